What follows belongs to an exercise in optimizing a design on an open flow for small area and a short achievable clock period; a production flow would make more cautious choices. Function was checked by simulation only, so behaviour that the tests miss may differ from the original. The runs stand in the order in which they began. Some may have run side by side, so a run need not build on the results above it, and the first need not be the original design. Not every run is shown, and edits may drop behaviour that the tests do not exercise. Power is estimated from default activity; no workload was simulated.

**flow/design.v**
```verilog
module bigkey_top (
  input  wire         clk,
  input  wire [255:0] key,
  input  wire [3:0]   count,
  input  wire         start,
  input  wire         encrypt,
  output wire [191:0] ksi,
  output wire [3:0]   new_count,
  output wire         data_ready
);
bigkey u_bigkey(
  .pcount_3_(count[3]),
  .pkey_5_(key[5]),
  .pkey_131_(key[131]),
  .pkey_144_(key[144]),
  .pkey_157_(key[157]),
  .pkey_230_(key[230]),
  .pkey_243_(key[243]),
  .pcount_2_(count[2]),
  .pkey_4_(key[4]),
  .pkey_132_(key[132]),
  .pkey_143_(key[143]),
  .pkey_158_(key[158]),
  .pkey_169_(key[169]),
  .pkey_231_(key[231]),
  .pkey_242_(key[242]),
  .pcount_1_(count[1]),
  .pkey_7_(key[7]),
  .pkey_146_(key[146]),
  .pkey_159_(key[159]),
  .pkey_168_(key[168]),
  .pkey_245_(key[245]),
  .pcount_0_(count[0]),
  .pkey_6_(key[6]),
  .pkey_130_(key[130]),
  .pkey_145_(key[145]),
  .pkey_167_(key[167]),
  .pkey_244_(key[244]),
  .pkey_9_(key[9]),
  .pkey_16_(key[16]),
  .pkey_27_(key[27]),
  .pkey_38_(key[38]),
  .pkey_49_(key[49]),
  .pkey_122_(key[122]),
  .pkey_148_(key[148]),
  .pkey_153_(key[153]),
  .pkey_166_(key[166]),
  .pkey_221_(key[221]),
  .pkey_247_(key[247]),
  .pkey_252_(key[252]),
  .pkey_8_(key[8]),
  .pkey_17_(key[17]),
  .pkey_26_(key[26]),
  .pkey_39_(key[39]),
  .pkey_48_(key[48]),
  .pkey_110_(key[110]),
  .pkey_121_(key[121]),
  .pkey_147_(key[147]),
  .pkey_154_(key[154]),
  .pkey_165_(key[165]),
  .pkey_220_(key[220]),
  .pkey_246_(key[246]),
  .pkey_253_(key[253]),
  .pkey_18_(key[18]),
  .pkey_29_(key[29]),
  .pkey_36_(key[36]),
  .pkey_47_(key[47]),
  .pkey_111_(key[111]),
  .pkey_120_(key[120]),
  .pkey_155_(key[155]),
  .pkey_164_(key[164]),
  .pkey_210_(key[210]),
  .pkey_249_(key[249]),
  .pkey_254_(key[254]),
  .pkey_19_(key[19]),
  .pkey_28_(key[28]),
  .pkey_37_(key[37]),
  .pkey_46_(key[46]),
  .pkey_112_(key[112]),
  .pkey_149_(key[149]),
  .pkey_156_(key[156]),
  .pkey_163_(key[163]),
  .pkey_211_(key[211]),
  .pkey_248_(key[248]),
  .pkey_255_(key[255]),
  .pkey_56_(key[56]),
  .pkey_67_(key[67]),
  .pkey_78_(key[78]),
  .pkey_89_(key[89]),
  .pkey_113_(key[113]),
  .pkey_126_(key[126]),
  .pkey_139_(key[139]),
  .pkey_162_(key[162]),
  .pkey_212_(key[212]),
  .pkey_225_(key[225]),
  .pkey_238_(key[238]),
  .pkey_57_(key[57]),
  .pkey_66_(key[66]),
  .pkey_79_(key[79]),
  .pkey_88_(key[88]),
  .pkey_114_(key[114]),
  .pkey_125_(key[125]),
  .pkey_150_(key[150]),
  .pkey_161_(key[161]),
  .pkey_213_(key[213]),
  .pkey_224_(key[224]),
  .pkey_239_(key[239]),
  .pkey_58_(key[58]),
  .pkey_69_(key[69]),
  .pkey_76_(key[76]),
  .pkey_87_(key[87]),
  .pkey_115_(key[115]),
  .pkey_124_(key[124]),
  .pkey_137_(key[137]),
  .pkey_151_(key[151]),
  .pkey_160_(key[160]),
  .pkey_214_(key[214]),
  .pkey_223_(key[223]),
  .pkey_236_(key[236]),
  .pkey_250_(key[250]),
  .pkey_59_(key[59]),
  .pkey_68_(key[68]),
  .pkey_77_(key[77]),
  .pkey_86_(key[86]),
  .pkey_116_(key[116]),
  .pkey_123_(key[123]),
  .pkey_138_(key[138]),
  .pkey_152_(key[152]),
  .pkey_215_(key[215]),
  .pkey_222_(key[222]),
  .pkey_237_(key[237]),
  .pkey_251_(key[251]),
  .pkey_1_(key[1]),
  .pkey_96_(key[96]),
  .pkey_117_(key[117]),
  .pkey_135_(key[135]),
  .pkey_140_(key[140]),
  .pkey_216_(key[216]),
  .pkey_229_(key[229]),
  .pkey_234_(key[234]),
  .pkey_0_(key[0]),
  .pkey_97_(key[97]),
  .pkey_118_(key[118]),
  .pkey_129_(key[129]),
  .pkey_136_(key[136]),
  .pkey_217_(key[217]),
  .pkey_228_(key[228]),
  .pkey_235_(key[235]),
  .pkey_3_(key[3]),
  .pkey_98_(key[98]),
  .pkey_119_(key[119]),
  .pkey_128_(key[128]),
  .pkey_133_(key[133]),
  .pkey_142_(key[142]),
  .pkey_218_(key[218]),
  .pkey_227_(key[227]),
  .pkey_232_(key[232]),
  .pkey_241_(key[241]),
  .pkey_2_(key[2]),
  .pkey_99_(key[99]),
  .pkey_127_(key[127]),
  .pkey_134_(key[134]),
  .pkey_141_(key[141]),
  .pkey_219_(key[219]),
  .pkey_226_(key[226]),
  .pkey_233_(key[233]),
  .pkey_240_(key[240]),
  .pkey_70_(key[70]),
  .pkey_81_(key[81]),
  .pkey_92_(key[92]),
  .pkey_108_(key[108]),
  .pkey_180_(key[180]),
  .pkey_193_(key[193]),
  .pkey_207_(key[207]),
  .pkey_71_(key[71]),
  .pkey_80_(key[80]),
  .pkey_93_(key[93]),
  .pkey_107_(key[107]),
  .pkey_194_(key[194]),
  .pkey_206_(key[206]),
  .clk(clk),
  .pkey_50_(key[50]),
  .pkey_61_(key[61]),
  .pkey_94_(key[94]),
  .pkey_182_(key[182]),
  .pkey_195_(key[195]),
  .pkey_209_(key[209]),
  .pstart_0_(start),
  .pkey_51_(key[51]),
  .pkey_60_(key[60]),
  .pkey_95_(key[95]),
  .pkey_109_(key[109]),
  .pkey_181_(key[181]),
  .pkey_196_(key[196]),
  .pkey_208_(key[208]),
  .pkey_52_(key[52]),
  .pkey_63_(key[63]),
  .pkey_74_(key[74]),
  .pkey_85_(key[85]),
  .pkey_104_(key[104]),
  .pkey_171_(key[171]),
  .pkey_197_(key[197]),
  .pkey_203_(key[203]),
  .pencrypt_0_(encrypt),
  .pkey_53_(key[53]),
  .pkey_62_(key[62]),
  .pkey_75_(key[75]),
  .pkey_84_(key[84]),
  .pkey_103_(key[103]),
  .pkey_172_(key[172]),
  .pkey_198_(key[198]),
  .pkey_202_(key[202]),
  .pkey_54_(key[54]),
  .pkey_65_(key[65]),
  .pkey_72_(key[72]),
  .pkey_83_(key[83]),
  .pkey_90_(key[90]),
  .pkey_106_(key[106]),
  .pkey_199_(key[199]),
  .pkey_205_(key[205]),
  .pkey_55_(key[55]),
  .pkey_64_(key[64]),
  .pkey_73_(key[73]),
  .pkey_82_(key[82]),
  .pkey_91_(key[91]),
  .pkey_105_(key[105]),
  .pkey_170_(key[170]),
  .pkey_204_(key[204]),
  .pkey_12_(key[12]),
  .pkey_23_(key[23]),
  .pkey_34_(key[34]),
  .pkey_45_(key[45]),
  .pkey_100_(key[100]),
  .pkey_175_(key[175]),
  .pkey_188_(key[188]),
  .pkey_13_(key[13]),
  .pkey_22_(key[22]),
  .pkey_35_(key[35]),
  .pkey_44_(key[44]),
  .pkey_176_(key[176]),
  .pkey_187_(key[187]),
  .pkey_14_(key[14]),
  .pkey_25_(key[25]),
  .pkey_32_(key[32]),
  .pkey_43_(key[43]),
  .pkey_102_(key[102]),
  .pkey_173_(key[173]),
  .pkey_201_(key[201]),
  .pkey_15_(key[15]),
  .pkey_24_(key[24]),
  .pkey_33_(key[33]),
  .pkey_42_(key[42]),
  .pkey_101_(key[101]),
  .pkey_174_(key[174]),
  .pkey_189_(key[189]),
  .pkey_200_(key[200]),
  .pkey_30_(key[30]),
  .pkey_41_(key[41]),
  .pkey_179_(key[179]),
  .pkey_184_(key[184]),
  .pkey_31_(key[31]),
  .pkey_40_(key[40]),
  .pkey_183_(key[183]),
  .pkey_190_(key[190]),
  .pkey_10_(key[10]),
  .pkey_21_(key[21]),
  .pkey_177_(key[177]),
  .pkey_186_(key[186]),
  .pkey_191_(key[191]),
  .pkey_11_(key[11]),
  .pkey_20_(key[20]),
  .pkey_178_(key[178]),
  .pkey_185_(key[185]),
  .pkey_192_(key[192]),
  .pksi_50_(ksi[50]),
  .pksi_61_(ksi[61]),
  .pksi_72_(ksi[72]),
  .pksi_83_(ksi[83]),
  .pksi_94_(ksi[94]),
  .pksi_102_(ksi[102]),
  .pksi_115_(ksi[115]),
  .pksi_128_(ksi[128]),
  .pdata_ready_0_(data_ready),
  .pksi_51_(ksi[51]),
  .pksi_60_(ksi[60]),
  .pksi_73_(ksi[73]),
  .pksi_82_(ksi[82]),
  .pksi_95_(ksi[95]),
  .pksi_101_(ksi[101]),
  .pksi_116_(ksi[116]),
  .pksi_127_(ksi[127]),
  .pksi_52_(ksi[52]),
  .pksi_63_(ksi[63]),
  .pksi_70_(ksi[70]),
  .pksi_81_(ksi[81]),
  .pksi_96_(ksi[96]),
  .pksi_100_(ksi[100]),
  .pksi_113_(ksi[113]),
  .pksi_53_(ksi[53]),
  .pksi_62_(ksi[62]),
  .pksi_71_(ksi[71]),
  .pksi_80_(ksi[80]),
  .pksi_97_(ksi[97]),
  .pksi_114_(ksi[114]),
  .pksi_129_(ksi[129]),
  .pksi_54_(ksi[54]),
  .pksi_65_(ksi[65]),
  .pksi_76_(ksi[76]),
  .pksi_87_(ksi[87]),
  .pksi_90_(ksi[90]),
  .pksi_119_(ksi[119]),
  .pksi_124_(ksi[124]),
  .pksi_191_(ksi[191]),
  .pksi_55_(ksi[55]),
  .pksi_64_(ksi[64]),
  .pksi_77_(ksi[77]),
  .pksi_86_(ksi[86]),
  .pksi_91_(ksi[91]),
  .pksi_123_(ksi[123]),
  .pksi_56_(ksi[56]),
  .pksi_67_(ksi[67]),
  .pksi_74_(ksi[74]),
  .pksi_85_(ksi[85]),
  .pksi_92_(ksi[92]),
  .pksi_117_(ksi[117]),
  .pksi_126_(ksi[126]),
  .pksi_57_(ksi[57]),
  .pksi_66_(ksi[66]),
  .pksi_75_(ksi[75]),
  .pksi_84_(ksi[84]),
  .pksi_93_(ksi[93]),
  .pksi_118_(ksi[118]),
  .pksi_125_(ksi[125]),
  .pksi_190_(ksi[190]),
  .pksi_14_(ksi[14]),
  .pksi_25_(ksi[25]),
  .pksi_36_(ksi[36]),
  .pksi_47_(ksi[47]),
  .pksi_120_(ksi[120]),
  .pksi_15_(ksi[15]),
  .pksi_24_(ksi[24]),
  .pksi_37_(ksi[37]),
  .pksi_46_(ksi[46]),
  .pksi_109_(ksi[109]),
  .pnew_count_3_(new_count[3]),
  .pksi_16_(ksi[16]),
  .pksi_27_(ksi[27]),
  .pksi_34_(ksi[34]),
  .pksi_45_(ksi[45]),
  .pksi_108_(ksi[108]),
  .pksi_122_(ksi[122]),
  .pksi_17_(ksi[17]),
  .pksi_26_(ksi[26]),
  .pksi_35_(ksi[35]),
  .pksi_44_(ksi[44]),
  .pksi_107_(ksi[107]),
  .pksi_121_(ksi[121]),
  .pksi_10_(ksi[10]),
  .pksi_21_(ksi[21]),
  .pksi_32_(ksi[32]),
  .pksi_43_(ksi[43]),
  .pksi_106_(ksi[106]),
  .pksi_111_(ksi[111]),
  .pnew_count_0_(new_count[0]),
  .pksi_11_(ksi[11]),
  .pksi_20_(ksi[20]),
  .pksi_33_(ksi[33]),
  .pksi_42_(ksi[42]),
  .pksi_105_(ksi[105]),
  .pksi_112_(ksi[112]),
  .pksi_12_(ksi[12]),
  .pksi_23_(ksi[23]),
  .pksi_30_(ksi[30]),
  .pksi_41_(ksi[41]),
  .pksi_104_(ksi[104]),
  .pnew_count_2_(new_count[2]),
  .pksi_13_(ksi[13]),
  .pksi_22_(ksi[22]),
  .pksi_31_(ksi[31]),
  .pksi_40_(ksi[40]),
  .pksi_103_(ksi[103]),
  .pksi_110_(ksi[110]),
  .pnew_count_1_(new_count[1]),
  .pksi_3_(ksi[3]),
  .pksi_151_(ksi[151]),
  .pksi_164_(ksi[164]),
  .pksi_177_(ksi[177]),
  .pksi_2_(ksi[2]),
  .pksi_152_(ksi[152]),
  .pksi_163_(ksi[163]),
  .pksi_178_(ksi[178]),
  .pksi_189_(ksi[189]),
  .pksi_1_(ksi[1]),
  .pksi_166_(ksi[166]),
  .pksi_179_(ksi[179]),
  .pksi_188_(ksi[188]),
  .pksi_0_(ksi[0]),
  .pksi_150_(ksi[150]),
  .pksi_165_(ksi[165]),
  .pksi_187_(ksi[187]),
  .pksi_18_(ksi[18]),
  .pksi_29_(ksi[29]),
  .pksi_142_(ksi[142]),
  .pksi_168_(ksi[168]),
  .pksi_173_(ksi[173]),
  .pksi_186_(ksi[186]),
  .pksi_19_(ksi[19]),
  .pksi_28_(ksi[28]),
  .pksi_130_(ksi[130]),
  .pksi_141_(ksi[141]),
  .pksi_167_(ksi[167]),
  .pksi_174_(ksi[174]),
  .pksi_185_(ksi[185]),
  .pksi_38_(ksi[38]),
  .pksi_49_(ksi[49]),
  .pksi_131_(ksi[131]),
  .pksi_140_(ksi[140]),
  .pksi_175_(ksi[175]),
  .pksi_184_(ksi[184]),
  .pksi_39_(ksi[39]),
  .pksi_48_(ksi[48]),
  .pksi_132_(ksi[132]),
  .pksi_169_(ksi[169]),
  .pksi_176_(ksi[176]),
  .pksi_183_(ksi[183]),
  .pksi_58_(ksi[58]),
  .pksi_69_(ksi[69]),
  .pksi_133_(ksi[133]),
  .pksi_146_(ksi[146]),
  .pksi_159_(ksi[159]),
  .pksi_182_(ksi[182]),
  .pksi_59_(ksi[59]),
  .pksi_68_(ksi[68]),
  .pksi_134_(ksi[134]),
  .pksi_145_(ksi[145]),
  .pksi_170_(ksi[170]),
  .pksi_181_(ksi[181]),
  .pksi_9_(ksi[9]),
  .pksi_78_(ksi[78]),
  .pksi_89_(ksi[89]),
  .pksi_135_(ksi[135]),
  .pksi_144_(ksi[144]),
  .pksi_157_(ksi[157]),
  .pksi_171_(ksi[171]),
  .pksi_180_(ksi[180]),
  .pksi_8_(ksi[8]),
  .pksi_79_(ksi[79]),
  .pksi_88_(ksi[88]),
  .pksi_136_(ksi[136]),
  .pksi_143_(ksi[143]),
  .pksi_158_(ksi[158]),
  .pksi_172_(ksi[172]),
  .pksi_7_(ksi[7]),
  .pksi_98_(ksi[98]),
  .pksi_137_(ksi[137]),
  .pksi_155_(ksi[155]),
  .pksi_160_(ksi[160]),
  .pksi_6_(ksi[6]),
  .pksi_99_(ksi[99]),
  .pksi_138_(ksi[138]),
  .pksi_149_(ksi[149]),
  .pksi_156_(ksi[156]),
  .pksi_5_(ksi[5]),
  .pksi_139_(ksi[139]),
  .pksi_148_(ksi[148]),
  .pksi_153_(ksi[153]),
  .pksi_162_(ksi[162]),
  .pksi_4_(ksi[4]),
  .pksi_147_(ksi[147]),
  .pksi_154_(ksi[154]),
  .pksi_161_(ksi[161]));
endmodule

module bigkey (
	pcount_3_, pkey_5_, pkey_131_, pkey_144_, pkey_157_, pkey_230_, pkey_243_, pcount_2_, 
	pkey_4_, pkey_132_, pkey_143_, pkey_158_, pkey_169_, pkey_231_, pkey_242_, pcount_1_, pkey_7_, pkey_146_, 
	pkey_159_, pkey_168_, pkey_245_, pcount_0_, pkey_6_, pkey_130_, pkey_145_, pkey_167_, pkey_244_, pkey_9_, 
	pkey_16_, pkey_27_, pkey_38_, pkey_49_, pkey_122_, pkey_148_, pkey_153_, pkey_166_, pkey_221_, pkey_247_, 
	pkey_252_, pkey_8_, pkey_17_, pkey_26_, pkey_39_, pkey_48_, pkey_110_, pkey_121_, pkey_147_, pkey_154_, 
	pkey_165_, pkey_220_, pkey_246_, pkey_253_, pkey_18_, pkey_29_, pkey_36_, pkey_47_, pkey_111_, pkey_120_, 
	pkey_155_, pkey_164_, pkey_210_, pkey_249_, pkey_254_, pkey_19_, pkey_28_, pkey_37_, pkey_46_, pkey_112_, 
	pkey_149_, pkey_156_, pkey_163_, pkey_211_, pkey_248_, pkey_255_, pkey_56_, pkey_67_, pkey_78_, pkey_89_, 
	pkey_113_, pkey_126_, pkey_139_, pkey_162_, pkey_212_, pkey_225_, pkey_238_, pkey_57_, pkey_66_, pkey_79_, 
	pkey_88_, pkey_114_, pkey_125_, pkey_150_, pkey_161_, pkey_213_, pkey_224_, pkey_239_, pkey_58_, pkey_69_, 
	pkey_76_, pkey_87_, pkey_115_, pkey_124_, pkey_137_, pkey_151_, pkey_160_, pkey_214_, pkey_223_, pkey_236_, 
	pkey_250_, pkey_59_, pkey_68_, pkey_77_, pkey_86_, pkey_116_, pkey_123_, pkey_138_, pkey_152_, pkey_215_, 
	pkey_222_, pkey_237_, pkey_251_, pkey_1_, pkey_96_, pkey_117_, pkey_135_, pkey_140_, pkey_216_, pkey_229_, 
	pkey_234_, pkey_0_, pkey_97_, pkey_118_, pkey_129_, pkey_136_, pkey_217_, pkey_228_, pkey_235_, pkey_3_, 
	pkey_98_, pkey_119_, pkey_128_, pkey_133_, pkey_142_, pkey_218_, pkey_227_, pkey_232_, pkey_241_, pkey_2_, 
	pkey_99_, pkey_127_, pkey_134_, pkey_141_, pkey_219_, pkey_226_, pkey_233_, pkey_240_, pkey_70_, pkey_81_, 
	pkey_92_, pkey_108_, pkey_180_, pkey_193_, pkey_207_, pkey_71_, pkey_80_, pkey_93_, pkey_107_, pkey_194_, 
	pkey_206_, clk, pkey_50_, pkey_61_, pkey_94_, pkey_182_, pkey_195_, pkey_209_, pstart_0_, pkey_51_, 
	pkey_60_, pkey_95_, pkey_109_, pkey_181_, pkey_196_, pkey_208_, pkey_52_, pkey_63_, pkey_74_, pkey_85_, 
	pkey_104_, pkey_171_, pkey_197_, pkey_203_, pencrypt_0_, pkey_53_, pkey_62_, pkey_75_, pkey_84_, pkey_103_, 
	pkey_172_, pkey_198_, pkey_202_, pkey_54_, pkey_65_, pkey_72_, pkey_83_, pkey_90_, pkey_106_, pkey_199_, 
	pkey_205_, pkey_55_, pkey_64_, pkey_73_, pkey_82_, pkey_91_, pkey_105_, pkey_170_, pkey_204_, pkey_12_, 
	pkey_23_, pkey_34_, pkey_45_, pkey_100_, pkey_175_, pkey_188_, pkey_13_, pkey_22_, pkey_35_, pkey_44_, 
	pkey_176_, pkey_187_, pkey_14_, pkey_25_, pkey_32_, pkey_43_, pkey_102_, pkey_173_, pkey_201_, pkey_15_, 
	pkey_24_, pkey_33_, pkey_42_, pkey_101_, pkey_174_, pkey_189_, pkey_200_, pkey_30_, pkey_41_, pkey_179_, 
	pkey_184_, pkey_31_, pkey_40_, pkey_183_, pkey_190_, pkey_10_, pkey_21_, pkey_177_, pkey_186_, pkey_191_, 
	pkey_11_, pkey_20_, pkey_178_, pkey_185_, pkey_192_, pksi_50_, pksi_61_, pksi_72_, pksi_83_, pksi_94_, 
	pksi_102_, pksi_115_, pksi_128_, pdata_ready_0_, pksi_51_, pksi_60_, pksi_73_, pksi_82_, pksi_95_, pksi_101_, 
	pksi_116_, pksi_127_, pksi_52_, pksi_63_, pksi_70_, pksi_81_, pksi_96_, pksi_100_, pksi_113_, pksi_53_, 
	pksi_62_, pksi_71_, pksi_80_, pksi_97_, pksi_114_, pksi_129_, pksi_54_, pksi_65_, pksi_76_, pksi_87_, 
	pksi_90_, pksi_119_, pksi_124_, pksi_191_, pksi_55_, pksi_64_, pksi_77_, pksi_86_, pksi_91_, pksi_123_, 
	pksi_56_, pksi_67_, pksi_74_, pksi_85_, pksi_92_, pksi_117_, pksi_126_, pksi_57_, pksi_66_, pksi_75_, 
	pksi_84_, pksi_93_, pksi_118_, pksi_125_, pksi_190_, pksi_14_, pksi_25_, pksi_36_, pksi_47_, pksi_120_, 
	pksi_15_, pksi_24_, pksi_37_, pksi_46_, pksi_109_, pnew_count_3_, pksi_16_, pksi_27_, pksi_34_, pksi_45_, 
	pksi_108_, pksi_122_, pksi_17_, pksi_26_, pksi_35_, pksi_44_, pksi_107_, pksi_121_, pksi_10_, pksi_21_, 
	pksi_32_, pksi_43_, pksi_106_, pksi_111_, pnew_count_0_, pksi_11_, pksi_20_, pksi_33_, pksi_42_, pksi_105_, 
	pksi_112_, pksi_12_, pksi_23_, pksi_30_, pksi_41_, pksi_104_, pnew_count_2_, pksi_13_, pksi_22_, pksi_31_, 
	pksi_40_, pksi_103_, pksi_110_, pnew_count_1_, pksi_3_, pksi_151_, pksi_164_, pksi_177_, pksi_2_, pksi_152_, 
	pksi_163_, pksi_178_, pksi_189_, pksi_1_, pksi_166_, pksi_179_, pksi_188_, pksi_0_, pksi_150_, pksi_165_, 
	pksi_187_, pksi_18_, pksi_29_, pksi_142_, pksi_168_, pksi_173_, pksi_186_, pksi_19_, pksi_28_, pksi_130_, 
	pksi_141_, pksi_167_, pksi_174_, pksi_185_, pksi_38_, pksi_49_, pksi_131_, pksi_140_, pksi_175_, pksi_184_, 
	pksi_39_, pksi_48_, pksi_132_, pksi_169_, pksi_176_, pksi_183_, pksi_58_, pksi_69_, pksi_133_, pksi_146_, 
	pksi_159_, pksi_182_, pksi_59_, pksi_68_, pksi_134_, pksi_145_, pksi_170_, pksi_181_, pksi_9_, pksi_78_, 
	pksi_89_, pksi_135_, pksi_144_, pksi_157_, pksi_171_, pksi_180_, pksi_8_, pksi_79_, pksi_88_, pksi_136_, 
	pksi_143_, pksi_158_, pksi_172_, pksi_7_, pksi_98_, pksi_137_, pksi_155_, pksi_160_, pksi_6_, pksi_99_, 
	pksi_138_, pksi_149_, pksi_156_, pksi_5_, pksi_139_, pksi_148_, pksi_153_, pksi_162_, pksi_4_, pksi_147_, 
	pksi_154_, pksi_161_);
input pcount_3_;
input pkey_5_;
input pkey_131_;
input pkey_144_;
input pkey_157_;
input pkey_230_;
input pkey_243_;
input pcount_2_;
input pkey_4_;
input pkey_132_;
input pkey_143_;
input pkey_158_;
input pkey_169_;
input pkey_231_;
input pkey_242_;
input pcount_1_;
input pkey_7_;
input pkey_146_;
input pkey_159_;
input pkey_168_;
input pkey_245_;
input pcount_0_;
input pkey_6_;
input pkey_130_;
input pkey_145_;
input pkey_167_;
input pkey_244_;
input pkey_9_;
input pkey_16_;
input pkey_27_;
input pkey_38_;
input pkey_49_;
input pkey_122_;
input pkey_148_;
input pkey_153_;
input pkey_166_;
input pkey_221_;
input pkey_247_;
input pkey_252_;
input pkey_8_;
input pkey_17_;
input pkey_26_;
input pkey_39_;
input pkey_48_;
input pkey_110_;
input pkey_121_;
input pkey_147_;
input pkey_154_;
input pkey_165_;
input pkey_220_;
input pkey_246_;
input pkey_253_;
input pkey_18_;
input pkey_29_;
input pkey_36_;
input pkey_47_;
input pkey_111_;
input pkey_120_;
input pkey_155_;
input pkey_164_;
input pkey_210_;
input pkey_249_;
input pkey_254_;
input pkey_19_;
input pkey_28_;
input pkey_37_;
input pkey_46_;
input pkey_112_;
input pkey_149_;
input pkey_156_;
input pkey_163_;
input pkey_211_;
input pkey_248_;
input pkey_255_;
input pkey_56_;
input pkey_67_;
input pkey_78_;
input pkey_89_;
input pkey_113_;
input pkey_126_;
input pkey_139_;
input pkey_162_;
input pkey_212_;
input pkey_225_;
input pkey_238_;
input pkey_57_;
input pkey_66_;
input pkey_79_;
input pkey_88_;
input pkey_114_;
input pkey_125_;
input pkey_150_;
input pkey_161_;
input pkey_213_;
input pkey_224_;
input pkey_239_;
input pkey_58_;
input pkey_69_;
input pkey_76_;
input pkey_87_;
input pkey_115_;
input pkey_124_;
input pkey_137_;
input pkey_151_;
input pkey_160_;
input pkey_214_;
input pkey_223_;
input pkey_236_;
input pkey_250_;
input pkey_59_;
input pkey_68_;
input pkey_77_;
input pkey_86_;
input pkey_116_;
input pkey_123_;
input pkey_138_;
input pkey_152_;
input pkey_215_;
input pkey_222_;
input pkey_237_;
input pkey_251_;
input pkey_1_;
input pkey_96_;
input pkey_117_;
input pkey_135_;
input pkey_140_;
input pkey_216_;
input pkey_229_;
input pkey_234_;
input pkey_0_;
input pkey_97_;
input pkey_118_;
input pkey_129_;
input pkey_136_;
input pkey_217_;
input pkey_228_;
input pkey_235_;
input pkey_3_;
input pkey_98_;
input pkey_119_;
input pkey_128_;
input pkey_133_;
input pkey_142_;
input pkey_218_;
input pkey_227_;
input pkey_232_;
input pkey_241_;
input pkey_2_;
input pkey_99_;
input pkey_127_;
input pkey_134_;
input pkey_141_;
input pkey_219_;
input pkey_226_;
input pkey_233_;
input pkey_240_;
input pkey_70_;
input pkey_81_;
input pkey_92_;
input pkey_108_;
input pkey_180_;
input pkey_193_;
input pkey_207_;
input pkey_71_;
input pkey_80_;
input pkey_93_;
input pkey_107_;
input pkey_194_;
input pkey_206_;
input clk;
input pkey_50_;
input pkey_61_;
input pkey_94_;
input pkey_182_;
input pkey_195_;
input pkey_209_;
input pstart_0_;
input pkey_51_;
input pkey_60_;
input pkey_95_;
input pkey_109_;
input pkey_181_;
input pkey_196_;
input pkey_208_;
input pkey_52_;
input pkey_63_;
input pkey_74_;
input pkey_85_;
input pkey_104_;
input pkey_171_;
input pkey_197_;
input pkey_203_;
input pencrypt_0_;
input pkey_53_;
input pkey_62_;
input pkey_75_;
input pkey_84_;
input pkey_103_;
input pkey_172_;
input pkey_198_;
input pkey_202_;
input pkey_54_;
input pkey_65_;
input pkey_72_;
input pkey_83_;
input pkey_90_;
input pkey_106_;
input pkey_199_;
input pkey_205_;
input pkey_55_;
input pkey_64_;
input pkey_73_;
input pkey_82_;
input pkey_91_;
input pkey_105_;
input pkey_170_;
input pkey_204_;
input pkey_12_;
input pkey_23_;
input pkey_34_;
input pkey_45_;
input pkey_100_;
input pkey_175_;
input pkey_188_;
input pkey_13_;
input pkey_22_;
input pkey_35_;
input pkey_44_;
input pkey_176_;
input pkey_187_;
input pkey_14_;
input pkey_25_;
input pkey_32_;
input pkey_43_;
input pkey_102_;
input pkey_173_;
input pkey_201_;
input pkey_15_;
input pkey_24_;
input pkey_33_;
input pkey_42_;
input pkey_101_;
input pkey_174_;
input pkey_189_;
input pkey_200_;
input pkey_30_;
input pkey_41_;
input pkey_179_;
input pkey_184_;
input pkey_31_;
input pkey_40_;
input pkey_183_;
input pkey_190_;
input pkey_10_;
input pkey_21_;
input pkey_177_;
input pkey_186_;
input pkey_191_;
input pkey_11_;
input pkey_20_;
input pkey_178_;
input pkey_185_;
input pkey_192_;
output pksi_50_;
output pksi_61_;
output pksi_72_;
output pksi_83_;
output pksi_94_;
output pksi_102_;
output pksi_115_;
output pksi_128_;
output pdata_ready_0_;
output pksi_51_;
output pksi_60_;
output pksi_73_;
output pksi_82_;
output pksi_95_;
output pksi_101_;
output pksi_116_;
output pksi_127_;
output pksi_52_;
output pksi_63_;
output pksi_70_;
output pksi_81_;
output pksi_96_;
output pksi_100_;
output pksi_113_;
output pksi_53_;
output pksi_62_;
output pksi_71_;
output pksi_80_;
output pksi_97_;
output pksi_114_;
output pksi_129_;
output pksi_54_;
output pksi_65_;
output pksi_76_;
output pksi_87_;
output pksi_90_;
output pksi_119_;
output pksi_124_;
output pksi_191_;
output pksi_55_;
output pksi_64_;
output pksi_77_;
output pksi_86_;
output pksi_91_;
output pksi_123_;
output pksi_56_;
output pksi_67_;
output pksi_74_;
output pksi_85_;
output pksi_92_;
output pksi_117_;
output pksi_126_;
output pksi_57_;
output pksi_66_;
output pksi_75_;
output pksi_84_;
output pksi_93_;
output pksi_118_;
output pksi_125_;
output pksi_190_;
output pksi_14_;
output pksi_25_;
output pksi_36_;
output pksi_47_;
output pksi_120_;
output pksi_15_;
output pksi_24_;
output pksi_37_;
output pksi_46_;
output pksi_109_;
output pnew_count_3_;
output pksi_16_;
output pksi_27_;
output pksi_34_;
output pksi_45_;
output pksi_108_;
output pksi_122_;
output pksi_17_;
output pksi_26_;
output pksi_35_;
output pksi_44_;
output pksi_107_;
output pksi_121_;
output pksi_10_;
output pksi_21_;
output pksi_32_;
output pksi_43_;
output pksi_106_;
output pksi_111_;
output pnew_count_0_;
output pksi_11_;
output pksi_20_;
output pksi_33_;
output pksi_42_;
output pksi_105_;
output pksi_112_;
output pksi_12_;
output pksi_23_;
output pksi_30_;
output pksi_41_;
output pksi_104_;
output pnew_count_2_;
output pksi_13_;
output pksi_22_;
output pksi_31_;
output pksi_40_;
output pksi_103_;
output pksi_110_;
output pnew_count_1_;
output pksi_3_;
output pksi_151_;
output pksi_164_;
output pksi_177_;
output pksi_2_;
output pksi_152_;
output pksi_163_;
output pksi_178_;
output pksi_189_;
output pksi_1_;
output pksi_166_;
output pksi_179_;
output pksi_188_;
output pksi_0_;
output pksi_150_;
output pksi_165_;
output pksi_187_;
output pksi_18_;
output pksi_29_;
output pksi_142_;
output pksi_168_;
output pksi_173_;
output pksi_186_;
output pksi_19_;
output pksi_28_;
output pksi_130_;
output pksi_141_;
output pksi_167_;
output pksi_174_;
output pksi_185_;
output pksi_38_;
output pksi_49_;
output pksi_131_;
output pksi_140_;
output pksi_175_;
output pksi_184_;
output pksi_39_;
output pksi_48_;
output pksi_132_;
output pksi_169_;
output pksi_176_;
output pksi_183_;
output pksi_58_;
output pksi_69_;
output pksi_133_;
output pksi_146_;
output pksi_159_;
output pksi_182_;
output pksi_59_;
output pksi_68_;
output pksi_134_;
output pksi_145_;
output pksi_170_;
output pksi_181_;
output pksi_9_;
output pksi_78_;
output pksi_89_;
output pksi_135_;
output pksi_144_;
output pksi_157_;
output pksi_171_;
output pksi_180_;
output pksi_8_;
output pksi_79_;
output pksi_88_;
output pksi_136_;
output pksi_143_;
output pksi_158_;
output pksi_172_;
output pksi_7_;
output pksi_98_;
output pksi_137_;
output pksi_155_;
output pksi_160_;
output pksi_6_;
output pksi_99_;
output pksi_138_;
output pksi_149_;
output pksi_156_;
output pksi_5_;
output pksi_139_;
output pksi_148_;
output pksi_153_;
output pksi_162_;
output pksi_4_;
output pksi_147_;
output pksi_154_;
output pksi_161_;
wire n_n2854;
wire n_n2866;
wire n_n2878;
wire n_n2893;
wire n_n2905;
wire n_n2918;
wire n_n2969;
wire n_n2981;
wire n_n2855;
wire n_n2864;
wire n_n2880;
wire n_n2892;
wire n_n2906;
wire n_n2916;
wire n_n2970;
wire n_n2980;
wire n_n2856;
wire n_n2868;
wire n_n2875;
wire n_n2891;
wire n_n2928;
wire n_n2940;
wire n_n2971;
wire n_n2984;
wire n_n2992;
wire n_n2857;
wire n_n2867;
wire n_n2876;
wire n_n2890;
wire n_n2929;
wire n_n2939;
wire n_n2972;
wire n_n2983;
wire n_n2744;
wire n_n2849;
wire n_n2861;
wire n_n2873;
wire n_n2888;
wire n_n2952;
wire n_n2965;
wire n_n2977;
wire n_n2990;
wire n_n2850;
wire n_n2860;
wire n_n2874;
wire n_n2887;
wire n_n2953;
wire n_n2963;
wire n_n2966;
wire n_n2991;
wire n_n2851;
wire n_n2863;
wire n_n2871;
wire n_n2886;
wire n_n2967;
wire n_n2979;
wire n_n2852;
wire n_n2862;
wire n_n2872;
wire n_n2884;
wire n_n2968;
wire n_n2978;
wire n_n2989;
wire n_n2739;
wire n_n2896;
wire n_n2908;
wire n_n2922;
wire n_n2934;
wire n_n2947;
wire n_n2960;
wire n_n2740;
wire n_n2897;
wire n_n2907;
wire n_n2923;
wire n_n2933;
wire n_n2948;
wire n_n2959;
wire n_n2742;
wire n_n2898;
wire n_n2911;
wire n_n2919;
wire n_n2932;
wire n_n2949;
wire n_n2962;
wire n_n2743;
wire n_n2900;
wire n_n2910;
wire n_n2920;
wire n_n2930;
wire n_n2951;
wire n_n2961;
wire n_n2734;
wire n_n2858;
wire n_n2870;
wire n_n2901;
wire n_n2913;
wire n_n2926;
wire n_n2938;
wire n_n2941;
wire n_n2956;
wire n_n2973;
wire n_n2987;
wire n_n2735;
wire n_n2859;
wire n_n2869;
wire n_n2902;
wire n_n2912;
wire n_n2927;
wire n_n2937;
wire n_n2942;
wire n_n2955;
wire n_n2974;
wire n_n2985;
wire n_n2736;
wire n_n2882;
wire n_n2895;
wire n_n2903;
wire n_n2915;
wire n_n2924;
wire n_n2936;
wire n_n2944;
wire n_n2958;
wire n_n2975;
wire n_n2738;
wire n_n2883;
wire n_n2894;
wire n_n2904;
wire n_n2914;
wire n_n2925;
wire n_n2935;
wire n_n2946;
wire n_n2957;
wire n_n2988;
wire n_n2792;
wire n_n2804;
wire n_n2817;
wire n_n2829;
wire n_n2842;
wire n_n2793;
wire n_n2803;
wire n_n2818;
wire n_n2828;
wire n_n2844;
wire n_n2794;
wire n_n2807;
wire n_n2815;
wire n_n2827;
wire n_n2845;
wire n_n2733;
wire n_n2795;
wire n_n2805;
wire n_n2816;
wire n_n2826;
wire n_n2846;
wire n_n2745;
wire n_n2759;
wire n_n2771;
wire n_n2784;
wire n_n2847;
wire n_n2747;
wire n_n2758;
wire n_n2772;
wire n_n2783;
wire n_n2848;
wire n_n2748;
wire n_n2761;
wire n_n2768;
wire n_n2782;
wire n_n2750;
wire n_n2760;
wire n_n2769;
wire n_n2781;
wire n_n2751;
wire n_n2763;
wire n_n2776;
wire n_n2788;
wire n_n2800;
wire n_n2814;
wire n_n2752;
wire n_n2762;
wire n_n2777;
wire n_n2787;
wire n_n2801;
wire n_n2813;
wire n_n2753;
wire n_n2765;
wire n_n2773;
wire n_n2786;
wire n_n2824;
wire n_n2836;
wire n_n2754;
wire n_n2764;
wire n_n2775;
wire n_n2785;
wire n_n2825;
wire n_n2835;
wire n_n2755;
wire n_n2767;
wire n_n2796;
wire n_n2809;
wire n_n2822;
wire n_n2833;
wire n_n2837;
wire n_n2756;
wire n_n2766;
wire n_n2797;
wire n_n2808;
wire n_n2823;
wire n_n2832;
wire n_n2839;
wire n_n2778;
wire n_n2791;
wire n_n2798;
wire n_n2812;
wire n_n2819;
wire n_n2831;
wire n_n2840;
wire n_n2780;
wire n_n2790;
wire n_n2799;
wire n_n2810;
wire n_n2820;
wire n_n2830;
wire n_n2841;
wire wire891;
wire wire894;
wire wire775;
wire wire776;
wire wire777;
wire wire778;
wire wire779;
wire wire780;
wire wire781;
wire wire782;
wire wire783;
wire wire887;
wire wire890;
wire n_n2997;
wire wire774;
wire n_n2993;
wire wire784;
wire wire785;
wire wire786;
wire wire787;
wire wire788;
wire wire789;
wire wire790;
wire wire791;
wire wire792;
wire wire793;
wire wire794;
wire wire795;
wire wire796;
wire wire797;
wire wire798;
wire wire799;
wire wire800;
wire wire801;
wire wire802;
wire wire803;
wire wire804;
wire wire805;
wire wire806;
wire wire807;
wire wire808;
wire wire809;
wire wire810;
wire wire811;
wire wire812;
wire wire813;
wire wire814;
wire wire815;
wire wire816;
wire wire817;
wire wire818;
wire wire819;
wire wire820;
wire wire821;
wire wire822;
wire wire823;
wire wire824;
wire wire825;
wire wire826;
wire wire827;
wire wire828;
wire wire829;
wire wire830;
wire wire831;
wire wire832;
wire wire833;
wire wire834;
wire wire835;
wire wire836;
wire wire837;
wire wire838;
wire wire839;
wire wire840;
wire wire841;
wire wire842;
wire wire843;
wire wire844;
wire wire845;
wire wire846;
wire wire847;
wire wire848;
wire wire849;
wire wire850;
wire wire851;
wire wire852;
wire wire853;
wire wire854;
wire wire855;
wire wire856;
wire wire857;
wire wire858;
wire wire859;
wire wire860;
wire wire861;
wire wire862;
wire wire863;
wire wire864;
wire wire865;
wire wire866;
wire wire867;
wire wire868;
wire wire869;
wire wire870;
wire wire871;
wire wire872;
wire wire873;
wire wire874;
wire wire875;
wire wire876;
wire wire877;
wire wire878;
wire wire879;
wire wire880;
wire wire881;
wire wire882;
wire wire883;
wire wire884;
wire wire885;
wire wire886;
wire wire893;
wire wire907;
wire wire917;
wire wire919;
wire wire920;
wire wire923;
wire wire925;
wire wire926;
wire wire929;
wire wire931;
wire wire932;
wire wire935;
wire wire937;
wire wire938;
wire wire941;
wire wire943;
wire wire944;
wire wire947;
wire wire949;
wire wire950;
wire wire953;
wire wire955;
wire wire956;
wire wire959;
wire wire961;
wire wire962;
wire wire965;
wire wire967;
wire wire968;
wire wire971;
wire wire973;
wire wire974;
wire wire977;
wire wire979;
wire wire980;
wire wire983;
wire wire985;
wire wire986;
wire wire989;
wire wire991;
wire wire992;
wire wire995;
wire wire997;
wire wire998;
wire wire1001;
wire wire1003;
wire wire1004;
wire wire1007;
wire wire1009;
wire wire1010;
wire wire1013;
wire wire1015;
wire wire1016;
wire wire1019;
wire wire1021;
wire wire1022;
wire wire1025;
wire wire1027;
wire wire1028;
wire wire1031;
wire wire1033;
wire wire1034;
wire wire1037;
wire wire1039;
wire wire1040;
wire wire1043;
wire wire1045;
wire wire1046;
wire wire1049;
wire wire1051;
wire wire1052;
wire wire1055;
wire wire1057;
wire wire1058;
wire wire1061;
wire wire1063;
wire wire1064;
wire wire1067;
wire wire1069;
wire wire1070;
wire wire1073;
wire wire1075;
wire wire1076;
wire wire1079;
wire wire1081;
wire wire1082;
wire wire1085;
wire wire1087;
wire wire1088;
wire wire1091;
wire wire1093;
wire wire1094;
wire wire1097;
wire wire1099;
wire wire1100;
wire wire1103;
wire wire1105;
wire wire1106;
wire wire1109;
wire wire1111;
wire wire1112;
wire wire1115;
wire wire1117;
wire wire1118;
wire wire1121;
wire wire1123;
wire wire1124;
wire wire1127;
wire wire1129;
wire wire1130;
wire wire1133;
wire wire1135;
wire wire1136;
wire wire1139;
wire wire1141;
wire wire1142;
wire wire1145;
wire wire1147;
wire wire1148;
wire wire1151;
wire wire1153;
wire wire1154;
wire wire1157;
wire wire1159;
wire wire1160;
wire wire1163;
wire wire1165;
wire wire1166;
wire wire1169;
wire wire1171;
wire wire1172;
wire wire1175;
wire wire1177;
wire wire1178;
wire wire1181;
wire wire1183;
wire wire1184;
wire wire1187;
wire wire1189;
wire wire1190;
wire wire1193;
wire wire1195;
wire wire1196;
wire wire1199;
wire wire1201;
wire wire1202;
wire wire1205;
wire wire1207;
wire wire1208;
wire wire1211;
wire wire1213;
wire wire1214;
wire wire1217;
wire wire1219;
wire wire1220;
wire wire1223;
wire wire1225;
wire wire1226;
wire wire1229;
wire wire1231;
wire wire1232;
wire wire1235;
wire wire1237;
wire wire1238;
wire wire1241;
wire wire1243;
wire wire1244;
wire wire1247;
wire wire1249;
wire wire1250;
wire wire1253;
wire wire1255;
wire wire1256;
wire wire1259;
wire wire1261;
wire wire1262;
wire wire1265;
wire wire1267;
wire wire1268;
wire wire1271;
wire wire1273;
wire wire1274;
wire wire1277;
wire wire1279;
wire wire1280;
wire wire1283;
wire wire1285;
wire wire1286;
wire wire1289;
wire wire1291;
wire wire1292;
wire wire1295;
wire wire1297;
wire wire1298;
wire wire1301;
wire wire1303;
wire wire1304;
wire wire1307;
wire wire1309;
wire wire1310;
wire wire1313;
wire wire1315;
wire wire1316;
wire wire1319;
wire wire1321;
wire wire1322;
wire wire1325;
wire wire1327;
wire wire1328;
wire wire1331;
wire wire1333;
wire wire1334;
wire wire1337;
wire wire1339;
wire wire1340;
wire wire1343;
wire wire1345;
wire wire1346;
wire wire1349;
wire wire1351;
wire wire1352;
wire wire1355;
wire wire1357;
wire wire1358;
wire wire1361;
wire wire1363;
wire wire1364;
wire wire1367;
wire wire1369;
wire wire1370;
wire wire1373;
wire wire1375;
wire wire1376;
wire wire1379;
wire wire1381;
wire wire1382;
wire wire1385;
wire wire1387;
wire wire1388;
wire wire1391;
wire wire1393;
wire wire1394;
wire wire1397;
wire wire1399;
wire wire1400;
wire wire1403;
wire wire1405;
wire wire1406;
wire wire1409;
wire wire1411;
wire wire1412;
wire wire1415;
wire wire1417;
wire wire1418;
wire wire1421;
wire wire1423;
wire wire1424;
wire wire1427;
wire wire1429;
wire wire1430;
wire wire1433;
wire wire1435;
wire wire1436;
wire wire1439;
wire wire1441;
wire wire1442;
wire wire1445;
wire wire1447;
wire wire1448;
wire wire1451;
wire wire1453;
wire wire1454;
wire wire1457;
wire wire1459;
wire wire1460;
wire wire1463;
wire wire1465;
wire wire1466;
wire wire1469;
wire wire1471;
wire wire1472;
wire wire1477;
wire wire1479;
wire wire1480;
wire wire1485;
wire wire1487;
wire wire1488;
wire wire1493;
wire wire1495;
wire wire1496;
wire wire1501;
wire wire1503;
wire wire1504;
wire wire1509;
wire wire1511;
wire wire1512;
wire wire1517;
wire wire1519;
wire wire1520;
wire wire1525;
wire wire1527;
wire wire1528;
wire wire1533;
wire wire1535;
wire wire1536;
wire wire1539;
wire wire1541;
wire wire1542;
wire wire1547;
wire wire1549;
wire wire1550;
wire wire1555;
wire wire1557;
wire wire1558;
wire wire1563;
wire wire1565;
wire wire1566;
wire wire1571;
wire wire1573;
wire wire1574;
wire wire1579;
wire wire1581;
wire wire1582;
wire wire1587;
wire wire1589;
wire wire1590;
wire wire1595;
wire wire1597;
wire wire1598;
wire wire1603;
wire wire1605;
wire wire1606;
wire wire1611;
wire wire1613;
wire wire1614;
wire wire1617;
wire wire1619;
wire wire1620;
wire wire1623;
wire wire1625;
wire wire1626;
wire wire1631;
wire wire1633;
wire wire1634;
wire wire1639;
wire wire1641;
wire wire1642;
wire wire1647;
wire wire1649;
wire wire1650;
wire wire1655;
wire wire1657;
wire wire1658;
wire wire1663;
wire wire1665;
wire wire1666;
wire wire1671;
wire wire1673;
wire wire1674;
wire wire1679;
wire wire1681;
wire wire1682;
wire wire1685;
wire wire1687;
wire wire1688;
wire wire1691;
wire wire1693;
wire wire1694;
wire wire1697;
wire wire1699;
wire wire1700;
wire wire1703;
wire wire1705;
wire wire1706;
wire wire1711;
wire wire1713;
wire wire1714;
wire wire1719;
wire wire1721;
wire wire1722;
wire wire1727;
wire wire1729;
wire wire1730;
wire wire1735;
wire wire1737;
wire wire1738;
wire wire1743;
wire wire1745;
wire wire1746;
wire wire1751;
wire wire1753;
wire wire1754;
wire wire1759;
wire wire1761;
wire wire1762;
wire wire1765;
wire wire1767;
wire wire1768;
wire wire1771;
wire wire1773;
wire wire1774;
wire wire1777;
wire wire1779;
wire wire1780;
wire wire1785;
wire wire1787;
wire wire1788;
wire wire1793;
wire wire1795;
wire wire1796;
wire wire1801;
wire wire1803;
wire wire1804;
wire wire1809;
wire wire1811;
wire wire1812;
wire wire1817;
wire wire1819;
wire wire1820;
wire wire1825;
wire wire1827;
wire wire1828;
wire wire1831;
wire wire1833;
wire wire1834;
wire wire1839;
wire wire1841;
wire wire1842;
wire wire1847;
wire wire1849;
wire wire1850;
wire wire1855;
wire wire1857;
wire wire1858;
wire wire1863;
wire wire1865;
wire wire1866;
wire wire1871;
wire wire1873;
wire wire1874;
wire wire1879;
wire wire1881;
wire wire1882;
wire wire1887;
wire wire1889;
wire wire1890;
wire wire1895;
wire wire1897;
wire wire1898;
wire wire1903;
wire wire1905;
wire wire1906;
wire wire1911;
wire wire1913;
wire wire1914;
wire wire1919;
wire wire1921;
wire wire1922;
wire wire1927;
wire wire1929;
wire wire1930;
wire wire1935;
wire wire1937;
wire wire1938;
wire wire1943;
wire wire1945;
wire wire1946;
wire wire1951;
wire wire1953;
wire wire1954;
wire wire1959;
wire wire1961;
wire wire1962;
wire wire1967;
wire wire1969;
wire wire1970;
wire wire1975;
wire wire1977;
wire wire1978;
wire wire1983;
wire wire1985;
wire wire1986;
wire wire1991;
wire wire1993;
wire wire1994;
wire wire1997;
wire wire1999;
wire wire2000;
wire wire2005;
wire wire2007;
wire wire2008;
wire wire2013;
wire wire2015;
wire wire2016;
wire wire2021;
wire wire2023;
wire wire2024;
wire wire2029;
wire wire2031;
wire wire2032;
wire wire2035;
wire wire2037;
wire wire2038;
wire wire2043;
wire wire2045;
wire wire2046;
wire wire2049;
wire wire2051;
wire wire2052;
wire wire2055;
wire wire2057;
wire wire2058;
wire wire2063;
wire wire2065;
wire wire2066;
wire wire2071;
wire wire2073;
wire wire2074;
wire wire2079;
wire wire2081;
wire wire2082;
wire wire2087;
wire wire2089;
wire wire2090;
wire wire2093;
wire wire2095;
wire wire2096;
wire wire2099;
wire wire2101;
wire wire2102;
wire wire2107;
wire wire2109;
wire wire2110;
wire wire2115;
wire wire2117;
wire wire2118;
wire wire2123;
wire wire2125;
wire wire2126;
wire wire2131;
wire wire2133;
wire wire2134;
wire wire2139;
wire wire2141;
wire wire2142;
wire wire2147;
wire wire2149;
wire wire2150;
wire wire2153;
wire wire2155;
wire wire2156;
wire wire2161;
wire wire2163;
wire wire2164;
wire wire2169;
wire wire2171;
wire wire2172;
wire wire2177;
wire wire2179;
wire wire2180;
wire wire2185;
wire wire2187;
wire wire2188;
wire wire2193;
wire wire2195;
wire wire2196;
wire wire2201;
wire wire2203;
wire wire2204;
wire wire2207;
wire wire2209;
wire wire2210;
wire wire2215;
wire wire2217;
wire wire2218;
wire wire2223;
wire wire2225;
wire wire2226;
wire wire2231;
wire wire2233;
wire wire2234;
wire wire2239;
wire wire2241;
wire wire2242;
wire wire2247;
wire wire2249;
wire wire2250;
wire wire2255;
wire wire2257;
wire wire2258;
wire wire2263;
wire wire2265;
wire wire2266;
wire wire2271;
wire wire2273;
wire wire2274;
wire wire2279;
wire wire2281;
wire wire2282;
wire wire2287;
wire wire2289;
wire wire2290;
wire wire2295;
wire wire2297;
wire wire2298;
wire wire2301;
wire wire2303;
wire wire2304;
wire wire2309;
wire wire2311;
wire wire2312;
wire wire2317;
wire wire2319;
wire wire2320;
wire wire2325;
wire wire2327;
wire wire2328;
wire wire2333;
wire wire2335;
wire wire2336;
wire wire2341;
wire wire2343;
wire wire2344;
wire wire2349;
wire wire2351;
wire wire2352;
wire wire2357;
wire wire2359;
wire wire2360;
wire wire2365;
wire wire2367;
wire wire2368;
wire wire2373;
wire wire2375;
wire wire2376;
wire wire2381;
wire wire2383;
wire wire2384;
wire wire2389;
wire wire2391;
wire wire2392;
wire wire2397;
wire wire2399;
wire wire2400;
wire wire2405;
wire wire2407;
wire wire2408;
wire wire2413;
wire wire2415;
wire wire2416;
wire wire2421;
wire wire2423;
wire wire2424;
wire wire2429;
wire wire2431;
wire wire2432;
wire wire2437;
wire wire2439;
wire wire2440;
wire wire2445;
wire wire2447;
wire wire2448;
wire wire2453;
wire wire2455;
wire wire2456;
wire wire2461;
wire wire2463;
wire wire2464;
wire wire2469;
wire wire2471;
wire wire2472;
wire wire2477;
wire wire2479;
wire wire2480;
wire wire7760;
wire wire7763;
wire wire7764;
wire wire7765;
wire wire7766;
wire wire7767;
wire wire7770;
wire wire7771;
wire wire7772;
wire wire7773;
wire wire7776;
wire wire7777;
wire wire7778;
wire wire7781;
wire wire7782;
wire wire7783;
wire wire7786;
wire wire7787;
wire wire7788;
wire wire7791;
wire wire7792;
wire wire7793;
wire wire7796;
wire wire7797;
wire wire7798;
wire wire7801;
wire wire7802;
wire wire7803;
wire wire7806;
wire wire7807;
wire wire7808;
wire wire7811;
wire wire7812;
wire wire7813;
wire wire7816;
wire wire7817;
wire wire7818;
wire wire7821;
wire wire7822;
wire wire7823;
wire wire7826;
wire wire7827;
wire wire7828;
wire wire7831;
wire wire7832;
wire wire7833;
wire wire7836;
wire wire7837;
wire wire7838;
wire wire7841;
wire wire7842;
wire wire7843;
wire wire7846;
wire wire7847;
wire wire7848;
wire wire7851;
wire wire7852;
wire wire7853;
wire wire7856;
wire wire7857;
wire wire7858;
wire wire7861;
wire wire7862;
wire wire7863;
wire wire7866;
wire wire7867;
wire wire7868;
wire wire7871;
wire wire7872;
wire wire7873;
wire wire7876;
wire wire7877;
wire wire7878;
wire wire7881;
wire wire7882;
wire wire7883;
wire wire7886;
wire wire7887;
wire wire7888;
wire wire7891;
wire wire7892;
wire wire7893;
wire wire7896;
wire wire7897;
wire wire7898;
wire wire7901;
wire wire7902;
wire wire7903;
wire wire7906;
wire wire7907;
wire wire7908;
wire wire7911;
wire wire7912;
wire wire7913;
wire wire7916;
wire wire7917;
wire wire7918;
wire wire7921;
wire wire7922;
wire wire7923;
wire wire7926;
wire wire7927;
wire wire7928;
wire wire7931;
wire wire7932;
wire wire7933;
wire wire7936;
wire wire7937;
wire wire7938;
wire wire7941;
wire wire7942;
wire wire7943;
wire wire7946;
wire wire7947;
wire wire7948;
wire wire7951;
wire wire7952;
wire wire7953;
wire wire7956;
wire wire7957;
wire wire7958;
wire wire7961;
wire wire7962;
wire wire7963;
wire wire7966;
wire wire7967;
wire wire7968;
wire wire7971;
wire wire7972;
wire wire7973;
wire wire7976;
wire wire7977;
wire wire7978;
wire wire7981;
wire wire7982;
wire wire7983;
wire wire7986;
wire wire7987;
wire wire7988;
wire wire7991;
wire wire7992;
wire wire7993;
wire wire7996;
wire wire7997;
wire wire7998;
wire wire8001;
wire wire8002;
wire wire8003;
wire wire8006;
wire wire8007;
wire wire8008;
wire wire8011;
wire wire8012;
wire wire8013;
wire wire8016;
wire wire8017;
wire wire8018;
wire wire8021;
wire wire8022;
wire wire8023;
wire wire8026;
wire wire8027;
wire wire8028;
wire wire8031;
wire wire8032;
wire wire8033;
wire wire8036;
wire wire8037;
wire wire8038;
wire wire8041;
wire wire8042;
wire wire8043;
wire wire8046;
wire wire8047;
wire wire8048;
wire wire8051;
wire wire8052;
wire wire8053;
wire wire8056;
wire wire8057;
wire wire8058;
wire wire8061;
wire wire8062;
wire wire8063;
wire wire8066;
wire wire8067;
wire wire8068;
wire wire8071;
wire wire8072;
wire wire8073;
wire wire8076;
wire wire8077;
wire wire8078;
wire wire8081;
wire wire8082;
wire wire8083;
wire wire8086;
wire wire8087;
wire wire8088;
wire wire8091;
wire wire8092;
wire wire8093;
wire wire8096;
wire wire8097;
wire wire8098;
wire wire8101;
wire wire8102;
wire wire8103;
wire wire8106;
wire wire8107;
wire wire8108;
wire wire8111;
wire wire8112;
wire wire8113;
wire wire8116;
wire wire8117;
wire wire8118;
wire wire8121;
wire wire8122;
wire wire8123;
wire wire8126;
wire wire8127;
wire wire8128;
wire wire8131;
wire wire8132;
wire wire8133;
wire wire8136;
wire wire8137;
wire wire8138;
wire wire8141;
wire wire8142;
wire wire8143;
wire wire8146;
wire wire8147;
wire wire8148;
wire wire8151;
wire wire8152;
wire wire8153;
wire wire8156;
wire wire8157;
wire wire8158;
wire wire8161;
wire wire8162;
wire wire8163;
wire wire8166;
wire wire8167;
wire wire8168;
wire wire8171;
wire wire8172;
wire wire8173;
wire wire8176;
wire wire8177;
wire wire8178;
wire wire8181;
wire wire8182;
wire wire8183;
wire wire8186;
wire wire8187;
wire wire8188;
wire wire8191;
wire wire8192;
wire wire8193;
wire wire8196;
wire wire8197;
wire wire8198;
wire wire8201;
wire wire8202;
wire wire8203;
wire wire8206;
wire wire8207;
wire wire8208;
wire wire8211;
wire wire8212;
wire wire8213;
wire wire8216;
wire wire8217;
wire wire8218;
wire wire8221;
wire wire8222;
wire wire8223;
wire wire8226;
wire wire8227;
wire wire8228;
wire wire8231;
wire wire8232;
wire wire8233;
wire wire8236;
wire wire8237;
wire wire8238;
wire wire8241;
wire wire8242;
wire wire8243;
wire wire8246;
wire wire8247;
wire wire8248;
wire wire8251;
wire wire8252;
wire wire8253;
wire wire8256;
wire wire8257;
wire wire8258;
wire wire8261;
wire wire8262;
wire wire8263;
wire wire8266;
wire wire8267;
wire wire8268;
wire wire8271;
wire wire8272;
wire wire8273;
wire wire8276;
wire wire8277;
wire wire8278;
wire wire8281;
wire wire8282;
wire wire8283;
wire wire8286;
wire wire8287;
wire wire8288;
wire wire8291;
wire wire8292;
wire wire8293;
wire wire8296;
wire wire8297;
wire wire8298;
wire wire8301;
wire wire8302;
wire wire8303;
wire wire8306;
wire wire8307;
wire wire8308;
wire wire8311;
wire wire8312;
wire wire8313;
wire wire8316;
wire wire8317;
wire wire8318;
wire wire8321;
wire wire8322;
wire wire8323;
wire wire8326;
wire wire8327;
wire wire8328;
wire wire8331;
wire wire8332;
wire wire8333;
wire wire8336;
wire wire8337;
wire wire8338;
wire wire8341;
wire wire8342;
wire wire8343;
wire wire8346;
wire wire8347;
wire wire8348;
wire wire8351;
wire wire8352;
wire wire8353;
wire wire8356;
wire wire8357;
wire wire8358;
wire wire8361;
wire wire8362;
wire wire8363;
wire wire8366;
wire wire8367;
wire wire8368;
wire wire8371;
wire wire8372;
wire wire8373;
wire wire8376;
wire wire8377;
wire wire8378;
wire wire8381;
wire wire8382;
wire wire8383;
wire wire8386;
wire wire8387;
wire wire8388;
wire wire8391;
wire wire8392;
wire wire8393;
wire wire8396;
wire wire8397;
wire wire8398;
wire wire8401;
wire wire8402;
wire wire8403;
wire wire8406;
wire wire8407;
wire wire8408;
wire wire8411;
wire wire8412;
wire wire8413;
wire wire8416;
wire wire8417;
wire wire8418;
wire wire8421;
wire wire8422;
wire wire8423;
wire wire8426;
wire wire8427;
wire wire8428;
wire wire8431;
wire wire8432;
wire wire8433;
wire wire8436;
wire wire8437;
wire wire8438;
wire wire8441;
wire wire8442;
wire wire8443;
wire wire8446;
wire wire8447;
wire wire8448;
wire wire8451;
wire wire8452;
wire wire8453;
wire wire8456;
wire wire8457;
wire wire8458;
wire wire8461;
wire wire8462;
wire wire8463;
wire wire8466;
wire wire8467;
wire wire8468;
wire wire8471;
wire wire8472;
wire wire8473;
wire wire8476;
wire wire8477;
wire wire8478;
wire wire8481;
wire wire8482;
wire wire8483;
wire wire8486;
wire wire8487;
wire wire8488;
wire wire8491;
wire wire8492;
wire wire8493;
wire wire8496;
wire wire8497;
wire wire8498;
wire wire8501;
wire wire8502;
wire wire8503;
wire wire8506;
wire wire8507;
wire wire8508;
wire wire8511;
wire wire8512;
wire wire8513;
wire wire8516;
wire wire8517;
wire wire8518;
wire wire8521;
wire wire8522;
wire wire8523;
wire wire8526;
wire wire8527;
wire wire8528;
wire wire8531;
wire wire8532;
wire wire8533;
wire wire8536;
wire wire8537;
wire wire8538;
wire wire8541;
wire wire8542;
wire wire8543;
wire wire8546;
wire wire8547;
wire wire8548;
wire wire8551;
wire wire8552;
wire wire8553;
wire wire8556;
wire wire8557;
wire wire8558;
wire wire8561;
wire wire8562;
wire wire8563;
wire wire8566;
wire wire8567;
wire wire8568;
wire wire8571;
wire wire8572;
wire wire8573;
wire wire8576;
wire wire8577;
wire wire8578;
wire wire8581;
wire wire8582;
wire wire8583;
wire wire8586;
wire wire8587;
wire wire8588;
wire wire8591;
wire wire8592;
wire wire8593;
wire wire8596;
wire wire8597;
wire wire8598;
wire wire8601;
wire wire8602;
wire wire8603;
wire wire8606;
wire wire8607;
wire wire8608;
wire wire8611;
wire wire8612;
wire wire8613;
wire wire8616;
wire wire8617;
wire wire8618;
wire wire8621;
wire wire8622;
wire wire8623;
wire wire8626;
wire wire8627;
wire wire8628;
wire wire8631;
wire wire8632;
wire wire8633;
wire wire8636;
wire wire8637;
wire wire8638;
wire wire8641;
wire wire8642;
wire wire8643;
wire wire8646;
wire wire8647;
wire wire8648;
wire wire8651;
wire wire8652;
wire wire8653;
wire wire8656;
wire wire8657;
wire wire8658;
wire wire8661;
wire wire8662;
wire wire8663;
wire wire8666;
wire wire8667;
wire wire8668;
wire wire8671;
wire wire8672;
wire wire8673;
wire wire8676;
wire wire8677;
wire wire8678;
wire wire8681;
wire wire8682;
wire wire8683;
wire wire8686;
wire wire8687;
wire wire8688;
wire wire8691;
wire wire8692;
wire wire8693;
wire wire8696;
wire wire8697;
wire wire8698;
wire wire8701;
wire wire8702;
wire wire8703;
wire wire8706;
wire wire8707;
wire wire8708;
wire wire8711;
wire wire8712;
wire wire8713;
wire wire8716;
wire wire8717;
wire wire8718;
wire wire8721;
wire wire8722;
wire wire8723;
wire wire8726;
wire wire8727;
wire wire8728;
wire wire8731;
wire wire8732;
wire wire8733;
wire wire8736;
wire wire8737;
wire wire8738;
wire wire8741;
wire wire8742;
wire wire8743;
wire wire8746;
wire wire8747;
wire wire8748;
wire wire8751;
wire wire8752;
wire wire8753;
wire wire8756;
wire wire8757;
wire wire8758;
wire wire8761;
wire wire8762;
wire wire8763;
wire wire8766;
wire wire8767;
wire wire8768;
wire wire8771;
wire wire8772;
wire wire8773;
wire wire8776;
wire wire8777;
wire wire8778;
wire wire8781;
wire wire8782;
wire wire8783;
wire wire8786;
wire wire8787;
wire wire8788;
wire wire8791;
wire wire8792;
wire wire8793;
wire wire8796;
wire wire8797;
wire wire8798;
wire wire8801;
wire wire8802;
wire wire8803;
wire wire8806;
wire wire8807;
wire wire8808;
wire wire8811;
wire wire8812;
wire wire8813;
wire wire8816;
wire wire8817;
wire wire8818;
wire wire8821;
wire wire8822;
wire wire8823;
wire wire8826;
wire wire8827;
wire wire8828;
wire wire8831;
wire wire8832;
wire wire8833;
wire wire8836;
wire wire8837;
wire wire8838;
wire wire8841;
wire wire8842;
wire wire8843;
wire wire8846;
wire wire8847;
wire wire8848;
wire wire8851;
wire wire8852;
wire wire8853;
wire wire8856;
wire wire8857;
wire wire8858;
wire wire8861;
wire wire8862;
wire wire8863;
wire wire8866;
wire wire8867;
wire wire8868;
wire wire8871;
wire wire8872;
wire wire8873;
wire wire8876;
wire wire8877;
wire wire8878;
wire wire8881;
wire wire8882;
wire wire8883;
wire wire8889;
reg pksi_17_;
reg pksi_185_;
reg n_n2879;
reg pksi_170_;
reg pksi_155_;
reg pksi_147_;
reg pksi_109_;
reg n_n2982;
reg pksi_19_;
reg n_n2865;
reg n_n2881;
reg n_n2391;
reg pksi_148_;
reg n_n2917;
reg pksi_107_;
reg pksi_110_;
reg pksi_9_;
reg pksi_176_;
reg pksi_180_;
reg pksi_178_;
reg pksi_135_;
reg pksi_129_;
reg pksi_100_;
reg pksi_117_;
reg pksi_118_;
reg pksi_5_;
reg pksi_169_;
reg n_n2877;
reg pksi_184_;
reg pksi_125_;
reg pksi_138_;
reg pksi_114_;
reg pksi_99_;
reg pksi_85_;
reg pksi_14_;
reg pksi_4_;
reg pksi_186_;
reg n_n2889;
reg pksi_141_;
reg pksi_113_;
reg pksi_115_;
reg pksi_98_;
reg pksi_2_;
reg pksi_23_;
reg pksi_177_;
reg pksi_189_;
reg n_n2954;
reg n_n2964;
reg pksi_97_;
reg pksi_102_;
reg pksi_11_;
reg pksi_173_;
reg pksi_179_;
reg pksi_171_;
reg pksi_104_;
reg pksi_103_;
reg n_n2853;
reg pksi_183_;
reg pksi_172_;
reg n_n2885;
reg pksi_116_;
reg pksi_96_;
reg pksi_119_;
reg pksi_84_;
reg pksi_159_;
reg n_n2909;
reg pksi_160_;
reg pksi_128_;
reg pksi_127_;
reg pksi_142_;
reg n_n2741;
reg pksi_149_;
reg pksi_162_;
reg pksi_154_;
reg pksi_121_;
reg pksi_134_;
reg pksi_126_;
reg pksi_82_;
reg n_n2899;
reg pksi_153_;
reg pksi_165_;
reg pksi_137_;
reg n_n2950;
reg pksi_101_;
reg pksi_93_;
reg pksi_161_;
reg pksi_156_;
reg n_n2921;
reg n_n2931;
reg pksi_123_;
reg pksi_111_;
reg pksi_92_;
reg pksi_15_;
reg n_n2379;
reg pksi_145_;
reg pksi_144_;
reg pksi_150_;
reg pksi_124_;
reg pksi_132_;
reg pksi_130_;
reg pksi_105_;
reg pksi_112_;
reg n_n2280;
reg pksi_6_;
reg pksi_188_;
reg pksi_152_;
reg pksi_163_;
reg pksi_166_;
reg pksi_131_;
reg n_n2943;
reg pksi_136_;
reg pksi_108_;
reg n_n2986;
reg n_n2737;
reg pksi_175_;
reg pksi_190_;
reg pksi_164_;
reg pksi_158_;
reg pksi_167_;
reg pksi_133_;
reg n_n2945;
reg pksi_122_;
reg n_n2976;
reg pksi_75_;
reg pksi_182_;
reg pksi_174_;
reg pksi_157_;
reg pksi_151_;
reg pksi_146_;
reg pksi_140_;
reg pksi_120_;
reg n_n2438;
reg pksi_106_;
reg pksi_57_;
reg pksi_36_;
reg pksi_38_;
reg pksi_28_;
reg n_n2843;
reg pksi_53_;
reg pksi_27_;
reg pksi_26_;
reg pksi_47_;
reg pksi_1_;
reg pksi_63_;
reg pksi_34_;
reg pksi_24_;
reg pksi_30_;
reg pksi_18_;
reg pksi_79_;
reg pksi_54_;
reg n_n2806;
reg pksi_46_;
reg pksi_39_;
reg pksi_8_;
reg n_n2746;
reg pksi_91_;
reg pksi_51_;
reg pksi_70_;
reg pksi_0_;
reg pksi_73_;
reg pksi_89_;
reg pksi_60_;
reg pksi_48_;
reg pksi_22_;
reg n_n2749;
reg pksi_77_;
reg pksi_64_;
reg pksi_56_;
reg pksi_80_;
reg pksi_81_;
reg n_n2770;
reg pksi_66_;
reg pksi_72_;
reg pksi_78_;
reg pksi_69_;
reg n_n2789;
reg pksi_40_;
reg pksi_32_;
reg pksi_94_;
reg pksi_87_;
reg pksi_61_;
reg pksi_59_;
reg n_n2802;
reg pksi_42_;
reg pksi_86_;
reg pksi_76_;
reg n_n2774;
reg pksi_50_;
reg pksi_33_;
reg pksi_12_;
reg pksi_74_;
reg pksi_95_;
reg pksi_58_;
reg pksi_62_;
reg pksi_29_;
reg pksi_3_;
reg pksi_83_;
reg pksi_68_;
reg pksi_71_;
reg pksi_37_;
reg pksi_41_;
reg n_n2834;
reg n_n2838;
reg n_n2757;
reg pksi_55_;
reg pksi_52_;
reg pksi_45_;
reg pksi_43_;
reg pksi_16_;
reg pksi_10_;
reg n_n2779;
reg pksi_67_;
reg pksi_31_;
reg pksi_25_;
reg pksi_35_;
reg pksi_20_;
reg pksi_21_;
reg pksi_49_;
reg pksi_65_;
reg pksi_44_;
reg n_n2811;
reg n_n2821;
reg pksi_7_;
reg pksi_13_;
always  @(posedge clk)
	pksi_17_<=n_n2854;
 always  @(posedge clk)
	pksi_185_<=n_n2866;
 always  @(posedge clk)
	n_n2879<=n_n2878;
 always  @(posedge clk)
	pksi_170_<=n_n2893;
 always  @(posedge clk)
	pksi_155_<=n_n2905;
 always  @(posedge clk)
	pksi_147_<=n_n2918;
 always  @(posedge clk)
	pksi_109_<=n_n2969;
 always  @(posedge clk)
	n_n2982<=n_n2981;
 always  @(posedge clk)
	pksi_19_<=n_n2855;
 always  @(posedge clk)
	n_n2865<=n_n2864;
 always  @(posedge clk)
	n_n2881<=n_n2880;
 always  @(posedge clk)
	n_n2391<=n_n2892;
 always  @(posedge clk)
	pksi_148_<=n_n2906;
 always  @(posedge clk)
	n_n2917<=n_n2916;
 always  @(posedge clk)
	pksi_107_<=n_n2970;
 always  @(posedge clk)
	pksi_110_<=n_n2980;
 always  @(posedge clk)
	pksi_9_<=n_n2856;
 always  @(posedge clk)
	pksi_176_<=n_n2868;
 always  @(posedge clk)
	pksi_180_<=n_n2875;
 always  @(posedge clk)
	pksi_178_<=n_n2891;
 always  @(posedge clk)
	pksi_135_<=n_n2928;
 always  @(posedge clk)
	pksi_129_<=n_n2940;
 always  @(posedge clk)
	pksi_100_<=n_n2971;
 always  @(posedge clk)
	pksi_117_<=n_n2984;
 always  @(posedge clk)
	pksi_118_<=n_n2992;
 always  @(posedge clk)
	pksi_5_<=n_n2857;
 always  @(posedge clk)
	pksi_169_<=n_n2867;
 always  @(posedge clk)
	n_n2877<=n_n2876;
 always  @(posedge clk)
	pksi_184_<=n_n2890;
 always  @(posedge clk)
	pksi_125_<=n_n2929;
 always  @(posedge clk)
	pksi_138_<=n_n2939;
 always  @(posedge clk)
	pksi_114_<=n_n2972;
 always  @(posedge clk)
	pksi_99_<=n_n2983;
 always  @(posedge clk)
	pksi_85_<=n_n2744;
 always  @(posedge clk)
	pksi_14_<=n_n2849;
 always  @(posedge clk)
	pksi_4_<=n_n2861;
 always  @(posedge clk)
	pksi_186_<=n_n2873;
 always  @(posedge clk)
	n_n2889<=n_n2888;
 always  @(posedge clk)
	pksi_141_<=n_n2952;
 always  @(posedge clk)
	pksi_113_<=n_n2965;
 always  @(posedge clk)
	pksi_115_<=n_n2977;
 always  @(posedge clk)
	pksi_98_<=n_n2990;
 always  @(posedge clk)
	pksi_2_<=n_n2850;
 always  @(posedge clk)
	pksi_23_<=n_n2860;
 always  @(posedge clk)
	pksi_177_<=n_n2874;
 always  @(posedge clk)
	pksi_189_<=n_n2887;
 always  @(posedge clk)
	n_n2954<=n_n2953;
 always  @(posedge clk)
	n_n2964<=n_n2963;
 always  @(posedge clk)
	pksi_97_<=n_n2966;
 always  @(posedge clk)
	pksi_102_<=n_n2991;
 always  @(posedge clk)
	pksi_11_<=n_n2851;
 always  @(posedge clk)
	pksi_173_<=n_n2863;
 always  @(posedge clk)
	pksi_179_<=n_n2871;
 always  @(posedge clk)
	pksi_171_<=n_n2886;
 always  @(posedge clk)
	pksi_104_<=n_n2967;
 always  @(posedge clk)
	pksi_103_<=n_n2979;
 always  @(posedge clk)
	n_n2853<=n_n2852;
 always  @(posedge clk)
	pksi_183_<=n_n2862;
 always  @(posedge clk)
	pksi_172_<=n_n2872;
 always  @(posedge clk)
	n_n2885<=n_n2884;
 always  @(posedge clk)
	pksi_116_<=n_n2968;
 always  @(posedge clk)
	pksi_96_<=n_n2978;
 always  @(posedge clk)
	pksi_119_<=n_n2989;
 always  @(posedge clk)
	pksi_84_<=n_n2739;
 always  @(posedge clk)
	pksi_159_<=n_n2896;
 always  @(posedge clk)
	n_n2909<=n_n2908;
 always  @(posedge clk)
	pksi_160_<=n_n2922;
 always  @(posedge clk)
	pksi_128_<=n_n2934;
 always  @(posedge clk)
	pksi_127_<=n_n2947;
 always  @(posedge clk)
	pksi_142_<=n_n2960;
 always  @(posedge clk)
	n_n2741<=n_n2740;
 always  @(posedge clk)
	pksi_149_<=n_n2897;
 always  @(posedge clk)
	pksi_162_<=n_n2907;
 always  @(posedge clk)
	pksi_154_<=n_n2923;
 always  @(posedge clk)
	pksi_121_<=n_n2933;
 always  @(posedge clk)
	pksi_134_<=n_n2948;
 always  @(posedge clk)
	pksi_126_<=n_n2959;
 always  @(posedge clk)
	pksi_82_<=n_n2742;
 always  @(posedge clk)
	n_n2899<=n_n2898;
 always  @(posedge clk)
	pksi_153_<=n_n2911;
 always  @(posedge clk)
	pksi_165_<=n_n2919;
 always  @(posedge clk)
	pksi_137_<=n_n2932;
 always  @(posedge clk)
	n_n2950<=n_n2949;
 always  @(posedge clk)
	pksi_101_<=n_n2962;
 always  @(posedge clk)
	pksi_93_<=n_n2743;
 always  @(posedge clk)
	pksi_161_<=n_n2900;
 always  @(posedge clk)
	pksi_156_<=n_n2910;
 always  @(posedge clk)
	n_n2921<=n_n2920;
 always  @(posedge clk)
	n_n2931<=n_n2930;
 always  @(posedge clk)
	pksi_123_<=n_n2951;
 always  @(posedge clk)
	pksi_111_<=n_n2961;
 always  @(posedge clk)
	pksi_92_<=n_n2734;
 always  @(posedge clk)
	pksi_15_<=n_n2858;
 always  @(posedge clk)
	n_n2379<=n_n2870;
 always  @(posedge clk)
	pksi_145_<=n_n2901;
 always  @(posedge clk)
	pksi_144_<=n_n2913;
 always  @(posedge clk)
	pksi_150_<=n_n2926;
 always  @(posedge clk)
	pksi_124_<=n_n2938;
 always  @(posedge clk)
	pksi_132_<=n_n2941;
 always  @(posedge clk)
	pksi_130_<=n_n2956;
 always  @(posedge clk)
	pksi_105_<=n_n2973;
 always  @(posedge clk)
	pksi_112_<=n_n2987;
 always  @(posedge clk)
	n_n2280<=n_n2735;
 always  @(posedge clk)
	pksi_6_<=n_n2859;
 always  @(posedge clk)
	pksi_188_<=n_n2869;
 always  @(posedge clk)
	pksi_152_<=n_n2902;
 always  @(posedge clk)
	pksi_163_<=n_n2912;
 always  @(posedge clk)
	pksi_166_<=n_n2927;
 always  @(posedge clk)
	pksi_131_<=n_n2937;
 always  @(posedge clk)
	n_n2943<=n_n2942;
 always  @(posedge clk)
	pksi_136_<=n_n2955;
 always  @(posedge clk)
	pksi_108_<=n_n2974;
 always  @(posedge clk)
	n_n2986<=n_n2985;
 always  @(posedge clk)
	n_n2737<=n_n2736;
 always  @(posedge clk)
	pksi_175_<=n_n2882;
 always  @(posedge clk)
	pksi_190_<=n_n2895;
 always  @(posedge clk)
	pksi_164_<=n_n2903;
 always  @(posedge clk)
	pksi_158_<=n_n2915;
 always  @(posedge clk)
	pksi_167_<=n_n2924;
 always  @(posedge clk)
	pksi_133_<=n_n2936;
 always  @(posedge clk)
	n_n2945<=n_n2944;
 always  @(posedge clk)
	pksi_122_<=n_n2958;
 always  @(posedge clk)
	n_n2976<=n_n2975;
 always  @(posedge clk)
	pksi_75_<=n_n2738;
 always  @(posedge clk)
	pksi_182_<=n_n2883;
 always  @(posedge clk)
	pksi_174_<=n_n2894;
 always  @(posedge clk)
	pksi_157_<=n_n2904;
 always  @(posedge clk)
	pksi_151_<=n_n2914;
 always  @(posedge clk)
	pksi_146_<=n_n2925;
 always  @(posedge clk)
	pksi_140_<=n_n2935;
 always  @(posedge clk)
	pksi_120_<=n_n2946;
 always  @(posedge clk)
	n_n2438<=n_n2957;
 always  @(posedge clk)
	pksi_106_<=n_n2988;
 always  @(posedge clk)
	pksi_57_<=n_n2792;
 always  @(posedge clk)
	pksi_36_<=n_n2804;
 always  @(posedge clk)
	pksi_38_<=n_n2817;
 always  @(posedge clk)
	pksi_28_<=n_n2829;
 always  @(posedge clk)
	n_n2843<=n_n2842;
 always  @(posedge clk)
	pksi_53_<=n_n2793;
 always  @(posedge clk)
	pksi_27_<=n_n2803;
 always  @(posedge clk)
	pksi_26_<=n_n2818;
 always  @(posedge clk)
	pksi_47_<=n_n2828;
 always  @(posedge clk)
	pksi_1_<=n_n2844;
 always  @(posedge clk)
	pksi_63_<=n_n2794;
 always  @(posedge clk)
	pksi_34_<=n_n2807;
 always  @(posedge clk)
	pksi_24_<=n_n2815;
 always  @(posedge clk)
	pksi_30_<=n_n2827;
 always  @(posedge clk)
	pksi_18_<=n_n2845;
 always  @(posedge clk)
	pksi_79_<=n_n2733;
 always  @(posedge clk)
	pksi_54_<=n_n2795;
 always  @(posedge clk)
	n_n2806<=n_n2805;
 always  @(posedge clk)
	pksi_46_<=n_n2816;
 always  @(posedge clk)
	pksi_39_<=n_n2826;
 always  @(posedge clk)
	pksi_8_<=n_n2846;
 always  @(posedge clk)
	n_n2746<=n_n2745;
 always  @(posedge clk)
	pksi_91_<=n_n2759;
 always  @(posedge clk)
	pksi_51_<=n_n2771;
 always  @(posedge clk)
	pksi_70_<=n_n2784;
 always  @(posedge clk)
	pksi_0_<=n_n2847;
 always  @(posedge clk)
	pksi_73_<=n_n2747;
 always  @(posedge clk)
	pksi_89_<=n_n2758;
 always  @(posedge clk)
	pksi_60_<=n_n2772;
 always  @(posedge clk)
	pksi_48_<=n_n2783;
 always  @(posedge clk)
	pksi_22_<=n_n2848;
 always  @(posedge clk)
	n_n2749<=n_n2748;
 always  @(posedge clk)
	pksi_77_<=n_n2761;
 always  @(posedge clk)
	pksi_64_<=n_n2768;
 always  @(posedge clk)
	pksi_56_<=n_n2782;
 always  @(posedge clk)
	pksi_80_<=n_n2750;
 always  @(posedge clk)
	pksi_81_<=n_n2760;
 always  @(posedge clk)
	n_n2770<=n_n2769;
 always  @(posedge clk)
	pksi_66_<=n_n2781;
 always  @(posedge clk)
	pksi_72_<=n_n2751;
 always  @(posedge clk)
	pksi_78_<=n_n2763;
 always  @(posedge clk)
	pksi_69_<=n_n2776;
 always  @(posedge clk)
	n_n2789<=n_n2788;
 always  @(posedge clk)
	pksi_40_<=n_n2800;
 always  @(posedge clk)
	pksi_32_<=n_n2814;
 always  @(posedge clk)
	pksi_94_<=n_n2752;
 always  @(posedge clk)
	pksi_87_<=n_n2762;
 always  @(posedge clk)
	pksi_61_<=n_n2777;
 always  @(posedge clk)
	pksi_59_<=n_n2787;
 always  @(posedge clk)
	n_n2802<=n_n2801;
 always  @(posedge clk)
	pksi_42_<=n_n2813;
 always  @(posedge clk)
	pksi_86_<=n_n2753;
 always  @(posedge clk)
	pksi_76_<=n_n2765;
 always  @(posedge clk)
	n_n2774<=n_n2773;
 always  @(posedge clk)
	pksi_50_<=n_n2786;
 always  @(posedge clk)
	pksi_33_<=n_n2824;
 always  @(posedge clk)
	pksi_12_<=n_n2836;
 always  @(posedge clk)
	pksi_74_<=n_n2754;
 always  @(posedge clk)
	pksi_95_<=n_n2764;
 always  @(posedge clk)
	pksi_58_<=n_n2775;
 always  @(posedge clk)
	pksi_62_<=n_n2785;
 always  @(posedge clk)
	pksi_29_<=n_n2825;
 always  @(posedge clk)
	pksi_3_<=n_n2835;
 always  @(posedge clk)
	pksi_83_<=n_n2755;
 always  @(posedge clk)
	pksi_68_<=n_n2767;
 always  @(posedge clk)
	pksi_71_<=n_n2796;
 always  @(posedge clk)
	pksi_37_<=n_n2809;
 always  @(posedge clk)
	pksi_41_<=n_n2822;
 always  @(posedge clk)
	n_n2834<=n_n2833;
 always  @(posedge clk)
	n_n2838<=n_n2837;
 always  @(posedge clk)
	n_n2757<=n_n2756;
 always  @(posedge clk)
	pksi_55_<=n_n2766;
 always  @(posedge clk)
	pksi_52_<=n_n2797;
 always  @(posedge clk)
	pksi_45_<=n_n2808;
 always  @(posedge clk)
	pksi_43_<=n_n2823;
 always  @(posedge clk)
	pksi_16_<=n_n2832;
 always  @(posedge clk)
	pksi_10_<=n_n2839;
 always  @(posedge clk)
	n_n2779<=n_n2778;
 always  @(posedge clk)
	pksi_67_<=n_n2791;
 always  @(posedge clk)
	pksi_31_<=n_n2798;
 always  @(posedge clk)
	pksi_25_<=n_n2812;
 always  @(posedge clk)
	pksi_35_<=n_n2819;
 always  @(posedge clk)
	pksi_20_<=n_n2831;
 always  @(posedge clk)
	pksi_21_<=n_n2840;
 always  @(posedge clk)
	pksi_49_<=n_n2780;
 always  @(posedge clk)
	pksi_65_<=n_n2790;
 always  @(posedge clk)
	pksi_44_<=n_n2799;
 always  @(posedge clk)
	n_n2811<=n_n2810;
 always  @(posedge clk)
	n_n2821<=n_n2820;
 always  @(posedge clk)
	pksi_7_<=n_n2830;
 always  @(posedge clk)
	pksi_13_<=n_n2841;
 assign pdata_ready_0_ = ( (~ pstart_0_)  &  wire891 ) ;
 assign pnew_count_3_ = ( pstart_0_  &  (~ pencrypt_0_) ) | ( (~ pstart_0_)  &  wire907 ) | ( (~ pstart_0_)  &  wire8889 ) ;
 assign pnew_count_0_ = ( (~ pcount_0_)  &  (~ pstart_0_) ) | ( pstart_0_  &  (~ pencrypt_0_) ) ;
 assign pnew_count_2_ = ( pstart_0_  &  (~ pencrypt_0_) ) | ( (~ pstart_0_)  &  wire894 ) ;
 assign pnew_count_1_ = ( pstart_0_  &  (~ pencrypt_0_) ) | ( pcount_1_  &  pcount_0_  &  (~ pencrypt_0_) ) | ( (~ pcount_1_)  &  (~ pcount_0_)  &  (~ pencrypt_0_) ) | ( (~ pcount_1_)  &  pcount_0_  &  (~ pstart_0_)  &  pencrypt_0_ ) | ( pcount_1_  &  (~ pcount_0_)  &  (~ pstart_0_)  &  pencrypt_0_ ) ;
 assign n_n2854 = ( wire2477 ) | ( wire2479 ) | ( wire2480 ) | ( wire7767 ) ;
 assign n_n2866 = ( wire2469 ) | ( wire2471 ) | ( wire2472 ) | ( wire7773 ) ;
 assign n_n2878 = ( wire2461 ) | ( wire2463 ) | ( wire2464 ) | ( wire7778 ) ;
 assign n_n2893 = ( wire2453 ) | ( wire2455 ) | ( wire2456 ) | ( wire7783 ) ;
 assign n_n2905 = ( wire2445 ) | ( wire2447 ) | ( wire2448 ) | ( wire7788 ) ;
 assign n_n2918 = ( wire2437 ) | ( wire2439 ) | ( wire2440 ) | ( wire7793 ) ;
 assign n_n2969 = ( wire2429 ) | ( wire2431 ) | ( wire2432 ) | ( wire7798 ) ;
 assign n_n2981 = ( wire2421 ) | ( wire2423 ) | ( wire2424 ) | ( wire7803 ) ;
 assign n_n2855 = ( wire2413 ) | ( wire2415 ) | ( wire2416 ) | ( wire7808 ) ;
 assign n_n2864 = ( wire2405 ) | ( wire2407 ) | ( wire2408 ) | ( wire7813 ) ;
 assign n_n2880 = ( wire2397 ) | ( wire2399 ) | ( wire2400 ) | ( wire7818 ) ;
 assign n_n2892 = ( wire2389 ) | ( wire2391 ) | ( wire2392 ) | ( wire7823 ) ;
 assign n_n2906 = ( wire2381 ) | ( wire2383 ) | ( wire2384 ) | ( wire7828 ) ;
 assign n_n2916 = ( wire2373 ) | ( wire2375 ) | ( wire2376 ) | ( wire7833 ) ;
 assign n_n2970 = ( wire2365 ) | ( wire2367 ) | ( wire2368 ) | ( wire7838 ) ;
 assign n_n2980 = ( wire2357 ) | ( wire2359 ) | ( wire2360 ) | ( wire7843 ) ;
 assign n_n2856 = ( wire2349 ) | ( wire2351 ) | ( wire2352 ) | ( wire7848 ) ;
 assign n_n2868 = ( wire2341 ) | ( wire2343 ) | ( wire2344 ) | ( wire7853 ) ;
 assign n_n2875 = ( wire2333 ) | ( wire2335 ) | ( wire2336 ) | ( wire7858 ) ;
 assign n_n2891 = ( wire2325 ) | ( wire2327 ) | ( wire2328 ) | ( wire7863 ) ;
 assign n_n2928 = ( wire2317 ) | ( wire2319 ) | ( wire2320 ) | ( wire7868 ) ;
 assign n_n2940 = ( wire2309 ) | ( wire2311 ) | ( wire2312 ) | ( wire7873 ) ;
 assign n_n2971 = ( wire2301 ) | ( wire2303 ) | ( wire2304 ) | ( wire7878 ) ;
 assign n_n2984 = ( wire2295 ) | ( wire2297 ) | ( wire2298 ) | ( wire7883 ) ;
 assign n_n2992 = ( wire2287 ) | ( wire2289 ) | ( wire2290 ) | ( wire7888 ) ;
 assign n_n2857 = ( wire2279 ) | ( wire2281 ) | ( wire2282 ) | ( wire7893 ) ;
 assign n_n2867 = ( wire2271 ) | ( wire2273 ) | ( wire2274 ) | ( wire7898 ) ;
 assign n_n2876 = ( wire2263 ) | ( wire2265 ) | ( wire2266 ) | ( wire7903 ) ;
 assign n_n2890 = ( wire2255 ) | ( wire2257 ) | ( wire2258 ) | ( wire7908 ) ;
 assign n_n2929 = ( wire2247 ) | ( wire2249 ) | ( wire2250 ) | ( wire7913 ) ;
 assign n_n2939 = ( wire2239 ) | ( wire2241 ) | ( wire2242 ) | ( wire7918 ) ;
 assign n_n2972 = ( wire2231 ) | ( wire2233 ) | ( wire2234 ) | ( wire7923 ) ;
 assign n_n2983 = ( wire2223 ) | ( wire2225 ) | ( wire2226 ) | ( wire7928 ) ;
 assign n_n2744 = ( wire2215 ) | ( wire2217 ) | ( wire2218 ) | ( wire7933 ) ;
 assign n_n2849 = ( wire2207 ) | ( wire2209 ) | ( wire2210 ) | ( wire7938 ) ;
 assign n_n2861 = ( wire2201 ) | ( wire2203 ) | ( wire2204 ) | ( wire7943 ) ;
 assign n_n2873 = ( wire2193 ) | ( wire2195 ) | ( wire2196 ) | ( wire7948 ) ;
 assign n_n2888 = ( wire2185 ) | ( wire2187 ) | ( wire2188 ) | ( wire7953 ) ;
 assign n_n2952 = ( wire2177 ) | ( wire2179 ) | ( wire2180 ) | ( wire7958 ) ;
 assign n_n2965 = ( wire2169 ) | ( wire2171 ) | ( wire2172 ) | ( wire7963 ) ;
 assign n_n2977 = ( wire2161 ) | ( wire2163 ) | ( wire2164 ) | ( wire7968 ) ;
 assign n_n2990 = ( wire2153 ) | ( wire2155 ) | ( wire2156 ) | ( wire7973 ) ;
 assign n_n2850 = ( wire2147 ) | ( wire2149 ) | ( wire2150 ) | ( wire7978 ) ;
 assign n_n2860 = ( wire2139 ) | ( wire2141 ) | ( wire2142 ) | ( wire7983 ) ;
 assign n_n2874 = ( wire2131 ) | ( wire2133 ) | ( wire2134 ) | ( wire7988 ) ;
 assign n_n2887 = ( wire2123 ) | ( wire2125 ) | ( wire2126 ) | ( wire7993 ) ;
 assign n_n2953 = ( wire2115 ) | ( wire2117 ) | ( wire2118 ) | ( wire7998 ) ;
 assign n_n2963 = ( wire2107 ) | ( wire2109 ) | ( wire2110 ) | ( wire8003 ) ;
 assign n_n2966 = ( wire2099 ) | ( wire2101 ) | ( wire2102 ) | ( wire8008 ) ;
 assign n_n2991 = ( wire2093 ) | ( wire2095 ) | ( wire2096 ) | ( wire8013 ) ;
 assign n_n2851 = ( wire2087 ) | ( wire2089 ) | ( wire2090 ) | ( wire8018 ) ;
 assign n_n2863 = ( wire2079 ) | ( wire2081 ) | ( wire2082 ) | ( wire8023 ) ;
 assign n_n2871 = ( wire2071 ) | ( wire2073 ) | ( wire2074 ) | ( wire8028 ) ;
 assign n_n2886 = ( wire2063 ) | ( wire2065 ) | ( wire2066 ) | ( wire8033 ) ;
 assign n_n2967 = ( wire2055 ) | ( wire2057 ) | ( wire2058 ) | ( wire8038 ) ;
 assign n_n2979 = ( wire2049 ) | ( wire2051 ) | ( wire2052 ) | ( wire8043 ) ;
 assign n_n2852 = ( wire2043 ) | ( wire2045 ) | ( wire2046 ) | ( wire8048 ) ;
 assign n_n2862 = ( wire2035 ) | ( wire2037 ) | ( wire2038 ) | ( wire8053 ) ;
 assign n_n2872 = ( wire2029 ) | ( wire2031 ) | ( wire2032 ) | ( wire8058 ) ;
 assign n_n2884 = ( wire2021 ) | ( wire2023 ) | ( wire2024 ) | ( wire8063 ) ;
 assign n_n2968 = ( wire2013 ) | ( wire2015 ) | ( wire2016 ) | ( wire8068 ) ;
 assign n_n2978 = ( wire2005 ) | ( wire2007 ) | ( wire2008 ) | ( wire8073 ) ;
 assign n_n2989 = ( wire1997 ) | ( wire1999 ) | ( wire2000 ) | ( wire8078 ) ;
 assign n_n2739 = ( wire1991 ) | ( wire1993 ) | ( wire1994 ) | ( wire8083 ) ;
 assign n_n2896 = ( wire1983 ) | ( wire1985 ) | ( wire1986 ) | ( wire8088 ) ;
 assign n_n2908 = ( wire1975 ) | ( wire1977 ) | ( wire1978 ) | ( wire8093 ) ;
 assign n_n2922 = ( wire1967 ) | ( wire1969 ) | ( wire1970 ) | ( wire8098 ) ;
 assign n_n2934 = ( wire1959 ) | ( wire1961 ) | ( wire1962 ) | ( wire8103 ) ;
 assign n_n2947 = ( wire1951 ) | ( wire1953 ) | ( wire1954 ) | ( wire8108 ) ;
 assign n_n2960 = ( wire1943 ) | ( wire1945 ) | ( wire1946 ) | ( wire8113 ) ;
 assign n_n2740 = ( wire1935 ) | ( wire1937 ) | ( wire1938 ) | ( wire8118 ) ;
 assign n_n2897 = ( wire1927 ) | ( wire1929 ) | ( wire1930 ) | ( wire8123 ) ;
 assign n_n2907 = ( wire1919 ) | ( wire1921 ) | ( wire1922 ) | ( wire8128 ) ;
 assign n_n2923 = ( wire1911 ) | ( wire1913 ) | ( wire1914 ) | ( wire8133 ) ;
 assign n_n2933 = ( wire1903 ) | ( wire1905 ) | ( wire1906 ) | ( wire8138 ) ;
 assign n_n2948 = ( wire1895 ) | ( wire1897 ) | ( wire1898 ) | ( wire8143 ) ;
 assign n_n2959 = ( wire1887 ) | ( wire1889 ) | ( wire1890 ) | ( wire8148 ) ;
 assign n_n2742 = ( wire1879 ) | ( wire1881 ) | ( wire1882 ) | ( wire8153 ) ;
 assign n_n2898 = ( wire1871 ) | ( wire1873 ) | ( wire1874 ) | ( wire8158 ) ;
 assign n_n2911 = ( wire1863 ) | ( wire1865 ) | ( wire1866 ) | ( wire8163 ) ;
 assign n_n2919 = ( wire1855 ) | ( wire1857 ) | ( wire1858 ) | ( wire8168 ) ;
 assign n_n2932 = ( wire1847 ) | ( wire1849 ) | ( wire1850 ) | ( wire8173 ) ;
 assign n_n2949 = ( wire1839 ) | ( wire1841 ) | ( wire1842 ) | ( wire8178 ) ;
 assign n_n2962 = ( wire1831 ) | ( wire1833 ) | ( wire1834 ) | ( wire8183 ) ;
 assign n_n2743 = ( wire1825 ) | ( wire1827 ) | ( wire1828 ) | ( wire8188 ) ;
 assign n_n2900 = ( wire1817 ) | ( wire1819 ) | ( wire1820 ) | ( wire8193 ) ;
 assign n_n2910 = ( wire1809 ) | ( wire1811 ) | ( wire1812 ) | ( wire8198 ) ;
 assign n_n2920 = ( wire1801 ) | ( wire1803 ) | ( wire1804 ) | ( wire8203 ) ;
 assign n_n2930 = ( wire1793 ) | ( wire1795 ) | ( wire1796 ) | ( wire8208 ) ;
 assign n_n2951 = ( wire1785 ) | ( wire1787 ) | ( wire1788 ) | ( wire8213 ) ;
 assign n_n2961 = ( wire1777 ) | ( wire1779 ) | ( wire1780 ) | ( wire8218 ) ;
 assign n_n2734 = ( wire1771 ) | ( wire1773 ) | ( wire1774 ) | ( wire8223 ) ;
 assign n_n2858 = ( wire1765 ) | ( wire1767 ) | ( wire1768 ) | ( wire8228 ) ;
 assign n_n2870 = ( wire1759 ) | ( wire1761 ) | ( wire1762 ) | ( wire8233 ) ;
 assign n_n2901 = ( wire1751 ) | ( wire1753 ) | ( wire1754 ) | ( wire8238 ) ;
 assign n_n2913 = ( wire1743 ) | ( wire1745 ) | ( wire1746 ) | ( wire8243 ) ;
 assign n_n2926 = ( wire1735 ) | ( wire1737 ) | ( wire1738 ) | ( wire8248 ) ;
 assign n_n2938 = ( wire1727 ) | ( wire1729 ) | ( wire1730 ) | ( wire8253 ) ;
 assign n_n2941 = ( wire1719 ) | ( wire1721 ) | ( wire1722 ) | ( wire8258 ) ;
 assign n_n2956 = ( wire1711 ) | ( wire1713 ) | ( wire1714 ) | ( wire8263 ) ;
 assign n_n2973 = ( wire1703 ) | ( wire1705 ) | ( wire1706 ) | ( wire8268 ) ;
 assign n_n2987 = ( wire1697 ) | ( wire1699 ) | ( wire1700 ) | ( wire8273 ) ;
 assign n_n2735 = ( wire1691 ) | ( wire1693 ) | ( wire1694 ) | ( wire8278 ) ;
 assign n_n2859 = ( wire1685 ) | ( wire1687 ) | ( wire1688 ) | ( wire8283 ) ;
 assign n_n2869 = ( wire1679 ) | ( wire1681 ) | ( wire1682 ) | ( wire8288 ) ;
 assign n_n2902 = ( wire1671 ) | ( wire1673 ) | ( wire1674 ) | ( wire8293 ) ;
 assign n_n2912 = ( wire1663 ) | ( wire1665 ) | ( wire1666 ) | ( wire8298 ) ;
 assign n_n2927 = ( wire1655 ) | ( wire1657 ) | ( wire1658 ) | ( wire8303 ) ;
 assign n_n2937 = ( wire1647 ) | ( wire1649 ) | ( wire1650 ) | ( wire8308 ) ;
 assign n_n2942 = ( wire1639 ) | ( wire1641 ) | ( wire1642 ) | ( wire8313 ) ;
 assign n_n2955 = ( wire1631 ) | ( wire1633 ) | ( wire1634 ) | ( wire8318 ) ;
 assign n_n2974 = ( wire1623 ) | ( wire1625 ) | ( wire1626 ) | ( wire8323 ) ;
 assign n_n2985 = ( wire1617 ) | ( wire1619 ) | ( wire1620 ) | ( wire8328 ) ;
 assign n_n2736 = ( wire1611 ) | ( wire1613 ) | ( wire1614 ) | ( wire8333 ) ;
 assign n_n2882 = ( wire1603 ) | ( wire1605 ) | ( wire1606 ) | ( wire8338 ) ;
 assign n_n2895 = ( wire1595 ) | ( wire1597 ) | ( wire1598 ) | ( wire8343 ) ;
 assign n_n2903 = ( wire1587 ) | ( wire1589 ) | ( wire1590 ) | ( wire8348 ) ;
 assign n_n2915 = ( wire1579 ) | ( wire1581 ) | ( wire1582 ) | ( wire8353 ) ;
 assign n_n2924 = ( wire1571 ) | ( wire1573 ) | ( wire1574 ) | ( wire8358 ) ;
 assign n_n2936 = ( wire1563 ) | ( wire1565 ) | ( wire1566 ) | ( wire8363 ) ;
 assign n_n2944 = ( wire1555 ) | ( wire1557 ) | ( wire1558 ) | ( wire8368 ) ;
 assign n_n2958 = ( wire1547 ) | ( wire1549 ) | ( wire1550 ) | ( wire8373 ) ;
 assign n_n2975 = ( wire1539 ) | ( wire1541 ) | ( wire1542 ) | ( wire8378 ) ;
 assign n_n2738 = ( wire1533 ) | ( wire1535 ) | ( wire1536 ) | ( wire8383 ) ;
 assign n_n2883 = ( wire1525 ) | ( wire1527 ) | ( wire1528 ) | ( wire8388 ) ;
 assign n_n2894 = ( wire1517 ) | ( wire1519 ) | ( wire1520 ) | ( wire8393 ) ;
 assign n_n2904 = ( wire1509 ) | ( wire1511 ) | ( wire1512 ) | ( wire8398 ) ;
 assign n_n2914 = ( wire1501 ) | ( wire1503 ) | ( wire1504 ) | ( wire8403 ) ;
 assign n_n2925 = ( wire1493 ) | ( wire1495 ) | ( wire1496 ) | ( wire8408 ) ;
 assign n_n2935 = ( wire1485 ) | ( wire1487 ) | ( wire1488 ) | ( wire8413 ) ;
 assign n_n2946 = ( wire1477 ) | ( wire1479 ) | ( wire1480 ) | ( wire8418 ) ;
 assign n_n2957 = ( wire1469 ) | ( wire1471 ) | ( wire1472 ) | ( wire8423 ) ;
 assign n_n2988 = ( wire1463 ) | ( wire1465 ) | ( wire1466 ) | ( wire8428 ) ;
 assign n_n2792 = ( wire1457 ) | ( wire1459 ) | ( wire1460 ) | ( wire8433 ) ;
 assign n_n2804 = ( wire1451 ) | ( wire1453 ) | ( wire1454 ) | ( wire8438 ) ;
 assign n_n2817 = ( wire1445 ) | ( wire1447 ) | ( wire1448 ) | ( wire8443 ) ;
 assign n_n2829 = ( wire1439 ) | ( wire1441 ) | ( wire1442 ) | ( wire8448 ) ;
 assign n_n2842 = ( wire1433 ) | ( wire1435 ) | ( wire1436 ) | ( wire8453 ) ;
 assign n_n2793 = ( wire1427 ) | ( wire1429 ) | ( wire1430 ) | ( wire8458 ) ;
 assign n_n2803 = ( wire1421 ) | ( wire1423 ) | ( wire1424 ) | ( wire8463 ) ;
 assign n_n2818 = ( wire1415 ) | ( wire1417 ) | ( wire1418 ) | ( wire8468 ) ;
 assign n_n2828 = ( wire1409 ) | ( wire1411 ) | ( wire1412 ) | ( wire8473 ) ;
 assign n_n2844 = ( wire1403 ) | ( wire1405 ) | ( wire1406 ) | ( wire8478 ) ;
 assign n_n2794 = ( wire1397 ) | ( wire1399 ) | ( wire1400 ) | ( wire8483 ) ;
 assign n_n2807 = ( wire1391 ) | ( wire1393 ) | ( wire1394 ) | ( wire8488 ) ;
 assign n_n2815 = ( wire1385 ) | ( wire1387 ) | ( wire1388 ) | ( wire8493 ) ;
 assign n_n2827 = ( wire1379 ) | ( wire1381 ) | ( wire1382 ) | ( wire8498 ) ;
 assign n_n2845 = ( wire1373 ) | ( wire1375 ) | ( wire1376 ) | ( wire8503 ) ;
 assign n_n2733 = ( wire1367 ) | ( wire1369 ) | ( wire1370 ) | ( wire8508 ) ;
 assign n_n2795 = ( wire1361 ) | ( wire1363 ) | ( wire1364 ) | ( wire8513 ) ;
 assign n_n2805 = ( wire1355 ) | ( wire1357 ) | ( wire1358 ) | ( wire8518 ) ;
 assign n_n2816 = ( wire1349 ) | ( wire1351 ) | ( wire1352 ) | ( wire8523 ) ;
 assign n_n2826 = ( wire1343 ) | ( wire1345 ) | ( wire1346 ) | ( wire8528 ) ;
 assign n_n2846 = ( wire1337 ) | ( wire1339 ) | ( wire1340 ) | ( wire8533 ) ;
 assign n_n2745 = ( wire1331 ) | ( wire1333 ) | ( wire1334 ) | ( wire8538 ) ;
 assign n_n2759 = ( wire1325 ) | ( wire1327 ) | ( wire1328 ) | ( wire8543 ) ;
 assign n_n2771 = ( wire1319 ) | ( wire1321 ) | ( wire1322 ) | ( wire8548 ) ;
 assign n_n2784 = ( wire1313 ) | ( wire1315 ) | ( wire1316 ) | ( wire8553 ) ;
 assign n_n2847 = ( wire1307 ) | ( wire1309 ) | ( wire1310 ) | ( wire8558 ) ;
 assign n_n2747 = ( wire1301 ) | ( wire1303 ) | ( wire1304 ) | ( wire8563 ) ;
 assign n_n2758 = ( wire1295 ) | ( wire1297 ) | ( wire1298 ) | ( wire8568 ) ;
 assign n_n2772 = ( wire1289 ) | ( wire1291 ) | ( wire1292 ) | ( wire8573 ) ;
 assign n_n2783 = ( wire1283 ) | ( wire1285 ) | ( wire1286 ) | ( wire8578 ) ;
 assign n_n2848 = ( wire1277 ) | ( wire1279 ) | ( wire1280 ) | ( wire8583 ) ;
 assign n_n2748 = ( wire1271 ) | ( wire1273 ) | ( wire1274 ) | ( wire8588 ) ;
 assign n_n2761 = ( wire1265 ) | ( wire1267 ) | ( wire1268 ) | ( wire8593 ) ;
 assign n_n2768 = ( wire1259 ) | ( wire1261 ) | ( wire1262 ) | ( wire8598 ) ;
 assign n_n2782 = ( wire1253 ) | ( wire1255 ) | ( wire1256 ) | ( wire8603 ) ;
 assign n_n2750 = ( wire1247 ) | ( wire1249 ) | ( wire1250 ) | ( wire8608 ) ;
 assign n_n2760 = ( wire1241 ) | ( wire1243 ) | ( wire1244 ) | ( wire8613 ) ;
 assign n_n2769 = ( wire1235 ) | ( wire1237 ) | ( wire1238 ) | ( wire8618 ) ;
 assign n_n2781 = ( wire1229 ) | ( wire1231 ) | ( wire1232 ) | ( wire8623 ) ;
 assign n_n2751 = ( wire1223 ) | ( wire1225 ) | ( wire1226 ) | ( wire8628 ) ;
 assign n_n2763 = ( wire1217 ) | ( wire1219 ) | ( wire1220 ) | ( wire8633 ) ;
 assign n_n2776 = ( wire1211 ) | ( wire1213 ) | ( wire1214 ) | ( wire8638 ) ;
 assign n_n2788 = ( wire1205 ) | ( wire1207 ) | ( wire1208 ) | ( wire8643 ) ;
 assign n_n2800 = ( wire1199 ) | ( wire1201 ) | ( wire1202 ) | ( wire8648 ) ;
 assign n_n2814 = ( wire1193 ) | ( wire1195 ) | ( wire1196 ) | ( wire8653 ) ;
 assign n_n2752 = ( wire1187 ) | ( wire1189 ) | ( wire1190 ) | ( wire8658 ) ;
 assign n_n2762 = ( wire1181 ) | ( wire1183 ) | ( wire1184 ) | ( wire8663 ) ;
 assign n_n2777 = ( wire1175 ) | ( wire1177 ) | ( wire1178 ) | ( wire8668 ) ;
 assign n_n2787 = ( wire1169 ) | ( wire1171 ) | ( wire1172 ) | ( wire8673 ) ;
 assign n_n2801 = ( wire1163 ) | ( wire1165 ) | ( wire1166 ) | ( wire8678 ) ;
 assign n_n2813 = ( wire1157 ) | ( wire1159 ) | ( wire1160 ) | ( wire8683 ) ;
 assign n_n2753 = ( wire1151 ) | ( wire1153 ) | ( wire1154 ) | ( wire8688 ) ;
 assign n_n2765 = ( wire1145 ) | ( wire1147 ) | ( wire1148 ) | ( wire8693 ) ;
 assign n_n2773 = ( wire1139 ) | ( wire1141 ) | ( wire1142 ) | ( wire8698 ) ;
 assign n_n2786 = ( wire1133 ) | ( wire1135 ) | ( wire1136 ) | ( wire8703 ) ;
 assign n_n2824 = ( wire1127 ) | ( wire1129 ) | ( wire1130 ) | ( wire8708 ) ;
 assign n_n2836 = ( wire1121 ) | ( wire1123 ) | ( wire1124 ) | ( wire8713 ) ;
 assign n_n2754 = ( wire1115 ) | ( wire1117 ) | ( wire1118 ) | ( wire8718 ) ;
 assign n_n2764 = ( wire1109 ) | ( wire1111 ) | ( wire1112 ) | ( wire8723 ) ;
 assign n_n2775 = ( wire1103 ) | ( wire1105 ) | ( wire1106 ) | ( wire8728 ) ;
 assign n_n2785 = ( wire1097 ) | ( wire1099 ) | ( wire1100 ) | ( wire8733 ) ;
 assign n_n2825 = ( wire1091 ) | ( wire1093 ) | ( wire1094 ) | ( wire8738 ) ;
 assign n_n2835 = ( wire1085 ) | ( wire1087 ) | ( wire1088 ) | ( wire8743 ) ;
 assign n_n2755 = ( wire1079 ) | ( wire1081 ) | ( wire1082 ) | ( wire8748 ) ;
 assign n_n2767 = ( wire1073 ) | ( wire1075 ) | ( wire1076 ) | ( wire8753 ) ;
 assign n_n2796 = ( wire1067 ) | ( wire1069 ) | ( wire1070 ) | ( wire8758 ) ;
 assign n_n2809 = ( wire1061 ) | ( wire1063 ) | ( wire1064 ) | ( wire8763 ) ;
 assign n_n2822 = ( wire1055 ) | ( wire1057 ) | ( wire1058 ) | ( wire8768 ) ;
 assign n_n2833 = ( wire1049 ) | ( wire1051 ) | ( wire1052 ) | ( wire8773 ) ;
 assign n_n2837 = ( wire1043 ) | ( wire1045 ) | ( wire1046 ) | ( wire8778 ) ;
 assign n_n2756 = ( wire1037 ) | ( wire1039 ) | ( wire1040 ) | ( wire8783 ) ;
 assign n_n2766 = ( wire1031 ) | ( wire1033 ) | ( wire1034 ) | ( wire8788 ) ;
 assign n_n2797 = ( wire1025 ) | ( wire1027 ) | ( wire1028 ) | ( wire8793 ) ;
 assign n_n2808 = ( wire1019 ) | ( wire1021 ) | ( wire1022 ) | ( wire8798 ) ;
 assign n_n2823 = ( wire1013 ) | ( wire1015 ) | ( wire1016 ) | ( wire8803 ) ;
 assign n_n2832 = ( wire1007 ) | ( wire1009 ) | ( wire1010 ) | ( wire8808 ) ;
 assign n_n2839 = ( wire1001 ) | ( wire1003 ) | ( wire1004 ) | ( wire8813 ) ;
 assign n_n2778 = ( wire995 ) | ( wire997 ) | ( wire998 ) | ( wire8818 ) ;
 assign n_n2791 = ( wire989 ) | ( wire991 ) | ( wire992 ) | ( wire8823 ) ;
 assign n_n2798 = ( wire983 ) | ( wire985 ) | ( wire986 ) | ( wire8828 ) ;
 assign n_n2812 = ( wire977 ) | ( wire979 ) | ( wire980 ) | ( wire8833 ) ;
 assign n_n2819 = ( wire971 ) | ( wire973 ) | ( wire974 ) | ( wire8838 ) ;
 assign n_n2831 = ( wire965 ) | ( wire967 ) | ( wire968 ) | ( wire8843 ) ;
 assign n_n2840 = ( wire959 ) | ( wire961 ) | ( wire962 ) | ( wire8848 ) ;
 assign n_n2780 = ( wire953 ) | ( wire955 ) | ( wire956 ) | ( wire8853 ) ;
 assign n_n2790 = ( wire947 ) | ( wire949 ) | ( wire950 ) | ( wire8858 ) ;
 assign n_n2799 = ( wire941 ) | ( wire943 ) | ( wire944 ) | ( wire8863 ) ;
 assign n_n2810 = ( wire935 ) | ( wire937 ) | ( wire938 ) | ( wire8868 ) ;
 assign n_n2820 = ( wire929 ) | ( wire931 ) | ( wire932 ) | ( wire8873 ) ;
 assign n_n2830 = ( wire923 ) | ( wire925 ) | ( wire926 ) | ( wire8878 ) ;
 assign n_n2841 = ( wire917 ) | ( wire919 ) | ( wire920 ) | ( wire8883 ) ;
 assign wire891 = ( (~ pcount_0_)  &  (~ pencrypt_0_)  &  wire887 ) | ( pcount_0_  &  pencrypt_0_  &  wire890 ) ;
 assign wire894 = ( pcount_2_  &  (~ pcount_1_)  &  pencrypt_0_ ) | ( pcount_2_  &  (~ pcount_0_)  &  pencrypt_0_ ) | ( pcount_2_  &  pcount_1_  &  (~ pencrypt_0_) ) | ( pcount_2_  &  pcount_0_  &  (~ pencrypt_0_) ) | ( (~ pcount_2_)  &  pcount_1_  &  pcount_0_  &  pencrypt_0_ ) | ( (~ pcount_2_)  &  (~ pcount_1_)  &  (~ pcount_0_)  &  (~ pencrypt_0_) ) ;
 assign wire775 = ( pksi_117_ ) | ( pksi_17_ ) ;
 assign wire776 = ( pksi_185_ ) | ( n_n2737 ) ;
 assign wire777 = ( pksi_72_ ) | ( n_n2879 ) ;
 assign wire778 = ( pksi_170_ ) | ( pksi_78_ ) ;
 assign wire779 = ( pksi_69_ ) | ( pksi_155_ ) ;
 assign wire780 = ( pksi_147_ ) | ( n_n2789 ) ;
 assign wire781 = ( pksi_109_ ) | ( pksi_10_ ) ;
 assign wire782 = ( pksi_11_ ) | ( n_n2982 ) ;
 assign wire783 = ( pksi_188_ ) | ( n_n2741 ) ;
 assign wire887 = ( (~ pcount_3_)  &  (~ pcount_2_)  &  (~ pcount_1_) ) ;
 assign wire890 = ( pcount_3_  &  pcount_2_  &  pcount_1_ ) ;
 assign n_n2997 = ( (~ pcount_3_)  &  (~ pcount_2_)  &  (~ pcount_1_) ) | ( (~ pcount_2_)  &  (~ pcount_1_)  &  (~ pcount_0_) ) | ( pcount_3_  &  pcount_2_  &  pcount_1_  &  pcount_0_ ) ;
 assign wire774 = ( (~ pcount_3_)  &  pcount_2_  &  pcount_1_  &  pcount_0_ ) ;
 assign n_n2993 = ( (~ pcount_3_)  &  pcount_2_  &  pcount_1_  &  pcount_0_ ) | ( pcount_3_  &  pcount_2_  &  pcount_1_  &  (~ pcount_0_) ) | ( (~ pcount_3_)  &  (~ pcount_2_)  &  (~ pcount_1_)  &  (~ pcount_0_) ) ;
 assign wire784 = ( pksi_94_ ) | ( n_n2881 ) ;
 assign wire785 = ( pksi_95_ ) | ( pksi_174_ ) ;
 assign wire786 = ( pksi_61_ ) | ( pksi_148_ ) ;
 assign wire787 = ( pksi_65_ ) | ( pksi_165_ ) ;
 assign wire788 = ( pksi_137_ ) | ( n_n2802 ) ;
 assign wire789 = ( pksi_122_ ) | ( pksi_30_ ) ;
 assign wire790 = ( pksi_114_ ) | ( n_n2843 ) ;
 assign wire791 = ( pksi_71_ ) | ( pksi_150_ ) ;
 assign wire792 = ( pksi_42_ ) | ( pksi_132_ ) ;
 assign wire793 = ( pksi_19_ ) | ( n_n2986 ) ;
 assign wire794 = ( n_n2865 ) | ( n_n2280 ) ;
 assign wire795 = ( pksi_87_ ) | ( n_n2391 ) ;
 assign wire796 = ( pksi_59_ ) | ( n_n2917 ) ;
 assign wire797 = ( pksi_107_ ) | ( pksi_21_ ) ;
 assign wire798 = ( pksi_110_ ) | ( pksi_2_ ) ;
 assign wire799 = ( pksi_84_ ) | ( pksi_176_ ) ;
 assign wire800 = ( pksi_86_ ) | ( pksi_175_ ) ;
 assign wire801 = ( pksi_162_ ) | ( n_n2779 ) ;
 assign wire802 = ( pksi_27_ ) | ( pksi_121_ ) ;
 assign wire803 = ( pksi_39_ ) | ( n_n2438 ) ;
 assign wire804 = ( pksi_105_ ) | ( pksi_1_ ) ;
 assign wire805 = ( pksi_52_ ) | ( pksi_166_ ) ;
 assign wire806 = ( pksi_129_ ) | ( pksi_25_ ) ;
 assign wire807 = ( pksi_126_ ) | ( pksi_47_ ) ;
 assign wire808 = ( pksi_100_ ) | ( pksi_13_ ) ;
 assign wire809 = ( pksi_112_ ) | ( pksi_9_ ) ;
 assign wire810 = ( pksi_180_ ) | ( n_n2749 ) ;
 assign wire811 = ( pksi_77_ ) | ( pksi_178_ ) ;
 assign wire812 = ( pksi_31_ ) | ( pksi_135_ ) ;
 assign wire813 = ( pksi_118_ ) | ( pksi_4_ ) ;
 assign wire814 = ( pksi_93_ ) | ( pksi_179_ ) ;
 assign wire815 = ( pksi_74_ ) | ( pksi_182_ ) ;
 assign wire816 = ( pksi_55_ ) | ( pksi_159_ ) ;
 assign wire817 = ( pksi_58_ ) | ( pksi_157_ ) ;
 assign wire818 = ( pksi_128_ ) | ( pksi_36_ ) ;
 assign wire819 = ( pksi_142_ ) | ( pksi_28_ ) ;
 assign wire820 = ( pksi_24_ ) | ( n_n2945 ) ;
 assign wire821 = ( pksi_106_ ) | ( pksi_5_ ) ;
 assign wire822 = ( pksi_75_ ) | ( pksi_169_ ) ;
 assign wire823 = ( pksi_80_ ) | ( n_n2877 ) ;
 assign wire824 = ( pksi_81_ ) | ( pksi_184_ ) ;
 assign wire825 = ( pksi_125_ ) | ( pksi_44_ ) ;
 assign wire826 = ( pksi_138_ ) | ( n_n2811 ) ;
 assign wire827 = ( pksi_99_ ) | ( n_n2853 ) ;
 assign wire828 = ( pksi_82_ ) | ( n_n2379 ) ;
 assign wire829 = ( pksi_83_ ) | ( n_n2885 ) ;
 assign wire830 = ( pksi_76_ ) | ( pksi_190_ ) ;
 assign wire831 = ( pksi_50_ ) | ( pksi_158_ ) ;
 assign wire832 = ( pksi_140_ ) | ( n_n2806 ) ;
 assign wire833 = ( pksi_32_ ) | ( n_n2943 ) ;
 assign wire834 = ( pksi_85_ ) | ( pksi_172_ ) ;
 assign wire835 = ( pksi_14_ ) | ( pksi_103_ ) ;
 assign wire836 = ( pksi_186_ ) | ( n_n2746 ) ;
 assign wire837 = ( pksi_91_ ) | ( n_n2889 ) ;
 assign wire838 = ( pksi_41_ ) | ( pksi_141_ ) ;
 assign wire839 = ( pksi_113_ ) | ( n_n2834 ) ;
 assign wire840 = ( pksi_115_ ) | ( pksi_0_ ) ;
 assign wire841 = ( pksi_98_ ) | ( pksi_6_ ) ;
 assign wire842 = ( pksi_34_ ) | ( pksi_133_ ) ;
 assign wire843 = ( pksi_43_ ) | ( n_n2954 ) ;
 assign wire844 = ( pksi_40_ ) | ( n_n2931 ) ;
 assign wire845 = ( pksi_45_ ) | ( pksi_131_ ) ;
 assign wire846 = ( pksi_102_ ) | ( pksi_23_ ) ;
 assign wire847 = ( pksi_73_ ) | ( pksi_177_ ) ;
 assign wire848 = ( pksi_189_ ) | ( pksi_89_ ) ;
 assign wire849 = ( pksi_16_ ) | ( n_n2964 ) ;
 assign wire850 = ( pksi_97_ ) | ( pksi_3_ ) ;
 assign wire851 = ( pksi_92_ ) | ( pksi_173_ ) ;
 assign wire852 = ( pksi_171_ ) | ( n_n2757 ) ;
 assign wire853 = ( pksi_12_ ) | ( pksi_104_ ) ;
 assign wire854 = ( pksi_29_ ) | ( pksi_130_ ) ;
 assign wire855 = ( pksi_183_ ) | ( pksi_79_ ) ;
 assign wire856 = ( pksi_116_ ) | ( n_n2838 ) ;
 assign wire857 = ( pksi_96_ ) | ( pksi_22_ ) ;
 assign wire858 = ( pksi_119_ ) | ( pksi_15_ ) ;
 assign wire859 = ( pksi_33_ ) | ( pksi_136_ ) ;
 assign wire860 = ( pksi_124_ ) | ( pksi_37_ ) ;
 assign wire861 = ( pksi_49_ ) | ( n_n2909 ) ;
 assign wire862 = ( pksi_57_ ) | ( pksi_160_ ) ;
 assign wire863 = ( pksi_127_ ) | ( pksi_38_ ) ;
 assign wire864 = ( pksi_164_ ) | ( n_n2774 ) ;
 assign wire865 = ( pksi_68_ ) | ( pksi_149_ ) ;
 assign wire866 = ( pksi_53_ ) | ( pksi_154_ ) ;
 assign wire867 = ( pksi_26_ ) | ( pksi_134_ ) ;
 assign wire868 = ( pksi_60_ ) | ( pksi_152_ ) ;
 assign wire869 = ( pksi_35_ ) | ( n_n2950 ) ;
 assign wire870 = ( pksi_101_ ) | ( pksi_20_ ) ;
 assign wire871 = ( pksi_64_ ) | ( n_n2899 ) ;
 assign wire872 = ( pksi_56_ ) | ( pksi_153_ ) ;
 assign wire873 = ( pksi_70_ ) | ( pksi_144_ ) ;
 assign wire874 = ( pksi_8_ ) | ( n_n2976 ) ;
 assign wire875 = ( pksi_123_ ) | ( n_n2821 ) ;
 assign wire876 = ( pksi_111_ ) | ( pksi_7_ ) ;
 assign wire877 = ( pksi_161_ ) | ( n_n2770 ) ;
 assign wire878 = ( pksi_66_ ) | ( pksi_156_ ) ;
 assign wire879 = ( pksi_67_ ) | ( n_n2921 ) ;
 assign wire880 = ( pksi_62_ ) | ( pksi_151_ ) ;
 assign wire881 = ( pksi_54_ ) | ( pksi_146_ ) ;
 assign wire882 = ( pksi_108_ ) | ( pksi_18_ ) ;
 assign wire883 = ( pksi_51_ ) | ( pksi_145_ ) ;
 assign wire884 = ( pksi_63_ ) | ( pksi_167_ ) ;
 assign wire885 = ( pksi_163_ ) | ( pksi_48_ ) ;
 assign wire886 = ( pksi_120_ ) | ( pksi_46_ ) ;
 assign wire893 = ( (~ pcount_2_)  &  pencrypt_0_ ) | ( (~ pcount_1_)  &  pencrypt_0_ ) | ( (~ pcount_0_)  &  pencrypt_0_ ) | ( pcount_2_  &  (~ pencrypt_0_) ) | ( pcount_1_  &  (~ pencrypt_0_) ) | ( pcount_0_  &  (~ pencrypt_0_) ) ;
 assign pksi_90_ = ( n_n2280 ) ;
 assign pksi_191_ = ( n_n2391 ) ;
 assign pksi_187_ = ( n_n2391 ) ;
 assign pksi_168_ = ( n_n2379 ) ;
 assign pksi_181_ = ( n_n2379 ) ;
 assign pksi_88_ = ( n_n2280 ) ;
 assign pksi_143_ = ( n_n2438 ) ;
 assign pksi_139_ = ( n_n2438 ) ;
 assign wire907 = ( pcount_3_  &  wire893 ) ;
 assign wire917 = ( (~ pstart_0_)  &  (~ pencrypt_0_)  &  wire8881 ) | ( (~ pstart_0_)  &  n_n2993  &  wire8881 ) ;
 assign wire919 = ( pksi_100_  &  (~ n_n2997)  &  wire7764 ) | ( pksi_13_  &  (~ n_n2997)  &  wire7764 ) ;
 assign wire920 = ( (~ pksi_100_)  &  pksi_13_  &  (~ n_n2993)  &  wire7765 ) | ( pksi_100_  &  (~ pksi_13_)  &  (~ n_n2993)  &  wire7765 ) ;
 assign wire923 = ( (~ pstart_0_)  &  (~ pencrypt_0_)  &  wire8876 ) | ( (~ pstart_0_)  &  n_n2993  &  wire8876 ) ;
 assign wire925 = ( pksi_111_  &  (~ n_n2997)  &  wire7764 ) | ( pksi_7_  &  (~ n_n2997)  &  wire7764 ) ;
 assign wire926 = ( (~ pksi_111_)  &  pksi_7_  &  (~ n_n2993)  &  wire7765 ) | ( pksi_111_  &  (~ pksi_7_)  &  (~ n_n2993)  &  wire7765 ) ;
 assign wire929 = ( (~ pstart_0_)  &  (~ pencrypt_0_)  &  wire8871 ) | ( (~ pstart_0_)  &  n_n2993  &  wire8871 ) ;
 assign wire931 = ( pksi_123_  &  (~ n_n2997)  &  wire7764 ) | ( n_n2821  &  (~ n_n2997)  &  wire7764 ) ;
 assign wire932 = ( (~ pksi_123_)  &  n_n2821  &  (~ n_n2993)  &  wire7765 ) | ( pksi_123_  &  (~ n_n2821)  &  (~ n_n2993)  &  wire7765 ) ;
 assign wire935 = ( (~ pstart_0_)  &  (~ pencrypt_0_)  &  wire8866 ) | ( (~ pstart_0_)  &  n_n2993  &  wire8866 ) ;
 assign wire937 = ( pksi_138_  &  (~ n_n2997)  &  wire7764 ) | ( n_n2811  &  (~ n_n2997)  &  wire7764 ) ;
 assign wire938 = ( (~ pksi_138_)  &  n_n2811  &  (~ n_n2993)  &  wire7765 ) | ( pksi_138_  &  (~ n_n2811)  &  (~ n_n2993)  &  wire7765 ) ;
 assign wire941 = ( (~ pstart_0_)  &  (~ pencrypt_0_)  &  wire8861 ) | ( (~ pstart_0_)  &  n_n2993  &  wire8861 ) ;
 assign wire943 = ( pksi_125_  &  (~ n_n2997)  &  wire7764 ) | ( pksi_44_  &  (~ n_n2997)  &  wire7764 ) ;
 assign wire944 = ( (~ pksi_125_)  &  pksi_44_  &  (~ n_n2993)  &  wire7765 ) | ( pksi_125_  &  (~ pksi_44_)  &  (~ n_n2993)  &  wire7765 ) ;
 assign wire947 = ( (~ pstart_0_)  &  (~ pencrypt_0_)  &  wire8856 ) | ( (~ pstart_0_)  &  n_n2993  &  wire8856 ) ;
 assign wire949 = ( pksi_65_  &  (~ n_n2997)  &  wire7764 ) | ( pksi_165_  &  (~ n_n2997)  &  wire7764 ) ;
 assign wire950 = ( (~ pksi_65_)  &  pksi_165_  &  (~ n_n2993)  &  wire7765 ) | ( pksi_65_  &  (~ pksi_165_)  &  (~ n_n2993)  &  wire7765 ) ;
 assign wire953 = ( (~ pstart_0_)  &  (~ pencrypt_0_)  &  wire8851 ) | ( (~ pstart_0_)  &  n_n2993  &  wire8851 ) ;
 assign wire955 = ( pksi_49_  &  (~ n_n2997)  &  wire7764 ) | ( n_n2909  &  (~ n_n2997)  &  wire7764 ) ;
 assign wire956 = ( (~ pksi_49_)  &  n_n2909  &  (~ n_n2993)  &  wire7765 ) | ( pksi_49_  &  (~ n_n2909)  &  (~ n_n2993)  &  wire7765 ) ;
 assign wire959 = ( (~ pstart_0_)  &  (~ pencrypt_0_)  &  wire8846 ) | ( (~ pstart_0_)  &  n_n2993  &  wire8846 ) ;
 assign wire961 = ( pksi_107_  &  (~ n_n2997)  &  wire7764 ) | ( pksi_21_  &  (~ n_n2997)  &  wire7764 ) ;
 assign wire962 = ( (~ pksi_107_)  &  pksi_21_  &  (~ n_n2993)  &  wire7765 ) | ( pksi_107_  &  (~ pksi_21_)  &  (~ n_n2993)  &  wire7765 ) ;
 assign wire965 = ( (~ pstart_0_)  &  (~ pencrypt_0_)  &  wire8841 ) | ( (~ pstart_0_)  &  n_n2993  &  wire8841 ) ;
 assign wire967 = ( pksi_101_  &  (~ n_n2997)  &  wire7764 ) | ( pksi_20_  &  (~ n_n2997)  &  wire7764 ) ;
 assign wire968 = ( (~ pksi_101_)  &  pksi_20_  &  (~ n_n2993)  &  wire7765 ) | ( pksi_101_  &  (~ pksi_20_)  &  (~ n_n2993)  &  wire7765 ) ;
 assign wire971 = ( (~ pstart_0_)  &  (~ pencrypt_0_)  &  wire8836 ) | ( (~ pstart_0_)  &  n_n2993  &  wire8836 ) ;
 assign wire973 = ( pksi_35_  &  (~ n_n2997)  &  wire7764 ) | ( n_n2950  &  (~ n_n2997)  &  wire7764 ) ;
 assign wire974 = ( (~ pksi_35_)  &  n_n2950  &  (~ n_n2993)  &  wire7765 ) | ( pksi_35_  &  (~ n_n2950)  &  (~ n_n2993)  &  wire7765 ) ;
 assign wire977 = ( (~ pstart_0_)  &  (~ pencrypt_0_)  &  wire8831 ) | ( (~ pstart_0_)  &  n_n2993  &  wire8831 ) ;
 assign wire979 = ( pksi_129_  &  (~ n_n2997)  &  wire7764 ) | ( pksi_25_  &  (~ n_n2997)  &  wire7764 ) ;
 assign wire980 = ( (~ pksi_129_)  &  pksi_25_  &  (~ n_n2993)  &  wire7765 ) | ( pksi_129_  &  (~ pksi_25_)  &  (~ n_n2993)  &  wire7765 ) ;
 assign wire983 = ( (~ pstart_0_)  &  (~ pencrypt_0_)  &  wire8826 ) | ( (~ pstart_0_)  &  n_n2993  &  wire8826 ) ;
 assign wire985 = ( pksi_31_  &  (~ n_n2997)  &  wire7764 ) | ( pksi_135_  &  (~ n_n2997)  &  wire7764 ) ;
 assign wire986 = ( (~ pksi_31_)  &  pksi_135_  &  (~ n_n2993)  &  wire7765 ) | ( pksi_31_  &  (~ pksi_135_)  &  (~ n_n2993)  &  wire7765 ) ;
 assign wire989 = ( (~ pstart_0_)  &  (~ pencrypt_0_)  &  wire8821 ) | ( (~ pstart_0_)  &  n_n2993  &  wire8821 ) ;
 assign wire991 = ( pksi_67_  &  (~ n_n2997)  &  wire7764 ) | ( n_n2921  &  (~ n_n2997)  &  wire7764 ) ;
 assign wire992 = ( (~ pksi_67_)  &  n_n2921  &  (~ n_n2993)  &  wire7765 ) | ( pksi_67_  &  (~ n_n2921)  &  (~ n_n2993)  &  wire7765 ) ;
 assign wire995 = ( (~ pstart_0_)  &  (~ pencrypt_0_)  &  wire8816 ) | ( (~ pstart_0_)  &  n_n2993  &  wire8816 ) ;
 assign wire997 = ( pksi_162_  &  (~ n_n2997)  &  wire7764 ) | ( n_n2779  &  (~ n_n2997)  &  wire7764 ) ;
 assign wire998 = ( (~ pksi_162_)  &  n_n2779  &  (~ n_n2993)  &  wire7765 ) | ( pksi_162_  &  (~ n_n2779)  &  (~ n_n2993)  &  wire7765 ) ;
 assign wire1001 = ( (~ pstart_0_)  &  (~ pencrypt_0_)  &  wire8811 ) | ( (~ pstart_0_)  &  n_n2993  &  wire8811 ) ;
 assign wire1003 = ( pksi_109_  &  (~ n_n2997)  &  wire7764 ) | ( pksi_10_  &  (~ n_n2997)  &  wire7764 ) ;
 assign wire1004 = ( (~ pksi_109_)  &  pksi_10_  &  (~ n_n2993)  &  wire7765 ) | ( pksi_109_  &  (~ pksi_10_)  &  (~ n_n2993)  &  wire7765 ) ;
 assign wire1007 = ( (~ pstart_0_)  &  (~ pencrypt_0_)  &  wire8806 ) | ( (~ pstart_0_)  &  n_n2993  &  wire8806 ) ;
 assign wire1009 = ( pksi_16_  &  (~ n_n2997)  &  wire7764 ) | ( n_n2964  &  (~ n_n2997)  &  wire7764 ) ;
 assign wire1010 = ( (~ pksi_16_)  &  n_n2964  &  (~ n_n2993)  &  wire7765 ) | ( pksi_16_  &  (~ n_n2964)  &  (~ n_n2993)  &  wire7765 ) ;
 assign wire1013 = ( (~ pstart_0_)  &  (~ pencrypt_0_)  &  wire8801 ) | ( (~ pstart_0_)  &  n_n2993  &  wire8801 ) ;
 assign wire1015 = ( pksi_43_  &  (~ n_n2997)  &  wire7764 ) | ( n_n2954  &  (~ n_n2997)  &  wire7764 ) ;
 assign wire1016 = ( (~ pksi_43_)  &  n_n2954  &  (~ n_n2993)  &  wire7765 ) | ( pksi_43_  &  (~ n_n2954)  &  (~ n_n2993)  &  wire7765 ) ;
 assign wire1019 = ( (~ pstart_0_)  &  (~ pencrypt_0_)  &  wire8796 ) | ( (~ pstart_0_)  &  n_n2993  &  wire8796 ) ;
 assign wire1021 = ( pksi_45_  &  (~ n_n2997)  &  wire7764 ) | ( pksi_131_  &  (~ n_n2997)  &  wire7764 ) ;
 assign wire1022 = ( (~ pksi_45_)  &  pksi_131_  &  (~ n_n2993)  &  wire7765 ) | ( pksi_45_  &  (~ pksi_131_)  &  (~ n_n2993)  &  wire7765 ) ;
 assign wire1025 = ( (~ pstart_0_)  &  (~ pencrypt_0_)  &  wire8791 ) | ( (~ pstart_0_)  &  n_n2993  &  wire8791 ) ;
 assign wire1027 = ( pksi_52_  &  (~ n_n2997)  &  wire7764 ) | ( pksi_166_  &  (~ n_n2997)  &  wire7764 ) ;
 assign wire1028 = ( (~ pksi_52_)  &  pksi_166_  &  (~ n_n2993)  &  wire7765 ) | ( pksi_52_  &  (~ pksi_166_)  &  (~ n_n2993)  &  wire7765 ) ;
 assign wire1031 = ( (~ pstart_0_)  &  (~ pencrypt_0_)  &  wire8786 ) | ( (~ pstart_0_)  &  n_n2993  &  wire8786 ) ;
 assign wire1033 = ( pksi_55_  &  (~ n_n2997)  &  wire7764 ) | ( pksi_159_  &  (~ n_n2997)  &  wire7764 ) ;
 assign wire1034 = ( (~ pksi_55_)  &  pksi_159_  &  (~ n_n2993)  &  wire7765 ) | ( pksi_55_  &  (~ pksi_159_)  &  (~ n_n2993)  &  wire7765 ) ;
 assign wire1037 = ( (~ pstart_0_)  &  (~ pencrypt_0_)  &  wire8781 ) | ( (~ pstart_0_)  &  n_n2993  &  wire8781 ) ;
 assign wire1039 = ( pksi_171_  &  (~ n_n2997)  &  wire7764 ) | ( n_n2757  &  (~ n_n2997)  &  wire7764 ) ;
 assign wire1040 = ( (~ pksi_171_)  &  n_n2757  &  (~ n_n2993)  &  wire7765 ) | ( pksi_171_  &  (~ n_n2757)  &  (~ n_n2993)  &  wire7765 ) ;
 assign wire1043 = ( (~ pstart_0_)  &  (~ pencrypt_0_)  &  wire8776 ) | ( (~ pstart_0_)  &  n_n2993  &  wire8776 ) ;
 assign wire1045 = ( pksi_116_  &  (~ n_n2997)  &  wire7764 ) | ( n_n2838  &  (~ n_n2997)  &  wire7764 ) ;
 assign wire1046 = ( (~ pksi_116_)  &  n_n2838  &  (~ n_n2993)  &  wire7765 ) | ( pksi_116_  &  (~ n_n2838)  &  (~ n_n2993)  &  wire7765 ) ;
 assign wire1049 = ( (~ pstart_0_)  &  (~ pencrypt_0_)  &  wire8771 ) | ( (~ pstart_0_)  &  n_n2993  &  wire8771 ) ;
 assign wire1051 = ( pksi_113_  &  (~ n_n2997)  &  wire7764 ) | ( n_n2834  &  (~ n_n2997)  &  wire7764 ) ;
 assign wire1052 = ( (~ pksi_113_)  &  n_n2834  &  (~ n_n2993)  &  wire7765 ) | ( pksi_113_  &  (~ n_n2834)  &  (~ n_n2993)  &  wire7765 ) ;
 assign wire1055 = ( (~ pstart_0_)  &  (~ pencrypt_0_)  &  wire8766 ) | ( (~ pstart_0_)  &  n_n2993  &  wire8766 ) ;
 assign wire1057 = ( pksi_41_  &  (~ n_n2997)  &  wire7764 ) | ( pksi_141_  &  (~ n_n2997)  &  wire7764 ) ;
 assign wire1058 = ( (~ pksi_41_)  &  pksi_141_  &  (~ n_n2993)  &  wire7765 ) | ( pksi_41_  &  (~ pksi_141_)  &  (~ n_n2993)  &  wire7765 ) ;
 assign wire1061 = ( (~ pstart_0_)  &  (~ pencrypt_0_)  &  wire8761 ) | ( (~ pstart_0_)  &  n_n2993  &  wire8761 ) ;
 assign wire1063 = ( pksi_124_  &  (~ n_n2997)  &  wire7764 ) | ( pksi_37_  &  (~ n_n2997)  &  wire7764 ) ;
 assign wire1064 = ( (~ pksi_124_)  &  pksi_37_  &  (~ n_n2993)  &  wire7765 ) | ( pksi_124_  &  (~ pksi_37_)  &  (~ n_n2993)  &  wire7765 ) ;
 assign wire1067 = ( (~ pstart_0_)  &  (~ pencrypt_0_)  &  wire8756 ) | ( (~ pstart_0_)  &  n_n2993  &  wire8756 ) ;
 assign wire1069 = ( pksi_71_  &  (~ n_n2997)  &  wire7764 ) | ( pksi_150_  &  (~ n_n2997)  &  wire7764 ) ;
 assign wire1070 = ( (~ pksi_71_)  &  pksi_150_  &  (~ n_n2993)  &  wire7765 ) | ( pksi_71_  &  (~ pksi_150_)  &  (~ n_n2993)  &  wire7765 ) ;
 assign wire1073 = ( (~ pstart_0_)  &  (~ pencrypt_0_)  &  wire8751 ) | ( (~ pstart_0_)  &  n_n2993  &  wire8751 ) ;
 assign wire1075 = ( pksi_68_  &  (~ n_n2997)  &  wire7764 ) | ( pksi_149_  &  (~ n_n2997)  &  wire7764 ) ;
 assign wire1076 = ( (~ pksi_68_)  &  pksi_149_  &  (~ n_n2993)  &  wire7765 ) | ( pksi_68_  &  (~ pksi_149_)  &  (~ n_n2993)  &  wire7765 ) ;
 assign wire1079 = ( (~ pstart_0_)  &  (~ pencrypt_0_)  &  wire8746 ) | ( (~ pstart_0_)  &  n_n2993  &  wire8746 ) ;
 assign wire1081 = ( pksi_83_  &  (~ n_n2997)  &  wire7764 ) | ( n_n2885  &  (~ n_n2997)  &  wire7764 ) ;
 assign wire1082 = ( (~ pksi_83_)  &  n_n2885  &  (~ n_n2993)  &  wire7765 ) | ( pksi_83_  &  (~ n_n2885)  &  (~ n_n2993)  &  wire7765 ) ;
 assign wire1085 = ( (~ pstart_0_)  &  (~ pencrypt_0_)  &  wire8741 ) | ( (~ pstart_0_)  &  n_n2993  &  wire8741 ) ;
 assign wire1087 = ( pksi_97_  &  (~ n_n2997)  &  wire7764 ) | ( pksi_3_  &  (~ n_n2997)  &  wire7764 ) ;
 assign wire1088 = ( (~ pksi_97_)  &  pksi_3_  &  (~ n_n2993)  &  wire7765 ) | ( pksi_97_  &  (~ pksi_3_)  &  (~ n_n2993)  &  wire7765 ) ;
 assign wire1091 = ( (~ pstart_0_)  &  (~ pencrypt_0_)  &  wire8736 ) | ( (~ pstart_0_)  &  n_n2993  &  wire8736 ) ;
 assign wire1093 = ( pksi_29_  &  (~ n_n2997)  &  wire7764 ) | ( pksi_130_  &  (~ n_n2997)  &  wire7764 ) ;
 assign wire1094 = ( (~ pksi_29_)  &  pksi_130_  &  (~ n_n2993)  &  wire7765 ) | ( pksi_29_  &  (~ pksi_130_)  &  (~ n_n2993)  &  wire7765 ) ;
 assign wire1097 = ( (~ pstart_0_)  &  (~ pencrypt_0_)  &  wire8731 ) | ( (~ pstart_0_)  &  n_n2993  &  wire8731 ) ;
 assign wire1099 = ( pksi_62_  &  (~ n_n2997)  &  wire7764 ) | ( pksi_151_  &  (~ n_n2997)  &  wire7764 ) ;
 assign wire1100 = ( (~ pksi_62_)  &  pksi_151_  &  (~ n_n2993)  &  wire7765 ) | ( pksi_62_  &  (~ pksi_151_)  &  (~ n_n2993)  &  wire7765 ) ;
 assign wire1103 = ( (~ pstart_0_)  &  (~ pencrypt_0_)  &  wire8726 ) | ( (~ pstart_0_)  &  n_n2993  &  wire8726 ) ;
 assign wire1105 = ( pksi_58_  &  (~ n_n2997)  &  wire7764 ) | ( pksi_157_  &  (~ n_n2997)  &  wire7764 ) ;
 assign wire1106 = ( (~ pksi_58_)  &  pksi_157_  &  (~ n_n2993)  &  wire7765 ) | ( pksi_58_  &  (~ pksi_157_)  &  (~ n_n2993)  &  wire7765 ) ;
 assign wire1109 = ( (~ pstart_0_)  &  (~ pencrypt_0_)  &  wire8721 ) | ( (~ pstart_0_)  &  n_n2993  &  wire8721 ) ;
 assign wire1111 = ( pksi_95_  &  (~ n_n2997)  &  wire7764 ) | ( pksi_174_  &  (~ n_n2997)  &  wire7764 ) ;
 assign wire1112 = ( (~ pksi_95_)  &  pksi_174_  &  (~ n_n2993)  &  wire7765 ) | ( pksi_95_  &  (~ pksi_174_)  &  (~ n_n2993)  &  wire7765 ) ;
 assign wire1115 = ( (~ pstart_0_)  &  (~ pencrypt_0_)  &  wire8716 ) | ( (~ pstart_0_)  &  n_n2993  &  wire8716 ) ;
 assign wire1117 = ( pksi_74_  &  (~ n_n2997)  &  wire7764 ) | ( pksi_182_  &  (~ n_n2997)  &  wire7764 ) ;
 assign wire1118 = ( (~ pksi_74_)  &  pksi_182_  &  (~ n_n2993)  &  wire7765 ) | ( pksi_74_  &  (~ pksi_182_)  &  (~ n_n2993)  &  wire7765 ) ;
 assign wire1121 = ( (~ pstart_0_)  &  (~ pencrypt_0_)  &  wire8711 ) | ( (~ pstart_0_)  &  n_n2993  &  wire8711 ) ;
 assign wire1123 = ( pksi_12_  &  (~ n_n2997)  &  wire7764 ) | ( pksi_104_  &  (~ n_n2997)  &  wire7764 ) ;
 assign wire1124 = ( (~ pksi_12_)  &  pksi_104_  &  (~ n_n2993)  &  wire7765 ) | ( pksi_12_  &  (~ pksi_104_)  &  (~ n_n2993)  &  wire7765 ) ;
 assign wire1127 = ( (~ pstart_0_)  &  (~ pencrypt_0_)  &  wire8706 ) | ( (~ pstart_0_)  &  n_n2993  &  wire8706 ) ;
 assign wire1129 = ( pksi_33_  &  (~ n_n2997)  &  wire7764 ) | ( pksi_136_  &  (~ n_n2997)  &  wire7764 ) ;
 assign wire1130 = ( (~ pksi_33_)  &  pksi_136_  &  (~ n_n2993)  &  wire7765 ) | ( pksi_33_  &  (~ pksi_136_)  &  (~ n_n2993)  &  wire7765 ) ;
 assign wire1133 = ( (~ pstart_0_)  &  (~ pencrypt_0_)  &  wire8701 ) | ( (~ pstart_0_)  &  n_n2993  &  wire8701 ) ;
 assign wire1135 = ( pksi_50_  &  (~ n_n2997)  &  wire7764 ) | ( pksi_158_  &  (~ n_n2997)  &  wire7764 ) ;
 assign wire1136 = ( (~ pksi_50_)  &  pksi_158_  &  (~ n_n2993)  &  wire7765 ) | ( pksi_50_  &  (~ pksi_158_)  &  (~ n_n2993)  &  wire7765 ) ;
 assign wire1139 = ( (~ pstart_0_)  &  (~ pencrypt_0_)  &  wire8696 ) | ( (~ pstart_0_)  &  n_n2993  &  wire8696 ) ;
 assign wire1141 = ( pksi_164_  &  (~ n_n2997)  &  wire7764 ) | ( n_n2774  &  (~ n_n2997)  &  wire7764 ) ;
 assign wire1142 = ( (~ pksi_164_)  &  n_n2774  &  (~ n_n2993)  &  wire7765 ) | ( pksi_164_  &  (~ n_n2774)  &  (~ n_n2993)  &  wire7765 ) ;
 assign wire1145 = ( (~ pstart_0_)  &  (~ pencrypt_0_)  &  wire8691 ) | ( (~ pstart_0_)  &  n_n2993  &  wire8691 ) ;
 assign wire1147 = ( pksi_76_  &  (~ n_n2997)  &  wire7764 ) | ( pksi_190_  &  (~ n_n2997)  &  wire7764 ) ;
 assign wire1148 = ( (~ pksi_76_)  &  pksi_190_  &  (~ n_n2993)  &  wire7765 ) | ( pksi_76_  &  (~ pksi_190_)  &  (~ n_n2993)  &  wire7765 ) ;
 assign wire1151 = ( (~ pstart_0_)  &  (~ pencrypt_0_)  &  wire8686 ) | ( (~ pstart_0_)  &  n_n2993  &  wire8686 ) ;
 assign wire1153 = ( pksi_86_  &  (~ n_n2997)  &  wire7764 ) | ( pksi_175_  &  (~ n_n2997)  &  wire7764 ) ;
 assign wire1154 = ( (~ pksi_86_)  &  pksi_175_  &  (~ n_n2993)  &  wire7765 ) | ( pksi_86_  &  (~ pksi_175_)  &  (~ n_n2993)  &  wire7765 ) ;
 assign wire1157 = ( (~ pstart_0_)  &  (~ pencrypt_0_)  &  wire8681 ) | ( (~ pstart_0_)  &  n_n2993  &  wire8681 ) ;
 assign wire1159 = ( pksi_42_  &  (~ n_n2997)  &  wire7764 ) | ( pksi_132_  &  (~ n_n2997)  &  wire7764 ) ;
 assign wire1160 = ( (~ pksi_42_)  &  pksi_132_  &  (~ n_n2993)  &  wire7765 ) | ( pksi_42_  &  (~ pksi_132_)  &  (~ n_n2993)  &  wire7765 ) ;
 assign wire1163 = ( (~ pstart_0_)  &  (~ pencrypt_0_)  &  wire8676 ) | ( (~ pstart_0_)  &  n_n2993  &  wire8676 ) ;
 assign wire1165 = ( pksi_137_  &  (~ n_n2997)  &  wire7764 ) | ( n_n2802  &  (~ n_n2997)  &  wire7764 ) ;
 assign wire1166 = ( (~ pksi_137_)  &  n_n2802  &  (~ n_n2993)  &  wire7765 ) | ( pksi_137_  &  (~ n_n2802)  &  (~ n_n2993)  &  wire7765 ) ;
 assign wire1169 = ( (~ pstart_0_)  &  (~ pencrypt_0_)  &  wire8671 ) | ( (~ pstart_0_)  &  n_n2993  &  wire8671 ) ;
 assign wire1171 = ( pksi_59_  &  (~ n_n2997)  &  wire7764 ) | ( n_n2917  &  (~ n_n2997)  &  wire7764 ) ;
 assign wire1172 = ( (~ pksi_59_)  &  n_n2917  &  (~ n_n2993)  &  wire7765 ) | ( pksi_59_  &  (~ n_n2917)  &  (~ n_n2993)  &  wire7765 ) ;
 assign wire1175 = ( (~ pstart_0_)  &  (~ pencrypt_0_)  &  wire8666 ) | ( (~ pstart_0_)  &  n_n2993  &  wire8666 ) ;
 assign wire1177 = ( pksi_61_  &  (~ n_n2997)  &  wire7764 ) | ( pksi_148_  &  (~ n_n2997)  &  wire7764 ) ;
 assign wire1178 = ( (~ pksi_61_)  &  pksi_148_  &  (~ n_n2993)  &  wire7765 ) | ( pksi_61_  &  (~ pksi_148_)  &  (~ n_n2993)  &  wire7765 ) ;
 assign wire1181 = ( (~ pstart_0_)  &  (~ pencrypt_0_)  &  wire8661 ) | ( (~ pstart_0_)  &  n_n2993  &  wire8661 ) ;
 assign wire1183 = ( pksi_87_  &  (~ n_n2997)  &  wire7764 ) | ( n_n2391  &  (~ n_n2997)  &  wire7764 ) ;
 assign wire1184 = ( (~ pksi_87_)  &  n_n2391  &  (~ n_n2993)  &  wire7765 ) | ( pksi_87_  &  (~ n_n2391)  &  (~ n_n2993)  &  wire7765 ) ;
 assign wire1187 = ( (~ pstart_0_)  &  (~ pencrypt_0_)  &  wire8656 ) | ( (~ pstart_0_)  &  n_n2993  &  wire8656 ) ;
 assign wire1189 = ( pksi_94_  &  (~ n_n2997)  &  wire7764 ) | ( n_n2881  &  (~ n_n2997)  &  wire7764 ) ;
 assign wire1190 = ( (~ pksi_94_)  &  n_n2881  &  (~ n_n2993)  &  wire7765 ) | ( pksi_94_  &  (~ n_n2881)  &  (~ n_n2993)  &  wire7765 ) ;
 assign wire1193 = ( (~ pstart_0_)  &  (~ pencrypt_0_)  &  wire8651 ) | ( (~ pstart_0_)  &  n_n2993  &  wire8651 ) ;
 assign wire1195 = ( pksi_32_  &  (~ n_n2997)  &  wire7764 ) | ( n_n2943  &  (~ n_n2997)  &  wire7764 ) ;
 assign wire1196 = ( (~ pksi_32_)  &  n_n2943  &  (~ n_n2993)  &  wire7765 ) | ( pksi_32_  &  (~ n_n2943)  &  (~ n_n2993)  &  wire7765 ) ;
 assign wire1199 = ( (~ pstart_0_)  &  (~ pencrypt_0_)  &  wire8646 ) | ( (~ pstart_0_)  &  n_n2993  &  wire8646 ) ;
 assign wire1201 = ( pksi_40_  &  (~ n_n2997)  &  wire7764 ) | ( n_n2931  &  (~ n_n2997)  &  wire7764 ) ;
 assign wire1202 = ( (~ pksi_40_)  &  n_n2931  &  (~ n_n2993)  &  wire7765 ) | ( pksi_40_  &  (~ n_n2931)  &  (~ n_n2993)  &  wire7765 ) ;
 assign wire1205 = ( (~ pstart_0_)  &  (~ pencrypt_0_)  &  wire8641 ) | ( (~ pstart_0_)  &  n_n2993  &  wire8641 ) ;
 assign wire1207 = ( pksi_147_  &  (~ n_n2997)  &  wire7764 ) | ( n_n2789  &  (~ n_n2997)  &  wire7764 ) ;
 assign wire1208 = ( (~ pksi_147_)  &  n_n2789  &  (~ n_n2993)  &  wire7765 ) | ( pksi_147_  &  (~ n_n2789)  &  (~ n_n2993)  &  wire7765 ) ;
 assign wire1211 = ( (~ pstart_0_)  &  (~ pencrypt_0_)  &  wire8636 ) | ( (~ pstart_0_)  &  n_n2993  &  wire8636 ) ;
 assign wire1213 = ( pksi_69_  &  (~ n_n2997)  &  wire7764 ) | ( pksi_155_  &  (~ n_n2997)  &  wire7764 ) ;
 assign wire1214 = ( (~ pksi_69_)  &  pksi_155_  &  (~ n_n2993)  &  wire7765 ) | ( pksi_69_  &  (~ pksi_155_)  &  (~ n_n2993)  &  wire7765 ) ;
 assign wire1217 = ( (~ pstart_0_)  &  (~ pencrypt_0_)  &  wire8631 ) | ( (~ pstart_0_)  &  n_n2993  &  wire8631 ) ;
 assign wire1219 = ( pksi_170_  &  (~ n_n2997)  &  wire7764 ) | ( pksi_78_  &  (~ n_n2997)  &  wire7764 ) ;
 assign wire1220 = ( (~ pksi_170_)  &  pksi_78_  &  (~ n_n2993)  &  wire7765 ) | ( pksi_170_  &  (~ pksi_78_)  &  (~ n_n2993)  &  wire7765 ) ;
 assign wire1223 = ( (~ pstart_0_)  &  (~ pencrypt_0_)  &  wire8626 ) | ( (~ pstart_0_)  &  n_n2993  &  wire8626 ) ;
 assign wire1225 = ( pksi_72_  &  (~ n_n2997)  &  wire7764 ) | ( n_n2879  &  (~ n_n2997)  &  wire7764 ) ;
 assign wire1226 = ( (~ pksi_72_)  &  n_n2879  &  (~ n_n2993)  &  wire7765 ) | ( pksi_72_  &  (~ n_n2879)  &  (~ n_n2993)  &  wire7765 ) ;
 assign wire1229 = ( (~ pstart_0_)  &  (~ pencrypt_0_)  &  wire8621 ) | ( (~ pstart_0_)  &  n_n2993  &  wire8621 ) ;
 assign wire1231 = ( pksi_66_  &  (~ n_n2997)  &  wire7764 ) | ( pksi_156_  &  (~ n_n2997)  &  wire7764 ) ;
 assign wire1232 = ( (~ pksi_66_)  &  pksi_156_  &  (~ n_n2993)  &  wire7765 ) | ( pksi_66_  &  (~ pksi_156_)  &  (~ n_n2993)  &  wire7765 ) ;
 assign wire1235 = ( (~ pstart_0_)  &  (~ pencrypt_0_)  &  wire8616 ) | ( (~ pstart_0_)  &  n_n2993  &  wire8616 ) ;
 assign wire1237 = ( pksi_161_  &  (~ n_n2997)  &  wire7764 ) | ( n_n2770  &  (~ n_n2997)  &  wire7764 ) ;
 assign wire1238 = ( (~ pksi_161_)  &  n_n2770  &  (~ n_n2993)  &  wire7765 ) | ( pksi_161_  &  (~ n_n2770)  &  (~ n_n2993)  &  wire7765 ) ;
 assign wire1241 = ( (~ pstart_0_)  &  (~ pencrypt_0_)  &  wire8611 ) | ( (~ pstart_0_)  &  n_n2993  &  wire8611 ) ;
 assign wire1243 = ( pksi_81_  &  (~ n_n2997)  &  wire7764 ) | ( pksi_184_  &  (~ n_n2997)  &  wire7764 ) ;
 assign wire1244 = ( (~ pksi_81_)  &  pksi_184_  &  (~ n_n2993)  &  wire7765 ) | ( pksi_81_  &  (~ pksi_184_)  &  (~ n_n2993)  &  wire7765 ) ;
 assign wire1247 = ( (~ pstart_0_)  &  (~ pencrypt_0_)  &  wire8606 ) | ( (~ pstart_0_)  &  n_n2993  &  wire8606 ) ;
 assign wire1249 = ( pksi_80_  &  (~ n_n2997)  &  wire7764 ) | ( n_n2877  &  (~ n_n2997)  &  wire7764 ) ;
 assign wire1250 = ( (~ pksi_80_)  &  n_n2877  &  (~ n_n2993)  &  wire7765 ) | ( pksi_80_  &  (~ n_n2877)  &  (~ n_n2993)  &  wire7765 ) ;
 assign wire1253 = ( (~ pstart_0_)  &  (~ pencrypt_0_)  &  wire8601 ) | ( (~ pstart_0_)  &  n_n2993  &  wire8601 ) ;
 assign wire1255 = ( pksi_56_  &  (~ n_n2997)  &  wire7764 ) | ( pksi_153_  &  (~ n_n2997)  &  wire7764 ) ;
 assign wire1256 = ( (~ pksi_56_)  &  pksi_153_  &  (~ n_n2993)  &  wire7765 ) | ( pksi_56_  &  (~ pksi_153_)  &  (~ n_n2993)  &  wire7765 ) ;
 assign wire1259 = ( (~ pstart_0_)  &  (~ pencrypt_0_)  &  wire8596 ) | ( (~ pstart_0_)  &  n_n2993  &  wire8596 ) ;
 assign wire1261 = ( pksi_64_  &  (~ n_n2997)  &  wire7764 ) | ( n_n2899  &  (~ n_n2997)  &  wire7764 ) ;
 assign wire1262 = ( (~ pksi_64_)  &  n_n2899  &  (~ n_n2993)  &  wire7765 ) | ( pksi_64_  &  (~ n_n2899)  &  (~ n_n2993)  &  wire7765 ) ;
 assign wire1265 = ( (~ pstart_0_)  &  (~ pencrypt_0_)  &  wire8591 ) | ( (~ pstart_0_)  &  n_n2993  &  wire8591 ) ;
 assign wire1267 = ( pksi_77_  &  (~ n_n2997)  &  wire7764 ) | ( pksi_178_  &  (~ n_n2997)  &  wire7764 ) ;
 assign wire1268 = ( (~ pksi_77_)  &  pksi_178_  &  (~ n_n2993)  &  wire7765 ) | ( pksi_77_  &  (~ pksi_178_)  &  (~ n_n2993)  &  wire7765 ) ;
 assign wire1271 = ( (~ pstart_0_)  &  (~ pencrypt_0_)  &  wire8586 ) | ( (~ pstart_0_)  &  n_n2993  &  wire8586 ) ;
 assign wire1273 = ( pksi_180_  &  (~ n_n2997)  &  wire7764 ) | ( n_n2749  &  (~ n_n2997)  &  wire7764 ) ;
 assign wire1274 = ( (~ pksi_180_)  &  n_n2749  &  (~ n_n2993)  &  wire7765 ) | ( pksi_180_  &  (~ n_n2749)  &  (~ n_n2993)  &  wire7765 ) ;
 assign wire1277 = ( (~ pstart_0_)  &  (~ pencrypt_0_)  &  wire8581 ) | ( (~ pstart_0_)  &  n_n2993  &  wire8581 ) ;
 assign wire1279 = ( pksi_96_  &  (~ n_n2997)  &  wire7764 ) | ( pksi_22_  &  (~ n_n2997)  &  wire7764 ) ;
 assign wire1280 = ( (~ pksi_96_)  &  pksi_22_  &  (~ n_n2993)  &  wire7765 ) | ( pksi_96_  &  (~ pksi_22_)  &  (~ n_n2993)  &  wire7765 ) ;
 assign wire1283 = ( (~ pstart_0_)  &  (~ pencrypt_0_)  &  wire8576 ) | ( (~ pstart_0_)  &  n_n2993  &  wire8576 ) ;
 assign wire1285 = ( pksi_163_  &  (~ n_n2997)  &  wire7764 ) | ( pksi_48_  &  (~ n_n2997)  &  wire7764 ) ;
 assign wire1286 = ( (~ pksi_163_)  &  pksi_48_  &  (~ n_n2993)  &  wire7765 ) | ( pksi_163_  &  (~ pksi_48_)  &  (~ n_n2993)  &  wire7765 ) ;
 assign wire1289 = ( (~ pstart_0_)  &  (~ pencrypt_0_)  &  wire8571 ) | ( (~ pstart_0_)  &  n_n2993  &  wire8571 ) ;
 assign wire1291 = ( pksi_60_  &  (~ n_n2997)  &  wire7764 ) | ( pksi_152_  &  (~ n_n2997)  &  wire7764 ) ;
 assign wire1292 = ( (~ pksi_60_)  &  pksi_152_  &  (~ n_n2993)  &  wire7765 ) | ( pksi_60_  &  (~ pksi_152_)  &  (~ n_n2993)  &  wire7765 ) ;
 assign wire1295 = ( (~ pstart_0_)  &  (~ pencrypt_0_)  &  wire8566 ) | ( (~ pstart_0_)  &  n_n2993  &  wire8566 ) ;
 assign wire1297 = ( pksi_189_  &  (~ n_n2997)  &  wire7764 ) | ( pksi_89_  &  (~ n_n2997)  &  wire7764 ) ;
 assign wire1298 = ( (~ pksi_189_)  &  pksi_89_  &  (~ n_n2993)  &  wire7765 ) | ( pksi_189_  &  (~ pksi_89_)  &  (~ n_n2993)  &  wire7765 ) ;
 assign wire1301 = ( (~ pstart_0_)  &  (~ pencrypt_0_)  &  wire8561 ) | ( (~ pstart_0_)  &  n_n2993  &  wire8561 ) ;
 assign wire1303 = ( pksi_73_  &  (~ n_n2997)  &  wire7764 ) | ( pksi_177_  &  (~ n_n2997)  &  wire7764 ) ;
 assign wire1304 = ( (~ pksi_73_)  &  pksi_177_  &  (~ n_n2993)  &  wire7765 ) | ( pksi_73_  &  (~ pksi_177_)  &  (~ n_n2993)  &  wire7765 ) ;
 assign wire1307 = ( (~ pstart_0_)  &  (~ pencrypt_0_)  &  wire8556 ) | ( (~ pstart_0_)  &  n_n2993  &  wire8556 ) ;
 assign wire1309 = ( pksi_115_  &  (~ n_n2997)  &  wire7764 ) | ( pksi_0_  &  (~ n_n2997)  &  wire7764 ) ;
 assign wire1310 = ( (~ pksi_115_)  &  pksi_0_  &  (~ n_n2993)  &  wire7765 ) | ( pksi_115_  &  (~ pksi_0_)  &  (~ n_n2993)  &  wire7765 ) ;
 assign wire1313 = ( (~ pstart_0_)  &  (~ pencrypt_0_)  &  wire8551 ) | ( (~ pstart_0_)  &  n_n2993  &  wire8551 ) ;
 assign wire1315 = ( pksi_70_  &  (~ n_n2997)  &  wire7764 ) | ( pksi_144_  &  (~ n_n2997)  &  wire7764 ) ;
 assign wire1316 = ( (~ pksi_70_)  &  pksi_144_  &  (~ n_n2993)  &  wire7765 ) | ( pksi_70_  &  (~ pksi_144_)  &  (~ n_n2993)  &  wire7765 ) ;
 assign wire1319 = ( (~ pstart_0_)  &  (~ pencrypt_0_)  &  wire8546 ) | ( (~ pstart_0_)  &  n_n2993  &  wire8546 ) ;
 assign wire1321 = ( pksi_51_  &  (~ n_n2997)  &  wire7764 ) | ( pksi_145_  &  (~ n_n2997)  &  wire7764 ) ;
 assign wire1322 = ( (~ pksi_51_)  &  pksi_145_  &  (~ n_n2993)  &  wire7765 ) | ( pksi_51_  &  (~ pksi_145_)  &  (~ n_n2993)  &  wire7765 ) ;
 assign wire1325 = ( (~ pstart_0_)  &  (~ pencrypt_0_)  &  wire8541 ) | ( (~ pstart_0_)  &  n_n2993  &  wire8541 ) ;
 assign wire1327 = ( pksi_91_  &  (~ n_n2997)  &  wire7764 ) | ( n_n2889  &  (~ n_n2997)  &  wire7764 ) ;
 assign wire1328 = ( (~ pksi_91_)  &  n_n2889  &  (~ n_n2993)  &  wire7765 ) | ( pksi_91_  &  (~ n_n2889)  &  (~ n_n2993)  &  wire7765 ) ;
 assign wire1331 = ( (~ pstart_0_)  &  (~ pencrypt_0_)  &  wire8536 ) | ( (~ pstart_0_)  &  n_n2993  &  wire8536 ) ;
 assign wire1333 = ( pksi_186_  &  (~ n_n2997)  &  wire7764 ) | ( n_n2746  &  (~ n_n2997)  &  wire7764 ) ;
 assign wire1334 = ( (~ pksi_186_)  &  n_n2746  &  (~ n_n2993)  &  wire7765 ) | ( pksi_186_  &  (~ n_n2746)  &  (~ n_n2993)  &  wire7765 ) ;
 assign wire1337 = ( (~ pstart_0_)  &  (~ pencrypt_0_)  &  wire8531 ) | ( (~ pstart_0_)  &  n_n2993  &  wire8531 ) ;
 assign wire1339 = ( pksi_8_  &  (~ n_n2997)  &  wire7764 ) | ( n_n2976  &  (~ n_n2997)  &  wire7764 ) ;
 assign wire1340 = ( (~ pksi_8_)  &  n_n2976  &  (~ n_n2993)  &  wire7765 ) | ( pksi_8_  &  (~ n_n2976)  &  (~ n_n2993)  &  wire7765 ) ;
 assign wire1343 = ( (~ pstart_0_)  &  (~ pencrypt_0_)  &  wire8526 ) | ( (~ pstart_0_)  &  n_n2993  &  wire8526 ) ;
 assign wire1345 = ( pksi_39_  &  (~ n_n2997)  &  wire7764 ) | ( n_n2438  &  (~ n_n2997)  &  wire7764 ) ;
 assign wire1346 = ( (~ pksi_39_)  &  n_n2438  &  (~ n_n2993)  &  wire7765 ) | ( pksi_39_  &  (~ n_n2438)  &  (~ n_n2993)  &  wire7765 ) ;
 assign wire1349 = ( (~ pstart_0_)  &  (~ pencrypt_0_)  &  wire8521 ) | ( (~ pstart_0_)  &  n_n2993  &  wire8521 ) ;
 assign wire1351 = ( pksi_120_  &  (~ n_n2997)  &  wire7764 ) | ( pksi_46_  &  (~ n_n2997)  &  wire7764 ) ;
 assign wire1352 = ( (~ pksi_120_)  &  pksi_46_  &  (~ n_n2993)  &  wire7765 ) | ( pksi_120_  &  (~ pksi_46_)  &  (~ n_n2993)  &  wire7765 ) ;
 assign wire1355 = ( (~ pstart_0_)  &  (~ pencrypt_0_)  &  wire8516 ) | ( (~ pstart_0_)  &  n_n2993  &  wire8516 ) ;
 assign wire1357 = ( pksi_140_  &  (~ n_n2997)  &  wire7764 ) | ( n_n2806  &  (~ n_n2997)  &  wire7764 ) ;
 assign wire1358 = ( (~ pksi_140_)  &  n_n2806  &  (~ n_n2993)  &  wire7765 ) | ( pksi_140_  &  (~ n_n2806)  &  (~ n_n2993)  &  wire7765 ) ;
 assign wire1361 = ( (~ pstart_0_)  &  (~ pencrypt_0_)  &  wire8511 ) | ( (~ pstart_0_)  &  n_n2993  &  wire8511 ) ;
 assign wire1363 = ( pksi_54_  &  (~ n_n2997)  &  wire7764 ) | ( pksi_146_  &  (~ n_n2997)  &  wire7764 ) ;
 assign wire1364 = ( (~ pksi_54_)  &  pksi_146_  &  (~ n_n2993)  &  wire7765 ) | ( pksi_54_  &  (~ pksi_146_)  &  (~ n_n2993)  &  wire7765 ) ;
 assign wire1367 = ( (~ pstart_0_)  &  (~ pencrypt_0_)  &  wire8506 ) | ( (~ pstart_0_)  &  n_n2993  &  wire8506 ) ;
 assign wire1369 = ( pksi_183_  &  (~ n_n2997)  &  wire7764 ) | ( pksi_79_  &  (~ n_n2997)  &  wire7764 ) ;
 assign wire1370 = ( (~ pksi_183_)  &  pksi_79_  &  (~ n_n2993)  &  wire7765 ) | ( pksi_183_  &  (~ pksi_79_)  &  (~ n_n2993)  &  wire7765 ) ;
 assign wire1373 = ( (~ pstart_0_)  &  (~ pencrypt_0_)  &  wire8501 ) | ( (~ pstart_0_)  &  n_n2993  &  wire8501 ) ;
 assign wire1375 = ( pksi_108_  &  (~ n_n2997)  &  wire7764 ) | ( pksi_18_  &  (~ n_n2997)  &  wire7764 ) ;
 assign wire1376 = ( (~ pksi_108_)  &  pksi_18_  &  (~ n_n2993)  &  wire7765 ) | ( pksi_108_  &  (~ pksi_18_)  &  (~ n_n2993)  &  wire7765 ) ;
 assign wire1379 = ( (~ pstart_0_)  &  (~ pencrypt_0_)  &  wire8496 ) | ( (~ pstart_0_)  &  n_n2993  &  wire8496 ) ;
 assign wire1381 = ( pksi_122_  &  (~ n_n2997)  &  wire7764 ) | ( pksi_30_  &  (~ n_n2997)  &  wire7764 ) ;
 assign wire1382 = ( (~ pksi_122_)  &  pksi_30_  &  (~ n_n2993)  &  wire7765 ) | ( pksi_122_  &  (~ pksi_30_)  &  (~ n_n2993)  &  wire7765 ) ;
 assign wire1385 = ( (~ pstart_0_)  &  (~ pencrypt_0_)  &  wire8491 ) | ( (~ pstart_0_)  &  n_n2993  &  wire8491 ) ;
 assign wire1387 = ( pksi_24_  &  (~ n_n2997)  &  wire7764 ) | ( n_n2945  &  (~ n_n2997)  &  wire7764 ) ;
 assign wire1388 = ( (~ pksi_24_)  &  n_n2945  &  (~ n_n2993)  &  wire7765 ) | ( pksi_24_  &  (~ n_n2945)  &  (~ n_n2993)  &  wire7765 ) ;
 assign wire1391 = ( (~ pstart_0_)  &  (~ pencrypt_0_)  &  wire8486 ) | ( (~ pstart_0_)  &  n_n2993  &  wire8486 ) ;
 assign wire1393 = ( pksi_34_  &  (~ n_n2997)  &  wire7764 ) | ( pksi_133_  &  (~ n_n2997)  &  wire7764 ) ;
 assign wire1394 = ( (~ pksi_34_)  &  pksi_133_  &  (~ n_n2993)  &  wire7765 ) | ( pksi_34_  &  (~ pksi_133_)  &  (~ n_n2993)  &  wire7765 ) ;
 assign wire1397 = ( (~ pstart_0_)  &  (~ pencrypt_0_)  &  wire8481 ) | ( (~ pstart_0_)  &  n_n2993  &  wire8481 ) ;
 assign wire1399 = ( pksi_63_  &  (~ n_n2997)  &  wire7764 ) | ( pksi_167_  &  (~ n_n2997)  &  wire7764 ) ;
 assign wire1400 = ( (~ pksi_63_)  &  pksi_167_  &  (~ n_n2993)  &  wire7765 ) | ( pksi_63_  &  (~ pksi_167_)  &  (~ n_n2993)  &  wire7765 ) ;
 assign wire1403 = ( (~ pstart_0_)  &  (~ pencrypt_0_)  &  wire8476 ) | ( (~ pstart_0_)  &  n_n2993  &  wire8476 ) ;
 assign wire1405 = ( pksi_105_  &  (~ n_n2997)  &  wire7764 ) | ( pksi_1_  &  (~ n_n2997)  &  wire7764 ) ;
 assign wire1406 = ( (~ pksi_105_)  &  pksi_1_  &  (~ n_n2993)  &  wire7765 ) | ( pksi_105_  &  (~ pksi_1_)  &  (~ n_n2993)  &  wire7765 ) ;
 assign wire1409 = ( (~ pstart_0_)  &  (~ pencrypt_0_)  &  wire8471 ) | ( (~ pstart_0_)  &  n_n2993  &  wire8471 ) ;
 assign wire1411 = ( pksi_126_  &  (~ n_n2997)  &  wire7764 ) | ( pksi_47_  &  (~ n_n2997)  &  wire7764 ) ;
 assign wire1412 = ( (~ pksi_126_)  &  pksi_47_  &  (~ n_n2993)  &  wire7765 ) | ( pksi_126_  &  (~ pksi_47_)  &  (~ n_n2993)  &  wire7765 ) ;
 assign wire1415 = ( (~ pstart_0_)  &  (~ pencrypt_0_)  &  wire8466 ) | ( (~ pstart_0_)  &  n_n2993  &  wire8466 ) ;
 assign wire1417 = ( pksi_26_  &  (~ n_n2997)  &  wire7764 ) | ( pksi_134_  &  (~ n_n2997)  &  wire7764 ) ;
 assign wire1418 = ( (~ pksi_26_)  &  pksi_134_  &  (~ n_n2993)  &  wire7765 ) | ( pksi_26_  &  (~ pksi_134_)  &  (~ n_n2993)  &  wire7765 ) ;
 assign wire1421 = ( (~ pstart_0_)  &  (~ pencrypt_0_)  &  wire8461 ) | ( (~ pstart_0_)  &  n_n2993  &  wire8461 ) ;
 assign wire1423 = ( pksi_27_  &  (~ n_n2997)  &  wire7764 ) | ( pksi_121_  &  (~ n_n2997)  &  wire7764 ) ;
 assign wire1424 = ( (~ pksi_27_)  &  pksi_121_  &  (~ n_n2993)  &  wire7765 ) | ( pksi_27_  &  (~ pksi_121_)  &  (~ n_n2993)  &  wire7765 ) ;
 assign wire1427 = ( (~ pstart_0_)  &  (~ pencrypt_0_)  &  wire8456 ) | ( (~ pstart_0_)  &  n_n2993  &  wire8456 ) ;
 assign wire1429 = ( pksi_53_  &  (~ n_n2997)  &  wire7764 ) | ( pksi_154_  &  (~ n_n2997)  &  wire7764 ) ;
 assign wire1430 = ( (~ pksi_53_)  &  pksi_154_  &  (~ n_n2993)  &  wire7765 ) | ( pksi_53_  &  (~ pksi_154_)  &  (~ n_n2993)  &  wire7765 ) ;
 assign wire1433 = ( (~ pstart_0_)  &  (~ pencrypt_0_)  &  wire8451 ) | ( (~ pstart_0_)  &  n_n2993  &  wire8451 ) ;
 assign wire1435 = ( pksi_114_  &  (~ n_n2997)  &  wire7764 ) | ( n_n2843  &  (~ n_n2997)  &  wire7764 ) ;
 assign wire1436 = ( (~ pksi_114_)  &  n_n2843  &  (~ n_n2993)  &  wire7765 ) | ( pksi_114_  &  (~ n_n2843)  &  (~ n_n2993)  &  wire7765 ) ;
 assign wire1439 = ( (~ pstart_0_)  &  (~ pencrypt_0_)  &  wire8446 ) | ( (~ pstart_0_)  &  n_n2993  &  wire8446 ) ;
 assign wire1441 = ( pksi_142_  &  (~ n_n2997)  &  wire7764 ) | ( pksi_28_  &  (~ n_n2997)  &  wire7764 ) ;
 assign wire1442 = ( (~ pksi_142_)  &  pksi_28_  &  (~ n_n2993)  &  wire7765 ) | ( pksi_142_  &  (~ pksi_28_)  &  (~ n_n2993)  &  wire7765 ) ;
 assign wire1445 = ( (~ pstart_0_)  &  (~ pencrypt_0_)  &  wire8441 ) | ( (~ pstart_0_)  &  n_n2993  &  wire8441 ) ;
 assign wire1447 = ( pksi_127_  &  (~ n_n2997)  &  wire7764 ) | ( pksi_38_  &  (~ n_n2997)  &  wire7764 ) ;
 assign wire1448 = ( (~ pksi_127_)  &  pksi_38_  &  (~ n_n2993)  &  wire7765 ) | ( pksi_127_  &  (~ pksi_38_)  &  (~ n_n2993)  &  wire7765 ) ;
 assign wire1451 = ( (~ pstart_0_)  &  (~ pencrypt_0_)  &  wire8436 ) | ( (~ pstart_0_)  &  n_n2993  &  wire8436 ) ;
 assign wire1453 = ( pksi_128_  &  (~ n_n2997)  &  wire7764 ) | ( pksi_36_  &  (~ n_n2997)  &  wire7764 ) ;
 assign wire1454 = ( (~ pksi_128_)  &  pksi_36_  &  (~ n_n2993)  &  wire7765 ) | ( pksi_128_  &  (~ pksi_36_)  &  (~ n_n2993)  &  wire7765 ) ;
 assign wire1457 = ( (~ pstart_0_)  &  (~ pencrypt_0_)  &  wire8431 ) | ( (~ pstart_0_)  &  n_n2993  &  wire8431 ) ;
 assign wire1459 = ( pksi_57_  &  (~ n_n2997)  &  wire7764 ) | ( pksi_160_  &  (~ n_n2997)  &  wire7764 ) ;
 assign wire1460 = ( (~ pksi_57_)  &  pksi_160_  &  (~ n_n2993)  &  wire7765 ) | ( pksi_57_  &  (~ pksi_160_)  &  (~ n_n2993)  &  wire7765 ) ;
 assign wire1463 = ( (~ pstart_0_)  &  (~ pencrypt_0_)  &  wire8426 ) | ( (~ pstart_0_)  &  (~ n_n2993)  &  wire8426 ) ;
 assign wire1465 = ( pksi_106_  &  n_n2997  &  wire7763 ) | ( pksi_5_  &  n_n2997  &  wire7763 ) ;
 assign wire1466 = ( (~ pksi_106_)  &  pksi_5_  &  n_n2993  &  wire7771 ) | ( pksi_106_  &  (~ pksi_5_)  &  n_n2993  &  wire7771 ) ;
 assign wire1469 = ( (~ pstart_0_)  &  (~ pencrypt_0_)  &  wire8421 ) | ( (~ pstart_0_)  &  (~ n_n2993)  &  wire8421 ) ;
 assign wire1471 = ( pksi_39_  &  n_n2997  &  wire7763 ) | ( n_n2438  &  n_n2997  &  wire7763 ) ;
 assign wire1472 = ( (~ pksi_39_)  &  n_n2438  &  n_n2993  &  wire7771 ) | ( pksi_39_  &  (~ n_n2438)  &  n_n2993  &  wire7771 ) ;
 assign wire1477 = ( (~ pstart_0_)  &  (~ pencrypt_0_)  &  wire8416 ) | ( (~ pstart_0_)  &  (~ n_n2993)  &  wire8416 ) ;
 assign wire1479 = ( pksi_120_  &  n_n2997  &  wire7763 ) | ( pksi_46_  &  n_n2997  &  wire7763 ) ;
 assign wire1480 = ( (~ pksi_120_)  &  pksi_46_  &  n_n2993  &  wire7771 ) | ( pksi_120_  &  (~ pksi_46_)  &  n_n2993  &  wire7771 ) ;
 assign wire1485 = ( (~ pstart_0_)  &  (~ pencrypt_0_)  &  wire8411 ) | ( (~ pstart_0_)  &  (~ n_n2993)  &  wire8411 ) ;
 assign wire1487 = ( pksi_140_  &  n_n2997  &  wire7763 ) | ( n_n2806  &  n_n2997  &  wire7763 ) ;
 assign wire1488 = ( (~ pksi_140_)  &  n_n2806  &  n_n2993  &  wire7771 ) | ( pksi_140_  &  (~ n_n2806)  &  n_n2993  &  wire7771 ) ;
 assign wire1493 = ( (~ pstart_0_)  &  (~ pencrypt_0_)  &  wire8406 ) | ( (~ pstart_0_)  &  (~ n_n2993)  &  wire8406 ) ;
 assign wire1495 = ( pksi_54_  &  n_n2997  &  wire7763 ) | ( pksi_146_  &  n_n2997  &  wire7763 ) ;
 assign wire1496 = ( (~ pksi_54_)  &  pksi_146_  &  n_n2993  &  wire7771 ) | ( pksi_54_  &  (~ pksi_146_)  &  n_n2993  &  wire7771 ) ;
 assign wire1501 = ( (~ pstart_0_)  &  (~ pencrypt_0_)  &  wire8401 ) | ( (~ pstart_0_)  &  (~ n_n2993)  &  wire8401 ) ;
 assign wire1503 = ( pksi_62_  &  n_n2997  &  wire7763 ) | ( pksi_151_  &  n_n2997  &  wire7763 ) ;
 assign wire1504 = ( (~ pksi_62_)  &  pksi_151_  &  n_n2993  &  wire7771 ) | ( pksi_62_  &  (~ pksi_151_)  &  n_n2993  &  wire7771 ) ;
 assign wire1509 = ( (~ pstart_0_)  &  (~ pencrypt_0_)  &  wire8396 ) | ( (~ pstart_0_)  &  (~ n_n2993)  &  wire8396 ) ;
 assign wire1511 = ( pksi_58_  &  n_n2997  &  wire7763 ) | ( pksi_157_  &  n_n2997  &  wire7763 ) ;
 assign wire1512 = ( (~ pksi_58_)  &  pksi_157_  &  n_n2993  &  wire7771 ) | ( pksi_58_  &  (~ pksi_157_)  &  n_n2993  &  wire7771 ) ;
 assign wire1517 = ( (~ pstart_0_)  &  (~ pencrypt_0_)  &  wire8391 ) | ( (~ pstart_0_)  &  (~ n_n2993)  &  wire8391 ) ;
 assign wire1519 = ( pksi_95_  &  n_n2997  &  wire7763 ) | ( pksi_174_  &  n_n2997  &  wire7763 ) ;
 assign wire1520 = ( (~ pksi_95_)  &  pksi_174_  &  n_n2993  &  wire7771 ) | ( pksi_95_  &  (~ pksi_174_)  &  n_n2993  &  wire7771 ) ;
 assign wire1525 = ( (~ pstart_0_)  &  (~ pencrypt_0_)  &  wire8386 ) | ( (~ pstart_0_)  &  (~ n_n2993)  &  wire8386 ) ;
 assign wire1527 = ( pksi_74_  &  n_n2997  &  wire7763 ) | ( pksi_182_  &  n_n2997  &  wire7763 ) ;
 assign wire1528 = ( (~ pksi_74_)  &  pksi_182_  &  n_n2993  &  wire7771 ) | ( pksi_74_  &  (~ pksi_182_)  &  n_n2993  &  wire7771 ) ;
 assign wire1533 = ( (~ pstart_0_)  &  (~ pencrypt_0_)  &  wire8381 ) | ( (~ pstart_0_)  &  n_n2993  &  wire8381 ) ;
 assign wire1535 = ( pksi_75_  &  (~ n_n2997)  &  wire7764 ) | ( pksi_169_  &  (~ n_n2997)  &  wire7764 ) ;
 assign wire1536 = ( (~ pksi_75_)  &  pksi_169_  &  (~ n_n2993)  &  wire7765 ) | ( pksi_75_  &  (~ pksi_169_)  &  (~ n_n2993)  &  wire7765 ) ;
 assign wire1539 = ( (~ pstart_0_)  &  (~ pencrypt_0_)  &  wire8376 ) | ( (~ pstart_0_)  &  (~ n_n2993)  &  wire8376 ) ;
 assign wire1541 = ( pksi_8_  &  n_n2997  &  wire7763 ) | ( n_n2976  &  n_n2997  &  wire7763 ) ;
 assign wire1542 = ( (~ pksi_8_)  &  n_n2976  &  n_n2993  &  wire7771 ) | ( pksi_8_  &  (~ n_n2976)  &  n_n2993  &  wire7771 ) ;
 assign wire1547 = ( (~ pstart_0_)  &  (~ pencrypt_0_)  &  wire8371 ) | ( (~ pstart_0_)  &  (~ n_n2993)  &  wire8371 ) ;
 assign wire1549 = ( pksi_122_  &  n_n2997  &  wire7763 ) | ( pksi_30_  &  n_n2997  &  wire7763 ) ;
 assign wire1550 = ( (~ pksi_122_)  &  pksi_30_  &  n_n2993  &  wire7771 ) | ( pksi_122_  &  (~ pksi_30_)  &  n_n2993  &  wire7771 ) ;
 assign wire1555 = ( (~ pstart_0_)  &  (~ pencrypt_0_)  &  wire8366 ) | ( (~ pstart_0_)  &  (~ n_n2993)  &  wire8366 ) ;
 assign wire1557 = ( pksi_24_  &  n_n2997  &  wire7763 ) | ( n_n2945  &  n_n2997  &  wire7763 ) ;
 assign wire1558 = ( (~ pksi_24_)  &  n_n2945  &  n_n2993  &  wire7771 ) | ( pksi_24_  &  (~ n_n2945)  &  n_n2993  &  wire7771 ) ;
 assign wire1563 = ( (~ pstart_0_)  &  (~ pencrypt_0_)  &  wire8361 ) | ( (~ pstart_0_)  &  (~ n_n2993)  &  wire8361 ) ;
 assign wire1565 = ( pksi_34_  &  n_n2997  &  wire7763 ) | ( pksi_133_  &  n_n2997  &  wire7763 ) ;
 assign wire1566 = ( (~ pksi_34_)  &  pksi_133_  &  n_n2993  &  wire7771 ) | ( pksi_34_  &  (~ pksi_133_)  &  n_n2993  &  wire7771 ) ;
 assign wire1571 = ( (~ pstart_0_)  &  (~ pencrypt_0_)  &  wire8356 ) | ( (~ pstart_0_)  &  (~ n_n2993)  &  wire8356 ) ;
 assign wire1573 = ( pksi_63_  &  n_n2997  &  wire7763 ) | ( pksi_167_  &  n_n2997  &  wire7763 ) ;
 assign wire1574 = ( (~ pksi_63_)  &  pksi_167_  &  n_n2993  &  wire7771 ) | ( pksi_63_  &  (~ pksi_167_)  &  n_n2993  &  wire7771 ) ;
 assign wire1579 = ( (~ pstart_0_)  &  (~ pencrypt_0_)  &  wire8351 ) | ( (~ pstart_0_)  &  (~ n_n2993)  &  wire8351 ) ;
 assign wire1581 = ( pksi_50_  &  n_n2997  &  wire7763 ) | ( pksi_158_  &  n_n2997  &  wire7763 ) ;
 assign wire1582 = ( (~ pksi_50_)  &  pksi_158_  &  n_n2993  &  wire7771 ) | ( pksi_50_  &  (~ pksi_158_)  &  n_n2993  &  wire7771 ) ;
 assign wire1587 = ( (~ pstart_0_)  &  (~ pencrypt_0_)  &  wire8346 ) | ( (~ pstart_0_)  &  (~ n_n2993)  &  wire8346 ) ;
 assign wire1589 = ( pksi_164_  &  n_n2997  &  wire7763 ) | ( n_n2774  &  n_n2997  &  wire7763 ) ;
 assign wire1590 = ( (~ pksi_164_)  &  n_n2774  &  n_n2993  &  wire7771 ) | ( pksi_164_  &  (~ n_n2774)  &  n_n2993  &  wire7771 ) ;
 assign wire1595 = ( (~ pstart_0_)  &  (~ pencrypt_0_)  &  wire8341 ) | ( (~ pstart_0_)  &  (~ n_n2993)  &  wire8341 ) ;
 assign wire1597 = ( pksi_76_  &  n_n2997  &  wire7763 ) | ( pksi_190_  &  n_n2997  &  wire7763 ) ;
 assign wire1598 = ( (~ pksi_76_)  &  pksi_190_  &  n_n2993  &  wire7771 ) | ( pksi_76_  &  (~ pksi_190_)  &  n_n2993  &  wire7771 ) ;
 assign wire1603 = ( (~ pstart_0_)  &  (~ pencrypt_0_)  &  wire8336 ) | ( (~ pstart_0_)  &  (~ n_n2993)  &  wire8336 ) ;
 assign wire1605 = ( pksi_86_  &  n_n2997  &  wire7763 ) | ( pksi_175_  &  n_n2997  &  wire7763 ) ;
 assign wire1606 = ( (~ pksi_86_)  &  pksi_175_  &  n_n2993  &  wire7771 ) | ( pksi_86_  &  (~ pksi_175_)  &  n_n2993  &  wire7771 ) ;
 assign wire1611 = ( (~ pstart_0_)  &  (~ pencrypt_0_)  &  wire8331 ) | ( (~ pstart_0_)  &  n_n2993  &  wire8331 ) ;
 assign wire1613 = ( pksi_185_  &  (~ n_n2997)  &  wire7764 ) | ( n_n2737  &  (~ n_n2997)  &  wire7764 ) ;
 assign wire1614 = ( (~ pksi_185_)  &  n_n2737  &  (~ n_n2993)  &  wire7765 ) | ( pksi_185_  &  (~ n_n2737)  &  (~ n_n2993)  &  wire7765 ) ;
 assign wire1617 = ( (~ pstart_0_)  &  (~ pencrypt_0_)  &  wire8326 ) | ( (~ pstart_0_)  &  (~ n_n2993)  &  wire8326 ) ;
 assign wire1619 = ( pksi_19_  &  n_n2997  &  wire7763 ) | ( n_n2986  &  n_n2997  &  wire7763 ) ;
 assign wire1620 = ( (~ pksi_19_)  &  n_n2986  &  n_n2993  &  wire7771 ) | ( pksi_19_  &  (~ n_n2986)  &  n_n2993  &  wire7771 ) ;
 assign wire1623 = ( (~ pstart_0_)  &  (~ pencrypt_0_)  &  wire8321 ) | ( (~ pstart_0_)  &  (~ n_n2993)  &  wire8321 ) ;
 assign wire1625 = ( pksi_108_  &  n_n2997  &  wire7763 ) | ( pksi_18_  &  n_n2997  &  wire7763 ) ;
 assign wire1626 = ( (~ pksi_108_)  &  pksi_18_  &  n_n2993  &  wire7771 ) | ( pksi_108_  &  (~ pksi_18_)  &  n_n2993  &  wire7771 ) ;
 assign wire1631 = ( (~ pstart_0_)  &  (~ pencrypt_0_)  &  wire8316 ) | ( (~ pstart_0_)  &  (~ n_n2993)  &  wire8316 ) ;
 assign wire1633 = ( pksi_33_  &  n_n2997  &  wire7763 ) | ( pksi_136_  &  n_n2997  &  wire7763 ) ;
 assign wire1634 = ( (~ pksi_33_)  &  pksi_136_  &  n_n2993  &  wire7771 ) | ( pksi_33_  &  (~ pksi_136_)  &  n_n2993  &  wire7771 ) ;
 assign wire1639 = ( (~ pstart_0_)  &  (~ pencrypt_0_)  &  wire8311 ) | ( (~ pstart_0_)  &  (~ n_n2993)  &  wire8311 ) ;
 assign wire1641 = ( pksi_32_  &  n_n2997  &  wire7763 ) | ( n_n2943  &  n_n2997  &  wire7763 ) ;
 assign wire1642 = ( (~ pksi_32_)  &  n_n2943  &  n_n2993  &  wire7771 ) | ( pksi_32_  &  (~ n_n2943)  &  n_n2993  &  wire7771 ) ;
 assign wire1647 = ( (~ pstart_0_)  &  (~ pencrypt_0_)  &  wire8306 ) | ( (~ pstart_0_)  &  (~ n_n2993)  &  wire8306 ) ;
 assign wire1649 = ( pksi_45_  &  n_n2997  &  wire7763 ) | ( pksi_131_  &  n_n2997  &  wire7763 ) ;
 assign wire1650 = ( (~ pksi_45_)  &  pksi_131_  &  n_n2993  &  wire7771 ) | ( pksi_45_  &  (~ pksi_131_)  &  n_n2993  &  wire7771 ) ;
 assign wire1655 = ( (~ pstart_0_)  &  (~ pencrypt_0_)  &  wire8301 ) | ( (~ pstart_0_)  &  (~ n_n2993)  &  wire8301 ) ;
 assign wire1657 = ( pksi_52_  &  n_n2997  &  wire7763 ) | ( pksi_166_  &  n_n2997  &  wire7763 ) ;
 assign wire1658 = ( (~ pksi_52_)  &  pksi_166_  &  n_n2993  &  wire7771 ) | ( pksi_52_  &  (~ pksi_166_)  &  n_n2993  &  wire7771 ) ;
 assign wire1663 = ( (~ pstart_0_)  &  (~ pencrypt_0_)  &  wire8296 ) | ( (~ pstart_0_)  &  (~ n_n2993)  &  wire8296 ) ;
 assign wire1665 = ( pksi_163_  &  n_n2997  &  wire7763 ) | ( pksi_48_  &  n_n2997  &  wire7763 ) ;
 assign wire1666 = ( (~ pksi_163_)  &  pksi_48_  &  n_n2993  &  wire7771 ) | ( pksi_163_  &  (~ pksi_48_)  &  n_n2993  &  wire7771 ) ;
 assign wire1671 = ( (~ pstart_0_)  &  (~ pencrypt_0_)  &  wire8291 ) | ( (~ pstart_0_)  &  (~ n_n2993)  &  wire8291 ) ;
 assign wire1673 = ( pksi_60_  &  n_n2997  &  wire7763 ) | ( pksi_152_  &  n_n2997  &  wire7763 ) ;
 assign wire1674 = ( (~ pksi_60_)  &  pksi_152_  &  n_n2993  &  wire7771 ) | ( pksi_60_  &  (~ pksi_152_)  &  n_n2993  &  wire7771 ) ;
 assign wire1679 = ( (~ pstart_0_)  &  (~ pencrypt_0_)  &  wire8286 ) | ( (~ pstart_0_)  &  (~ n_n2993)  &  wire8286 ) ;
 assign wire1681 = ( pksi_188_  &  n_n2997  &  wire7763 ) | ( n_n2741  &  n_n2997  &  wire7763 ) ;
 assign wire1682 = ( (~ pksi_188_)  &  n_n2741  &  n_n2993  &  wire7771 ) | ( pksi_188_  &  (~ n_n2741)  &  n_n2993  &  wire7771 ) ;
 assign wire1685 = ( (~ pstart_0_)  &  (~ pencrypt_0_)  &  wire8281 ) | ( (~ pstart_0_)  &  n_n2993  &  wire8281 ) ;
 assign wire1687 = ( pksi_98_  &  (~ n_n2997)  &  wire7764 ) | ( pksi_6_  &  (~ n_n2997)  &  wire7764 ) ;
 assign wire1688 = ( (~ pksi_98_)  &  pksi_6_  &  (~ n_n2993)  &  wire7765 ) | ( pksi_98_  &  (~ pksi_6_)  &  (~ n_n2993)  &  wire7765 ) ;
 assign wire1691 = ( (~ pstart_0_)  &  (~ pencrypt_0_)  &  wire8276 ) | ( (~ pstart_0_)  &  n_n2993  &  wire8276 ) ;
 assign wire1693 = ( n_n2865  &  (~ n_n2997)  &  wire7764 ) | ( n_n2280  &  (~ n_n2997)  &  wire7764 ) ;
 assign wire1694 = ( (~ n_n2865)  &  n_n2280  &  (~ n_n2993)  &  wire7765 ) | ( n_n2865  &  (~ n_n2280)  &  (~ n_n2993)  &  wire7765 ) ;
 assign wire1697 = ( (~ pstart_0_)  &  (~ pencrypt_0_)  &  wire8271 ) | ( (~ pstart_0_)  &  (~ n_n2993)  &  wire8271 ) ;
 assign wire1699 = ( pksi_112_  &  n_n2997  &  wire7763 ) | ( pksi_9_  &  n_n2997  &  wire7763 ) ;
 assign wire1700 = ( (~ pksi_112_)  &  pksi_9_  &  n_n2993  &  wire7771 ) | ( pksi_112_  &  (~ pksi_9_)  &  n_n2993  &  wire7771 ) ;
 assign wire1703 = ( (~ pstart_0_)  &  (~ pencrypt_0_)  &  wire8266 ) | ( (~ pstart_0_)  &  (~ n_n2993)  &  wire8266 ) ;
 assign wire1705 = ( pksi_105_  &  n_n2997  &  wire7763 ) | ( pksi_1_  &  n_n2997  &  wire7763 ) ;
 assign wire1706 = ( (~ pksi_105_)  &  pksi_1_  &  n_n2993  &  wire7771 ) | ( pksi_105_  &  (~ pksi_1_)  &  n_n2993  &  wire7771 ) ;
 assign wire1711 = ( (~ pstart_0_)  &  (~ pencrypt_0_)  &  wire8261 ) | ( (~ pstart_0_)  &  (~ n_n2993)  &  wire8261 ) ;
 assign wire1713 = ( pksi_29_  &  n_n2997  &  wire7763 ) | ( pksi_130_  &  n_n2997  &  wire7763 ) ;
 assign wire1714 = ( (~ pksi_29_)  &  pksi_130_  &  n_n2993  &  wire7771 ) | ( pksi_29_  &  (~ pksi_130_)  &  n_n2993  &  wire7771 ) ;
 assign wire1719 = ( (~ pstart_0_)  &  (~ pencrypt_0_)  &  wire8256 ) | ( (~ pstart_0_)  &  (~ n_n2993)  &  wire8256 ) ;
 assign wire1721 = ( pksi_42_  &  n_n2997  &  wire7763 ) | ( pksi_132_  &  n_n2997  &  wire7763 ) ;
 assign wire1722 = ( (~ pksi_42_)  &  pksi_132_  &  n_n2993  &  wire7771 ) | ( pksi_42_  &  (~ pksi_132_)  &  n_n2993  &  wire7771 ) ;
 assign wire1727 = ( (~ pstart_0_)  &  (~ pencrypt_0_)  &  wire8251 ) | ( (~ pstart_0_)  &  (~ n_n2993)  &  wire8251 ) ;
 assign wire1729 = ( pksi_124_  &  n_n2997  &  wire7763 ) | ( pksi_37_  &  n_n2997  &  wire7763 ) ;
 assign wire1730 = ( (~ pksi_124_)  &  pksi_37_  &  n_n2993  &  wire7771 ) | ( pksi_124_  &  (~ pksi_37_)  &  n_n2993  &  wire7771 ) ;
 assign wire1735 = ( (~ pstart_0_)  &  (~ pencrypt_0_)  &  wire8246 ) | ( (~ pstart_0_)  &  (~ n_n2993)  &  wire8246 ) ;
 assign wire1737 = ( pksi_71_  &  n_n2997  &  wire7763 ) | ( pksi_150_  &  n_n2997  &  wire7763 ) ;
 assign wire1738 = ( (~ pksi_71_)  &  pksi_150_  &  n_n2993  &  wire7771 ) | ( pksi_71_  &  (~ pksi_150_)  &  n_n2993  &  wire7771 ) ;
 assign wire1743 = ( (~ pstart_0_)  &  (~ pencrypt_0_)  &  wire8241 ) | ( (~ pstart_0_)  &  (~ n_n2993)  &  wire8241 ) ;
 assign wire1745 = ( pksi_70_  &  n_n2997  &  wire7763 ) | ( pksi_144_  &  n_n2997  &  wire7763 ) ;
 assign wire1746 = ( (~ pksi_70_)  &  pksi_144_  &  n_n2993  &  wire7771 ) | ( pksi_70_  &  (~ pksi_144_)  &  n_n2993  &  wire7771 ) ;
 assign wire1751 = ( (~ pstart_0_)  &  (~ pencrypt_0_)  &  wire8236 ) | ( (~ pstart_0_)  &  (~ n_n2993)  &  wire8236 ) ;
 assign wire1753 = ( pksi_51_  &  n_n2997  &  wire7763 ) | ( pksi_145_  &  n_n2997  &  wire7763 ) ;
 assign wire1754 = ( (~ pksi_51_)  &  pksi_145_  &  n_n2993  &  wire7771 ) | ( pksi_51_  &  (~ pksi_145_)  &  n_n2993  &  wire7771 ) ;
 assign wire1759 = ( (~ pstart_0_)  &  (~ pencrypt_0_)  &  wire8231 ) | ( (~ pstart_0_)  &  (~ n_n2993)  &  wire8231 ) ;
 assign wire1761 = ( pksi_82_  &  n_n2997  &  wire7763 ) | ( n_n2379  &  n_n2997  &  wire7763 ) ;
 assign wire1762 = ( (~ pksi_82_)  &  n_n2379  &  n_n2993  &  wire7771 ) | ( pksi_82_  &  (~ n_n2379)  &  n_n2993  &  wire7771 ) ;
 assign wire1765 = ( (~ pstart_0_)  &  (~ pencrypt_0_)  &  wire8226 ) | ( (~ pstart_0_)  &  n_n2993  &  wire8226 ) ;
 assign wire1767 = ( pksi_119_  &  (~ n_n2997)  &  wire7764 ) | ( pksi_15_  &  (~ n_n2997)  &  wire7764 ) ;
 assign wire1768 = ( (~ pksi_119_)  &  pksi_15_  &  (~ n_n2993)  &  wire7765 ) | ( pksi_119_  &  (~ pksi_15_)  &  (~ n_n2993)  &  wire7765 ) ;
 assign wire1771 = ( (~ pstart_0_)  &  (~ pencrypt_0_)  &  wire8221 ) | ( (~ pstart_0_)  &  n_n2993  &  wire8221 ) ;
 assign wire1773 = ( pksi_92_  &  (~ n_n2997)  &  wire7764 ) | ( pksi_173_  &  (~ n_n2997)  &  wire7764 ) ;
 assign wire1774 = ( (~ pksi_92_)  &  pksi_173_  &  (~ n_n2993)  &  wire7765 ) | ( pksi_92_  &  (~ pksi_173_)  &  (~ n_n2993)  &  wire7765 ) ;
 assign wire1777 = ( (~ pstart_0_)  &  (~ pencrypt_0_)  &  wire8216 ) | ( (~ pstart_0_)  &  (~ n_n2993)  &  wire8216 ) ;
 assign wire1779 = ( pksi_111_  &  n_n2997  &  wire7763 ) | ( pksi_7_  &  n_n2997  &  wire7763 ) ;
 assign wire1780 = ( (~ pksi_111_)  &  pksi_7_  &  n_n2993  &  wire7771 ) | ( pksi_111_  &  (~ pksi_7_)  &  n_n2993  &  wire7771 ) ;
 assign wire1785 = ( (~ pstart_0_)  &  (~ pencrypt_0_)  &  wire8211 ) | ( (~ pstart_0_)  &  (~ n_n2993)  &  wire8211 ) ;
 assign wire1787 = ( pksi_123_  &  n_n2997  &  wire7763 ) | ( n_n2821  &  n_n2997  &  wire7763 ) ;
 assign wire1788 = ( (~ pksi_123_)  &  n_n2821  &  n_n2993  &  wire7771 ) | ( pksi_123_  &  (~ n_n2821)  &  n_n2993  &  wire7771 ) ;
 assign wire1793 = ( (~ pstart_0_)  &  (~ pencrypt_0_)  &  wire8206 ) | ( (~ pstart_0_)  &  (~ n_n2993)  &  wire8206 ) ;
 assign wire1795 = ( pksi_40_  &  n_n2997  &  wire7763 ) | ( n_n2931  &  n_n2997  &  wire7763 ) ;
 assign wire1796 = ( (~ pksi_40_)  &  n_n2931  &  n_n2993  &  wire7771 ) | ( pksi_40_  &  (~ n_n2931)  &  n_n2993  &  wire7771 ) ;
 assign wire1801 = ( (~ pstart_0_)  &  (~ pencrypt_0_)  &  wire8201 ) | ( (~ pstart_0_)  &  (~ n_n2993)  &  wire8201 ) ;
 assign wire1803 = ( pksi_67_  &  n_n2997  &  wire7763 ) | ( n_n2921  &  n_n2997  &  wire7763 ) ;
 assign wire1804 = ( (~ pksi_67_)  &  n_n2921  &  n_n2993  &  wire7771 ) | ( pksi_67_  &  (~ n_n2921)  &  n_n2993  &  wire7771 ) ;
 assign wire1809 = ( (~ pstart_0_)  &  (~ pencrypt_0_)  &  wire8196 ) | ( (~ pstart_0_)  &  (~ n_n2993)  &  wire8196 ) ;
 assign wire1811 = ( pksi_66_  &  n_n2997  &  wire7763 ) | ( pksi_156_  &  n_n2997  &  wire7763 ) ;
 assign wire1812 = ( (~ pksi_66_)  &  pksi_156_  &  n_n2993  &  wire7771 ) | ( pksi_66_  &  (~ pksi_156_)  &  n_n2993  &  wire7771 ) ;
 assign wire1817 = ( (~ pstart_0_)  &  (~ pencrypt_0_)  &  wire8191 ) | ( (~ pstart_0_)  &  (~ n_n2993)  &  wire8191 ) ;
 assign wire1819 = ( pksi_161_  &  n_n2997  &  wire7763 ) | ( n_n2770  &  n_n2997  &  wire7763 ) ;
 assign wire1820 = ( (~ pksi_161_)  &  n_n2770  &  n_n2993  &  wire7771 ) | ( pksi_161_  &  (~ n_n2770)  &  n_n2993  &  wire7771 ) ;
 assign wire1825 = ( (~ pstart_0_)  &  (~ pencrypt_0_)  &  wire8186 ) | ( (~ pstart_0_)  &  n_n2993  &  wire8186 ) ;
 assign wire1827 = ( pksi_93_  &  (~ n_n2997)  &  wire7764 ) | ( pksi_179_  &  (~ n_n2997)  &  wire7764 ) ;
 assign wire1828 = ( (~ pksi_93_)  &  pksi_179_  &  (~ n_n2993)  &  wire7765 ) | ( pksi_93_  &  (~ pksi_179_)  &  (~ n_n2993)  &  wire7765 ) ;
 assign wire1831 = ( (~ pstart_0_)  &  (~ pencrypt_0_)  &  wire8181 ) | ( (~ pstart_0_)  &  (~ n_n2993)  &  wire8181 ) ;
 assign wire1833 = ( pksi_101_  &  n_n2997  &  wire7763 ) | ( pksi_20_  &  n_n2997  &  wire7763 ) ;
 assign wire1834 = ( (~ pksi_101_)  &  pksi_20_  &  n_n2993  &  wire7771 ) | ( pksi_101_  &  (~ pksi_20_)  &  n_n2993  &  wire7771 ) ;
 assign wire1839 = ( (~ pstart_0_)  &  (~ pencrypt_0_)  &  wire8176 ) | ( (~ pstart_0_)  &  (~ n_n2993)  &  wire8176 ) ;
 assign wire1841 = ( pksi_35_  &  n_n2997  &  wire7763 ) | ( n_n2950  &  n_n2997  &  wire7763 ) ;
 assign wire1842 = ( (~ pksi_35_)  &  n_n2950  &  n_n2993  &  wire7771 ) | ( pksi_35_  &  (~ n_n2950)  &  n_n2993  &  wire7771 ) ;
 assign wire1847 = ( (~ pstart_0_)  &  (~ pencrypt_0_)  &  wire8171 ) | ( (~ pstart_0_)  &  (~ n_n2993)  &  wire8171 ) ;
 assign wire1849 = ( pksi_137_  &  n_n2997  &  wire7763 ) | ( n_n2802  &  n_n2997  &  wire7763 ) ;
 assign wire1850 = ( (~ pksi_137_)  &  n_n2802  &  n_n2993  &  wire7771 ) | ( pksi_137_  &  (~ n_n2802)  &  n_n2993  &  wire7771 ) ;
 assign wire1855 = ( (~ pstart_0_)  &  (~ pencrypt_0_)  &  wire8166 ) | ( (~ pstart_0_)  &  (~ n_n2993)  &  wire8166 ) ;
 assign wire1857 = ( pksi_65_  &  n_n2997  &  wire7763 ) | ( pksi_165_  &  n_n2997  &  wire7763 ) ;
 assign wire1858 = ( (~ pksi_65_)  &  pksi_165_  &  n_n2993  &  wire7771 ) | ( pksi_65_  &  (~ pksi_165_)  &  n_n2993  &  wire7771 ) ;
 assign wire1863 = ( (~ pstart_0_)  &  (~ pencrypt_0_)  &  wire8161 ) | ( (~ pstart_0_)  &  (~ n_n2993)  &  wire8161 ) ;
 assign wire1865 = ( pksi_56_  &  n_n2997  &  wire7763 ) | ( pksi_153_  &  n_n2997  &  wire7763 ) ;
 assign wire1866 = ( (~ pksi_56_)  &  pksi_153_  &  n_n2993  &  wire7771 ) | ( pksi_56_  &  (~ pksi_153_)  &  n_n2993  &  wire7771 ) ;
 assign wire1871 = ( (~ pstart_0_)  &  (~ pencrypt_0_)  &  wire8156 ) | ( (~ pstart_0_)  &  (~ n_n2993)  &  wire8156 ) ;
 assign wire1873 = ( pksi_64_  &  n_n2997  &  wire7763 ) | ( n_n2899  &  n_n2997  &  wire7763 ) ;
 assign wire1874 = ( (~ pksi_64_)  &  n_n2899  &  n_n2993  &  wire7771 ) | ( pksi_64_  &  (~ n_n2899)  &  n_n2993  &  wire7771 ) ;
 assign wire1879 = ( (~ pstart_0_)  &  (~ pencrypt_0_)  &  wire8151 ) | ( (~ pstart_0_)  &  n_n2993  &  wire8151 ) ;
 assign wire1881 = ( pksi_82_  &  (~ n_n2997)  &  wire7764 ) | ( n_n2379  &  (~ n_n2997)  &  wire7764 ) ;
 assign wire1882 = ( (~ pksi_82_)  &  n_n2379  &  (~ n_n2993)  &  wire7765 ) | ( pksi_82_  &  (~ n_n2379)  &  (~ n_n2993)  &  wire7765 ) ;
 assign wire1887 = ( (~ pstart_0_)  &  (~ pencrypt_0_)  &  wire8146 ) | ( (~ pstart_0_)  &  (~ n_n2993)  &  wire8146 ) ;
 assign wire1889 = ( pksi_126_  &  n_n2997  &  wire7763 ) | ( pksi_47_  &  n_n2997  &  wire7763 ) ;
 assign wire1890 = ( (~ pksi_126_)  &  pksi_47_  &  n_n2993  &  wire7771 ) | ( pksi_126_  &  (~ pksi_47_)  &  n_n2993  &  wire7771 ) ;
 assign wire1895 = ( (~ pstart_0_)  &  (~ pencrypt_0_)  &  wire8141 ) | ( (~ pstart_0_)  &  (~ n_n2993)  &  wire8141 ) ;
 assign wire1897 = ( pksi_26_  &  n_n2997  &  wire7763 ) | ( pksi_134_  &  n_n2997  &  wire7763 ) ;
 assign wire1898 = ( (~ pksi_26_)  &  pksi_134_  &  n_n2993  &  wire7771 ) | ( pksi_26_  &  (~ pksi_134_)  &  n_n2993  &  wire7771 ) ;
 assign wire1903 = ( (~ pstart_0_)  &  (~ pencrypt_0_)  &  wire8136 ) | ( (~ pstart_0_)  &  (~ n_n2993)  &  wire8136 ) ;
 assign wire1905 = ( pksi_27_  &  n_n2997  &  wire7763 ) | ( pksi_121_  &  n_n2997  &  wire7763 ) ;
 assign wire1906 = ( (~ pksi_27_)  &  pksi_121_  &  n_n2993  &  wire7771 ) | ( pksi_27_  &  (~ pksi_121_)  &  n_n2993  &  wire7771 ) ;
 assign wire1911 = ( (~ pstart_0_)  &  (~ pencrypt_0_)  &  wire8131 ) | ( (~ pstart_0_)  &  (~ n_n2993)  &  wire8131 ) ;
 assign wire1913 = ( pksi_53_  &  n_n2997  &  wire7763 ) | ( pksi_154_  &  n_n2997  &  wire7763 ) ;
 assign wire1914 = ( (~ pksi_53_)  &  pksi_154_  &  n_n2993  &  wire7771 ) | ( pksi_53_  &  (~ pksi_154_)  &  n_n2993  &  wire7771 ) ;
 assign wire1919 = ( (~ pstart_0_)  &  (~ pencrypt_0_)  &  wire8126 ) | ( (~ pstart_0_)  &  (~ n_n2993)  &  wire8126 ) ;
 assign wire1921 = ( pksi_162_  &  n_n2997  &  wire7763 ) | ( n_n2779  &  n_n2997  &  wire7763 ) ;
 assign wire1922 = ( (~ pksi_162_)  &  n_n2779  &  n_n2993  &  wire7771 ) | ( pksi_162_  &  (~ n_n2779)  &  n_n2993  &  wire7771 ) ;
 assign wire1927 = ( (~ pstart_0_)  &  (~ pencrypt_0_)  &  wire8121 ) | ( (~ pstart_0_)  &  (~ n_n2993)  &  wire8121 ) ;
 assign wire1929 = ( pksi_68_  &  n_n2997  &  wire7763 ) | ( pksi_149_  &  n_n2997  &  wire7763 ) ;
 assign wire1930 = ( (~ pksi_68_)  &  pksi_149_  &  n_n2993  &  wire7771 ) | ( pksi_68_  &  (~ pksi_149_)  &  n_n2993  &  wire7771 ) ;
 assign wire1935 = ( (~ pstart_0_)  &  (~ pencrypt_0_)  &  wire8116 ) | ( (~ pstart_0_)  &  n_n2993  &  wire8116 ) ;
 assign wire1937 = ( pksi_188_  &  (~ n_n2997)  &  wire7764 ) | ( n_n2741  &  (~ n_n2997)  &  wire7764 ) ;
 assign wire1938 = ( (~ pksi_188_)  &  n_n2741  &  (~ n_n2993)  &  wire7765 ) | ( pksi_188_  &  (~ n_n2741)  &  (~ n_n2993)  &  wire7765 ) ;
 assign wire1943 = ( (~ pstart_0_)  &  (~ pencrypt_0_)  &  wire8111 ) | ( (~ pstart_0_)  &  (~ n_n2993)  &  wire8111 ) ;
 assign wire1945 = ( pksi_142_  &  n_n2997  &  wire7763 ) | ( pksi_28_  &  n_n2997  &  wire7763 ) ;
 assign wire1946 = ( (~ pksi_142_)  &  pksi_28_  &  n_n2993  &  wire7771 ) | ( pksi_142_  &  (~ pksi_28_)  &  n_n2993  &  wire7771 ) ;
 assign wire1951 = ( (~ pstart_0_)  &  (~ pencrypt_0_)  &  wire8106 ) | ( (~ pstart_0_)  &  (~ n_n2993)  &  wire8106 ) ;
 assign wire1953 = ( pksi_127_  &  n_n2997  &  wire7763 ) | ( pksi_38_  &  n_n2997  &  wire7763 ) ;
 assign wire1954 = ( (~ pksi_127_)  &  pksi_38_  &  n_n2993  &  wire7771 ) | ( pksi_127_  &  (~ pksi_38_)  &  n_n2993  &  wire7771 ) ;
 assign wire1959 = ( (~ pstart_0_)  &  (~ pencrypt_0_)  &  wire8101 ) | ( (~ pstart_0_)  &  (~ n_n2993)  &  wire8101 ) ;
 assign wire1961 = ( pksi_128_  &  n_n2997  &  wire7763 ) | ( pksi_36_  &  n_n2997  &  wire7763 ) ;
 assign wire1962 = ( (~ pksi_128_)  &  pksi_36_  &  n_n2993  &  wire7771 ) | ( pksi_128_  &  (~ pksi_36_)  &  n_n2993  &  wire7771 ) ;
 assign wire1967 = ( (~ pstart_0_)  &  (~ pencrypt_0_)  &  wire8096 ) | ( (~ pstart_0_)  &  (~ n_n2993)  &  wire8096 ) ;
 assign wire1969 = ( pksi_57_  &  n_n2997  &  wire7763 ) | ( pksi_160_  &  n_n2997  &  wire7763 ) ;
 assign wire1970 = ( (~ pksi_57_)  &  pksi_160_  &  n_n2993  &  wire7771 ) | ( pksi_57_  &  (~ pksi_160_)  &  n_n2993  &  wire7771 ) ;
 assign wire1975 = ( (~ pstart_0_)  &  (~ pencrypt_0_)  &  wire8091 ) | ( (~ pstart_0_)  &  (~ n_n2993)  &  wire8091 ) ;
 assign wire1977 = ( pksi_49_  &  n_n2997  &  wire7763 ) | ( n_n2909  &  n_n2997  &  wire7763 ) ;
 assign wire1978 = ( (~ pksi_49_)  &  n_n2909  &  n_n2993  &  wire7771 ) | ( pksi_49_  &  (~ n_n2909)  &  n_n2993  &  wire7771 ) ;
 assign wire1983 = ( (~ pstart_0_)  &  (~ pencrypt_0_)  &  wire8086 ) | ( (~ pstart_0_)  &  (~ n_n2993)  &  wire8086 ) ;
 assign wire1985 = ( pksi_55_  &  n_n2997  &  wire7763 ) | ( pksi_159_  &  n_n2997  &  wire7763 ) ;
 assign wire1986 = ( (~ pksi_55_)  &  pksi_159_  &  n_n2993  &  wire7771 ) | ( pksi_55_  &  (~ pksi_159_)  &  n_n2993  &  wire7771 ) ;
 assign wire1991 = ( (~ pstart_0_)  &  (~ pencrypt_0_)  &  wire8081 ) | ( (~ pstart_0_)  &  n_n2993  &  wire8081 ) ;
 assign wire1993 = ( pksi_84_  &  (~ n_n2997)  &  wire7764 ) | ( pksi_176_  &  (~ n_n2997)  &  wire7764 ) ;
 assign wire1994 = ( (~ pksi_84_)  &  pksi_176_  &  (~ n_n2993)  &  wire7765 ) | ( pksi_84_  &  (~ pksi_176_)  &  (~ n_n2993)  &  wire7765 ) ;
 assign wire1997 = ( (~ pstart_0_)  &  (~ pencrypt_0_)  &  wire8076 ) | ( (~ pstart_0_)  &  (~ n_n2993)  &  wire8076 ) ;
 assign wire1999 = ( pksi_119_  &  n_n2997  &  wire7763 ) | ( pksi_15_  &  n_n2997  &  wire7763 ) ;
 assign wire2000 = ( (~ pksi_119_)  &  pksi_15_  &  n_n2993  &  wire7771 ) | ( pksi_119_  &  (~ pksi_15_)  &  n_n2993  &  wire7771 ) ;
 assign wire2005 = ( (~ pstart_0_)  &  (~ pencrypt_0_)  &  wire8071 ) | ( (~ pstart_0_)  &  (~ n_n2993)  &  wire8071 ) ;
 assign wire2007 = ( pksi_96_  &  n_n2997  &  wire7763 ) | ( pksi_22_  &  n_n2997  &  wire7763 ) ;
 assign wire2008 = ( (~ pksi_96_)  &  pksi_22_  &  n_n2993  &  wire7771 ) | ( pksi_96_  &  (~ pksi_22_)  &  n_n2993  &  wire7771 ) ;
 assign wire2013 = ( (~ pstart_0_)  &  (~ pencrypt_0_)  &  wire8066 ) | ( (~ pstart_0_)  &  (~ n_n2993)  &  wire8066 ) ;
 assign wire2015 = ( pksi_116_  &  n_n2997  &  wire7763 ) | ( n_n2838  &  n_n2997  &  wire7763 ) ;
 assign wire2016 = ( (~ pksi_116_)  &  n_n2838  &  n_n2993  &  wire7771 ) | ( pksi_116_  &  (~ n_n2838)  &  n_n2993  &  wire7771 ) ;
 assign wire2021 = ( (~ pstart_0_)  &  (~ pencrypt_0_)  &  wire8061 ) | ( (~ pstart_0_)  &  (~ n_n2993)  &  wire8061 ) ;
 assign wire2023 = ( pksi_83_  &  n_n2997  &  wire7763 ) | ( n_n2885  &  n_n2997  &  wire7763 ) ;
 assign wire2024 = ( (~ pksi_83_)  &  n_n2885  &  n_n2993  &  wire7771 ) | ( pksi_83_  &  (~ n_n2885)  &  n_n2993  &  wire7771 ) ;
 assign wire2029 = ( (~ pstart_0_)  &  (~ pencrypt_0_)  &  wire8056 ) | ( (~ pstart_0_)  &  (~ n_n2993)  &  wire8056 ) ;
 assign wire2031 = ( pksi_85_  &  n_n2997  &  wire7763 ) | ( pksi_172_  &  n_n2997  &  wire7763 ) ;
 assign wire2032 = ( (~ pksi_85_)  &  pksi_172_  &  n_n2993  &  wire7771 ) | ( pksi_85_  &  (~ pksi_172_)  &  n_n2993  &  wire7771 ) ;
 assign wire2035 = ( (~ pstart_0_)  &  (~ pencrypt_0_)  &  wire8051 ) | ( (~ pstart_0_)  &  (~ n_n2993)  &  wire8051 ) ;
 assign wire2037 = ( pksi_183_  &  n_n2997  &  wire7763 ) | ( pksi_79_  &  n_n2997  &  wire7763 ) ;
 assign wire2038 = ( (~ pksi_183_)  &  pksi_79_  &  n_n2993  &  wire7771 ) | ( pksi_183_  &  (~ pksi_79_)  &  n_n2993  &  wire7771 ) ;
 assign wire2043 = ( (~ pstart_0_)  &  (~ pencrypt_0_)  &  wire8046 ) | ( (~ pstart_0_)  &  n_n2993  &  wire8046 ) ;
 assign wire2045 = ( pksi_99_  &  (~ n_n2997)  &  wire7764 ) | ( n_n2853  &  (~ n_n2997)  &  wire7764 ) ;
 assign wire2046 = ( (~ pksi_99_)  &  n_n2853  &  (~ n_n2993)  &  wire7765 ) | ( pksi_99_  &  (~ n_n2853)  &  (~ n_n2993)  &  wire7765 ) ;
 assign wire2049 = ( (~ pstart_0_)  &  (~ pencrypt_0_)  &  wire8041 ) | ( (~ pstart_0_)  &  (~ n_n2993)  &  wire8041 ) ;
 assign wire2051 = ( pksi_14_  &  n_n2997  &  wire7763 ) | ( pksi_103_  &  n_n2997  &  wire7763 ) ;
 assign wire2052 = ( (~ pksi_14_)  &  pksi_103_  &  n_n2993  &  wire7771 ) | ( pksi_14_  &  (~ pksi_103_)  &  n_n2993  &  wire7771 ) ;
 assign wire2055 = ( (~ pstart_0_)  &  (~ pencrypt_0_)  &  wire8036 ) | ( (~ pstart_0_)  &  (~ n_n2993)  &  wire8036 ) ;
 assign wire2057 = ( pksi_12_  &  n_n2997  &  wire7763 ) | ( pksi_104_  &  n_n2997  &  wire7763 ) ;
 assign wire2058 = ( (~ pksi_12_)  &  pksi_104_  &  n_n2993  &  wire7771 ) | ( pksi_12_  &  (~ pksi_104_)  &  n_n2993  &  wire7771 ) ;
 assign wire2063 = ( (~ pstart_0_)  &  (~ pencrypt_0_)  &  wire8031 ) | ( (~ pstart_0_)  &  (~ n_n2993)  &  wire8031 ) ;
 assign wire2065 = ( pksi_171_  &  n_n2997  &  wire7763 ) | ( n_n2757  &  n_n2997  &  wire7763 ) ;
 assign wire2066 = ( (~ pksi_171_)  &  n_n2757  &  n_n2993  &  wire7771 ) | ( pksi_171_  &  (~ n_n2757)  &  n_n2993  &  wire7771 ) ;
 assign wire2071 = ( (~ pstart_0_)  &  (~ pencrypt_0_)  &  wire8026 ) | ( (~ pstart_0_)  &  (~ n_n2993)  &  wire8026 ) ;
 assign wire2073 = ( pksi_93_  &  n_n2997  &  wire7763 ) | ( pksi_179_  &  n_n2997  &  wire7763 ) ;
 assign wire2074 = ( (~ pksi_93_)  &  pksi_179_  &  n_n2993  &  wire7771 ) | ( pksi_93_  &  (~ pksi_179_)  &  n_n2993  &  wire7771 ) ;
 assign wire2079 = ( (~ pstart_0_)  &  (~ pencrypt_0_)  &  wire8021 ) | ( (~ pstart_0_)  &  (~ n_n2993)  &  wire8021 ) ;
 assign wire2081 = ( pksi_92_  &  n_n2997  &  wire7763 ) | ( pksi_173_  &  n_n2997  &  wire7763 ) ;
 assign wire2082 = ( (~ pksi_92_)  &  pksi_173_  &  n_n2993  &  wire7771 ) | ( pksi_92_  &  (~ pksi_173_)  &  n_n2993  &  wire7771 ) ;
 assign wire2087 = ( (~ pstart_0_)  &  (~ pencrypt_0_)  &  wire8016 ) | ( (~ pstart_0_)  &  n_n2993  &  wire8016 ) ;
 assign wire2089 = ( pksi_11_  &  (~ n_n2997)  &  wire7764 ) | ( n_n2982  &  (~ n_n2997)  &  wire7764 ) ;
 assign wire2090 = ( (~ pksi_11_)  &  n_n2982  &  (~ n_n2993)  &  wire7765 ) | ( pksi_11_  &  (~ n_n2982)  &  (~ n_n2993)  &  wire7765 ) ;
 assign wire2093 = ( (~ pstart_0_)  &  (~ pencrypt_0_)  &  wire8011 ) | ( (~ pstart_0_)  &  (~ n_n2993)  &  wire8011 ) ;
 assign wire2095 = ( pksi_102_  &  n_n2997  &  wire7763 ) | ( pksi_23_  &  n_n2997  &  wire7763 ) ;
 assign wire2096 = ( (~ pksi_102_)  &  pksi_23_  &  n_n2993  &  wire7771 ) | ( pksi_102_  &  (~ pksi_23_)  &  n_n2993  &  wire7771 ) ;
 assign wire2099 = ( (~ pstart_0_)  &  (~ pencrypt_0_)  &  wire8006 ) | ( (~ pstart_0_)  &  (~ n_n2993)  &  wire8006 ) ;
 assign wire2101 = ( pksi_97_  &  n_n2997  &  wire7763 ) | ( pksi_3_  &  n_n2997  &  wire7763 ) ;
 assign wire2102 = ( (~ pksi_97_)  &  pksi_3_  &  n_n2993  &  wire7771 ) | ( pksi_97_  &  (~ pksi_3_)  &  n_n2993  &  wire7771 ) ;
 assign wire2107 = ( (~ pstart_0_)  &  (~ pencrypt_0_)  &  wire8001 ) | ( (~ pstart_0_)  &  (~ n_n2993)  &  wire8001 ) ;
 assign wire2109 = ( pksi_16_  &  n_n2997  &  wire7763 ) | ( n_n2964  &  n_n2997  &  wire7763 ) ;
 assign wire2110 = ( (~ pksi_16_)  &  n_n2964  &  n_n2993  &  wire7771 ) | ( pksi_16_  &  (~ n_n2964)  &  n_n2993  &  wire7771 ) ;
 assign wire2115 = ( (~ pstart_0_)  &  (~ pencrypt_0_)  &  wire7996 ) | ( (~ pstart_0_)  &  (~ n_n2993)  &  wire7996 ) ;
 assign wire2117 = ( pksi_43_  &  n_n2997  &  wire7763 ) | ( n_n2954  &  n_n2997  &  wire7763 ) ;
 assign wire2118 = ( (~ pksi_43_)  &  n_n2954  &  n_n2993  &  wire7771 ) | ( pksi_43_  &  (~ n_n2954)  &  n_n2993  &  wire7771 ) ;
 assign wire2123 = ( (~ pstart_0_)  &  (~ pencrypt_0_)  &  wire7991 ) | ( (~ pstart_0_)  &  (~ n_n2993)  &  wire7991 ) ;
 assign wire2125 = ( pksi_189_  &  n_n2997  &  wire7763 ) | ( pksi_89_  &  n_n2997  &  wire7763 ) ;
 assign wire2126 = ( (~ pksi_189_)  &  pksi_89_  &  n_n2993  &  wire7771 ) | ( pksi_189_  &  (~ pksi_89_)  &  n_n2993  &  wire7771 ) ;
 assign wire2131 = ( (~ pstart_0_)  &  (~ pencrypt_0_)  &  wire7986 ) | ( (~ pstart_0_)  &  (~ n_n2993)  &  wire7986 ) ;
 assign wire2133 = ( pksi_73_  &  n_n2997  &  wire7763 ) | ( pksi_177_  &  n_n2997  &  wire7763 ) ;
 assign wire2134 = ( (~ pksi_73_)  &  pksi_177_  &  n_n2993  &  wire7771 ) | ( pksi_73_  &  (~ pksi_177_)  &  n_n2993  &  wire7771 ) ;
 assign wire2139 = ( (~ pstart_0_)  &  (~ pencrypt_0_)  &  wire7981 ) | ( (~ pstart_0_)  &  n_n2993  &  wire7981 ) ;
 assign wire2141 = ( pksi_102_  &  (~ n_n2997)  &  wire7764 ) | ( pksi_23_  &  (~ n_n2997)  &  wire7764 ) ;
 assign wire2142 = ( (~ pksi_102_)  &  pksi_23_  &  (~ n_n2993)  &  wire7765 ) | ( pksi_102_  &  (~ pksi_23_)  &  (~ n_n2993)  &  wire7765 ) ;
 assign wire2147 = ( (~ pstart_0_)  &  (~ pencrypt_0_)  &  wire7976 ) | ( (~ pstart_0_)  &  n_n2993  &  wire7976 ) ;
 assign wire2149 = ( pksi_110_  &  (~ n_n2997)  &  wire7764 ) | ( pksi_2_  &  (~ n_n2997)  &  wire7764 ) ;
 assign wire2150 = ( (~ pksi_110_)  &  pksi_2_  &  (~ n_n2993)  &  wire7765 ) | ( pksi_110_  &  (~ pksi_2_)  &  (~ n_n2993)  &  wire7765 ) ;
 assign wire2153 = ( (~ pstart_0_)  &  (~ pencrypt_0_)  &  wire7971 ) | ( (~ pstart_0_)  &  (~ n_n2993)  &  wire7971 ) ;
 assign wire2155 = ( pksi_98_  &  n_n2997  &  wire7763 ) | ( pksi_6_  &  n_n2997  &  wire7763 ) ;
 assign wire2156 = ( (~ pksi_98_)  &  pksi_6_  &  n_n2993  &  wire7771 ) | ( pksi_98_  &  (~ pksi_6_)  &  n_n2993  &  wire7771 ) ;
 assign wire2161 = ( (~ pstart_0_)  &  (~ pencrypt_0_)  &  wire7966 ) | ( (~ pstart_0_)  &  (~ n_n2993)  &  wire7966 ) ;
 assign wire2163 = ( pksi_115_  &  n_n2997  &  wire7763 ) | ( pksi_0_  &  n_n2997  &  wire7763 ) ;
 assign wire2164 = ( (~ pksi_115_)  &  pksi_0_  &  n_n2993  &  wire7771 ) | ( pksi_115_  &  (~ pksi_0_)  &  n_n2993  &  wire7771 ) ;
 assign wire2169 = ( (~ pstart_0_)  &  (~ pencrypt_0_)  &  wire7961 ) | ( (~ pstart_0_)  &  (~ n_n2993)  &  wire7961 ) ;
 assign wire2171 = ( pksi_113_  &  n_n2997  &  wire7763 ) | ( n_n2834  &  n_n2997  &  wire7763 ) ;
 assign wire2172 = ( (~ pksi_113_)  &  n_n2834  &  n_n2993  &  wire7771 ) | ( pksi_113_  &  (~ n_n2834)  &  n_n2993  &  wire7771 ) ;
 assign wire2177 = ( (~ pstart_0_)  &  (~ pencrypt_0_)  &  wire7956 ) | ( (~ pstart_0_)  &  (~ n_n2993)  &  wire7956 ) ;
 assign wire2179 = ( pksi_41_  &  n_n2997  &  wire7763 ) | ( pksi_141_  &  n_n2997  &  wire7763 ) ;
 assign wire2180 = ( (~ pksi_41_)  &  pksi_141_  &  n_n2993  &  wire7771 ) | ( pksi_41_  &  (~ pksi_141_)  &  n_n2993  &  wire7771 ) ;
 assign wire2185 = ( (~ pstart_0_)  &  (~ pencrypt_0_)  &  wire7951 ) | ( (~ pstart_0_)  &  (~ n_n2993)  &  wire7951 ) ;
 assign wire2187 = ( pksi_91_  &  n_n2997  &  wire7763 ) | ( n_n2889  &  n_n2997  &  wire7763 ) ;
 assign wire2188 = ( (~ pksi_91_)  &  n_n2889  &  n_n2993  &  wire7771 ) | ( pksi_91_  &  (~ n_n2889)  &  n_n2993  &  wire7771 ) ;
 assign wire2193 = ( (~ pstart_0_)  &  (~ pencrypt_0_)  &  wire7946 ) | ( (~ pstart_0_)  &  (~ n_n2993)  &  wire7946 ) ;
 assign wire2195 = ( pksi_186_  &  n_n2997  &  wire7763 ) | ( n_n2746  &  n_n2997  &  wire7763 ) ;
 assign wire2196 = ( (~ pksi_186_)  &  n_n2746  &  n_n2993  &  wire7771 ) | ( pksi_186_  &  (~ n_n2746)  &  n_n2993  &  wire7771 ) ;
 assign wire2201 = ( (~ pstart_0_)  &  (~ pencrypt_0_)  &  wire7941 ) | ( (~ pstart_0_)  &  n_n2993  &  wire7941 ) ;
 assign wire2203 = ( pksi_118_  &  (~ n_n2997)  &  wire7764 ) | ( pksi_4_  &  (~ n_n2997)  &  wire7764 ) ;
 assign wire2204 = ( (~ pksi_118_)  &  pksi_4_  &  (~ n_n2993)  &  wire7765 ) | ( pksi_118_  &  (~ pksi_4_)  &  (~ n_n2993)  &  wire7765 ) ;
 assign wire2207 = ( (~ pstart_0_)  &  (~ pencrypt_0_)  &  wire7936 ) | ( (~ pstart_0_)  &  n_n2993  &  wire7936 ) ;
 assign wire2209 = ( pksi_14_  &  (~ n_n2997)  &  wire7764 ) | ( pksi_103_  &  (~ n_n2997)  &  wire7764 ) ;
 assign wire2210 = ( (~ pksi_14_)  &  pksi_103_  &  (~ n_n2993)  &  wire7765 ) | ( pksi_14_  &  (~ pksi_103_)  &  (~ n_n2993)  &  wire7765 ) ;
 assign wire2215 = ( (~ pstart_0_)  &  (~ pencrypt_0_)  &  wire7931 ) | ( (~ pstart_0_)  &  n_n2993  &  wire7931 ) ;
 assign wire2217 = ( pksi_85_  &  (~ n_n2997)  &  wire7764 ) | ( pksi_172_  &  (~ n_n2997)  &  wire7764 ) ;
 assign wire2218 = ( (~ pksi_85_)  &  pksi_172_  &  (~ n_n2993)  &  wire7765 ) | ( pksi_85_  &  (~ pksi_172_)  &  (~ n_n2993)  &  wire7765 ) ;
 assign wire2223 = ( (~ pstart_0_)  &  (~ pencrypt_0_)  &  wire7926 ) | ( (~ pstart_0_)  &  (~ n_n2993)  &  wire7926 ) ;
 assign wire2225 = ( pksi_99_  &  n_n2997  &  wire7763 ) | ( n_n2853  &  n_n2997  &  wire7763 ) ;
 assign wire2226 = ( (~ pksi_99_)  &  n_n2853  &  n_n2993  &  wire7771 ) | ( pksi_99_  &  (~ n_n2853)  &  n_n2993  &  wire7771 ) ;
 assign wire2231 = ( (~ pstart_0_)  &  (~ pencrypt_0_)  &  wire7921 ) | ( (~ pstart_0_)  &  (~ n_n2993)  &  wire7921 ) ;
 assign wire2233 = ( pksi_114_  &  n_n2997  &  wire7763 ) | ( n_n2843  &  n_n2997  &  wire7763 ) ;
 assign wire2234 = ( (~ pksi_114_)  &  n_n2843  &  n_n2993  &  wire7771 ) | ( pksi_114_  &  (~ n_n2843)  &  n_n2993  &  wire7771 ) ;
 assign wire2239 = ( (~ pstart_0_)  &  (~ pencrypt_0_)  &  wire7916 ) | ( (~ pstart_0_)  &  (~ n_n2993)  &  wire7916 ) ;
 assign wire2241 = ( pksi_138_  &  n_n2997  &  wire7763 ) | ( n_n2811  &  n_n2997  &  wire7763 ) ;
 assign wire2242 = ( (~ pksi_138_)  &  n_n2811  &  n_n2993  &  wire7771 ) | ( pksi_138_  &  (~ n_n2811)  &  n_n2993  &  wire7771 ) ;
 assign wire2247 = ( (~ pstart_0_)  &  (~ pencrypt_0_)  &  wire7911 ) | ( (~ pstart_0_)  &  (~ n_n2993)  &  wire7911 ) ;
 assign wire2249 = ( pksi_125_  &  n_n2997  &  wire7763 ) | ( pksi_44_  &  n_n2997  &  wire7763 ) ;
 assign wire2250 = ( (~ pksi_125_)  &  pksi_44_  &  n_n2993  &  wire7771 ) | ( pksi_125_  &  (~ pksi_44_)  &  n_n2993  &  wire7771 ) ;
 assign wire2255 = ( (~ pstart_0_)  &  (~ pencrypt_0_)  &  wire7906 ) | ( (~ pstart_0_)  &  (~ n_n2993)  &  wire7906 ) ;
 assign wire2257 = ( pksi_81_  &  n_n2997  &  wire7763 ) | ( pksi_184_  &  n_n2997  &  wire7763 ) ;
 assign wire2258 = ( (~ pksi_81_)  &  pksi_184_  &  n_n2993  &  wire7771 ) | ( pksi_81_  &  (~ pksi_184_)  &  n_n2993  &  wire7771 ) ;
 assign wire2263 = ( (~ pstart_0_)  &  (~ pencrypt_0_)  &  wire7901 ) | ( (~ pstart_0_)  &  (~ n_n2993)  &  wire7901 ) ;
 assign wire2265 = ( pksi_80_  &  n_n2997  &  wire7763 ) | ( n_n2877  &  n_n2997  &  wire7763 ) ;
 assign wire2266 = ( (~ pksi_80_)  &  n_n2877  &  n_n2993  &  wire7771 ) | ( pksi_80_  &  (~ n_n2877)  &  n_n2993  &  wire7771 ) ;
 assign wire2271 = ( (~ pstart_0_)  &  (~ pencrypt_0_)  &  wire7896 ) | ( (~ pstart_0_)  &  (~ n_n2993)  &  wire7896 ) ;
 assign wire2273 = ( pksi_75_  &  n_n2997  &  wire7763 ) | ( pksi_169_  &  n_n2997  &  wire7763 ) ;
 assign wire2274 = ( (~ pksi_75_)  &  pksi_169_  &  n_n2993  &  wire7771 ) | ( pksi_75_  &  (~ pksi_169_)  &  n_n2993  &  wire7771 ) ;
 assign wire2279 = ( (~ pstart_0_)  &  (~ pencrypt_0_)  &  wire7891 ) | ( (~ pstart_0_)  &  n_n2993  &  wire7891 ) ;
 assign wire2281 = ( pksi_106_  &  (~ n_n2997)  &  wire7764 ) | ( pksi_5_  &  (~ n_n2997)  &  wire7764 ) ;
 assign wire2282 = ( (~ pksi_106_)  &  pksi_5_  &  (~ n_n2993)  &  wire7765 ) | ( pksi_106_  &  (~ pksi_5_)  &  (~ n_n2993)  &  wire7765 ) ;
 assign wire2287 = ( (~ pstart_0_)  &  (~ pencrypt_0_)  &  wire7886 ) | ( (~ pstart_0_)  &  (~ n_n2993)  &  wire7886 ) ;
 assign wire2289 = ( pksi_118_  &  n_n2997  &  wire7763 ) | ( pksi_4_  &  n_n2997  &  wire7763 ) ;
 assign wire2290 = ( (~ pksi_118_)  &  pksi_4_  &  n_n2993  &  wire7771 ) | ( pksi_118_  &  (~ pksi_4_)  &  n_n2993  &  wire7771 ) ;
 assign wire2295 = ( (~ pstart_0_)  &  (~ pencrypt_0_)  &  wire7881 ) | ( (~ pstart_0_)  &  (~ n_n2993)  &  wire7881 ) ;
 assign wire2297 = ( pksi_117_  &  n_n2997  &  wire7763 ) | ( pksi_17_  &  n_n2997  &  wire7763 ) ;
 assign wire2298 = ( (~ pksi_117_)  &  pksi_17_  &  n_n2993  &  wire7771 ) | ( pksi_117_  &  (~ pksi_17_)  &  n_n2993  &  wire7771 ) ;
 assign wire2301 = ( (~ pstart_0_)  &  (~ pencrypt_0_)  &  wire7876 ) | ( (~ pstart_0_)  &  (~ n_n2993)  &  wire7876 ) ;
 assign wire2303 = ( pksi_100_  &  n_n2997  &  wire7763 ) | ( pksi_13_  &  n_n2997  &  wire7763 ) ;
 assign wire2304 = ( (~ pksi_100_)  &  pksi_13_  &  n_n2993  &  wire7771 ) | ( pksi_100_  &  (~ pksi_13_)  &  n_n2993  &  wire7771 ) ;
 assign wire2309 = ( (~ pstart_0_)  &  (~ pencrypt_0_)  &  wire7871 ) | ( (~ pstart_0_)  &  (~ n_n2993)  &  wire7871 ) ;
 assign wire2311 = ( pksi_129_  &  n_n2997  &  wire7763 ) | ( pksi_25_  &  n_n2997  &  wire7763 ) ;
 assign wire2312 = ( (~ pksi_129_)  &  pksi_25_  &  n_n2993  &  wire7771 ) | ( pksi_129_  &  (~ pksi_25_)  &  n_n2993  &  wire7771 ) ;
 assign wire2317 = ( (~ pstart_0_)  &  (~ pencrypt_0_)  &  wire7866 ) | ( (~ pstart_0_)  &  (~ n_n2993)  &  wire7866 ) ;
 assign wire2319 = ( pksi_31_  &  n_n2997  &  wire7763 ) | ( pksi_135_  &  n_n2997  &  wire7763 ) ;
 assign wire2320 = ( (~ pksi_31_)  &  pksi_135_  &  n_n2993  &  wire7771 ) | ( pksi_31_  &  (~ pksi_135_)  &  n_n2993  &  wire7771 ) ;
 assign wire2325 = ( (~ pstart_0_)  &  (~ pencrypt_0_)  &  wire7861 ) | ( (~ pstart_0_)  &  (~ n_n2993)  &  wire7861 ) ;
 assign wire2327 = ( pksi_77_  &  n_n2997  &  wire7763 ) | ( pksi_178_  &  n_n2997  &  wire7763 ) ;
 assign wire2328 = ( (~ pksi_77_)  &  pksi_178_  &  n_n2993  &  wire7771 ) | ( pksi_77_  &  (~ pksi_178_)  &  n_n2993  &  wire7771 ) ;
 assign wire2333 = ( (~ pstart_0_)  &  (~ pencrypt_0_)  &  wire7856 ) | ( (~ pstart_0_)  &  (~ n_n2993)  &  wire7856 ) ;
 assign wire2335 = ( pksi_180_  &  n_n2997  &  wire7763 ) | ( n_n2749  &  n_n2997  &  wire7763 ) ;
 assign wire2336 = ( (~ pksi_180_)  &  n_n2749  &  n_n2993  &  wire7771 ) | ( pksi_180_  &  (~ n_n2749)  &  n_n2993  &  wire7771 ) ;
 assign wire2341 = ( (~ pstart_0_)  &  (~ pencrypt_0_)  &  wire7851 ) | ( (~ pstart_0_)  &  (~ n_n2993)  &  wire7851 ) ;
 assign wire2343 = ( pksi_84_  &  n_n2997  &  wire7763 ) | ( pksi_176_  &  n_n2997  &  wire7763 ) ;
 assign wire2344 = ( (~ pksi_84_)  &  pksi_176_  &  n_n2993  &  wire7771 ) | ( pksi_84_  &  (~ pksi_176_)  &  n_n2993  &  wire7771 ) ;
 assign wire2349 = ( (~ pstart_0_)  &  (~ pencrypt_0_)  &  wire7846 ) | ( (~ pstart_0_)  &  n_n2993  &  wire7846 ) ;
 assign wire2351 = ( pksi_112_  &  (~ n_n2997)  &  wire7764 ) | ( pksi_9_  &  (~ n_n2997)  &  wire7764 ) ;
 assign wire2352 = ( (~ pksi_112_)  &  pksi_9_  &  (~ n_n2993)  &  wire7765 ) | ( pksi_112_  &  (~ pksi_9_)  &  (~ n_n2993)  &  wire7765 ) ;
 assign wire2357 = ( (~ pstart_0_)  &  (~ pencrypt_0_)  &  wire7841 ) | ( (~ pstart_0_)  &  (~ n_n2993)  &  wire7841 ) ;
 assign wire2359 = ( pksi_110_  &  n_n2997  &  wire7763 ) | ( pksi_2_  &  n_n2997  &  wire7763 ) ;
 assign wire2360 = ( (~ pksi_110_)  &  pksi_2_  &  n_n2993  &  wire7771 ) | ( pksi_110_  &  (~ pksi_2_)  &  n_n2993  &  wire7771 ) ;
 assign wire2365 = ( (~ pstart_0_)  &  (~ pencrypt_0_)  &  wire7836 ) | ( (~ pstart_0_)  &  (~ n_n2993)  &  wire7836 ) ;
 assign wire2367 = ( pksi_107_  &  n_n2997  &  wire7763 ) | ( pksi_21_  &  n_n2997  &  wire7763 ) ;
 assign wire2368 = ( (~ pksi_107_)  &  pksi_21_  &  n_n2993  &  wire7771 ) | ( pksi_107_  &  (~ pksi_21_)  &  n_n2993  &  wire7771 ) ;
 assign wire2373 = ( (~ pstart_0_)  &  (~ pencrypt_0_)  &  wire7831 ) | ( (~ pstart_0_)  &  (~ n_n2993)  &  wire7831 ) ;
 assign wire2375 = ( pksi_59_  &  n_n2997  &  wire7763 ) | ( n_n2917  &  n_n2997  &  wire7763 ) ;
 assign wire2376 = ( (~ pksi_59_)  &  n_n2917  &  n_n2993  &  wire7771 ) | ( pksi_59_  &  (~ n_n2917)  &  n_n2993  &  wire7771 ) ;
 assign wire2381 = ( (~ pstart_0_)  &  (~ pencrypt_0_)  &  wire7826 ) | ( (~ pstart_0_)  &  (~ n_n2993)  &  wire7826 ) ;
 assign wire2383 = ( pksi_61_  &  n_n2997  &  wire7763 ) | ( pksi_148_  &  n_n2997  &  wire7763 ) ;
 assign wire2384 = ( (~ pksi_61_)  &  pksi_148_  &  n_n2993  &  wire7771 ) | ( pksi_61_  &  (~ pksi_148_)  &  n_n2993  &  wire7771 ) ;
 assign wire2389 = ( (~ pstart_0_)  &  (~ pencrypt_0_)  &  wire7821 ) | ( (~ pstart_0_)  &  (~ n_n2993)  &  wire7821 ) ;
 assign wire2391 = ( pksi_87_  &  n_n2997  &  wire7763 ) | ( n_n2391  &  n_n2997  &  wire7763 ) ;
 assign wire2392 = ( (~ pksi_87_)  &  n_n2391  &  n_n2993  &  wire7771 ) | ( pksi_87_  &  (~ n_n2391)  &  n_n2993  &  wire7771 ) ;
 assign wire2397 = ( (~ pstart_0_)  &  (~ pencrypt_0_)  &  wire7816 ) | ( (~ pstart_0_)  &  (~ n_n2993)  &  wire7816 ) ;
 assign wire2399 = ( pksi_94_  &  n_n2997  &  wire7763 ) | ( n_n2881  &  n_n2997  &  wire7763 ) ;
 assign wire2400 = ( (~ pksi_94_)  &  n_n2881  &  n_n2993  &  wire7771 ) | ( pksi_94_  &  (~ n_n2881)  &  n_n2993  &  wire7771 ) ;
 assign wire2405 = ( (~ pstart_0_)  &  (~ pencrypt_0_)  &  wire7811 ) | ( (~ pstart_0_)  &  (~ n_n2993)  &  wire7811 ) ;
 assign wire2407 = ( n_n2865  &  n_n2997  &  wire7763 ) | ( n_n2280  &  n_n2997  &  wire7763 ) ;
 assign wire2408 = ( (~ n_n2865)  &  n_n2280  &  n_n2993  &  wire7771 ) | ( n_n2865  &  (~ n_n2280)  &  n_n2993  &  wire7771 ) ;
 assign wire2413 = ( (~ pstart_0_)  &  (~ pencrypt_0_)  &  wire7806 ) | ( (~ pstart_0_)  &  n_n2993  &  wire7806 ) ;
 assign wire2415 = ( pksi_19_  &  (~ n_n2997)  &  wire7764 ) | ( n_n2986  &  (~ n_n2997)  &  wire7764 ) ;
 assign wire2416 = ( (~ pksi_19_)  &  n_n2986  &  (~ n_n2993)  &  wire7765 ) | ( pksi_19_  &  (~ n_n2986)  &  (~ n_n2993)  &  wire7765 ) ;
 assign wire2421 = ( (~ pstart_0_)  &  (~ pencrypt_0_)  &  wire7801 ) | ( (~ pstart_0_)  &  (~ n_n2993)  &  wire7801 ) ;
 assign wire2423 = ( pksi_11_  &  n_n2997  &  wire7763 ) | ( n_n2982  &  n_n2997  &  wire7763 ) ;
 assign wire2424 = ( (~ pksi_11_)  &  n_n2982  &  n_n2993  &  wire7771 ) | ( pksi_11_  &  (~ n_n2982)  &  n_n2993  &  wire7771 ) ;
 assign wire2429 = ( (~ pstart_0_)  &  (~ pencrypt_0_)  &  wire7796 ) | ( (~ pstart_0_)  &  (~ n_n2993)  &  wire7796 ) ;
 assign wire2431 = ( pksi_109_  &  n_n2997  &  wire7763 ) | ( pksi_10_  &  n_n2997  &  wire7763 ) ;
 assign wire2432 = ( (~ pksi_109_)  &  pksi_10_  &  n_n2993  &  wire7771 ) | ( pksi_109_  &  (~ pksi_10_)  &  n_n2993  &  wire7771 ) ;
 assign wire2437 = ( (~ pstart_0_)  &  (~ pencrypt_0_)  &  wire7791 ) | ( (~ pstart_0_)  &  (~ n_n2993)  &  wire7791 ) ;
 assign wire2439 = ( pksi_147_  &  n_n2997  &  wire7763 ) | ( n_n2789  &  n_n2997  &  wire7763 ) ;
 assign wire2440 = ( (~ pksi_147_)  &  n_n2789  &  n_n2993  &  wire7771 ) | ( pksi_147_  &  (~ n_n2789)  &  n_n2993  &  wire7771 ) ;
 assign wire2445 = ( (~ pstart_0_)  &  (~ pencrypt_0_)  &  wire7786 ) | ( (~ pstart_0_)  &  (~ n_n2993)  &  wire7786 ) ;
 assign wire2447 = ( pksi_69_  &  n_n2997  &  wire7763 ) | ( pksi_155_  &  n_n2997  &  wire7763 ) ;
 assign wire2448 = ( (~ pksi_69_)  &  pksi_155_  &  n_n2993  &  wire7771 ) | ( pksi_69_  &  (~ pksi_155_)  &  n_n2993  &  wire7771 ) ;
 assign wire2453 = ( (~ pstart_0_)  &  (~ pencrypt_0_)  &  wire7781 ) | ( (~ pstart_0_)  &  (~ n_n2993)  &  wire7781 ) ;
 assign wire2455 = ( pksi_170_  &  n_n2997  &  wire7763 ) | ( pksi_78_  &  n_n2997  &  wire7763 ) ;
 assign wire2456 = ( (~ pksi_170_)  &  pksi_78_  &  n_n2993  &  wire7771 ) | ( pksi_170_  &  (~ pksi_78_)  &  n_n2993  &  wire7771 ) ;
 assign wire2461 = ( (~ pstart_0_)  &  (~ pencrypt_0_)  &  wire7776 ) | ( (~ pstart_0_)  &  (~ n_n2993)  &  wire7776 ) ;
 assign wire2463 = ( pksi_72_  &  n_n2997  &  wire7763 ) | ( n_n2879  &  n_n2997  &  wire7763 ) ;
 assign wire2464 = ( (~ pksi_72_)  &  n_n2879  &  n_n2993  &  wire7771 ) | ( pksi_72_  &  (~ n_n2879)  &  n_n2993  &  wire7771 ) ;
 assign wire2469 = ( (~ pstart_0_)  &  (~ pencrypt_0_)  &  wire7770 ) | ( (~ pstart_0_)  &  (~ n_n2993)  &  wire7770 ) ;
 assign wire2471 = ( pksi_185_  &  n_n2997  &  wire7763 ) | ( n_n2737  &  n_n2997  &  wire7763 ) ;
 assign wire2472 = ( (~ pksi_185_)  &  n_n2737  &  n_n2993  &  wire7771 ) | ( pksi_185_  &  (~ n_n2737)  &  n_n2993  &  wire7771 ) ;
 assign wire2477 = ( (~ pstart_0_)  &  (~ pencrypt_0_)  &  wire7760 ) | ( (~ pstart_0_)  &  n_n2993  &  wire7760 ) ;
 assign wire2479 = ( pksi_117_  &  (~ n_n2997)  &  wire7764 ) | ( pksi_17_  &  (~ n_n2997)  &  wire7764 ) ;
 assign wire2480 = ( (~ pksi_117_)  &  pksi_17_  &  (~ n_n2993)  &  wire7765 ) | ( pksi_117_  &  (~ pksi_17_)  &  (~ n_n2993)  &  wire7765 ) ;
 assign wire7760 = ( pksi_17_  &  pksi_117_ ) ;
 assign wire7763 = ( (~ pencrypt_0_)  &  (~ pstart_0_) ) ;
 assign wire7764 = ( (~ pencrypt_0_)  &  (~ pstart_0_) ) ;
 assign wire7765 = ( pencrypt_0_  &  (~ pstart_0_) ) ;
 assign wire7766 = ( pkey_57_  &  pstart_0_  &  pencrypt_0_ ) | ( pkey_0_  &  pstart_0_  &  (~ pencrypt_0_) ) ;
 assign wire7767 = ( wire7766 ) | ( (~ wire775)  &  n_n2997  &  wire7763 ) ;
 assign wire7770 = ( n_n2737  &  pksi_185_ ) ;
 assign wire7771 = ( pencrypt_0_  &  (~ pstart_0_) ) ;
 assign wire7772 = ( pkey_211_  &  pstart_0_  &  pencrypt_0_ ) | ( pkey_219_  &  pstart_0_  &  (~ pencrypt_0_) ) ;
 assign wire7773 = ( wire7772 ) | ( (~ wire776)  &  (~ n_n2997)  &  wire7764 ) ;
 assign wire7776 = ( n_n2879  &  pksi_72_ ) ;
 assign wire7777 = ( pkey_213_  &  pstart_0_  &  (~ pencrypt_0_) ) | ( pstart_0_  &  pencrypt_0_  &  pkey_205_ ) ;
 assign wire7778 = ( wire7777 ) | ( (~ wire777)  &  (~ n_n2997)  &  wire7764 ) ;
 assign wire7781 = ( pksi_78_  &  pksi_170_ ) ;
 assign wire7782 = ( pkey_230_  &  pstart_0_  &  pencrypt_0_ ) | ( pkey_238_  &  pstart_0_  &  (~ pencrypt_0_) ) ;
 assign wire7783 = ( wire7782 ) | ( (~ wire778)  &  (~ n_n2997)  &  wire7764 ) ;
 assign wire7786 = ( pksi_155_  &  pksi_69_ ) ;
 assign wire7787 = ( pkey_156_  &  pstart_0_  &  pencrypt_0_ ) | ( pkey_164_  &  pstart_0_  &  (~ pencrypt_0_) ) ;
 assign wire7788 = ( wire7787 ) | ( (~ wire779)  &  (~ n_n2997)  &  wire7764 ) ;
 assign wire7791 = ( n_n2789  &  pksi_147_ ) ;
 assign wire7792 = ( pstart_0_  &  pkey_181_  &  pencrypt_0_ ) | ( pstart_0_  &  (~ pencrypt_0_)  &  pkey_189_ ) ;
 assign wire7793 = ( wire7792 ) | ( (~ wire780)  &  (~ n_n2997)  &  wire7764 ) ;
 assign wire7796 = ( pksi_10_  &  pksi_109_ ) ;
 assign wire7797 = ( pkey_28_  &  pstart_0_  &  (~ pencrypt_0_) ) | ( pstart_0_  &  pencrypt_0_  &  pkey_20_ ) ;
 assign wire7798 = ( wire7797 ) | ( (~ wire781)  &  (~ n_n2997)  &  wire7764 ) ;
 assign wire7801 = ( n_n2982  &  pksi_11_ ) ;
 assign wire7802 = ( pstart_0_  &  (~ pencrypt_0_)  &  pkey_53_ ) | ( pstart_0_  &  pencrypt_0_  &  pkey_45_ ) ;
 assign wire7803 = ( wire7802 ) | ( (~ wire782)  &  (~ n_n2997)  &  wire7764 ) ;
 assign wire7806 = ( n_n2986  &  pksi_19_ ) ;
 assign wire7807 = ( pkey_0_  &  pstart_0_  &  pencrypt_0_ ) | ( pkey_8_  &  pstart_0_  &  (~ pencrypt_0_) ) ;
 assign wire7808 = ( wire7807 ) | ( n_n2997  &  (~ wire793)  &  wire7763 ) ;
 assign wire7811 = ( n_n2280  &  n_n2865 ) ;
 assign wire7812 = ( pstart_0_  &  pkey_203_  &  pencrypt_0_ ) | ( pkey_211_  &  pstart_0_  &  (~ pencrypt_0_) ) ;
 assign wire7813 = ( wire7812 ) | ( (~ n_n2997)  &  (~ wire794)  &  wire7764 ) ;
 assign wire7816 = ( n_n2881  &  pksi_94_ ) ;
 assign wire7817 = ( pkey_213_  &  pstart_0_  &  pencrypt_0_ ) | ( pkey_221_  &  pstart_0_  &  (~ pencrypt_0_) ) ;
 assign wire7818 = ( wire7817 ) | ( (~ n_n2997)  &  (~ wire784)  &  wire7764 ) ;
 assign wire7821 = ( n_n2391  &  pksi_87_ ) ;
 assign wire7822 = ( pkey_222_  &  pstart_0_  &  pencrypt_0_ ) | ( pkey_230_  &  pstart_0_  &  (~ pencrypt_0_) ) ;
 assign wire7823 = ( wire7822 ) | ( (~ n_n2997)  &  (~ wire795)  &  wire7764 ) ;
 assign wire7826 = ( pksi_148_  &  pksi_61_ ) ;
 assign wire7827 = ( pkey_164_  &  pstart_0_  &  pencrypt_0_ ) | ( pstart_0_  &  (~ pencrypt_0_)  &  pkey_172_ ) ;
 assign wire7828 = ( wire7827 ) | ( (~ n_n2997)  &  (~ wire786)  &  wire7764 ) ;
 assign wire7831 = ( n_n2917  &  pksi_59_ ) ;
 assign wire7832 = ( pstart_0_  &  pkey_181_  &  (~ pencrypt_0_) ) | ( pstart_0_  &  pencrypt_0_  &  pkey_173_ ) ;
 assign wire7833 = ( wire7832 ) | ( (~ n_n2997)  &  (~ wire796)  &  wire7764 ) ;
 assign wire7836 = ( pksi_21_  &  pksi_107_ ) ;
 assign wire7837 = ( pkey_28_  &  pstart_0_  &  pencrypt_0_ ) | ( pkey_36_  &  pstart_0_  &  (~ pencrypt_0_) ) ;
 assign wire7838 = ( wire7837 ) | ( (~ n_n2997)  &  (~ wire797)  &  wire7764 ) ;
 assign wire7841 = ( pksi_2_  &  pksi_110_ ) ;
 assign wire7842 = ( pkey_37_  &  pstart_0_  &  pencrypt_0_ ) | ( pstart_0_  &  (~ pencrypt_0_)  &  pkey_45_ ) ;
 assign wire7843 = ( wire7842 ) | ( (~ n_n2997)  &  (~ wire798)  &  wire7764 ) ;
 assign wire7846 = ( pksi_9_  &  pksi_112_ ) ;
 assign wire7847 = ( pkey_8_  &  pstart_0_  &  pencrypt_0_ ) | ( pkey_16_  &  pstart_0_  &  (~ pencrypt_0_) ) ;
 assign wire7848 = ( wire7847 ) | ( n_n2997  &  (~ wire809)  &  wire7763 ) ;
 assign wire7851 = ( pksi_176_  &  pksi_84_ ) ;
 assign wire7852 = ( pstart_0_  &  pkey_196_  &  pencrypt_0_ ) | ( pstart_0_  &  (~ pencrypt_0_)  &  pkey_204_ ) ;
 assign wire7853 = ( wire7852 ) | ( (~ n_n2997)  &  (~ wire799)  &  wire7764 ) ;
 assign wire7856 = ( n_n2749  &  pksi_180_ ) ;
 assign wire7857 = ( pkey_252_  &  pstart_0_  &  pencrypt_0_ ) | ( pstart_0_  &  pkey_197_  &  (~ pencrypt_0_) ) ;
 assign wire7858 = ( wire7857 ) | ( (~ n_n2997)  &  (~ wire810)  &  wire7764 ) ;
 assign wire7861 = ( pksi_178_  &  pksi_77_ ) ;
 assign wire7862 = ( pkey_214_  &  pstart_0_  &  pencrypt_0_ ) | ( pkey_222_  &  pstart_0_  &  (~ pencrypt_0_) ) ;
 assign wire7863 = ( wire7862 ) | ( (~ n_n2997)  &  (~ wire811)  &  wire7764 ) ;
 assign wire7866 = ( pksi_135_  &  pksi_31_ ) ;
 assign wire7867 = ( pkey_67_  &  pstart_0_  &  (~ pencrypt_0_) ) | ( pstart_0_  &  pencrypt_0_  &  pkey_190_ ) ;
 assign wire7868 = ( wire7867 ) | ( (~ n_n2997)  &  (~ wire812)  &  wire7764 ) ;
 assign wire7871 = ( pksi_25_  &  pksi_129_ ) ;
 assign wire7872 = ( pkey_116_  &  pstart_0_  &  pencrypt_0_ ) | ( pkey_124_  &  pstart_0_  &  (~ pencrypt_0_) ) ;
 assign wire7873 = ( wire7872 ) | ( (~ n_n2997)  &  (~ wire806)  &  wire7764 ) ;
 assign wire7876 = ( pksi_13_  &  pksi_100_ ) ;
 assign wire7877 = ( pkey_36_  &  pstart_0_  &  pencrypt_0_ ) | ( pstart_0_  &  (~ pencrypt_0_)  &  pkey_44_ ) ;
 assign wire7878 = ( wire7877 ) | ( (~ n_n2997)  &  (~ wire808)  &  wire7764 ) ;
 assign wire7881 = ( pksi_17_  &  pksi_117_ ) ;
 assign wire7882 = ( pkey_61_  &  pstart_0_  &  pencrypt_0_ ) | ( pkey_6_  &  pstart_0_  &  (~ pencrypt_0_) ) ;
 assign wire7883 = ( wire7882 ) | ( (~ wire775)  &  (~ n_n2997)  &  wire7764 ) ;
 assign wire7886 = ( pksi_4_  &  pksi_118_ ) ;
 assign wire7887 = ( pstart_0_  &  (~ pencrypt_0_)  &  pkey_62_ ) | ( pstart_0_  &  pencrypt_0_  &  pkey_54_ ) ;
 assign wire7888 = ( wire7887 ) | ( (~ n_n2997)  &  (~ wire813)  &  wire7764 ) ;
 assign wire7891 = ( pksi_5_  &  pksi_106_ ) ;
 assign wire7892 = ( pkey_16_  &  pstart_0_  &  pencrypt_0_ ) | ( pstart_0_  &  (~ pencrypt_0_)  &  pkey_24_ ) ;
 assign wire7893 = ( wire7892 ) | ( n_n2997  &  (~ wire821)  &  wire7763 ) ;
 assign wire7896 = ( pksi_169_  &  pksi_75_ ) ;
 assign wire7897 = ( pkey_219_  &  pstart_0_  &  pencrypt_0_ ) | ( pstart_0_  &  pkey_196_  &  (~ pencrypt_0_) ) ;
 assign wire7898 = ( wire7897 ) | ( (~ n_n2997)  &  (~ wire822)  &  wire7764 ) ;
 assign wire7901 = ( n_n2877  &  pksi_80_ ) ;
 assign wire7902 = ( pstart_0_  &  pkey_197_  &  pencrypt_0_ ) | ( pstart_0_  &  (~ pencrypt_0_)  &  pkey_205_ ) ;
 assign wire7903 = ( wire7902 ) | ( (~ n_n2997)  &  (~ wire823)  &  wire7764 ) ;
 assign wire7906 = ( pksi_184_  &  pksi_81_ ) ;
 assign wire7907 = ( pkey_206_  &  pstart_0_  &  pencrypt_0_ ) | ( pkey_214_  &  pstart_0_  &  (~ pencrypt_0_) ) ;
 assign wire7908 = ( wire7907 ) | ( (~ n_n2997)  &  (~ wire824)  &  wire7764 ) ;
 assign wire7911 = ( pksi_44_  &  pksi_125_ ) ;
 assign wire7912 = ( pkey_67_  &  pstart_0_  &  pencrypt_0_ ) | ( pstart_0_  &  (~ pencrypt_0_)  &  pkey_75_ ) ;
 assign wire7913 = ( wire7912 ) | ( (~ n_n2997)  &  (~ wire825)  &  wire7764 ) ;
 assign wire7916 = ( n_n2811  &  pksi_138_ ) ;
 assign wire7917 = ( pkey_116_  &  pstart_0_  &  (~ pencrypt_0_) ) | ( pstart_0_  &  pencrypt_0_  &  pkey_44_ ) ;
 assign wire7918 = ( wire7917 ) | ( (~ n_n2997)  &  (~ wire826)  &  wire7764 ) ;
 assign wire7921 = ( n_n2843  &  pksi_114_ ) ;
 assign wire7922 = ( pstart_0_  &  pkey_52_  &  (~ pencrypt_0_) ) | ( pstart_0_  &  pencrypt_0_  &  pkey_44_ ) ;
 assign wire7923 = ( wire7922 ) | ( (~ n_n2997)  &  (~ wire790)  &  wire7764 ) ;
 assign wire7926 = ( n_n2853  &  pksi_99_ ) ;
 assign wire7927 = ( pkey_61_  &  pstart_0_  &  (~ pencrypt_0_) ) | ( pstart_0_  &  pencrypt_0_  &  pkey_53_ ) ;
 assign wire7928 = ( wire7927 ) | ( (~ n_n2997)  &  (~ wire827)  &  wire7764 ) ;
 assign wire7931 = ( pksi_172_  &  pksi_85_ ) ;
 assign wire7932 = ( pkey_226_  &  pstart_0_  &  pencrypt_0_ ) | ( pkey_234_  &  pstart_0_  &  (~ pencrypt_0_) ) ;
 assign wire7933 = ( wire7932 ) | ( n_n2997  &  (~ wire834)  &  wire7763 ) ;
 assign wire7936 = ( pksi_103_  &  pksi_14_ ) ;
 assign wire7937 = ( pstart_0_  &  pencrypt_0_  &  pkey_25_ ) | ( pstart_0_  &  (~ pencrypt_0_)  &  pkey_33_ ) ;
 assign wire7938 = ( wire7937 ) | ( n_n2997  &  (~ wire835)  &  wire7763 ) ;
 assign wire7941 = ( pksi_4_  &  pksi_118_ ) ;
 assign wire7942 = ( pkey_48_  &  pstart_0_  &  pencrypt_0_ ) | ( pkey_56_  &  pstart_0_  &  (~ pencrypt_0_) ) ;
 assign wire7943 = ( wire7942 ) | ( n_n2997  &  (~ wire813)  &  wire7763 ) ;
 assign wire7946 = ( n_n2746  &  pksi_186_ ) ;
 assign wire7947 = ( pkey_244_  &  pstart_0_  &  (~ pencrypt_0_) ) | ( pstart_0_  &  pencrypt_0_  &  pkey_172_ ) ;
 assign wire7948 = ( wire7947 ) | ( (~ n_n2997)  &  (~ wire836)  &  wire7764 ) ;
 assign wire7951 = ( n_n2889  &  pksi_91_ ) ;
 assign wire7952 = ( pkey_206_  &  pstart_0_  &  (~ pencrypt_0_) ) | ( pstart_0_  &  pencrypt_0_  &  pkey_198_ ) ;
 assign wire7953 = ( wire7952 ) | ( (~ n_n2997)  &  (~ wire837)  &  wire7764 ) ;
 assign wire7956 = ( pksi_141_  &  pksi_41_ ) ;
 assign wire7957 = ( pkey_125_  &  pstart_0_  &  pencrypt_0_ ) | ( pkey_70_  &  pstart_0_  &  (~ pencrypt_0_) ) ;
 assign wire7958 = ( wire7957 ) | ( (~ n_n2997)  &  (~ wire838)  &  wire7764 ) ;
 assign wire7961 = ( n_n2834  &  pksi_113_ ) ;
 assign wire7962 = ( pkey_19_  &  pstart_0_  &  pencrypt_0_ ) | ( pkey_27_  &  pstart_0_  &  (~ pencrypt_0_) ) ;
 assign wire7963 = ( wire7962 ) | ( (~ n_n2997)  &  (~ wire839)  &  wire7764 ) ;
 assign wire7966 = ( pksi_0_  &  pksi_115_ ) ;
 assign wire7967 = ( pstart_0_  &  pencrypt_0_  &  pkey_13_ ) | ( pstart_0_  &  (~ pencrypt_0_)  &  pkey_21_ ) ;
 assign wire7968 = ( wire7967 ) | ( (~ n_n2997)  &  (~ wire840)  &  wire7764 ) ;
 assign wire7971 = ( pksi_6_  &  pksi_98_ ) ;
 assign wire7972 = ( pkey_38_  &  pstart_0_  &  pencrypt_0_ ) | ( pkey_46_  &  pstart_0_  &  (~ pencrypt_0_) ) ;
 assign wire7973 = ( wire7972 ) | ( (~ n_n2997)  &  (~ wire841)  &  wire7764 ) ;
 assign wire7976 = ( pksi_2_  &  pksi_110_ ) ;
 assign wire7977 = ( pstart_0_  &  pencrypt_0_  &  pkey_33_ ) | ( pstart_0_  &  (~ pencrypt_0_)  &  pkey_41_ ) ;
 assign wire7978 = ( wire7977 ) | ( n_n2997  &  (~ wire798)  &  wire7763 ) ;
 assign wire7981 = ( pksi_23_  &  pksi_102_ ) ;
 assign wire7982 = ( pkey_48_  &  pstart_0_  &  (~ pencrypt_0_) ) | ( pstart_0_  &  pencrypt_0_  &  pkey_40_ ) ;
 assign wire7983 = ( wire7982 ) | ( n_n2997  &  (~ wire846)  &  wire7763 ) ;
 assign wire7986 = ( pksi_177_  &  pksi_73_ ) ;
 assign wire7987 = ( pkey_244_  &  pstart_0_  &  pencrypt_0_ ) | ( pkey_252_  &  pstart_0_  &  (~ pencrypt_0_) ) ;
 assign wire7988 = ( wire7987 ) | ( (~ n_n2997)  &  (~ wire847)  &  wire7764 ) ;
 assign wire7991 = ( pksi_89_  &  pksi_189_ ) ;
 assign wire7992 = ( pkey_253_  &  pstart_0_  &  pencrypt_0_ ) | ( pstart_0_  &  (~ pencrypt_0_)  &  pkey_198_ ) ;
 assign wire7993 = ( wire7992 ) | ( (~ n_n2997)  &  (~ wire848)  &  wire7764 ) ;
 assign wire7996 = ( n_n2954  &  pksi_43_ ) ;
 assign wire7997 = ( pkey_70_  &  pstart_0_  &  pencrypt_0_ ) | ( pkey_78_  &  pstart_0_  &  (~ pencrypt_0_) ) ;
 assign wire7998 = ( wire7997 ) | ( (~ n_n2997)  &  (~ wire843)  &  wire7764 ) ;
 assign wire8001 = ( n_n2964  &  pksi_16_ ) ;
 assign wire8002 = ( pkey_19_  &  pstart_0_  &  (~ pencrypt_0_) ) | ( pstart_0_  &  pencrypt_0_  &  pkey_11_ ) ;
 assign wire8003 = ( wire8002 ) | ( (~ n_n2997)  &  (~ wire849)  &  wire7764 ) ;
 assign wire8006 = ( pksi_3_  &  pksi_97_ ) ;
 assign wire8007 = ( pkey_27_  &  pstart_0_  &  pencrypt_0_ ) | ( pkey_4_  &  pstart_0_  &  (~ pencrypt_0_) ) ;
 assign wire8008 = ( wire8007 ) | ( (~ n_n2997)  &  (~ wire850)  &  wire7764 ) ;
 assign wire8011 = ( pksi_23_  &  pksi_102_ ) ;
 assign wire8012 = ( pkey_46_  &  pstart_0_  &  pencrypt_0_ ) | ( pstart_0_  &  (~ pencrypt_0_)  &  pkey_54_ ) ;
 assign wire8013 = ( wire8012 ) | ( (~ n_n2997)  &  (~ wire846)  &  wire7764 ) ;
 assign wire8016 = ( n_n2982  &  pksi_11_ ) ;
 assign wire8017 = ( pkey_49_  &  pstart_0_  &  (~ pencrypt_0_) ) | ( pstart_0_  &  pencrypt_0_  &  pkey_41_ ) ;
 assign wire8018 = ( wire8017 ) | ( (~ wire782)  &  n_n2997  &  wire7763 ) ;
 assign wire8021 = ( pksi_173_  &  pksi_92_ ) ;
 assign wire8022 = ( pkey_195_  &  pstart_0_  &  pencrypt_0_ ) | ( pstart_0_  &  pkey_203_  &  (~ pencrypt_0_) ) ;
 assign wire8023 = ( wire8022 ) | ( (~ n_n2997)  &  (~ wire851)  &  wire7764 ) ;
 assign wire8026 = ( pksi_179_  &  pksi_93_ ) ;
 assign wire8027 = ( pkey_220_  &  pstart_0_  &  pencrypt_0_ ) | ( pkey_228_  &  pstart_0_  &  (~ pencrypt_0_) ) ;
 assign wire8028 = ( wire8027 ) | ( (~ n_n2997)  &  (~ wire814)  &  wire7764 ) ;
 assign wire8031 = ( n_n2757  &  pksi_171_ ) ;
 assign wire8032 = ( pkey_245_  &  pstart_0_  &  pencrypt_0_ ) | ( pkey_253_  &  pstart_0_  &  (~ pencrypt_0_) ) ;
 assign wire8033 = ( wire8032 ) | ( (~ n_n2997)  &  (~ wire852)  &  wire7764 ) ;
 assign wire8036 = ( pksi_104_  &  pksi_12_ ) ;
 assign wire8037 = ( pkey_4_  &  pstart_0_  &  pencrypt_0_ ) | ( pstart_0_  &  (~ pencrypt_0_)  &  pkey_12_ ) ;
 assign wire8038 = ( wire8037 ) | ( (~ n_n2997)  &  (~ wire853)  &  wire7764 ) ;
 assign wire8041 = ( pksi_103_  &  pksi_14_ ) ;
 assign wire8042 = ( pkey_29_  &  pstart_0_  &  pencrypt_0_ ) | ( pkey_37_  &  pstart_0_  &  (~ pencrypt_0_) ) ;
 assign wire8043 = ( wire8042 ) | ( (~ n_n2997)  &  (~ wire835)  &  wire7764 ) ;
 assign wire8046 = ( n_n2853  &  pksi_99_ ) ;
 assign wire8047 = ( pkey_49_  &  pstart_0_  &  pencrypt_0_ ) | ( pkey_57_  &  pstart_0_  &  (~ pencrypt_0_) ) ;
 assign wire8048 = ( wire8047 ) | ( n_n2997  &  (~ wire827)  &  wire7763 ) ;
 assign wire8051 = ( pksi_79_  &  pksi_183_ ) ;
 assign wire8052 = ( pkey_195_  &  pstart_0_  &  (~ pencrypt_0_) ) | ( pstart_0_  &  pencrypt_0_  &  pkey_62_ ) ;
 assign wire8053 = ( wire8052 ) | ( (~ n_n2997)  &  (~ wire855)  &  wire7764 ) ;
 assign wire8056 = ( pksi_172_  &  pksi_85_ ) ;
 assign wire8057 = ( pkey_228_  &  pstart_0_  &  pencrypt_0_ ) | ( pstart_0_  &  (~ pencrypt_0_)  &  pkey_172_ ) ;
 assign wire8058 = ( wire8057 ) | ( (~ n_n2997)  &  (~ wire834)  &  wire7764 ) ;
 assign wire8061 = ( n_n2885  &  pksi_83_ ) ;
 assign wire8062 = ( pkey_237_  &  pstart_0_  &  pencrypt_0_ ) | ( pkey_245_  &  pstart_0_  &  (~ pencrypt_0_) ) ;
 assign wire8063 = ( wire8062 ) | ( (~ n_n2997)  &  (~ wire829)  &  wire7764 ) ;
 assign wire8066 = ( n_n2838  &  pksi_116_ ) ;
 assign wire8067 = ( pstart_0_  &  pencrypt_0_  &  pkey_12_ ) | ( pstart_0_  &  (~ pencrypt_0_)  &  pkey_20_ ) ;
 assign wire8068 = ( wire8067 ) | ( (~ n_n2997)  &  (~ wire856)  &  wire7764 ) ;
 assign wire8071 = ( pksi_22_  &  pksi_96_ ) ;
 assign wire8072 = ( pkey_29_  &  pstart_0_  &  (~ pencrypt_0_) ) | ( pstart_0_  &  pencrypt_0_  &  pkey_21_ ) ;
 assign wire8073 = ( wire8072 ) | ( (~ n_n2997)  &  (~ wire857)  &  wire7764 ) ;
 assign wire8076 = ( pksi_15_  &  pksi_119_ ) ;
 assign wire8077 = ( pkey_38_  &  pstart_0_  &  (~ pencrypt_0_) ) | ( pstart_0_  &  pencrypt_0_  &  pkey_30_ ) ;
 assign wire8078 = ( wire8077 ) | ( (~ n_n2997)  &  (~ wire858)  &  wire7764 ) ;
 assign wire8081 = ( pksi_176_  &  pksi_84_ ) ;
 assign wire8082 = ( pkey_194_  &  pstart_0_  &  pencrypt_0_ ) | ( pstart_0_  &  (~ pencrypt_0_)  &  pkey_202_ ) ;
 assign wire8083 = ( wire8082 ) | ( n_n2997  &  (~ wire799)  &  wire7763 ) ;
 assign wire8086 = ( pksi_159_  &  pksi_55_ ) ;
 assign wire8087 = ( pkey_254_  &  pstart_0_  &  pencrypt_0_ ) | ( pkey_131_  &  pstart_0_  &  (~ pencrypt_0_) ) ;
 assign wire8088 = ( wire8087 ) | ( (~ n_n2997)  &  (~ wire816)  &  wire7764 ) ;
 assign wire8091 = ( n_n2909  &  pksi_49_ ) ;
 assign wire8092 = ( pkey_180_  &  pstart_0_  &  pencrypt_0_ ) | ( pstart_0_  &  (~ pencrypt_0_)  &  pkey_188_ ) ;
 assign wire8093 = ( wire8092 ) | ( (~ n_n2997)  &  (~ wire861)  &  wire7764 ) ;
 assign wire8096 = ( pksi_160_  &  pksi_57_ ) ;
 assign wire8097 = ( pkey_142_  &  pstart_0_  &  pencrypt_0_ ) | ( pkey_150_  &  pstart_0_  &  (~ pencrypt_0_) ) ;
 assign wire8098 = ( wire8097 ) | ( (~ n_n2997)  &  (~ wire862)  &  wire7764 ) ;
 assign wire8101 = ( pksi_36_  &  pksi_128_ ) ;
 assign wire8102 = ( pkey_68_  &  pstart_0_  &  pencrypt_0_ ) | ( pkey_76_  &  pstart_0_  &  (~ pencrypt_0_) ) ;
 assign wire8103 = ( wire8102 ) | ( (~ n_n2997)  &  (~ wire818)  &  wire7764 ) ;
 assign wire8106 = ( pksi_38_  &  pksi_127_ ) ;
 assign wire8107 = ( pkey_93_  &  pstart_0_  &  pencrypt_0_ ) | ( pstart_0_  &  (~ pencrypt_0_)  &  pkey_101_ ) ;
 assign wire8108 = ( wire8107 ) | ( (~ n_n2997)  &  (~ wire863)  &  wire7764 ) ;
 assign wire8111 = ( pksi_28_  &  pksi_142_ ) ;
 assign wire8112 = ( pkey_118_  &  pstart_0_  &  pencrypt_0_ ) | ( pkey_126_  &  pstart_0_  &  (~ pencrypt_0_) ) ;
 assign wire8113 = ( wire8112 ) | ( (~ n_n2997)  &  (~ wire819)  &  wire7764 ) ;
 assign wire8116 = ( n_n2741  &  pksi_188_ ) ;
 assign wire8117 = ( pkey_210_  &  pstart_0_  &  (~ pencrypt_0_) ) | ( pstart_0_  &  pencrypt_0_  &  pkey_202_ ) ;
 assign wire8118 = ( wire8117 ) | ( (~ wire783)  &  n_n2997  &  wire7763 ) ;
 assign wire8121 = ( pksi_149_  &  pksi_68_ ) ;
 assign wire8122 = ( pkey_131_  &  pstart_0_  &  pencrypt_0_ ) | ( pkey_139_  &  pstart_0_  &  (~ pencrypt_0_) ) ;
 assign wire8123 = ( wire8122 ) | ( (~ n_n2997)  &  (~ wire865)  &  wire7764 ) ;
 assign wire8126 = ( n_n2779  &  pksi_162_ ) ;
 assign wire8127 = ( pkey_180_  &  pstart_0_  &  (~ pencrypt_0_) ) | ( pstart_0_  &  pencrypt_0_  &  pkey_172_ ) ;
 assign wire8128 = ( wire8127 ) | ( (~ n_n2997)  &  (~ wire801)  &  wire7764 ) ;
 assign wire8131 = ( pksi_154_  &  pksi_53_ ) ;
 assign wire8132 = ( pkey_150_  &  pstart_0_  &  pencrypt_0_ ) | ( pkey_158_  &  pstart_0_  &  (~ pencrypt_0_) ) ;
 assign wire8133 = ( wire8132 ) | ( (~ n_n2997)  &  (~ wire866)  &  wire7764 ) ;
 assign wire8136 = ( pksi_121_  &  pksi_27_ ) ;
 assign wire8137 = ( pkey_68_  &  pstart_0_  &  (~ pencrypt_0_) ) | ( pstart_0_  &  pencrypt_0_  &  pkey_91_ ) ;
 assign wire8138 = ( wire8137 ) | ( (~ n_n2997)  &  (~ wire802)  &  wire7764 ) ;
 assign wire8141 = ( pksi_134_  &  pksi_26_ ) ;
 assign wire8142 = ( pstart_0_  &  pkey_109_  &  (~ pencrypt_0_) ) | ( pstart_0_  &  pencrypt_0_  &  pkey_101_ ) ;
 assign wire8143 = ( wire8142 ) | ( (~ n_n2997)  &  (~ wire867)  &  wire7764 ) ;
 assign wire8146 = ( pksi_47_  &  pksi_126_ ) ;
 assign wire8147 = ( pkey_110_  &  pstart_0_  &  pencrypt_0_ ) | ( pkey_118_  &  pstart_0_  &  (~ pencrypt_0_) ) ;
 assign wire8148 = ( wire8147 ) | ( (~ n_n2997)  &  (~ wire807)  &  wire7764 ) ;
 assign wire8151 = ( n_n2379  &  pksi_82_ ) ;
 assign wire8152 = ( pkey_210_  &  pstart_0_  &  pencrypt_0_ ) | ( pkey_218_  &  pstart_0_  &  (~ pencrypt_0_) ) ;
 assign wire8153 = ( wire8152 ) | ( n_n2997  &  (~ wire828)  &  wire7763 ) ;
 assign wire8156 = ( n_n2899  &  pksi_64_ ) ;
 assign wire8157 = ( pkey_139_  &  pstart_0_  &  pencrypt_0_ ) | ( pkey_147_  &  pstart_0_  &  (~ pencrypt_0_) ) ;
 assign wire8158 = ( wire8157 ) | ( (~ n_n2997)  &  (~ wire871)  &  wire7764 ) ;
 assign wire8161 = ( pksi_153_  &  pksi_56_ ) ;
 assign wire8162 = ( pkey_133_  &  pstart_0_  &  pencrypt_0_ ) | ( pkey_141_  &  pstart_0_  &  (~ pencrypt_0_) ) ;
 assign wire8163 = ( wire8162 ) | ( (~ n_n2997)  &  (~ wire872)  &  wire7764 ) ;
 assign wire8166 = ( pksi_165_  &  pksi_65_ ) ;
 assign wire8167 = ( pkey_134_  &  pstart_0_  &  (~ pencrypt_0_) ) | ( pstart_0_  &  pencrypt_0_  &  pkey_189_ ) ;
 assign wire8168 = ( wire8167 ) | ( (~ n_n2997)  &  (~ wire787)  &  wire7764 ) ;
 assign wire8171 = ( n_n2802  &  pksi_137_ ) ;
 assign wire8172 = ( pstart_0_  &  pencrypt_0_  &  pkey_83_ ) | ( pstart_0_  &  (~ pencrypt_0_)  &  pkey_91_ ) ;
 assign wire8173 = ( wire8172 ) | ( (~ n_n2997)  &  (~ wire788)  &  wire7764 ) ;
 assign wire8176 = ( n_n2950  &  pksi_35_ ) ;
 assign wire8177 = ( pstart_0_  &  pkey_109_  &  pencrypt_0_ ) | ( pkey_117_  &  pstart_0_  &  (~ pencrypt_0_) ) ;
 assign wire8178 = ( wire8177 ) | ( (~ n_n2997)  &  (~ wire869)  &  wire7764 ) ;
 assign wire8181 = ( pksi_20_  &  pksi_101_ ) ;
 assign wire8182 = ( pkey_3_  &  pstart_0_  &  pencrypt_0_ ) | ( pstart_0_  &  (~ pencrypt_0_)  &  pkey_11_ ) ;
 assign wire8183 = ( wire8182 ) | ( (~ n_n2997)  &  (~ wire870)  &  wire7764 ) ;
 assign wire8186 = ( pksi_179_  &  pksi_93_ ) ;
 assign wire8187 = ( pkey_218_  &  pstart_0_  &  pencrypt_0_ ) | ( pkey_226_  &  pstart_0_  &  (~ pencrypt_0_) ) ;
 assign wire8188 = ( wire8187 ) | ( n_n2997  &  (~ wire814)  &  wire7763 ) ;
 assign wire8191 = ( n_n2770  &  pksi_161_ ) ;
 assign wire8192 = ( pkey_147_  &  pstart_0_  &  pencrypt_0_ ) | ( pkey_155_  &  pstart_0_  &  (~ pencrypt_0_) ) ;
 assign wire8193 = ( wire8192 ) | ( (~ n_n2997)  &  (~ wire877)  &  wire7764 ) ;
 assign wire8196 = ( pksi_156_  &  pksi_66_ ) ;
 assign wire8197 = ( pkey_133_  &  pstart_0_  &  (~ pencrypt_0_) ) | ( pstart_0_  &  pencrypt_0_  &  pkey_188_ ) ;
 assign wire8198 = ( wire8197 ) | ( (~ n_n2997)  &  (~ wire878)  &  wire7764 ) ;
 assign wire8201 = ( n_n2921  &  pksi_67_ ) ;
 assign wire8202 = ( pkey_134_  &  pstart_0_  &  pencrypt_0_ ) | ( pkey_142_  &  pstart_0_  &  (~ pencrypt_0_) ) ;
 assign wire8203 = ( wire8202 ) | ( (~ n_n2997)  &  (~ wire879)  &  wire7764 ) ;
 assign wire8206 = ( n_n2931  &  pksi_40_ ) ;
 assign wire8207 = ( pstart_0_  &  pencrypt_0_  &  pkey_75_ ) | ( pstart_0_  &  (~ pencrypt_0_)  &  pkey_83_ ) ;
 assign wire8208 = ( wire8207 ) | ( (~ n_n2997)  &  (~ wire844)  &  wire7764 ) ;
 assign wire8211 = ( n_n2821  &  pksi_123_ ) ;
 assign wire8212 = ( pkey_117_  &  pstart_0_  &  pencrypt_0_ ) | ( pkey_125_  &  pstart_0_  &  (~ pencrypt_0_) ) ;
 assign wire8213 = ( wire8212 ) | ( (~ n_n2997)  &  (~ wire875)  &  wire7764 ) ;
 assign wire8216 = ( pksi_7_  &  pksi_111_ ) ;
 assign wire8217 = ( pkey_126_  &  pstart_0_  &  pencrypt_0_ ) | ( pkey_3_  &  pstart_0_  &  (~ pencrypt_0_) ) ;
 assign wire8218 = ( wire8217 ) | ( (~ n_n2997)  &  (~ wire876)  &  wire7764 ) ;
 assign wire8221 = ( pksi_173_  &  pksi_92_ ) ;
 assign wire8222 = ( pkey_227_  &  pstart_0_  &  pencrypt_0_ ) | ( pkey_235_  &  pstart_0_  &  (~ pencrypt_0_) ) ;
 assign wire8223 = ( wire8222 ) | ( n_n2997  &  (~ wire851)  &  wire7763 ) ;
 assign wire8226 = ( pksi_15_  &  pksi_119_ ) ;
 assign wire8227 = ( pstart_0_  &  (~ pencrypt_0_)  &  pkey_32_ ) | ( pstart_0_  &  pencrypt_0_  &  pkey_24_ ) ;
 assign wire8228 = ( wire8227 ) | ( n_n2997  &  (~ wire858)  &  wire7763 ) ;
 assign wire8231 = ( n_n2379  &  pksi_82_ ) ;
 assign wire8232 = ( pkey_212_  &  pstart_0_  &  pencrypt_0_ ) | ( pkey_220_  &  pstart_0_  &  (~ pencrypt_0_) ) ;
 assign wire8233 = ( wire8232 ) | ( (~ n_n2997)  &  (~ wire828)  &  wire7764 ) ;
 assign wire8236 = ( pksi_145_  &  pksi_51_ ) ;
 assign wire8237 = ( pkey_155_  &  pstart_0_  &  pencrypt_0_ ) | ( pkey_132_  &  pstart_0_  &  (~ pencrypt_0_) ) ;
 assign wire8238 = ( wire8237 ) | ( (~ n_n2997)  &  (~ wire883)  &  wire7764 ) ;
 assign wire8241 = ( pksi_144_  &  pksi_70_ ) ;
 assign wire8242 = ( pkey_149_  &  pstart_0_  &  pencrypt_0_ ) | ( pkey_157_  &  pstart_0_  &  (~ pencrypt_0_) ) ;
 assign wire8243 = ( wire8242 ) | ( (~ n_n2997)  &  (~ wire873)  &  wire7764 ) ;
 assign wire8246 = ( pksi_150_  &  pksi_71_ ) ;
 assign wire8247 = ( pkey_182_  &  pstart_0_  &  (~ pencrypt_0_) ) | ( pstart_0_  &  pencrypt_0_  &  pkey_174_ ) ;
 assign wire8248 = ( wire8247 ) | ( (~ n_n2997)  &  (~ wire791)  &  wire7764 ) ;
 assign wire8251 = ( pksi_37_  &  pksi_124_ ) ;
 assign wire8252 = ( pstart_0_  &  pencrypt_0_  &  pkey_100_ ) | ( pstart_0_  &  (~ pencrypt_0_)  &  pkey_44_ ) ;
 assign wire8253 = ( wire8252 ) | ( (~ n_n2997)  &  (~ wire860)  &  wire7764 ) ;
 assign wire8256 = ( pksi_132_  &  pksi_42_ ) ;
 assign wire8257 = ( pkey_124_  &  pstart_0_  &  pencrypt_0_ ) | ( pkey_69_  &  pstart_0_  &  (~ pencrypt_0_) ) ;
 assign wire8258 = ( wire8257 ) | ( (~ n_n2997)  &  (~ wire792)  &  wire7764 ) ;
 assign wire8261 = ( pksi_130_  &  pksi_29_ ) ;
 assign wire8262 = ( pkey_86_  &  pstart_0_  &  pencrypt_0_ ) | ( pkey_94_  &  pstart_0_  &  (~ pencrypt_0_) ) ;
 assign wire8263 = ( wire8262 ) | ( (~ n_n2997)  &  (~ wire854)  &  wire7764 ) ;
 assign wire8266 = ( pksi_1_  &  pksi_105_ ) ;
 assign wire8267 = ( pstart_0_  &  pkey_52_  &  pencrypt_0_ ) | ( pstart_0_  &  pkey_60_  &  (~ pencrypt_0_) ) ;
 assign wire8268 = ( wire8267 ) | ( (~ n_n2997)  &  (~ wire804)  &  wire7764 ) ;
 assign wire8271 = ( pksi_9_  &  pksi_112_ ) ;
 assign wire8272 = ( pstart_0_  &  (~ pencrypt_0_)  &  pkey_22_ ) | ( pstart_0_  &  pencrypt_0_  &  pkey_14_ ) ;
 assign wire8273 = ( wire8272 ) | ( (~ n_n2997)  &  (~ wire809)  &  wire7764 ) ;
 assign wire8276 = ( n_n2280  &  n_n2865 ) ;
 assign wire8277 = ( pkey_235_  &  pstart_0_  &  pencrypt_0_ ) | ( pkey_243_  &  pstart_0_  &  (~ pencrypt_0_) ) ;
 assign wire8278 = ( wire8277 ) | ( n_n2997  &  (~ wire794)  &  wire7763 ) ;
 assign wire8281 = ( pksi_6_  &  pksi_98_ ) ;
 assign wire8282 = ( pstart_0_  &  pencrypt_0_  &  pkey_32_ ) | ( pstart_0_  &  (~ pencrypt_0_)  &  pkey_40_ ) ;
 assign wire8283 = ( wire8282 ) | ( n_n2997  &  (~ wire841)  &  wire7763 ) ;
 assign wire8286 = ( n_n2741  &  pksi_188_ ) ;
 assign wire8287 = ( pkey_212_  &  pstart_0_  &  (~ pencrypt_0_) ) | ( pstart_0_  &  pencrypt_0_  &  pkey_204_ ) ;
 assign wire8288 = ( wire8287 ) | ( (~ wire783)  &  (~ n_n2997)  &  wire7764 ) ;
 assign wire8291 = ( pksi_152_  &  pksi_60_ ) ;
 assign wire8292 = ( pkey_132_  &  pstart_0_  &  pencrypt_0_ ) | ( pkey_140_  &  pstart_0_  &  (~ pencrypt_0_) ) ;
 assign wire8293 = ( wire8292 ) | ( (~ n_n2997)  &  (~ wire868)  &  wire7764 ) ;
 assign wire8296 = ( pksi_48_  &  pksi_163_ ) ;
 assign wire8297 = ( pkey_141_  &  pstart_0_  &  pencrypt_0_ ) | ( pkey_149_  &  pstart_0_  &  (~ pencrypt_0_) ) ;
 assign wire8298 = ( wire8297 ) | ( (~ n_n2997)  &  (~ wire885)  &  wire7764 ) ;
 assign wire8301 = ( pksi_166_  &  pksi_52_ ) ;
 assign wire8302 = ( pkey_182_  &  pstart_0_  &  pencrypt_0_ ) | ( pstart_0_  &  (~ pencrypt_0_)  &  pkey_190_ ) ;
 assign wire8303 = ( wire8302 ) | ( (~ n_n2997)  &  (~ wire805)  &  wire7764 ) ;
 assign wire8306 = ( pksi_131_  &  pksi_45_ ) ;
 assign wire8307 = ( pkey_92_  &  pstart_0_  &  pencrypt_0_ ) | ( pstart_0_  &  (~ pencrypt_0_)  &  pkey_100_ ) ;
 assign wire8308 = ( wire8307 ) | ( (~ n_n2997)  &  (~ wire845)  &  wire7764 ) ;
 assign wire8311 = ( n_n2943  &  pksi_32_ ) ;
 assign wire8312 = ( pkey_69_  &  pstart_0_  &  pencrypt_0_ ) | ( pkey_77_  &  pstart_0_  &  (~ pencrypt_0_) ) ;
 assign wire8313 = ( wire8312 ) | ( (~ n_n2997)  &  (~ wire833)  &  wire7764 ) ;
 assign wire8316 = ( pksi_136_  &  pksi_33_ ) ;
 assign wire8317 = ( pkey_78_  &  pstart_0_  &  pencrypt_0_ ) | ( pkey_86_  &  pstart_0_  &  (~ pencrypt_0_) ) ;
 assign wire8318 = ( wire8317 ) | ( (~ n_n2997)  &  (~ wire859)  &  wire7764 ) ;
 assign wire8321 = ( pksi_18_  &  pksi_108_ ) ;
 assign wire8322 = ( pstart_0_  &  pkey_60_  &  pencrypt_0_ ) | ( pkey_5_  &  pstart_0_  &  (~ pencrypt_0_) ) ;
 assign wire8323 = ( wire8322 ) | ( (~ n_n2997)  &  (~ wire882)  &  wire7764 ) ;
 assign wire8326 = ( n_n2986  &  pksi_19_ ) ;
 assign wire8327 = ( pkey_6_  &  pstart_0_  &  pencrypt_0_ ) | ( pstart_0_  &  (~ pencrypt_0_)  &  pkey_14_ ) ;
 assign wire8328 = ( wire8327 ) | ( (~ n_n2997)  &  (~ wire793)  &  wire7764 ) ;
 assign wire8331 = ( n_n2737  &  pksi_185_ ) ;
 assign wire8332 = ( pkey_243_  &  pstart_0_  &  pencrypt_0_ ) | ( pkey_251_  &  pstart_0_  &  (~ pencrypt_0_) ) ;
 assign wire8333 = ( wire8332 ) | ( (~ wire776)  &  n_n2997  &  wire7763 ) ;
 assign wire8336 = ( pksi_175_  &  pksi_86_ ) ;
 assign wire8337 = ( pkey_221_  &  pstart_0_  &  pencrypt_0_ ) | ( pkey_229_  &  pstart_0_  &  (~ pencrypt_0_) ) ;
 assign wire8338 = ( wire8337 ) | ( (~ n_n2997)  &  (~ wire800)  &  wire7764 ) ;
 assign wire8341 = ( pksi_190_  &  pksi_76_ ) ;
 assign wire8342 = ( pkey_246_  &  pstart_0_  &  pencrypt_0_ ) | ( pkey_254_  &  pstart_0_  &  (~ pencrypt_0_) ) ;
 assign wire8343 = ( wire8342 ) | ( (~ n_n2997)  &  (~ wire830)  &  wire7764 ) ;
 assign wire8346 = ( n_n2774  &  pksi_164_ ) ;
 assign wire8347 = ( pkey_140_  &  pstart_0_  &  pencrypt_0_ ) | ( pkey_148_  &  pstart_0_  &  (~ pencrypt_0_) ) ;
 assign wire8348 = ( wire8347 ) | ( (~ n_n2997)  &  (~ wire864)  &  wire7764 ) ;
 assign wire8351 = ( pksi_158_  &  pksi_50_ ) ;
 assign wire8352 = ( pkey_165_  &  pstart_0_  &  pencrypt_0_ ) | ( pstart_0_  &  (~ pencrypt_0_)  &  pkey_173_ ) ;
 assign wire8353 = ( wire8352 ) | ( (~ n_n2997)  &  (~ wire831)  &  wire7764 ) ;
 assign wire8356 = ( pksi_167_  &  pksi_63_ ) ;
 assign wire8357 = ( pkey_158_  &  pstart_0_  &  pencrypt_0_ ) | ( pkey_166_  &  pstart_0_  &  (~ pencrypt_0_) ) ;
 assign wire8358 = ( wire8357 ) | ( (~ n_n2997)  &  (~ wire884)  &  wire7764 ) ;
 assign wire8361 = ( pksi_133_  &  pksi_34_ ) ;
 assign wire8362 = ( pkey_92_  &  pstart_0_  &  (~ pencrypt_0_) ) | ( pstart_0_  &  pencrypt_0_  &  pkey_84_ ) ;
 assign wire8363 = ( wire8362 ) | ( (~ n_n2997)  &  (~ wire842)  &  wire7764 ) ;
 assign wire8366 = ( n_n2945  &  pksi_24_ ) ;
 assign wire8367 = ( pkey_77_  &  pstart_0_  &  pencrypt_0_ ) | ( pstart_0_  &  pkey_85_  &  (~ pencrypt_0_) ) ;
 assign wire8368 = ( wire8367 ) | ( (~ n_n2997)  &  (~ wire820)  &  wire7764 ) ;
 assign wire8371 = ( pksi_30_  &  pksi_122_ ) ;
 assign wire8372 = ( pkey_110_  &  pstart_0_  &  (~ pencrypt_0_) ) | ( pstart_0_  &  pencrypt_0_  &  pkey_102_ ) ;
 assign wire8373 = ( wire8372 ) | ( (~ n_n2997)  &  (~ wire789)  &  wire7764 ) ;
 assign wire8376 = ( n_n2976  &  pksi_8_ ) ;
 assign wire8377 = ( pkey_5_  &  pstart_0_  &  pencrypt_0_ ) | ( pstart_0_  &  (~ pencrypt_0_)  &  pkey_13_ ) ;
 assign wire8378 = ( wire8377 ) | ( (~ n_n2997)  &  (~ wire874)  &  wire7764 ) ;
 assign wire8381 = ( pksi_169_  &  pksi_75_ ) ;
 assign wire8382 = ( pkey_251_  &  pstart_0_  &  pencrypt_0_ ) | ( pkey_194_  &  pstart_0_  &  (~ pencrypt_0_) ) ;
 assign wire8383 = ( wire8382 ) | ( n_n2997  &  (~ wire822)  &  wire7763 ) ;
 assign wire8386 = ( pksi_182_  &  pksi_74_ ) ;
 assign wire8387 = ( pkey_229_  &  pstart_0_  &  pencrypt_0_ ) | ( pkey_237_  &  pstart_0_  &  (~ pencrypt_0_) ) ;
 assign wire8388 = ( wire8387 ) | ( (~ n_n2997)  &  (~ wire815)  &  wire7764 ) ;
 assign wire8391 = ( pksi_174_  &  pksi_95_ ) ;
 assign wire8392 = ( pkey_238_  &  pstart_0_  &  pencrypt_0_ ) | ( pkey_246_  &  pstart_0_  &  (~ pencrypt_0_) ) ;
 assign wire8393 = ( wire8392 ) | ( (~ n_n2997)  &  (~ wire785)  &  wire7764 ) ;
 assign wire8396 = ( pksi_157_  &  pksi_58_ ) ;
 assign wire8397 = ( pkey_148_  &  pstart_0_  &  pencrypt_0_ ) | ( pkey_156_  &  pstart_0_  &  (~ pencrypt_0_) ) ;
 assign wire8398 = ( wire8397 ) | ( (~ n_n2997)  &  (~ wire817)  &  wire7764 ) ;
 assign wire8401 = ( pksi_151_  &  pksi_62_ ) ;
 assign wire8402 = ( pkey_157_  &  pstart_0_  &  pencrypt_0_ ) | ( pkey_165_  &  pstart_0_  &  (~ pencrypt_0_) ) ;
 assign wire8403 = ( wire8402 ) | ( (~ n_n2997)  &  (~ wire880)  &  wire7764 ) ;
 assign wire8406 = ( pksi_146_  &  pksi_54_ ) ;
 assign wire8407 = ( pkey_166_  &  pstart_0_  &  pencrypt_0_ ) | ( pstart_0_  &  (~ pencrypt_0_)  &  pkey_174_ ) ;
 assign wire8408 = ( wire8407 ) | ( (~ n_n2997)  &  (~ wire881)  &  wire7764 ) ;
 assign wire8411 = ( n_n2806  &  pksi_140_ ) ;
 assign wire8412 = ( pkey_76_  &  pstart_0_  &  pencrypt_0_ ) | ( pstart_0_  &  (~ pencrypt_0_)  &  pkey_84_ ) ;
 assign wire8413 = ( wire8412 ) | ( (~ n_n2997)  &  (~ wire832)  &  wire7764 ) ;
 assign wire8416 = ( pksi_46_  &  pksi_120_ ) ;
 assign wire8417 = ( pstart_0_  &  pkey_85_  &  pencrypt_0_ ) | ( pkey_93_  &  pstart_0_  &  (~ pencrypt_0_) ) ;
 assign wire8418 = ( wire8417 ) | ( (~ n_n2997)  &  (~ wire886)  &  wire7764 ) ;
 assign wire8421 = ( n_n2438  &  pksi_39_ ) ;
 assign wire8422 = ( pkey_94_  &  pstart_0_  &  pencrypt_0_ ) | ( pstart_0_  &  (~ pencrypt_0_)  &  pkey_102_ ) ;
 assign wire8423 = ( wire8422 ) | ( (~ n_n2997)  &  (~ wire803)  &  wire7764 ) ;
 assign wire8426 = ( pksi_5_  &  pksi_106_ ) ;
 assign wire8427 = ( pstart_0_  &  pencrypt_0_  &  pkey_22_ ) | ( pstart_0_  &  (~ pencrypt_0_)  &  pkey_30_ ) ;
 assign wire8428 = ( wire8427 ) | ( (~ n_n2997)  &  (~ wire821)  &  wire7764 ) ;
 assign wire8431 = ( pksi_160_  &  pksi_57_ ) ;
 assign wire8432 = ( pkey_136_  &  pstart_0_  &  pencrypt_0_ ) | ( pkey_144_  &  pstart_0_  &  (~ pencrypt_0_) ) ;
 assign wire8433 = ( wire8432 ) | ( n_n2997  &  (~ wire862)  &  wire7763 ) ;
 assign wire8436 = ( pksi_36_  &  pksi_128_ ) ;
 assign wire8437 = ( pkey_66_  &  pstart_0_  &  pencrypt_0_ ) | ( pstart_0_  &  pkey_74_  &  (~ pencrypt_0_) ) ;
 assign wire8438 = ( wire8437 ) | ( n_n2997  &  (~ wire818)  &  wire7763 ) ;
 assign wire8441 = ( pksi_38_  &  pksi_127_ ) ;
 assign wire8442 = ( pkey_89_  &  pstart_0_  &  pencrypt_0_ ) | ( pkey_97_  &  pstart_0_  &  (~ pencrypt_0_) ) ;
 assign wire8443 = ( wire8442 ) | ( n_n2997  &  (~ wire863)  &  wire7763 ) ;
 assign wire8446 = ( pksi_28_  &  pksi_142_ ) ;
 assign wire8447 = ( pkey_112_  &  pstart_0_  &  pencrypt_0_ ) | ( pkey_120_  &  pstart_0_  &  (~ pencrypt_0_) ) ;
 assign wire8448 = ( wire8447 ) | ( n_n2997  &  (~ wire819)  &  wire7763 ) ;
 assign wire8451 = ( n_n2843  &  pksi_114_ ) ;
 assign wire8452 = ( pkey_50_  &  pstart_0_  &  (~ pencrypt_0_) ) | ( pstart_0_  &  pencrypt_0_  &  pkey_42_ ) ;
 assign wire8453 = ( wire8452 ) | ( n_n2997  &  (~ wire790)  &  wire7763 ) ;
 assign wire8456 = ( pksi_154_  &  pksi_53_ ) ;
 assign wire8457 = ( pkey_144_  &  pstart_0_  &  pencrypt_0_ ) | ( pkey_152_  &  pstart_0_  &  (~ pencrypt_0_) ) ;
 assign wire8458 = ( wire8457 ) | ( n_n2997  &  (~ wire866)  &  wire7763 ) ;
 assign wire8461 = ( pksi_121_  &  pksi_27_ ) ;
 assign wire8462 = ( pkey_123_  &  pstart_0_  &  pencrypt_0_ ) | ( pkey_66_  &  pstart_0_  &  (~ pencrypt_0_) ) ;
 assign wire8463 = ( wire8462 ) | ( n_n2997  &  (~ wire802)  &  wire7763 ) ;
 assign wire8466 = ( pksi_134_  &  pksi_26_ ) ;
 assign wire8467 = ( pkey_97_  &  pstart_0_  &  pencrypt_0_ ) | ( pstart_0_  &  (~ pencrypt_0_)  &  pkey_105_ ) ;
 assign wire8468 = ( wire8467 ) | ( n_n2997  &  (~ wire867)  &  wire7763 ) ;
 assign wire8471 = ( pksi_47_  &  pksi_126_ ) ;
 assign wire8472 = ( pstart_0_  &  pkey_104_  &  pencrypt_0_ ) | ( pkey_112_  &  pstart_0_  &  (~ pencrypt_0_) ) ;
 assign wire8473 = ( wire8472 ) | ( n_n2997  &  (~ wire807)  &  wire7763 ) ;
 assign wire8476 = ( pksi_1_  &  pksi_105_ ) ;
 assign wire8477 = ( pkey_50_  &  pstart_0_  &  pencrypt_0_ ) | ( pkey_58_  &  pstart_0_  &  (~ pencrypt_0_) ) ;
 assign wire8478 = ( wire8477 ) | ( n_n2997  &  (~ wire804)  &  wire7763 ) ;
 assign wire8481 = ( pksi_167_  &  pksi_63_ ) ;
 assign wire8482 = ( pkey_152_  &  pstart_0_  &  pencrypt_0_ ) | ( pkey_160_  &  pstart_0_  &  (~ pencrypt_0_) ) ;
 assign wire8483 = ( wire8482 ) | ( n_n2997  &  (~ wire884)  &  wire7763 ) ;
 assign wire8486 = ( pksi_133_  &  pksi_34_ ) ;
 assign wire8487 = ( pstart_0_  &  (~ pencrypt_0_)  &  pkey_90_ ) | ( pstart_0_  &  pencrypt_0_  &  pkey_82_ ) ;
 assign wire8488 = ( wire8487 ) | ( n_n2997  &  (~ wire842)  &  wire7763 ) ;
 assign wire8491 = ( n_n2945  &  pksi_24_ ) ;
 assign wire8492 = ( pkey_81_  &  pstart_0_  &  (~ pencrypt_0_) ) | ( pstart_0_  &  pencrypt_0_  &  pkey_73_ ) ;
 assign wire8493 = ( wire8492 ) | ( n_n2997  &  (~ wire820)  &  wire7763 ) ;
 assign wire8496 = ( pksi_30_  &  pksi_122_ ) ;
 assign wire8497 = ( pkey_96_  &  pstart_0_  &  pencrypt_0_ ) | ( pstart_0_  &  pkey_104_  &  (~ pencrypt_0_) ) ;
 assign wire8498 = ( wire8497 ) | ( n_n2997  &  (~ wire789)  &  wire7763 ) ;
 assign wire8501 = ( pksi_18_  &  pksi_108_ ) ;
 assign wire8502 = ( pkey_58_  &  pstart_0_  &  pencrypt_0_ ) | ( pkey_1_  &  pstart_0_  &  (~ pencrypt_0_) ) ;
 assign wire8503 = ( wire8502 ) | ( n_n2997  &  (~ wire882)  &  wire7763 ) ;
 assign wire8506 = ( pksi_79_  &  pksi_183_ ) ;
 assign wire8507 = ( pkey_56_  &  pstart_0_  &  pencrypt_0_ ) | ( pkey_227_  &  pstart_0_  &  (~ pencrypt_0_) ) ;
 assign wire8508 = ( wire8507 ) | ( n_n2997  &  (~ wire855)  &  wire7763 ) ;
 assign wire8511 = ( pksi_146_  &  pksi_54_ ) ;
 assign wire8512 = ( pkey_160_  &  pstart_0_  &  pencrypt_0_ ) | ( pkey_168_  &  pstart_0_  &  (~ pencrypt_0_) ) ;
 assign wire8513 = ( wire8512 ) | ( n_n2997  &  (~ wire881)  &  wire7763 ) ;
 assign wire8516 = ( n_n2806  &  pksi_140_ ) ;
 assign wire8517 = ( pstart_0_  &  pkey_74_  &  pencrypt_0_ ) | ( pstart_0_  &  (~ pencrypt_0_)  &  pkey_82_ ) ;
 assign wire8518 = ( wire8517 ) | ( n_n2997  &  (~ wire832)  &  wire7763 ) ;
 assign wire8521 = ( pksi_46_  &  pksi_120_ ) ;
 assign wire8522 = ( pkey_81_  &  pstart_0_  &  pencrypt_0_ ) | ( pkey_89_  &  pstart_0_  &  (~ pencrypt_0_) ) ;
 assign wire8523 = ( wire8522 ) | ( n_n2997  &  (~ wire886)  &  wire7763 ) ;
 assign wire8526 = ( n_n2438  &  pksi_39_ ) ;
 assign wire8527 = ( pkey_88_  &  pstart_0_  &  pencrypt_0_ ) | ( pkey_96_  &  pstart_0_  &  (~ pencrypt_0_) ) ;
 assign wire8528 = ( wire8527 ) | ( n_n2997  &  (~ wire803)  &  wire7763 ) ;
 assign wire8531 = ( n_n2976  &  pksi_8_ ) ;
 assign wire8532 = ( pkey_1_  &  pstart_0_  &  pencrypt_0_ ) | ( pkey_9_  &  pstart_0_  &  (~ pencrypt_0_) ) ;
 assign wire8533 = ( wire8532 ) | ( n_n2997  &  (~ wire874)  &  wire7763 ) ;
 assign wire8536 = ( n_n2746  &  pksi_186_ ) ;
 assign wire8537 = ( pkey_234_  &  pstart_0_  &  pencrypt_0_ ) | ( pkey_242_  &  pstart_0_  &  (~ pencrypt_0_) ) ;
 assign wire8538 = ( wire8537 ) | ( n_n2997  &  (~ wire836)  &  wire7763 ) ;
 assign wire8541 = ( n_n2889  &  pksi_91_ ) ;
 assign wire8542 = ( pstart_0_  &  (~ pencrypt_0_)  &  pkey_200_ ) | ( pstart_0_  &  pencrypt_0_  &  pkey_192_ ) ;
 assign wire8543 = ( wire8542 ) | ( n_n2997  &  (~ wire837)  &  wire7763 ) ;
 assign wire8546 = ( pksi_145_  &  pksi_51_ ) ;
 assign wire8547 = ( pkey_130_  &  pstart_0_  &  (~ pencrypt_0_) ) | ( pstart_0_  &  pencrypt_0_  &  pkey_187_ ) ;
 assign wire8548 = ( wire8547 ) | ( n_n2997  &  (~ wire883)  &  wire7763 ) ;
 assign wire8551 = ( pksi_144_  &  pksi_70_ ) ;
 assign wire8552 = ( pkey_145_  &  pstart_0_  &  pencrypt_0_ ) | ( pkey_153_  &  pstart_0_  &  (~ pencrypt_0_) ) ;
 assign wire8553 = ( wire8552 ) | ( n_n2997  &  (~ wire873)  &  wire7763 ) ;
 assign wire8556 = ( pksi_0_  &  pksi_115_ ) ;
 assign wire8557 = ( pkey_9_  &  pstart_0_  &  pencrypt_0_ ) | ( pkey_17_  &  pstart_0_  &  (~ pencrypt_0_) ) ;
 assign wire8558 = ( wire8557 ) | ( n_n2997  &  (~ wire840)  &  wire7763 ) ;
 assign wire8561 = ( pksi_177_  &  pksi_73_ ) ;
 assign wire8562 = ( pkey_242_  &  pstart_0_  &  pencrypt_0_ ) | ( pkey_250_  &  pstart_0_  &  (~ pencrypt_0_) ) ;
 assign wire8563 = ( wire8562 ) | ( n_n2997  &  (~ wire847)  &  wire7763 ) ;
 assign wire8566 = ( pksi_89_  &  pksi_189_ ) ;
 assign wire8567 = ( pkey_249_  &  pstart_0_  &  pencrypt_0_ ) | ( pstart_0_  &  (~ pencrypt_0_)  &  pkey_192_ ) ;
 assign wire8568 = ( wire8567 ) | ( n_n2997  &  (~ wire848)  &  wire7763 ) ;
 assign wire8571 = ( pksi_152_  &  pksi_60_ ) ;
 assign wire8572 = ( pkey_130_  &  pstart_0_  &  pencrypt_0_ ) | ( pkey_138_  &  pstart_0_  &  (~ pencrypt_0_) ) ;
 assign wire8573 = ( wire8572 ) | ( n_n2997  &  (~ wire868)  &  wire7763 ) ;
 assign wire8576 = ( pksi_48_  &  pksi_163_ ) ;
 assign wire8577 = ( pkey_137_  &  pstart_0_  &  pencrypt_0_ ) | ( pkey_145_  &  pstart_0_  &  (~ pencrypt_0_) ) ;
 assign wire8578 = ( wire8577 ) | ( n_n2997  &  (~ wire885)  &  wire7763 ) ;
 assign wire8581 = ( pksi_22_  &  pksi_96_ ) ;
 assign wire8582 = ( pkey_17_  &  pstart_0_  &  pencrypt_0_ ) | ( pstart_0_  &  (~ pencrypt_0_)  &  pkey_25_ ) ;
 assign wire8583 = ( wire8582 ) | ( n_n2997  &  (~ wire857)  &  wire7763 ) ;
 assign wire8586 = ( n_n2749  &  pksi_180_ ) ;
 assign wire8587 = ( pkey_250_  &  pstart_0_  &  pencrypt_0_ ) | ( pkey_193_  &  pstart_0_  &  (~ pencrypt_0_) ) ;
 assign wire8588 = ( wire8587 ) | ( n_n2997  &  (~ wire810)  &  wire7763 ) ;
 assign wire8591 = ( pksi_178_  &  pksi_77_ ) ;
 assign wire8592 = ( pstart_0_  &  pkey_208_  &  pencrypt_0_ ) | ( pkey_216_  &  pstart_0_  &  (~ pencrypt_0_) ) ;
 assign wire8593 = ( wire8592 ) | ( n_n2997  &  (~ wire811)  &  wire7763 ) ;
 assign wire8596 = ( n_n2899  &  pksi_64_ ) ;
 assign wire8597 = ( pstart_0_  &  pkey_171_  &  pencrypt_0_ ) | ( pstart_0_  &  (~ pencrypt_0_)  &  pkey_179_ ) ;
 assign wire8598 = ( wire8597 ) | ( n_n2997  &  (~ wire871)  &  wire7763 ) ;
 assign wire8601 = ( pksi_153_  &  pksi_56_ ) ;
 assign wire8602 = ( pkey_129_  &  pstart_0_  &  pencrypt_0_ ) | ( pkey_137_  &  pstart_0_  &  (~ pencrypt_0_) ) ;
 assign wire8603 = ( wire8602 ) | ( n_n2997  &  (~ wire872)  &  wire7763 ) ;
 assign wire8606 = ( n_n2877  &  pksi_80_ ) ;
 assign wire8607 = ( pkey_193_  &  pstart_0_  &  pencrypt_0_ ) | ( pstart_0_  &  (~ pencrypt_0_)  &  pkey_201_ ) ;
 assign wire8608 = ( wire8607 ) | ( n_n2997  &  (~ wire823)  &  wire7763 ) ;
 assign wire8611 = ( pksi_184_  &  pksi_81_ ) ;
 assign wire8612 = ( pstart_0_  &  pkey_208_  &  (~ pencrypt_0_) ) | ( pstart_0_  &  pencrypt_0_  &  pkey_200_ ) ;
 assign wire8613 = ( wire8612 ) | ( n_n2997  &  (~ wire824)  &  wire7763 ) ;
 assign wire8616 = ( n_n2770  &  pksi_161_ ) ;
 assign wire8617 = ( pstart_0_  &  (~ pencrypt_0_)  &  pkey_187_ ) | ( pstart_0_  &  pencrypt_0_  &  pkey_179_ ) ;
 assign wire8618 = ( wire8617 ) | ( n_n2997  &  (~ wire877)  &  wire7763 ) ;
 assign wire8621 = ( pksi_156_  &  pksi_66_ ) ;
 assign wire8622 = ( pkey_129_  &  pstart_0_  &  (~ pencrypt_0_) ) | ( pstart_0_  &  pencrypt_0_  &  pkey_186_ ) ;
 assign wire8623 = ( wire8622 ) | ( n_n2997  &  (~ wire878)  &  wire7763 ) ;
 assign wire8626 = ( n_n2879  &  pksi_72_ ) ;
 assign wire8627 = ( pkey_209_  &  pstart_0_  &  (~ pencrypt_0_) ) | ( pstart_0_  &  pencrypt_0_  &  pkey_201_ ) ;
 assign wire8628 = ( wire8627 ) | ( (~ wire777)  &  n_n2997  &  wire7763 ) ;
 assign wire8631 = ( pksi_78_  &  pksi_170_ ) ;
 assign wire8632 = ( pkey_224_  &  pstart_0_  &  pencrypt_0_ ) | ( pkey_232_  &  pstart_0_  &  (~ pencrypt_0_) ) ;
 assign wire8633 = ( wire8632 ) | ( (~ wire778)  &  n_n2997  &  wire7763 ) ;
 assign wire8636 = ( pksi_155_  &  pksi_69_ ) ;
 assign wire8637 = ( pkey_154_  &  pstart_0_  &  pencrypt_0_ ) | ( pkey_162_  &  pstart_0_  &  (~ pencrypt_0_) ) ;
 assign wire8638 = ( wire8637 ) | ( (~ wire779)  &  n_n2997  &  wire7763 ) ;
 assign wire8641 = ( n_n2789  &  pksi_147_ ) ;
 assign wire8642 = ( pstart_0_  &  pencrypt_0_  &  pkey_177_ ) | ( pstart_0_  &  (~ pencrypt_0_)  &  pkey_185_ ) ;
 assign wire8643 = ( wire8642 ) | ( (~ wire780)  &  n_n2997  &  wire7763 ) ;
 assign wire8646 = ( n_n2931  &  pksi_40_ ) ;
 assign wire8647 = ( pkey_107_  &  pstart_0_  &  pencrypt_0_ ) | ( pkey_115_  &  pstart_0_  &  (~ pencrypt_0_) ) ;
 assign wire8648 = ( wire8647 ) | ( n_n2997  &  (~ wire844)  &  wire7763 ) ;
 assign wire8651 = ( n_n2943  &  pksi_32_ ) ;
 assign wire8652 = ( pstart_0_  &  pencrypt_0_  &  pkey_65_ ) | ( pstart_0_  &  (~ pencrypt_0_)  &  pkey_73_ ) ;
 assign wire8653 = ( wire8652 ) | ( n_n2997  &  (~ wire833)  &  wire7763 ) ;
 assign wire8656 = ( n_n2881  &  pksi_94_ ) ;
 assign wire8657 = ( pkey_209_  &  pstart_0_  &  pencrypt_0_ ) | ( pkey_217_  &  pstart_0_  &  (~ pencrypt_0_) ) ;
 assign wire8658 = ( wire8657 ) | ( n_n2997  &  (~ wire784)  &  wire7763 ) ;
 assign wire8661 = ( n_n2391  &  pksi_87_ ) ;
 assign wire8662 = ( pkey_216_  &  pstart_0_  &  pencrypt_0_ ) | ( pkey_224_  &  pstart_0_  &  (~ pencrypt_0_) ) ;
 assign wire8663 = ( wire8662 ) | ( n_n2997  &  (~ wire795)  &  wire7763 ) ;
 assign wire8666 = ( pksi_148_  &  pksi_61_ ) ;
 assign wire8667 = ( pkey_162_  &  pstart_0_  &  pencrypt_0_ ) | ( pstart_0_  &  (~ pencrypt_0_)  &  pkey_170_ ) ;
 assign wire8668 = ( wire8667 ) | ( n_n2997  &  (~ wire786)  &  wire7763 ) ;
 assign wire8671 = ( n_n2917  &  pksi_59_ ) ;
 assign wire8672 = ( pkey_169_  &  pstart_0_  &  pencrypt_0_ ) | ( pstart_0_  &  (~ pencrypt_0_)  &  pkey_177_ ) ;
 assign wire8673 = ( wire8672 ) | ( n_n2997  &  (~ wire796)  &  wire7763 ) ;
 assign wire8676 = ( n_n2802  &  pksi_137_ ) ;
 assign wire8677 = ( pkey_115_  &  pstart_0_  &  pencrypt_0_ ) | ( pkey_123_  &  pstart_0_  &  (~ pencrypt_0_) ) ;
 assign wire8678 = ( wire8677 ) | ( n_n2997  &  (~ wire788)  &  wire7763 ) ;
 assign wire8681 = ( pksi_132_  &  pksi_42_ ) ;
 assign wire8682 = ( pkey_122_  &  pstart_0_  &  pencrypt_0_ ) | ( pstart_0_  &  (~ pencrypt_0_)  &  pkey_65_ ) ;
 assign wire8683 = ( wire8682 ) | ( n_n2997  &  (~ wire792)  &  wire7763 ) ;
 assign wire8686 = ( pksi_175_  &  pksi_86_ ) ;
 assign wire8687 = ( pkey_217_  &  pstart_0_  &  pencrypt_0_ ) | ( pkey_225_  &  pstart_0_  &  (~ pencrypt_0_) ) ;
 assign wire8688 = ( wire8687 ) | ( n_n2997  &  (~ wire800)  &  wire7763 ) ;
 assign wire8691 = ( pksi_190_  &  pksi_76_ ) ;
 assign wire8692 = ( pkey_240_  &  pstart_0_  &  pencrypt_0_ ) | ( pkey_248_  &  pstart_0_  &  (~ pencrypt_0_) ) ;
 assign wire8693 = ( wire8692 ) | ( n_n2997  &  (~ wire830)  &  wire7763 ) ;
 assign wire8696 = ( n_n2774  &  pksi_164_ ) ;
 assign wire8697 = ( pkey_138_  &  pstart_0_  &  pencrypt_0_ ) | ( pkey_146_  &  pstart_0_  &  (~ pencrypt_0_) ) ;
 assign wire8698 = ( wire8697 ) | ( n_n2997  &  (~ wire864)  &  wire7763 ) ;
 assign wire8701 = ( pksi_158_  &  pksi_50_ ) ;
 assign wire8702 = ( pkey_161_  &  pstart_0_  &  pencrypt_0_ ) | ( pkey_169_  &  pstart_0_  &  (~ pencrypt_0_) ) ;
 assign wire8703 = ( wire8702 ) | ( n_n2997  &  (~ wire831)  &  wire7763 ) ;
 assign wire8706 = ( pksi_136_  &  pksi_33_ ) ;
 assign wire8707 = ( pkey_80_  &  pstart_0_  &  (~ pencrypt_0_) ) | ( pstart_0_  &  pencrypt_0_  &  pkey_72_ ) ;
 assign wire8708 = ( wire8707 ) | ( n_n2997  &  (~ wire859)  &  wire7763 ) ;
 assign wire8711 = ( pksi_104_  &  pksi_12_ ) ;
 assign wire8712 = ( pkey_2_  &  pstart_0_  &  pencrypt_0_ ) | ( pstart_0_  &  (~ pencrypt_0_)  &  pkey_10_ ) ;
 assign wire8713 = ( wire8712 ) | ( n_n2997  &  (~ wire853)  &  wire7763 ) ;
 assign wire8716 = ( pksi_182_  &  pksi_74_ ) ;
 assign wire8717 = ( pkey_225_  &  pstart_0_  &  pencrypt_0_ ) | ( pkey_233_  &  pstart_0_  &  (~ pencrypt_0_) ) ;
 assign wire8718 = ( wire8717 ) | ( n_n2997  &  (~ wire815)  &  wire7763 ) ;
 assign wire8721 = ( pksi_174_  &  pksi_95_ ) ;
 assign wire8722 = ( pkey_232_  &  pstart_0_  &  pencrypt_0_ ) | ( pkey_240_  &  pstart_0_  &  (~ pencrypt_0_) ) ;
 assign wire8723 = ( wire8722 ) | ( n_n2997  &  (~ wire785)  &  wire7763 ) ;
 assign wire8726 = ( pksi_157_  &  pksi_58_ ) ;
 assign wire8727 = ( pkey_146_  &  pstart_0_  &  pencrypt_0_ ) | ( pkey_154_  &  pstart_0_  &  (~ pencrypt_0_) ) ;
 assign wire8728 = ( wire8727 ) | ( n_n2997  &  (~ wire817)  &  wire7763 ) ;
 assign wire8731 = ( pksi_151_  &  pksi_62_ ) ;
 assign wire8732 = ( pkey_153_  &  pstart_0_  &  pencrypt_0_ ) | ( pkey_161_  &  pstart_0_  &  (~ pencrypt_0_) ) ;
 assign wire8733 = ( wire8732 ) | ( n_n2997  &  (~ wire880)  &  wire7763 ) ;
 assign wire8736 = ( pksi_130_  &  pksi_29_ ) ;
 assign wire8737 = ( pkey_80_  &  pstart_0_  &  pencrypt_0_ ) | ( pkey_88_  &  pstart_0_  &  (~ pencrypt_0_) ) ;
 assign wire8738 = ( wire8737 ) | ( n_n2997  &  (~ wire854)  &  wire7763 ) ;
 assign wire8741 = ( pksi_3_  &  pksi_97_ ) ;
 assign wire8742 = ( pkey_59_  &  pstart_0_  &  pencrypt_0_ ) | ( pkey_2_  &  pstart_0_  &  (~ pencrypt_0_) ) ;
 assign wire8743 = ( wire8742 ) | ( n_n2997  &  (~ wire850)  &  wire7763 ) ;
 assign wire8746 = ( n_n2885  &  pksi_83_ ) ;
 assign wire8747 = ( pkey_233_  &  pstart_0_  &  pencrypt_0_ ) | ( pkey_241_  &  pstart_0_  &  (~ pencrypt_0_) ) ;
 assign wire8748 = ( wire8747 ) | ( n_n2997  &  (~ wire829)  &  wire7763 ) ;
 assign wire8751 = ( pksi_149_  &  pksi_68_ ) ;
 assign wire8752 = ( pkey_163_  &  pstart_0_  &  pencrypt_0_ ) | ( pstart_0_  &  pkey_171_  &  (~ pencrypt_0_) ) ;
 assign wire8753 = ( wire8752 ) | ( n_n2997  &  (~ wire865)  &  wire7763 ) ;
 assign wire8756 = ( pksi_150_  &  pksi_71_ ) ;
 assign wire8757 = ( pkey_168_  &  pstart_0_  &  pencrypt_0_ ) | ( pstart_0_  &  (~ pencrypt_0_)  &  pkey_176_ ) ;
 assign wire8758 = ( wire8757 ) | ( n_n2997  &  (~ wire791)  &  wire7763 ) ;
 assign wire8761 = ( pksi_37_  &  pksi_124_ ) ;
 assign wire8762 = ( pkey_98_  &  pstart_0_  &  pencrypt_0_ ) | ( pstart_0_  &  (~ pencrypt_0_)  &  pkey_106_ ) ;
 assign wire8763 = ( wire8762 ) | ( n_n2997  &  (~ wire860)  &  wire7763 ) ;
 assign wire8766 = ( pksi_141_  &  pksi_41_ ) ;
 assign wire8767 = ( pkey_121_  &  pstart_0_  &  pencrypt_0_ ) | ( pstart_0_  &  (~ pencrypt_0_)  &  pkey_64_ ) ;
 assign wire8768 = ( wire8767 ) | ( n_n2997  &  (~ wire838)  &  wire7763 ) ;
 assign wire8771 = ( n_n2834  &  pksi_113_ ) ;
 assign wire8772 = ( pstart_0_  &  pkey_51_  &  pencrypt_0_ ) | ( pkey_59_  &  pstart_0_  &  (~ pencrypt_0_) ) ;
 assign wire8773 = ( wire8772 ) | ( n_n2997  &  (~ wire839)  &  wire7763 ) ;
 assign wire8776 = ( n_n2838  &  pksi_116_ ) ;
 assign wire8777 = ( pkey_18_  &  pstart_0_  &  (~ pencrypt_0_) ) | ( pstart_0_  &  pencrypt_0_  &  pkey_10_ ) ;
 assign wire8778 = ( wire8777 ) | ( n_n2997  &  (~ wire856)  &  wire7763 ) ;
 assign wire8781 = ( n_n2757  &  pksi_171_ ) ;
 assign wire8782 = ( pkey_241_  &  pstart_0_  &  pencrypt_0_ ) | ( pkey_249_  &  pstart_0_  &  (~ pencrypt_0_) ) ;
 assign wire8783 = ( wire8782 ) | ( n_n2997  &  (~ wire852)  &  wire7763 ) ;
 assign wire8786 = ( pksi_159_  &  pksi_55_ ) ;
 assign wire8787 = ( pkey_248_  &  pstart_0_  &  pencrypt_0_ ) | ( pkey_163_  &  pstart_0_  &  (~ pencrypt_0_) ) ;
 assign wire8788 = ( wire8787 ) | ( n_n2997  &  (~ wire816)  &  wire7763 ) ;
 assign wire8791 = ( pksi_166_  &  pksi_52_ ) ;
 assign wire8792 = ( pstart_0_  &  pencrypt_0_  &  pkey_176_ ) | ( pstart_0_  &  (~ pencrypt_0_)  &  pkey_184_ ) ;
 assign wire8793 = ( wire8792 ) | ( n_n2997  &  (~ wire805)  &  wire7763 ) ;
 assign wire8796 = ( pksi_131_  &  pksi_45_ ) ;
 assign wire8797 = ( pkey_98_  &  pstart_0_  &  (~ pencrypt_0_) ) | ( pstart_0_  &  pencrypt_0_  &  pkey_90_ ) ;
 assign wire8798 = ( wire8797 ) | ( n_n2997  &  (~ wire845)  &  wire7763 ) ;
 assign wire8801 = ( n_n2954  &  pksi_43_ ) ;
 assign wire8802 = ( pstart_0_  &  (~ pencrypt_0_)  &  pkey_72_ ) | ( pstart_0_  &  pencrypt_0_  &  pkey_64_ ) ;
 assign wire8803 = ( wire8802 ) | ( n_n2997  &  (~ wire843)  &  wire7763 ) ;
 assign wire8806 = ( n_n2964  &  pksi_16_ ) ;
 assign wire8807 = ( pstart_0_  &  pkey_51_  &  (~ pencrypt_0_) ) | ( pstart_0_  &  pencrypt_0_  &  pkey_43_ ) ;
 assign wire8808 = ( wire8807 ) | ( n_n2997  &  (~ wire849)  &  wire7763 ) ;
 assign wire8811 = ( pksi_10_  &  pksi_109_ ) ;
 assign wire8812 = ( pkey_18_  &  pstart_0_  &  pencrypt_0_ ) | ( pkey_26_  &  pstart_0_  &  (~ pencrypt_0_) ) ;
 assign wire8813 = ( wire8812 ) | ( (~ wire781)  &  n_n2997  &  wire7763 ) ;
 assign wire8816 = ( n_n2779  &  pksi_162_ ) ;
 assign wire8817 = ( pstart_0_  &  pencrypt_0_  &  pkey_170_ ) | ( pstart_0_  &  (~ pencrypt_0_)  &  pkey_178_ ) ;
 assign wire8818 = ( wire8817 ) | ( n_n2997  &  (~ wire801)  &  wire7763 ) ;
 assign wire8821 = ( n_n2921  &  pksi_67_ ) ;
 assign wire8822 = ( pkey_128_  &  pstart_0_  &  pencrypt_0_ ) | ( pkey_136_  &  pstart_0_  &  (~ pencrypt_0_) ) ;
 assign wire8823 = ( wire8822 ) | ( n_n2997  &  (~ wire879)  &  wire7763 ) ;
 assign wire8826 = ( pksi_135_  &  pksi_31_ ) ;
 assign wire8827 = ( pkey_99_  &  pstart_0_  &  (~ pencrypt_0_) ) | ( pstart_0_  &  pencrypt_0_  &  pkey_184_ ) ;
 assign wire8828 = ( wire8827 ) | ( n_n2997  &  (~ wire812)  &  wire7763 ) ;
 assign wire8831 = ( pksi_25_  &  pksi_129_ ) ;
 assign wire8832 = ( pkey_114_  &  pstart_0_  &  pencrypt_0_ ) | ( pkey_122_  &  pstart_0_  &  (~ pencrypt_0_) ) ;
 assign wire8833 = ( wire8832 ) | ( n_n2997  &  (~ wire806)  &  wire7763 ) ;
 assign wire8836 = ( n_n2950  &  pksi_35_ ) ;
 assign wire8837 = ( pkey_113_  &  pstart_0_  &  (~ pencrypt_0_) ) | ( pstart_0_  &  pencrypt_0_  &  pkey_105_ ) ;
 assign wire8838 = ( wire8837 ) | ( n_n2997  &  (~ wire869)  &  wire7763 ) ;
 assign wire8841 = ( pksi_20_  &  pksi_101_ ) ;
 assign wire8842 = ( pstart_0_  &  pencrypt_0_  &  pkey_35_ ) | ( pstart_0_  &  (~ pencrypt_0_)  &  pkey_43_ ) ;
 assign wire8843 = ( wire8842 ) | ( n_n2997  &  (~ wire870)  &  wire7763 ) ;
 assign wire8846 = ( pksi_21_  &  pksi_107_ ) ;
 assign wire8847 = ( pkey_26_  &  pstart_0_  &  pencrypt_0_ ) | ( pstart_0_  &  (~ pencrypt_0_)  &  pkey_34_ ) ;
 assign wire8848 = ( wire8847 ) | ( n_n2997  &  (~ wire797)  &  wire7763 ) ;
 assign wire8851 = ( n_n2909  &  pksi_49_ ) ;
 assign wire8852 = ( pstart_0_  &  (~ pencrypt_0_)  &  pkey_186_ ) | ( pstart_0_  &  pencrypt_0_  &  pkey_178_ ) ;
 assign wire8853 = ( wire8852 ) | ( n_n2997  &  (~ wire861)  &  wire7763 ) ;
 assign wire8856 = ( pksi_165_  &  pksi_65_ ) ;
 assign wire8857 = ( pkey_128_  &  pstart_0_  &  (~ pencrypt_0_) ) | ( pstart_0_  &  pencrypt_0_  &  pkey_185_ ) ;
 assign wire8858 = ( wire8857 ) | ( n_n2997  &  (~ wire787)  &  wire7763 ) ;
 assign wire8861 = ( pksi_44_  &  pksi_125_ ) ;
 assign wire8862 = ( pkey_99_  &  pstart_0_  &  pencrypt_0_ ) | ( pkey_107_  &  pstart_0_  &  (~ pencrypt_0_) ) ;
 assign wire8863 = ( wire8862 ) | ( n_n2997  &  (~ wire825)  &  wire7763 ) ;
 assign wire8866 = ( n_n2811  &  pksi_138_ ) ;
 assign wire8867 = ( pkey_114_  &  pstart_0_  &  (~ pencrypt_0_) ) | ( pstart_0_  &  pencrypt_0_  &  pkey_106_ ) ;
 assign wire8868 = ( wire8867 ) | ( n_n2997  &  (~ wire826)  &  wire7763 ) ;
 assign wire8871 = ( n_n2821  &  pksi_123_ ) ;
 assign wire8872 = ( pkey_113_  &  pstart_0_  &  pencrypt_0_ ) | ( pkey_121_  &  pstart_0_  &  (~ pencrypt_0_) ) ;
 assign wire8873 = ( wire8872 ) | ( n_n2997  &  (~ wire875)  &  wire7763 ) ;
 assign wire8876 = ( pksi_7_  &  pksi_111_ ) ;
 assign wire8877 = ( pkey_120_  &  pstart_0_  &  pencrypt_0_ ) | ( pstart_0_  &  (~ pencrypt_0_)  &  pkey_35_ ) ;
 assign wire8878 = ( wire8877 ) | ( n_n2997  &  (~ wire876)  &  wire7763 ) ;
 assign wire8881 = ( pksi_13_  &  pksi_100_ ) ;
 assign wire8882 = ( pstart_0_  &  pencrypt_0_  &  pkey_34_ ) | ( pstart_0_  &  (~ pencrypt_0_)  &  pkey_42_ ) ;
 assign wire8883 = ( wire8882 ) | ( n_n2997  &  (~ wire808)  &  wire7763 ) ;
 assign wire8889 = ( pencrypt_0_  &  wire774 ) | ( (~ pcount_0_)  &  (~ pencrypt_0_)  &  wire887 ) ;
endmodule
```
**flow/run.sh**
```bash
#!/bin/bash
# synth_recipe.tcl (not shown) runs the flow's synth.tcl, then flattens the netlist and writes it again
# the make line also repeats each setting of config.mk as NAME=value (left out here)
make -C /OpenROAD-flow-scripts/flow DESIGN_CONFIG=/design/flow/config.mk WORK_HOME=/design/flow/orfs CLKGATE_MAP_FILE= SYNTH_SCRIPT=/design/flow/synth_recipe.tcl finish
```
**flow/config.mk**
```make
export PLATFORM = sky130hd
export DESIGN_NAME = bigkey_top
export DESIGN_NICKNAME = bigkey_top
export VERILOG_FILES = /design/flow/design.v
export SDC_FILE = /design/flow/constraint.sdc
export NUM_CORES = 4
export LEC_CHECK = 0
export CAP_MARGIN = 20
export CORE_MARGIN = 2
export CORE_UTILIZATION = 40
export SLEW_MARGIN = 20
```
**flow/constraint.sdc**
```tcl
create_clock -name core_clock -period 4.5 [get_ports {clk}]
set_input_delay 0.9000 -clock core_clock [delete_from_list [all_inputs] [get_ports {clk}]]
set_output_delay 0.9000 -clock core_clock [all_outputs]
set_load 0.01 [all_outputs]
```
==> results of run 1 <==
-- cells in the final DEF, fill, tap and decap left out, drive strengths merged, types with 2 or more instances in the layout --
cell / netlist / routed
a211oi: 438 / 438
clkdlybuf4s50: 0 / 421
nand2: 279 / 279
dfxtp: 224 / 224
o21ai: 222 / 222
a21oi: 178 / 178
a22oi: 170 / 170
a31oi: 164 / 164
a21boi: 160 / 160
nor2: 117 / 117
nand3b: 112 / 112
o22ai: 109 / 109
and4b: 108 / 108
a32oi: 108 / 108
o2111a: 108 / 108
buf: 336 / 48
clkbuf: 328 / 45
o211ai: 10 / 10
inv: 10 / 10
mux2i: 6 / 6
nand3: 6 / 6
diode: 0 / 5
nand4b: 5 / 5
clkinv: 0 / 5
bufinv: 0 / 5
o32ai: 4 / 4
a2111oi: 4 / 4
xnor2: 3 / 3
a221oi: 3 / 3
nand4: 2 / 2
a211o: 2 / 2
nor4: 2 / 2
-- routing by layer --
layer | vias up | routed length [um]
met5 | - | 23
met4 | 4 | 4789
met3 | 202 | 9316
met2 | 1464 | 47680
met1 | 13453 | 43200
li1 | 12293 | -
-- cells by family after synthesis --
| logic type | after synthesis | synth area share, % |
|---|---|---|
| xor gates and xnor gates | 4 | 0.1489 |
| AOI/OAI and AO/OA | 1685 | 50.57 |
| muxes | 7 | 0.3030 |
| and+or+nand+nor | 638 | 15.17 |
| buffers and inverters | 674 | 14.76 |
| DFF | 224 | 19.05 |
-- worst max-delay path, cell delays in order --
cell and delay (ns):
clkdlybuf4s50_1 0.55, buf_4 0.27, nor4_4 0.33, nand2_1 0.09, a21oi_1 0.14, clkdlybuf4s50_1 0.57
-- final cells by class --
type / instances / area (um^2) / share of cell area, %
well taps: 765 / 957.2 / 3.530
repair buffers: 469 / 4852 / 17.89
multi-input cells: 2334 / 15660 / 57.76
flip-flops and latches: 224 / 4484 / 16.54
clock buffers: 45 / 928.4 / 3.424
diodes: 5 / 12.51 / 0.04614
clock inverters: 10 / 175.2 / 0.6460
inverters: 10 / 45.04 / 0.1661
-- report_power, final --
group          switching [mW]  total (mW)  internal (mW)
clock                    1.07        2.77           1.70
combinational            3.12        6.39           3.27
sequential               2.12        5.02           2.90
total                    6.32        14.2           7.86
-- path summary, 6_finish.rpt --
check                                         from                to  slack, ns  cells past startpoint
worst max register to register  u_bigkey.pksi_138_  u_bigkey.n_n2811       3.09                      4
worst max-delay path                      count[0]        data_ready       0.74                      6
worst min-delay path              u_bigkey.n_n2811  u_bigkey.n_n2811       0.59                      2
worst min register to register    u_bigkey.n_n2811  u_bigkey.n_n2811       0.59                      2
-- through the flow --
step | cells | hold WS [ns] | worst slack (ns) | power, mW
after CTS | 3857 | 0.5729 | 0.7391 | 14.05
after global placement | 3802 | 0.5310 | 0.7532 | 10.91
after detailed placement | 3802 | 0.5587 | 0.7387 | 11.28
after global routing | 3858 | 0.6083 | 0.6078 | 15.00
after floorplan | 3232 | 0.5153 | 1.172 | 9.362
final | 3862 | 0.5864 | 0.7437 | 14.18
==> key figures, run 1 <==
Clock tree
  • Number of H-tree levels: 1
  • CTS max path bufs: 3
  • # resized after CTS: 0
  • Clock Sink Count: 224
  • Latest clock arrival within the worst-skew pair: 0.59 ns
  • Post-CTS setup repair buffer count: 0
  • Root cell of the clock tree: clkbuf_16
  • Clock-pin slew reported for the worst setup and hold paths after clock tree synthesis: 0.06 ns
  • TritonCTS clock tree: built
  • Count of hold buffers inserted by post-cts repair: 0
  • Number of buffers created by CTS: 30

Detailed routing
  • Per-cell routed wire length: 27.19 um
  • Ratio of routed vias to standard cells: 7.099
  • First-pass DRT Iterations: 6
  • Antenna Violating Nets Remaining: 0
  • Vias: 27,416
  • Wire length reported by the detailed router: approximately 110,000 um
  • Count of routing violations after the opening detailed-route iteration: 3,370
  • Count of unresolved DRC violations after routing: 0

Min path
  • Classification of the worst-slack hold path: register to register

Yosys
  • Prevailing post-synth register cell: dfxtp_1
  • Synthesized area per cell: 7.282 um^2
  • Most numerous cell in the Yosys netlist: a211oi_1
  • Area fraction of the dominant cell type after synthesis: a little under a fifth
  • Cell count after synthesis: roughly 3,200
  • Commonest cells in the netlist: 435 x a211oi_1, 328 x clkbuf_1, 279 x nand2_1
  • Async set or reset register ratio after synthesis: 0%
  • Count of flip-flops with a built-in enable after synthesis: 0
  • Area leader, netlist: dfxtp_1
  • Count of distinct cell types in the synthesized netlist: 51
  • Top post-synthesis cells by area: dfxtp_1 19%, a211oi_1 14%, buf_4 6.7%
  • Post-Syn Area: 23,540 um^2
  • Proportion of synthesized chip area in sequential cells: 19.05%
  • Synth Register Bits: 224
  • Syn Nets: 3,495
  • YS warnings: 1

GRT
  • Largest net degree at the start of global routing: roughly 190
  • Busiest layer in global routing: met2
  • Global Route met2 Usage: 51.03%
  • Met3 demand-to-capacity share in global routing: under 10%
  • Aggregate global-route resource usage: 32.29%
  • Met1 Use GR: a little over two fifths
  • Antenna violations before repair: 6
  • Overflow left after global routing: 0
  • First-pass GRT wire length: 155,600 um
  • Via count of the first global-routing pass: ~25,000

Place
  • DPL Wire Length: 63,230 um
  • Routability congestion estimate from global placement: 0.8665
  • Post-placement cell area: approximately 26,000 um^2
  • Count of buffers from port buffering: 425

Pwr
  • Power per cell area: 522.9 nW/um^2
  • Leakage: slightly below 9 nW
  • Largest vdd supply drop: 0.3483 mV

Floorplan
  • I/O pin total: 460
  • Starting utilization of the core area: 40.64%
  • Horizontal die dimension: 246.6 um
  • Row cnt: just under 90
  • Die area: 60,800 um^2
  • Height of the die: 246.6 um
  • Core Footprint: between 50,000 and 60,000 um^2

STA
  • Unrepaired setup endpoints after global routing: false
  • Period utilisation layout: approximately 83%
  • Worst slew pin tran: between 1 and 1.5 ns
  • Clock period minus worst slack: between 3 and 4 ns
  • Fin. Hold Viols: 0
  • Max-slew headroom: 31.26%
  • Post-route setup TNS: 0 ns
  • Slew Limit Fails: 0
  • Final worst clock skew: approximately 0.012 ns
  • Max Clk Rate: 0.2662 GHz
  • Final-report setup violation count: 0

Setup path
  • Type of destination of the critical path: output pin
  • Arrival time of the worst setup path: 2.86 ns
  • Start-to-end type of the worst setup path: primary input to output pin
  • Required time at the endpoint of the critical path: ~3.6 ns
  • Crit start category: primary input
  • Biggest fanout along the worst timing path: 9

Layout
  • Number of inserted filler cells in the final layout: around 5,700
  • Number of nets at the end of the flow: 3,332
  • Layout Utilization: a little under half
  • Cell area after layout: 27,120 um^2
  • Share of final-layout standard cells stronger than drive strength 1: approximately 3.7%
  • Area growth, synth to finish: 15.21%

Run status
  • Run status: no timing/DRC/antenna violations

Run
  • Reported max-cap violation count: 0
## Run 2: large edit since run 1, in outline
flow/design.v: 5055 -> 1812 lines; modules unchanged: 1
  bigkey: edited, 4582 -> 1339 lines, shown in part
==> module bigkey as of run 2, first 14 of 1339 lines <==
module bigkey (
	pcount_3_, pkey_5_, pkey_131_, pkey_144_, pkey_157_, pkey_230_, pkey_243_, pcount_2_, 
	pkey_4_, pkey_132_, pkey_143_, pkey_158_, pkey_169_, pkey_231_, pkey_242_, pcount_1_, pkey_7_, pkey_146_, 
	pkey_159_, pkey_168_, pkey_245_, pcount_0_, pkey_6_, pkey_130_, pkey_145_, pkey_167_, pkey_244_, pkey_9_, 
	pkey_16_, pkey_27_, pkey_38_, pkey_49_, pkey_122_, pkey_148_, pkey_153_, pkey_166_, pkey_221_, pkey_247_, 
	pkey_252_, pkey_8_, pkey_17_, pkey_26_, pkey_39_, pkey_48_, pkey_110_, pkey_121_, pkey_147_, pkey_154_, 
	pkey_165_, pkey_220_, pkey_246_, pkey_253_, pkey_18_, pkey_29_, pkey_36_, pkey_47_, pkey_111_, pkey_120_, 
	pkey_155_, pkey_164_, pkey_210_, pkey_249_, pkey_254_, pkey_19_, pkey_28_, pkey_37_, pkey_46_, pkey_112_, 
	pkey_149_, pkey_156_, pkey_163_, pkey_211_, pkey_248_, pkey_255_, pkey_56_, pkey_67_, pkey_78_, pkey_89_, 
	pkey_113_, pkey_126_, pkey_139_, pkey_162_, pkey_212_, pkey_225_, pkey_238_, pkey_57_, pkey_66_, pkey_79_, 
	pkey_88_, pkey_114_, pkey_125_, pkey_150_, pkey_161_, pkey_213_, pkey_224_, pkey_239_, pkey_58_, pkey_69_, 
	pkey_76_, pkey_87_, pkey_115_, pkey_124_, pkey_137_, pkey_151_, pkey_160_, pkey_214_, pkey_223_, pkey_236_, 
	pkey_250_, pkey_59_, pkey_68_, pkey_77_, pkey_86_, pkey_116_, pkey_123_, pkey_138_, pkey_152_, pkey_215_, 
	pkey_222_, pkey_237_, pkey_251_, pkey_1_, pkey_96_, pkey_117_, pkey_135_, pkey_140_, pkey_216_, pkey_229_, 
==> key figures, run 2 <==
Clock tree
  • Post-CTS setup repair buffer count: 0 (unchanged)
  • Root cell of the clock tree: clkbuf_16
  • # resized after CTS: 0 (unchanged)
  • Clock-pin slew reported for the worst setup and hold paths after clock tree synthesis: 0.06 ns (about the same)
  • Clock Sink Count: 224 (unchanged)
  • Count of hold buffers inserted by post-cts repair: 0 (unchanged)
  • Latest clock arrival within the worst-skew pair: 0.57 ns (-0.02 ns)
  • TritonCTS clock tree: built
  • CTS max path bufs: 3 (unchanged)
  • Number of buffers created by CTS: 29 (-3.3%)
  • Number of H-tree levels: 1 (unchanged)

Pwr
  • Largest vdd supply drop: 0.2207 mV (-37%)
  • Net switching power figure: 2.912 mW (-54%)
  • Seq pwr share: 35.3% (about the same)
  • Fraction of power consumed by the clock network: 27.7% (+8.2 points)
  • Leakage: 7.456 nW (-16%)
  • Power per cell area: 390.8 nW/um^2 (-25%)
  • Logic gate share of total power: 37.1% (-8.0 points)
  • Fraction of power spent switching nets: 35.37% (-9.2 points)
  • Int Pwr: 5.321 mW (-32%)

Place
  • Routability congestion estimate from global placement: 0.8385 (-3.2%)
  • Count of buffers from port buffering: 425 (unchanged)
  • DPL Wire Length: 40,170 um (-36%)
  • Post-placement cell area: 20,150 um^2 (-22%)

Floorplan
  • Height of the die: 210.2 um (-15%)
  • Starting utilization of the core area: 40.53% (-0.11 points)
  • Row cnt: 75 (-15%)
  • Core Footprint: 41,950 um^2 (-28%)
  • Horizontal die dimension: 210.2 um (-15%)
  • Die area: 44,170 um^2 (-27%)
  • I/O pin total: 460 (unchanged)

Detailed routing
  • Antenna Violating Nets Remaining: 0 (unchanged)
  • Wire length reported by the detailed router: 61,120 um (-42%)
  • Count of unresolved DRC violations after routing: 0 (unchanged)
  • Count of routing violations after the opening detailed-route iteration: 1,203 (-64%)
  • First-pass DRT Iterations: 5 (-1)
  • Ratio of routed vias to standard cells: 5.939 (-16%)
  • Per-cell routed wire length: 22.04 um (-19%)
  • Vias: 16,470 (-40%)

Setup path
  • Max stage delay cell, worst path: clkdlybuf4s50_1
  • Arrival time of the worst setup path: 2.88 ns (+0.02 ns)
  • Biggest fanout along the worst timing path: 14 (+5)
  • Most frequent cell on the critical path: clkdlybuf4s50_1
  • Type of destination of the critical path: output pin
  • Max stage delay on crit path: 0.67 ns (+0.10 ns)
  • Start-to-end type of the worst setup path: primary input to output pin
  • Cells along the critical path: clkdlybuf4s50_1, nor3_1, nand2_1, a21oi_1, clkdlybuf4s50_1
  • Crit start category: primary input
  • Required time at the endpoint of the critical path: 3.60 ns (about the same)
  • Crit path max-delay family: buffers and inverters
  • Worst Path Buf+Inv: 2 (-1)

Yosys
  • Most numerous cell in the Yosys netlist: nand2_1
  • Post-Syn Area: 17,000 um^2 (-28%)
  • Async set or reset register ratio after synthesis: 0% (unchanged)
  • Commonest cells in the netlist: 343 x nand2_1, 332 x o211ai_1, 233 x nor2b_1
  • YS warnings: 1 (unchanged)
  • Area leader, netlist: dfxtp_1
  • Synth Register Bits: 224 (unchanged)
  • Cell count after synthesis: 2,081 (-36%)
  • Area fraction of the dominant cell type after synthesis: 26.38% (+7.3 points)
  • Top post-synthesis cells by area: dfxtp_1 26%, o211ai_1 15%, buf_4 9.2%
  • Count of flip-flops with a built-in enable after synthesis: 0 (unchanged)
  • Synthesized area per cell: 8.170 um^2 (+12%)
  • Syn Nets: 2,349 (-33%)
  • Prevailing post-synth register cell: dfxtp_1
  • Count of distinct cell types in the synthesized netlist: 34 (-33%)
  • Proportion of synthesized chip area in sequential cells: 26.38% (+7.3 points)

Layout
  • Register containing the most flip-flops in the final layout: u_bigkey.s
  • Number of nets at the end of the flow: 2,479 (-26%)
  • Registers with the highest flip-flop counts: u_bigkey.s x224
  • Flip-flop count of the largest register, all copies and words added: around 220
  • Commonest non-fill, non-tap cells in the layout: 423 x clkdlybuf4s50_1, 343 x nand2_1, 332 x o211ai_1
  • Share of final-layout standard cells stronger than drive strength 1: 8.740% (+5.1 points)
  • Most common cell after layout, fill and taps aside: clkdlybuf4s50_1
  • Area growth, synth to finish: 23.91%
  • Cell area after layout: 21,070 um^2 (-22%)

STA
  • Final worst clock skew: 0.007272 ns (-0.005106 ns)
  • Post-route setup TNS: 0 ns (unchanged)
  • Worst slew pin tran: 1.300 ns (+0.2691 ns)
  • Slew Limit Fails: 0 (unchanged)
  • Period utilisation layout: 84.01% (+0.54 points)
  • Clock period minus worst slack: 3.781 ns (+0.02434 ns)
  • Max-slew headroom: 13.32% (-18 points)
  • Final-report setup violation count: 0 (unchanged)
  • Max Clk Rate: 0.2645 GHz (-0.64%)
  • Fin. Hold Viols: 0 (unchanged)
  • Unrepaired setup endpoints after global routing: false

GRT
  • Antenna violations before repair: 3 (-3)
  • Aggregate global-route resource usage: 26.44% (-5.9 points)
  • Via count of the first global-routing pass: 16,298 (-34%)
  • Largest net degree at the start of global routing: 221 (+14%)
  • Overflow left after global routing: 0 (unchanged)
  • First-pass GRT wire length: 93,560 um (-40%)

Run
  • Reported max-cap violation count: 0 (unchanged)

Min path
  • Classification of the worst-slack hold path: register to register

Run status
  • Run status: no timing/DRC/antenna violations
## run 2: worst register-to-register path: stages, from the launching register on
cell and delay, ns:
dfxtp_1 0.45, nor2b_1 0.21, o211ai_1 0.13, o211ai_1 0.16
## run 2: layer usage
metal | vias to the layer above | track usage [%] | part of all wire, %
met2 | 648 | 43.48 | 46
met4 | 0 | 9.464 | 2.8
li1 | 7777 | - | -
met3 | 117 | 5.691 | 7.5
met5 | - | 0 | 0
met1 | 7928 | 34.12 | 43
## run 2: kinds of logic (layout without fill, tap and decap cells)
logic type	after synthesis	after routing	share of synthesized area [%]
fa+ha+maj	5	5	0.3680
xor+xnor	2	2	0.1031
other cells	0	3	0
simple gates	701	701	19.08
mux	219	219	13.72
buf+inv	352	502	12.85
flops	224	224	26.38
compound gates	578	578	27.51
## run 2: area by class of cell
type,count,area (um^2)
Inverter,5,26.28
Antenna cell,3,7.507
Fill cell,3961,20880
Tap cell,539,674.4
Timing Repair Buffer,446,4564
Clock buffer,47,883.3
Clock inverter,4,23.77
Multi-Input combinational cell,1505,10400
Sequential cell,224,4484
## run 2: stage by stage
stage	instances	total power, mW	util (%)	worst slack [ns]	hold WS, ns
2_1_floorplan	2081	4.971	-	1.489	0.5233
3_3_place_gp	2719	5.887	48.04	0.7091	0.5388
3_5_place_dp	2719	5.962	48.04	0.6993	0.5478
4_1_cts	2770	8.274	50.20	0.7010	0.5594
5_1_grt	2770	8.668	50.20	0.5306	0.5775
6_report	2773	8.234	50.22	0.7194	0.5533
## run 2: final timing paths
check                       start              end  slack, ns  depth (start not counted)
setup / recovery         count[3]       data_ready       0.72                          5
hold / removal    u_bigkey.s[200]  u_bigkey.s[200]       0.55                          2
setup reg to reg  u_bigkey.s[187]  u_bigkey.s[187]       3.46                          3
hold reg to reg   u_bigkey.s[200]  u_bigkey.s[200]       0.55                          2
## run 2: power by group through the flow
| stage | clock (mW) | combinational, mW | sequential, mW |
|---|---|---|---|
| final | 2.28 | 3.05 | 2.90 |
| after floorplan | 0 | 2.18 | 2.79 |
| after global placement | 0 | 2.99 | 2.90 |
| after global routing | 2.41 | 3.29 | 2.98 |
| after detailed placement | 0 | 3.04 | 2.93 |
| after CTS | 2.33 | 3.05 | 2.89 |
--- run 3: outline of the changes from run 2 ---
flow/design.v: 1812 -> 2266 lines; modules unchanged: 1
  bigkey: edited, 1339 -> 1787 lines, shown in part
  bk_f: new, 3 lines
  bk_ld: new, 3 lines
==> module bigkey as of run 3, first 4 of 1787 lines <==
module bigkey (
	pcount_3_, pkey_5_, pkey_131_, pkey_144_, pkey_157_, pkey_230_, pkey_243_, pcount_2_, 
	pkey_4_, pkey_132_, pkey_143_, pkey_158_, pkey_169_, pkey_231_, pkey_242_, pcount_1_, pkey_7_, pkey_146_, 
	pkey_159_, pkey_168_, pkey_245_, pcount_0_, pkey_6_, pkey_130_, pkey_145_, pkey_167_, pkey_244_, pkey_9_, 
==> module bk_f as of run 3 <==
module bk_f (input a, input b, input [2:0] t, output y);
  assign y = a ? (b ? t[2] : t[1]) : (b ? t[1] : t[0]);
endmodule
==> module bk_ld as of run 3 <==
module bk_ld (input f, input l1, input k1, input l0, input k0, output y);
  assign y = f | (l1 & k1) | (l0 & k0);
endmodule
removed: flow/run.sh
==> flow/flow/run.sh (new file) <==
#!/bin/bash
# The standard layout, with the port buffers made of small fast buffers
# (buf_1) instead of the default delay-cell buffers.
set -euo pipefail
export BUFFER_PORTS_ARGS="-buffer_cell sky130_fd_sc_hd__buf_1"
bash standard.sh BUFFER_PORTS_ARGS="$BUFFER_PORTS_ARGS" finish > standard.log 2>&1
==> flow/standard.sh (new file) <==
#!/bin/bash
# synth_recipe.tcl (not shown) runs the flow's synth.tcl, then flattens the netlist and writes it again
# the make line also repeats each setting of config.mk as NAME=value (left out here)
make -C /OpenROAD-flow-scripts/flow DESIGN_CONFIG=/design/flow/config.mk WORK_HOME=/design/flow/orfs CLKGATE_MAP_FILE= SYNTH_SCRIPT=/design/flow/synth_recipe.tcl "${@:-finish}"
--- a/flow/config.mk
+++ b/flow/config.mk
@@ -9,3 +9,4 @@
 export CORE_MARGIN = 2
 export CORE_UTILIZATION = 40
 export SLEW_MARGIN = 20
+export SYNTH_HIERARCHICAL = 1
==> key figures, run 3 <==
Clock tree
  • Number of buffers created by CTS: 28 (-3.4%)
  • Latest clock arrival within the worst-skew pair: 0.54 ns (-0.03 ns)
  • Root cell of the clock tree: clkbuf_16
  • # resized after CTS: 0 (unchanged)
  • Post-CTS setup repair buffer count: 0 (unchanged)
  • Clock Sink Count: 224 (unchanged)
  • Number of H-tree levels: 1 (unchanged)
  • TritonCTS clock tree: built
  • CTS max path bufs: 3 (unchanged)
  • Clock-pin slew reported for the worst setup and hold paths after clock tree synthesis: 0.06 ns (about the same)
  • Count of hold buffers inserted by post-cts repair: 0 (unchanged)

GRT
  • Overflow left after global routing: 0 (unchanged)
  • Via count of the first global-routing pass: 13,132 (-19%)
  • Aggregate global-route resource usage: 25.10% (-1.3 points)
  • Largest net degree at the start of global routing: 113 (-49%)
  • First-pass GRT wire length: 73,720 um (-21%)
  • Antenna violations before repair: 3 (unchanged)

Place
  • DPL Wire Length: 31,310 um (-22%)
  • Post-placement cell area: 16,390 um^2 (-19%)
  • Routability congestion estimate from global placement: 0.8368 (-0.20%)
  • Count of buffers from port buffering: 425 (unchanged)
  • Setup slack at placement: 1.048 ns (+0.3487 ns)

Layout
  • Cell area after layout: 17,390 um^2 (-17%)
  • Area growth, synth to finish: 25.13%
  • Register containing the most flip-flops in the final layout: u_bigkey.s
  • Number of inserted filler cells in the final layout: 3,330 (-16%)
  • Share of final-layout standard cells stronger than drive strength 1: 16.63% (+7.9 points)
  • Commonest non-fill, non-tap cells in the layout: 425 x buf_1, 227 x nand2_1, 225 x xnor2_1
  • Registers with the highest flip-flop counts: u_bigkey.s x224
  • Most common cell after layout, fill and taps aside: buf_1
  • Number of nets at the end of the flow: 2,141 (-14%)
  • Flip-flop count of the largest register, all copies and words added: 224 (unchanged)

Setup path
  • Type of destination of the critical path: output pin
  • Required time at the endpoint of the critical path: 3.60 ns (about the same)
  • Worst reg2reg path depth: 3 (unchanged)
  • Arrival time of the worst setup path: 2.44 ns (-0.44 ns)
  • Start-to-end type of the worst setup path: primary input to output pin
  • Biggest fanout along the worst timing path: 5 (-9)
  • Crit start category: primary input

Yosys
  • Post-Syn Area: 13,890 um^2 (-18%)
  • Top post-synthesis cells by area: dfxtp_1 32%, o221a_2 18%, a221o_1 16%
  • Count of flip-flops with a built-in enable after synthesis: 0 (unchanged)
  • Prevailing post-synth register cell: dfxtp_1
  • Area leader, netlist: dfxtp_1
  • Area fraction of the dominant cell type after synthesis: 32.28% (+5.9 points)
  • YS warnings: 7 (+6)
  • Async set or reset register ratio after synthesis: 0% (unchanged)
  • Syn Nets: 1,674 (-29%)
  • Synthesized area per cell: 9.881 um^2 (+21%)
  • Cell count after synthesis: 1,406 (-32%)
  • Count of distinct cell types in the synthesized netlist: 37 (+8.8%)
  • Commonest cells in the netlist: 228 x nand2_1, 225 x xnor2_1
  • Synth Register Bits: 224 (unchanged)
  • Most numerous cell in the Yosys netlist: nand2_1
  • Proportion of synthesized chip area in sequential cells: 32.28% (+5.9 points)

Floorplan
  • Starting utilization of the core area: 40.42% (-0.11 points)
  • Die area: 36,240 um^2 (-18%)
  • Core Footprint: 34,370 um^2 (-18%)
  • Row cnt: 68 (-9.3%)
  • Height of the die: 190.4 um (-9.4%)
  • Horizontal die dimension: 190.4 um (-9.4%)
  • I/O pin total: 460 (unchanged)

Detailed routing
  • Vias: 14,509 (-12%)
  • Per-cell routed wire length: 20.58 um (-6.6%)
  • Antenna Violating Nets Remaining: 0 (unchanged)
  • Wire length reported by the detailed router: 48,460 um (-21%)
  • Ratio of routed vias to standard cells: 6.164 (+3.8%)
  • Count of unresolved DRC violations after routing: 0 (unchanged)
  • First-pass DRT Iterations: 7 (+2)
  • Count of routing violations after the opening detailed-route iteration: 1,009 (-16%)

Run status
  • Run status: no timing/DRC/antenna violations

Pwr
  • Seq pwr share: 33.3% (-2.0 points)
  • Int Pwr: 9.479 mW (+78%)
  • Fraction of power spent switching nets: 38.83% (+3.5 points)
  • Largest vdd supply drop: 0.3826 mV (+73%)
  • Power per cell area: 891.4 nW/um^2 (+130%)
  • Logic gate share of total power: 51.4% (+14 points)
  • Net switching power figure: 6.018 mW (+110%)
  • Leakage: 6.134 nW (-18%)
  • Fraction of power consumed by the clock network: 15.3% (-12 points)

STA
  • Clock period minus worst slack: 3.340 ns (-0.4406 ns)
  • Period utilisation layout: 74.22% (-9.8 points)
  • Slew Limit Fails: 0 (unchanged)
  • Final worst clock skew: 0.01012 ns (+0.002846 ns)
  • Max-slew headroom: 47.90% (+35 points)
  • Unrepaired setup endpoints after global routing: false
  • Post-route setup slack: 1.160 ns (+0.4406 ns)
  • Final-report setup violation count: 0 (unchanged)
  • Fin. Hold Viols: 0 (unchanged)
  • Worst slew pin tran: 0.7798 ns (-0.5203 ns)
  • Max Clk Rate: 0.2994 GHz (+13%)
  • Post-route setup TNS: 0 ns (unchanged)

Min path
  • Worst hold stages: 2 (unchanged)
  • Classification of the worst-slack hold path: primary input to register

Run
  • Reported max-cap violation count: 0 (unchanged)
[run 3: changes by cell type after synthesis, moves of 222 or more]
cell      change
a221o_1     +224
nor2b_1     -230
o211ai_1    -332
o221a_2     +224
or3_1       +222
xnor2_1     +223
[run 3: path summary, 6_finish.rpt]
path | startpoint | to | slack, ns
max | count[1] | new_count[2] | 1.16
min | key[219] | u_bigkey.s[179] | 0.61
max reg2reg | u_bigkey.s[185] | u_bigkey.s[82] | 3.21
min reg2reg | u_bigkey.s[214] | u_bigkey.s[67] | 0.73
[run 3: cell families (layout without fill, tap and decap cells)]
family                     count (synthesis)  count (layout)  synth area share [%]
and+or+nand+nor                          470             470                 17.06
AOI/OAI and AO/OA                        468             468                 35.45
xor gates and xnor gates                 225             225                 14.18
DFF                                      224             224                 32.28
buffers and inverters                     14             502                0.5854
adders and majority gates                  5               5                0.4503
other                                      0               5                     0
[run 3: cell type report]
class | count | area [um^2] | area share (%)
clock inverters | 5 | 53.80 | 0.3095
flip-flops and latches | 224 | 4484 | 25.79
repair buffers | 446 | 1878 | 10.80
well taps | 455 | 569.3 | 3.275
inverters | 5 | 23.77 | 0.1367
diodes | 5 | 12.51 | 0.07197
multi-input cells | 1168 | 9434 | 54.26
clock buffers | 46 | 929.6 | 5.347
[run 3: metal layers]
metal	up-vias	GRT usage, %	wire (um)
li1	6819	-	-
met1	7120	34.07	21410
met2	478	40.07	22300
met3	90	4.269	3131
met4	2	8.915	1595
met5	-	0	12
[run 3: worst max-delay path: stages]
cell       delay (ns)
buf_1            0.33
inv_1            0.13
ha_1             0.28
nor2b_1          0.16
a2111oi_0        0.42
a21oi_1          0.07
buf_1            0.14
[run 3: power by group through the flow]
stage	clock network, mW	registers, mW	logic [mW]
6_report	2.38	5.16	7.96
5_1_grt	2.50	5.42	8.77
4_1_cts	2.43	5.11	7.99
3_5_place_dp	0	5.12	7.96
3_3_place_gp	0	5.03	7.69
2_1_floorplan	0	5.20	5.93
[run 3: per-module statistics from Yosys, one instance, submodules excluded, a selection]
module | cells inside | flops+latches | cell area [um^2]
bk_ld | 1 | 0 | 10.01
bk_f | 4 | 0 | 30.03
bigkey | 286 | 224 | 4925
[run 3: stage by stage]
stage                     util (%)  hold slack [ns]  std cells  total power [mW]
after detailed placement     47.68           0.7092       2298             13.07
after global routing         50.56           0.6010       2351             16.69
final                        50.58           0.6097       2354             15.50
after global placement       47.68           0.6983       2298             12.72
after CTS                    50.54           0.5831       2349             15.52
after floorplan                  -           0.6826       1406             11.13
## Run 4: large edit since run 3, in outline
flow/design.v: 2266 -> 2195 lines; modules unchanged: 1
  bigkey: edited, 1787 -> 1714 lines, not shown
  bk_pair: new, 8 lines, not shown
  removed: bk_f, bk_ld
new, not shown: flow/flow/bk_pair_cells.v
==> flow/flow/run.sh (replaced) <==
#!/bin/bash
# The standard layout, except that
#  - module bk_pair is read as the gate-level version in flow/bk_pair_cells.v
#    (same function; the registers and their names are untouched), and
#  - the port buffers are small fast buffers (buf_1) instead of the default.
set -euo pipefail
python3 flow/subst.py design.v flow/bk_pair_cells.v design_cells.v > subst.log 2>&1
bash standard.sh VERILOG_FILES="$PWD/design_cells.v" \
  BUFFER_PORTS_ARGS="-buffer_cell sky130_fd_sc_hd__buf_1" finish > standard.log 2>&1
==> flow/flow/subst.py (new file) <==
# Writes argv[3]: argv[1] (design.v) with module bk_pair replaced by the one in argv[2].
import re, sys
src = open(sys.argv[1]).read()
new, n = re.subn(r'^module bk_pair\b.*?^endmodule\b', lambda m: open(sys.argv[2]).read().strip(), src, flags=re.S | re.M)
assert n == 1, n
open(sys.argv[3], 'w').write(new)
--- a/flow/config.mk
+++ b/flow/config.mk
@@ -9,4 +9,3 @@
 export CORE_MARGIN = 2
 export CORE_UTILIZATION = 40
 export SLEW_MARGIN = 20
-export SYNTH_HIERARCHICAL = 1
==> key figures, run 4 <==
Run status
  • Run status: no timing/DRC/antenna violations

Yosys
  • Proportion of synthesized chip area in sequential cells: 33.89% (+1.6 points)
  • Synthesized area per cell: 8.899 um^2 (-9.9%)
  • Prevailing post-synth register cell: dfxtp_1
  • Synth Register Bits: 224 (unchanged)
  • YS warnings: 1 (-6)
  • Commonest cells in the netlist: 227 x nand2_1, 224 x a222oi_1, 224 x a22oi_1, 224 x dfxtp_1, 197 x buf_4
  • Cell count after synthesis: 1,487 (+5.8%)
  • Syn Nets: 1,756 (+4.9%)
  • Async set or reset register ratio after synthesis: 0% (unchanged)
  • Post-Syn Area: 13,230 um^2 (-4.8%)
  • Top post-synthesis cells by area: dfxtp_1 34%, a222oi_1 17%, a22oi_1 13%
  • Count of distinct cell types in the synthesized netlist: 35 (-5.4%)
  • Area fraction of the dominant cell type after synthesis: 33.89% (+1.6 points)
  • Count of flip-flops with a built-in enable after synthesis: 0 (unchanged)
  • Area leader, netlist: dfxtp_1
  • Most numerous cell in the Yosys netlist: nand2_1

Detailed routing
  • First-pass DRT Iterations: 8 (+1)
  • Count of routing violations after the opening detailed-route iteration: 1,999 (+98%)
  • Vias: 13,439 (-7.4%)
  • Wire length reported by the detailed router: 45,300 um (-6.5%)
  • Antenna Violating Nets Remaining: 0 (unchanged)
  • Count of unresolved DRC violations after routing: 0 (unchanged)
  • Ratio of routed vias to standard cells: 6.048 (-1.9%)
  • Per-cell routed wire length: 20.39 um (-0.95%)

STA
  • Fin. Hold Viols: 0 (unchanged)
  • Clock period minus worst slack: 3.246 ns (-0.09370 ns)
  • Max-slew headroom: 37.92% (-10 points)
  • Max Clk Rate: 0.3080 GHz (+2.9%)
  • Period utilisation layout: 72.14% (-2.1 points)
  • Slew Limit Fails: 0 (unchanged)
  • Final-report setup violation count: 0 (unchanged)
  • Worst slew pin tran: 0.9312 ns (+0.1514 ns)
  • Unrepaired setup endpoints after global routing: false
  • Final worst clock skew: 0.01392 ns (+0.003806 ns)

Setup path
  • Type of destination of the critical path: output pin
  • Crit start category: primary input
  • Arrival time of the worst setup path: 2.35 ns (-0.09 ns)
  • Worst reg2reg path startpoint: u_bigkey.n_n2391
  • Start-to-end type of the worst setup path: primary input to output pin
  • Flop2flop setup slack: 3.35 ns (+0.14 ns)
  • Worst reg2reg path depth: 3 (unchanged)
  • Endpoint of the lowest-slack register-to-register path: u_bigkey.pksi_87_
  • Required time at the endpoint of the critical path: 3.60 ns (about the same)
  • Biggest fanout along the worst timing path: 7 (+2)

Clock tree
  • Clock Sink Count: 224 (unchanged)
  • Latest clock arrival within the worst-skew pair: 0.54 ns (about the same)
  • Number of buffers created by CTS: 27 (-3.6%)
  • Clock-pin slew reported for the worst setup and hold paths after clock tree synthesis: 0.06 ns (about the same)
  • Root cell of the clock tree: clkbuf_16
  • TritonCTS clock tree: built
  • Count of hold buffers inserted by post-cts repair: 0 (unchanged)
  • CTS max path bufs: 3 (unchanged)
  • Number of H-tree levels: 1 (unchanged)
  • # resized after CTS: 0 (unchanged)
  • Post-CTS setup repair buffer count: 0 (unchanged)

GRT
  • Overflow left after global routing: 0 (unchanged)
  • Aggregate global-route resource usage: 24.20% (-0.90 points)
  • Via count of the first global-routing pass: 12,594 (-4.1%)
  • Antenna violations before repair: 0 (-3)
  • Largest net degree at the start of global routing: 113 (unchanged)
  • First-pass GRT wire length: 67,560 um (-8.3%)

Layout
  • Layout Utilization: 46.49% (-4.1 points)
  • Commonest non-fill, non-tap cells in the layout: 425 x buf_1, 227 x nand2_1, 224 x dfxtp_1, 224 x a222oi_1, 224 x a22oi_1
  • Most common cell after layout, fill and taps aside: buf_1
  • Share of final-layout standard cells stronger than drive strength 1: 4.272% (-12 points)
  • Number of nets at the end of the flow: 2,032 (-5.1%)
  • Area of the multi-input gates: 7317 um^2 (-22%)
  • Area occupied by registers: 4484 um^2 (unchanged)
  • Area growth, synth to finish: 14.32%
  • Number of inserted filler cells in the final layout: 3,282 (-1.4%)

Min path
  • Classification of the worst-slack hold path: register to register
  • Critical hold path startpoint: u_bigkey.n_n2964
  • Hold-critical path endpoint: u_bigkey.pksi_16_
  • Worst hold stages: 3 (+1)

Floorplan
  • I/O pin total: 460 (unchanged)
  • Die area: 34,550 um^2 (-4.7%)
  • Row cnt: 66 (-2.9%)
  • Horizontal die dimension: 185.9 um (-2.4%)
  • Core Footprint: 32,540 um^2 (-5.3%)
  • Starting utilization of the core area: 40.67% (+0.25 points)
  • Height of the die: 185.9 um (-2.4%)

Place
  • Routability congestion estimate from global placement: 0.7976 (-4.7%)
  • Count of buffers from port buffering: 425 (unchanged)
  • DPL Wire Length: 30,010 um (-4.2%)

Run
  • Reported max-cap violation count: 0 (unchanged)

Pwr
  • Largest vdd supply drop: 0.3640 mV (-4.9%)
  • Leakage: 5.962 nW (-2.8%)
  • Power per cell area: 574.7 nW/um^2 (-36%)
  • Total Power Consumption: 8.694 mW (-44%)
[run 4: cell count changes after synthesis, moves of 3 or more]
cell	delta
a221o_1	-224
nor2_1	+115
nand2b_1	-3
a21oi_2	-3
buf_4	+192
xor2_1	+112
nor3_1	+4
or3_1	-224
xnor2_1	-224
a22oi_1	+224
a222oi_1	+224
o221a_2	-224
and2_1	+110
[run 4: final cells by class]
type / count / area share, %
diodes: 1 / 0.01654
clock buffers: 42 / 5.236
clock inverters: 3 / 0.1241
inverters: 5 / 0.2564
multi-input cells: 1055 / 48.37
flip-flops and latches: 224 / 29.64
well taps: 442 / 3.656
repair buffers: 450 / 12.70
[run 4: kinds of logic after synthesis]
group / after synthesis / share of synthesized area (%)
AO/OA/AOI/OAI: 469 / 30.81
XOR/XNOR: 113 / 7.479
adder cells (fa/ha/maj): 6 / 0.5673
buffers and inverters: 208 / 11.58
flip-flops: 224 / 33.89
multiplexers: 2 / 0.1985
AND/OR/NAND/NOR: 465 / 15.48
[run 4: routing by layer]
layer  global-route usage (%)  up-vias  wire (um)
li1                         -     6279          -
met1                    30.02     6434      18070
met2                    41.23      646      21530
met3                    5.870       80       4488
met4                    7.559        0       1220
met5                        0        -          0
[run 4: worst max path at each step]
stage,end,slack (ns),depth (start not counted),from
2_1_floorplan,new_count[0],-0.53,5,start
3_3_place_gp,u_bigkey.pksi_135_,1.08,9,count[1]
3_5_place_dp,u_bigkey.pksi_135_,1.04,9,count[1]
4_1_cts,new_count[2],1.25,7,count[1]
5_1_grt,new_count[2],1.02,7,count[1]
6_report,new_count[2],1.25,7,count[1]
[run 4: stage by stage]
step	hold slack, ns	setup TNS, ns	area, um^2	setup WS, ns	instances
2_1_floorplan	0.5637	-7.513	13330	-0.5349	1487
3_3_place_gp	0.5771	0	14310	1.077	2176
3_5_place_dp	0.5982	0	14310	1.036	2176
4_1_cts	0.5815	0	15120	1.246	2221
5_1_grt	0.6061	0	15120	1.025	2221
6_report	0.6066	0	15130	1.254	2222
[run 4: critical path, cell delays in order]
cell and delay, ns:
buf_1 0.39, inv_8 0.04, ha_1 0.22, nor2b_1 0.18, a2111oi_0 0.41, a21oi_1 0.07
buf_1 0.14
[run 4: where the power goes]
| group | internal [mW] | leakage [nW] | total (mW) | switching [mW] |
|---|---|---|---|---|
| combinational | 1.40 | 3.68 | 3.31 | 1.91 |
| sequential | 2.66 | 1.89 | 3.34 | 0.683 |
| clock | 1.19 | 0.399 | 2.05 | 0.854 |
## Run 5: large edit since run 4, in outline
flow/design.v: 2195 -> 2199 lines; modules unchanged: 1
  bigkey: edited, 1714 -> 1716 lines, not shown
  bk_pair: edited, 8 -> 10 lines, not shown
==> flow/flow/bk_pair_cells.v (replaced) <==
// Gate-level bk_pair for the layout: the same function as the RTL's bk_pair,
// in sky130 cells chosen for area.
module bk_pair (input a, input b, input ta0, input ta1, input ta2, input tb0, input tb1, input tb2, input l1, input l0,
                input ka1, input ka0, input kb1, input kb0, output da, output db);
  wire x, n, z, fa, fb;
  sky130_fd_sc_hd__xor2_1   ux (.A(a), .B(b), .X(x));
  sky130_fd_sc_hd__and2_1   un (.A(a), .B(b), .X(n));
  sky130_fd_sc_hd__nor2_1   uz (.A(a), .B(b), .Y(z));
  sky130_fd_sc_hd__a222oi_1 ufa (.A1(x), .A2(ta1), .B1(n), .B2(ta2), .C1(z), .C2(ta0), .Y(fa));
  sky130_fd_sc_hd__a221o_1  uda (.A1(l1), .A2(ka1), .B1(l0), .B2(ka0), .C1(fa), .X(da));
  sky130_fd_sc_hd__a222oi_1 ufb (.A1(x), .A2(tb1), .B1(n), .B2(tb2), .C1(z), .C2(tb0), .Y(fb));
  sky130_fd_sc_hd__a221o_1  udb (.A1(l1), .A2(kb1), .B1(l0), .B2(kb0), .C1(fb), .X(db));
endmodule
==> key figures, run 5 <==
Floorplan
  • I/O pin total: 460 (unchanged)
  • Horizontal die dimension: 184.0 um (-1.0%)
  • Starting utilization of the core area: 40.86% (+0.19 points)
  • Height of the die: 184.0 um (-1.0%)
  • Core Footprint: 31,720 um^2 (-2.5%)
  • Die area: 33,860 um^2 (-2.0%)
  • Row cnt: 65 (-1.5%)

Layout
  • Area growth, synth to finish: 15.20%
  • Commonest non-fill, non-tap cells in the layout: 425 x buf_1, 224 x dfxtp_1, 224 x a221o_1, 224 x a222oi_1, 115 x nor2_1
  • Area occupied by registers: 4484 um^2 (unchanged)
  • Area of the multi-input gates: 7046 um^2 (-3.7%)
  • Number of nets at the end of the flow: 1,803 (-11%)
  • Cell area after layout: 14,930 um^2 (-1.3%)
  • Share of final-layout standard cells stronger than drive strength 1: 4.884% (+0.61 points)
  • Most common cell after layout, fill and taps aside: buf_1
  • Number of inserted filler cells in the final layout: 3,077 (-6.2%)
  • Antenna cell count: 0 (-1)

GRT
  • Aggregate global-route resource usage: 24.40% (+0.20 points)
  • First-pass GRT wire length: 67,200 um (-0.54%)
  • Largest net degree at the start of global routing: 225 (+99%)
  • Overflow left after global routing: 0 (unchanged)
  • Via count of the first global-routing pass: 12,183 (-3.3%)
  • Antenna violations before repair: 1 (+1)

Min path
  • Hold-critical path endpoint: u_bigkey.pksi_65_
  • Classification of the worst-slack hold path: primary input to register
  • Worst hold stages: 2 (-1)
  • Critical hold path startpoint: key[128]

Pwr
  • Total Power Consumption: 13.22 mW (+52%)
  • Fraction of power consumed by the clock network: 18.6% (-4.9 points)
  • Seq pwr share: 32.1% (-6.3 points)
  • Net switching power figure: 5.190 mW (+51%)
  • Logic gate share of total power: 49.3% (+11 points)
  • Int Pwr: 8.033 mW (+53%)
  • Largest vdd supply drop: 0.3314 mV (-8.9%)
  • Power per cell area: 885.5 nW/um^2 (+54%)
  • Fraction of power spent switching nets: 39.25% (-0.34 points)
  • Leakage: 5.341 nW (-10%)

Place
  • Routability congestion estimate from global placement: 0.8003 (+0.34%)
  • DPL Wire Length: 28,760 um (-4.2%)
  • Setup slack at placement: 1.091 ns (+0.05495 ns)
  • Post-placement cell area: 13,930 um^2 (-2.7%)
  • Count of buffers from port buffering: 425 (unchanged)

Yosys
  • Cell count after synthesis: 1,264 (-15%)
  • Post-Syn Area: 12,960 um^2 (-2.1%)
  • Count of flip-flops with a built-in enable after synthesis: 0 (unchanged)
  • Area fraction of the dominant cell type after synthesis: 34.60% (+0.71 points)
  • Top post-synthesis cells by area: dfxtp_1 35%, a221o_1 17%, a222oi_1 17%
  • Synthesized area per cell: 10.25 um^2 (+15%)
  • Commonest cells in the netlist: 224 x a221o_1, 224 x a222oi_1, 224 x dfxtp_1
  • Area leader, netlist: dfxtp_1
  • Synth Register Bits: 224 (unchanged)
  • Syn Nets: 1,532 (-13%)
  • Proportion of synthesized chip area in sequential cells: 34.60% (+0.71 points)
  • Count of distinct cell types in the synthesized netlist: 38 (+8.6%)
  • Async set or reset register ratio after synthesis: 0% (unchanged)
  • Prevailing post-synth register cell: dfxtp_1
  • YS warnings: 1 (unchanged)

Setup path
  • Start-to-end type of the worst setup path: primary input to output pin
  • Biggest fanout along the worst timing path: 6 (-1)
  • Flop2flop setup slack: 3.24 ns (-0.11 ns)
  • Required time at the endpoint of the critical path: 3.60 ns (about the same)
  • Crit start category: primary input
  • Type of destination of the critical path: output pin
  • Worst reg2reg path depth: 3 (unchanged)
  • Endpoint of the lowest-slack register-to-register path: u_bigkey.n_n2865
  • Arrival time of the worst setup path: 2.37 ns (+0.02 ns)
  • Worst reg2reg path startpoint: u_bigkey.n_n2280

STA
  • Max Clk Rate: 0.3060 GHz (-0.67%)
  • Post-route setup TNS: 0 ns (unchanged)
  • Worst slew pin tran: 1.098 ns (+0.1672 ns)
  • Post-route setup slack: 1.232 ns (-0.02186 ns)
  • Clock period minus worst slack: 3.268 ns (+0.02186 ns)
  • Unrepaired setup endpoints after global routing: false
  • Final-report setup violation count: 0 (unchanged)
  • Final worst clock skew: 0.01464 ns (+0.0007159 ns)
  • Period utilisation layout: 72.63% (+0.49 points)
  • Max-slew headroom: 26.77% (-11 points)
  • Slew Limit Fails: 0 (unchanged)
  • Fin. Hold Viols: 0 (unchanged)

Detailed routing
  • Count of unresolved DRC violations after routing: 0 (unchanged)
  • Ratio of routed vias to standard cells: 6.609 (+9.3%)
  • Count of routing violations after the opening detailed-route iteration: 2,282 (+14%)
  • First-pass DRT Iterations: 13 (+5)
  • Vias: 12,940 (-3.7%)
  • Antenna Violating Nets Remaining: 0 (unchanged)
  • Wire length reported by the detailed router: 44,960 um (-0.76%)
  • Per-cell routed wire length: 22.96 um (+13%)

Clock tree
  • # resized after CTS: 0 (unchanged)
  • CTS max path bufs: 3 (unchanged)
  • Clock Sink Count: 224 (unchanged)
  • Clock-pin slew reported for the worst setup and hold paths after clock tree synthesis: 0.06 ns (about the same)
  • Root cell of the clock tree: clkbuf_16
  • Post-CTS setup repair buffer count: 0 (unchanged)
  • TritonCTS clock tree: built
  • Latest clock arrival within the worst-skew pair: 0.54 ns (about the same)
  • Number of buffers created by CTS: 28 (+3.7%)
  • Count of hold buffers inserted by post-cts repair: 0 (unchanged)
  • Number of H-tree levels: 1 (unchanged)

Run
  • Reported max-cap violation count: 0 (unchanged)

Run status
  • Run status: no timing/DRC/antenna violations
run 5: worst max-delay path by stage:
stage | from | slack, ns | depth (start not counted) | end
after floorplan | count[1] | -1.41 | 7 | u_bigkey.n_n2280
after global placement | count[0] | 1.07 | 9 | u_bigkey.n_n2950
after detailed placement | count[0] | 1.09 | 9 | u_bigkey.n_n2889
after CTS | count[1] | 1.23 | 6 | new_count[2]
after global routing | count[1] | 1.11 | 6 | new_count[2]
final | count[1] | 1.23 | 6 | new_count[2]
run 5: layout make-up:
class	instances	area share (%)
sequential	224	30.03
multi-input combinational	836	47.18
clock inverter	9	1.140
clock buffer	42	5.589
tap	402	3.369
inverter	3	0.1425
timing repair buffer	442	12.54
run 5: power by group through the flow:
stage          clock (mW)  combinational, mW  sequential, mW
2_1_floorplan           0               6.09            4.01
3_3_place_gp            0               6.23            4.20
3_5_place_dp            0               6.39            4.26
4_1_cts              2.51               6.44            4.23
5_1_grt              2.59               7.14            4.41
6_report             2.46               6.52            4.25
run 5: cell families after synthesis:
kind of cell,after synthesis,synth area share (%)
AO/OA/AOI/OAI,468,35.83
XOR/XNOR,113,7.636
adder cells (fa/ha/maj),5,0.4827
buffers and inverters,204,11.67
flip-flops,224,34.60
multiplexers,1,0.08687
AND/OR/NAND/NOR,249,9.692
run 5: per-layer routing:
metal,track usage (%),share of wire [%]
met1,31.88,41
met2,39.52,46
met3,4.715,9.7
met4,9.792,3.9
met5,0,0.029
run 5: worst max-delay path: stages:
cell,delay [ns]
buf_1,0.33
ha_1,0.38
nand2b_1,0.14
a21oi_1,0.06
a211oi_1,0.36
buf_1,0.20
run 5: per-stage QoR:
stage	hold slack (ns)	instances	util, %
after floorplan	0.7443	1264	-
after global placement	0.7636	1907	43.91
after detailed placement	0.7785	1907	43.91
after CTS	0.5825	1958	47.08
after global routing	0.6033	1958	47.08
final	0.6142	1958	47.08
==> run 6, diff against run 5 <==
--- a/flow/config.mk
+++ b/flow/config.mk
@@ -5,7 +5,9 @@
 export SDC_FILE = /design/flow/constraint.sdc
 export NUM_CORES = 4
 export LEC_CHECK = 0
+export ABC_CLOCK_PERIOD_IN_PS = 400
 export CAP_MARGIN = 20
 export CORE_MARGIN = 2
 export CORE_UTILIZATION = 40
+export SETUP_SLACK_MARGIN = 2.1
 export SLEW_MARGIN = 20
==> key figures, run 6 <==
GRT
  • Aggregate global-route resource usage: 25.26% (+0.86 points)
  • Antenna violations before repair: 3 (+2)
  • Via count of the first global-routing pass: 12,287 (+0.85%)
  • Largest net degree at the start of global routing: 225 (unchanged)
  • Overflow left after global routing: 0 (unchanged)
  • First-pass GRT wire length: 68,860 um (+2.5%)

Floorplan
  • I/O pin total: 460 (unchanged)
  • Die area: 33,860 um^2 (unchanged)
  • Core Footprint: 31,720 um^2 (unchanged)
  • Horizontal die dimension: 184.0 um (unchanged)
  • Height of the die: 184.0 um (unchanged)
  • Row cnt: 65 (unchanged)
  • Starting utilization of the core area: 40.86% (unchanged)

Detailed routing
  • Count of unresolved DRC violations after routing: 0 (unchanged)
  • Count of routing violations after the opening detailed-route iteration: 2,255 (-1.2%)
  • Ratio of routed vias to standard cells: 6.575 (-0.50%)
  • Wire length reported by the detailed router: 47,310 um (+5.2%)
  • Per-cell routed wire length: 23.88 um (+4.0%)
  • First-pass DRT Iterations: 10 (-3)
  • Vias: 13,026 (+0.66%)
  • Antenna Violating Nets Remaining: 0 (unchanged)

STA
  • Unrepaired setup endpoints after global routing: true
  • Slew Limit Fails: 0 (unchanged)
  • Worst slew pin tran: 1.137 ns (+0.03824 ns)
  • Final worst clock skew: 0.01506 ns (+0.0004215 ns)
  • Post-route setup TNS: 0 ns (unchanged)
  • Post-Route Hold Slack: 0.5995 ns (-0.01465 ns)
  • Final-report setup violation count: 0 (unchanged)
  • Max-slew headroom: 24.22% (-2.5 points)
  • Max Clk Rate: 0.3609 GHz (+18%)
  • Clock period minus worst slack: 2.771 ns (-0.4973 ns)
  • Fin. Hold Viols: 0 (unchanged)
  • Period utilisation layout: 61.58% (-11 points)

Place
  • Routability congestion estimate from global placement: 0.8002 (about the same)
  • Post-placement cell area: 13,940 um^2 (+0.12%)
  • DPL Wire Length: 29,040 um (+1.0%)
  • Count of buffers from port buffering: 425 (unchanged)
  • Total instance count after detailed placement: 1,910 (+0.16%)

Setup path
  • Crit start category: primary input
  • Worst reg2reg path depth: 3 (unchanged)
  • Arrival time of the worst setup path: 1.87 ns (-0.50 ns)
  • Start-to-end type of the worst setup path: primary input to output pin
  • Endpoint of the lowest-slack register-to-register path: u_bigkey.n_n2280
  • Biggest fanout along the worst timing path: 5 (-1)
  • Required time at the endpoint of the critical path: 3.60 ns (about the same)
  • Worst reg2reg path startpoint: u_bigkey.n_n2280
  • Flop2flop setup slack: 3.31 ns (+0.07 ns)
  • Type of destination of the critical path: output pin

Yosys
  • Area fraction of the dominant cell type after synthesis: 34.60% (unchanged)
  • YS warnings: 1 (unchanged)
  • Cell count after synthesis: 1,264 (unchanged)
  • Top post-synthesis cells by area: dfxtp_1 35%, a221o_1 17%, a222oi_1 17%
  • Prevailing post-synth register cell: dfxtp_1
  • Area leader, netlist: dfxtp_1
  • Async set or reset register ratio after synthesis: 0% (unchanged)
  • Synthesized area per cell: 10.25 um^2 (unchanged)
  • Proportion of synthesized chip area in sequential cells: 34.60% (unchanged)
  • Count of flip-flops with a built-in enable after synthesis: 0 (unchanged)
  • Syn Nets: 1,532 (unchanged)
  • Commonest cells in the netlist: 224 x a221o_1, 224 x a222oi_1, 224 x dfxtp_1
  • Synth Register Bits: 224 (unchanged)
  • Post-Syn Area: 12,960 um^2 (unchanged)
  • Count of distinct cell types in the synthesized netlist: 38 (unchanged)

Layout
  • Most common cell after layout, fill and taps aside: buf_1
  • Number of inserted filler cells in the final layout: 3,052 (-0.81%)
  • Final standard cell count with taps included and fillers excluded: 1,981 (+1.2%)
  • Number of nets at the end of the flow: 1,825 (+1.2%)
  • Commonest non-fill, non-tap cells in the layout: 414 x buf_1, 224 x dfxtp_1, 224 x a221o_1, 224 x a222oi_1
  • Cell area after layout: 15,280 um^2 (+2.3%)
  • Layout Utilization: 48.16% (+1.1 points)
  • Antenna cell count: 0 (unchanged)
  • Share of final-layout standard cells stronger than drive strength 1: 7.410% (+2.5 points)
  • Area growth, synth to finish: 17.86%

Pwr
  • Power per cell area: 857.1 nW/um^2 (-3.2%)
  • Int Pwr: 7.860 mW (-2.2%)
  • Largest vdd supply drop: 0.4053 mV (+22%)
  • Fraction of power spent switching nets: 39.97% (+0.72 points)
  • Net switching power figure: 5.233 mW (+0.84%)
  • Logic gate share of total power: 50.5% (+1.2 points)
  • Seq pwr share: 32.4% (+0.3 points)
  • Leakage: 5.520 nW (+3.3%)
  • Fraction of power consumed by the clock network: 17.2% (-1.4 points)

Min path
  • Classification of the worst-slack hold path: primary input to register
  • Critical hold path startpoint: key[61]
  • Hold-critical path endpoint: u_bigkey.pksi_99_
  • Worst hold stages: 2 (unchanged)

Clock tree
  • Root cell of the clock tree: clkbuf_16
  • Clock-pin slew reported for the worst setup and hold paths after clock tree synthesis: 0.06 ns (about the same)
  • Latest clock arrival within the worst-skew pair: 0.55 ns (about the same)
  • Count of hold buffers inserted by post-cts repair: 0 (unchanged)
  • Clock Sink Count: 224 (unchanged)
  • Number of H-tree levels: 1 (unchanged)
  • CTS max path bufs: 3 (unchanged)
  • Number of buffers created by CTS: 28 (unchanged)
  • TritonCTS clock tree: built

Run status
  • Run status: no timing/DRC/antenna violations

Run
  • Reported max-cap violation count: 0 (unchanged)
[run 6: cell count changes in the layout (fill, tap and decap cells not counted), sizes merged]
cell,change
clkbuf,+9
bufinv,-4
bufbuf,+1
buf,+18
clkinv,-1
[run 6: area by class of cell]
cell class	instances	area [um^2]	area share [%]
well taps	402	503.0	3.293
clock buffers	48	857.1	5.611
flip-flops and latches	224	4484	29.36
repair buffers	464	2233	14.62
multi-input cells	836	7129	46.67
inverters	3	23.77	0.1556
clock inverters	4	45.04	0.2949
[run 6: power groups by stage]
stage | clock [mW] | combinational (mW) | sequential (mW)
after detailed placement | 0 | 6.40 | 4.25
after floorplan | 0 | 6.09 | 4.01
after global routing | 2.35 | 7.23 | 4.41
after global placement | 0 | 6.23 | 4.19
final | 2.25 | 6.61 | 4.24
after CTS | 2.28 | 6.48 | 4.22
[run 6: per-stage QoR]
stage               total power, mW  setup slack [ns]
finish                        13.09             1.729
global route                  14.00             1.693
CTS                           12.98             1.725
detailed placement            10.65            0.9755
global placement              10.41             1.006
floorplan                     10.10            -1.405
[run 6: critical path: stages]
cell,delay (ns)
buf_12,0.10
inv_6,0.04
ha_4,0.17
or3_4,0.32
a21oi_2,0.12
a211oi_1,0.06
buf_2,0.16
[run 6: how the worst max path moves through the flow]
stage | startpoint | to | cells after the start
floorplan | count[1] | u_bigkey.n_n2280 | 7
global placement | count[0] | u_bigkey.pksi_99_ | 9
detailed placement | count[0] | u_bigkey.pksi_115_ | 9
CTS | count[0] | data_ready | 7
global route | count[1] | new_count[2] | 7
finish | count[1] | new_count[2] | 7
[run 6: what timing repair did]
action | in CTS | in global routing
buffers inserted | 8 | 3
pin swaps | 7 | 2
gates resized for setup | 42 | 12
setup endpoints to repair | 229 | 229
gates cloned | 2 | 6
[run 6: per-layer routing]
layer | up-vias | GRT usage, % | share of wire, % | wire length, um
met5 | - | 0 | 0.076 | 36
met4 | 6 | 9.056 | 3.1 | 1462
met3 | 94 | 6.101 | 9.7 | 4604
met2 | 699 | 41.31 | 47 | 22410
met1 | 6367 | 32.35 | 40 | 18800
li1 | 5860 | - | - | -
[run 6: kinds of logic after synthesis]
| family | Yosys count | share of synthesized area, % |
|---|---|---|
| AO/OA/AOI/OAI | 468 | 35.83 |
| XOR/XNOR | 113 | 7.636 |
| adder cells (fa/ha/maj) | 5 | 0.4827 |
| buffers and inverters | 204 | 11.67 |
| flip-flops | 224 | 34.60 |
| multiplexers | 1 | 0.08687 |
| AND/OR/NAND/NOR | 249 | 9.692 |
==> run 7, diff against run 6 <==
--- a/flow/flow/bk_pair_cells.v
+++ b/flow/flow/bk_pair_cells.v
@@ -3,8 +3,7 @@
 module bk_pair (input a, input b, input ta0, input ta1, input ta2, input tb0, input tb1, input tb2, input l1, input l0,
                 input ka1, input ka0, input kb1, input kb0, output da, output db);
   wire x, n, z, fa, fb;
-  sky130_fd_sc_hd__xor2_1   ux (.A(a), .B(b), .X(x));
-  sky130_fd_sc_hd__and2_1   un (.A(a), .B(b), .X(n));
+  sky130_fd_sc_hd__ha_1     uh (.A(a), .B(b), .SUM(x), .COUT(n));
   sky130_fd_sc_hd__nor2_1   uz (.A(a), .B(b), .Y(z));
   sky130_fd_sc_hd__a222oi_1 ufa (.A1(x), .A2(ta1), .B1(n), .B2(ta2), .C1(z), .C2(ta0), .Y(fa));
   sky130_fd_sc_hd__a221o_1  uda (.A1(l1), .A2(ka1), .B1(l0), .B2(ka0), .C1(fa), .X(da));
--- a/flow/config.mk
+++ b/flow/config.mk
@@ -9,5 +9,7 @@
 export CAP_MARGIN = 20
 export CORE_MARGIN = 2
 export CORE_UTILIZATION = 40
+export CTS_BUF_LIST = sky130_fd_sc_hd__clkbuf_4 sky130_fd_sc_hd__clkbuf_8
+export CTS_CLUSTER_SIZE = 24
 export SETUP_SLACK_MARGIN = 2.1
 export SLEW_MARGIN = 20
==> key figures, run 7 <==
GRT
  • Largest net degree at the start of global routing: 225 (unchanged)
  • Overflow left after global routing: 0 (unchanged)
  • Aggregate global-route resource usage: 25.93% (+0.67 points)
  • Via count of the first global-routing pass: 12,314 (+0.22%)
  • First-pass GRT wire length: 69,290 um (+0.62%)
  • Antenna violations before repair: 2 (-1)

Clock tree
  • Number of buffers created by CTS: 42 (+50%)
  • CTS max path bufs: 3 (unchanged)
  • TritonCTS clock tree: built
  • Clock Sink Count: 224 (unchanged)
  • Count of hold buffers inserted by post-cts repair: 0 (unchanged)
  • Root cell of the clock tree: clkbuf_8
  • Latest clock arrival within the worst-skew pair: 0.54 ns (about the same)
  • Number of H-tree levels: 2 (+1)
  • Clock-pin slew reported for the worst setup and hold paths after clock tree synthesis: 0.07 ns (about the same)

Yosys
  • Commonest cells in the netlist: 224 x a221o_1, 224 x a222oi_1, 224 x dfxtp_1
  • Async set or reset register ratio after synthesis: 0% (unchanged)
  • Proportion of synthesized chip area in sequential cells: 35.36% (+0.76 points)
  • Top post-synthesis cells by area: dfxtp_1 35%, a221o_1 18%, a222oi_1 18%
  • Prevailing post-synth register cell: dfxtp_1
  • Count of distinct cell types in the synthesized netlist: 37 (-2.6%)
  • YS warnings: 1 (unchanged)
  • Area leader, netlist: dfxtp_1
  • Count of flip-flops with a built-in enable after synthesis: 0 (unchanged)
  • Area fraction of the dominant cell type after synthesis: 35.36% (+0.76 points)
  • Synthesized area per cell: 11.01 um^2 (+7.3%)
  • Syn Nets: 1,532 (unchanged)
  • Post-Syn Area: 12,680 um^2 (-2.2%)
  • Cell count after synthesis: 1,152 (-8.9%)
  • Synth Register Bits: 224 (unchanged)

Layout
  • Area growth, synth to finish: 18.50%
  • Number of nets at the end of the flow: 1,833 (+0.44%)
  • Area occupied by registers: 4484 um^2 (unchanged)
  • Share of final-layout standard cells stronger than drive strength 1: 9.838% (+2.4 points)
  • Layout Utilization: 47.87% (-0.29 points)
  • Area of the multi-input gates: 6859 um^2 (-3.8%)
  • Most common cell after layout, fill and taps aside: buf_1
  • Commonest non-fill, non-tap cells in the layout: 414 x buf_1, 224 x dfxtp_1, 224 x a221o_1, 224 x a222oi_1, 114 x nor2_1
  • Cell area after layout: 15,030 um^2 (-1.6%)
  • Number of inserted filler cells in the final layout: 3,052 (unchanged)

STA
  • Clock period minus worst slack: 2.810 ns (+0.03866 ns)
  • Final worst clock skew: 0.02055 ns (+0.005491 ns)
  • Unrepaired setup endpoints after global routing: true
  • Post-route setup slack: 1.690 ns (-0.03866 ns)
  • Fin. Hold Viols: 0 (unchanged)
  • Slew Limit Fails: 0 (unchanged)
  • Period utilisation layout: 62.44% (+0.86 points)
  • Max-slew headroom: 19.33% (-4.9 points)
  • Worst slew pin tran: 1.210 ns (+0.07332 ns)
  • Max Clk Rate: 0.3559 GHz (-1.4%)
  • Final-report setup violation count: 0 (unchanged)
  • Post-Route Hold Slack: 0.6117 ns (+0.01222 ns)

Place
  • Post-placement cell area: 13,620 um^2 (-2.3%)
  • Count of buffers from port buffering: 425 (unchanged)
  • Routability congestion estimate from global placement: 0.8081 (+0.99%)
  • Setup slack at placement: 1.035 ns (+0.05921 ns)
  • DPL Wire Length: 27,870 um (-4.0%)

Run
  • Reported max-cap violation count: 0 (unchanged)

Pwr
  • Power per cell area: 850.1 nW/um^2 (-0.81%)
  • Largest vdd supply drop: 0.4090 mV (+0.90%)
  • Leakage: 5.696 nW (+3.2%)

Setup path
  • Crit start category: primary input
  • Arrival time of the worst setup path: 1.91 ns (+0.04 ns)
  • Type of destination of the critical path: output pin
  • Biggest fanout along the worst timing path: 4 (-1)
  • Required time at the endpoint of the critical path: 3.60 ns (about the same)
  • Worst reg2reg path depth: 3 (unchanged)
  • Start-to-end type of the worst setup path: primary input to output pin

Detailed routing
  • Count of routing violations after the opening detailed-route iteration: 2,389 (+5.9%)
  • Antenna Violating Nets Remaining: 0 (unchanged)
  • Wire length reported by the detailed router: 47,040 um (-0.55%)
  • First-pass DRT Iterations: 13 (+3)
  • Vias: 12,772 (-1.9%)
  • Count of unresolved DRC violations after routing: 0 (unchanged)
  • Per-cell routed wire length: 24.92 um (+4.3%)
  • Ratio of routed vias to standard cells: 6.765 (+2.9%)

Floorplan
  • Die area: 33,140 um^2 (-2.1%)
  • I/O pin total: 460 (unchanged)
  • Horizontal die dimension: 182.1 um (-1.1%)
  • Row cnt: 65 (unchanged)
  • Starting utilization of the core area: 40.39% (-0.47 points)
  • Height of the die: 182.1 um (-1.1%)
  • Core Footprint: 31,390 um^2 (-1.0%)

Min path
  • Classification of the worst-slack hold path: primary input to register
  • Worst hold stages: 2 (unchanged)

Run status
  • Run status: no timing/DRC/antenna violations
-- run 7: cell types whose count changed after synthesis, sizes merged --
cell  previous run  this run
and2           115         3
ha               5       117
xor2           112         0
-- run 7: metal layers --
metal	vias up	part of all wire, %	GRT usage, %
met1	6322	41	33.81
met4	2	3.3	11.03
met5	-	0.028	0
met3	101	9.1	5.927
met2	687	46	41.28
li1	5660	-	-
-- run 7: cell families (layout without fill, tap and decap cells) --
group           count (synthesis)  after routing  share of synthesized area (%)
simple gates                  137            137                          4.381
other cells                     0              2                              0
fa+ha+maj                     117            117                          11.54
flops                         224            224                          35.36
buf+inv                       204            536                          11.93
xor+xnor                        1              1                        0.06908
mux                             1              1                        0.08879
compound gates                468            468                          36.63
-- run 7: critical path, cell delays in order --
cell and delay (ns):
buf_12 0.12, buf_4 0.14, ha_4 0.15, or2_4 0.22, a21oi_2 0.13, o32ai_1 0.09
buf_2 0.15
-- run 7: area by class of cell --
cell class | instances | share of cell area (%)
timing repair buffer | 458 | 14.61
antenna | 2 | 0.03331
clock inverter | 9 | 0.6495
inverter | 3 | 0.2415
tap | 402 | 3.347
sequential | 224 | 29.84
multi-input combinational | 724 | 45.65
clock buffer | 66 | 5.629
-- run 7: report_power, final --
part | total, mW | internal, mW | switching (mW)
sequential | 3.95 | 3.12 | 0.838
clock | 2.23 | 1.31 | 0.919
combinational | 6.59 | 3.41 | 3.19
total | 12.8 | 7.83 | 4.95
-- run 7: worst paths after layout --
kind / end / from / slack, ns
worst min register to register: u_bigkey.pksi_8_ / u_bigkey.n_n2976 / 0.77
worst min-delay path: u_bigkey.pksi_92_ / key[235] / 0.61
worst max-delay path: new_count[0] / count[1] / 1.69
worst max register to register: u_bigkey.pksi_150_ / u_bigkey.pksi_71_ / 3.22
-- run 7: metrics by stage --
stage               setup TNS (ns)  power, mW  cells
floorplan                  -157.37      9.722   1152
global placement                 0      10.05   1794
detailed placement               0      10.32   1794
CTS                              0      12.65   1882
global route                     0      13.73   1887
finish                           0      12.77   1888
-- run 7: timing repair --
action,CTS,global route
pin swaps,11,23
gates resized for setup,45,16
buffers inserted,7,3
endpoints found under the setup margin,229,229
cloned,6,1
--- run 8: outline of the changes from run 7 ---
flow/design.v: 2199 -> 1906 lines; modules unchanged: 2
  bigkey: edited, 1716 -> 1308 lines, shown in part
  bk_ctl: new, 115 lines, not shown
==> module bigkey as of run 8, first 4 of 1308 lines <==
module bigkey (
	pcount_3_, pkey_5_, pkey_131_, pkey_144_, pkey_157_, pkey_230_, pkey_243_, pcount_2_, 
	pkey_4_, pkey_132_, pkey_143_, pkey_158_, pkey_169_, pkey_231_, pkey_242_, pcount_1_, pkey_7_, pkey_146_, 
	pkey_159_, pkey_168_, pkey_245_, pcount_0_, pkey_6_, pkey_130_, pkey_145_, pkey_167_, pkey_244_, pkey_9_, 
new, not shown: flow/flow/bk_ctl_cells.v
==> flow/flow/run.sh (replaced) <==
#!/bin/bash
# The standard layout, except that
#  - modules bk_pair and bk_ctl are read as the gate-level versions in
#    flow/*_cells.v (same functions; the registers and their names are untouched),
#  - the port buffers are small fast buffers (buf_1) instead of the default.
set -euo pipefail
python3 flow/subst.py design.v design_cells.v flow/bk_pair_cells.v flow/bk_ctl_cells.v > subst.log 2>&1
bash standard.sh VERILOG_FILES="$PWD/design_cells.v" \
  BUFFER_PORTS_ARGS="-buffer_cell sky130_fd_sc_hd__buf_1" finish > standard.log 2>&1
==> flow/flow/subst.py (replaced) <==
# Writes argv[2]: argv[1] (design.v) with each module defined in the files
# argv[3:] replacing the module of the same name.
import re, sys
src = open(sys.argv[1]).read()
for f in sys.argv[3:]:
    text = open(f).read()
    name = re.search(r'^module\s+(\w+)', text, re.M).group(1)
    src, n = re.subn(r'^module %s\b.*?^endmodule\b' % name, lambda m: text.strip(), src, flags=re.S | re.M)
    assert n == 1, (name, n)
open(sys.argv[2], 'w').write(src)
--- a/flow/config.mk
+++ b/flow/config.mk
@@ -5,7 +5,6 @@
 export SDC_FILE = /design/flow/constraint.sdc
 export NUM_CORES = 4
 export LEC_CHECK = 0
-export ABC_CLOCK_PERIOD_IN_PS = 400
 export CAP_MARGIN = 20
 export CORE_MARGIN = 2
 export CORE_UTILIZATION = 40
==> key figures, run 8 <==
Run status
  • Run status: no timing/DRC/antenna violations

Yosys
  • Syn Nets: 1,498 (-2.2%)
  • Top post-synthesis cells by area: dfxtp_1 36%, a221o_1 18%, a222oi_1 18%
  • Synth Register Bits: 224 (unchanged)
  • Async set or reset register ratio after synthesis: 0% (unchanged)
  • Prevailing post-synth register cell: dfxtp_1
  • Proportion of synthesized chip area in sequential cells: 35.93% (+0.57 points)
  • Cell count after synthesis: 1,123 (-2.5%)
  • Area fraction of the dominant cell type after synthesis: 35.93% (+0.57 points)
  • Area leader, netlist: dfxtp_1
  • Post-Syn Area: 12,480 um^2 (-1.6%)
  • Count of flip-flops with a built-in enable after synthesis: 0 (unchanged)
  • YS warnings: 1 (unchanged)
  • Commonest cells in the netlist: 224 x a221o_1, 224 x a222oi_1, 224 x dfxtp_1
  • Synthesized area per cell: 11.11 um^2 (+0.95%)
  • Count of distinct cell types in the synthesized netlist: 19 (-49%)

Pwr
  • Fraction of power consumed by the clock network: 15.7% (-1.7 points)
  • Largest vdd supply drop: 0.4259 mV (+4.1%)
  • Seq pwr share: 30.2% (-0.8 points)
  • Fraction of power spent switching nets: 39.45% (+0.73 points)
  • Leakage: 6.238 nW (+9.5%)
  • Net switching power figure: 5.216 mW (+5.4%)
  • Int Pwr: 8.006 mW (+2.3%)
  • Logic gate share of total power: 54.1% (+2.5 points)
  • Total Power Consumption: 13.22 mW (+3.5%)
  • Power per cell area: 824.5 nW/um^2 (-3.0%)

Run
  • Reported max-cap violation count: 0 (unchanged)

STA
  • Max Clk Rate: 0.3725 GHz (+4.7%)
  • Slew Limit Fails: 0 (unchanged)
  • Period utilisation layout: 59.65% (-2.8 points)
  • Post-route setup TNS: 0 ns (unchanged)
  • Fin. Hold Viols: 0 (unchanged)
  • Post-route setup slack: 1.816 ns (+0.1252 ns)
  • Unrepaired setup endpoints after global routing: true
  • Clock period minus worst slack: 2.684 ns (-0.1252 ns)
  • Final-report setup violation count: 0 (unchanged)
  • Final worst clock skew: 0.01376 ns (-0.006792 ns)
  • Post-Route Hold Slack: 0.6144 ns (+0.002630 ns)
  • Worst slew pin tran: 0.7286 ns (-0.4814 ns)
  • Max-slew headroom: 51.42% (+32 points)

Place
  • Routability congestion estimate from global placement: 0.8276 (+2.4%)
  • Count of buffers from port buffering: 425 (unchanged)
  • Setup slack at placement: 0.6383 ns (-0.3964 ns)
  • Post-placement cell area: 13,550 um^2 (-0.53%)
  • DPL Wire Length: 28,330 um (+1.7%)

Clock tree
  • Clock Sink Count: 224 (unchanged)
  • Latest clock arrival within the worst-skew pair: 0.54 ns (about the same)
  • Clock-pin slew reported for the worst setup and hold paths after clock tree synthesis: 0.06 ns (about the same)
  • Root cell of the clock tree: clkbuf_8
  • Number of H-tree levels: 2 (unchanged)
  • TritonCTS clock tree: built
  • Number of buffers created by CTS: 42 (unchanged)
  • CTS max path bufs: 3 (unchanged)
  • Count of hold buffers inserted by post-cts repair: 0 (unchanged)

Setup path
  • Max stage delay on crit path: 0.37 ns (+0.15 ns)
  • Crit path max-delay family: buffers and inverters
  • Worst Path Buf+Inv: 6 (+3)
  • Type of destination of the critical path: register
  • Crit start category: primary input
  • Biggest fanout along the worst timing path: 6 (+2)
  • Required time at the endpoint of the critical path: 4.99 ns (+1.39 ns)
  • Max stage delay cell, worst path: a222oi_1
  • Cells along the critical path: buf_12, xnor2_4, buf_4, nor2_1, nand2_1, nand4_1, buf_4, buf_6, or2_4, buf_12, clkbuf_16, a222oi_1, a221o_1
  • Start-to-end type of the worst setup path: primary input to register
  • Arrival time of the worst setup path: 3.17 ns (+1.26 ns)
  • Critical path origin: encrypt
  • Worst reg2reg path startpoint: u_bigkey.n_n2438

Detailed routing
  • Ratio of routed vias to standard cells: 7.008 (+3.6%)
  • Wire length reported by the detailed router: 54,310 um (+15%)
  • First-pass DRT Iterations: 10 (-3)
  • Per-cell routed wire length: 28.24 um (+13%)
  • Antenna Violating Nets Remaining: 0 (unchanged)
  • Count of unresolved DRC violations after routing: 0 (unchanged)
  • Vias: 13,477 (+5.5%)
  • Count of routing violations after the opening detailed-route iteration: 2,554 (+6.9%)

Layout
  • Area growth, synth to finish: 28.50%
  • Commonest non-fill, non-tap cells in the layout: 414 x buf_1, 224 x dfxtp_1, 224 x a221o_1, 224 x a222oi_1, 114 x nor2_1
  • Share of final-layout standard cells stronger than drive strength 1: 13.11% (+3.3 points)
  • Cell area after layout: 16,040 um^2 (+6.7%)
  • Number of nets at the end of the flow: 1,874 (+2.2%)
  • Most common cell after layout, fill and taps aside: buf_1

GRT
  • Aggregate global-route resource usage: 29.39% (+3.5 points)
  • Largest net degree at the start of global routing: 113 (-50%)
  • Antenna violations before repair: 6 (+4)
  • First-pass GRT wire length: 76,060 um (+9.8%)
  • Overflow left after global routing: 0 (unchanged)
  • Via count of the first global-routing pass: 12,757 (+3.6%)

Floorplan
  • I/O pin total: 460 (unchanged)
  • Starting utilization of the core area: 40.69% (+0.30 points)
  • Core Footprint: 30,670 um^2 (-2.3%)
  • Die area: 32,630 um^2 (-1.6%)
  • Row cnt: 64 (-1.5%)
  • Height of the die: 180.6 um (-0.78%)
  • Horizontal die dimension: 180.6 um (-0.78%)

Min path
  • Critical hold path startpoint: key[201]
  • Classification of the worst-slack hold path: primary input to register
[run 8: worst register-to-register path, stage by stage, from the launching register on]
cell      delay, ns
dfxtp_1        0.44
ha_1           0.29
a222oi_1       0.39
a221o_1        0.17
[run 8: area by class of cell]
| class | count | area, um^2 |
|---|---|---|
| sequential | 224 | 4484 |
| multi-input combinational | 708 | 6709 |
| clock inverter | 1 | 5.005 |
| fill | 2894 | 14630 |
| tap | 396 | 495.5 |
| inverter | 1 | 3.754 |
| timing repair buffer | 522 | 3486 |
| clock buffer | 70 | 850.8 |
| antenna | 1 | 2.502 |
[run 8: final timing paths]
kind                                     endpoint  slack, ns  cells after the start
worst max-delay path            u_bigkey.pksi_14_       1.82                     13
worst min-delay path            u_bigkey.pksi_80_       0.61                      2
worst max register to register   u_bigkey.n_n2438       3.16                      3
worst min register to register  u_bigkey.pksi_80_       0.76                      3
[run 8: routing by layer]
metal | GRT usage [%] | vias to the layer above | share of wire [%]
met2 | 46.01 | 986 | 45
met3 | 7.902 | 146 | 12
met4 | 13.16 | 8 | 4.1
met1 | 37.81 | 6594 | 39
li1 | - | 5743 | -
met5 | 0 | - | 0.099
[run 8: power by group through the flow]
stage | Combinational, mW | Clock [mW] | Sequential, mW
2_1_floorplan | 6.05 | 0 | 3.77
3_3_place_gp | 6.28 | 0 | 3.96
3_5_place_dp | 6.52 | 0 | 4.00
4_1_cts | 6.81 | 2.10 | 3.97
5_1_grt | 7.76 | 2.19 | 4.13
6_report | 7.15 | 2.08 | 3.99
[run 8: cell families after synthesis]
group | synth area share, %
adder cells (fa/ha/maj) | 11.23
AND/OR/NAND/NOR | 4.151
buffers and inverters | 11.82
XOR/XNOR | 0.4913
multiplexers | 0.3208
AO/OA/AOI/OAI | 36.05
flip-flops | 35.93
[run 8: timing repair]
| item | in CTS | in global routing |
|---|---|---|
| buffers inserted | 24 | 9 |
| pin swaps | 121 | 148 |
| gates resized for setup | 49 | 32 |
| endpoints found under the setup margin | 229 | 229 |
| gates cloned | 27 | 20 |
| endpoints found under the hold margin | 0 | 0 |
[run 8: per-stage QoR]
| stage | std cells | utilization (%) |
|---|---|---|
| 6_report | 1923 | 52.29 |
| 5_1_grt | 1923 | 52.29 |
| 4_1_cts | 1893 | 50.42 |
| 3_5_place_dp | 1771 | 44.17 |
| 3_3_place_gp | 1771 | 44.17 |
| 2_1_floorplan | 1123 | - |
## Run 9: large edit since run 8, in outline
flow/design.v: 1906 -> 1911 lines; modules unchanged: 2
  bigkey: edited, 1308 -> 1308 lines, not shown
  bk_ctl: edited, 115 -> 120 lines, not shown
changed, not shown: flow/flow/bk_ctl_cells.v
==> flow/config.mk (replaced) <==
export PLATFORM = sky130hd
export DESIGN_NAME = bigkey_top
export DESIGN_NICKNAME = bigkey_top
export VERILOG_FILES = /design/flow/design.v
export SDC_FILE = /design/flow/constraint.sdc
export NUM_CORES = 4
export LEC_CHECK = 0
export CAP_MARGIN = 20
export CORE_MARGIN = 2
export CORE_UTILIZATION = 55
export SETUP_SLACK_MARGIN = 1.9
export SLEW_MARGIN = 20
==> key figures, run 9 <==
STA
  • Period utilisation layout: 59.04% (-0.62 points)
  • Post-route setup TNS: 0 ns (unchanged)
  • Post-Route Hold Slack: 0.6265 ns (+0.01212 ns)
  • Final worst clock skew: 0.007826 ns (-0.005934 ns)
  • Fin. Hold Viols: 0 (unchanged)
  • Worst slew pin tran: 0.4561 ns (-0.2725 ns)
  • Clock period minus worst slack: 2.657 ns (-0.02779 ns)
  • Max-slew headroom: 69.59% (+18 points)
  • Post-route setup slack: 1.843 ns (+0.02779 ns)
  • Max Clk Rate: 0.3764 GHz (+1.0%)
  • Unrepaired setup endpoints after global routing: true

Pwr
  • Logic gate share of total power: 53.2% (-0.9 points)
  • Fraction of power consumed by the clock network: 15.9% (+0.2 points)
  • Fraction of power spent switching nets: 39.58% (+0.13 points)
  • Total Power Consumption: 12.90 mW (-2.4%)
  • Power per cell area: 889.3 nW/um^2 (+7.9%)
  • Seq pwr share: 30.9% (+0.7 points)

Yosys
  • Count of distinct cell types in the synthesized netlist: 21 (+2)
  • Proportion of synthesized chip area in sequential cells: 35.23% (-0.70 points)
  • Count of flip-flops with a built-in enable after synthesis: 0 (unchanged)
  • Post-Syn Area: 12,730 um^2 (+2.0%)
  • YS warnings: 1 (unchanged)
  • Area leader, netlist: dfxtp_1
  • Cell count after synthesis: 1,143 (+1.8%)
  • Top post-synthesis cells by area: dfxtp_1 35%, a221o_1 18%, a222oi_1 18%
  • Prevailing post-synth register cell: dfxtp_1
  • Syn Nets: 1,518 (+1.3%)
  • Async set or reset register ratio after synthesis: 0% (unchanged)

Layout
  • Layout Utilization: 63.88% (+12 points)
  • Area of the multi-input gates: 6660 um^2 (-0.73%)
  • Area occupied by registers: 4484 um^2 (unchanged)
  • Area growth, synth to finish: 13.98%
  • Share of final-layout standard cells stronger than drive strength 1: 7.356% (-5.8 points)
  • Commonest non-fill, non-tap cells in the layout: 417 x buf_1, 224 x dfxtp_1, 224 x a221o_1, 224 x a222oi_1, 115 x nor2_1

GRT
  • Met1 Use GR: 44.35% (+6.5 points)
  • Overflow left after global routing: 0 (unchanged)
  • Via count of the first global-routing pass: 11,854 (-7.1%)
  • Largest net degree at the start of global routing: 57 (-50%)
  • Busiest layer in global routing: met2
  • Global Route met2 Usage: 54.19% (+8.2 points)

Detailed routing
  • Count of routing violations after the opening detailed-route iteration: 2,819 (+10%)
  • Antenna Violating Nets Remaining: 0 (unchanged)
  • Ratio of routed vias to standard cells: 7.317 (+4.4%)
  • Vias: 12,658 (-6.1%)
  • Per-cell routed wire length: 27.04 um (-4.2%)
  • Wire length reported by the detailed router: 46,780 um (-14%)

Floorplan
  • Horizontal die dimension: 156.1 um (-14%)
  • I/O pin total: 460 (unchanged)
  • Row cnt: 55 (-14%)
  • Core Footprint: 22,710 um^2 (-26%)
  • Height of the die: 156.1 um (-14%)

Min path
  • Classification of the worst-slack hold path: primary input to register

Place
  • Post-placement cell area: 13,320 um^2 (-1.7%)
  • Total instance count after detailed placement: 1,659 (-6.3%)
  • Count of buffers from port buffering: 425 (unchanged)
  • Setup slack at placement: 0.7340 ns (+0.09574 ns)

Setup path
  • Worst reg2reg path depth: 3 (unchanged)
  • Required time at the endpoint of the critical path: 4.98 ns (about the same)
  • Arrival time of the worst setup path: 3.13 ns (-0.04 ns)
  • Worst reg2reg path startpoint: u_bigkey.pksi_42_
  • Start-to-end type of the worst setup path: primary input to register
  • End point of the critical path: u_bigkey.pksi_43_
  • Biggest fanout along the worst timing path: 7 (+1)
  • Max stage delay on crit path: 0.34 ns (-0.03 ns)
  • Crit start category: primary input
  • Endpoint of the lowest-slack register-to-register path: u_bigkey.pksi_42_

Clock tree
  • Root cell of the clock tree: clkbuf_16
  • Clock Sink Count: 224 (unchanged)
  • Latest clock arrival within the worst-skew pair: 0.53 ns (about the same)

Run status
  • Run status: no timing/DRC/antenna violations

Run
  • Reported max-cap violation count: 0 (unchanged)
-- run 9: cell count changes after synthesis, moves of 2 or more --
cell     delta
or3_1       -2
or2_1       -2
nor3_2      +2
nor2_2      +2
inv_8      +20
a21o_1      -2
a21oi_2     +2
-- run 9: area by class of cell --
| cell class | instances | area share, % |
|---|---|---|
| Tap cell | 285 | 2.458 |
| Timing Repair inverter | 5 | 0.3709 |
| Sequential cell | 224 | 30.91 |
| Multi-Input combinational cell | 702 | 45.91 |
| Timing Repair Buffer | 443 | 12.53 |
| Antenna cell | 4 | 0.06900 |
| Clock inverter | 8 | 0.2760 |
| Clock buffer | 38 | 5.356 |
| Inverter | 21 | 2.113 |
-- run 9: per-layer routing --
layer | vias to the layer above | part of all wire, %
met5 | - | 0.056
met3 | 122 | 13
met1 | 6006 | 37
li1 | 5557 | -
met4 | 4 | 4.4
met2 | 969 | 46
-- run 9: cells by family after synthesis --
| logic type | synth area share, % |
|---|---|
| AOI/OAI and AO/OA | 35.37 |
| xor gates and xnor gates | 0.4817 |
| adders and majority gates | 11.01 |
| buffers and inverters | 13.36 |
| DFF | 35.23 |
| muxes | 0.3146 |
| and+or+nand+nor | 4.227 |
-- run 9: what timing repair did --
| action | CTS | global route |
|---|---|---|
| gates cloned | 0 | 5 |
| pin swaps | 5 | 46 |
| endpoints found under the setup margin | 229 | 228 |
| resized for setup | 14 | 35 |
| buffers inserted | 9 | 7 |
-- run 9: power by group through the flow --
| stage | Combinational (mW) | Clock [mW] | Sequential [mW] |
|---|---|---|---|
| 2_1_floorplan | 6.09 | 0 | 3.78 |
| 3_3_place_gp | 6.33 | 0 | 3.95 |
| 3_5_place_dp | 6.55 | 0 | 3.99 |
| 4_1_cts | 6.61 | 2.07 | 3.96 |
| 5_1_grt | 7.48 | 2.16 | 4.11 |
| 6_report | 6.87 | 2.05 | 3.98 |
-- run 9: worst min-delay path by stage --
| stage | startpoint | end | slack, ns | depth (start not counted) |
|---|---|---|---|---|
| after floorplan | u_bigkey.n_n2982 | u_bigkey.pksi_11_ | 0.71 | 3 |
| after global placement | u_bigkey.n_n2865 | u_bigkey.n_n2280 | 0.74 | 3 |
| after detailed placement | u_bigkey.n_n2964 | u_bigkey.n_n2964 | 0.74 | 3 |
| after CTS | key[12] | u_bigkey.pksi_104_ | 0.61 | 2 |
| after global routing | key[76] | u_bigkey.pksi_140_ | 0.62 | 2 |
| final | key[12] | u_bigkey.pksi_104_ | 0.63 | 2 |
==> run 10, diff against run 9 <==
==> flow/flow/bk_ctl_cells.v (replaced) <==
// Gate-level bk_ctl for the layout: the same function as the RTL's bk_ctl.
// u[i] = (count[i] == encrypt): bit i carries the increment (encrypt) or
// decrement (not encrypt) on to bit i+1. sp is class 0's "special" mode flag.
// Each distributed signal is made inverted and then driven by its own inverters.
module bk_ctl (input start, input encrypt, input c0, input c1, input c2, input c3,
               output nc0, output nc1, output nc2, output nc3, output dr,
               output [2:0] tn0a, output [2:0] tn1a, output [2:0] tn0b, output [2:0] tn1b,
               output [3:0] ld1, output [3:0] ld0);
  wire u0, u1, u2, u3, a4cn, a4n, o01, o23, t0000, t0111, t1110, t1111e, sp, spn;
  sky130_fd_sc_hd__xnor2_1 gu0 (.A(c0), .B(encrypt), .Y(u0));
  sky130_fd_sc_hd__xnor2_1 gu1 (.A(c1), .B(encrypt), .Y(u1));
  sky130_fd_sc_hd__xnor2_1 gu2 (.A(c2), .B(encrypt), .Y(u2));
  sky130_fd_sc_hd__xnor2_1 gu3 (.A(c3), .B(encrypt), .Y(u3));
  // new_count[i] = start ? ~encrypt : (encrypt ? inc[i] : dec[i]); data_ready likewise
  wire h2n, h3n, l2, l3, inc1, dec1, inc2, dec2, inc3, dec3, m1, m2, m3, z01, z23, z4n, m4;
  sky130_fd_sc_hd__mux2i_1 gn0 (.A0(c0), .A1(encrypt), .S(start), .Y(nc0));
  sky130_fd_sc_hd__xor2_1  gi1 (.A(c1), .B(c0), .X(inc1));
  sky130_fd_sc_hd__xnor2_1 gd1 (.A(c1), .B(c0), .Y(dec1));
  sky130_fd_sc_hd__mux2i_1 gm1 (.A0(dec1), .A1(inc1), .S(encrypt), .Y(m1));
  sky130_fd_sc_hd__mux2i_1 gn1 (.A0(m1), .A1(encrypt), .S(start), .Y(nc1));
  sky130_fd_sc_hd__nand2_1 gh2 (.A(c0), .B(c1), .Y(h2n));
  sky130_fd_sc_hd__nor2_1  gl2 (.A(c0), .B(c1), .Y(l2));
  sky130_fd_sc_hd__xnor2_1 gi2 (.A(c2), .B(h2n), .Y(inc2));
  sky130_fd_sc_hd__xor2_1  gd2 (.A(c2), .B(l2), .X(dec2));
  sky130_fd_sc_hd__mux2i_1 gm2 (.A0(dec2), .A1(inc2), .S(encrypt), .Y(m2));
  sky130_fd_sc_hd__mux2i_1 gn2 (.A0(m2), .A1(encrypt), .S(start), .Y(nc2));
  sky130_fd_sc_hd__nand3_1 gh3 (.A(c0), .B(c1), .C(c2), .Y(h3n));
  sky130_fd_sc_hd__nor3_1  gl3 (.A(c0), .B(c1), .C(c2), .Y(l3));
  sky130_fd_sc_hd__xnor2_1 gi3 (.A(c3), .B(h3n), .Y(inc3));
  sky130_fd_sc_hd__xor2_1  gd3 (.A(c3), .B(l3), .X(dec3));
  sky130_fd_sc_hd__mux2i_1 gm3 (.A0(dec3), .A1(inc3), .S(encrypt), .Y(m3));
  sky130_fd_sc_hd__mux2i_1 gn3 (.A0(m3), .A1(encrypt), .S(start), .Y(nc3));
  sky130_fd_sc_hd__nor2_1  gz01 (.A(c0), .B(c1), .Y(z01));
  sky130_fd_sc_hd__nor2_1  gz23 (.A(c2), .B(c3), .Y(z23));
  sky130_fd_sc_hd__nand2_1 gz4 (.A(z01), .B(z23), .Y(z4n));
  sky130_fd_sc_hd__nand4_1 ga4c (.A(c0), .B(c1), .C(c2), .D(c3), .Y(a4cn));
  sky130_fd_sc_hd__mux2i_1 gm4 (.A0(z4n), .A1(a4cn), .S(encrypt), .Y(m4));
  sky130_fd_sc_hd__nor2b_1 gdr (.A(start), .B_N(m4), .Y(dr));
  sky130_fd_sc_hd__nand4_1 ga4 (.A(u0), .B(u1), .C(u2), .D(u3), .Y(a4n));
  sky130_fd_sc_hd__nor2_1  go01 (.A(u0), .B(u1), .Y(o01));
  sky130_fd_sc_hd__nor2_1  go23 (.A(u2), .B(u3), .Y(o23));
  sky130_fd_sc_hd__nand2_1 gt0 (.A(o01), .B(o23), .Y(t0000));
  sky130_fd_sc_hd__nand4b_1 gt7 (.A_N(u3), .B(u2), .C(u1), .D(u0), .Y(t0111));
  sky130_fd_sc_hd__nand4b_1 gte (.A_N(u0), .B(u1), .C(u2), .D(u3), .Y(t1110));
  sky130_fd_sc_hd__or2_1   gtf (.A(a4n), .B(encrypt), .X(t1111e));
  sky130_fd_sc_hd__nand4_1 gsp (.A(t0000), .B(t0111), .C(t1110), .D(t1111e), .Y(sp));
  sky130_fd_sc_hd__inv_1   gspn (.A(sp), .Y(spn));
  wire [2:0] tn0n, tn1n;
  wire ldec1, ld0n;
  sky130_fd_sc_hd__nor3_2   ga0 (.A(start), .B(encrypt), .C(spn), .Y(tn0n[0]));
  sky130_fd_sc_hd__nor2_2   ga1 (.A(start), .B(sp), .Y(tn0n[1]));
  sky130_fd_sc_hd__a21oi_2  ga2 (.A1(encrypt), .A2(spn), .B1(start), .Y(tn0n[2]));
  sky130_fd_sc_hd__nor3_2   gb0 (.A(start), .B(encrypt), .C(sp), .Y(tn1n[0]));
  sky130_fd_sc_hd__nor2_2   gb1 (.A(start), .B(spn), .Y(tn1n[1]));
  sky130_fd_sc_hd__a21oi_2  gb2 (.A1(encrypt), .A2(sp), .B1(start), .Y(tn1n[2]));
  sky130_fd_sc_hd__nand2_4  gl1 (.A(start), .B(encrypt), .Y(ldec1));
  sky130_fd_sc_hd__nand2b_4 gl0 (.A_N(encrypt), .B(start), .Y(ld0n));
  sky130_fd_sc_hd__inv_8    gi0a0 (.A(tn0n[0]), .Y(tn0a[0]));
  sky130_fd_sc_hd__inv_8    gi0b0 (.A(tn0n[0]), .Y(tn0b[0]));
  sky130_fd_sc_hd__inv_8    gi1a0 (.A(tn1n[0]), .Y(tn1a[0]));
  sky130_fd_sc_hd__inv_8    gi1b0 (.A(tn1n[0]), .Y(tn1b[0]));
  sky130_fd_sc_hd__inv_8    gi0a1 (.A(tn0n[1]), .Y(tn0a[1]));
  sky130_fd_sc_hd__inv_8    gi0b1 (.A(tn0n[1]), .Y(tn0b[1]));
  sky130_fd_sc_hd__inv_8    gi1a1 (.A(tn1n[1]), .Y(tn1a[1]));
  sky130_fd_sc_hd__inv_8    gi1b1 (.A(tn1n[1]), .Y(tn1b[1]));
  sky130_fd_sc_hd__inv_8    gi0a2 (.A(tn0n[2]), .Y(tn0a[2]));
  sky130_fd_sc_hd__inv_8    gi0b2 (.A(tn0n[2]), .Y(tn0b[2]));
  sky130_fd_sc_hd__inv_8    gi1a2 (.A(tn1n[2]), .Y(tn1a[2]));
  sky130_fd_sc_hd__inv_8    gi1b2 (.A(tn1n[2]), .Y(tn1b[2]));
  sky130_fd_sc_hd__inv_8    gil10 (.A(ldec1), .Y(ld1[0]));
  sky130_fd_sc_hd__inv_8    gil00 (.A(ld0n), .Y(ld0[0]));
  sky130_fd_sc_hd__inv_8    gil11 (.A(ldec1), .Y(ld1[1]));
  sky130_fd_sc_hd__inv_8    gil01 (.A(ld0n), .Y(ld0[1]));
  sky130_fd_sc_hd__inv_8    gil12 (.A(ldec1), .Y(ld1[2]));
  sky130_fd_sc_hd__inv_8    gil02 (.A(ld0n), .Y(ld0[2]));
  sky130_fd_sc_hd__inv_8    gil13 (.A(ldec1), .Y(ld1[3]));
  sky130_fd_sc_hd__inv_8    gil03 (.A(ld0n), .Y(ld0[3]));
endmodule
==> key figures, run 10 <==
Yosys
  • Prevailing post-synth register cell: dfxtp_1
  • Commonest cells in the netlist: 224 x a221o_1, 224 x a222oi_1, 224 x dfxtp_1
  • Cell count after synthesis: 1,156 (+1.1%)
  • Count of flip-flops with a built-in enable after synthesis: 0 (unchanged)
  • Area fraction of the dominant cell type after synthesis: 34.97%
  • Synthesized area per cell: 11.09 um^2
  • Async set or reset register ratio after synthesis: 0% (unchanged)
  • YS warnings: 1 (unchanged)
  • Post-Syn Area: 12,820 um^2 (+0.75%)
  • Proportion of synthesized chip area in sequential cells: 34.97% (-0.26 points)
  • Area leader, netlist: dfxtp_1
  • Top post-synthesis cells by area: dfxtp_1 35%, a221o_1 17%, a222oi_1 17%
  • Count of distinct cell types in the synthesized netlist: 23 (+9.5%)
  • Syn Nets: 1,531 (+0.86%)
  • Synth Register Bits: 224

Detailed routing
  • Antenna Violating Nets Remaining: 0 (unchanged)
  • Top layer used by detailed routing: met5
  • Wire length reported by the detailed router: 50,160 um (+7.2%)
  • Met1 routed wirelength after detailed routing: 18,590 um (+7.4%)
  • Vias: 13,243 (+4.6%)
  • First-pass DRT Iterations: 11
  • Count of unresolved DRC violations after routing: 0
  • Per-cell routed wire length: 27.98 um (+3.4%)
  • Met3 WL: 6329 um (+4.3%)
  • Count of routing violations after the opening detailed-route iteration: 3,005 (+6.6%)
  • Wire length on met2: 22,960 um (+7.5%)
  • Ratio of routed vias to standard cells: 7.386 (+0.95%)

Min path
  • Hold-critical path endpoint: u_bigkey.pksi_93_
  • Critical hold path startpoint: key[226]
  • Classification of the worst-slack hold path: primary input to register
  • Worst hold stages: 2 (unchanged)

Layout
  • Share of final-layout standard cells stronger than drive strength 1: 8.808% (+1.5 points)
  • Commonest non-fill, non-tap cells in the layout: 416 x buf_1, 224 x dfxtp_1, 224 x a221o_1, 224 x a222oi_1, 116 x nor2_1
  • Area growth, synth to finish: 17.37%
  • Number of nets at the end of the flow: 1,833
  • Cell area after layout: roughly 15,000 um^2
  • Most common cell after layout, fill and taps aside: buf_1

Clock tree
  • Count of hold buffers inserted by post-cts repair: 0
  • Number of H-tree levels: 1
  • TritonCTS clock tree: built
  • Root cell of the clock tree: clkbuf_16
  • CTS max path bufs: 3
  • Number of buffers created by CTS: 25
  • Clock-pin slew reported for the worst setup and hold paths after clock tree synthesis: 0.06 ns
  • Clock Sink Count: 224 (unchanged)
  • Latest clock arrival within the worst-skew pair: 0.53 ns (about the same)

STA
  • Clock period minus worst slack: 2.875 ns (+0.2187 ns)
  • Final-report setup violation count: 0
  • Worst slew pin tran: 0.4830 ns (+0.02683 ns)
  • Max-slew headroom: 67.80% (-1.8 points)
  • Period utilisation layout: 63.90% (+4.9 points)
  • Max Clk Rate: 0.3478 GHz (-7.6%)
  • Slew Limit Fails: 0
  • Unrepaired setup endpoints after global routing: true
  • Post-route setup TNS: 0 ns (unchanged)
  • Fin. Hold Viols: 0 (unchanged)
  • Final worst clock skew: 0.005743 ns (-0.002083 ns)

Setup path
  • Flop2flop setup slack: 3.09 ns
  • Worst reg2reg path depth: 3 (unchanged)
  • Worst Path Buf+Inv: 3
  • Arrival time of the worst setup path: 1.98 ns (-1.15 ns)
  • Cells along the critical path: buf_6, buf_8, nor3_4, xor2_1, mux2i_1, mux2i_1, buf_2
  • Crit start category: primary input
  • Start-to-end type of the worst setup path: primary input to output pin
  • Critical path origin: count[0]
  • Most frequent cell on the critical path: mux2i_1
  • Biggest fanout along the worst timing path: 4 (-3)
  • Max stage delay cell, worst path: xor2_1
  • Required time at the endpoint of the critical path: 3.60 ns (-1.38 ns)
  • Endpoint of the lowest-slack register-to-register path: u_bigkey.pksi_180_
  • Type of destination of the critical path: output pin
  • Crit path max-delay family: buffers and inverters
  • Worst reg2reg path startpoint: u_bigkey.n_n2749
  • Max stage delay on crit path: 0.20 ns (-0.14 ns)

Pwr
  • Fraction of power consumed by the clock network: 16.0% (about the same)
  • Seq pwr share: 30.5% (-0.4 points)
  • Largest vdd supply drop: 0.4673 mV
  • Int Pwr: 7.902 mW
  • Logic gate share of total power: 53.5% (+0.3 points)
  • Total Power Consumption: 13.09 mW (+1.4%)
  • Power per cell area: 869.6 nW/um^2 (-2.2%)
  • Leakage: 5.724 nW
  • Net switching power figure: about 5.2 mW
  • Fraction of power spent switching nets: 39.62% (about the same)

Place
  • DPL Wire Length: around 29,000 um
  • Post-placement cell area: 13,470 um^2 (+1.1%)
  • Count of buffers from port buffering: 425 (unchanged)
  • Routability congestion estimate from global placement: around 0.85

GRT
  • Overflow left after global routing: 0 (unchanged)
  • Aggregate global-route resource usage: a little over a third
  • Via count of the first global-routing pass: 12,095 (+2.0%)
  • Busiest layer in global routing: met2
  • First-pass GRT wire length: 67,810 um
  • Met3 demand-to-capacity share in global routing: 7.893%
  • Met1 Use GR: 44.66% (+0.31 points)
  • Antenna violations before repair: 4
  • Largest net degree at the start of global routing: 57 (unchanged)
  • Global Route met2 Usage: 56.39% (+2.2 points)

Floorplan
  • Row cnt: 55 (unchanged)
  • Height of the die: 156.7 um (+0.36%)
  • Die area: 24,550 um^2
  • Starting utilization of the core area: 56.29%
  • Core Footprint: 22,780 um^2 (+0.30%)
  • Horizontal die dimension: 156.7 um (+0.36%)
  • I/O pin total: 460 (unchanged)

Run status
  • Run status: no timing/DRC/antenna violations

Run
  • Reported max-cap violation count: 0 (unchanged)
run 10: changes by cell type after synthesis:
cell,delta
mux2i_1,+4
nand2_1,+1
nor2_1,+2
xnor2_1,+2
nor3_1,+1
xor2_1,+1
nor2b_1,+1
nand4_1,+1
run 10: kinds of logic (layout without fill, tap and decap cells):
group / count (synthesis) / in the layout / synth area share (%)
other cells: 0 / 4 / 0
simple gates: 135 / 135 / 4.420
flops: 224 / 224 / 34.97
buf+inv: 217 / 537 / 13.26
fa+ha+maj: 112 / 112 / 10.93
xor+xnor: 10 / 10 / 0.6831
compound gates: 450 / 450 / 35.11
mux: 8 / 8 / 0.6245
run 10: power by group through the flow:
| stage | logic (mW) | clock network, mW | registers [mW] |
|---|---|---|---|
| floorplan | 6.08 | 0 | 3.78 |
| global placement | 6.34 | 0 | 3.95 |
| detailed placement | 6.56 | 0 | 3.98 |
| CTS | 6.63 | 2.11 | 3.96 |
| global route | 7.61 | 2.18 | 4.12 |
| finish | 7.00 | 2.10 | 3.99 |
run 10: per-stage QoR:
step / setup WS (ns) / std cells / utilization (%) / hold WS (ns)
5_1_grt: 1.597 / 1792 / 66.06 / 0.6306
3_5_place_dp: 0.7832 / 1701 / 59.15 / 0.7428
3_3_place_gp: 0.8564 / 1701 / 59.15 / 0.7328
2_1_floorplan: 1.837 / 1156 / - / 0.7142
6_report: 1.625 / 1793 / 66.07 / 0.6268
4_1_cts: 1.782 / 1755 / 63.44 / 0.6129
run 10: worst max path at each step:
stage               cells past startpoint                  to  slack (ns)
CTS                                     7        new_count[3]        1.78
global route                           14  u_bigkey.pksi_140_        1.60
floorplan                               9    u_bigkey.n_n2280        1.84
finish                                  7        new_count[3]        1.62
global placement                        9  u_bigkey.pksi_109_        0.86
detailed placement                      9  u_bigkey.pksi_180_        0.78
run 10: worst reg2reg max path: stages, from the launching register on:
cell and delay (ns):
dfxtp_1 0.32, ha_1 0.32, a222oi_1 0.51, a221o_1 0.20
run 10: area by class of cell:
class                           count  area [um^2]
Fill cell                        1892         7729
Multi-Input combinational cell    715         6771
Sequential cell                   224         4484
Timing Repair Buffer              456         2029
Clock buffer                       38        744.5
Tap cell                          313        391.6
Inverter                           21        327.8
Timing Repair inverter             15        201.4
Clock inverter                      7        88.84
Antenna cell                        4        10.01
run 10: what timing repair did:
| action | in CTS | in global routing |
|---|---|---|
| gates resized for setup | 19 | 53 |
| pin swaps | 4 | 131 |
| cloned | 1 | 15 |
| setup buffers | 8 | 19 |
| setup endpoints to repair | 229 | 175 |
==> run 11, diff against run 10 <==
==> flow/flow/bk_ctl_cells.v (replaced) <==
// Gate-level bk_ctl for the layout: the same function as the RTL's bk_ctl.
// u[i] = (count[i] == encrypt): bit i carries the increment (encrypt) or
// decrement (not encrypt) on to bit i+1. sp is class 0's "special" mode flag.
// Each distributed signal is made inverted and then driven by its own inverters.
module bk_ctl (input start, input encrypt, input c0, input c1, input c2, input c3,
               output nc0, output nc1, output nc2, output nc3, output dr,
               output [2:0] tn0a, output [2:0] tn1a, output [2:0] tn0b, output [2:0] tn1b,
               output [3:0] ld1, output [3:0] ld0);
  wire u0, u1, u2, u3, x1, x2, x3, p2n, p3n, a4n, sp, spn;
  sky130_fd_sc_hd__xnor2_1 gu0 (.A(c0), .B(encrypt), .Y(u0));
  sky130_fd_sc_hd__xnor2_1 gu1 (.A(c1), .B(encrypt), .Y(u1));
  sky130_fd_sc_hd__xnor2_1 gu2 (.A(c2), .B(encrypt), .Y(u2));
  sky130_fd_sc_hd__xnor2_1 gu3 (.A(c3), .B(encrypt), .Y(u3));
  sky130_fd_sc_hd__mux2i_1 gn0 (.A0(c0), .A1(encrypt), .S(start), .Y(nc0));
  sky130_fd_sc_hd__xnor2_1 gx1 (.A(c1), .B(u0), .Y(x1));
  sky130_fd_sc_hd__mux2i_1 gn1 (.A0(x1), .A1(encrypt), .S(start), .Y(nc1));
  sky130_fd_sc_hd__nand2_1 gp2 (.A(u0), .B(u1), .Y(p2n));
  sky130_fd_sc_hd__xor2_1  gx2 (.A(c2), .B(p2n), .X(x2));
  sky130_fd_sc_hd__mux2i_1 gn2 (.A0(x2), .A1(encrypt), .S(start), .Y(nc2));
  sky130_fd_sc_hd__nand3_1 gp3 (.A(u0), .B(u1), .C(u2), .Y(p3n));
  sky130_fd_sc_hd__xor2_1  gx3 (.A(c3), .B(p3n), .X(x3));
  sky130_fd_sc_hd__mux2i_1 gn3 (.A0(x3), .A1(encrypt), .S(start), .Y(nc3));
  sky130_fd_sc_hd__nand4_1 ga4 (.A(u0), .B(u1), .C(u2), .D(u3), .Y(a4n));
  sky130_fd_sc_hd__nor2_1  gdr (.A(start), .B(a4n), .Y(dr));
  // sp = encrypt ? (count is 0, 7 or 14) : (count is 0, 1, 8 or 15), from count directly
  wire t1n, a4cn, spd, x30, h7, z01, z23, z4n, spe;
  sky130_fd_sc_hd__a211o_1 gd1s (.A1(c3), .A2(c0), .B1(c2), .C1(c1), .X(t1n));
  sky130_fd_sc_hd__nand4_1 ga4c (.A(c0), .B(c1), .C(c2), .D(c3), .Y(a4cn));
  sky130_fd_sc_hd__nand2_1 gd2s (.A(t1n), .B(a4cn), .Y(spd));
  sky130_fd_sc_hd__xor2_1  ge1s (.A(c3), .B(c0), .X(x30));
  sky130_fd_sc_hd__nand3_1 ge2s (.A(c2), .B(c1), .C(x30), .Y(h7));
  sky130_fd_sc_hd__nor2_1  gz01 (.A(c0), .B(c1), .Y(z01));
  sky130_fd_sc_hd__nor2_1  gz23 (.A(c2), .B(c3), .Y(z23));
  sky130_fd_sc_hd__nand2_1 gz4 (.A(z01), .B(z23), .Y(z4n));
  sky130_fd_sc_hd__nand2_1 ge3s (.A(z4n), .B(h7), .Y(spe));
  sky130_fd_sc_hd__mux2i_1 gspn (.A0(spd), .A1(spe), .S(encrypt), .Y(spn));
  sky130_fd_sc_hd__inv_1   gsp (.A(spn), .Y(sp));
  wire [2:0] tn0n, tn1n;
  wire ld1n, ld0n;
  sky130_fd_sc_hd__nor3_2   ga0 (.A(start), .B(encrypt), .C(spn), .Y(tn0n[0]));
  sky130_fd_sc_hd__nor2_2   ga1 (.A(start), .B(sp), .Y(tn0n[1]));
  sky130_fd_sc_hd__a21oi_2  ga2 (.A1(encrypt), .A2(spn), .B1(start), .Y(tn0n[2]));
  sky130_fd_sc_hd__nor3_2   gb0 (.A(start), .B(encrypt), .C(sp), .Y(tn1n[0]));
  sky130_fd_sc_hd__nor2_2   gb1 (.A(start), .B(spn), .Y(tn1n[1]));
  sky130_fd_sc_hd__a21oi_2  gb2 (.A1(encrypt), .A2(sp), .B1(start), .Y(tn1n[2]));
  sky130_fd_sc_hd__nand2_4  gl1 (.A(start), .B(encrypt), .Y(ld1n));
  sky130_fd_sc_hd__nand2b_4 gl0 (.A_N(encrypt), .B(start), .Y(ld0n));
  sky130_fd_sc_hd__inv_8    gi0a0 (.A(tn0n[0]), .Y(tn0a[0]));
  sky130_fd_sc_hd__inv_8    gi0b0 (.A(tn0n[0]), .Y(tn0b[0]));
  sky130_fd_sc_hd__inv_8    gi1a0 (.A(tn1n[0]), .Y(tn1a[0]));
  sky130_fd_sc_hd__inv_8    gi1b0 (.A(tn1n[0]), .Y(tn1b[0]));
  sky130_fd_sc_hd__inv_8    gi0a1 (.A(tn0n[1]), .Y(tn0a[1]));
  sky130_fd_sc_hd__inv_8    gi0b1 (.A(tn0n[1]), .Y(tn0b[1]));
  sky130_fd_sc_hd__inv_8    gi1a1 (.A(tn1n[1]), .Y(tn1a[1]));
  sky130_fd_sc_hd__inv_8    gi1b1 (.A(tn1n[1]), .Y(tn1b[1]));
  sky130_fd_sc_hd__inv_8    gi0a2 (.A(tn0n[2]), .Y(tn0a[2]));
  sky130_fd_sc_hd__inv_8    gi0b2 (.A(tn0n[2]), .Y(tn0b[2]));
  sky130_fd_sc_hd__inv_8    gi1a2 (.A(tn1n[2]), .Y(tn1a[2]));
  sky130_fd_sc_hd__inv_8    gi1b2 (.A(tn1n[2]), .Y(tn1b[2]));
  sky130_fd_sc_hd__inv_8    gil10 (.A(ld1n), .Y(ld1[0]));
  sky130_fd_sc_hd__inv_8    gil00 (.A(ld0n), .Y(ld0[0]));
  sky130_fd_sc_hd__inv_8    gil11 (.A(ld1n), .Y(ld1[1]));
  sky130_fd_sc_hd__inv_8    gil01 (.A(ld0n), .Y(ld0[1]));
  sky130_fd_sc_hd__inv_8    gil12 (.A(ld1n), .Y(ld1[2]));
  sky130_fd_sc_hd__inv_8    gil02 (.A(ld0n), .Y(ld0[2]));
  sky130_fd_sc_hd__inv_8    gil13 (.A(ld1n), .Y(ld1[3]));
  sky130_fd_sc_hd__inv_8    gil03 (.A(ld0n), .Y(ld0[3]));
endmodule
==> key figures, run 11 <==
Yosys
  • Proportion of synthesized chip area in sequential cells: 35.19% (+0.22 points)
  • Count of flip-flops with a built-in enable after synthesis: 0 (unchanged)
  • Count of distinct cell types in the synthesized netlist: 20 (-13%)
  • Syn Nets: 1,521 (-0.65%)
  • Synth Register Bits: 224 (unchanged)
  • Synthesized area per cell: 11.12 um^2 (+0.25%)
  • Top post-synthesis cells by area: dfxtp_1 35%, a221o_1 18%, a222oi_1 18%
  • Post-Syn Area: 12,740 um^2 (-0.61%)
  • Area fraction of the dominant cell type after synthesis: 35.19% (+0.22 points)
  • Cell count after synthesis: 1,146 (-0.87%)
  • YS warnings: 1 (unchanged)
  • Prevailing post-synth register cell: dfxtp_1
  • Area leader, netlist: dfxtp_1
  • Async set or reset register ratio after synthesis: 0% (unchanged)
  • Commonest cells in the netlist: 224 x a221o_1, 224 x a222oi_1, 224 x dfxtp_1

Place
  • Total instance count after detailed placement: 1,662 (-2.3%)
  • Setup slack at placement: 1.241 ns (+0.4580 ns)
  • DPL Wire Length: 28,320 um (-2.5%)
  • Routability congestion estimate from global placement: 0.8294 (-2.3%)
  • Count of buffers from port buffering: 425 (unchanged)
  • Post-placement cell area: 13,260 um^2 (-1.6%)

Setup path
  • Start-to-end type of the worst setup path: primary input to output pin
  • Crit start category: primary input
  • Arrival time of the worst setup path: 1.82 ns (-0.16 ns)
  • Required time at the endpoint of the critical path: 3.60 ns (about the same)
  • Type of destination of the critical path: output pin
  • Biggest fanout along the worst timing path: 4 (unchanged)

Clock tree
  • Clock Sink Count: 224 (unchanged)
  • Count of hold buffers inserted by post-cts repair: 0 (unchanged)
  • Root cell of the clock tree: clkbuf_16
  • TritonCTS clock tree: built
  • Number of H-tree levels: 1 (unchanged)
  • Clock-pin slew reported for the worst setup and hold paths after clock tree synthesis: 0.06 ns (about the same)
  • CTS max path bufs: 3 (unchanged)
  • Latest clock arrival within the worst-skew pair: 0.53 ns (about the same)
  • Number of buffers created by CTS: 26 (+4.0%)

GRT
  • Aggregate global-route resource usage: 34.28% (-0.60 points)
  • Via count of the first global-routing pass: 11,842 (-2.1%)
  • Antenna violations before repair: 6 (+2)
  • Largest net degree at the start of global routing: 57 (unchanged)
  • First-pass GRT wire length: 66,590 um (-1.8%)
  • Overflow left after global routing: 0 (unchanged)

Pwr
  • Leakage: 5.441 nW (-4.9%)
  • Power per cell area: 891.9 nW/um^2 (+2.6%)
  • Total Power Consumption: 12.79 mW (-2.3%)
  • Largest vdd supply drop: 0.4281 mV (-8.4%)

STA
  • Final-report setup violation count: 0 (unchanged)
  • Max-slew headroom: 69.04% (+1.2 points)
  • Unrepaired setup endpoints after global routing: true
  • Max Clk Rate: 0.3673 GHz (+5.6%)
  • Slew Limit Fails: 0 (unchanged)
  • Worst slew pin tran: 0.4643 ns (-0.01864 ns)
  • Fin. Hold Viols: 0 (unchanged)
  • Post-route setup TNS: 0 ns (unchanged)
  • Final worst clock skew: 0.01342 ns (+0.007679 ns)
  • Clock period minus worst slack: 2.723 ns (-0.1525 ns)
  • Post-route setup slack: 1.777 ns (+0.1525 ns)
  • Period utilisation layout: 60.51% (-3.4 points)
  • Post-Route Hold Slack: 0.6118 ns (-0.01497 ns)

Floorplan
  • Height of the die: 156.2 um (-0.30%)
  • Die area: 24,400 um^2 (-0.60%)
  • Row cnt: 55 (unchanged)
  • I/O pin total: 460 (unchanged)
  • Core Footprint: 22,710 um^2 (-0.30%)
  • Horizontal die dimension: 156.2 um (-0.30%)
  • Starting utilization of the core area: 56.12% (-0.18 points)

Layout
  • Number of nets at the end of the flow: 1,788 (-2.5%)
  • Number of inserted filler cells in the final layout: 1,980 (+4.7%)
  • Area growth, synth to finish: 12.52%
  • Cell area after layout: 14,340 um^2 (-4.7%)
  • Layout Utilization: 63.14% (-2.9 points)
  • Most common cell after layout, fill and taps aside: buf_1
  • Share of final-layout standard cells stronger than drive strength 1: 6.774% (-2.0 points)
  • Final standard cell count with taps included and fillers excluded: 1,722 (-4.0%)
  • Commonest non-fill, non-tap cells in the layout: 416 x buf_1, 224 x dfxtp_1, 224 x a221o_1, 224 x a222oi_1, 115 x nor2_1

Detailed routing
  • Wire length reported by the detailed router: 45,720 um (-8.9%)
  • Count of unresolved DRC violations after routing: 0 (unchanged)
  • Ratio of routed vias to standard cells: 7.344 (-0.57%)
  • Antenna Violating Nets Remaining: 0 (unchanged)
  • Count of routing violations after the opening detailed-route iteration: 2,674 (-11%)
  • Vias: 12,646 (-4.5%)
  • Per-cell routed wire length: 26.55 um (-5.1%)
  • First-pass DRT Iterations: 10 (-1)

Run
  • Reported max-cap violation count: 0 (unchanged)

Min path
  • Classification of the worst-slack hold path: primary input to register

Run status
  • Run status: no timing/DRC/antenna violations
==> run 11: cell types whose count changed after synthesis <==
cell / change
a211o_1: +1
mux2i_1: -3
nand2_1: +1
nand3_1: +1
nand4_1: -1
nand4b_1: -2
nor2_1: -2
nor2b_1: -1
nor3_1: -1
or2_1: -1
xnor2_1: -2
==> run 11: cell families after synthesis <==
group	Yosys count	share of synthesized area (%)
fa+ha+maj	112	11.00
flops	224	35.19
simple gates	129	4.133
xor+xnor	8	0.5499
mux	5	0.3928
buf+inv	217	13.34
compound gates	451	35.40
==> run 11: final cells by class <==
class	instances	area [um^2]	share of cell area, %
Antenna cell	5	12.51	0.08726
Clock buffer	36	769.5	5.366
Clock inverter	11	83.83	0.5846
Inverter	21	229.0	1.597
Multi-Input combinational cell	705	6658	46.43
Sequential cell	224	4484	31.27
Tap cell	285	356.6	2.487
Timing Repair Buffer	435	1745	12.17
==> run 11: critical path, stage by stage <==
cell and delay [ns]:
buf_12 0.11, xnor2_4 0.19, nand2_1 0.09, xor2_1 0.18
mux2i_1 0.18, buf_2 0.17
==> run 11: what timing repair did <==
item / CTS / global route
setup endpoints to repair: 116 / 210
pin swaps: 5 / 9
setup buffers: 3 / 5
resized for setup: 19 / 15
==> run 11: path summary, 6_finish.rpt <==
kind	from	to	slack, ns	depth (start not counted)
worst max-delay path	count[0]	new_count[2]	1.78	6
worst min-delay path	key[97]	u_bigkey.pksi_38_	0.61	2
worst min register to register	u_bigkey.n_n2899	u_bigkey.n_n2899	0.77	3
worst max register to register	u_bigkey.pksi_84_	u_bigkey.pksi_176_	3.19	3
==> run 11: layer usage <==
layer  global-route usage, %  part of all wire, %  vias to the layer above
met1                   43.09                   38                     6089
li1                        -                    -                     5547
met3                   8.585                   12                      115
met5                       0                0.028                        -
met2                   55.60                   46                      893
met4                   15.64                  4.5                        2
==> run 11: power by group <==
part / internal [mW] / switching (mW)
sequential: 3.13 / 0.844
clock: 1.25 / 0.864
combinational: 3.42 / 3.29
total: 7.79 / 5.00
==> run 12, diff against run 11 <==
--- a/flow/config.mk
+++ b/flow/config.mk
@@ -7,6 +7,6 @@
 export LEC_CHECK = 0
 export CAP_MARGIN = 20
 export CORE_MARGIN = 2
-export CORE_UTILIZATION = 55
-export SETUP_SLACK_MARGIN = 1.9
+export CORE_UTILIZATION = 65
+export SETUP_SLACK_MARGIN = 2.0
 export SLEW_MARGIN = 20
==> key figures, run 12 <==
Run status
  • Run status: no timing/DRC/antenna violations

STA
  • Post-Route Hold Slack: 0.6319 ns (+0.02011 ns)
  • Post-route setup TNS: 0 ns (unchanged)
  • Final worst clock skew: 0.009969 ns (-0.003454 ns)
  • Worst slew pin tran: 0.4625 ns (-0.001878 ns)
  • Final-report setup violation count: 0 (unchanged)
  • Max-slew headroom: 69.17% (+0.13 points)
  • Period utilisation layout: 62.62% (+2.1 points)
  • Clock period minus worst slack: 2.818 ns (+0.09526 ns)
  • Unrepaired setup endpoints after global routing: true
  • Fin. Hold Viols: 0 (unchanged)
  • Max Clk Rate: 0.3549 GHz (-3.4%)
  • Slew Limit Fails: 0 (unchanged)

Detailed routing
  • Antenna Violating Nets Remaining: 0 (unchanged)
  • Vias: 12,834 (+1.5%)
  • Count of unresolved DRC violations after routing: 0 (unchanged)
  • Ratio of routed vias to standard cells: 7.558 (+2.9%)
  • Count of routing violations after the opening detailed-route iteration: 2,904 (+8.6%)
  • Wire length reported by the detailed router: 44,450 um (-2.8%)
  • First-pass DRT Iterations: 14 (+4)
  • Per-cell routed wire length: 26.17 um (-1.4%)

Setup path
  • Crit path max-delay family: buffers and inverters
  • Max stage delay cell, worst path: mux2i_1
  • Start-to-end type of the worst setup path: primary input to output pin
  • Required time at the endpoint of the critical path: 3.60 ns (about the same)
  • Flop2flop setup slack: 3.18 ns (about the same)
  • Arrival time of the worst setup path: 1.92 ns (+0.10 ns)
  • Worst reg2reg path startpoint: u_bigkey.pksi_66_
  • Cells along the critical path: buf_8, buf_12, xnor2_4, nand2_1, xor2_1, mux2i_1, buf_2
  • Worst reg2reg path depth: 3 (unchanged)
  • Biggest fanout along the worst timing path: 5 (+1)
  • Crit start category: primary input
  • Endpoint of the lowest-slack register-to-register path: u_bigkey.pksi_66_
  • Max stage delay on crit path: 0.21 ns (+0.02 ns)
  • Type of destination of the critical path: output pin
  • Worst Path Buf+Inv: 3 (+1)

Place
  • Count of buffers from port buffering: 425 (unchanged)
  • Post-placement cell area: 13,260 um^2 (about the same)
  • Total instance count after detailed placement: 1,642 (-1.2%)
  • Routability congestion estimate from global placement: 0.8788 (+6.0%)
  • DPL Wire Length: 27,420 um (-3.2%)

Min path
  • Classification of the worst-slack hold path: primary input to register
  • Critical hold path startpoint: key[162]
  • Hold-critical path endpoint: u_bigkey.pksi_69_
  • Worst hold stages: 2 (unchanged)

Layout
  • Commonest non-fill, non-tap cells in the layout: 415 x buf_1, 224 x dfxtp_1, 224 x a221o_1, 224 x a222oi_1, 115 x nor2_1
  • Area occupied by registers: 4484 um^2 (unchanged)
  • Area of the multi-input gates: 6641 um^2 (-0.24%)
  • Cell area after layout: 14,250 um^2 (-0.59%)
  • Final standard cell count with taps included and fillers excluded: 1,698 (-1.4%)
  • Number of nets at the end of the flow: 1,792 (+0.22%)
  • Number of inserted filler cells in the final layout: 1,500 (-24%)
  • Area growth, synth to finish: 11.86%
  • Share of final-layout standard cells stronger than drive strength 1: 6.573% (-0.20 points)
  • Most common cell after layout, fill and taps aside: buf_1

Yosys
  • Cell count after synthesis: 1,146 (unchanged)
  • Post-Syn Area: 12,740 um^2 (unchanged)
  • Count of flip-flops with a built-in enable after synthesis: 0 (unchanged)
  • Area fraction of the dominant cell type after synthesis: 35.19% (unchanged)
  • Synth Register Bits: 224 (unchanged)
  • Proportion of synthesized chip area in sequential cells: 35.19% (unchanged)
  • Prevailing post-synth register cell: dfxtp_1
  • Async set or reset register ratio after synthesis: 0% (unchanged)
  • Commonest cells in the netlist: 224 x a221o_1, 224 x a222oi_1, 224 x dfxtp_1
  • YS warnings: 1 (unchanged)
  • Count of distinct cell types in the synthesized netlist: 20 (unchanged)
  • Top post-synthesis cells by area: dfxtp_1 35%, a221o_1 18%, a222oi_1 18%
  • Area leader, netlist: dfxtp_1
  • Syn Nets: 1,521 (unchanged)
  • Synthesized area per cell: 11.12 um^2 (unchanged)

Pwr
  • Fraction of power consumed by the clock network: 15.2% (-1.3 points)
  • Power per cell area: 887.3 nW/um^2 (-0.52%)
  • Int Pwr: 7.664 mW (-1.7%)
  • Logic gate share of total power: 53.5% (+1.0 points)
  • Leakage: 5.414 nW (-0.50%)
  • Largest vdd supply drop: 0.4981 mV (+16%)
  • Net switching power figure: 4.984 mW (-0.22%)
  • Seq pwr share: 31.3% (+0.3 points)
  • Fraction of power spent switching nets: 39.40% (+0.35 points)

Clock tree
  • Clock Sink Count: 224 (unchanged)
  • Number of buffers created by CTS: 24 (-7.7%)
  • Root cell of the clock tree: clkbuf_16
  • Latest clock arrival within the worst-skew pair: 0.52 ns (about the same)
  • Number of H-tree levels: 1 (unchanged)
  • Clock-pin slew reported for the worst setup and hold paths after clock tree synthesis: 0.06 ns (about the same)
  • CTS max path bufs: 3 (unchanged)
  • TritonCTS clock tree: built

GRT
  • Largest net degree at the start of global routing: 57 (unchanged)
  • First-pass GRT wire length: 64,430 um (-3.2%)
  • Overflow left after global routing: 0 (unchanged)
  • Aggregate global-route resource usage: 38.93% (+4.6 points)
  • Antenna violations before repair: 2 (-4)
  • Via count of the first global-routing pass: 11,689 (-1.3%)

Floorplan
  • Row cnt: 51 (-7.3%)
  • Starting utilization of the core area: 65.91% (+9.8 points)
  • I/O pin total: 460 (unchanged)
  • Horizontal die dimension: 144.0 um (-7.8%)
  • Core Footprint: 19,330 um^2 (-15%)
  • Die area: 20,740 um^2 (-15%)
  • Height of the die: 144.0 um (-7.8%)

Run
  • Reported max-cap violation count: 0 (unchanged)
[run 12: cell count changes in the layout (fill, tap and decap cells not counted), sizes merged]
cell    delta
inv        +1
clkbuf     -2
bufinv     -1
clkinv     -4
buf        +4
diode      -2
[run 12: logic make-up after synthesis]
family	after synthesis	share of synthesized area, %
AO/OA/AOI/OAI	451	35.40
flip-flops	224	35.19
buffers and inverters	217	13.34
AND/OR/NAND/NOR	129	4.133
adder cells (fa/ha/maj)	112	11.00
XOR/XNOR	8	0.5499
multiplexers	5	0.3928
[run 12: stage by stage]
step / total power, mW / setup WS, ns / util, %
after floorplan: 9.788 / 1.984 / -
after global placement: 10.10 / 1.382 / 68.58
after detailed placement: 10.43 / 1.352 / 68.58
after CTS: 12.38 / 1.679 / 72.96
after global routing: 13.47 / 1.651 / 73.70
final: 12.65 / 1.682 / 73.73
[run 12: per-layer routing]
layer  vias up  GRT usage, %  wire, um
li1       5544             -         -
met5         -             0         0
met4         0         16.46      1932
met2      1075         61.75     20470
met3       138         10.00      6250
met1      6077         50.49     15800
[run 12: power groups by stage]
| stage | Sequential, mW | Combinational [mW] | Clock [mW] |
|---|---|---|---|
| floorplan | 3.77 | 6.01 | 0 |
| global placement | 3.92 | 6.18 | 0 |
| detailed placement | 3.97 | 6.46 | 0 |
| CTS | 3.93 | 6.52 | 1.92 |
| global route | 4.09 | 7.37 | 2.02 |
| finish | 3.95 | 6.77 | 1.92 |
[run 12: worst max-delay path by stage]
stage                    endpoint  slack [ns]  cells past startpoint     start
5_1_grt              new_count[2]        1.65                      7   encrypt
4_1_cts              new_count[2]        1.68                      7   encrypt
3_3_place_gp   u_bigkey.pksi_156_        1.38                      8   encrypt
3_5_place_dp     u_bigkey.n_n2391        1.35                      8   encrypt
6_report             new_count[2]        1.68                      7   encrypt
2_1_floorplan    u_bigkey.n_n2379        1.98                      9  count[3]
[run 12: final cells by class]
class / count / share of cell area, %
multi-input cells: 705 / 46.59
repair buffers: 438 / 12.50
clock buffers: 35 / 5.073
diodes: 3 / 0.05266
clock inverters: 4 / 0.1404
flip-flops and latches: 224 / 31.46
repair inverters: 3 / 0.1843
inverters: 21 / 1.676
well taps: 265 / 2.326
[run 12: timing repair]
action | in CTS | in global routing
cloned | 0 | 3
pin swaps | 4 | 4
setup buffers | 4 | 7
setup endpoints to repair | 208 | 229
hold buffers | 0 | 0
gates resized for setup | 18 | 5
==> run 13, diff against run 12 <==
--- a/flow/config.mk
+++ b/flow/config.mk
@@ -7,6 +7,9 @@
 export LEC_CHECK = 0
 export CAP_MARGIN = 20
 export CORE_MARGIN = 2
-export CORE_UTILIZATION = 65
-export SETUP_SLACK_MARGIN = 2.0
+export CORE_UTILIZATION = 55
+export CTS_BUF_LIST = sky130_fd_sc_hd__clkbuf_16
+export CTS_CLUSTER_DIAMETER = 80
+export CTS_CLUSTER_SIZE = 16
+export SETUP_SLACK_MARGIN = 1.9
 export SLEW_MARGIN = 20
==> key figures, run 13 <==
STA
  • Clock period minus worst slack: 2.748 ns (-0.06965 ns)
  • Slew Limit Fails: 0 (unchanged)
  • Max-slew headroom: 68.94% (-0.23 points)
  • Worst slew pin tran: 0.4659 ns (+0.003437 ns)
  • Post-route setup TNS: 0 ns (unchanged)
  • Fin. Hold Viols: 0 (unchanged)
  • Final-report setup violation count: 0 (unchanged)
  • Post-Route Hold Slack: 0.6554 ns (+0.02349 ns)
  • Final worst clock skew: 0.008056 ns (-0.001912 ns)
  • Unrepaired setup endpoints after global routing: true
  • Max Clk Rate: 0.3638 GHz (+2.5%)
  • Period utilisation layout: 61.08% (-1.5 points)

Setup path
  • Arrival time of the worst setup path: 1.85 ns (-0.07 ns)
  • Crit start category: primary input
  • Biggest fanout along the worst timing path: 4 (-1)
  • Start-to-end type of the worst setup path: primary input to output pin
  • Flop2flop setup slack: 3.19 ns (about the same)
  • Crit path max-delay family: XOR/XNOR gates
  • Type of destination of the critical path: output pin
  • Worst reg2reg path depth: 3 (unchanged)
  • Cells along the critical path: buf_12, xnor2_4, nand2_1, xor2_1, mux2i_1, buf_2
  • Worst Path Buf+Inv: 2 (-1)
  • Required time at the endpoint of the critical path: 3.60 ns (about the same)
  • Worst reg2reg path startpoint: u_bigkey.pksi_84_
  • Endpoint of the lowest-slack register-to-register path: u_bigkey.pksi_176_
  • Max stage delay on crit path: 0.19 ns (-0.02 ns)
  • Max stage delay cell, worst path: xnor2_4

Floorplan
  • Core Footprint: 22,710 um^2 (+17%)
  • Starting utilization of the core area: 56.12% (-9.8 points)
  • I/O pin total: 460 (unchanged)
  • Row cnt: 55 (+7.8%)
  • Height of the die: 156.2 um (+8.5%)
  • Die area: 24,400 um^2 (+18%)
  • Horizontal die dimension: 156.2 um (+8.5%)

Clock tree
  • Root cell of the clock tree: clkbuf_16
  • Latest clock arrival within the worst-skew pair: 0.49 ns (-0.03 ns)
  • TritonCTS clock tree: built
  • Number of H-tree levels: 1 (unchanged)
  • Clock-pin slew reported for the worst setup and hold paths after clock tree synthesis: 0.08 ns (+0.02 ns)
  • Clock Sink Count: 224 (unchanged)
  • CTS max path bufs: 3 (unchanged)
  • Number of buffers created by CTS: 17 (-29%)

Run status
  • Run status: no timing/DRC/antenna violations

Detailed routing
  • Count of routing violations after the opening detailed-route iteration: 2,672 (-8.0%)
  • Wire length reported by the detailed router: 45,380 um (+2.1%)
  • Vias: 12,622 (-1.7%)
  • First-pass DRT Iterations: 13 (-1)
  • Ratio of routed vias to standard cells: 7.460 (-1.3%)
  • Per-cell routed wire length: 26.82 um (+2.5%)
  • Antenna Violating Nets Remaining: 0 (unchanged)
  • Count of unresolved DRC violations after routing: 0 (unchanged)

Layout
  • Most common cell after layout, fill and taps aside: buf_1
  • Cell area after layout: 13,920 um^2 (-2.3%)
  • Commonest non-fill, non-tap cells in the layout: 416 x buf_1, 224 x dfxtp_1, 224 x a221o_1, 224 x a222oi_1, 115 x nor2_1
  • Final standard cell count with taps included and fillers excluded: 1,692 (-0.35%)
  • Share of final-layout standard cells stronger than drive strength 1: 4.993% (-1.6 points)
  • Number of nets at the end of the flow: 1,779 (-0.73%)
  • Area growth, synth to finish: 9.259%

GRT
  • Largest net degree at the start of global routing: 57 (unchanged)
  • Overflow left after global routing: 0 (unchanged)
  • Aggregate global-route resource usage: 34.10% (-4.8 points)
  • First-pass GRT wire length: 65,970 um (+2.4%)
  • Antenna violations before repair: 7 (+5)
  • Via count of the first global-routing pass: 11,738 (+0.42%)

Yosys
  • Area fraction of the dominant cell type after synthesis: 35.19% (unchanged)
  • Synth Register Bits: 224 (unchanged)
  • Syn Nets: 1,521 (unchanged)
  • Count of distinct cell types in the synthesized netlist: 20 (unchanged)
  • YS warnings: 1 (unchanged)
  • Top post-synthesis cells by area: dfxtp_1 35%, a221o_1 18%, a222oi_1 18%
  • Area leader, netlist: dfxtp_1
  • Async set or reset register ratio after synthesis: 0% (unchanged)
  • Post-Syn Area: 12,740 um^2 (unchanged)
  • Synthesized area per cell: 11.12 um^2 (unchanged)
  • Count of flip-flops with a built-in enable after synthesis: 0 (unchanged)
  • Commonest cells in the netlist: 224 x a221o_1, 224 x a222oi_1, 224 x dfxtp_1
  • Prevailing post-synth register cell: dfxtp_1
  • Proportion of synthesized chip area in sequential cells: 35.19% (unchanged)
  • Cell count after synthesis: 1,146 (unchanged)

Min path
  • Classification of the worst-slack hold path: primary input to register
  • Worst hold stages: 2 (unchanged)
  • Critical hold path startpoint: key[248]
  • Hold-critical path endpoint: u_bigkey.pksi_76_

Place
  • Count of buffers from port buffering: 425 (unchanged)
  • Post-placement cell area: 13,260 um^2 (about the same)
  • DPL Wire Length: 28,320 um (+3.3%)
  • Routability congestion estimate from global placement: 0.8294 (-5.6%)
  • Total instance count after detailed placement: 1,662 (+1.2%)

Pwr
  • Leakage: 5.222 nW (-3.5%)
  • Largest vdd supply drop: 0.4396 mV (-12%)
  • Power per cell area: 866.5 nW/um^2 (-2.3%)

Run
  • Reported max-cap violation count: 0 (unchanged)
run 13: power by group:
part           switching [mW]  internal (mW)  total (mW)
Sequential              0.842           3.12        3.96
Clock                   0.721          0.672        1.39
Combinational            3.29           3.42        6.71
run 13: layer usage:
layer	part of all wire [%]	global-route usage, %	vias to the layer above
met4	4.4	15.99	2
met3	12	8.336	114
met5	0.029	0	-
met1	38	43.36	6129
met2	46	54.64	881
li1	-	-	5496
run 13: metrics by stage:
stage	power [mW]	util (%)	setup slack [ns]
after global placement	10.16	58.40	1.315
after detailed placement	10.43	58.40	1.241
after floorplan	9.786	-	1.902
after CTS	11.86	60.82	1.867
after global routing	12.91	61.31	1.735
final	12.06	61.31	1.752
run 13: how the worst max path moves through the flow:
stage	endpoint	depth (start not counted)	from	slack [ns]
CTS	new_count[2]	6	encrypt	1.87
global route	new_count[2]	6	count[0]	1.73
global placement	u_bigkey.pksi_108_	7	encrypt	1.31
finish	new_count[2]	6	count[0]	1.75
floorplan	u_bigkey.n_n2379	9	count[3]	1.90
detailed placement	u_bigkey.pksi_104_	7	encrypt	1.24
run 13: layout make-up:
type,instances,area (um^2)
Fill cell,2022,8786
Multi-Input combinational cell,705,6658
Sequential cell,224,4484
Timing Repair Buffer,435,1758
Clock buffer,17,425.4
Tap cell,285,356.6
Inverter,21,229.0
Antenna cell,5,12.51
run 13: cell families after synthesis:
kind of cell	Yosys count	share of synthesized area, %
multiplexers	5	0.3928
buffers and inverters	217	13.34
flip-flops	224	35.19
adder cells (fa/ha/maj)	112	11.00
AO/OA/AOI/OAI	451	35.40
XOR/XNOR	8	0.5499
AND/OR/NAND/NOR	129	4.133
run 13: repair_timing:
| action | 4_1_cts | 5_1_grt |
|---|---|---|
| gates resized for setup | 20 | 14 |
| pin swaps | 5 | 13 |
| hold endpoints to repair | 0 | 0 |
| setup endpoints to repair | 119 | 157 |
| hold buffers | 0 | 0 |
| setup buffers | 3 | 5 |
| cloned | 0 | 0 |
run 13: worst register-to-register path, stage by stage, from the launching register on:
cell	delay (ns)
dfxtp_1	0.35
ha_1	0.32
a222oi_1	0.39
a221o_1	0.19
==> run 14, diff against run 13 <==
--- a/flow/flow/bk_ctl_cells.v
+++ b/flow/flow/bk_ctl_cells.v
@@ -11,17 +11,17 @@
   sky130_fd_sc_hd__xnor2_1 gu1 (.A(c1), .B(encrypt), .Y(u1));
   sky130_fd_sc_hd__xnor2_1 gu2 (.A(c2), .B(encrypt), .Y(u2));
   sky130_fd_sc_hd__xnor2_1 gu3 (.A(c3), .B(encrypt), .Y(u3));
-  sky130_fd_sc_hd__mux2i_1 gn0 (.A0(c0), .A1(encrypt), .S(start), .Y(nc0));
+  sky130_fd_sc_hd__mux2i_2 gn0 (.A0(c0), .A1(encrypt), .S(start), .Y(nc0));
   sky130_fd_sc_hd__xnor2_1 gx1 (.A(c1), .B(u0), .Y(x1));
-  sky130_fd_sc_hd__mux2i_1 gn1 (.A0(x1), .A1(encrypt), .S(start), .Y(nc1));
+  sky130_fd_sc_hd__mux2i_2 gn1 (.A0(x1), .A1(encrypt), .S(start), .Y(nc1));
   sky130_fd_sc_hd__nand2_1 gp2 (.A(u0), .B(u1), .Y(p2n));
   sky130_fd_sc_hd__xor2_1  gx2 (.A(c2), .B(p2n), .X(x2));
-  sky130_fd_sc_hd__mux2i_1 gn2 (.A0(x2), .A1(encrypt), .S(start), .Y(nc2));
+  sky130_fd_sc_hd__mux2i_2 gn2 (.A0(x2), .A1(encrypt), .S(start), .Y(nc2));
   sky130_fd_sc_hd__nand3_1 gp3 (.A(u0), .B(u1), .C(u2), .Y(p3n));
   sky130_fd_sc_hd__xor2_1  gx3 (.A(c3), .B(p3n), .X(x3));
-  sky130_fd_sc_hd__mux2i_1 gn3 (.A0(x3), .A1(encrypt), .S(start), .Y(nc3));
+  sky130_fd_sc_hd__mux2i_2 gn3 (.A0(x3), .A1(encrypt), .S(start), .Y(nc3));
   sky130_fd_sc_hd__nand4_1 ga4 (.A(u0), .B(u1), .C(u2), .D(u3), .Y(a4n));
-  sky130_fd_sc_hd__nor2_1  gdr (.A(start), .B(a4n), .Y(dr));
+  sky130_fd_sc_hd__nor2_2  gdr (.A(start), .B(a4n), .Y(dr));
   // sp = encrypt ? (count is 0, 7 or 14) : (count is 0, 1, 8 or 15), from count directly
   wire t1n, a4cn, spd, x30, h7, z01, z23, z4n, spe;
   sky130_fd_sc_hd__a211o_1 gd1s (.A1(c3), .A2(c0), .B1(c2), .C1(c1), .X(t1n));
--- a/flow/config.mk
+++ b/flow/config.mk
@@ -8,8 +8,5 @@
 export CAP_MARGIN = 20
 export CORE_MARGIN = 2
 export CORE_UTILIZATION = 55
-export CTS_BUF_LIST = sky130_fd_sc_hd__clkbuf_16
-export CTS_CLUSTER_DIAMETER = 80
-export CTS_CLUSTER_SIZE = 16
 export SETUP_SLACK_MARGIN = 1.9
 export SLEW_MARGIN = 20
==> key figures, run 14 <==
Run status
  • Run status: no timing/DRC/antenna violations

Pwr
  • Logic gate share of total power: 51.8% (-3.8 points)
  • Fraction of power consumed by the clock network: 17.4% (+5.9 points)
  • Net switching power figure: 4.961 mW (+2.3%)
  • Seq pwr share: 30.8% (-2.1 points)
  • Fraction of power spent switching nets: 38.52% (-1.7 points)
  • Leakage: 5.445 nW (+4.3%)
  • Power per cell area: 895.4 nW/um^2 (+3.3%)
  • Int Pwr: 7.919 mW (+9.8%)
  • Largest vdd supply drop: 0.3868 mV (-12%)

Yosys
  • Post-Syn Area: 12,760 um^2 (+0.14%)
  • Commonest cells in the netlist: 224 x a221o_1, 224 x a222oi_1, 224 x dfxtp_1
  • Count of flip-flops with a built-in enable after synthesis: 0 (unchanged)
  • Cell count after synthesis: 1,146 (unchanged)
  • Syn Nets: 1,521 (unchanged)
  • Area fraction of the dominant cell type after synthesis: 35.14% (-0.048 points)
  • Area leader, netlist: dfxtp_1
  • Count of distinct cell types in the synthesized netlist: 21 (+5.0%)
  • Synthesized area per cell: 11.14 um^2 (+0.14%)
  • YS warnings: 1 (unchanged)
  • Proportion of synthesized chip area in sequential cells: 35.14% (-0.048 points)
  • Synth Register Bits: 224 (unchanged)
  • Prevailing post-synth register cell: dfxtp_1
  • Async set or reset register ratio after synthesis: 0% (unchanged)
  • Top post-synthesis cells by area: dfxtp_1 35%, a221o_1 18%, a222oi_1 18%

Min path
  • Classification of the worst-slack hold path: primary input to register

STA
  • Final worst clock skew: 0.01112 ns (+0.003062 ns)
  • Fin. Hold Viols: 0 (unchanged)
  • Final-report setup violation count: 0 (unchanged)
  • Slew Limit Fails: 0 (unchanged)
  • Max Clk Rate: 0.3700 GHz (+1.7%)
  • Post-route setup slack: 1.798 ns (+0.04602 ns)
  • Clock period minus worst slack: 2.702 ns (-0.04602 ns)
  • Worst slew pin tran: 0.4635 ns (-0.002356 ns)
  • Period utilisation layout: 60.05% (-1.0 points)
  • Max-slew headroom: 69.10% (+0.16 points)
  • Post-route setup TNS: 0 ns (unchanged)
  • Post-Route Hold Slack: 0.6246 ns (-0.03085 ns)
  • Unrepaired setup endpoints after global routing: true

Setup path
  • Arrival time of the worst setup path: 1.80 ns (-0.05 ns)
  • Flop2flop setup slack: 3.24 ns (+0.05 ns)
  • Required time at the endpoint of the critical path: 3.60 ns (about the same)
  • Biggest fanout along the worst timing path: 6 (+2)
  • Crit start category: primary input
  • Start-to-end type of the worst setup path: primary input to output pin
  • Type of destination of the critical path: output pin

Clock tree
  • Number of H-tree levels: 1 (unchanged)
  • Latest clock arrival within the worst-skew pair: 0.54 ns (+0.05 ns)
  • CTS max path bufs: 3 (unchanged)
  • Clock Sink Count: 224 (unchanged)
  • Number of buffers created by CTS: 26 (+9)
  • Root cell of the clock tree: clkbuf_16
  • Count of hold buffers inserted by post-cts repair: 0 (unchanged)
  • Clock-pin slew reported for the worst setup and hold paths after clock tree synthesis: 0.06 ns (-0.02 ns)
  • TritonCTS clock tree: built

Layout
  • Most common cell after layout, fill and taps aside: buf_1
  • Commonest non-fill, non-tap cells in the layout: 415 x buf_1, 224 x dfxtp_1, 224 x a221o_1, 224 x a222oi_1, 114 x nor2_1
  • Number of nets at the end of the flow: 1,786 (+0.39%)
  • Area growth, synth to finish: 12.72%
  • Number of inserted filler cells in the final layout: 2,039 (+0.84%)
  • Share of final-layout standard cells stronger than drive strength 1: 6.858% (+1.9 points)

Detailed routing
  • Count of unresolved DRC violations after routing: 0 (unchanged)
  • Ratio of routed vias to standard cells: 7.359 (-1.4%)
  • First-pass DRT Iterations: 10 (-3)
  • Per-cell routed wire length: 26.27 um (-2.0%)
  • Antenna Violating Nets Remaining: 0 (unchanged)
  • Wire length reported by the detailed router: 45,110 um (-0.59%)
  • Count of routing violations after the opening detailed-route iteration: 2,964 (+11%)
  • Vias: 12,635 (+0.10%)

Place
  • DPL Wire Length: 28,470 um (+0.54%)
  • Setup slack at placement: 1.159 ns (-0.08183 ns)
  • Count of buffers from port buffering: 425 (unchanged)
  • Routability congestion estimate from global placement: 0.8545 (+3.0%)

Floorplan
  • Horizontal die dimension: 156.3 um (about the same)
  • Core Footprint: 22,710 um^2 (unchanged)
  • Row cnt: 55 (unchanged)
  • Height of the die: 156.3 um (about the same)
  • Starting utilization of the core area: 56.19% (+0.077 points)
  • I/O pin total: 460 (unchanged)
  • Die area: 24,440 um^2 (+0.13%)

Run
  • Reported max-cap violation count: 0 (unchanged)

GRT
  • Largest net degree at the start of global routing: 57 (unchanged)
  • Overflow left after global routing: 0 (unchanged)
  • Antenna violations before repair: 2 (-5)
  • Via count of the first global-routing pass: 12,031 (+2.5%)
  • First-pass GRT wire length: 67,150 um (+1.8%)
  • Aggregate global-route resource usage: 34.28% (+0.18 points)
run 14: cell types whose count changed after synthesis:
cell,previous run,this run
nor2_1,115,114
nor2_2,2,3
mux2i_1,5,1
mux2i_2,0,4
run 14: cells by family after synthesis:
group	count (synthesis)	share of synthesized area [%]
simple gates	129	4.147
xor+xnor	8	0.5491
buf+inv	217	13.32
flops	224	35.14
compound gates	451	35.35
fa+ha+maj	112	10.98
mux	5	0.5098
run 14: layer usage:
metal	track usage (%)	up-vias	wire length, um
li1	-	5549	-
met1	43.05	6125	16900
met2	55.86	844	21010
met3	8.806	117	5367
met4	14.55	0	1842
met5	0	-	0
run 14: worst paths after layout:
kind                startpoint  depth (start not counted)            endpoint
max                   count[2]                          6        new_count[3]
min                   key[219]                          2  u_bigkey.pksi_169_
max reg2reg  u_bigkey.pksi_51_                          3  u_bigkey.pksi_145_
min reg2reg   u_bigkey.n_n2885                          3   u_bigkey.pksi_83_
run 14: timing repair:
action	in CTS	in global routing
endpoints found under the setup margin	142	19
endpoints found under the hold margin	0	0
gates resized for setup	24	10
setup buffers	3	3
pin swaps	5	7
run 14: area by class of cell:
cell class / count / area, um^2 / area share (%)
multi-input combinational: 705 / 6671 / 46.38
sequential: 224 / 4484 / 31.18
timing repair buffer: 433 / 1735 / 12.07
clock buffer: 40 / 794.5 / 5.524
tap: 285 / 356.6 / 2.479
inverter: 21 / 229.0 / 1.592
clock inverter: 6 / 105.1 / 0.7307
antenna: 3 / 7.507 / 0.05219
run 14: worst max-delay path: stages:
cell     delay (ns)
buf_4          0.15
xnor2_2        0.19
nand3_2        0.11
xor2_1         0.16
mux2i_2        0.14
buf_2          0.16
run 14: power by group through the flow:
stage                     registers (mW)  clock network [mW]  logic, mW
after floorplan                     3.77                   0       6.01
after global placement              3.94                   0       6.25
after detailed placement            3.97                   0       6.46
after CTS                           3.94                2.26       6.51
after global routing                4.09                2.34       7.33
final                               3.96                2.24       6.67
run 14: metrics by stage:
stage               util [%]  instances  area, um^2  power, mW
floorplan                  -       1146       12790      9.790
global placement       58.51       1662       13290      10.19
detailed placement     58.51       1662       13290      10.43
CTS                    62.98       1711       14300      12.71
global route           63.33       1716       14380      13.76
finish                 63.34       1717       14380      12.88
==> run 15, diff against run 14 <==
--- a/flow/config.mk
+++ b/flow/config.mk
@@ -8,5 +8,8 @@
 export CAP_MARGIN = 20
 export CORE_MARGIN = 2
 export CORE_UTILIZATION = 55
+export CTS_BUF_LIST = sky130_fd_sc_hd__clkbuf_16
+export CTS_CLUSTER_DIAMETER = 80
+export CTS_CLUSTER_SIZE = 16
 export SETUP_SLACK_MARGIN = 1.9
 export SLEW_MARGIN = 20
==> key figures, run 15 <==
Min path
  • Critical hold path startpoint: key[28]
  • Classification of the worst-slack hold path: primary input to register
  • Hold-critical path endpoint: u_bigkey.pksi_109_
  • Worst hold stages: 2 (unchanged)

Yosys
  • Count of distinct cell types in the synthesized netlist: 21 (unchanged)
  • Proportion of synthesized chip area in sequential cells: 35.14% (unchanged)
  • YS warnings: 1 (unchanged)
  • Async set or reset register ratio after synthesis: 0% (unchanged)
  • Syn Nets: 1,521 (unchanged)
  • Synthesized area per cell: 11.14 um^2 (unchanged)
  • Area fraction of the dominant cell type after synthesis: 35.14% (unchanged)
  • Top post-synthesis cells by area: dfxtp_1 35%, a221o_1 18%, a222oi_1 18%
  • Post-Syn Area: 12,760 um^2 (unchanged)
  • Area leader, netlist: dfxtp_1
  • Synth Register Bits: 224 (unchanged)
  • Count of flip-flops with a built-in enable after synthesis: 0 (unchanged)
  • Prevailing post-synth register cell: dfxtp_1
  • Commonest cells in the netlist: 224 x a221o_1, 224 x a222oi_1, 224 x dfxtp_1
  • Cell count after synthesis: 1,146 (unchanged)

STA
  • Post-route setup TNS: 0 ns (unchanged)
  • Worst slew pin tran: 0.4623 ns (-0.001265 ns)
  • Fin. Hold Viols: 0 (unchanged)
  • Slew Limit Fails: 0 (unchanged)
  • Max Clk Rate: 0.3697 GHz (about the same)
  • Period utilisation layout: 60.10% (about the same)
  • Clock period minus worst slack: 2.705 ns (+0.002310 ns)
  • Unrepaired setup endpoints after global routing: true
  • Final-report setup violation count: 0 (unchanged)
  • Final worst clock skew: 0.005841 ns (-0.005277 ns)
  • Max-slew headroom: 69.18% (+0.084 points)

Layout
  • Commonest non-fill, non-tap cells in the layout: 416 x buf_1, 224 x dfxtp_1, 224 x a221o_1, 224 x a222oi_1, 114 x nor2_1
  • Area growth, synth to finish: 9.197%
  • Share of final-layout standard cells stronger than drive strength 1: 5.350% (-1.5 points)
  • Number of inserted filler cells in the final layout: 2,081 (+2.1%)
  • Most common cell after layout, fill and taps aside: buf_1
  • Number of nets at the end of the flow: 1,779 (-0.39%)
  • Layout Utilization: 61.36% (-2.0 points)

Setup path
  • Crit start category: primary input
  • Required time at the endpoint of the critical path: 3.60 ns (about the same)
  • Worst reg2reg path startpoint: u_bigkey.n_n2280
  • Flop2flop setup slack: 3.23 ns (about the same)
  • Arrival time of the worst setup path: 1.80 ns (about the same)
  • Worst reg2reg path depth: 3 (unchanged)
  • Start-to-end type of the worst setup path: primary input to output pin
  • Worst Path Buf+Inv: 2 (unchanged)
  • Max stage delay cell, worst path: xnor2_2
  • Type of destination of the critical path: output pin
  • Crit path max-delay family: XOR/XNOR gates
  • Biggest fanout along the worst timing path: 6 (unchanged)
  • Cells along the critical path: buf_2, xnor2_2, nand3_2, xor2_1, mux2i_2, buf_2
  • Max stage delay on crit path: 0.19 ns (about the same)
  • Most frequent cell on the critical path: buf_2
  • Endpoint of the lowest-slack register-to-register path: u_bigkey.n_n2280
  • Critical path origin: count[2]

Pwr
  • Total Power Consumption: 12.03 mW (-6.6%)
  • Leakage: 5.213 nW (-4.3%)
  • Power per cell area: 863.5 nW/um^2 (-3.6%)
  • Largest vdd supply drop: 0.4073 mV (+5.3%)

Floorplan
  • Height of the die: 156.3 um (unchanged)
  • Core Footprint: 22,710 um^2 (unchanged)
  • Die area: 24,440 um^2 (unchanged)
  • Starting utilization of the core area: 56.19% (unchanged)
  • I/O pin total: 460 (unchanged)
  • Horizontal die dimension: 156.3 um (unchanged)
  • Row cnt: 55 (unchanged)

Run status
  • Run status: no timing/DRC/antenna violations

Clock tree
  • Root cell of the clock tree: clkbuf_16
  • Number of buffers created by CTS: 17 (-35%)
  • TritonCTS clock tree: built
  • CTS max path bufs: 3 (unchanged)
  • Number of H-tree levels: 1 (unchanged)
  • Clock Sink Count: 224 (unchanged)
  • Clock-pin slew reported for the worst setup and hold paths after clock tree synthesis: 0.07 ns (about the same)
  • Latest clock arrival within the worst-skew pair: 0.49 ns (-0.05 ns)

Detailed routing
  • Antenna Violating Nets Remaining: 0 (unchanged)
  • Wire length reported by the detailed router: 45,250 um (+0.30%)
  • Count of routing violations after the opening detailed-route iteration: 2,764 (-6.7%)
  • Count of unresolved DRC violations after routing: 0 (unchanged)
  • First-pass DRT Iterations: 10 (unchanged)
  • Ratio of routed vias to standard cells: 7.451 (+1.3%)
  • Per-cell routed wire length: 26.73 um (+1.7%)
  • Vias: 12,615 (-0.16%)

GRT
  • Antenna violations before repair: 5 (+3)
  • Largest net degree at the start of global routing: 57 (unchanged)
  • Overflow left after global routing: 0 (unchanged)
  • First-pass GRT wire length: 66,600 um (-0.82%)
  • Aggregate global-route resource usage: 34.17% (-0.11 points)
  • Via count of the first global-routing pass: 11,812 (-1.8%)

Place
  • DPL Wire Length: 28,470 um (unchanged)
  • Count of buffers from port buffering: 425 (unchanged)
  • Routability congestion estimate from global placement: 0.8545 (unchanged)

Run
  • Reported max-cap violation count: 0 (unchanged)
[run 15: cell counts after synthesis]
Identical to the previous run, type by type.
[run 15: cell type report]
cell class | count | area (um^2) | area share [%]
multi-input combinational | 705 | 6664 | 47.82
sequential | 224 | 4484 | 32.18
timing repair buffer | 434 | 1747 | 12.53
clock buffer | 17 | 425.4 | 3.053
tap | 285 | 356.6 | 2.559
inverter | 21 | 234.0 | 1.679
antenna | 6 | 15.01 | 0.1077
timing repair inverter | 1 | 8.758 | 0.06285
[run 15: stage by stage]
stage                     setup slack (ns)  instance area, um^2  hold WS [ns]  std cells
after floorplan                      1.902                12790        0.7142       1146
after global placement               1.260                13290        0.7329       1662
after detailed placement             1.159                13290        0.7430       1662
after CTS                            1.801                13840        0.6494       1683
after global routing                 1.781                13930        0.6571       1692
final                                1.795                13930        0.6582       1693
[run 15: cell families (layout without fill, tap and decap cells)]
| logic type | after synthesis | count (layout) | share of synthesized area [%] |
|---|---|---|---|
| buf+inv | 217 | 473 | 13.32 |
| fa+ha+maj | 112 | 112 | 10.98 |
| compound gates | 451 | 451 | 35.35 |
| simple gates | 129 | 129 | 4.147 |
| flops | 224 | 224 | 35.14 |
| xor+xnor | 8 | 8 | 0.5491 |
| mux | 5 | 5 | 0.5098 |
| other cells | 0 | 6 | 0 |
[run 15: worst max-delay path by stage]
stage	slack (ns)	to	cells past startpoint
after floorplan	1.90	u_bigkey.n_n2379	9
after global placement	1.26	u_bigkey.pksi_99_	7
after detailed placement	1.16	u_bigkey.pksi_145_	10
after CTS	1.80	new_count[3]	6
after global routing	1.78	new_count[3]	6
final	1.80	new_count[3]	6
[run 15: per-layer routing]
layer / vias up / wire length (um) / track usage, %
met5: - / 0 / 0
met4: 0 / 1970 / 14.98
met3: 112 / 5642 / 9.222
met2: 885 / 20740 / 55.02
met1: 6115 / 16900 / 43.00
li1: 5503 / - / -
[run 15: power by group]
group / leakage (nW) / switching, mW / internal, mW / total, mW
clock network: 0.210 / 0.725 / 0.673 / 1.40
logic: 3.11 / 3.26 / 3.41 / 6.68
registers: 1.89 / 0.838 / 3.12 / 3.96
total: 5.21 / 4.83 / 7.21 / 12.0
[run 15: what timing repair did]
| action | 4_1_cts | 5_1_grt |
|---|---|---|
| buffers inserted | 4 | 3 |
| resized for setup | 24 | 6 |
| setup endpoints to repair | 229 | 55 |
| hold buffers | 0 | 0 |
| pin swaps | 4 | 8 |
| cloned | 0 | 1 |
==> run 16, diff against run 15 <==
--- a/flow/config.mk
+++ b/flow/config.mk
@@ -9,7 +9,7 @@
 export CORE_MARGIN = 2
 export CORE_UTILIZATION = 55
 export CTS_BUF_LIST = sky130_fd_sc_hd__clkbuf_16
-export CTS_CLUSTER_DIAMETER = 80
-export CTS_CLUSTER_SIZE = 16
+export CTS_CLUSTER_DIAMETER = 100
+export CTS_CLUSTER_SIZE = 26
 export SETUP_SLACK_MARGIN = 1.9
 export SLEW_MARGIN = 20
==> key figures, run 16 <==
Run status
  • Run status: no timing/DRC/antenna violations

Setup path
  • Crit start category: primary input
  • Worst reg2reg path startpoint: u_bigkey.pksi_51_
  • Arrival time of the worst setup path: 1.80 ns (about the same)
  • Worst Path Buf+Inv: 2 (unchanged)
  • Start-to-end type of the worst setup path: primary input to output pin
  • Required time at the endpoint of the critical path: 3.60 ns (about the same)
  • Biggest fanout along the worst timing path: 6 (unchanged)
  • Flop2flop setup slack: 3.21 ns (-0.02 ns)
  • Max stage delay cell, worst path: xnor2_4
  • Worst reg2reg path depth: 3 (unchanged)
  • Type of destination of the critical path: output pin
  • Endpoint of the lowest-slack register-to-register path: u_bigkey.pksi_145_
  • Crit path max-delay family: XOR/XNOR gates
  • Max stage delay on crit path: 0.20 ns (about the same)
  • Cells along the critical path: buf_12, xnor2_4, nand3_2, xor2_1, mux2i_2, buf_2

Yosys
  • Post-Syn Area: 12,760 um^2 (unchanged)
  • Area leader, netlist: dfxtp_1
  • Prevailing post-synth register cell: dfxtp_1
  • Top post-synthesis cells by area: dfxtp_1 35%, a221o_1 18%, a222oi_1 18%
  • Synth Register Bits: 224 (unchanged)
  • Cell count after synthesis: 1,146 (unchanged)
  • Count of distinct cell types in the synthesized netlist: 21 (unchanged)
  • Count of flip-flops with a built-in enable after synthesis: 0 (unchanged)
  • Synthesized area per cell: 11.14 um^2 (unchanged)
  • Async set or reset register ratio after synthesis: 0% (unchanged)
  • YS warnings: 1 (unchanged)
  • Area fraction of the dominant cell type after synthesis: 35.14% (unchanged)
  • Proportion of synthesized chip area in sequential cells: 35.14% (unchanged)
  • Syn Nets: 1,521 (unchanged)
  • Commonest cells in the netlist: 224 x a221o_1, 224 x a222oi_1, 224 x dfxtp_1

Layout
  • Final standard cell count with taps included and fillers excluded: 1,693 (unchanged)
  • Share of final-layout standard cells stronger than drive strength 1: 5.421% (+0.071 points)
  • Cell area after layout: 13,940 um^2 (about the same)
  • Layout Utilization: 61.37% (about the same)
  • Commonest non-fill, non-tap cells in the layout: 414 x buf_1, 224 x dfxtp_1, 224 x a221o_1, 224 x a222oi_1, 114 x nor2_1
  • Most common cell after layout, fill and taps aside: buf_1
  • Number of nets at the end of the flow: 1,775 (-0.22%)
  • Area growth, synth to finish: 9.207% (about the same)

STA
  • Post-route setup TNS: 0 ns (unchanged)
  • Clock period minus worst slack: 2.701 ns (-0.003570 ns)
  • Worst slew pin tran: 0.4623 ns (+0.00001776 ns)
  • Max Clk Rate: 0.3702 GHz (+0.13%)
  • Post-Route Hold Slack: 0.6600 ns (+0.001780 ns)
  • Max-slew headroom: 69.18% (about the same)
  • Fin. Hold Viols: 0 (unchanged)
  • Final-report setup violation count: 0 (unchanged)
  • Final worst clock skew: 0.01287 ns (+0.007025 ns)
  • Period utilisation layout: 60.03% (-0.079 points)
  • Unrepaired setup endpoints after global routing: true
  • Slew Limit Fails: 0 (unchanged)
  • Post-route setup slack: 1.799 ns (+0.003570 ns)

Pwr
  • Largest vdd supply drop: 0.3823 mV (-6.2%)
  • Leakage: 5.212 nW (about the same)
  • Total Power Consumption: 11.97 mW (-0.53%)
  • Power per cell area: 858.8 nW/um^2 (-0.54%)

Min path
  • Hold-critical path endpoint: u_bigkey.pksi_185_
  • Classification of the worst-slack hold path: primary input to register
  • Critical hold path startpoint: key[219]
  • Worst hold stages: 2 (unchanged)

Clock tree
  • Number of H-tree levels: 1 (unchanged)
  • Root cell of the clock tree: clkbuf_16
  • TritonCTS clock tree: built
  • Clock-pin slew reported for the worst setup and hold paths after clock tree synthesis: 0.11 ns (+0.04 ns)
  • Clock Sink Count: 224 (unchanged)
  • Latest clock arrival within the worst-skew pair: 0.49 ns (about the same)
  • CTS max path bufs: 3 (unchanged)
  • Number of buffers created by CTS: 12 (-5)

Floorplan
  • Row cnt: 55 (unchanged)
  • I/O pin total: 460 (unchanged)
  • Height of the die: 156.3 um (unchanged)
  • Die area: 24,440 um^2 (unchanged)
  • Horizontal die dimension: 156.3 um (unchanged)
  • Core Footprint: 22,710 um^2 (unchanged)
  • Starting utilization of the core area: 56.19% (unchanged)

Place
  • DPL Wire Length: 28,470 um (unchanged)
  • Post-placement cell area: 13,290 um^2 (unchanged)
  • Count of buffers from port buffering: 425 (unchanged)
  • Total instance count after detailed placement: 1,662 (unchanged)
  • Routability congestion estimate from global placement: 0.8545 (unchanged)
  • Setup slack at placement: 1.159 ns (unchanged)

GRT
  • First-pass GRT wire length: 66,430 um (-0.26%)
  • Overflow left after global routing: 0 (unchanged)
  • Global Route met2 Usage: 54.63% (-0.40 points)
  • Aggregate global-route resource usage: 34.00% (-0.17 points)
  • Largest net degree at the start of global routing: 57 (unchanged)
  • Via count of the first global-routing pass: 11,793 (-0.16%)
  • Met3 demand-to-capacity share in global routing: 9.000% (-0.22 points)
  • Met1 Use GR: 42.97% (about the same)
  • Antenna violations before repair: 5 (unchanged)
  • Busiest layer in global routing: met2

Detailed routing
  • First-pass DRT Iterations: 10 (unchanged)
  • Antenna Violating Nets Remaining: 0 (unchanged)
  • Count of routing violations after the opening detailed-route iteration: 2,860 (+3.5%)
  • Per-cell routed wire length: 26.79 um (+0.23%)
  • Ratio of routed vias to standard cells: 7.434 (-0.23%)
  • Vias: 12,586 (-0.23%)
  • Wire length reported by the detailed router: 45,360 um (+0.23%)
  • Count of unresolved DRC violations after routing: 0 (unchanged)

Run
  • Reported max-cap violation count: 0 (unchanged)
## run 16: cell count changes in the layout (fill, tap and decap cells not counted), sizes merged
cell	before	now
clkinv	1	2
bufinv	0	2
buf	434	433
clkbuf	17	15
## run 16: logic make-up after synthesis
logic type	synth area share, %
adders and majority gates	10.98
AOI/OAI and AO/OA	35.35
and+or+nand+nor	4.147
muxes	0.5098
xor gates and xnor gates	0.5491
DFF	35.14
buffers and inverters	13.32
## run 16: worst max path at each step
stage             start            endpoint  slack (ns)  depth (start not counted)
6_report       count[0]        new_count[3]        1.80                          6
5_1_grt         encrypt        new_count[1]        1.79                          6
4_1_cts         encrypt        new_count[2]        1.84                          6
3_5_place_dp   count[0]  u_bigkey.pksi_145_        1.16                         10
3_3_place_gp    encrypt   u_bigkey.pksi_99_        1.26                          7
2_1_floorplan  count[3]    u_bigkey.n_n2379        1.90                          9
## run 16: worst reg2reg max path: cells and delay by family (launching register included)
kind            cells  cell delay (ns)
fa+ha+maj           1             0.32
compound gates      2             0.57
flops               1             0.34
## run 16: cell type report
cell class / instances / area [um^2]
inverter: 21 / 234.0
timing repair buffer: 435 / 1773
multi-input combinational: 705 / 6675
fill: 2077 / 8773
sequential: 224 / 4484
clock inverter: 3 / 63.81
antenna: 6 / 15.01
tap: 285 / 356.6
clock buffer: 13 / 325.3
timing repair inverter: 1 / 8.758
## run 16: routing by layer
metal / vias up / routed length (um)
li1: 5507 / -
met1: 6146 / 16810
met2: 823 / 21130
met3: 110 / 5400
met4: 0 / 2019
met5: - / 0
## run 16: power breakdown
part / internal [mW] / leakage, nW / switching (mW)
Sequential: 3.12 / 1.89 / 0.834
Combinational: 3.42 / 3.13 / 3.26
Clock: 0.640 / 0.190 / 0.699
Total: 7.17 / 5.21 / 4.79
## run 16: timing repair
item / in CTS / in global routing
endpoints found under the setup margin: 229 / 94
gates resized for setup: 24 / 13
hold buffers: 0 / 0
pin swaps: 5 / 8
buffers inserted: 5 / 3
gates cloned: 0 / 1
==> run 17, diff against run 16 <==
--- a/flow/config.mk
+++ b/flow/config.mk
@@ -9,7 +9,7 @@
 export CORE_MARGIN = 2
 export CORE_UTILIZATION = 55
 export CTS_BUF_LIST = sky130_fd_sc_hd__clkbuf_16
-export CTS_CLUSTER_DIAMETER = 100
-export CTS_CLUSTER_SIZE = 26
-export SETUP_SLACK_MARGIN = 1.9
+export CTS_CLUSTER_DIAMETER = 80
+export CTS_CLUSTER_SIZE = 16
+export SETUP_SLACK_MARGIN = 1.75
 export SLEW_MARGIN = 20
==> key figures, run 17 <==
Yosys
  • Post-Syn Area: 12,760 um^2 (unchanged)
  • Prevailing post-synth register cell: dfxtp_1
  • Area fraction of the dominant cell type after synthesis: 35.14% (unchanged)
  • Syn Nets: 1,521 (unchanged)
  • Synth Register Bits: 224 (unchanged)
  • Cell count after synthesis: 1,146 (unchanged)
  • Commonest cells in the netlist: 224 x a221o_1, 224 x a222oi_1, 224 x dfxtp_1
  • Count of flip-flops with a built-in enable after synthesis: 0 (unchanged)
  • Area leader, netlist: dfxtp_1
  • YS warnings: 1 (unchanged)
  • Top post-synthesis cells by area: dfxtp_1 35%, a221o_1 18%, a222oi_1 18%
  • Count of distinct cell types in the synthesized netlist: 21 (unchanged)
  • Async set or reset register ratio after synthesis: 0% (unchanged)
  • Synthesized area per cell: 11.14 um^2 (unchanged)
  • Proportion of synthesized chip area in sequential cells: 35.14% (unchanged)

Place
  • Post-placement cell area: 13,270 um^2 (-0.12%)
  • Count of buffers from port buffering: 425 (unchanged)
  • Routability congestion estimate from global placement: 0.8702 (+1.8%)
  • DPL Wire Length: 28,340 um (-0.45%)

Clock tree
  • Clock Sink Count: 224 (unchanged)
  • CTS max path bufs: 3 (unchanged)
  • TritonCTS clock tree: built
  • Count of hold buffers inserted by post-cts repair: 0 (unchanged)
  • Number of buffers created by CTS: 18 (+6)
  • Latest clock arrival within the worst-skew pair: 0.50 ns (about the same)
  • Clock-pin slew reported for the worst setup and hold paths after clock tree synthesis: 0.08 ns (-0.03 ns)
  • Root cell of the clock tree: clkbuf_16
  • Number of H-tree levels: 1 (unchanged)

STA
  • Period utilisation layout: 61.45% (+1.4 points)
  • Max-slew headroom: 55.81% (-13 points)
  • Clock period minus worst slack: 2.765 ns (+0.06434 ns)
  • Final worst clock skew: 0.01053 ns (-0.002332 ns)
  • Post-route setup TNS: 0 ns (unchanged)
  • Worst slew pin tran: 0.6593 ns (+0.1970 ns)
  • Unrepaired setup endpoints after global routing: true
  • Fin. Hold Viols: 0 (unchanged)
  • Max Clk Rate: 0.3616 GHz (-2.3%)
  • Final-report setup violation count: 0 (unchanged)
  • Post-Route Hold Slack: 0.6531 ns (-0.006869 ns)
  • Slew Limit Fails: 0 (unchanged)

Setup path
  • Start-to-end type of the worst setup path: primary input to output pin
  • Type of destination of the critical path: output pin
  • Max stage delay on crit path: 0.18 ns (-0.02 ns)
  • Biggest fanout along the worst timing path: 6 (unchanged)
  • Max stage delay cell, worst path: xnor2_4
  • Cells along the critical path: buf_8, buf_12, xnor2_4, nand2_1, xor2_1, mux2i_2, buf_2
  • Critical path origin: encrypt
  • Required time at the endpoint of the critical path: 3.60 ns (about the same)
  • Worst reg2reg path startpoint: u_bigkey.n_n2280
  • Crit start category: primary input
  • Arrival time of the worst setup path: 1.87 ns (+0.07 ns)

Pwr
  • Leakage: 5.225 nW (+0.25%)
  • Largest vdd supply drop: 0.3814 mV (-0.23%)
  • Total Power Consumption: 12.10 mW (+1.1%)
  • Power per cell area: 868.0 nW/um^2 (+1.1%)

GRT
  • Via count of the first global-routing pass: 11,775 (-0.15%)
  • Overflow left after global routing: 0 (unchanged)
  • Largest net degree at the start of global routing: 57 (unchanged)
  • Aggregate global-route resource usage: 34.59% (+0.59 points)
  • Antenna violations before repair: 4 (-1)
  • First-pass GRT wire length: 67,300 um (+1.3%)

Layout
  • Area of the multi-input gates: 6658 um^2 (-0.26%)
  • Number of inserted filler cells in the final layout: 2,008 (-3.3%)
  • Share of final-layout standard cells stronger than drive strength 1: 5.402% (-0.019 points)
  • Most common cell after layout, fill and taps aside: buf_1
  • Number of nets at the end of the flow: 1,778 (+0.17%)
  • Cell area after layout: 13,940 um^2 (about the same)
  • Area occupied by registers: 4484 um^2 (unchanged)
  • Layout Utilization: 61.41% (about the same)
  • Commonest non-fill, non-tap cells in the layout: 417 x buf_1, 224 x dfxtp_1, 224 x a221o_1, 224 x a222oi_1, 114 x nor2_1
  • Area growth, synth to finish: 9.275% (about the same)

Detailed routing
  • Count of unresolved DRC violations after routing: 0 (unchanged)
  • Count of routing violations after the opening detailed-route iteration: 2,699 (-5.6%)
  • Per-cell routed wire length: 26.73 um (-0.20%)
  • Ratio of routed vias to standard cells: 7.441 (about the same)
  • Vias: 12,634 (+0.38%)
  • Wire length reported by the detailed router: 45,400 um (about the same)
  • Antenna Violating Nets Remaining: 0 (unchanged)
  • First-pass DRT Iterations: 14 (+4)

Floorplan
  • Height of the die: 156.3 um (unchanged)
  • Row cnt: 55 (unchanged)
  • Die area: 24,440 um^2 (unchanged)
  • Core Footprint: 22,710 um^2 (unchanged)
  • Horizontal die dimension: 156.3 um (unchanged)
  • I/O pin total: 460 (unchanged)
  • Starting utilization of the core area: 56.19% (unchanged)

Run status
  • Run status: no timing/DRC/antenna violations

Min path
  • Classification of the worst-slack hold path: primary input to register
  • Critical hold path startpoint: key[36]

Run
  • Reported max-cap violation count: 0 (unchanged)
[run 17: what timing repair did]
item	CTS	global route
pin swaps	2	4
gates resized for setup	16	7
buffers inserted	5	1
setup endpoints to repair	228	229
[run 17: worst paths after layout]
check / endpoint / slack, ns / cells past startpoint
worst max register to register: u_bigkey.n_n2865 / 3.24 / 3
worst max-delay path: new_count[2] / 1.73 / 7
worst min register to register: u_bigkey.pksi_11_ / 0.76 / 3
worst min-delay path: u_bigkey.pksi_107_ / 0.65 / 2
[run 17: critical path, delay by kind of cell]
kind                      cells  cell delay (ns)
xor gates and xnor gates      2             0.33
buffers and inverters         3             0.39
muxes                         1             0.14
and+or+nand+nor               1             0.09
[run 17: stage by stage]
| step | setup WS (ns) | cells |
|---|---|---|
| finish | 1.735 | 1698 |
| global route | 1.678 | 1696 |
| CTS | 1.673 | 1691 |
| detailed placement | 0.9701 | 1662 |
| global placement | 1.016 | 1662 |
| floorplan | 1.735 | 1146 |
[run 17: kinds of logic after synthesis]
family          count (synthesis)  share of synthesized area [%]
compound gates                451                          35.35
simple gates                  129                          4.147
flops                         224                          35.14
xor+xnor                        8                         0.5491
buf+inv                       217                          13.32
fa+ha+maj                     112                          10.98
mux                             5                         0.5098
[run 17: report_power, final]
group	switching, mW	leakage (nW)	internal, mW	total [mW]
clock	0.766	0.249	0.758	1.52
combinational	3.22	3.09	3.40	6.62
sequential	0.837	1.89	3.12	3.96
total	4.83	5.22	7.28	12.1
[run 17: metal layers]
layer,up-vias,global-route usage (%),share of wire [%]
met5,-,0,0
met3,99,7.422,12
met2,885,54.58,46
met1,6137,45.80,38
met4,0,14.81,3.8
li1,5513,-,-
[run 17: cell type report]
cell class | instances | area share, %
Tap cell | 285 | 2.557
Clock inverter | 5 | 0.1884
Antenna cell | 6 | 0.1077
Clock buffer | 19 | 3.410
Multi-Input combinational cell | 705 | 47.74
Sequential cell | 224 | 32.16
Timing Repair Buffer | 433 | 12.19
Inverter | 21 | 1.642
==> run 18, diff against run 17 <==
--- a/flow/config.mk
+++ b/flow/config.mk
@@ -11,5 +11,5 @@
 export CTS_BUF_LIST = sky130_fd_sc_hd__clkbuf_16
 export CTS_CLUSTER_DIAMETER = 80
 export CTS_CLUSTER_SIZE = 16
-export SETUP_SLACK_MARGIN = 1.75
+export SETUP_SLACK_MARGIN = 1.6
 export SLEW_MARGIN = 20
==> key figures, run 18 <==
GRT
  • Largest net degree at the start of global routing: 57 (unchanged)
  • Via count of the first global-routing pass: 11,717 (-0.49%)
  • Aggregate global-route resource usage: 34.37% (-0.22 points)
  • First-pass GRT wire length: 66,940 um (-0.53%)
  • Antenna violations before repair: 4 (unchanged)
  • Overflow left after global routing: 0 (unchanged)

STA
  • Post-route setup slack: 1.638 ns (-0.09652 ns)
  • Max-slew headroom: 53.36% (-2.4 points)
  • Worst slew pin tran: 0.6995 ns (+0.04022 ns)
  • Slew Limit Fails: 0 (unchanged)
  • Max Clk Rate: 0.3494 GHz (-3.4%)
  • Period utilisation layout: 63.60% (+2.1 points)
  • Unrepaired setup endpoints after global routing: true
  • Post-route setup TNS: 0 ns (unchanged)
  • Fin. Hold Viols: 0 (unchanged)
  • Final-report setup violation count: 0 (unchanged)
  • Clock period minus worst slack: 2.862 ns (+0.09652 ns)
  • Final worst clock skew: 0.01013 ns (-0.0004077 ns)

Floorplan
  • Height of the die: 156.3 um (unchanged)
  • Starting utilization of the core area: 56.19% (unchanged)
  • Die area: 24,440 um^2 (unchanged)
  • Horizontal die dimension: 156.3 um (unchanged)
  • Core Footprint: 22,710 um^2 (unchanged)
  • I/O pin total: 460 (unchanged)
  • Row cnt: 55 (unchanged)

Run status
  • Run status: no timing/DRC/antenna violations

Pwr
  • Total Power Consumption: 12.00 mW (-0.85%)
  • Logic gate share of total power: 55.4% (+0.7 points)
  • Fraction of power consumed by the clock network: 11.6% (-1.0 points)
  • Net switching power figure: 4.802 mW (-0.49%)
  • Int Pwr: 7.198 mW (-1.1%)
  • Fraction of power spent switching nets: 40.01% (+0.15 points)
  • Seq pwr share: 33.0% (+0.3 points)
  • Leakage: 5.169 nW (-1.1%)
  • Power per cell area: 867.6 nW/um^2 (about the same)
  • Largest vdd supply drop: 0.4062 mV (+6.5%)

Setup path
  • Flop2flop setup slack: 3.20 ns (-0.04 ns)
  • Crit start category: primary input
  • Biggest fanout along the worst timing path: 7 (+1)
  • Worst reg2reg path startpoint: u_bigkey.pksi_140_
  • Type of destination of the critical path: output pin
  • Critical path origin: encrypt
  • Arrival time of the worst setup path: 1.96 ns (+0.09 ns)
  • Endpoint of the lowest-slack register-to-register path: u_bigkey.pksi_140_
  • Worst reg2reg path depth: 3 (unchanged)
  • Required time at the endpoint of the critical path: 3.60 ns (about the same)
  • End point of the critical path: new_count[3]
  • Start-to-end type of the worst setup path: primary input to output pin

Clock tree
  • Count of hold buffers inserted by post-cts repair: 0 (unchanged)
  • Latest clock arrival within the worst-skew pair: 0.49 ns (about the same)
  • Number of buffers created by CTS: 17 (-1)
  • Clock-pin slew reported for the worst setup and hold paths after clock tree synthesis: 0.07 ns (about the same)
  • Number of H-tree levels: 1 (unchanged)
  • Clock Sink Count: 224 (unchanged)
  • Root cell of the clock tree: clkbuf_16
  • TritonCTS clock tree: built
  • CTS max path bufs: 3 (unchanged)

Place
  • Setup slack at placement: 0.8636 ns (-0.1065 ns)
  • Count of buffers from port buffering: 425 (unchanged)
  • Routability congestion estimate from global placement: 0.8597 (-1.2%)
  • Post-placement cell area: 13,260 um^2 (-0.10%)
  • DPL Wire Length: 28,500 um (+0.55%)

Detailed routing
  • Wire length reported by the detailed router: 45,400 um (about the same)
  • Antenna Violating Nets Remaining: 0 (unchanged)
  • Per-cell routed wire length: 26.91 um (+0.65%)
  • Count of routing violations after the opening detailed-route iteration: 2,671 (-1.0%)
  • Vias: 12,528 (-0.84%)
  • First-pass DRT Iterations: 12 (-2)
  • Ratio of routed vias to standard cells: 7.426 (-0.19%)
  • Count of unresolved DRC violations after routing: 0 (unchanged)

Layout
  • Number of inserted filler cells in the final layout: 2,062 (+2.7%)
  • Area growth, synth to finish: 8.393%
  • Share of final-layout standard cells stronger than drive strength 1: 4.861% (-0.54 points)
  • Layout Utilization: 60.91% (-0.50 points)
  • Number of nets at the end of the flow: 1,776 (-0.11%)
  • Commonest non-fill, non-tap cells in the layout: 419 x buf_1, 224 x dfxtp_1, 224 x a221o_1, 224 x a222oi_1, 114 x nor2_1
  • Most common cell after layout, fill and taps aside: buf_1
  • Cell area after layout: 13,830 um^2 (-0.81%)

Yosys
  • Top post-synthesis cells by area: dfxtp_1 35%, a221o_1 18%, a222oi_1 18%
  • Count of distinct cell types in the synthesized netlist: 21 (unchanged)
  • Prevailing post-synth register cell: dfxtp_1
  • Post-Syn Area: 12,760 um^2 (unchanged)
  • Synth Register Bits: 224 (unchanged)
  • Cell count after synthesis: 1,146 (unchanged)
  • Syn Nets: 1,521 (unchanged)
  • Area fraction of the dominant cell type after synthesis: 35.14% (unchanged)
  • YS warnings: 1 (unchanged)
  • Count of flip-flops with a built-in enable after synthesis: 0 (unchanged)
  • Proportion of synthesized chip area in sequential cells: 35.14% (unchanged)
  • Async set or reset register ratio after synthesis: 0% (unchanged)
  • Area leader, netlist: dfxtp_1
  • Commonest cells in the netlist: 224 x a221o_1, 224 x a222oi_1, 224 x dfxtp_1
  • Synthesized area per cell: 11.14 um^2 (unchanged)

Run
  • Reported max-cap violation count: 0 (unchanged)

Min path
  • Classification of the worst-slack hold path: primary input to register
-- run 18: final cells by class --
| class | instances | area (um^2) | area share (%) |
|---|---|---|---|
| inverter | 21 | 229.0 | 1.655 |
| clock buffer | 17 | 425.4 | 3.076 |
| sequential | 224 | 4484 | 32.42 |
| antenna | 3 | 7.507 | 0.05427 |
| multi-input combinational | 705 | 6658 | 48.13 |
| tap | 285 | 356.6 | 2.578 |
| timing repair buffer | 432 | 1672 | 12.09 |
-- run 18: cell families (layout without fill, tap and decap cells) --
kind of cell	Yosys count	in the layout	share of synthesized area, %
buffers and inverters	217	470	13.32
multiplexers	5	5	0.5098
XOR/XNOR	8	8	0.5491
AND/OR/NAND/NOR	129	129	4.147
flip-flops	224	224	35.14
adder cells (fa/ha/maj)	112	112	10.98
AO/OA/AOI/OAI	451	451	35.35
other	0	3	0
-- run 18: metal layers --
metal	GRT usage (%)	up-vias	wire, um
li1	-	5494	-
met1	44.49	6060	17540
met2	55.72	873	20670
met3	7.699	101	5563
met4	13.67	0	1626
met5	0	-	0
-- run 18: worst min path at each step --
stage | depth (start not counted) | startpoint | end
after floorplan | 3 | u_bigkey.n_n2865 | u_bigkey.n_n2280
after global routing | 2 | key[141] | u_bigkey.pksi_153_
after detailed placement | 3 | u_bigkey.n_n2976 | u_bigkey.pksi_8_
after global placement | 3 | u_bigkey.n_n2976 | u_bigkey.pksi_8_
after CTS | 2 | key[98] | u_bigkey.pksi_45_
final | 2 | key[147] | u_bigkey.n_n2899
-- run 18: power by group through the flow --
stage	logic (mW)	clock network, mW	registers [mW]
6_report	6.65	1.39	3.96
5_1_grt	7.32	1.48	4.09
4_1_cts	6.48	1.41	3.94
3_5_place_dp	6.44	0	3.97
3_3_place_gp	6.23	0	3.93
2_1_floorplan	6.01	0	3.77
-- run 18: per-stage QoR --
stage,hold WS (ns),cells
6_report,0.6605,1687
5_1_grt,0.6677,1687
4_1_cts,0.6458,1683
3_5_place_dp,0.7483,1662
3_3_place_gp,0.7354,1662
2_1_floorplan,0.7142,1146
-- run 18: worst max-delay path, cell delays in order --
cell	delay, ns
buf_2	0.14
buf_12	0.16
xnor2_4	0.20
nand3_2	0.09
xor2_1	0.16
mux2i_2	0.15
buf_2	0.16
-- run 18: repair_timing --
item / in CTS / in global routing
pin swaps: 0 / 3
buffers inserted: 4 / 1
gates resized for setup: 8 / 16
setup endpoints to repair: 124 / 141
==> run 19, diff against run 18 <==
--- a/flow/config.mk
+++ b/flow/config.mk
@@ -11,5 +11,5 @@
 export CTS_BUF_LIST = sky130_fd_sc_hd__clkbuf_16
 export CTS_CLUSTER_DIAMETER = 80
 export CTS_CLUSTER_SIZE = 16
-export SETUP_SLACK_MARGIN = 1.6
+export SETUP_SLACK_MARGIN = 2.0
 export SLEW_MARGIN = 20
==> key figures, run 19 <==
Min path
  • Classification of the worst-slack hold path: primary input to register
  • Hold-critical path endpoint: u_bigkey.pksi_28_
  • Critical hold path startpoint: key[120]
  • Worst hold stages: 2 (unchanged)

Setup path
  • Worst reg2reg path depth: 3 (unchanged)
  • Arrival time of the worst setup path: 1.77 ns (-0.19 ns)
  • Flop2flop setup slack: 3.22 ns (+0.02 ns)
  • Max stage delay on crit path: 0.20 ns (about the same)
  • Biggest fanout along the worst timing path: 6 (-1)
  • Start-to-end type of the worst setup path: primary input to output pin
  • Required time at the endpoint of the critical path: 3.60 ns (about the same)
  • Endpoint of the lowest-slack register-to-register path: u_bigkey.pksi_70_
  • Cells along the critical path: buf_6, xnor2_4, nand3_2, xor2_1, mux2i_2, buf_2
  • Worst reg2reg path startpoint: u_bigkey.pksi_70_
  • Max stage delay cell, worst path: xnor2_4
  • Crit start category: primary input
  • Type of destination of the critical path: output pin

STA
  • Slew Limit Fails: 0 (unchanged)
  • Worst slew pin tran: 0.6308 ns (-0.06872 ns)
  • Fin. Hold Viols: 0 (unchanged)
  • Period utilisation layout: 59.31% (-4.3 points)
  • Final worst clock skew: 0.005485 ns (-0.004642 ns)
  • Unrepaired setup endpoints after global routing: true
  • Max Clk Rate: 0.3747 GHz (+7.2%)
  • Clock period minus worst slack: 2.669 ns (-0.1932 ns)
  • Max-slew headroom: 57.72% (+4.4 points)
  • Final-report setup violation count: 0 (unchanged)
  • Post-route setup TNS: 0 ns (unchanged)

Detailed routing
  • First-pass DRT Iterations: 11 (-1)
  • Vias: 12,630 (+0.81%)
  • Wire length reported by the detailed router: 46,620 um (+2.7%)
  • Per-cell routed wire length: 27.39 um (+1.8%)
  • Count of routing violations after the opening detailed-route iteration: 2,678 (+0.26%)
  • Antenna Violating Nets Remaining: 0 (unchanged)
  • Count of unresolved DRC violations after routing: 0 (unchanged)
  • Ratio of routed vias to standard cells: 7.421 (about the same)

Floorplan
  • Core Footprint: 22,710 um^2 (unchanged)
  • Height of the die: 156.3 um (unchanged)
  • Die area: 24,440 um^2 (unchanged)
  • Horizontal die dimension: 156.3 um (unchanged)
  • Starting utilization of the core area: 56.19% (unchanged)
  • I/O pin total: 460 (unchanged)
  • Row cnt: 55 (unchanged)

Pwr
  • Largest vdd supply drop: 0.3834 mV (-5.6%)
  • Seq pwr share: 32.8% (-0.2 points)
  • Fraction of power spent switching nets: 40.17% (+0.15 points)
  • Logic gate share of total power: 55.6% (+0.2 points)
  • Leakage: 5.276 nW (+2.1%)
  • Power per cell area: 858.9 nW/um^2 (-1.0%)
  • Net switching power figure: 4.850 mW (+1.0%)
  • Fraction of power consumed by the clock network: 11.6% (about the same)
  • Int Pwr: 7.224 mW (+0.36%)

Layout
  • Share of final-layout standard cells stronger than drive strength 1: 6.228% (+1.4 points)
  • Area growth, synth to finish: 10.16%
  • Most common cell after layout, fill and taps aside: buf_1
  • Final standard cell count with taps included and fillers excluded: 1,702 (+0.89%)
  • Commonest non-fill, non-tap cells in the layout: 415 x buf_1, 224 x dfxtp_1, 224 x a221o_1, 224 x a222oi_1, 114 x nor2_1
  • Number of nets at the end of the flow: 1,790 (+0.79%)

Yosys
  • Area leader, netlist: dfxtp_1
  • Async set or reset register ratio after synthesis: 0% (unchanged)
  • Main combinational cell family by area after synthesis: compound AO/OA/AOI/OAI gates
  • Area share of and/or/nand/nor cells after synthesis: 4.147% (unchanged)
  • Synth Register Bits: 224 (unchanged)
  • Area fraction of the dominant cell type after synthesis: 35.14% (unchanged)
  • Syn Nets: 1,521 (unchanged)
  • Multiplexer share of the synthesized area: 0.5099% (unchanged)
  • Count of distinct cell types in the synthesized netlist: 21 (unchanged)
  • Prevailing post-synth register cell: dfxtp_1
  • Adder and majority gate portion of the synthesized area: 10.98% (unchanged)
  • Proportion of synthesized chip area in sequential cells: 35.14% (unchanged)
  • Post-Syn Area: 12,760 um^2 (unchanged)
  • Commonest cells in the netlist: 224 x a221o_1, 224 x a222oi_1, 224 x dfxtp_1
  • Top post-synthesis cells by area: dfxtp_1 35%, a221o_1 18%, a222oi_1 18%
  • Cell count after synthesis: 1,146 (unchanged)
  • YS warnings: 1 (unchanged)
  • Area share of xor/xnor cells in the synthesized design: 0.5491% (unchanged)
  • Synthesized area per cell: 11.14 um^2 (unchanged)
  • Complex-gate fraction of the synthesized area: 35.35% (unchanged)
  • Count of flip-flops with a built-in enable after synthesis: 0 (unchanged)

Clock tree
  • Clock Sink Count: 224 (unchanged)
  • CTS max path bufs: 3 (unchanged)
  • Number of H-tree levels: 1 (unchanged)
  • TritonCTS clock tree: built
  • Latest clock arrival within the worst-skew pair: 0.49 ns (about the same)
  • Clock-pin slew reported for the worst setup and hold paths after clock tree synthesis: 0.07 ns (about the same)
  • Root cell of the clock tree: clkbuf_16
  • Number of buffers created by CTS: 17 (unchanged)

GRT
  • Overflow left after global routing: 0 (unchanged)
  • First-pass GRT wire length: 66,880 um (about the same)
  • Antenna violations before repair: 4 (unchanged)
  • Aggregate global-route resource usage: 34.25% (-0.12 points)
  • Via count of the first global-routing pass: 11,678 (-0.33%)
  • Largest net degree at the start of global routing: 57 (unchanged)

Run status
  • Run status: no timing/DRC/antenna violations

Place
  • Count of buffers from port buffering: 425 (unchanged)
  • Routability congestion estimate from global placement: 0.8475 (-1.4%)
  • DPL Wire Length: 28,130 um (-1.3%)
  • Total instance count after detailed placement: 1,662 (unchanged)

Run
  • Reported max-cap violation count: 0 (unchanged)
run 19: cell counts after synthesis:
Identical to the previous run, type by type.
run 19: cell type report:
type,count,area [um^2]
Tap cell,285,356.6
Inverter,21,241.5
Fill cell,2000,8652
Multi-Input combinational cell,705,6676
Timing Repair inverter,5,43.79
Timing Repair Buffer,441,1819
Clock buffer,17,425.4
Antenna cell,4,10.01
Sequential cell,224,4484
run 19: through the flow:
step | instance area [um^2] | setup WS (ns) | power, mW | util (%) | hold WS, ns
2_1_floorplan | 12820 | 1.984 | 9.792 | - | 0.7142
3_3_place_gp | 13310 | 1.109 | 10.18 | 58.63 | 0.7343
3_5_place_dp | 13310 | 1.042 | 10.42 | 58.63 | 0.7471
4_1_cts | 13870 | 1.856 | 11.86 | 61.06 | 0.6473
5_1_grt | 14060 | 1.801 | 12.93 | 61.90 | 0.6602
6_report | 14060 | 1.831 | 12.07 | 61.90 | 0.6595
run 19: timing repair:
item                                    4_1_cts  5_1_grt
buffers inserted                              6        8
cloned                                        0        5
pin swaps                                     6        9
endpoints found under the setup margin      229      147
gates resized for setup                      26       13
hold buffers                                  0        0
run 19: how the worst max path moves through the flow:
| stage | startpoint | endpoint | slack (ns) | cells after the start |
|---|---|---|---|---|
| after global routing | count[0] | new_count[2] | 1.80 | 6 |
| after global placement | encrypt | u_bigkey.pksi_123_ | 1.11 | 7 |
| final | count[1] | new_count[3] | 1.83 | 6 |
| after detailed placement | encrypt | u_bigkey.pksi_156_ | 1.04 | 7 |
| after floorplan | count[3] | u_bigkey.n_n2379 | 1.98 | 9 |
| after CTS | encrypt | new_count[3] | 1.86 | 6 |
run 19: critical path, delay by kind of cell:
family | cells | cell delay (ns)
xor+xnor | 2 | 0.36
buf+inv | 2 | 0.27
simple gates | 1 | 0.10
mux | 1 | 0.14
run 19: logic make-up after synthesis:
logic type | count (synthesis)
and+or+nand+nor | 129
buffers and inverters | 217
xor gates and xnor gates | 8
DFF | 224
muxes | 5
AOI/OAI and AO/OA | 451
adders and majority gates | 112
run 19: routing by layer:
layer	global-route usage [%]	up-vias	share of wire [%]
met2	55.40	907	46
met5	0	-	0
met1	44.76	6094	39
li1	-	5527	-
met3	7.422	102	12
met4	13.11	0	3.5
run 19: power groups by stage:
stage,clock (mW),sequential (mW),combinational (mW)
3_5_place_dp,0,3.98,6.44
3_3_place_gp,0,3.94,6.23
2_1_floorplan,0,3.77,6.02
4_1_cts,1.42,3.94,6.50
6_report,1.40,3.96,6.71
5_1_grt,1.48,4.10,7.35
==> run 20, diff against run 19 <==
--- a/flow/config.mk
+++ b/flow/config.mk
@@ -11,5 +11,5 @@
 export CTS_BUF_LIST = sky130_fd_sc_hd__clkbuf_16
 export CTS_CLUSTER_DIAMETER = 80
 export CTS_CLUSTER_SIZE = 16
-export SETUP_SLACK_MARGIN = 2.0
+export SETUP_SLACK_MARGIN = 2.2
 export SLEW_MARGIN = 20
==> key figures, run 20 <==
Clock tree
  • Latest clock arrival within the worst-skew pair: 0.50 ns (about the same)
  • Number of buffers created by CTS: 17 (unchanged)
  • Clock Sink Count: 224 (unchanged)
  • Clock-pin slew reported for the worst setup and hold paths after clock tree synthesis: 0.07 ns (about the same)
  • Root cell of the clock tree: clkbuf_16
  • TritonCTS clock tree: built
  • CTS max path bufs: 3 (unchanged)
  • Number of H-tree levels: 1 (unchanged)
  • Count of hold buffers inserted by post-cts repair: 0 (unchanged)

Setup path
  • Crit start category: primary input
  • Max stage delay cell, worst path: xnor2_4
  • Worst reg2reg path depth: 3 (unchanged)
  • Biggest fanout along the worst timing path: 5 (-1)
  • Cells along the critical path: buf_16, xnor2_4, nand2_2, xor2_1, mux2i_2, buf_2
  • Cell depth of the worst setup path: 6 (unchanged)
  • Max stage delay on crit path: 0.19 ns (about the same)
  • Arrival time of the worst setup path: 1.81 ns (+0.04 ns)
  • Worst reg2reg path startpoint: u_bigkey.pksi_28_
  • Start-to-end type of the worst setup path: primary input to output pin
  • Crit path max-delay family: XOR/XNOR gates
  • Critical path origin: encrypt
  • Required time at the endpoint of the critical path: 3.60 ns (about the same)
  • Worst Path Buf+Inv: 2 (unchanged)
  • Type of destination of the critical path: output pin

GRT
  • First-pass GRT wire length: 67,530 um (+0.97%)
  • Via count of the first global-routing pass: 11,924 (+2.1%)
  • Aggregate global-route resource usage: 34.63% (+0.38 points)
  • Overflow left after global routing: 0 (unchanged)
  • Largest net degree at the start of global routing: 57 (unchanged)
  • Antenna violations before repair: 5 (+1)

STA
  • Period utilisation layout: 60.31% (+1.0 points)
  • Fin. Hold Viols: 0 (unchanged)
  • Max-slew headroom: 69.85% (+12 points)
  • Unrepaired setup endpoints after global routing: true
  • Final-report setup violation count: 0 (unchanged)
  • Clock period minus worst slack: 2.714 ns (+0.04524 ns)
  • Post-route setup TNS: 0 ns (unchanged)
  • Max Clk Rate: 0.3685 GHz (-1.7%)
  • Worst slew pin tran: 0.4522 ns (-0.1786 ns)
  • Final worst clock skew: 0.004515 ns (-0.0009695 ns)
  • Slew Limit Fails: 0 (unchanged)

Yosys
  • Top post-synthesis cells by area: dfxtp_1 35%, a221o_1 18%, a222oi_1 18%
  • Commonest cells in the netlist: 224 x a221o_1, 224 x a222oi_1, 224 x dfxtp_1
  • Synthesized area per cell: 11.14 um^2 (unchanged)
  • Count of distinct cell types in the synthesized netlist: 21 (unchanged)
  • Area fraction of the dominant cell type after synthesis: 35.14% (unchanged)
  • Adder and majority gate portion of the synthesized area: 10.98% (unchanged)
  • Proportion of synthesized chip area in sequential cells: 35.14% (unchanged)
  • Syn Nets: 1,521 (unchanged)
  • Area share of and/or/nand/nor cells after synthesis: 4.147% (unchanged)
  • Async set or reset register ratio after synthesis: 0% (unchanged)
  • Area share of xor/xnor cells in the synthesized design: 0.5491% (unchanged)
  • Cell count after synthesis: 1,146 (unchanged)
  • Count of flip-flops with a built-in enable after synthesis: 0 (unchanged)
  • Synth Register Bits: 224 (unchanged)
  • Prevailing post-synth register cell: dfxtp_1
  • Complex-gate fraction of the synthesized area: 35.35% (unchanged)
  • Main combinational cell family by area after synthesis: compound AO/OA/AOI/OAI gates
  • Area leader, netlist: dfxtp_1
  • YS warnings: 1 (unchanged)
  • Multiplexer share of the synthesized area: 0.5099% (unchanged)
  • Post-Syn Area: 12,760 um^2 (unchanged)

Min path
  • Critical hold path startpoint: key[34]
  • Worst hold stages: 2 (unchanged)
  • Classification of the worst-slack hold path: primary input to register

Place
  • Routability congestion estimate from global placement: 0.8250 (-2.7%)
  • DPL Wire Length: 28,640 um (+1.8%)
  • Count of buffers from port buffering: 425 (unchanged)

Detailed routing
  • Antenna Violating Nets Remaining: 0 (unchanged)
  • First-pass DRT Iterations: 13 (+2)
  • Count of unresolved DRC violations after routing: 0 (unchanged)
  • Count of routing violations after the opening detailed-route iteration: 2,951 (+10%)
  • Per-cell routed wire length: 28.66 um (+4.6%)
  • Vias: 13,058 (+3.4%)
  • Wire length reported by the detailed router: 49,720 um (+6.7%)
  • Ratio of routed vias to standard cells: 7.526 (+1.4%)

Run
  • Reported max-cap violation count: 0 (unchanged)

Floorplan
  • Die area: 24,440 um^2 (unchanged)
  • Height of the die: 156.3 um (unchanged)
  • Row cnt: 55 (unchanged)
  • I/O pin total: 460 (unchanged)
  • Horizontal die dimension: 156.3 um (unchanged)
  • Core Footprint: 22,710 um^2 (unchanged)
  • Starting utilization of the core area: 56.19% (unchanged)

Layout
  • Share of final-layout standard cells stronger than drive strength 1: 8.518% (+2.3 points)
  • Commonest non-fill, non-tap cells in the layout: 414 x buf_1, 224 x dfxtp_1, 224 x a221o_1, 224 x a222oi_1, 114 x nor2_1
  • Area growth, synth to finish: 15.49%
  • Layout Utilization: 64.90% (+3.0 points)
  • Number of nets at the end of the flow: 1,820 (+1.7%)
  • Most common cell after layout, fill and taps aside: buf_1

Pwr
  • Leakage: 5.564 nW (+5.5%)
  • Power per cell area: 836.3 nW/um^2 (-2.6%)
  • Largest vdd supply drop: 0.5243 mV (+37%)

Run status
  • Run status: no timing/DRC/antenna violations
==> run 20: cell counts after synthesis <==
Identical to the previous run, type by type.
==> run 20: final timing paths <==
check             slack, ns            endpoint
setup reg to reg       3.21  u_bigkey.pksi_142_
setup / recovery       1.79        new_count[2]
hold / removal         0.65   u_bigkey.pksi_21_
hold reg to reg        0.77   u_bigkey.pksi_16_
==> run 20: what timing repair did <==
item | in CTS | in global routing
endpoints found under the setup margin | 229 | 229
setup buffers | 9 | 23
cloned | 0 | 17
endpoints found under the hold margin | 0 | 0
gates resized for setup | 32 | 82
pin swaps | 14 | 228
==> run 20: power breakdown <==
group | leakage [nW] | switching (mW) | internal, mW
combinational | 3.46 | 3.41 | 3.52
sequential | 1.89 | 0.853 | 3.12
clock | 0.214 | 0.741 | 0.677
==> run 20: cell type report <==
class | count | area (um^2)
diodes | 6 | 15.01
clock buffers | 17 | 425.4
clock inverters | 1 | 8.758
fillers | 1856 | 7971
inverters | 21 | 336.6
multi-input cells | 705 | 6691
flip-flops and latches | 224 | 4484
well taps | 285 | 356.6
repair buffers | 460 | 2146
repair inverters | 16 | 274.0
==> run 20: cell families after synthesis <==
| logic type | Yosys count |
|---|---|
| xor+xnor | 8 |
| fa+ha+maj | 112 |
| simple gates | 129 |
| mux | 5 |
| buf+inv | 217 |
| compound gates | 451 |
| flops | 224 |
==> run 20: through the flow <==
step                      std cells  instance area [um^2]  hold slack [ns]  setup WS, ns  power [mW]
final                          1735                 14740           0.6535         1.786       12.33
after global routing           1731                 14730           0.6523         1.739       13.15
after CTS                      1689                 13930           0.6371         1.841       11.89
after detailed placement       1662                 13360           0.7426         1.077       10.44
after global placement         1662                 13360           0.7360         1.076       10.20
after floorplan                1146                 12860           0.7142         1.992       9.802
==> run 20: per-layer routing <==
| layer | share of wire, % | global-route usage [%] | vias to the layer above |
|---|---|---|---|
| met5 | 0.032 | 0 | - |
| met4 | 4.4 | 14.72 | 2 |
| met3 | 13 | 9.360 | 128 |
| met2 | 46 | 55.28 | 1020 |
| met1 | 37 | 44.16 | 6296 |
| li1 | - | - | 5612 |
==> run 21, diff against run 20 <==
--- a/flow/config.mk
+++ b/flow/config.mk
@@ -9,7 +9,7 @@
 export CORE_MARGIN = 2
 export CORE_UTILIZATION = 55
 export CTS_BUF_LIST = sky130_fd_sc_hd__clkbuf_16
-export CTS_CLUSTER_DIAMETER = 80
-export CTS_CLUSTER_SIZE = 16
-export SETUP_SLACK_MARGIN = 2.2
+export CTS_CLUSTER_DIAMETER = 90
+export CTS_CLUSTER_SIZE = 20
+export SETUP_SLACK_MARGIN = 1.9
 export SLEW_MARGIN = 20
==> key figures, run 21 <==
Run status
  • Run status: no timing/DRC/antenna violations

Setup path
  • Crit start category: primary input
  • Crit path max-delay family: XOR/XNOR gates
  • Max stage delay on crit path: 0.19 ns (about the same)
  • Most frequent cell on the critical path: buf_2
  • Type of destination of the critical path: output pin
  • Biggest fanout along the worst timing path: 6 (+1)
  • Worst Path Buf+Inv: 2 (unchanged)
  • Max stage delay cell, worst path: xnor2_2
  • Cells along the critical path: buf_2, xnor2_2, nand3_2, xor2_1, mux2i_2, buf_2
  • Required time at the endpoint of the critical path: 3.60 ns (about the same)
  • Arrival time of the worst setup path: 1.80 ns (about the same)
  • Start-to-end type of the worst setup path: primary input to output pin

Detailed routing
  • Count of unresolved DRC violations after routing: 0 (unchanged)
  • Vias: 12,506 (-4.2%)
  • Ratio of routed vias to standard cells: 7.391 (-1.8%)
  • Antenna Violating Nets Remaining: 0 (unchanged)
  • Wire length reported by the detailed router: 45,100 um (-9.3%)
  • Count of routing violations after the opening detailed-route iteration: 2,507 (-15%)
  • Per-cell routed wire length: 26.66 um (-7.0%)
  • First-pass DRT Iterations: 10 (-3)

Clock tree
  • Clock-pin slew reported for the worst setup and hold paths after clock tree synthesis: 0.09 ns (+0.02 ns)
  • Number of buffers created by CTS: 15 (-2)
  • CTS max path bufs: 3 (unchanged)
  • Count of hold buffers inserted by post-cts repair: 0 (unchanged)
  • Root cell of the clock tree: clkbuf_16
  • TritonCTS clock tree: built
  • Latest clock arrival within the worst-skew pair: 0.49 ns (about the same)
  • Number of H-tree levels: 1 (unchanged)
  • Clock Sink Count: 224 (unchanged)

Yosys
  • Cell count after synthesis: 1,146 (unchanged)
  • Area fraction of the dominant cell type after synthesis: 35.14% (unchanged)
  • Syn Nets: 1,521 (unchanged)
  • Post-Syn Area: 12,760 um^2 (unchanged)
  • Commonest cells in the netlist: 224 x a221o_1, 224 x a222oi_1, 224 x dfxtp_1
  • Area leader, netlist: dfxtp_1
  • Count of flip-flops with a built-in enable after synthesis: 0 (unchanged)
  • Async set or reset register ratio after synthesis: 0% (unchanged)
  • YS warnings: 1 (unchanged)
  • Proportion of synthesized chip area in sequential cells: 35.14% (unchanged)
  • Prevailing post-synth register cell: dfxtp_1
  • Top post-synthesis cells by area: dfxtp_1 35%, a221o_1 18%, a222oi_1 18%
  • Synth Register Bits: 224 (unchanged)
  • Count of distinct cell types in the synthesized netlist: 21 (unchanged)
  • Synthesized area per cell: 11.14 um^2 (unchanged)

Floorplan
  • Die area: 24,440 um^2 (unchanged)
  • Row cnt: 55 (unchanged)
  • Starting utilization of the core area: 56.19% (unchanged)
  • Horizontal die dimension: 156.3 um (unchanged)
  • Core Footprint: 22,710 um^2 (unchanged)
  • I/O pin total: 460 (unchanged)
  • Height of the die: 156.3 um (unchanged)

Layout
  • Share of final-layout standard cells stronger than drive strength 1: 5.278% (-3.2 points)
  • Area growth, synth to finish: 8.942%
  • Number of nets at the end of the flow: 1,777 (-2.4%)
  • Final standard cell count with taps included and fillers excluded: 1,692 (-2.5%)
  • Most common cell after layout, fill and taps aside: buf_1
  • Cell area after layout: 13,900 um^2 (-5.7%)
  • Number of inserted filler cells in the final layout: 2,084 (+12%)
  • Commonest non-fill, non-tap cells in the layout: 416 x buf_1, 224 x dfxtp_1, 224 x a221o_1, 224 x a222oi_1, 114 x nor2_1

STA
  • Final-report setup violation count: 0 (unchanged)
  • Clock period minus worst slack: 2.704 ns (-0.01036 ns)
  • Worst slew pin tran: 0.4618 ns (+0.009610 ns)
  • Fin. Hold Viols: 0 (unchanged)
  • Post-route setup TNS: 0 ns (unchanged)
  • Period utilisation layout: 60.08% (-0.23 points)
  • Max Clk Rate: 0.3699 GHz (+0.38%)
  • Unrepaired setup endpoints after global routing: true
  • Post-Route Hold Slack: 0.6597 ns (+0.006165 ns)
  • Final worst clock skew: 0.01407 ns (+0.009559 ns)
  • Slew Limit Fails: 0 (unchanged)
  • Max-slew headroom: 69.21% (-0.64 points)

Pwr
  • Power per cell area: 860.7 nW/um^2 (+2.9%)
  • Seq pwr share: 33.0% (+0.7 points)
  • Leakage: 5.201 nW (-6.5%)
  • Fraction of power spent switching nets: 40.28% (-0.31 points)
  • Fraction of power consumed by the clock network: 11.1% (-0.4 points)
  • Logic gate share of total power: 55.9% (-0.3 points)
  • Int Pwr: 7.146 mW (-2.4%)
  • Largest vdd supply drop: 0.4416 mV (-16%)
  • Net switching power figure: 4.819 mW (-3.7%)

GRT
  • Overflow left after global routing: 0 (unchanged)
  • Via count of the first global-routing pass: 11,803 (-1.0%)
  • First-pass GRT wire length: 66,520 um (-1.5%)
  • Aggregate global-route resource usage: 34.03% (-0.60 points)
  • Antenna violations before repair: 3 (-2)
  • Largest net degree at the start of global routing: 57 (unchanged)

Place
  • Routability congestion estimate from global placement: 0.8545 (+3.6%)
  • Count of buffers from port buffering: 425 (unchanged)
  • Post-placement cell area: 13,290 um^2 (-0.52%)
  • Total instance count after detailed placement: 1,662 (unchanged)
  • DPL Wire Length: 28,470 um (-0.59%)

Run
  • Reported max-cap violation count: 0 (unchanged)

Min path
  • Classification of the worst-slack hold path: primary input to register
run 21: cell counts after synthesis:
No cell type changed its count.
run 21: timing repair:
| action | in CTS | in global routing |
|---|---|---|
| resized for setup | 24 | 6 |
| gates cloned | 0 | 1 |
| buffers inserted | 4 | 3 |
| endpoints found under the setup margin | 226 | 62 |
| pin swaps | 4 | 8 |
run 21: power groups by stage:
stage / Clock, mW / Combinational (mW) / Sequential [mW]
after floorplan: 0 / 6.01 / 3.77
after detailed placement: 0 / 6.46 / 3.97
after CTS: 1.35 / 6.51 / 3.94
after global routing: 1.41 / 7.34 / 4.09
final: 1.33 / 6.68 / 3.95
after global placement: 0 / 6.25 / 3.94
run 21: final cells by class:
cell class                 instances  area, um^2  area share (%)
sequential                       224        4484           32.26
timing repair buffer             434        1747           12.56
timing repair inverter             1       8.758         0.06300
antenna                            5       12.51         0.09000
clock buffer                      15       375.4           2.700
multi-input combinational        705        6664           47.93
inverter                          21       234.0           1.683
clock inverter                     2       20.02          0.1440
tap                              285       356.6           2.565
run 21: path summary, 6_finish.rpt:
path,cells after the start,slack (ns),from,end
max,6,1.80,count[2],new_count[3]
min,2,0.66,key[46],u_bigkey.pksi_98_
max reg2reg,3,3.22,u_bigkey.pksi_67_,u_bigkey.n_n2921
min reg2reg,3,0.76,u_bigkey.n_n2976,u_bigkey.pksi_8_
run 21: per-layer routing:
layer / track usage [%] / routed length [um] / vias to the layer above
li1: - / - / 5503
met4: 13.89 / 1914 / 0
met5: 0 / 0 / -
met2: 55.38 / 20830 / 807
met1: 43.24 / 17110 / 6096
met3: 8.391 / 5244 / 100
run 21: logic make-up (layout without fill, tap and decap cells):
kind of cell	Yosys count	in the layout	share of synthesized area [%]
compound gates	451	451	35.35
flops	224	224	35.14
buf+inv	217	473	13.32
simple gates	129	129	4.147
fa+ha+maj	112	112	10.98
xor+xnor	8	8	0.5491
mux	5	5	0.5098
other cells	0	5	0
run 21: metrics by stage:
| step | setup slack (ns) | total power [mW] | utilization [%] |
|---|---|---|---|
| 2_1_floorplan | 1.902 | 9.790 | - |
| 3_5_place_dp | 1.159 | 10.43 | 58.51 |
| 6_report | 1.796 | 11.96 | 61.22 |
| 3_3_place_gp | 1.260 | 10.19 | 58.51 |
| 5_1_grt | 1.781 | 12.84 | 61.20 |
| 4_1_cts | 1.801 | 11.80 | 60.79 |

==> afterwards: timing with drivers on the ports <==
No port has a modelled driver above. Below, the same layouts with a new extraction and two added sets of constraints.
Step 1 sets driving cells, clkbuf_16 on the clock port and buf_2 on the other inputs (assumed; they add their load-dependent delay and slew).
Step 2 adds t to the input delays and takes it off the output delays; t is the mean of the earliest and latest rising clock arrival at the registers after step 1. Input paths then give back, and output paths get back, about the clock's delay inside the block.
Slacks: no drivers / after step 1 / after step 2; pairs: no drivers / after step 1.
run | t, ns | slack for setup (ns) | worst setup path at the end
run 1 | 0.641 | 0.744 / 0.721 / 0.649 | input to register
run 2 | 0.619 | 0.719 / 0.696 / 0.696 | input to output
run 3 | 0.586 | 1.160 / 1.136 / 0.921 | input to register
run 4 | 0.586 | 1.254 / 1.231 / 0.990 | input to register
run 5 | 0.581 | 1.232 / 1.207 / 1.041 | input to register
run 6 | 0.595 | 1.729 / 1.662 / 1.276 | input to register
run 7 | 0.579 | 1.690 / 1.633 / 1.203 | input to register
run 8 | 0.584 | 1.816 / 1.809 / 1.227 | input to register
run 9 | 0.578 | 1.843 / 1.821 / 1.266 | input to register
run 10 | 0.573 | 1.625 / 1.592 / 1.120 | input to register
run 11 | 0.573 | 1.777 / 1.714 / 1.334 | input to register
run 12 | 0.568 | 1.682 / 1.644 / 1.345 | input to register
run 13 | 0.538 | 1.752 / 1.689 / 1.376 | input to register
run 14 | 0.581 | 1.798 / 1.775 / 1.394 | input to register
run 15 | 0.541 | 1.795 / 1.766 / 1.435 | input to register
run 16 | 0.532 | 1.799 / 1.742 / 1.456 | input to register
run 17 | 0.549 | 1.735 / 1.690 / 1.393 | input to register
run 18 | 0.535 | 1.638 / 1.604 / 1.230 | input to register
run 19 | 0.540 | 1.831 / 1.776 / 1.319 | input to register
run 20 | 0.550 | 1.786 / 1.727 / 1.334 | input to register
run 21 | 0.530 | 1.796 / 1.767 / 1.463 | input to register
After both steps every run listed still meets setup and hold. The setup slack of run 8, which loses most, moves by -0.007 ns with the drivers and by -0.589 ns with both steps.
